This design comes from an exercise in tuning for small area, a short achievable clock period and few clock cycles on the open sky130 flow, not from production work. At most, simulation tests tie the RTL to the original design; equivalence was not proved. Order is by start time. A run may have started before the one above it ended, and the first run may already hold edits. Some runs may be left out. An edit can pass the tests and still lose a function that they never use. Function not checked in runs 2 to 6, 9, 14 to 16 and 22: the RTL went through the layout flow alone. Power and IR drop assume default switching activity.

===== flow/run.sh =====
#!/bin/bash
# synth_recipe.tcl (not shown) runs the flow's synth.tcl, then flattens the netlist and writes it again
# the make line also repeats each setting of config.mk as NAME=value (left out here)
make -C /OpenROAD-flow-scripts/flow DESIGN_CONFIG=/design/flow/config.mk WORK_HOME=/design/flow/orfs CLKGATE_MAP_FILE= SYNTH_SCRIPT=/design/flow/synth_recipe.tcl finish

===== flow/config.mk =====
export PLATFORM = sky130hd
export DESIGN_NAME = ARS_des
export DESIGN_NICKNAME = ARS_des
export VERILOG_FILES = /design/flow/design.v
export SDC_FILE = /design/flow/constraint.sdc
export NUM_CORES = 4
export LEC_CHECK = 0
export CAP_MARGIN = 20
export CORE_MARGIN = 2
export CORE_UTILIZATION = 40
export SLEW_MARGIN = 20

===== flow/constraint.sdc =====
create_clock -name core_clock -period 6.0 [get_ports {clk}]
set_input_delay 1.2000 -clock core_clock [delete_from_list [all_inputs] [get_ports {clk}]]
set_output_delay 1.2000 -clock core_clock [all_outputs]
set_load 0.01 [all_outputs]

===== flow/design.v =====
module ARS_des(clk,reset,key,din,flag,dout,ready);
 input [64:1] din;
input [64:1] key;
input clk,reset;
input flag;
output [64:1] dout;
output ready;
reg [64:1] data1;
reg [64:1] key1;
wire [32:1] dout1,dout2;
wire [48:1] key2;
reg [4:1] round;
reg [4:1] state;
reg ready;
reg [64:1] dout;
parameter s0=4'h0,s1=4'h1,s2= 4'h2,s3=4'h3,s4= 4'h4,s5= 4'h5,s6= 4'h6,s7= 4'h7,s8= 4'h8,s9= 4'h9,s10= 4'ha,s11= 4'hb,s12= 4'hc;
function [64:1]	IP;
input	[64:1]	IPin;
begin
IP=	 {IPin[58],IPin[50],IPin[42],IPin[34],IPin[26],IPin[18],IPin[10],IPin[2],
      IPin[60],IPin[52],IPin[44],IPin[36],IPin[28],IPin[20],IPin[12],IPin[4],
      IPin[62],IPin[54],IPin[46],IPin[38],IPin[30],IPin[22],IPin[14],IPin[6],
      IPin[64],IPin[56],IPin[48],IPin[40],IPin[32],IPin[24],IPin[16],IPin[8],
      IPin[57],IPin[49],IPin[41],IPin[33],IPin[25],IPin[17],IPin[9],IPin[1],
      IPin[59],IPin[51],IPin[43],IPin[35],IPin[27],IPin[19],IPin[11],IPin[3],
      IPin[61],IPin[53],IPin[45],IPin[37],IPin[29],IPin[21],IPin[13],IPin[5],
      IPin[63],IPin[55],IPin[47],IPin[39],IPin[31],IPin[23],IPin[15],IPin[7]};
end
endfunction
function [64:1] IVIP;
input    [64:1]  IP_1in;
begin
IVIP = {IP_1in[40],IP_1in[8],IP_1in[48],IP_1in[16],IP_1in[56],IP_1in[24],IP_1in[64],IP_1in[32],
        IP_1in[39],IP_1in[7],IP_1in[47],IP_1in[15],IP_1in[55],IP_1in[23],IP_1in[63],IP_1in[31],
        IP_1in[38],IP_1in[6],IP_1in[46],IP_1in[14],IP_1in[54],IP_1in[22],IP_1in[62],IP_1in[30],
        IP_1in[37],IP_1in[5],IP_1in[45],IP_1in[13],IP_1in[53],IP_1in[21],IP_1in[61],IP_1in[29],
        IP_1in[36],IP_1in[4],IP_1in[44],IP_1in[12],IP_1in[52],IP_1in[20],IP_1in[60],IP_1in[28],
        IP_1in[35],IP_1in[3],IP_1in[43],IP_1in[11],IP_1in[51],IP_1in[19],IP_1in[59],IP_1in[27],
        IP_1in[34],IP_1in[2],IP_1in[42],IP_1in[10],IP_1in[50],IP_1in[18],IP_1in[58],IP_1in[26],
        IP_1in[33],IP_1in[1],IP_1in[41],IP_1in[9],IP_1in[49],IP_1in[17],IP_1in[57],IP_1in[25]};
end
endfunction
always @(posedge clk) 
begin
if(reset == 0) begin  
             state	=	s0;
		     ready	=	0;
		     round=	(flag == 0)? 4'h0  : 4'hf;
             end 
else 
case(state)
		s0 : begin 
		     data1  = din;  
		     key1  = key; 
		     state = s1; 
		     end
		s1 : begin 
				data1 = IP({data1[64:33], data1[32:1]});
				if(flag == 0) 
				begin 
				round = 0; 
				state = s2; 
				end
				else          
				begin 
				round = 15;state = s4; 
				end
			 end
		s2 : begin  
				data1 = {dout1, dout2};
				round = round + 4'h1;
				state = s3;
			 end
		s3 : begin 
				if(round == 15) 
					begin 
						data1 = IVIP({dout2, dout1}); 
						state = s6;
					end
				else 
				state = s2; 
			 end
		s4 : begin 
				data1 = {dout1, dout2};
				round = round - 4'h1;
				state = s5;
			 end
		s5 : begin 
				if(round == 0) 
					begin 
						data1 = IVIP({dout2, dout1}); 
						state = s6;
					end
				else state = s4; 
			 end
		s6: begin 
				dout = data1; ready = 1; 
				state = s7; 
			 end
		s7: begin 
		      ready = 1; 
		      state = s7;
		      end
		default : state = s7;
		endcase
end
ARS_ENDEcrp 	c1 (.OUTR(dout2),  .OUTL(dout1),  .INR(data1[32:1]),  .INL(data1[64:33]),  .K_sub(key2));
ARS_keyExtension	c2(.K_sub(key2), .key(key1), .round(round));
endmodule
module ARS_ENDEcrp(OUTR, OUTL, INR, INL, K_sub);
output	[32:1]	OUTR, OUTL;
input	[32:1]	INR, INL;
input	[48:1]	K_sub;
wire	[48:1] E;
wire	[48:1] X;
wire	[48:1] S;
assign E[48:1] = {	INR[32], INR[1], INR[2], INR[3], INR[4], INR[5], INR[4], INR[5],
			INR[6], INR[7], INR[8], INR[9], INR[8], INR[9], INR[10], INR[11],
			INR[12], INR[13], INR[12], INR[13], INR[14], INR[15], INR[16],
			INR[17], INR[16], INR[17], INR[18], INR[19], INR[20], INR[21],
			INR[20], INR[21], INR[22], INR[23], INR[24], INR[25], INR[24],
			INR[25], INR[26], INR[27], INR[28], INR[29], INR[28], INR[29],
			INR[30], INR[31], INR[32], INR[1]};
assign X = E ^ K_sub;
ARS_sbox1 u0( .addr(X[06:01]), .dout(S[04:01]) );
ARS_sbox2 u1( .addr(X[12:07]), .dout(S[08:05]) );
ARS_sbox3 u2( .addr(X[18:13]), .dout(S[12:09]) );
ARS_sbox4 u3( .addr(X[24:19]), .dout(S[16:13]) );
ARS_sbox5 u4( .addr(X[30:25]), .dout(S[20:17]) );
ARS_sbox6 u5( .addr(X[36:31]), .dout(S[24:21]) );
ARS_sbox7 u6( .addr(X[42:37]), .dout(S[28:25]) );
ARS_sbox8 u7( .addr(X[48:43]), .dout(S[32:29]) );
assign OUTR = {	S[16], S[7], S[20], S[21], S[29], S[12], S[28],
			S[17], S[1], S[15], S[23], S[26], S[5], S[18],
			S[31], S[10], S[2], S[8], S[24], S[14], S[32],
			S[27], S[3], S[9], S[19], S[13], S[30], S[6],
			S[22], S[11], S[4], S[25]}^ INL;
assign OUTL = INR;
endmodule
module ARS_sbox1(addr, dout);
input	[6:1] addr;
output	[4:1] dout;
reg	[4:1] dout;
always @(addr) begin
    case ({addr[6],addr[1], addr[5:2]})	
         0:  dout =  14;
         1:  dout =   4;
         2:  dout =  13;
         3:  dout =   1;
         4:  dout =   2;
         5:  dout =  15;
         6:  dout =  11;
         7:  dout =   8;
         8:  dout =   3;
         9:  dout =  10;
        10:  dout =   6;
        11:  dout =  12;
        12:  dout =   5;
        13:  dout =   9;
        14:  dout =   0;
        15:  dout =   7;
        16:  dout =   0;
        17:  dout =  15;
        18:  dout =   7;
        19:  dout =   4;
        20:  dout =  14;
        21:  dout =   2;
        22:  dout =  13;
        23:  dout =   1;
        24:  dout =  10;
        25:  dout =   6;
        26:  dout =  12;
        27:  dout =  11;
        28:  dout =   9;
        29:  dout =   5;
        30:  dout =   3;
        31:  dout =   8;
        32:  dout =   4;
        33:  dout =   1;
        34:  dout =  14;
        35:  dout =   8;
        36:  dout =  13;
        37:  dout =   6;
        38:  dout =   2;
        39:  dout =  11;
        40:  dout =  15;
        41:  dout =  12;
        42:  dout =   9;
        43:  dout =   7;
        44:  dout =   3;
        45:  dout =  10;
        46:  dout =   5;
        47:  dout =   0;
        48:  dout =  15;
        49:  dout =  12;
        50:  dout =   8;
        51:  dout =   2;
        52:  dout =   4;
        53:  dout =   9;
        54:  dout =   1;
        55:  dout =   7;
        56:  dout =   5;
        57:  dout =  11;
        58:  dout =   3;
        59:  dout =  14;
        60:  dout =  10;
        61:  dout =   0;
        62:  dout =   6;
        63:  dout =  13;
    endcase
    end
endmodule
module ARS_sbox2(addr, dout);
input	[6:1] addr;
output	[4:1] dout;
reg	[4:1] dout;
always @(addr) begin
    case ({addr[6],addr[1], addr[5:2]})
         0:  dout = 15;
         1:  dout =  1;
         2:  dout =  8;
         3:  dout = 14;
         4:  dout =  6;
         5:  dout = 11;
         6:  dout =  3;
         7:  dout =  4;
         8:  dout =  9;
         9:  dout =  7;
        10:  dout =  2;
        11:  dout = 13;
        12:  dout = 12;
        13:  dout =  0;
        14:  dout =  5;
        15:  dout = 10;
        16:  dout =  3;
        17:  dout = 13;
        18:  dout =  4;
        19:  dout =  7;
        20:  dout = 15;
        21:  dout =  2;
        22:  dout =  8;
        23:  dout = 14;
        24:  dout = 12;
        25:  dout =  0;
        26:  dout =  1;
        27:  dout = 10;
        28:  dout =  6;
        29:  dout =  9;
        30:  dout = 11;
        31:  dout =  5;
        32:  dout =  0;
        33:  dout = 14;
        34:  dout =  7;
        35:  dout = 11;
        36:  dout = 10;
        37:  dout =  4;
        38:  dout = 13;
        39:  dout =  1;
        40:  dout =  5;
        41:  dout =  8;
        42:  dout = 12;
        43:  dout =  6;
        44:  dout =  9;
        45:  dout =  3;
        46:  dout =  2;
        47:  dout = 15;
        48:  dout = 13;
        49:  dout =  8;
        50:  dout = 10;
        51:  dout =  1;
        52:  dout =  3;
        53:  dout = 15;
        54:  dout =  4;
        55:  dout =  2;
        56:  dout = 11;
        57:  dout =  6;
        58:  dout =  7;
        59:  dout = 12;
        60:  dout =  0;
        61:  dout =  5;
        62:  dout = 14;
        63:  dout =  9;
    endcase
    end
endmodule
module ARS_sbox3(addr, dout);
input	[6:1] addr;
output	[4:1] dout;
reg	[4:1] dout;
always @(addr) begin
    case ({addr[6],addr[1], addr[5:2]})
         0:  dout = 10;
         1:  dout =  0;
         2:  dout =  9;
         3:  dout = 14;
         4:  dout =  6;
         5:  dout =  3;
         6:  dout = 15;
         7:  dout =  5;
         8:  dout =  1;
         9:  dout = 13;
        10:  dout = 12;
        11:  dout =  7;
        12:  dout = 11;
        13:  dout =  4;
        14:  dout =  2;
        15:  dout =  8;
        16:  dout = 13;
        17:  dout =  7;
        18:  dout =  0;
        19:  dout =  9;
        20:  dout =  3;
        21:  dout =  4;
        22:  dout =  6;
        23:  dout = 10;
        24:  dout =  2;
        25:  dout =  8;
        26:  dout =  5;
        27:  dout = 14;
        28:  dout = 12;
        29:  dout = 11;
        30:  dout = 15;
        31:  dout =  1;
        32:  dout = 13;
        33:  dout =  6;
        34:  dout =  4;
        35:  dout =  9;
        36:  dout =  8;
        37:  dout = 15;
        38:  dout =  3;
        39:  dout =  0;
        40:  dout = 11;
        41:  dout =  1;
        42:  dout =  2;
        43:  dout = 12;
        44:  dout =  5;
        45:  dout = 10;
        46:  dout = 14;
        47:  dout =  7;
        48:  dout =  1;
        49:  dout = 10;
        50:  dout = 13;
        51:  dout =  0;
        52:  dout =  6;
        53:  dout =  9;
        54:  dout =  8;
        55:  dout =  7;
        56:  dout =  4;
        57:  dout = 15;
        58:  dout = 14;
        59:  dout =  3;
        60:  dout = 11;
        61:  dout =  5;
        62:  dout =  2;
        63:  dout = 12;
    endcase
    end
endmodule
module ARS_sbox4(addr, dout);
input	[6:1] addr;
output	[4:1] dout;
reg	[4:1] dout;
always @(addr) begin
    case ({addr[6],addr[1], addr[5:2]})
         0:  dout =  7;
         1:  dout = 13;
         2:  dout = 14;
         3:  dout =  3;
         4:  dout =  0;
         5:  dout =  6;
         6:  dout =  9;
         7:  dout = 10;
         8:  dout =  1;
         9:  dout =  2;
        10:  dout =  8;
        11:  dout =  5;
        12:  dout = 11;
        13:  dout = 12;
        14:  dout =  4;
        15:  dout = 15;
        16:  dout = 13;
        17:  dout =  8;
        18:  dout = 11;
        19:  dout =  5;
        20:  dout =  6;
        21:  dout = 15;
        22:  dout =  0;
        23:  dout =  3;
        24:  dout =  4;
        25:  dout =  7;
        26:  dout =  2;
        27:  dout = 12;
        28:  dout =  1;
        29:  dout = 10;
        30:  dout = 14;
        31:  dout =  9;
        32:  dout = 10;
        33:  dout =  6;
        34:  dout =  9;
        35:  dout =  0;
        36:  dout = 12;
        37:  dout = 11;
        38:  dout =  7;
        39:  dout = 13;
        40:  dout = 15;
        41:  dout =  1;
        42:  dout =  3;
        43:  dout = 14;
        44:  dout =  5;
        45:  dout =  2;
        46:  dout =  8;
        47:  dout =  4;
        48:  dout =  3;
        49:  dout = 15;
        50:  dout =  0;
        51:  dout =  6;
        52:  dout = 10;
        53:  dout =  1;
        54:  dout = 13;
        55:  dout =  8;
        56:  dout =  9;
        57:  dout =  4;
        58:  dout =  5;
        59:  dout = 11;
        60:  dout = 12;
        61:  dout =  7;
        62:  dout =  2;
        63:  dout = 14;
    endcase
    end
endmodule
module ARS_sbox5(addr, dout);
input	[6:1] addr;
output	[4:1] dout;
reg	[4:1] dout;
always @(addr) begin
    case ({addr[6],addr[1], addr[5:2]})	
         0:  dout =  2;
         1:  dout = 12;
         2:  dout =  4;
         3:  dout =  1;
         4:  dout =  7;
         5:  dout = 10;
         6:  dout = 11;
         7:  dout =  6;
         8:  dout =  8;
         9:  dout =  5;
        10:  dout =  3;
        11:  dout = 15;
        12:  dout = 13;
        13:  dout =  0;
        14:  dout = 14;
        15:  dout =  9;
        16:  dout = 14;
        17:  dout = 11;
        18:  dout =  2;
        19:  dout = 12;
        20:  dout =  4;
        21:  dout =  7;
        22:  dout = 13;
        23:  dout =  1;
        24:  dout =  5;
        25:  dout =  0;
        26:  dout = 15;
        27:  dout = 10;
        28:  dout =  3;
        29:  dout =  9;
        30:  dout =  8;
        31:  dout =  6;
        32:  dout =  4;
        33:  dout =  2;
        34:  dout =  1;
        35:  dout = 11;
        36:  dout = 10;
        37:  dout = 13;
        38:  dout =  7;
        39:  dout =  8;
        40:  dout = 15;
        41:  dout =  9;
        42:  dout = 12;
        43:  dout =  5;
        44:  dout =  6;
        45:  dout =  3;
        46:  dout =  0;
        47:  dout = 14;
        48:  dout = 11;
        49:  dout =  8;
        50:  dout = 12;
        51:  dout =  7;
        52:  dout =  1;
        53:  dout = 14;
        54:  dout =  2;
        55:  dout = 13;
        56:  dout =  6;
        57:  dout = 15;
        58:  dout =  0;
        59:  dout =  9;
        60:  dout = 10;
        61:  dout =  4;
        62:  dout =  5;
        63:  dout =  3;
    endcase
    end
endmodule
module ARS_sbox6(addr, dout);
input	[6:1] addr;
output	[4:1] dout;
reg	[4:1] dout;
always @(addr) begin
    case ({addr[6],addr[1], addr[5:2]})	
         0:  dout = 12;
         1:  dout =  1;
         2:  dout = 10;
         3:  dout = 15;
         4:  dout =  9;
         5:  dout =  2;
         6:  dout =  6;
         7:  dout =  8;
         8:  dout =  0;
         9:  dout = 13;
        10:  dout =  3;
        11:  dout =  4;
        12:  dout = 14;
        13:  dout =  7;
        14:  dout =  5;
        15:  dout = 11;
        16:  dout = 10;
        17:  dout = 15;
        18:  dout =  4;
        19:  dout =  2;
        20:  dout =  7;
        21:  dout = 12;
        22:  dout =  9;
        23:  dout =  5;
        24:  dout =  6;
        25:  dout =  1;
        26:  dout = 13;
        27:  dout = 14;
        28:  dout =  0;
        29:  dout = 11;
        30:  dout =  3;
        31:  dout =  8;
        32:  dout =  9;
        33:  dout = 14;
        34:  dout = 15;
        35:  dout =  5;
        36:  dout =  2;
        37:  dout =  8;
        38:  dout = 12;
        39:  dout =  3;
        40:  dout =  7;
        41:  dout =  0;
        42:  dout =  4;
        43:  dout = 10;
        44:  dout =  1;
        45:  dout = 13;
        46:  dout = 11;
        47:  dout =  6;
        48:  dout =  4;
        49:  dout =  3;
        50:  dout =  2;
        51:  dout = 12;
        52:  dout =  9;
        53:  dout =  5;
        54:  dout = 15;
        55:  dout = 10;
        56:  dout = 11;
        57:  dout = 14;
        58:  dout =  1;
        59:  dout =  7;
        60:  dout =  6;
        61:  dout =  0;
        62:  dout =  8;
        63:  dout = 13;
    endcase
    end
endmodule
module ARS_sbox7(addr, dout);
input	[6:1] addr;
output	[4:1] dout;
reg	[4:1] dout;
always @(addr) begin
    case ({addr[6],addr[1], addr[5:2]})	
         0:  dout =  4;
         1:  dout = 11;
         2:  dout =  2;
         3:  dout = 14;
         4:  dout = 15;
         5:  dout =  0;
         6:  dout =  8;
         7:  dout = 13;
         8:  dout =  3;
         9:  dout = 12;
        10:  dout =  9;
        11:  dout =  7;
        12:  dout =  5;
        13:  dout = 10;
        14:  dout =  6;
        15:  dout =  1;
        16:  dout = 13;
        17:  dout =  0;
        18:  dout = 11;
        19:  dout =  7;
        20:  dout =  4;
        21:  dout =  9;
        22:  dout =  1;
        23:  dout = 10;
        24:  dout = 14;
        25:  dout =  3;
        26:  dout =  5;
        27:  dout = 12;
        28:  dout =  2;
        29:  dout = 15;
        30:  dout =  8;
        31:  dout =  6;
        32:  dout =  1;
        33:  dout =  4;
        34:  dout = 11;
        35:  dout = 13;
        36:  dout = 12;
        37:  dout =  3;
        38:  dout =  7;
        39:  dout = 14;
        40:  dout = 10;
        41:  dout = 15;
        42:  dout =  6;
        43:  dout =  8;
        44:  dout =  0;
        45:  dout =  5;
        46:  dout =  9;
        47:  dout =  2;
        48:  dout =  6;
        49:  dout = 11;
        50:  dout = 13;
        51:  dout =  8;
        52:  dout =  1;
        53:  dout =  4;
        54:  dout = 10;
        55:  dout =  7;
        56:  dout =  9;
        57:  dout =  5;
        58:  dout =  0;
        59:  dout = 15;
        60:  dout = 14;
        61:  dout =  2;
        62:  dout =  3;
        63:  dout = 12;
    endcase
    end
endmodule
module ARS_sbox8(addr, dout);
input	[6:1] addr;
output	[4:1] dout;
reg	[4:1] dout;
always @(addr) begin
    case ({addr[6],addr[1], addr[5:2]})	
         0:  dout = 13;
         1:  dout =  2;
         2:  dout =  8;
         3:  dout =  4;
         4:  dout =  6;
         5:  dout = 15;
         6:  dout = 11;
         7:  dout =  1;
         8:  dout = 10;
         9:  dout =  9;
        10:  dout =  3;
        11:  dout = 14;
        12:  dout =  5;
        13:  dout =  0;
        14:  dout = 12;
        15:  dout =  7;
        16:  dout =  1;
        17:  dout = 15;
        18:  dout = 13;
        19:  dout =  8;
        20:  dout = 10;
        21:  dout =  3;
        22:  dout =  7;
        23:  dout =  4;
        24:  dout = 12;
        25:  dout =  5;
        26:  dout =  6;
        27:  dout = 11;
        28:  dout =  0;
        29:  dout = 14;
        30:  dout =  9;
        31:  dout =  2;
        32:  dout =  7;
        33:  dout = 11;
        34:  dout =  4;
        35:  dout =  1;
        36:  dout =  9;
        37:  dout = 12;
        38:  dout = 14;
        39:  dout =  2;
        40:  dout =  0;
        41:  dout =  6;
        42:  dout = 10;
        43:  dout = 13;
        44:  dout = 15;
        45:  dout =  3;
        46:  dout =  5;
        47:  dout =  8;
        48:  dout =  2;
        49:  dout =  1;
        50:  dout = 14;
        51:  dout =  7;
        52:  dout =  4;
        53:  dout = 10;
        54:  dout =  8;
        55:  dout = 13;
        56:  dout = 15;
        57:  dout = 12;
        58:  dout =  9;
        59:  dout =  0;
        60:  dout =  3;
        61:  dout =  5;
        62:  dout =  6;
        63:  dout = 11;
    endcase
    end
endmodule
module ARS_keyExtension(K_sub, key, round);
output	[1:48]	K_sub;
input	[1:64]	key;
input	[3:0]	round;
wire [55:0]	K;
reg  [1:48]	K_sub;
wire [1:48]	K1, K2, K3, K4, K5, K6, K7, K8, K9;
wire [1:48]	K10, K11, K12, K13, K14, K15, K16;
assign K = {		key[01 : 07], key[09:15], key[17:23], key[25:31],
				key[33: 39], key[41:47], key[49:55], key[57:63]
		   }; 
always @(K1 or K2 or K3 or K4 or K5 or K6 or K7 or K8 or K9 or K10
              or K11 or K12 or K13 or K14 or K15 or K16 or round)
	case (round)
            0:  K_sub = K1;
            1:  K_sub = K2;
            2:  K_sub = K3;
            3:  K_sub = K4;
            4:  K_sub = K5;
            5:  K_sub = K6;
            6:  K_sub = K7;
            7:  K_sub = K8;
            8:  K_sub = K9;
            9:  K_sub = K10;
            10: K_sub = K11;
            11: K_sub = K12;
            12: K_sub = K13;
            13: K_sub = K14;
            14: K_sub = K15;
            15: K_sub = K16;
	endcase
assign K1[1] = K[47];
assign K1[2] = K[11];
assign K1[3] = K[26];
assign K1[4] = K[3];
assign K1[5] = K[13];
assign K1[6] = K[41];
assign K1[7] = K[27];
assign K1[8] = K[6];
assign K1[9] = K[54];
assign K1[10] = K[48];
assign K1[11] = K[39];
assign K1[12] = K[19];
assign K1[13] = K[53];
assign K1[14] = K[25];
assign K1[15] = K[33];
assign K1[16] = K[34];
assign K1[17] = K[17];
assign K1[18] = K[5];
assign K1[19] = K[4];
assign K1[20] = K[55];
assign K1[21] = K[24];
assign K1[22] = K[32];
assign K1[23] = K[40];
assign K1[24] = K[20];
assign K1[25] = K[36];
assign K1[26] = K[31];
assign K1[27] = K[21];
assign K1[28] = K[8];
assign K1[29] = K[23];
assign K1[30] = K[52];
assign K1[31] = K[14];
assign K1[32] = K[29];
assign K1[33] = K[51];
assign K1[34] = K[9];
assign K1[35] = K[35];
assign K1[36] = K[30];
assign K1[37] = K[2];
assign K1[38] = K[37];
assign K1[39] = K[22];
assign K1[40] = K[0];
assign K1[41] = K[42];
assign K1[42] = K[38];
assign K1[43] = K[16];
assign K1[44] = K[43];
assign K1[45] = K[44];
assign K1[46] = K[1];
assign K1[47] = K[7];
assign K1[48] = K[28];
assign K2[1] = K[54];
assign K2[2] = K[18];
assign K2[3] = K[33];
assign K2[4] = K[10];
assign K2[5] = K[20];
assign K2[6] = K[48];
assign K2[7] = K[34];
assign K2[8] = K[13];
assign K2[9] = K[4];
assign K2[10] = K[55];
assign K2[11] = K[46];
assign K2[12] = K[26];
assign K2[13] = K[3];
assign K2[14] = K[32];
assign K2[15] = K[40];
assign K2[16] = K[41];
assign K2[17] = K[24];
assign K2[18] = K[12];
assign K2[19] = K[11];
assign K2[20] = K[5];
assign K2[21] = K[6];
assign K2[22] = K[39];
assign K2[23] = K[47];
assign K2[24] = K[27];
assign K2[25] = K[43];
assign K2[26] = K[38];
assign K2[27] = K[28];
assign K2[28] = K[15];
assign K2[29] = K[30];
assign K2[30] = K[0];
assign K2[31] = K[21];
assign K2[32] = K[36];
assign K2[33] = K[31];
assign K2[34] = K[16];
assign K2[35] = K[42];
assign K2[36] = K[37];
assign K2[37] = K[9];
assign K2[38] = K[44];
assign K2[39] = K[29];
assign K2[40] = K[7];
assign K2[41] = K[49];
assign K2[42] = K[45];
assign K2[43] = K[23];
assign K2[44] = K[50];
assign K2[45] = K[51];
assign K2[46] = K[8];
assign K2[47] = K[14];
assign K2[48] = K[35];
assign K3[1] = K[11];
assign K3[2] = K[32];
assign K3[3] = K[47];
assign K3[4] = K[24];
assign K3[5] = K[34];
assign K3[6] = K[5];
assign K3[7] = K[48];
assign K3[8] = K[27];
assign K3[9] = K[18];
assign K3[10] = K[12];
assign K3[11] = K[3];
assign K3[12] = K[40];
assign K3[13] = K[17];
assign K3[14] = K[46];
assign K3[15] = K[54];
assign K3[16] = K[55];
assign K3[17] = K[13];
assign K3[18] = K[26];
assign K3[19] = K[25];
assign K3[20] = K[19];
assign K3[21] = K[20];
assign K3[22] = K[53];
assign K3[23] = K[4];
assign K3[24] = K[41];
assign K3[25] = K[2];
assign K3[26] = K[52];
assign K3[27] = K[42];
assign K3[28] = K[29];
assign K3[29] = K[44];
assign K3[30] = K[14];
assign K3[31] = K[35];
assign K3[32] = K[50];
assign K3[33] = K[45];
assign K3[34] = K[30];
assign K3[35] = K[1];
assign K3[36] = K[51];
assign K3[37] = K[23];
assign K3[38] = K[31];
assign K3[39] = K[43];
assign K3[40] = K[21];
assign K3[41] = K[8];
assign K3[42] = K[0];
assign K3[43] = K[37];
assign K3[44] = K[9];
assign K3[45] = K[38];
assign K3[46] = K[22];
assign K3[47] = K[28];
assign K3[48] = K[49];
assign K4[1] = K[25];
assign K4[2] = K[46];
assign K4[3] = K[4];
assign K4[4] = K[13];
assign K4[5] = K[48];
assign K4[6] = K[19];
assign K4[7] = K[5];
assign K4[8] = K[41];
assign K4[9] = K[32];
assign K4[10] = K[26];
assign K4[11] = K[17];
assign K4[12] = K[54];
assign K4[13] = K[6];
assign K4[14] = K[3];
assign K4[15] = K[11];
assign K4[16] = K[12];
assign K4[17] = K[27];
assign K4[18] = K[40];
assign K4[19] = K[39];
assign K4[20] = K[33];
assign K4[21] = K[34];
assign K4[22] = K[10];
assign K4[23] = K[18];
assign K4[24] = K[55];
assign K4[25] = K[16];
assign K4[26] = K[7];
assign K4[27] = K[1];
assign K4[28] = K[43];
assign K4[29] = K[31];
assign K4[30] = K[28];
assign K4[31] = K[49];
assign K4[32] = K[9];
assign K4[33] = K[0];
assign K4[34] = K[44];
assign K4[35] = K[15];
assign K4[36] = K[38];
assign K4[37] = K[37];
assign K4[38] = K[45];
assign K4[39] = K[2];
assign K4[40] = K[35];
assign K4[41] = K[22];
assign K4[42] = K[14];
assign K4[43] = K[51];
assign K4[44] = K[23];
assign K4[45] = K[52];
assign K4[46] = K[36];
assign K4[47] = K[42];
assign K4[48] = K[8];
assign K5[1] = K[39];
assign K5[2] = K[3];
assign K5[3] = K[18];
assign K5[4] = K[27];
assign K5[5] = K[5];
assign K5[6] = K[33];
assign K5[7] = K[19];
assign K5[8] = K[55];
assign K5[9] = K[46];
assign K5[10] = K[40];
assign K5[11] = K[6];
assign K5[12] = K[11];
assign K5[13] = K[20];
assign K5[14] = K[17];
assign K5[15] = K[25];
assign K5[16] = K[26];
assign K5[17] = K[41];
assign K5[18] = K[54];
assign K5[19] = K[53];
assign K5[20] = K[47];
assign K5[21] = K[48];
assign K5[22] = K[24];
assign K5[23] = K[32];
assign K5[24] = K[12];
assign K5[25] = K[30];
assign K5[26] = K[21];
assign K5[27] = K[15];
assign K5[28] = K[2];
assign K5[29] = K[45];
assign K5[30] = K[42];
assign K5[31] = K[8];
assign K5[32] = K[23];
assign K5[33] = K[14];
assign K5[34] = K[31];
assign K5[35] = K[29];
assign K5[36] = K[52];
assign K5[37] = K[51];
assign K5[38] = K[0];
assign K5[39] = K[16];
assign K5[40] = K[49];
assign K5[41] = K[36];
assign K5[42] = K[28];
assign K5[43] = K[38];
assign K5[44] = K[37];
assign K5[45] = K[7];
assign K5[46] = K[50];
assign K5[47] = K[1];
assign K5[48] = K[22];
assign K6[1] = K[53];
assign K6[2] = K[17];
assign K6[3] = K[32];
assign K6[4] = K[41];
assign K6[5] = K[19];
assign K6[6] = K[47];
assign K6[7] = K[33];
assign K6[8] = K[12];
assign K6[9] = K[3];
assign K6[10] = K[54];
assign K6[11] = K[20];
assign K6[12] = K[25];
assign K6[13] = K[34];
assign K6[14] = K[6];
assign K6[15] = K[39];
assign K6[16] = K[40];
assign K6[17] = K[55];
assign K6[18] = K[11];
assign K6[19] = K[10];
assign K6[20] = K[4];
assign K6[21] = K[5];
assign K6[22] = K[13];
assign K6[23] = K[46];
assign K6[24] = K[26];
assign K6[25] = K[44];
assign K6[26] = K[35];
assign K6[27] = K[29];
assign K6[28] = K[16];
assign K6[29] = K[0];
assign K6[30] = K[1];
assign K6[31] = K[22];
assign K6[32] = K[37];
assign K6[33] = K[28];
assign K6[34] = K[45];
assign K6[35] = K[43];
assign K6[36] = K[7];
assign K6[37] = K[38];
assign K6[38] = K[14];
assign K6[39] = K[30];
assign K6[40] = K[8];
assign K6[41] = K[50];
assign K6[42] = K[42];
assign K6[43] = K[52];
assign K6[44] = K[51];
assign K6[45] = K[21];
assign K6[46] = K[9];
assign K6[47] = K[15];
assign K6[48] = K[36];
assign K7[1] = K[10];
assign K7[2] = K[6];
assign K7[3] = K[46];
assign K7[4] = K[55];
assign K7[5] = K[33];
assign K7[6] = K[4];
assign K7[7] = K[47];
assign K7[8] = K[26];
assign K7[9] = K[17];
assign K7[10] = K[11];
assign K7[11] = K[34];
assign K7[12] = K[39];
assign K7[13] = K[48];
assign K7[14] = K[20];
assign K7[15] = K[53];
assign K7[16] = K[54];
assign K7[17] = K[12];
assign K7[18] = K[25];
assign K7[19] = K[24];
assign K7[20] = K[18];
assign K7[21] = K[19];
assign K7[22] = K[27];
assign K7[23] = K[3];
assign K7[24] = K[40];
assign K7[25] = K[31];
assign K7[26] = K[49];
assign K7[27] = K[43];
assign K7[28] = K[30];
assign K7[29] = K[14];
assign K7[30] = K[15];
assign K7[31] = K[36];
assign K7[32] = K[51];
assign K7[33] = K[42];
assign K7[34] = K[0];
assign K7[35] = K[2];
assign K7[36] = K[21];
assign K7[37] = K[52];
assign K7[38] = K[28];
assign K7[39] = K[44];
assign K7[40] = K[22];
assign K7[41] = K[9];
assign K7[42] = K[1];
assign K7[43] = K[7];
assign K7[44] = K[38];
assign K7[45] = K[35];
assign K7[46] = K[23];
assign K7[47] = K[29];
assign K7[48] = K[50];
assign K8[1] = K[24];
assign K8[2] = K[20];
assign K8[3] = K[3];
assign K8[4] = K[12];
assign K8[5] = K[47];
assign K8[6] = K[18];
assign K8[7] = K[4];
assign K8[8] = K[40];
assign K8[9] = K[6];
assign K8[10] = K[25];
assign K8[11] = K[48];
assign K8[12] = K[53];
assign K8[13] = K[5];
assign K8[14] = K[34];
assign K8[15] = K[10];
assign K8[16] = K[11];
assign K8[17] = K[26];
assign K8[18] = K[39];
assign K8[19] = K[13];
assign K8[20] = K[32];
assign K8[21] = K[33];
assign K8[22] = K[41];
assign K8[23] = K[17];
assign K8[24] = K[54];
assign K8[25] = K[45];
assign K8[26] = K[8];
assign K8[27] = K[2];
assign K8[28] = K[44];
assign K8[29] = K[28];
assign K8[30] = K[29];
assign K8[31] = K[50];
assign K8[32] = K[38];
assign K8[33] = K[1];
assign K8[34] = K[14];
assign K8[35] = K[16];
assign K8[36] = K[35];
assign K8[37] = K[7];
assign K8[38] = K[42];
assign K8[39] = K[31];
assign K8[40] = K[36];
assign K8[41] = K[23];
assign K8[42] = K[15];
assign K8[43] = K[21];
assign K8[44] = K[52];
assign K8[45] = K[49];
assign K8[46] = K[37];
assign K8[47] = K[43];
assign K8[48] = K[9];
assign K9[1] = K[6];
assign K9[2] = K[27];
assign K9[3] = K[10];
assign K9[4] = K[19];
assign K9[5] = K[54];
assign K9[6] = K[25];
assign K9[7] = K[11];
assign K9[8] = K[47];
assign K9[9] = K[13];
assign K9[10] = K[32];
assign K9[11] = K[55];
assign K9[12] = K[3];
assign K9[13] = K[12];
assign K9[14] = K[41];
assign K9[15] = K[17];
assign K9[16] = K[18];
assign K9[17] = K[33];
assign K9[18] = K[46];
assign K9[19] = K[20];
assign K9[20] = K[39];
assign K9[21] = K[40];
assign K9[22] = K[48];
assign K9[23] = K[24];
assign K9[24] = K[4];
assign K9[25] = K[52];
assign K9[26] = K[15];
assign K9[27] = K[9];
assign K9[28] = K[51];
assign K9[29] = K[35];
assign K9[30] = K[36];
assign K9[31] = K[2];
assign K9[32] = K[45];
assign K9[33] = K[8];
assign K9[34] = K[21];
assign K9[35] = K[23];
assign K9[36] = K[42];
assign K9[37] = K[14];
assign K9[38] = K[49];
assign K9[39] = K[38];
assign K9[40] = K[43];
assign K9[41] = K[30];
assign K9[42] = K[22];
assign K9[43] = K[28];
assign K9[44] = K[0];
assign K9[45] = K[1];
assign K9[46] = K[44];
assign K9[47] = K[50];
assign K9[48] = K[16];
assign K10[1] = K[20];
assign K10[2] = K[41];
assign K10[3] = K[24];
assign K10[4] = K[33];
assign K10[5] = K[11];
assign K10[6] = K[39];
assign K10[7] = K[25];
assign K10[8] = K[4];
assign K10[9] = K[27];
assign K10[10] = K[46];
assign K10[11] = K[12];
assign K10[12] = K[17];
assign K10[13] = K[26];
assign K10[14] = K[55];
assign K10[15] = K[6];
assign K10[16] = K[32];
assign K10[17] = K[47];
assign K10[18] = K[3];
assign K10[19] = K[34];
assign K10[20] = K[53];
assign K10[21] = K[54];
assign K10[22] = K[5];
assign K10[23] = K[13];
assign K10[24] = K[18];
assign K10[25] = K[7];
assign K10[26] = K[29];
assign K10[27] = K[23];
assign K10[28] = K[38];
assign K10[29] = K[49];
assign K10[30] = K[50];
assign K10[31] = K[16];
assign K10[32] = K[0];
assign K10[33] = K[22];
assign K10[34] = K[35];
assign K10[35] = K[37];
assign K10[36] = K[1];
assign K10[37] = K[28];
assign K10[38] = K[8];
assign K10[39] = K[52];
assign K10[40] = K[2];
assign K10[41] = K[44];
assign K10[42] = K[36];
assign K10[43] = K[42];
assign K10[44] = K[14];
assign K10[45] = K[15];
assign K10[46] = K[31];
assign K10[47] = K[9];
assign K10[48] = K[30];
assign K11[1] = K[34];
assign K11[2] = K[55];
assign K11[3] = K[13];
assign K11[4] = K[47];
assign K11[5] = K[25];
assign K11[6] = K[53];
assign K11[7] = K[39];
assign K11[8] = K[18];
assign K11[9] = K[41];
assign K11[10] = K[3];
assign K11[11] = K[26];
assign K11[12] = K[6];
assign K11[13] = K[40];
assign K11[14] = K[12];
assign K11[15] = K[20];
assign K11[16] = K[46];
assign K11[17] = K[4];
assign K11[18] = K[17];
assign K11[19] = K[48];
assign K11[20] = K[10];
assign K11[21] = K[11];
assign K11[22] = K[19];
assign K11[23] = K[27];
assign K11[24] = K[32];
assign K11[25] = K[21];
assign K11[26] = K[43];
assign K11[27] = K[37];
assign K11[28] = K[52];
assign K11[29] = K[8];
assign K11[30] = K[9];
assign K11[31] = K[30];
assign K11[32] = K[14];
assign K11[33] = K[36];
assign K11[34] = K[49];
assign K11[35] = K[51];
assign K11[36] = K[15];
assign K11[37] = K[42];
assign K11[38] = K[22];
assign K11[39] = K[7];
assign K11[40] = K[16];
assign K11[41] = K[31];
assign K11[42] = K[50];
assign K11[43] = K[1];
assign K11[44] = K[28];
assign K11[45] = K[29];
assign K11[46] = K[45];
assign K11[47] = K[23];
assign K11[48] = K[44];
assign K12[1] = K[48];
assign K12[2] = K[12];
assign K12[3] = K[27];
assign K12[4] = K[4];
assign K12[5] = K[39];
assign K12[6] = K[10];
assign K12[7] = K[53];
assign K12[8] = K[32];
assign K12[9] = K[55];
assign K12[10] = K[17];
assign K12[11] = K[40];
assign K12[12] = K[20];
assign K12[13] = K[54];
assign K12[14] = K[26];
assign K12[15] = K[34];
assign K12[16] = K[3];
assign K12[17] = K[18];
assign K12[18] = K[6];
assign K12[19] = K[5];
assign K12[20] = K[24];
assign K12[21] = K[25];
assign K12[22] = K[33];
assign K12[23] = K[41];
assign K12[24] = K[46];
assign K12[25] = K[35];
assign K12[26] = K[2];
assign K12[27] = K[51];
assign K12[28] = K[7];
assign K12[29] = K[22];
assign K12[30] = K[23];
assign K12[31] = K[44];
assign K12[32] = K[28];
assign K12[33] = K[50];
assign K12[34] = K[8];
assign K12[35] = K[38];
assign K12[36] = K[29];
assign K12[37] = K[1];
assign K12[38] = K[36];
assign K12[39] = K[21];
assign K12[40] = K[30];
assign K12[41] = K[45];
assign K12[42] = K[9];
assign K12[43] = K[15];
assign K12[44] = K[42];
assign K12[45] = K[43];
assign K12[46] = K[0];
assign K12[47] = K[37];
assign K12[48] = K[31];
assign K13[1] = K[5];
assign K13[2] = K[26];
assign K13[3] = K[41];
assign K13[4] = K[18];
assign K13[5] = K[53];
assign K13[6] = K[24];
assign K13[7] = K[10];
assign K13[8] = K[46];
assign K13[9] = K[12];
assign K13[10] = K[6];
assign K13[11] = K[54];
assign K13[12] = K[34];
assign K13[13] = K[11];
assign K13[14] = K[40];
assign K13[15] = K[48];
assign K13[16] = K[17];
assign K13[17] = K[32];
assign K13[18] = K[20];
assign K13[19] = K[19];
assign K13[20] = K[13];
assign K13[21] = K[39];
assign K13[22] = K[47];
assign K13[23] = K[55];
assign K13[24] = K[3];
assign K13[25] = K[49];
assign K13[26] = K[16];
assign K13[27] = K[38];
assign K13[28] = K[21];
assign K13[29] = K[36];
assign K13[30] = K[37];
assign K13[31] = K[31];
assign K13[32] = K[42];
assign K13[33] = K[9];
assign K13[34] = K[22];
assign K13[35] = K[52];
assign K13[36] = K[43];
assign K13[37] = K[15];
assign K13[38] = K[50];
assign K13[39] = K[35];
assign K13[40] = K[44];
assign K13[41] = K[0];
assign K13[42] = K[23];
assign K13[43] = K[29];
assign K13[44] = K[1];
assign K13[45] = K[2];
assign K13[46] = K[14];
assign K13[47] = K[51];
assign K13[48] = K[45];
assign K14[1] = K[19];
assign K14[2] = K[40];
assign K14[3] = K[55];
assign K14[4] = K[32];
assign K14[5] = K[10];
assign K14[6] = K[13];
assign K14[7] = K[24];
assign K14[8] = K[3];
assign K14[9] = K[26];
assign K14[10] = K[20];
assign K14[11] = K[11];
assign K14[12] = K[48];
assign K14[13] = K[25];
assign K14[14] = K[54];
assign K14[15] = K[5];
assign K14[16] = K[6];
assign K14[17] = K[46];
assign K14[18] = K[34];
assign K14[19] = K[33];
assign K14[20] = K[27];
assign K14[21] = K[53];
assign K14[22] = K[4];
assign K14[23] = K[12];
assign K14[24] = K[17];
assign K14[25] = K[8];
assign K14[26] = K[30];
assign K14[27] = K[52];
assign K14[28] = K[35];
assign K14[29] = K[50];
assign K14[30] = K[51];
assign K14[31] = K[45];
assign K14[32] = K[1];
assign K14[33] = K[23];
assign K14[34] = K[36];
assign K14[35] = K[7];
assign K14[36] = K[2];
assign K14[37] = K[29];
assign K14[38] = K[9];
assign K14[39] = K[49];
assign K14[40] = K[31];
assign K14[41] = K[14];
assign K14[42] = K[37];
assign K14[43] = K[43];
assign K14[44] = K[15];
assign K14[45] = K[16];
assign K14[46] = K[28];
assign K14[47] = K[38];
assign K14[48] = K[0];
assign K15[1] = K[33];
assign K15[2] = K[54];
assign K15[3] = K[12];
assign K15[4] = K[46];
assign K15[5] = K[24];
assign K15[6] = K[27];
assign K15[7] = K[13];
assign K15[8] = K[17];
assign K15[9] = K[40];
assign K15[10] = K[34];
assign K15[11] = K[25];
assign K15[12] = K[5];
assign K15[13] = K[39];
assign K15[14] = K[11];
assign K15[15] = K[19];
assign K15[16] = K[20];
assign K15[17] = K[3];
assign K15[18] = K[48];
assign K15[19] = K[47];
assign K15[20] = K[41];
assign K15[21] = K[10];
assign K15[22] = K[18];
assign K15[23] = K[26];
assign K15[24] = K[6];
assign K15[25] = K[22];
assign K15[26] = K[44];
assign K15[27] = K[7];
assign K15[28] = K[49];
assign K15[29] = K[9];
assign K15[30] = K[38];
assign K15[31] = K[0];
assign K15[32] = K[15];
assign K15[33] = K[37];
assign K15[34] = K[50];
assign K15[35] = K[21];
assign K15[36] = K[16];
assign K15[37] = K[43];
assign K15[38] = K[23];
assign K15[39] = K[8];
assign K15[40] = K[45];
assign K15[41] = K[28];
assign K15[42] = K[51];
assign K15[43] = K[2];
assign K15[44] = K[29];
assign K15[45] = K[30];
assign K15[46] = K[42];
assign K15[47] = K[52];
assign K15[48] = K[14];
assign K16[1] = K[40];
assign K16[2] = K[4];
assign K16[3] = K[19];
assign K16[4] = K[53];
assign K16[5] = K[6];
assign K16[6] = K[34];
assign K16[7] = K[20];
assign K16[8] = K[24];
assign K16[9] = K[47];
assign K16[10] = K[41];
assign K16[11] = K[32];
assign K16[12] = K[12];
assign K16[13] = K[46];
assign K16[14] = K[18];
assign K16[15] = K[26];
assign K16[16] = K[27];
assign K16[17] = K[10];
assign K16[18] = K[55];
assign K16[19] = K[54];
assign K16[20] = K[48];
assign K16[21] = K[17];
assign K16[22] = K[25];
assign K16[23] = K[33];
assign K16[24] = K[13];
assign K16[25] = K[29];
assign K16[26] = K[51];
assign K16[27] = K[14];
assign K16[28] = K[1];
assign K16[29] = K[16];
assign K16[30] = K[45];
assign K16[31] = K[7];
assign K16[32] = K[22];
assign K16[33] = K[44];
assign K16[34] = K[2];
assign K16[35] = K[28];
assign K16[36] = K[23];
assign K16[37] = K[50];
assign K16[38] = K[30];
assign K16[39] = K[15];
assign K16[40] = K[52];
assign K16[41] = K[35];
assign K16[42] = K[31];
assign K16[43] = K[9];
assign K16[44] = K[36];
assign K16[45] = K[37];
assign K16[46] = K[49];
assign K16[47] = K[0];
assign K16[48] = K[21];
endmodule

==> results of run 1 <==
## layout by cell type, fill, tap and decap left out, types with 9 or more instances in the layout
cell type        count
nand2_1            261
nor2_1             189
edfxtp_1           188
clkdlybuf4s50_1    187
a21oi_1            182
mux2i_1            115
buf_4               94
o21ai_0             93
nand3_1             81
a221oi_1            80
o22ai_1             61
a22oi_1             58
xnor2_1             53
nor3_1              51
inv_1               48
o211ai_1            47
ha_1                46
a211oi_1            42
a31oi_1             40
a311oi_1            31
xor2_1              30
a31o_2              24
a222oi_1            23
nand2b_1            22
mux2_2              22
a32oi_1             20
a21boi_0            18
or3_1               18
a211o_1             17
clkbuf_16           17
nand4_1             16
and3_1              15
o221ai_1            15
nor4_1              13
o31ai_1             11
o21a_1              11
xnor2_2             10
nand3b_1            10
inv_2                9
and2_1               9
## power by group
part	internal [W]	total [W]	leakage (nW)	switching, W
Clock	0.000568	0.00122	0.296	0.000653
Sequential	0.00166	0.00203	1.79	0.000376
Combinational	0.00260	0.00673	5.94	0.00413
Total	0.00482	0.00999	8.02	0.00516
## worst register-to-register path, stage by stage (launching register included)
cell,delay [ns]
edfxtp_1,0.52
inv_1,0.17
ha_4,0.53
or3_4,0.53
nor2_4,0.07
buf_4,0.25
nor4_1,0.51
a21oi_1,0.20
xor2_1,0.61
inv_2,0.27
ha_1,0.28
or3_1,0.41
o311ai_0,0.13
a21oi_1,0.12
nor4_2,0.25
buf_4,0.20
nor3b_1,0.19
o31a_1,0.18
nor3_2,0.04
## worst paths after layout
check,startpoint,endpoint,slack [ns],cells past startpoint
hold reg to reg,data1[37],dout[37],0.49,0
hold / removal,data1[37],dout[37],0.49,0
setup / recovery,round[2],data1[20],0.32,18
setup reg to reg,round[2],data1[20],0.32,18
## routing by layer
layer	GRT usage	up-vias	routed length, um	share of wire
li1	-	9596	-	-
met1	0.434	10400	34500	0.40
met2	0.460	1632	36500	0.42
met3	0.0727	270	9880	0.11
met4	0.178	0	5180	0.060
met5	0	-	0	0
## final cells by class
class	count	area, sq um	share of cell area
diodes	1	2.50	0.000107
repair buffers	289	2740	0.118
inverters	63	236	0.0102
multi-input cells	1924	13100	0.564
flip-flops and latches	192	5730	0.246
well taps	672	841	0.0361
clock inverters	15	186	0.00800
clock buffers	17	425	0.0183
## state kept, by name, summed over array words and instances (netlist names)
name and cells:
data1 64, dout 64, key1 56, round 4, state 3, ready 1
## stage by stage
stage	cell area (sq um)	hold WS, ns	power [W]
after floorplan	20400	0.421	0.00649
after global placement	22700	0.459	0.00847
after global routing	23300	0.498	0.0105
after detailed placement	22700	0.467	0.00857
final	23300	0.490	0.00999
after CTS	23300	0.494	0.00981
## cells by family after synthesis
family          share of synthesized area
simple gates                        0.164
buf+inv                            0.0799
xor+xnor                           0.0453
compound gates                      0.320
flops                               0.281
mux                                0.0798
fa+ha+maj                          0.0307
==> reports/results.tsv, run 1 <==
stage	metric	value	unit
run_status	outcome	no timing/DRC/antenna violations	
critical_path	path_delay_family	simple AND/OR/NAND/NOR gates	
pwr	vdd_drop_max	0.242	mV
sta	min_period_over_period	0.946	
synthesis	yosysTopAreaCell	edfxtp_1	
synthesis	yosysWarnings	10	
die	fp.dieH	230	um
synthesis	synth_ff_type	edfxtp_1	
clocking	clock-sinks	192	
die	fp.dieW	230	um
cells_and_area	fin_nets	2668	
placement	place_congestion	1.01	
placement	port_buffers	187	
clocking	postCtsSetupBuffers	0	
synthesis	synth_common_cells	nand2_1 (262), nor2_1 (190), edfxtp_1 (188), a21oi_1 (184), clkbuf_1 (136)	
pwr	p_leak	8.02	nW
sta	max_slew_margin	0.230	
cells_and_area	fin_util	0.463	
synthesis	synth_cell_types	103	
grt	grt_pass1_vias	20100	
cells_and_area	layout-drive-gt1-share	0.104	
critical_path	max_stage_delay	0.61	ns
sta	period_needed	5.68	ns
grt	grt.total_usage	0.317	
grt	grt.overflow.total	0	
routing	wl_per_cell	27.1	um
critical_path	crit_chain	inv_1, ha_4, or3_4, nor2_4, buf_4, nor4_1, a21oi_1, xor2_1, inv_2, ha_1, or3_1, o311ai_0, a21oi_1, nor4_2, buf_4, nor3b_1, o31a_1, nor3_2	
synthesis	yosysMostFrequentCell	nand2_1	
placement	pre_cts_ws	0.597	ns
clocking	cts_tree	built	
cells_and_area	instances_no_fill	3173	
die	dieArea	52800	sq um
synthesis	async_flop_share	0	
sta	setup_tns	0	ns
routing	ant_nets	0	
clocking	root_buffer	clkbuf_16	
critical_path	critPathBufInv	4	
sta	worstMarginPinSlew	1.15	ns
synthesis	synth_seq_area_share	0.281	
clocking	clockBufferDepth	2	
die	initial_core_util	0.406	
sta	layout_setup_ws	0.322	ns
critical_path	cp_slowest_cell	xor2_1	
critical_path	cp_max_fo	44	
critical_path	critical_path_required	6.28	ns
routing	postRouteWirelength	86100	um
critical_path	cp.arrival	5.96	ns
clocking	ctsResizeCount	0	
clocking	clock_latency	0.51	ns
critical_path	critPathKind	flip-flop to flip-flop	
placement	dp_hpwl	60000	um
placement	placed_cells	3140	
sta	skew	0.0222	ns
job	max_cap_viol_count	0	
cells_and_area	num-fill-cells	4935	
grt	grt_max_degree	88	
synthesis	synth_nets	2638	
routing	drc	0	
synthesis	synth_top_area_share	0.277	
clocking	numCtsBuffers	17	
grt	grt_pass1_wl	129000	um
die	rows	82	
cells_and_area	syn_to_final_growth	14.1	%
grt	antenna_found_initial	3	
critical_path	cp-end-kind	flip-flop	
routing	routed_via_density	6.91	
routing	drt_iter0_markers	3598	
clocking	clkTransAtPathRegs	0.09	ns
sta	slew_violations	0	
synthesis	synthesis.area	20400	sq um
synthesis	synth_seq_cells	192	
die	ios	196	
routing	first_pass_iters	10	
routing	num_vias	21900	
sta	hold_violations	0	
synthesis	synthTopCellsByArea	edfxtp_1 (28%), mux2i_1 (5.6%), nand2_1 (4.8%)	
hold_path	hold_path.class	flip-flop to flip-flop	
sta	setup_viol	0	
synthesis	synthCells	2457	
sta	fmax	176	MHz
die	fp.coreArea	50300	sq um
synthesis	synth_edf_count	188	
pwr	p_per_area	429	nW/um^2
sta	rsz0062_at_grt	no	
critical_path	cp-start-kind	flip-flop	
synthesis	syn_avg_cell_area	8.30	sq um
clocking	cts.hold.buffers_added	0	
clocking	cts-htree-levels	4	
Testbench counts, summed over its fixed seeds: cycles 26,112.
==> run 2, diff against run 1 <==
==> flow/design.v (replaced) <==
module ARS_des(clk,reset,key,din,flag,dout,ready);
input [64:1] din;
input [64:1] key;
input clk,reset;
input flag;
output [64:1] dout;
output ready;
function [64:1]	IP;
input	[64:1]	IPin;
begin
IP=	 {IPin[58],IPin[50],IPin[42],IPin[34],IPin[26],IPin[18],IPin[10],IPin[2],
      IPin[60],IPin[52],IPin[44],IPin[36],IPin[28],IPin[20],IPin[12],IPin[4],
      IPin[62],IPin[54],IPin[46],IPin[38],IPin[30],IPin[22],IPin[14],IPin[6],
      IPin[64],IPin[56],IPin[48],IPin[40],IPin[32],IPin[24],IPin[16],IPin[8],
      IPin[57],IPin[49],IPin[41],IPin[33],IPin[25],IPin[17],IPin[9],IPin[1],
      IPin[59],IPin[51],IPin[43],IPin[35],IPin[27],IPin[19],IPin[11],IPin[3],
      IPin[61],IPin[53],IPin[45],IPin[37],IPin[29],IPin[21],IPin[13],IPin[5],
      IPin[63],IPin[55],IPin[47],IPin[39],IPin[31],IPin[23],IPin[15],IPin[7]};
end
endfunction
function [64:1] IVIP;
input    [64:1]  IP_1in;
begin
IVIP = {IP_1in[40],IP_1in[8],IP_1in[48],IP_1in[16],IP_1in[56],IP_1in[24],IP_1in[64],IP_1in[32],
        IP_1in[39],IP_1in[7],IP_1in[47],IP_1in[15],IP_1in[55],IP_1in[23],IP_1in[63],IP_1in[31],
        IP_1in[38],IP_1in[6],IP_1in[46],IP_1in[14],IP_1in[54],IP_1in[22],IP_1in[62],IP_1in[30],
        IP_1in[37],IP_1in[5],IP_1in[45],IP_1in[13],IP_1in[53],IP_1in[21],IP_1in[61],IP_1in[29],
        IP_1in[36],IP_1in[4],IP_1in[44],IP_1in[12],IP_1in[52],IP_1in[20],IP_1in[60],IP_1in[28],
        IP_1in[35],IP_1in[3],IP_1in[43],IP_1in[11],IP_1in[51],IP_1in[19],IP_1in[59],IP_1in[27],
        IP_1in[34],IP_1in[2],IP_1in[42],IP_1in[10],IP_1in[50],IP_1in[18],IP_1in[58],IP_1in[26],
        IP_1in[33],IP_1in[1],IP_1in[41],IP_1in[9],IP_1in[49],IP_1in[17],IP_1in[57],IP_1in[25]};
end
endfunction
reg [64:1] data;      
reg [1:56] cd;        
reg [3:0] cnt;        
reg mode;             
reg ready;
wire [48:1] ksub = {cd[14], cd[17], cd[11], cd[24], cd[1], cd[5], cd[3], cd[28], cd[15], cd[6], cd[21], cd[10], cd[23], cd[19], cd[12], cd[4], cd[26], cd[8], cd[16], cd[7], cd[27], cd[20], cd[13], cd[2], cd[41], cd[52], cd[31], cd[37], cd[47], cd[55], cd[30], cd[40], cd[51], cd[45], cd[33], cd[48], cd[44], cd[49], cd[39], cd[56], cd[34], cd[53], cd[46], cd[42], cd[50], cd[36], cd[29], cd[32]};
wire [32:1] rl, rr;
ARS_ENDEcrp c1 (.OUTR(rr), .OUTL(rl), .INR(data[32:1]), .INL(data[64:33]), .K_sub(ksub));
wire one = (cnt == 4'd0) | (cnt == 4'd7) | (cnt == 4'd14);
always @(posedge clk) begin
  if (reset == 1'b0) begin
    data  <= IP(din);
    cd    <= flag ? {key[8], key[16], key[24], key[32], key[40], key[48], key[56], key[64], key[7], key[15], key[23], key[31], key[39], key[47], key[55], key[63], key[6], key[14], key[22], key[30], key[38], key[46], key[54], key[62], key[5], key[13], key[21], key[29], key[2], key[10], key[18], key[26], key[34], key[42], key[50], key[58], key[3], key[11], key[19], key[27], key[35], key[43], key[51], key[59], key[4], key[12], key[20], key[28], key[36], key[44], key[52], key[60], key[37], key[45], key[53], key[61]} : {key[16], key[24], key[32], key[40], key[48], key[56], key[64], key[7], key[15], key[23], key[31], key[39], key[47], key[55], key[63], key[6], key[14], key[22], key[30], key[38], key[46], key[54], key[62], key[5], key[13], key[21], key[29], key[8], key[10], key[18], key[26], key[34], key[42], key[50], key[58], key[3], key[11], key[19], key[27], key[35], key[43], key[51], key[59], key[4], key[12], key[20], key[28], key[36], key[44], key[52], key[60], key[37], key[45], key[53], key[61], key[2]};
    mode  <= flag;
    cnt   <= 4'd0;
    ready <= 1'b0;
  end else begin
    if (!ready) data <= {rl, rr};
    if (mode)
      cd <= one ? {cd[28], cd[1], cd[2], cd[3], cd[4], cd[5], cd[6], cd[7], cd[8], cd[9], cd[10], cd[11], cd[12], cd[13], cd[14], cd[15], cd[16], cd[17], cd[18], cd[19], cd[20], cd[21], cd[22], cd[23], cd[24], cd[25], cd[26], cd[27], cd[56], cd[29], cd[30], cd[31], cd[32], cd[33], cd[34], cd[35], cd[36], cd[37], cd[38], cd[39], cd[40], cd[41], cd[42], cd[43], cd[44], cd[45], cd[46], cd[47], cd[48], cd[49], cd[50], cd[51], cd[52], cd[53], cd[54], cd[55]} : {cd[27], cd[28], cd[1], cd[2], cd[3], cd[4], cd[5], cd[6], cd[7], cd[8], cd[9], cd[10], cd[11], cd[12], cd[13], cd[14], cd[15], cd[16], cd[17], cd[18], cd[19], cd[20], cd[21], cd[22], cd[23], cd[24], cd[25], cd[26], cd[55], cd[56], cd[29], cd[30], cd[31], cd[32], cd[33], cd[34], cd[35], cd[36], cd[37], cd[38], cd[39], cd[40], cd[41], cd[42], cd[43], cd[44], cd[45], cd[46], cd[47], cd[48], cd[49], cd[50], cd[51], cd[52], cd[53], cd[54]};
    else
      cd <= one ? {cd[2], cd[3], cd[4], cd[5], cd[6], cd[7], cd[8], cd[9], cd[10], cd[11], cd[12], cd[13], cd[14], cd[15], cd[16], cd[17], cd[18], cd[19], cd[20], cd[21], cd[22], cd[23], cd[24], cd[25], cd[26], cd[27], cd[28], cd[1], cd[30], cd[31], cd[32], cd[33], cd[34], cd[35], cd[36], cd[37], cd[38], cd[39], cd[40], cd[41], cd[42], cd[43], cd[44], cd[45], cd[46], cd[47], cd[48], cd[49], cd[50], cd[51], cd[52], cd[53], cd[54], cd[55], cd[56], cd[29]} : {cd[3], cd[4], cd[5], cd[6], cd[7], cd[8], cd[9], cd[10], cd[11], cd[12], cd[13], cd[14], cd[15], cd[16], cd[17], cd[18], cd[19], cd[20], cd[21], cd[22], cd[23], cd[24], cd[25], cd[26], cd[27], cd[28], cd[1], cd[2], cd[31], cd[32], cd[33], cd[34], cd[35], cd[36], cd[37], cd[38], cd[39], cd[40], cd[41], cd[42], cd[43], cd[44], cd[45], cd[46], cd[47], cd[48], cd[49], cd[50], cd[51], cd[52], cd[53], cd[54], cd[55], cd[56], cd[29], cd[30]};
    cnt <= cnt + 4'd1;
    if (cnt == 4'd15) ready <= 1'b1;
  end
end
assign dout = IVIP({data[32:1], data[64:33]});
endmodule
module ARS_ENDEcrp(OUTR, OUTL, INR, INL, K_sub);
output	[32:1]	OUTR, OUTL;
input	[32:1]	INR, INL;
input	[48:1]	K_sub;
wire	[48:1] E;
wire	[48:1] X;
wire	[48:1] S;
assign E[48:1] = {	INR[32], INR[1], INR[2], INR[3], INR[4], INR[5], INR[4], INR[5],
			INR[6], INR[7], INR[8], INR[9], INR[8], INR[9], INR[10], INR[11],
			INR[12], INR[13], INR[12], INR[13], INR[14], INR[15], INR[16],
			INR[17], INR[16], INR[17], INR[18], INR[19], INR[20], INR[21],
			INR[20], INR[21], INR[22], INR[23], INR[24], INR[25], INR[24],
			INR[25], INR[26], INR[27], INR[28], INR[29], INR[28], INR[29],
			INR[30], INR[31], INR[32], INR[1]};
assign X = E ^ K_sub;
ARS_sbox1 u0( .addr(X[06:01]), .dout(S[04:01]) );
ARS_sbox2 u1( .addr(X[12:07]), .dout(S[08:05]) );
ARS_sbox3 u2( .addr(X[18:13]), .dout(S[12:09]) );
ARS_sbox4 u3( .addr(X[24:19]), .dout(S[16:13]) );
ARS_sbox5 u4( .addr(X[30:25]), .dout(S[20:17]) );
ARS_sbox6 u5( .addr(X[36:31]), .dout(S[24:21]) );
ARS_sbox7 u6( .addr(X[42:37]), .dout(S[28:25]) );
ARS_sbox8 u7( .addr(X[48:43]), .dout(S[32:29]) );
assign OUTR = {	S[16], S[7], S[20], S[21], S[29], S[12], S[28],
			S[17], S[1], S[15], S[23], S[26], S[5], S[18],
			S[31], S[10], S[2], S[8], S[24], S[14], S[32],
			S[27], S[3], S[9], S[19], S[13], S[30], S[6],
			S[22], S[11], S[4], S[25]}^ INL;
assign OUTL = INR;
endmodule
module ARS_sbox1(addr, dout);
input	[6:1] addr;
output	[4:1] dout;
reg	[4:1] dout;
always @(addr) begin
    case ({addr[6],addr[1], addr[5:2]})	
         0:  dout =  14;
         1:  dout =   4;
         2:  dout =  13;
         3:  dout =   1;
         4:  dout =   2;
         5:  dout =  15;
         6:  dout =  11;
         7:  dout =   8;
         8:  dout =   3;
         9:  dout =  10;
        10:  dout =   6;
        11:  dout =  12;
        12:  dout =   5;
        13:  dout =   9;
        14:  dout =   0;
        15:  dout =   7;
        16:  dout =   0;
        17:  dout =  15;
        18:  dout =   7;
        19:  dout =   4;
        20:  dout =  14;
        21:  dout =   2;
        22:  dout =  13;
        23:  dout =   1;
        24:  dout =  10;
        25:  dout =   6;
        26:  dout =  12;
        27:  dout =  11;
        28:  dout =   9;
        29:  dout =   5;
        30:  dout =   3;
        31:  dout =   8;
        32:  dout =   4;
        33:  dout =   1;
        34:  dout =  14;
        35:  dout =   8;
        36:  dout =  13;
        37:  dout =   6;
        38:  dout =   2;
        39:  dout =  11;
        40:  dout =  15;
        41:  dout =  12;
        42:  dout =   9;
        43:  dout =   7;
        44:  dout =   3;
        45:  dout =  10;
        46:  dout =   5;
        47:  dout =   0;
        48:  dout =  15;
        49:  dout =  12;
        50:  dout =   8;
        51:  dout =   2;
        52:  dout =   4;
        53:  dout =   9;
        54:  dout =   1;
        55:  dout =   7;
        56:  dout =   5;
        57:  dout =  11;
        58:  dout =   3;
        59:  dout =  14;
        60:  dout =  10;
        61:  dout =   0;
        62:  dout =   6;
        63:  dout =  13;
    endcase
    end
endmodule
module ARS_sbox2(addr, dout);
input	[6:1] addr;
output	[4:1] dout;
reg	[4:1] dout;
always @(addr) begin
    case ({addr[6],addr[1], addr[5:2]})
         0:  dout = 15;
         1:  dout =  1;
         2:  dout =  8;
         3:  dout = 14;
         4:  dout =  6;
         5:  dout = 11;
         6:  dout =  3;
         7:  dout =  4;
         8:  dout =  9;
         9:  dout =  7;
        10:  dout =  2;
        11:  dout = 13;
        12:  dout = 12;
        13:  dout =  0;
        14:  dout =  5;
        15:  dout = 10;
        16:  dout =  3;
        17:  dout = 13;
        18:  dout =  4;
        19:  dout =  7;
        20:  dout = 15;
        21:  dout =  2;
        22:  dout =  8;
        23:  dout = 14;
        24:  dout = 12;
        25:  dout =  0;
        26:  dout =  1;
        27:  dout = 10;
        28:  dout =  6;
        29:  dout =  9;
        30:  dout = 11;
        31:  dout =  5;
        32:  dout =  0;
        33:  dout = 14;
        34:  dout =  7;
        35:  dout = 11;
        36:  dout = 10;
        37:  dout =  4;
        38:  dout = 13;
        39:  dout =  1;
        40:  dout =  5;
        41:  dout =  8;
        42:  dout = 12;
        43:  dout =  6;
        44:  dout =  9;
        45:  dout =  3;
        46:  dout =  2;
        47:  dout = 15;
        48:  dout = 13;
        49:  dout =  8;
        50:  dout = 10;
        51:  dout =  1;
        52:  dout =  3;
        53:  dout = 15;
        54:  dout =  4;
        55:  dout =  2;
        56:  dout = 11;
        57:  dout =  6;
        58:  dout =  7;
        59:  dout = 12;
        60:  dout =  0;
        61:  dout =  5;
        62:  dout = 14;
        63:  dout =  9;
    endcase
    end
endmodule
module ARS_sbox3(addr, dout);
input	[6:1] addr;
output	[4:1] dout;
reg	[4:1] dout;
always @(addr) begin
    case ({addr[6],addr[1], addr[5:2]})
         0:  dout = 10;
         1:  dout =  0;
         2:  dout =  9;
         3:  dout = 14;
         4:  dout =  6;
         5:  dout =  3;
         6:  dout = 15;
         7:  dout =  5;
         8:  dout =  1;
         9:  dout = 13;
        10:  dout = 12;
        11:  dout =  7;
        12:  dout = 11;
        13:  dout =  4;
        14:  dout =  2;
        15:  dout =  8;
        16:  dout = 13;
        17:  dout =  7;
        18:  dout =  0;
        19:  dout =  9;
        20:  dout =  3;
        21:  dout =  4;
        22:  dout =  6;
        23:  dout = 10;
        24:  dout =  2;
        25:  dout =  8;
        26:  dout =  5;
        27:  dout = 14;
        28:  dout = 12;
        29:  dout = 11;
        30:  dout = 15;
        31:  dout =  1;
        32:  dout = 13;
        33:  dout =  6;
        34:  dout =  4;
        35:  dout =  9;
        36:  dout =  8;
        37:  dout = 15;
        38:  dout =  3;
        39:  dout =  0;
        40:  dout = 11;
        41:  dout =  1;
        42:  dout =  2;
        43:  dout = 12;
        44:  dout =  5;
        45:  dout = 10;
        46:  dout = 14;
        47:  dout =  7;
        48:  dout =  1;
        49:  dout = 10;
        50:  dout = 13;
        51:  dout =  0;
        52:  dout =  6;
        53:  dout =  9;
        54:  dout =  8;
        55:  dout =  7;
        56:  dout =  4;
        57:  dout = 15;
        58:  dout = 14;
        59:  dout =  3;
        60:  dout = 11;
        61:  dout =  5;
        62:  dout =  2;
        63:  dout = 12;
    endcase
    end
endmodule
module ARS_sbox4(addr, dout);
input	[6:1] addr;
output	[4:1] dout;
reg	[4:1] dout;
always @(addr) begin
    case ({addr[6],addr[1], addr[5:2]})
         0:  dout =  7;
         1:  dout = 13;
         2:  dout = 14;
         3:  dout =  3;
         4:  dout =  0;
         5:  dout =  6;
         6:  dout =  9;
         7:  dout = 10;
         8:  dout =  1;
         9:  dout =  2;
        10:  dout =  8;
        11:  dout =  5;
        12:  dout = 11;
        13:  dout = 12;
        14:  dout =  4;
        15:  dout = 15;
        16:  dout = 13;
        17:  dout =  8;
        18:  dout = 11;
        19:  dout =  5;
        20:  dout =  6;
        21:  dout = 15;
        22:  dout =  0;
        23:  dout =  3;
        24:  dout =  4;
        25:  dout =  7;
        26:  dout =  2;
        27:  dout = 12;
        28:  dout =  1;
        29:  dout = 10;
        30:  dout = 14;
        31:  dout =  9;
        32:  dout = 10;
        33:  dout =  6;
        34:  dout =  9;
        35:  dout =  0;
        36:  dout = 12;
        37:  dout = 11;
        38:  dout =  7;
        39:  dout = 13;
        40:  dout = 15;
        41:  dout =  1;
        42:  dout =  3;
        43:  dout = 14;
        44:  dout =  5;
        45:  dout =  2;
        46:  dout =  8;
        47:  dout =  4;
        48:  dout =  3;
        49:  dout = 15;
        50:  dout =  0;
        51:  dout =  6;
        52:  dout = 10;
        53:  dout =  1;
        54:  dout = 13;
        55:  dout =  8;
        56:  dout =  9;
        57:  dout =  4;
        58:  dout =  5;
        59:  dout = 11;
        60:  dout = 12;
        61:  dout =  7;
        62:  dout =  2;
        63:  dout = 14;
    endcase
    end
endmodule
module ARS_sbox5(addr, dout);
input	[6:1] addr;
output	[4:1] dout;
reg	[4:1] dout;
always @(addr) begin
    case ({addr[6],addr[1], addr[5:2]})	
         0:  dout =  2;
         1:  dout = 12;
         2:  dout =  4;
         3:  dout =  1;
         4:  dout =  7;
         5:  dout = 10;
         6:  dout = 11;
         7:  dout =  6;
         8:  dout =  8;
         9:  dout =  5;
        10:  dout =  3;
        11:  dout = 15;
        12:  dout = 13;
        13:  dout =  0;
        14:  dout = 14;
        15:  dout =  9;
        16:  dout = 14;
        17:  dout = 11;
        18:  dout =  2;
        19:  dout = 12;
        20:  dout =  4;
        21:  dout =  7;
        22:  dout = 13;
        23:  dout =  1;
        24:  dout =  5;
        25:  dout =  0;
        26:  dout = 15;
        27:  dout = 10;
        28:  dout =  3;
        29:  dout =  9;
        30:  dout =  8;
        31:  dout =  6;
        32:  dout =  4;
        33:  dout =  2;
        34:  dout =  1;
        35:  dout = 11;
        36:  dout = 10;
        37:  dout = 13;
        38:  dout =  7;
        39:  dout =  8;
        40:  dout = 15;
        41:  dout =  9;
        42:  dout = 12;
        43:  dout =  5;
        44:  dout =  6;
        45:  dout =  3;
        46:  dout =  0;
        47:  dout = 14;
        48:  dout = 11;
        49:  dout =  8;
        50:  dout = 12;
        51:  dout =  7;
        52:  dout =  1;
        53:  dout = 14;
        54:  dout =  2;
        55:  dout = 13;
        56:  dout =  6;
        57:  dout = 15;
        58:  dout =  0;
        59:  dout =  9;
        60:  dout = 10;
        61:  dout =  4;
        62:  dout =  5;
        63:  dout =  3;
    endcase
    end
endmodule
module ARS_sbox6(addr, dout);
input	[6:1] addr;
output	[4:1] dout;
reg	[4:1] dout;
always @(addr) begin
    case ({addr[6],addr[1], addr[5:2]})	
         0:  dout = 12;
         1:  dout =  1;
         2:  dout = 10;
         3:  dout = 15;
         4:  dout =  9;
         5:  dout =  2;
         6:  dout =  6;
         7:  dout =  8;
         8:  dout =  0;
         9:  dout = 13;
        10:  dout =  3;
        11:  dout =  4;
        12:  dout = 14;
        13:  dout =  7;
        14:  dout =  5;
        15:  dout = 11;
        16:  dout = 10;
        17:  dout = 15;
        18:  dout =  4;
        19:  dout =  2;
        20:  dout =  7;
        21:  dout = 12;
        22:  dout =  9;
        23:  dout =  5;
        24:  dout =  6;
        25:  dout =  1;
        26:  dout = 13;
        27:  dout = 14;
        28:  dout =  0;
        29:  dout = 11;
        30:  dout =  3;
        31:  dout =  8;
        32:  dout =  9;
        33:  dout = 14;
        34:  dout = 15;
        35:  dout =  5;
        36:  dout =  2;
        37:  dout =  8;
        38:  dout = 12;
        39:  dout =  3;
        40:  dout =  7;
        41:  dout =  0;
        42:  dout =  4;
        43:  dout = 10;
        44:  dout =  1;
        45:  dout = 13;
        46:  dout = 11;
        47:  dout =  6;
        48:  dout =  4;
        49:  dout =  3;
        50:  dout =  2;
        51:  dout = 12;
        52:  dout =  9;
        53:  dout =  5;
        54:  dout = 15;
        55:  dout = 10;
        56:  dout = 11;
        57:  dout = 14;
        58:  dout =  1;
        59:  dout =  7;
        60:  dout =  6;
        61:  dout =  0;
        62:  dout =  8;
        63:  dout = 13;
    endcase
    end
endmodule
module ARS_sbox7(addr, dout);
input	[6:1] addr;
output	[4:1] dout;
reg	[4:1] dout;
always @(addr) begin
    case ({addr[6],addr[1], addr[5:2]})	
         0:  dout =  4;
         1:  dout = 11;
         2:  dout =  2;
         3:  dout = 14;
         4:  dout = 15;
         5:  dout =  0;
         6:  dout =  8;
         7:  dout = 13;
         8:  dout =  3;
         9:  dout = 12;
        10:  dout =  9;
        11:  dout =  7;
        12:  dout =  5;
        13:  dout = 10;
        14:  dout =  6;
        15:  dout =  1;
        16:  dout = 13;
        17:  dout =  0;
        18:  dout = 11;
        19:  dout =  7;
        20:  dout =  4;
        21:  dout =  9;
        22:  dout =  1;
        23:  dout = 10;
        24:  dout = 14;
        25:  dout =  3;
        26:  dout =  5;
        27:  dout = 12;
        28:  dout =  2;
        29:  dout = 15;
        30:  dout =  8;
        31:  dout =  6;
        32:  dout =  1;
        33:  dout =  4;
        34:  dout = 11;
        35:  dout = 13;
        36:  dout = 12;
        37:  dout =  3;
        38:  dout =  7;
        39:  dout = 14;
        40:  dout = 10;
        41:  dout = 15;
        42:  dout =  6;
        43:  dout =  8;
        44:  dout =  0;
        45:  dout =  5;
        46:  dout =  9;
        47:  dout =  2;
        48:  dout =  6;
        49:  dout = 11;
        50:  dout = 13;
        51:  dout =  8;
        52:  dout =  1;
        53:  dout =  4;
        54:  dout = 10;
        55:  dout =  7;
        56:  dout =  9;
        57:  dout =  5;
        58:  dout =  0;
        59:  dout = 15;
        60:  dout = 14;
        61:  dout =  2;
        62:  dout =  3;
        63:  dout = 12;
    endcase
    end
endmodule
module ARS_sbox8(addr, dout);
input	[6:1] addr;
output	[4:1] dout;
reg	[4:1] dout;
always @(addr) begin
    case ({addr[6],addr[1], addr[5:2]})	
         0:  dout = 13;
         1:  dout =  2;
         2:  dout =  8;
         3:  dout =  4;
         4:  dout =  6;
         5:  dout = 15;
         6:  dout = 11;
         7:  dout =  1;
         8:  dout = 10;
         9:  dout =  9;
        10:  dout =  3;
        11:  dout = 14;
        12:  dout =  5;
        13:  dout =  0;
        14:  dout = 12;
        15:  dout =  7;
        16:  dout =  1;
        17:  dout = 15;
        18:  dout = 13;
        19:  dout =  8;
        20:  dout = 10;
        21:  dout =  3;
        22:  dout =  7;
        23:  dout =  4;
        24:  dout = 12;
        25:  dout =  5;
        26:  dout =  6;
        27:  dout = 11;
        28:  dout =  0;
        29:  dout = 14;
        30:  dout =  9;
        31:  dout =  2;
        32:  dout =  7;
        33:  dout = 11;
        34:  dout =  4;
        35:  dout =  1;
        36:  dout =  9;
        37:  dout = 12;
        38:  dout = 14;
        39:  dout =  2;
        40:  dout =  0;
        41:  dout =  6;
        42:  dout = 10;
        43:  dout = 13;
        44:  dout = 15;
        45:  dout =  3;
        46:  dout =  5;
        47:  dout =  8;
        48:  dout =  2;
        49:  dout =  1;
        50:  dout = 14;
        51:  dout =  7;
        52:  dout =  4;
        53:  dout = 10;
        54:  dout =  8;
        55:  dout = 13;
        56:  dout = 15;
        57:  dout = 12;
        58:  dout =  9;
        59:  dout =  0;
        60:  dout =  3;
        61:  dout =  5;
        62:  dout =  6;
        63:  dout = 11;
    endcase
    end
endmodule
==> reports/results.tsv, run 2 <==
stage	metric	value	unit	change
die	fp.dieH	182	um	-21%
critical_path	cp_max_fo	11		-75%
synthesis	synthSimpleGateAreaFrac	0.112		-0.0518
grt	grt.overflow.total	0		unchanged
hold_path	hold_path.class	flip-flop to flip-flop		
cells_and_area	largest_reg_flops	64		
grt	grt_pass1_wl	59200	um	-54%
pwr	vdd_drop_max	0.288	mV	+19%
cells_and_area	layout-drive-gt1-share	0.148		+0.0439
critical_path	cp-end-kind	flip-flop		
critical_path	critPathBufInv	1		-3
routing	routed_via_density	5.99		-13%
synthesis	synth_xor_xnor_area_share	0.0951		+0.0499
clocking	postCtsSetupBuffers	0		unchanged
die	rows	64		-22%
clocking	cts_tree	built		
routing	first_pass_iters	5		-5
routing	postRouteWirelength	37800	um	-56%
critical_path	critPathKind	flip-flop to flip-flop		
clocking	cts-htree-levels	4		unchanged
die	fp.coreArea	30800	sq um	-39%
routing	ant_nets	0		unchanged
clocking	clkTransAtPathRegs	0.06	ns	-0.03 ns
run_status	outcome	no timing/DRC/antenna violations		
pwr	p_per_area	624	nW/um^2	+45%
die	ios	196		unchanged
pwr	p_leak	5.90	nW	-26%
synthesis	async_flop_share	0		unchanged
pwr	p_clk_frac	0.110		-0.012
synthesis	synthTopCellsByArea	mux4_2 (16%), edfxtp_1 (15%), dfxtp_1 (9.7%)		
synthesis	synth_common_cells	nand2_1 (117), mux2i_1 (113), mux4_2 (87), o21ai_0 (78), nor2_1 (67)		
clocking	clock_latency	0.44	ns	-0.07 ns
synthesis	yosysTopAreaCell	mux4_2		
synthesis	synth_edf_count	65		-65%
synthesis	synth_nets	1445		-45%
placement	port_buffers	187		unchanged
synthesis	synth_top_family_by_area	multiplexers		
synthesis	synth_seq_area_share	0.252		-0.0288
critical_path	critical_path_required	6.19	ns	-0.09 ns
die	initial_core_util	0.409		+0.00293
synthesis	synth_ff_type	edfxtp_1		
synthesis	synth_mux_area_frac	0.296		+0.216
grt	grt_pass1_vias	10400		-49%
cells_and_area	fin_util	0.497		+0.0332
die	dieArea	32900	sq um	-38%
routing	num_vias	10800		-51%
cells_and_area	largest_register	data		
pwr	swShare	0.474		-0.0427
synthesis	synthesis.area	12600	sq um	-38%
routing	wl_per_cell	21.0	um	-23%
sta	worstMarginPinSlew	1.12	ns	-0.0295 ns
sta	fmax	268	MHz	+52%
routing	drc	0		unchanged
clocking	numCtsBuffers	17		unchanged
sta	setup_tns	0	ns	unchanged
sta	hold_violations	0		unchanged
grt	grt.total_usage	0.227		-0.0899
synthesis	yosysWarnings	9		-1
sta	period_needed	3.74	ns	-1.94 ns
synthesis	synth-compound-area-share	0.133		-0.187
sta	max_slew_margin	0.249		+0.0190
clocking	clock-sinks	126		-34%
synthesis	synth_top_area_share	0.155		-0.121
placement	dp_hpwl	27100	um	-55%
pwr	power_frac_seq	0.188		-0.016
synthesis	synthCells	1249		-49%
sta	min_period_over_period	0.623		-0.324
cells_and_area	syn_to_final_growth	21.5	%	
synthesis	synth_fa_ha_area_frac	0.0661		+0.0355
synthesis	synth_cell_types	74		-28%
cells_and_area	n_antenna_cell	0		-1
synthesis	syn_avg_cell_area	10.1	sq um	+22%
cells_and_area	fin_nets	1586		-41%
critical_path	cp-start-kind	flip-flop		
sta	rsz0062_at_grt	no		
clocking	clockBufferDepth	2		unchanged
clocking	cts.hold.buffers_added	0		unchanged
placement	place_congestion	0.907		-10%
grt	antenna_found_initial	0		-3
critical_path	cp.arrival	3.93	ns	-2.03 ns
pwr	internal_power	0.00502	W	+4.1%
job	max_cap_viol_count	0		unchanged
critical_path	crit_chain	xor2_1, inv_1, ha_1, mux4_2, mux4_2, xnor2_1, mux2_2		
pwr	p_switching	0.00453	W	-12%
cells_and_area	mostFrequentLayoutCells	clkdlybuf4s50_1 (185), nand2_1 (116), mux2i_1 (113), mux4_2 (87), o21ai_0 (77)		
clocking	root_buffer	clkbuf_16		
sta	slew_violations	0		unchanged
sta	skew	0.0136	ns	-0.00858 ns
critical_path	path_common_cell	mux4_2		
synthesis	yosysMostFrequentCell	nand2_1		
critical_path	path_delay_family	multiplexers		
pwr	combPwrFrac	0.702		+0.028
critical_path	max_stage_delay	0.79	ns	+0.18 ns
critical_path	cp_slowest_cell	xor2_1		
synthesis	synth_seq_cells	126		-34%
grt	grt_max_degree	128		+45%
cells_and_area	final_common_cell	clkdlybuf4s50_1		
sta	setup_viol	0		unchanged
clocking	ctsResizeCount	0		unchanged
routing	drt_iter0_markers	845		-77%
die	fp.dieW	182	um	-21%
[run 2: changes by cell type after synthesis, moves of 55 or more]
cell      delta
o22ai_1     -59
nand2_1    -145
dfxtp_1     +57
nor2_1     -123
a21oi_1    -153
a22oi_1     -55
mux4_2      +79
a221oi_1    -76
clkbuf_1    -94
edfxtp_1   -123
[run 2: power groups by stage]
stage          Combinational (W)  Sequential [W]  Clock [W]
6_report                 0.00670         0.00180    0.00105
3_5_place_dp             0.00661         0.00181          0
5_1_grt                  0.00732         0.00184    0.00109
2_1_floorplan            0.00506         0.00160          0
3_3_place_gp             0.00652         0.00181          0
4_1_cts                  0.00666         0.00180    0.00106
[run 2: path summary, 6_finish.rpt]
path / cells after the start / startpoint / end / slack (ns)
min reg2reg: 1 / cnt[0] / cnt[0] / 0.45
max reg2reg: 7 / data[32] / data[10] / 2.26
max: 7 / data[32] / data[10] / 2.26
min: 1 / cnt[0] / cnt[0] / 0.45
[run 2: final cells by class]
| cell class | instances | area [sq um] |
|---|---|---|
| Fill cell | 2802 | 15500 |
| Multi-Input combinational cell | 992 | 8870 |
| Sequential cell | 126 | 3170 |
| Timing Repair Buffer | 203 | 2020 |
| Tap cell | 396 | 495 |
| Clock buffer | 19 | 433 |
| Inverter | 50 | 188 |
| Clock inverter | 13 | 123 |
[run 2: cell families after synthesis]
group	count (synthesis)
compound gates	249
simple gates	311
mux	250
flops	126
fa+ha+maj	67
buf+inv	131
xor+xnor	115
[run 2: per-stage QoR]
step / cells / cell area, sq um / hold slack [ns] / power (W) / worst slack, ns
floorplan: 1249 / 12600 / 0.415 / 0.00666 / 1.77
global placement: 1766 / 14700 / 0.436 / 0.00833 / 2.32
detailed placement: 1766 / 14700 / 0.445 / 0.00843 / 2.34
CTS: 1798 / 15300 / 0.460 / 0.00952 / 2.24
global route: 1799 / 15300 / 0.495 / 0.0102 / 2.15
finish: 1799 / 15300 / 0.453 / 0.00955 / 2.26
[run 2: layer usage]
metal	global-route usage	wire, um	share of wire	vias up
met2	0.369	18000	0.48	409
met5	0	0	0	-
li1	-	-	-	5019
met1	0.311	16500	0.44	5307
met3	0.0375	2330	0.062	48
met4	0.0725	904	0.024	0
==> run 3, diff against run 2 <==
--- a/flow/config.mk
+++ b/flow/config.mk
@@ -9,3 +9,4 @@
 export CORE_MARGIN = 2
 export CORE_UTILIZATION = 40
+export SETUP_SLACK_MARGIN = 3.0
 export SLEW_MARGIN = 20
==> reports/results.tsv, run 3 <==
stage	metric	value	unit	change
run_status	outcome	no timing/DRC/antenna violations		
sta	period_needed	3.07	ns	-0.666 ns
hold_path	min_to	cnt[0]		
die	dieArea	32900	sq um	unchanged
routing	routed_via_density	5.94		-0.97%
routing	wl_per_cell	20.9	um	-0.38%
synthesis	synth_cell_types	74		unchanged
critical_path	cp.arrival	3.27	ns	-0.66 ns
cells_and_area	num-fill-cells	2757		-1.6%
job	max_cap_viol_count	0		unchanged
critical_path	rrSetupSlack	2.93	ns	+0.67 ns
grt	grt_max_degree	91		-29%
pwr	vdd_drop_max	0.312	mV	+8.4%
placement	placed_cells	1767		+0.057%
die	fp.dieH	182	um	unchanged
die	fp.dieW	182	um	unchanged
synthesis	synth_nets	1445		unchanged
grt	grt_pass1_vias	10600		+2.0%
placement	port_buffers	187		unchanged
grt	grt_pass1_wl	60500	um	+2.1%
grt	grt.total_usage	0.234		+0.00612
sta	worstMarginPinSlew	1.08	ns	-0.0465 ns
synthesis	syn_avg_cell_area	10.1	sq um	unchanged
synthesis	synth_edf_count	65		unchanged
clocking	clockBufferDepth	2		unchanged
cells_and_area	layout-drive-gt1-share	0.196		+0.0482
synthesis	yosysWarnings	9		unchanged
sta	setup_viol	0		unchanged
routing	drt_iter0_markers	832		-1.5%
critical_path	timing.rr.start	data[31]		
sta	fmax	326	MHz	+22%
critical_path	critPathKind	flip-flop to flip-flop		
hold_path	hold_depth	1		unchanged
placement	place_congestion	0.898		-1.0%
routing	postRouteWirelength	38600	um	+2.1%
routing	first_pass_iters	5		unchanged
sta	min_period_over_period	0.512		-0.111
routing	num_vias	10900		+1.5%
sta	skew	0.0182	ns	+0.00458 ns
synthesis	synthTopCellsByArea	mux4_2 (16%), edfxtp_1 (15%), dfxtp_1 (9.7%)		
placement	dp_hpwl	27400	um	+1.1%
hold_path	hp-start	cnt[0]		
synthesis	synthCells	1249		unchanged
routing	drc	0		unchanged
cells_and_area	mostFrequentLayoutCells	clkdlybuf4s50_1 (185), nand2_1 (116), mux2i_1 (113), mux4_2 (87), o21ai_0 (77)		
cells_and_area	syn_to_final_growth	27.5	%	
cells_and_area	register_area	3180	sq um	+0.12%
synthesis	yosysTopAreaCell	mux4_2		
sta	layout_setup_ws	2.93	ns	+0.666 ns
synthesis	synth_ff_type	edfxtp_1		
grt	antenna_found_initial	2		+2
routing	ant_nets	0		unchanged
die	ios	196		unchanged
pwr	p_leak	6.18	nW	+4.6%
clocking	root_buffer	clkbuf_16		
sta	slew_violations	0		unchanged
clocking	cts-htree-levels	4		unchanged
synthesis	synth_top_area_share	0.155		unchanged
critical_path	cp_max_fo	9		-2
cells_and_area	instances_no_fill	1844		+2.5%
sta	rsz0062_at_grt	yes		
pwr	p_total	0.0102	W	+6.3%
cells_and_area	final_common_cell	clkdlybuf4s50_1		
cells_and_area	largest_register	data		
grt	grt.overflow.total	0		unchanged
synthesis	yosysMostFrequentCell	nand2_1		
sta	setup_tns	0	ns	unchanged
synthesis	synthesis.area	12600	sq um	unchanged
die	initial_core_util	0.409		unchanged
hold_path	hold_path.class	flip-flop to flip-flop		
critical_path	ff2ff_path_depth	7		unchanged
cells_and_area	largest_reg_flops	64		unchanged
clocking	clock-sinks	126		unchanged
cells_and_area	multiInputGateArea	9260	sq um	+4.4%
clocking	cts_tree	built		
sta	whs	0.457	ns	+0.00326 ns
critical_path	crit_start	data[31]		
clocking	clkTransAtPathRegs	0.06	ns	about the same
pwr	p_per_area	632	nW/um^2	+1.3%
synthesis	async_flop_share	0		unchanged
die	rows	64		unchanged
critical_path	cp-end-kind	flip-flop		
sta	max_slew_margin	0.280		+0.0311
die	fp.coreArea	30800	sq um	unchanged
clocking	clock_latency	0.46	ns	+0.02 ns
synthesis	synth_common_cells	nand2_1 (117), mux2i_1 (113), mux4_2 (87), o21ai_0 (78), nor2_1 (67)		
clocking	numCtsBuffers	17		unchanged
critical_path	critical_path_required	6.20	ns	about the same
synthesis	synth_seq_cells	126		unchanged
critical_path	r2r_end	data[10]		
sta	hold_violations	0		unchanged
critical_path	cp-start-kind	flip-flop		
placement	pre_cts_ws	2.48	ns	+0.139 ns
synthesis	synth_seq_area_share	0.252		unchanged
cells_and_area	fin_nets	1629		+2.7%
==> run 3: cell types whose count changed in the layout (fill, tap and decap cells not counted), sizes merged <==
cell      before  now
buf           18   61
clkinv         9    6
clkinvlp       2    4
diode          0    2
bufinv         2    1
clkbuf        19   20
inv           50   51
==> run 3: critical path, stage by stage, from the launching register on <==
cell and delay, ns:
edfxtp_1 0.53, xor2_4 0.36, ha_1 0.39, maj3_1 0.38
mux2_2 0.26, mux4_2 0.51, xnor2_1 0.15, mux2_2 0.26
==> run 3: metrics by stage <==
| stage | cell area, sq um | utilization |
|---|---|---|
| detailed placement | 14700 | 0.478 |
| CTS | 15700 | 0.508 |
| global placement | 14700 | 0.478 |
| global route | 16100 | 0.521 |
| floorplan | 12600 | - |
| finish | 16100 | 0.521 |
==> run 3: kinds of logic after synthesis <==
kind of cell | share of synthesized area
buffers and inverters | 0.0458
xor gates and xnor gates | 0.0951
adders and majority gates | 0.0661
DFF | 0.252
and+or+nand+nor | 0.112
AOI/OAI and AO/OA | 0.133
muxes | 0.296
==> run 3: final cells by class <==
cell class,instances,share of cell area
repair buffers,246,0.147
clock buffers,20,0.0290
flip-flops and latches,126,0.198
well taps,396,0.0308
inverters,50,0.0125
diodes,2,0.000311
clock inverters,12,0.00685
multi-input cells,992,0.576
==> run 3: per-layer routing <==
layer,track usage,share of wire,vias up
met5,0,0,-
met4,0.0696,0.021,0
met3,0.0417,0.052,44
met2,0.384,0.48,388
met1,0.315,0.45,5387
li1,-,-,5126
==> run 3: worst max path at each step <==
stage	end	slack, ns	depth (start not counted)
after floorplan	data[10]	3.06	7
after global placement	data[26]	2.51	5
after detailed placement	data[26]	2.48	5
after CTS	data[10]	2.85	7
after global routing	data[10]	2.85	7
final	data[10]	2.93	7
==> run 3: repair_timing <==
item	4_1_cts	5_1_grt
pin swaps	3	7
gates resized for setup	23	27
hold buffers	0	0
setup buffers	17	25
cloned	0	0
setup endpoints to repair	25	21
==> run 3: power breakdown <==
| part | total (W) | internal, W | switching (W) |
|---|---|---|---|
| registers | 0.00178 | 0.00125 | 0.000528 |
| clock network | 0.00106 | 0.000604 | 0.000455 |
| logic | 0.00732 | 0.00352 | 0.00379 |
==> run 4, diff against run 3 <==
--- a/flow/config.mk
+++ b/flow/config.mk
@@ -6,4 +6,5 @@
 export NUM_CORES = 4
 export LEC_CHECK = 0
+export ABC_AREA = 1
 export CAP_MARGIN = 20
 export CORE_MARGIN = 2
==> reports/results.tsv, run 4 <==
stage	metric	value	unit	change
placement	dp_hpwl	34200	um	+25%
pwr	p_per_area	533	nW/um^2	-16%
cells_and_area	multiInputGateArea	8110	sq um	-12%
routing	drc	0		unchanged
cells_and_area	syn_to_final_growth	21.3	%	
routing	drt_iter0_markers	1198		+44%
synthesis	async_flop_share	0		unchanged
die	initial_core_util	0.406		-0.00280
cells_and_area	register_area	3170	sq um	-0.12%
cells_and_area	largest_reg_flops	64		unchanged
sta	worstMarginPinSlew	1.12	ns	+0.0405 ns
cells_and_area	mostFrequentLayoutCells	nand2_1 (822), nand3_1 (573), inv_1 (193), clkdlybuf4s50_1 (185), o21ai_0 (90)		
clocking	clock_latency	0.44	ns	-0.02 ns
sta	period_needed	2.91	ns	-0.157 ns
synthesis	synth_nets	2303		+59%
pwr	p_leak	7.53	nW	+22%
cells_and_area	fin_nets	2430		+49%
routing	postRouteWirelength	45300	um	+18%
hold_path	hp-start	cnt[0]		
synthesis	synth_top_area_share	0.249		+0.0936
synthesis	yosysMostFrequentCell	nand2_1		
hold_path	hold_path.class	flip-flop to flip-flop		
clocking	clock-sinks	126		unchanged
synthesis	yosysWarnings	9		unchanged
clocking	root_buffer	clkbuf_16		
synthesis	synthTopCellsByArea	nand2_1 (25%), nand3_1 (23%), edfxtp_1 (16%)		
grt	grt_pass1_wl	69900	um	+16%
placement	port_buffers	187		unchanged
die	dieArea	32500	sq um	-1.4%
routing	wl_per_cell	17.1	um	-18%
sta	setup_tns	0	ns	unchanged
critical_path	cp_max_fo	5		-4
die	ios	196		unchanged
synthesis	synth_cell_types	25		-66%
critical_path	critical_path_required	4.80	ns	-1.40 ns
routing	routed_via_density	5.38		-9.3%
critical_path	cp.arrival	1.71	ns	-1.56 ns
critical_path	crit_chain	clkdlybuf4s50_1		
run_status	outcome	no timing/DRC/antenna violations		
synthesis	synth_seq_cells	126		unchanged
clocking	clockBufferDepth	2		unchanged
die	fp.coreArea	30600	sq um	-0.78%
critical_path	r2r_end	cd[44]		
sta	whs	0.479	ns	+0.0228 ns
sta	setup_viol	0		unchanged
sta	slew_violations	0		unchanged
sta	min_period_over_period	0.486		-0.0262
grt	antenna_found_initial	0		-2
hold_path	hold_depth	1		unchanged
job	max_cap_viol_count	0		unchanged
cells_and_area	layout-drive-gt1-share	0.0307		-0.166
hold_path	min_to	cnt[0]		
synthesis	synth_edf_count	65		unchanged
die	rows	64		unchanged
die	fp.dieW	180	um	-0.72%
sta	skew	0.0139	ns	-0.00422 ns
cells_and_area	largest_register	data		
sta	rsz0062_at_grt	no		
pwr	vdd_drop_max	0.228	mV	-27%
critical_path	rrSetupSlack	3.19	ns	+0.26 ns
synthesis	yosysTopAreaCell	nand2_1		
critical_path	cp-start-kind	flip-flop		
routing	ant_nets	0		unchanged
critical_path	critPathKind	flip-flop to output pin		
critical_path	ff2ff_path_depth	10		+3
critical_path	cp_slowest_cell	edfxtp_1		
placement	place_congestion	0.883		-1.6%
critical_path	critPathBufInv	1		+1
clocking	cts_tree	built		
sta	hold_violations	0		unchanged
synthesis	synth_seq_area_share	0.255		+0.00373
synthesis	synth_ff_type	edfxtp_1		
synthesis	synthCells	2107		+69%
cells_and_area	n_antenna_cell	0		-2
clocking	numCtsBuffers	17		unchanged
die	fp.dieH	180	um	-0.72%
cells_and_area	final_common_cell	nand2_1		
grt	grt.total_usage	0.270		+0.0366
synthesis	synth_common_cells	nand2_1 (824), nand3_1 (574), inv_1 (193), o21ai_0 (90)		
grt	grt.overflow.total	0		unchanged
routing	num_vias	14200		+30%
clocking	cts-htree-levels	4		unchanged
critical_path	path_delay_family	flip-flops		
clocking	clkTransAtPathRegs	0.06	ns	about the same
synthesis	syn_avg_cell_area	5.89	sq um	-42%
grt	grt_pass1_vias	12900		+22%
sta	fmax	343	MHz	+5.4%
synthesis	synthesis.area	12400	sq um	-1.5%
critical_path	timing.rr.start	cnt[0]		
routing	first_pass_iters	6		+1
sta	max_slew_margin	0.250		-0.0299
grt	grt_max_degree	150		+65%
cells_and_area	num-fill-cells	3205		+16%
critical_path	cp-end-kind	output pin		
critical_path	max_stage_delay	0.65	ns	+0.12 ns
[run 4: changes by cell type after synthesis, moves of 43 or more]
cell / delta
mux4_2: -87
mux2i_1: -113
inv_1: +152
mux2_2: -44
nand2_1: +707
xor2_1: -43
nand3_1: +528
[run 4: report_power, final]
part           switching [W]  total (W)  leakage (nW)  internal (W)
sequential          0.000411    0.00161          1.22       0.00120
combinational        0.00347    0.00534          6.02       0.00188
clock               0.000437    0.00107         0.292      0.000636
[run 4: area by class of cell]
| type | count | area share |
|---|---|---|
| clock buffer | 22 | 0.0330 |
| clock inverter | 10 | 0.00673 |
| inverter | 200 | 0.0499 |
| multi-input combinational | 1694 | 0.538 |
| sequential | 126 | 0.211 |
| tap | 396 | 0.0329 |
| timing repair buffer | 195 | 0.129 |
[run 4: worst max-delay path by stage]
| stage | cells past startpoint | to | slack, ns | startpoint |
|---|---|---|---|---|
| 2_1_floorplan | 4 | data[10] | 3.23 | reset |
| 3_3_place_gp | 5 | data[47] | 2.96 | reset |
| 3_5_place_dp | 5 | data[47] | 2.90 | reset |
| 4_1_cts | 1 | dout[40] | 3.08 | data[5] |
| 5_1_grt | 10 | cd[40] | 3.04 | cnt[0] |
| 6_report | 1 | dout[40] | 3.09 | data[5] |
[run 4: logic make-up (layout without fill, tap and decap cells)]
family          after synthesis  after routing  synth area share
simple gates               1451           1451             0.501
buf+inv                     287            427            0.0926
compound gates              154            154            0.0621
flops                       126            126             0.255
fa+ha+maj                    65             65            0.0655
xor+xnor                     24             24            0.0236
[run 4: what timing repair did]
item,in CTS,in global routing
hold buffers,0,0
resized for setup,0,1
hold endpoints to repair,0,0
setup buffers,1,0
pin swaps,0,0
endpoints found under the setup margin,1,1
[run 4: layer usage]
metal  track usage  part of all wire
met1         0.374              0.46
met2         0.429              0.45
met3        0.0449             0.067
met4        0.0848             0.028
met5             0                 0
[run 4: per-stage QoR]
step                utilization  total power, W  worst slack [ns]  instance area (sq um)  std cells
floorplan                     -         0.00528              3.23                  12400       2107
global placement          0.473         0.00690              2.96                  14500       2610
detailed placement        0.473         0.00688              2.90                  14500       2610
CTS                       0.492         0.00799              3.08                  15100       2643
global route              0.493         0.00882              3.04                  15100       2643
finish                    0.493         0.00803              3.09                  15100       2643
==> run 5, diff against run 4 <==
--- a/flow/config.mk
+++ b/flow/config.mk
@@ -10,4 +10,4 @@
 export CORE_MARGIN = 2
 export CORE_UTILIZATION = 40
-export SETUP_SLACK_MARGIN = 3.0
+export SETUP_SLACK_MARGIN = 4.2
 export SLEW_MARGIN = 20
==> reports/results.tsv, run 5 <==
stage	metric	value	unit	change
run_status	outcome	no timing/DRC/antenna violations		
critical_path	cp-end-kind	output pin		
grt	grt.total_usage	0.305		+0.0352
hold_path	min_to	ready		
placement	port_buffers	187		unchanged
pwr	p_per_area	567	nW/um^2	+6.4%
critical_path	path_delay_family	flip-flops		
routing	routed_via_density	5.63		+4.5%
critical_path	critPathKind	flip-flop to output pin		
routing	postRouteWirelength	55100	um	+22%
critical_path	rrSetupSlack	3.75	ns	+0.56 ns
sta	period_needed	2.41	ns	-0.506 ns
routing	num_vias	16100		+13%
synthesis	synth_top_area_share	0.249		unchanged
die	fp.dieW	180	um	unchanged
placement	dp_hpwl	33400	um	-2.4%
pwr	vdd_drop_max	0.283	mV	+24%
job	max_cap_viol_count	0		unchanged
die	fp.dieH	180	um	unchanged
cells_and_area	final_common_cell	nand2_1		
sta	setup_viol	0		unchanged
sta	max_slew_margin	0.602		+0.351
synthesis	synth_seq_cells	126		unchanged
cells_and_area	mostFrequentLayoutCells	nand2_1 (612), nand3_1 (358), nand3_2 (190), inv_1 (158), buf_4 (145)		
die	rows	64		unchanged
sta	fmax	415	MHz	+21%
sta	skew	0.0153	ns	+0.00136 ns
synthesis	yosysWarnings	9		unchanged
die	initial_core_util	0.406		unchanged
synthesis	synth_cell_types	25		unchanged
grt	antenna_found_initial	1		+1
placement	place_congestion	0.911		+3.1%
hold_path	hp-start	cnt[3]		
synthesis	synthesis.area	12400	sq um	unchanged
critical_path	cp.arrival	1.21	ns	-0.50 ns
routing	ant_nets	0		unchanged
clocking	clkTransAtPathRegs	0.07	ns	about the same
synthesis	async_flop_share	0		unchanged
critical_path	ff2ff_path_depth	10		unchanged
synthesis	yosysMostFrequentCell	nand2_1		
sta	setup_tns	0	ns	unchanged
clocking	numCtsBuffers	17		unchanged
sta	slew_violations	0		unchanged
synthesis	synth_edf_count	65		unchanged
clocking	clock_latency	0.44	ns	about the same
synthesis	synth_nets	2303		unchanged
hold_path	hold_path.class	flip-flop to flip-flop		
cells_and_area	largest_register	data		
critical_path	cp_slowest_cell	edfxtp_1		
routing	drc	0		unchanged
cells_and_area	num-fill-cells	2631		-18%
routing	wl_per_cell	19.2	um	+12%
cells_and_area	syn_to_final_growth	65.5	%	
clocking	clockBufferDepth	2		unchanged
critical_path	timing.rr.start	data[16]		
clocking	clock-sinks	126		unchanged
critical_path	r2r_end	data[7]		
cells_and_area	largest_reg_flops	64		unchanged
clocking	cts-htree-levels	4		unchanged
critical_path	critPathBufInv	1		unchanged
routing	first_pass_iters	5		-1
grt	grt_pass1_wl	78800	um	+13%
synthesis	synthTopCellsByArea	nand2_1 (25%), nand3_1 (23%), edfxtp_1 (16%)		
cells_and_area	fin_util	0.672		+0.179
clocking	cts.hold.buffers_added	0		unchanged
synthesis	synth_ff_type	edfxtp_1		
critical_path	cp_max_fo	2		-3
synthesis	synthCells	2107		unchanged
grt	grt_max_degree	114		-24%
critical_path	crit_chain	buf_2		
sta	min_period_over_period	0.401		-0.0843
grt	grt_pass1_vias	14500		+12%
clocking	cts_tree	built		
clocking	root_buffer	clkbuf_16		
sta	rsz0062_at_grt	yes		
hold_path	hold_depth	2		+1
pwr	p_total	0.0116	W	+45%
pwr	p_leak	9.74	nW	+29%
synthesis	yosysTopAreaCell	nand2_1		
critical_path	critical_path_required	4.80	ns	about the same
critical_path	max_stage_delay	0.55	ns	-0.10 ns
sta	worstMarginPinSlew	0.595	ns	-0.522 ns
cells_and_area	layout-drive-gt1-share	0.366		+0.335
critical_path	cp-start-kind	flip-flop		
sta	hold_violations	0		unchanged
die	dieArea	32500	sq um	unchanged
grt	grt.overflow.total	0		unchanged
routing	drt_iter0_markers	1459		+22%
synthesis	synth_common_cells	nand2_1 (824), nand3_1 (574), inv_1 (193), o21ai_0 (90)		
cells_and_area	fin_nets	2655		+9.3%
die	fp.coreArea	30600	sq um	unchanged
synthesis	syn_avg_cell_area	5.89	sq um	unchanged
die	ios	196		unchanged
synthesis	synth_seq_area_share	0.255		unchanged
## run 5: cell counts after synthesis
No cell type changed its count.
## run 5: through the flow
stage	hold slack (ns)	area (sq um)	worst slack (ns)	instances
after floorplan	0.430	12600	3.74	2107
after global placement	0.445	14500	2.51	2610
after detailed placement	0.456	14500	2.48	2610
after CTS	0.433	18000	3.61	2777
after global routing	0.583	20600	3.58	2869
final	0.559	20600	3.59	2869
## run 5: cell type report
class | instances | area [sq um] | area share
diodes | 1 | 2.50 | 0.000122
inverters | 200 | 858 | 0.0418
repair buffers | 414 | 4030 | 0.196
clock inverters | 14 | 129 | 0.00627
multi-input cells | 1696 | 11300 | 0.552
clock buffers | 18 | 450 | 0.0219
repair inverters | 4 | 47.5 | 0.00231
well taps | 396 | 495 | 0.0241
flip-flops and latches | 126 | 3200 | 0.156
## run 5: power breakdown
| part | switching [W] | internal, W | total (W) |
|---|---|---|---|
| sequential | 0.000299 | 0.00120 | 0.00149 |
| clock | 0.000472 | 0.000601 | 0.00107 |
| combinational | 0.00535 | 0.00373 | 0.00908 |
| total | 0.00612 | 0.00553 | 0.0116 |
## run 5: cells by family (layout without fill, tap and decap cells)
group,after synthesis,after routing,synth area share
XOR/XNOR,24,24,0.0236
AND/OR/NAND/NOR,1451,1453,0.501
AO/OA/AOI/OAI,154,154,0.0621
flip-flops,126,126,0.255
buffers and inverters,287,650,0.0926
other,0,1,0
adder cells (fa/ha/maj),65,65,0.0655
## run 5: repair_timing
action                     in CTS  in global routing
setup buffers                 125                 84
cloned                         10                  7
resized for setup             705                414
setup endpoints to repair     256                169
pin swaps                     146                216
## run 5: how the worst max path moves through the flow
stage,slack [ns],to,cells past startpoint,startpoint
3_3_place_gp,2.51,data[57],4,reset
6_report,3.59,dout[38],1,data[13]
4_1_cts,3.61,dout[38],1,data[13]
3_5_place_dp,2.48,data[57],5,reset
5_1_grt,3.58,dout[38],1,data[13]
2_1_floorplan,3.74,data[10],4,reset
## run 5: metal layers
layer	vias up	GRT usage	routed length [um]
met4	0	0.108	2170
met1	7643	0.412	22900
li1	7649	-	-
met2	725	0.499	25900
met5	-	0	0
met3	122	0.0435	4140
==> run 6, diff against run 5 <==
--- a/flow/config.mk
+++ b/flow/config.mk
@@ -10,4 +10,4 @@
 export CORE_MARGIN = 2
 export CORE_UTILIZATION = 40
-export SETUP_SLACK_MARGIN = 4.2
+export SETUP_SLACK_MARGIN = 3.6
 export SLEW_MARGIN = 20
==> reports/results.tsv, run 6 <==
stage	metric	value	unit	change
run_status	outcome	no timing/DRC/antenna violations		
grt	grt_pass1_wl	71900	um	-8.8%
placement	dp_hpwl	34100	um	+2.1%
synthesis	synth_common_cells	nand2_1 (824), nand3_1 (574), inv_1 (193), o21ai_0 (90)		
synthesis	synth_top_area_share	0.249		unchanged
synthesis	synthCells	2107		unchanged
pwr	p_leak	8.05	nW	-17%
die	fp.dieH	180	um	unchanged
hold_path	min_to	cnt[0]		
synthesis	synth_edf_count	65		unchanged
clocking	numCtsBuffers	17		unchanged
clocking	clock-sinks	126		unchanged
routing	first_pass_iters	5		unchanged
pwr	combPwrFrac	0.697		-0.083
critical_path	cp_slowest_cell	dfxtp_2		
cells_and_area	mostFrequentLayoutCells	nand2_1 (792), nand3_1 (558), inv_1 (185), clkdlybuf4s50_1 (120), o21ai_0 (90)		
sta	slew_violations	0		unchanged
cells_and_area	final_common_cell	nand2_1		
sta	period_needed	2.44	ns	+0.0304 ns
critical_path	max_stage_delay	0.50	ns	-0.05 ns
critical_path	path_delay_family	flip-flops		
sta	skew	0.0133	ns	-0.00196 ns
critical_path	ff2ff_path_depth	8		-2
cells_and_area	syn_to_final_growth	28.3	%	
critical_path	cp_max_fo	3		+1
pwr	p_per_area	538	nW/um^2	-5.1%
die	rows	64		unchanged
pwr	p_clk_frac	0.138		+0.046
clocking	clockBufferDepth	2		unchanged
die	ios	196		unchanged
critical_path	critical_path_required	4.80	ns	about the same
die	initial_core_util	0.406		unchanged
routing	routed_via_density	5.43		-3.4%
synthesis	synth_seq_area_share	0.255		unchanged
cells_and_area	fin_util	0.521		-0.151
clocking	root_buffer	clkbuf_16		
synthesis	yosysMostFrequentCell	nand2_1		
cells_and_area	n_antenna_cell	0		-1
sta	hold_violations	0		unchanged
critical_path	critPathKind	flip-flop to output pin		
sta	setup_tns	0	ns	unchanged
critical_path	cp-end-kind	output pin		
hold_path	hold_depth	1		-1
sta	min_period_over_period	0.407		+0.00507
critical_path	cp-start-kind	flip-flop		
synthesis	synth_seq_cells	126		unchanged
die	dieArea	32500	sq um	unchanged
grt	grt.total_usage	0.276		-0.0290
critical_path	timing.rr.start	data[12]		
synthesis	yosysTopAreaCell	nand2_1		
pwr	p_switching	0.00450	W	-27%
critical_path	critPathBufInv	1		unchanged
sta	max_slew_margin	0.354		-0.248
grt	grt.overflow.total	0		unchanged
routing	wl_per_cell	17.2	um	-11%
cells_and_area	postLayoutCellArea	15900	sq um	-22%
cells_and_area	fin_nets	2497		-6.0%
cells_and_area	largest_reg_flops	64		unchanged
clocking	cts.hold.buffers_added	0		unchanged
placement	place_congestion	0.903		-0.92%
clocking	clkTransAtPathRegs	0.06	ns	about the same
grt	antenna_found_initial	0		-1
synthesis	yosysWarnings	9		unchanged
die	fp.coreArea	30600	sq um	unchanged
critical_path	crit_chain	dlygate4sd2_1		
clocking	clock_latency	0.43	ns	about the same
synthesis	async_flop_share	0		unchanged
critical_path	rrSetupSlack	3.65	ns	-0.10 ns
sta	rsz0062_at_grt	yes		
placement	place_area	14500	sq um	-0.10%
placement	port_buffers	187		unchanged
sta	whs	0.465	ns	-0.0943 ns
pwr	power_frac_seq	0.165		+0.037
critical_path	r2r_end	data[25]		
job	max_cap_viol_count	0		unchanged
hold_path	hold_path.class	flip-flop to flip-flop		
synthesis	synth_nets	2303		unchanged
routing	num_vias	14700		-8.7%
routing	ant_nets	0		unchanged
cells_and_area	layout-drive-gt1-share	0.0908		-0.275
routing	drt_iter0_markers	1136		-22%
routing	postRouteWirelength	46500	um	-16%
pwr	internal_power	0.00407	W	-26%
pwr	p_total	0.00857	W	-26%
hold_path	hp-start	cnt[0]		
die	fp.dieW	180	um	unchanged
pwr	swShare	0.525		about the same
clocking	cts_tree	built		
synthesis	synthesis.area	12400	sq um	unchanged
cells_and_area	largest_register	data		
synthesis	synthTopCellsByArea	nand2_1 (25%), nand3_1 (23%), edfxtp_1 (16%)		
sta	fmax	410	MHz	-1.2%
sta	setup_viol	0		unchanged
synthesis	synth_ff_type	edfxtp_1		
synthesis	syn_avg_cell_area	5.89	sq um	unchanged
grt	grt_pass1_vias	13500		-6.9%
grt	grt_max_degree	114		unchanged
synthesis	synth_cell_types	25		unchanged
sta	worstMarginPinSlew	0.970	ns	+0.375 ns
clocking	cts-htree-levels	4		unchanged
pwr	vdd_drop_max	0.200	mV	-29%
critical_path	cp.arrival	1.24	ns	+0.03 ns
routing	drc	0		unchanged
-- run 6: logic make-up (layout without fill, tap and decap cells) --
logic type	count (synthesis)	after routing	share of synthesized area
and+or+nand+nor	1451	1452	0.501
buffers and inverters	287	493	0.0926
AOI/OAI and AO/OA	154	154	0.0621
DFF	126	126	0.255
adders and majority gates	65	65	0.0655
xor gates and xnor gates	24	24	0.0236
-- run 6: worst max-delay path by stage --
stage	startpoint	endpoint	cells past startpoint
floorplan	reset	data[10]	4
global placement	reset	data[11]	5
detailed placement	reset	data[43]	5
CTS	data[29]	dout[34]	1
global route	data[15]	data[19]	15
finish	ready	ready	1
-- run 6: per-stage QoR --
step	instances	setup slack, ns
after floorplan	2107	3.63
after global placement	2612	2.55
after detailed placement	2612	2.51
after CTS	2692	3.47
after global routing	2710	3.47
final	2710	3.56
-- run 6: power by group through the flow --
stage | sequential (W) | clock (W) | combinational (W)
6_report | 0.00141 | 0.00118 | 0.00597
4_1_cts | 0.00141 | 0.00119 | 0.00569
3_5_place_dp | 0.00162 | 0 | 0.00528
2_1_floorplan | 0.00150 | 0 | 0.00378
3_3_place_gp | 0.00162 | 0 | 0.00527
5_1_grt | 0.00145 | 0.00122 | 0.00673
-- run 6: layout make-up --
type / instances / area, sq um
fillers: 3228 / 14700
multi-input cells: 1695 / 8500
flip-flops and latches: 126 / 3170
repair buffers: 261 / 2340
inverters: 200 / 767
clock buffers: 23 / 532
well taps: 396 / 495
clock inverters: 9 / 123
-- run 6: timing repair --
| item | CTS | global route |
|---|---|---|
| resized for setup | 121 | 66 |
| gates cloned | 0 | 1 |
| setup buffers | 48 | 17 |
| pin swaps | 1 | 6 |
| setup endpoints to repair | 199 | 147 |
-- run 6: routing by layer --
| layer | up-vias | track usage | part of all wire |
|---|---|---|---|
| met5 | - | 0 | 0 |
| met4 | 0 | 0.104 | 0.034 |
| met3 | 71 | 0.0455 | 0.071 |
| met2 | 598 | 0.453 | 0.46 |
| met1 | 6750 | 0.365 | 0.44 |
| li1 | 7309 | - | - |
==> run 7, diff against run 6 <==
--- a/flow/design.v
+++ b/flow/design.v
@@ -37,8 +37,8 @@
 reg mode;             
 reg ready;
+reg sh1;              
 wire [48:1] ksub = {cd[14], cd[17], cd[11], cd[24], cd[1], cd[5], cd[3], cd[28], cd[15], cd[6], cd[21], cd[10], cd[23], cd[19], cd[12], cd[4], cd[26], cd[8], cd[16], cd[7], cd[27], cd[20], cd[13], cd[2], cd[41], cd[52], cd[31], cd[37], cd[47], cd[55], cd[30], cd[40], cd[51], cd[45], cd[33], cd[48], cd[44], cd[49], cd[39], cd[56], cd[34], cd[53], cd[46], cd[42], cd[50], cd[36], cd[29], cd[32]};
 wire [32:1] rl, rr;
 ARS_ENDEcrp c1 (.OUTR(rr), .OUTL(rl), .INR(data[32:1]), .INL(data[64:33]), .K_sub(ksub));
-wire one = (cnt == 4'd0) | (cnt == 4'd7) | (cnt == 4'd14);
 always @(posedge clk) begin
   if (reset == 1'b0) begin
@@ -48,11 +48,13 @@
     cnt   <= 4'd0;
     ready <= 1'b0;
+    sh1   <= 1'b1;
   end else begin
     if (!ready) data <= {rl, rr};
     if (mode)
-      cd <= one ? {cd[28], cd[1], cd[2], cd[3], cd[4], cd[5], cd[6], cd[7], cd[8], cd[9], cd[10], cd[11], cd[12], cd[13], cd[14], cd[15], cd[16], cd[17], cd[18], cd[19], cd[20], cd[21], cd[22], cd[23], cd[24], cd[25], cd[26], cd[27], cd[56], cd[29], cd[30], cd[31], cd[32], cd[33], cd[34], cd[35], cd[36], cd[37], cd[38], cd[39], cd[40], cd[41], cd[42], cd[43], cd[44], cd[45], cd[46], cd[47], cd[48], cd[49], cd[50], cd[51], cd[52], cd[53], cd[54], cd[55]} : {cd[27], cd[28], cd[1], cd[2], cd[3], cd[4], cd[5], cd[6], cd[7], cd[8], cd[9], cd[10], cd[11], cd[12], cd[13], cd[14], cd[15], cd[16], cd[17], cd[18], cd[19], cd[20], cd[21], cd[22], cd[23], cd[24], cd[25], cd[26], cd[55], cd[56], cd[29], cd[30], cd[31], cd[32], cd[33], cd[34], cd[35], cd[36], cd[37], cd[38], cd[39], cd[40], cd[41], cd[42], cd[43], cd[44], cd[45], cd[46], cd[47], cd[48], cd[49], cd[50], cd[51], cd[52], cd[53], cd[54]};
+      cd <= sh1 ? {cd[28], cd[1], cd[2], cd[3], cd[4], cd[5], cd[6], cd[7], cd[8], cd[9], cd[10], cd[11], cd[12], cd[13], cd[14], cd[15], cd[16], cd[17], cd[18], cd[19], cd[20], cd[21], cd[22], cd[23], cd[24], cd[25], cd[26], cd[27], cd[56], cd[29], cd[30], cd[31], cd[32], cd[33], cd[34], cd[35], cd[36], cd[37], cd[38], cd[39], cd[40], cd[41], cd[42], cd[43], cd[44], cd[45], cd[46], cd[47], cd[48], cd[49], cd[50], cd[51], cd[52], cd[53], cd[54], cd[55]} : {cd[27], cd[28], cd[1], cd[2], cd[3], cd[4], cd[5], cd[6], cd[7], cd[8], cd[9], cd[10], cd[11], cd[12], cd[13], cd[14], cd[15], cd[16], cd[17], cd[18], cd[19], cd[20], cd[21], cd[22], cd[23], cd[24], cd[25], cd[26], cd[55], cd[56], cd[29], cd[30], cd[31], cd[32], cd[33], cd[34], cd[35], cd[36], cd[37], cd[38], cd[39], cd[40], cd[41], cd[42], cd[43], cd[44], cd[45], cd[46], cd[47], cd[48], cd[49], cd[50], cd[51], cd[52], cd[53], cd[54]};
     else
-      cd <= one ? {cd[2], cd[3], cd[4], cd[5], cd[6], cd[7], cd[8], cd[9], cd[10], cd[11], cd[12], cd[13], cd[14], cd[15], cd[16], cd[17], cd[18], cd[19], cd[20], cd[21], cd[22], cd[23], cd[24], cd[25], cd[26], cd[27], cd[28], cd[1], cd[30], cd[31], cd[32], cd[33], cd[34], cd[35], cd[36], cd[37], cd[38], cd[39], cd[40], cd[41], cd[42], cd[43], cd[44], cd[45], cd[46], cd[47], cd[48], cd[49], cd[50], cd[51], cd[52], cd[53], cd[54], cd[55], cd[56], cd[29]} : {cd[3], cd[4], cd[5], cd[6], cd[7], cd[8], cd[9], cd[10], cd[11], cd[12], cd[13], cd[14], cd[15], cd[16], cd[17], cd[18], cd[19], cd[20], cd[21], cd[22], cd[23], cd[24], cd[25], cd[26], cd[27], cd[28], cd[1], cd[2], cd[31], cd[32], cd[33], cd[34], cd[35], cd[36], cd[37], cd[38], cd[39], cd[40], cd[41], cd[42], cd[43], cd[44], cd[45], cd[46], cd[47], cd[48], cd[49], cd[50], cd[51], cd[52], cd[53], cd[54], cd[55], cd[56], cd[29], cd[30]};
+      cd <= sh1 ? {cd[2], cd[3], cd[4], cd[5], cd[6], cd[7], cd[8], cd[9], cd[10], cd[11], cd[12], cd[13], cd[14], cd[15], cd[16], cd[17], cd[18], cd[19], cd[20], cd[21], cd[22], cd[23], cd[24], cd[25], cd[26], cd[27], cd[28], cd[1], cd[30], cd[31], cd[32], cd[33], cd[34], cd[35], cd[36], cd[37], cd[38], cd[39], cd[40], cd[41], cd[42], cd[43], cd[44], cd[45], cd[46], cd[47], cd[48], cd[49], cd[50], cd[51], cd[52], cd[53], cd[54], cd[55], cd[56], cd[29]} : {cd[3], cd[4], cd[5], cd[6], cd[7], cd[8], cd[9], cd[10], cd[11], cd[12], cd[13], cd[14], cd[15], cd[16], cd[17], cd[18], cd[19], cd[20], cd[21], cd[22], cd[23], cd[24], cd[25], cd[26], cd[27], cd[28], cd[1], cd[2], cd[31], cd[32], cd[33], cd[34], cd[35], cd[36], cd[37], cd[38], cd[39], cd[40], cd[41], cd[42], cd[43], cd[44], cd[45], cd[46], cd[47], cd[48], cd[49], cd[50], cd[51], cd[52], cd[53], cd[54], cd[55], cd[56], cd[29], cd[30]};
     cnt <= cnt + 4'd1;
+    sh1 <= (cnt == 4'd6) | (cnt == 4'd13);
     if (cnt == 4'd15) ready <= 1'b1;
   end
==> reports/results.tsv, run 7 <==
stage	metric	value	unit	change
grt	antenna_found_initial	1		+1
routing	routed_via_density	5.36		-1.4%
hold_path	hp-start	cnt[2]		
sta	min_period_over_period	0.395		-0.0118
clocking	root_buffer	clkbuf_16		
pwr	p_total	0.00871	W	+1.7%
routing	wl_per_cell	16.6	um	-3.5%
cells_and_area	n_antenna_cell	0		unchanged
critical_path	crit_chain	clkdlybuf4s15_1		
clocking	clockBufferDepth	2		unchanged
die	fp.dieH	179	um	-0.90%
grt	grt.total_usage	0.271		-0.00544
cells_and_area	largest_register	data		
routing	postRouteWirelength	43400	um	-6.7%
synthesis	synth_common_cells	nand2_1 (778), nand3_1 (516), inv_1 (161), o21ai_0 (87)		
sta	max_slew_margin	0.533		+0.180
sta	period_needed	2.37	ns	-0.0709 ns
sta	setup_viol	0		unchanged
synthesis	yosysMostFrequentCell	nand2_1		
synthesis	synth_edf_count	65		unchanged
die	ios	196		unchanged
cells_and_area	multiInputGateArea	8520	sq um	+0.18%
critical_path	timing.rr.start	data[24]		
grt	grt_pass1_wl	67200	um	-6.5%
sta	skew	0.0141	ns	+0.000761 ns
critical_path	cp_slowest_cell	edfxtp_1		
routing	drt_iter0_markers	1382		+22%
synthesis	yosysTopAreaCell	nand2_1		
critical_path	critPathBufInv	1		unchanged
die	initial_core_util	0.409		+0.00317
pwr	p_leak	7.87	nW	-2.2%
cells_and_area	fin_nets	2413		-3.4%
critical_path	cp-end-kind	output pin		
synthesis	synth_cell_types	33		+32%
die	fp.coreArea	29800	sq um	-2.6%
run_status	outcome	no timing/DRC/antenna violations		
synthesis	synth_nets	2217		-3.7%
hold_path	hold_depth	2		+1
cells_and_area	layout-drive-gt1-share	0.0996		+0.00880
clocking	cts.hold.buffers_added	0		unchanged
routing	wl_met2	19200	um	-10%
grt	grt_pass1_vias	12500		-7.3%
cells_and_area	final_common_cell	nand2_1		
sta	whs	0.525	ns	+0.0599 ns
critical_path	cp.arrival	1.17	ns	-0.07 ns
sta	rsz0062_at_grt	yes		
routing	first_pass_iters	5		unchanged
synthesis	synthCells	2021		-4.1%
hold_path	hold_path.class	flip-flop to flip-flop		
synthesis	synth_seq_cells	127		+0.79%
synthesis	async_flop_share	0		unchanged
pwr	p_per_area	548	nW/um^2	+1.9%
cells_and_area	syn_to_final_growth	30.5	%	
cells_and_area	mostFrequentLayoutCells	nand2_1 (762), nand3_1 (513), inv_1 (154), clkdlybuf4s50_1 (120), o21ai_0 (87)		
grt	grt_max_degree	67		-41%
routing	met3_length	3150	um	-5.1%
die	fp.dieW	179	um	-0.90%
hold_path	min_to	sh1		
die	dieArea	31900	sq um	-1.8%
critical_path	r2r_end	data[27]		
critical_path	rrSetupSlack	3.72	ns	+0.07 ns
pwr	vdd_drop_max	0.256	mV	+28%
synthesis	synthTopCellsByArea	nand2_1 (24%), nand3_1 (21%), edfxtp_1 (16%)		
grt	grt.overflow.total	0		unchanged
critical_path	ff2ff_path_depth	13		+5
routing	ant_nets	0		unchanged
routing	topRoutingLayerUsed	met5		
clocking	cts_tree	built		
clocking	clock-sinks	127		+0.79%
synthesis	syn_avg_cell_area	6.03	sq um	+2.3%
critical_path	max_stage_delay	0.42	ns	-0.08 ns
placement	port_buffers	187		unchanged
sta	slew_violations	0		unchanged
cells_and_area	register_area	3200	sq um	+0.83%
synthesis	yosysWarnings	9		unchanged
placement	dp_hpwl	31000	um	-9.0%
routing	met1_length	19700	um	-3.0%
critical_path	critPathKind	flip-flop to output pin		
clocking	clock_latency	0.44	ns	about the same
synthesis	synthesis.area	12200	sq um	-1.8%
placement	place_congestion	0.935		+3.6%
critical_path	path_delay_family	flip-flops		
critical_path	cp-start-kind	flip-flop		
sta	worstMarginPinSlew	0.697	ns	-0.273 ns
routing	drc	0		unchanged
clocking	cts-htree-levels	4		unchanged
cells_and_area	largest_reg_flops	64		unchanged
sta	fmax	422	MHz	+3.0%
synthesis	synth_top_area_share	0.240		-0.00951
routing	num_vias	14000		-4.6%
critical_path	critical_path_required	4.80	ns	about the same
die	rows	63		-1.6%
job	max_cap_viol_count	0		unchanged
clocking	numCtsBuffers	17		unchanged
critical_path	cp_max_fo	3		unchanged
sta	hold_violations	0		unchanged
sta	setup_tns	0	ns	unchanged
cells_and_area	num-fill-cells	3031		-6.1%
synthesis	synth_seq_area_share	0.262		+0.00641
synthesis	synth_ff_type	edfxtp_1		
clocking	clkTransAtPathRegs	0.07	ns	about the same
[run 7: metal layers]
metal / track usage / vias up
li1: - / 7046
met1: 0.385 / 6401
met2: 0.409 / 547
met3: 0.0448 / 49
met4: 0.104 / 2
met5: 0 / -
[run 7: how the worst max path moves through the flow]
stage                     to      from  cells past startpoint  slack, ns
finish              dout[33]  data[61]                      1       3.63
global route         data[5]  data[27]                     15       3.55
CTS                 dout[40]   data[5]                      2       3.51
detailed placement   data[3]     reset                      5       2.62
global placement     data[9]     reset                      5       2.64
floorplan               mode     reset                      4       3.63
[run 7: repair_timing]
| item | in CTS | in global routing |
|---|---|---|
| setup endpoints to repair | 152 | 70 |
| pin swaps | 1 | 5 |
| setup buffers | 45 | 30 |
| resized for setup | 141 | 72 |
[run 7: final cells by class]
class | instances | area share
Timing Repair Buffer | 271 | 0.155
Sequential cell | 127 | 0.201
Clock inverter | 15 | 0.0101
Tap cell | 390 | 0.0307
Inverter | 171 | 0.0411
Clock buffer | 17 | 0.0267
Multi-Input combinational cell | 1629 | 0.535
[run 7: cell families (layout without fill, tap and decap cells)]
kind of cell,after synthesis,after routing,synth area share
simple gates,1357,1357,0.475
compound gates,155,155,0.0654
xor+xnor,52,52,0.0451
buf+inv,265,474,0.0858
fa+ha+maj,65,65,0.0667
flops,127,127,0.262
[run 7: metrics by stage]
step | instance area [sq um] | util | cells | worst slack [ns]
3_3_place_gp | 14200 | 0.477 | 2513 | 2.64
3_5_place_dp | 14200 | 0.477 | 2513 | 2.62
5_1_grt | 15900 | 0.534 | 2620 | 3.55
4_1_cts | 15300 | 0.514 | 2590 | 3.51
6_report | 15900 | 0.534 | 2620 | 3.63
2_1_floorplan | 12200 | - | 2021 | 3.63
[run 7: power by group]
part | internal [W] | switching, W
registers | 0.00119 | 0.000238
clock network | 0.000563 | 0.000516
logic | 0.00234 | 0.00387
Testbench counts for the RTL of run 7, summed over its fixed seeds: cycles 13,056.
==> run 8, diff against run 7 <==
==> flow/flow/run.sh (new file) <==
#!/bin/bash
# Own layout flow: the standard ORFS layout with two changes.
#  1. Synthesis maps the logic with an area-oriented ABC script (flow/abc_area.script) instead of
#     ORFS's, and without the full-adder extraction. Flip-flop mapping (dfflibmap) is unchanged, so
#     the registers, their names and cell types are those of the standard synthesis.
#  2. Ports are buffered with sky130_fd_sc_hd__buf_1 instead of the default buffer cell.
# Each make run's full output goes to its own log file in this folder.
set -euo pipefail
work=$(pwd)
rm -rf "$work/scripts_area"
cp -r "$FLOW_HOME/scripts" "$work/scripts_area"
cp "$work/flow/abc_area.script" "$work/scripts_area/abc_area.script"
bash standard.sh synth SCRIPTS_DIR="$work/scripts_area" ABC_AREA=1 ADDER_MAP_FILE= > "$work/synth.log" 2>&1
bash standard.sh finish BUFFER_PORTS_ARGS="-buffer_cell sky130_fd_sc_hd__buf_1" > "$work/layout.log" 2>&1
test -f "$work/out/final.def"
==> flow/flow/abc_area.script (new file) <==
strash
&get -n
&deepsyn -T 60
&put
dch -f
map -a
topo
==> flow/standard.sh (new file) <==
#!/bin/bash
# synth_recipe.tcl (not shown) runs the flow's synth.tcl, then flattens the netlist and writes it again
# the make line also repeats each setting of config.mk as NAME=value (left out here)
make -C /OpenROAD-flow-scripts/flow DESIGN_CONFIG=/design/flow/config.mk WORK_HOME=/design/flow/orfs CLKGATE_MAP_FILE= SYNTH_SCRIPT=/design/flow/synth_recipe.tcl "${@:-finish}"
removed: flow/run.sh
==> reports/results.tsv, run 8 <==
stage	metric	value	unit	change
critical_path	ff2ff_path_depth	14		+1
hold_path	hold_path.class	flip-flop to flip-flop		
clocking	cts.hold.buffers_added	0		unchanged
critical_path	cp_slowest_cell	edfxtp_1		
job	max_cap_viol_count	0		unchanged
pwr	p_per_area	613	nW/um^2	+12%
synthesis	synth_seq_area_share	0.330		+0.0684
clocking	clockBufferDepth	2		unchanged
sta	setup_tns	0	ns	unchanged
die	rows	56		-11%
clocking	cts-htree-levels	4		unchanged
cells_and_area	n_antenna_cell	0		unchanged
cells_and_area	fin_nets	2029		-16%
clocking	clkTransAtPathRegs	0.06	ns	about the same
critical_path	crit_end	data[31]		
die	fp.dieW	159	um	-11%
placement	pre_cts_ws	2.76	ns	+0.139 ns
routing	drc	0		unchanged
placement	place_congestion	0.923		-1.4%
die	fp.coreArea	23600	sq um	-21%
pwr	p_switching	0.00444	W	-3.8%
synthesis	async_flop_share	0		unchanged
routing	first_pass_iters	9		+4
synthesis	synth_ff_type	edfxtp_1		
critical_path	crit_chain	xnor2_4, inv_4, nor2_4, nor2_4, inv_4, nand2_4, nand2_2, nand2_2, nand2_2, a31oi_1, nor2_1, o31ai_2, xor2_1, a21oi_1		
critical_path	rrSetupSlack	3.34	ns	-0.38 ns
die	fp.dieH	159	um	-11%
grt	grt_pass1_wl	57000	um	-15%
pwr	power_frac_seq	0.162		-0.002
synthesis	yosysMostFrequentCell	nand2_1		
critical_path	r2r_end	data[31]		
placement	port_buffers	187		unchanged
cells_and_area	syn_to_final_growth	52.6	%	
synthesis	synth_edf_count	65		unchanged
grt	grt_pass1_vias	11000		-11%
critical_path	critical_path_required	6.16	ns	+1.36 ns
critical_path	max_stage_delay	0.54	ns	+0.12 ns
synthesis	synthCells	1533		-24%
critical_path	cp-start-kind	flip-flop		
cells_and_area	fin_util	0.625		+0.0910
synthesis	synth_common_cells	nand2_1 (310), nor2_1 (286), nand3_1 (196), o21ai_0 (195), clkinv_1 (145)		
sta	min_period_over_period	0.443		+0.0479
sta	worstMarginPinSlew	1.03	ns	+0.333 ns
synthesis	yosysWarnings	9		unchanged
critical_path	critPathKind	flip-flop to flip-flop		
clocking	root_buffer	clkbuf_16		
routing	num_vias	12500		-11%
critical_path	crit_start	data[26]		
clocking	clock-sinks	127		unchanged
synthesis	synth_cell_types	34		+3.0%
synthesis	syn_avg_cell_area	6.31	sq um	+4.5%
sta	rsz0062_at_grt	yes		
cells_and_area	largest_reg_flops	64		unchanged
synthesis	synthTopCellsByArea	edfxtp_1 (20%), dfxtp_1 (13%), nand2_1 (12%)		
cells_and_area	final_common_cell	nand2_1		
synthesis	synth_seq_cells	127		unchanged
die	dieArea	25400	sq um	-20%
routing	drt_iter0_markers	1308		-5.4%
cells_and_area	postLayoutCellArea	14800	sq um	-7.2%
grt	grt.total_usage	0.280		+0.00880
sta	fmax	377	MHz	-11%
synthesis	synth_top_area_share	0.202		-0.0376
grt	grt_max_degree	111		+66%
pwr	vdd_drop_max	0.349	mV	+36%
routing	routed_via_density	5.60		+4.5%
pwr	combPwrFrac	0.718		+0.006
pwr	p_leak	5.88	nW	-25%
sta	hold_violations	0		unchanged
synthesis	synth_nets	1664		-25%
cells_and_area	mostFrequentLayoutCells	nand2_1 (248), nor2_1 (203), nand3_1 (189), buf_1 (173), o21ai_0 (156)		
critical_path	timing.rr.start	data[26]		
critical_path	cp_max_fo	4		+1
pwr	internal_power	0.00460	W	+12%
pwr	p_clk_frac	0.120		-0.004
critical_path	cp-end-kind	flip-flop		
pwr	swShare	0.491		-0.0388
cells_and_area	layout-drive-gt1-share	0.290		+0.191
placement	dp_hpwl	23800	um	-23%
clocking	clock_latency	0.44	ns	about the same
cells_and_area	largest_register	data		
grt	antenna_found_initial	4		+3
grt	grt.overflow.total	0		unchanged
synthesis	yosysTopAreaCell	edfxtp_1		
routing	postRouteWirelength	39000	um	-10%
critical_path	cp.arrival	2.82	ns	+1.65 ns
sta	layout_setup_ws	3.34	ns	-0.287 ns
critical_path	path_common_cell	nand2_2		
clocking	numCtsBuffers	17		unchanged
placement	place_area	11000	sq um	-22%
routing	wl_per_cell	17.5	um	+5.7%
clocking	cts_tree	built		
sta	period_needed	2.66	ns	+0.287 ns
sta	skew	0.0155	ns	+0.00139 ns
sta	max_slew_margin	0.313		-0.221
die	ios	196		unchanged
sta	whs	0.458	ns	-0.0670 ns
sta	setup_viol	0		unchanged
sta	slew_violations	0		unchanged
synthesis	synthesis.area	9670	sq um	-21%
routing	ant_nets	0		unchanged
run_status	outcome	no timing/DRC/antenna violations		
die	initial_core_util	0.409		about the same
[run 8: worst min path at each step]
stage            from      to  slack [ns]  depth (start not counted)
3_5_place_dp   cnt[0]  cnt[0]        0.45                          1
5_1_grt        cnt[0]  cnt[0]        0.49                          1
3_3_place_gp   cnt[0]  cnt[0]        0.44                          1
6_report       cnt[0]  cnt[0]        0.46                          1
4_1_cts        cnt[0]  cnt[0]        0.46                          1
2_1_floorplan  cnt[0]  cnt[0]        0.43                          1
[run 8: final cells by class]
class	count	area (sq um)
Inverter	145	739
Fill cell	2191	8860
Tap cell	319	399
Timing Repair Buffer	346	2210
Sequential cell	127	3200
Multi-Input combinational cell	1261	7610
Clock buffer	20	500
Clock inverter	11	101
[run 8: what timing repair did]
action                                  4_1_cts  5_1_grt
setup buffers                                93       61
gates resized for setup                     246      301
pin swaps                                    96      163
endpoints found under the setup margin      160      174
[run 8: per-layer routing]
layer	vias up	share of wire	GRT usage
met1	5825	0.42	0.373
met4	8	0.026	0.0893
met3	74	0.080	0.0758
met5	-	0.0015	0
li1	6039	-	-
met2	546	0.47	0.440
[run 8: power by group through the flow]
stage / combinational (W) / clock, W / sequential [W]
2_1_floorplan: 0.00271 / 0 / 0.00148
3_3_place_gp: 0.00367 / 0 / 0.00154
3_5_place_dp: 0.00365 / 0 / 0.00154
4_1_cts: 0.00496 / 0.00109 / 0.00146
5_1_grt: 0.00698 / 0.00113 / 0.00149
6_report: 0.00650 / 0.00108 / 0.00147
[run 8: kinds of logic (layout without fill, tap and decap cells)]
group	after synthesis	after routing	synth area share
AND/OR/NAND/NOR	845	845	0.366
AO/OA/AOI/OAI	381	381	0.216
XOR/XNOR	35	35	0.0317
flip-flops	127	127	0.330
buffers and inverters	145	522	0.0563
[run 8: per-stage QoR]
step	total power, W	std cells
2_1_floorplan	0.00419	1533
3_3_place_gp	0.00521	2044
3_5_place_dp	0.00520	2044
4_1_cts	0.00751	2168
5_1_grt	0.00959	2229
6_report	0.00905	2229
[run 8: worst max-delay path: cells and delay by family, from the launching register on]
family | cells | cell delay (ns)
DFF | 1 | 0.54
and+or+nand+nor | 7 | 0.58
AOI/OAI and AO/OA | 3 | 0.64
buffers and inverters | 2 | 0.19
xor gates and xnor gates | 2 | 0.43
==> run 9, diff against run 8 <==
==> flow/design.v (replaced) <==
module ARS_des(clk,reset,key,din,flag,dout,ready);
input [64:1] din;
input [64:1] key;
input clk,reset;
input flag;
output [64:1] dout;
output ready;
function [64:1]	IP;
input	[64:1]	IPin;
begin
IP=	 {IPin[58],IPin[50],IPin[42],IPin[34],IPin[26],IPin[18],IPin[10],IPin[2],
      IPin[60],IPin[52],IPin[44],IPin[36],IPin[28],IPin[20],IPin[12],IPin[4],
      IPin[62],IPin[54],IPin[46],IPin[38],IPin[30],IPin[22],IPin[14],IPin[6],
      IPin[64],IPin[56],IPin[48],IPin[40],IPin[32],IPin[24],IPin[16],IPin[8],
      IPin[57],IPin[49],IPin[41],IPin[33],IPin[25],IPin[17],IPin[9],IPin[1],
      IPin[59],IPin[51],IPin[43],IPin[35],IPin[27],IPin[19],IPin[11],IPin[3],
      IPin[61],IPin[53],IPin[45],IPin[37],IPin[29],IPin[21],IPin[13],IPin[5],
      IPin[63],IPin[55],IPin[47],IPin[39],IPin[31],IPin[23],IPin[15],IPin[7]};
end
endfunction
function [64:1] IVIP;
input    [64:1]  IP_1in;
begin
IVIP = {IP_1in[40],IP_1in[8],IP_1in[48],IP_1in[16],IP_1in[56],IP_1in[24],IP_1in[64],IP_1in[32],
        IP_1in[39],IP_1in[7],IP_1in[47],IP_1in[15],IP_1in[55],IP_1in[23],IP_1in[63],IP_1in[31],
        IP_1in[38],IP_1in[6],IP_1in[46],IP_1in[14],IP_1in[54],IP_1in[22],IP_1in[62],IP_1in[30],
        IP_1in[37],IP_1in[5],IP_1in[45],IP_1in[13],IP_1in[53],IP_1in[21],IP_1in[61],IP_1in[29],
        IP_1in[36],IP_1in[4],IP_1in[44],IP_1in[12],IP_1in[52],IP_1in[20],IP_1in[60],IP_1in[28],
        IP_1in[35],IP_1in[3],IP_1in[43],IP_1in[11],IP_1in[51],IP_1in[19],IP_1in[59],IP_1in[27],
        IP_1in[34],IP_1in[2],IP_1in[42],IP_1in[10],IP_1in[50],IP_1in[18],IP_1in[58],IP_1in[26],
        IP_1in[33],IP_1in[1],IP_1in[41],IP_1in[9],IP_1in[49],IP_1in[17],IP_1in[57],IP_1in[25]};
end
endfunction
reg [64:1] data;      
reg [1:56] cd;        
reg [3:0] cnt;        
reg mode;             
reg ready;
reg sh1;              
wire [48:1] ksub = {cd[14], cd[17], cd[11], cd[24], cd[1], cd[5], cd[3], cd[28], cd[15], cd[6], cd[21], cd[10], cd[23], cd[19], cd[12], cd[4], cd[26], cd[8], cd[16], cd[7], cd[27], cd[20], cd[13], cd[2], cd[41], cd[52], cd[31], cd[37], cd[47], cd[55], cd[30], cd[40], cd[51], cd[45], cd[33], cd[48], cd[44], cd[49], cd[39], cd[56], cd[34], cd[53], cd[46], cd[42], cd[50], cd[36], cd[29], cd[32]};
wire [32:1] rl, rr;
ARS_ENDEcrp c1 (.OUTR(rr), .OUTL(rl), .INR(data[32:1]), .INL(data[64:33]), .K_sub(ksub));
always @(posedge clk) begin
  if (reset == 1'b0) begin
    data  <= IP(din);
    cd    <= flag ? {key[8], key[16], key[24], key[32], key[40], key[48], key[56], key[64], key[7], key[15], key[23], key[31], key[39], key[47], key[55], key[63], key[6], key[14], key[22], key[30], key[38], key[46], key[54], key[62], key[5], key[13], key[21], key[29], key[2], key[10], key[18], key[26], key[34], key[42], key[50], key[58], key[3], key[11], key[19], key[27], key[35], key[43], key[51], key[59], key[4], key[12], key[20], key[28], key[36], key[44], key[52], key[60], key[37], key[45], key[53], key[61]} : {key[16], key[24], key[32], key[40], key[48], key[56], key[64], key[7], key[15], key[23], key[31], key[39], key[47], key[55], key[63], key[6], key[14], key[22], key[30], key[38], key[46], key[54], key[62], key[5], key[13], key[21], key[29], key[8], key[10], key[18], key[26], key[34], key[42], key[50], key[58], key[3], key[11], key[19], key[27], key[35], key[43], key[51], key[59], key[4], key[12], key[20], key[28], key[36], key[44], key[52], key[60], key[37], key[45], key[53], key[61], key[2]};
    mode  <= flag;
    cnt   <= 4'd0;
    ready <= 1'b0;
    sh1   <= 1'b1;
  end else begin
    if (!ready) data <= {rl, rr};
    if (mode)
      cd <= sh1 ? {cd[28], cd[1], cd[2], cd[3], cd[4], cd[5], cd[6], cd[7], cd[8], cd[9], cd[10], cd[11], cd[12], cd[13], cd[14], cd[15], cd[16], cd[17], cd[18], cd[19], cd[20], cd[21], cd[22], cd[23], cd[24], cd[25], cd[26], cd[27], cd[56], cd[29], cd[30], cd[31], cd[32], cd[33], cd[34], cd[35], cd[36], cd[37], cd[38], cd[39], cd[40], cd[41], cd[42], cd[43], cd[44], cd[45], cd[46], cd[47], cd[48], cd[49], cd[50], cd[51], cd[52], cd[53], cd[54], cd[55]} : {cd[27], cd[28], cd[1], cd[2], cd[3], cd[4], cd[5], cd[6], cd[7], cd[8], cd[9], cd[10], cd[11], cd[12], cd[13], cd[14], cd[15], cd[16], cd[17], cd[18], cd[19], cd[20], cd[21], cd[22], cd[23], cd[24], cd[25], cd[26], cd[55], cd[56], cd[29], cd[30], cd[31], cd[32], cd[33], cd[34], cd[35], cd[36], cd[37], cd[38], cd[39], cd[40], cd[41], cd[42], cd[43], cd[44], cd[45], cd[46], cd[47], cd[48], cd[49], cd[50], cd[51], cd[52], cd[53], cd[54]};
    else
      cd <= sh1 ? {cd[2], cd[3], cd[4], cd[5], cd[6], cd[7], cd[8], cd[9], cd[10], cd[11], cd[12], cd[13], cd[14], cd[15], cd[16], cd[17], cd[18], cd[19], cd[20], cd[21], cd[22], cd[23], cd[24], cd[25], cd[26], cd[27], cd[28], cd[1], cd[30], cd[31], cd[32], cd[33], cd[34], cd[35], cd[36], cd[37], cd[38], cd[39], cd[40], cd[41], cd[42], cd[43], cd[44], cd[45], cd[46], cd[47], cd[48], cd[49], cd[50], cd[51], cd[52], cd[53], cd[54], cd[55], cd[56], cd[29]} : {cd[3], cd[4], cd[5], cd[6], cd[7], cd[8], cd[9], cd[10], cd[11], cd[12], cd[13], cd[14], cd[15], cd[16], cd[17], cd[18], cd[19], cd[20], cd[21], cd[22], cd[23], cd[24], cd[25], cd[26], cd[27], cd[28], cd[1], cd[2], cd[31], cd[32], cd[33], cd[34], cd[35], cd[36], cd[37], cd[38], cd[39], cd[40], cd[41], cd[42], cd[43], cd[44], cd[45], cd[46], cd[47], cd[48], cd[49], cd[50], cd[51], cd[52], cd[53], cd[54], cd[55], cd[56], cd[29], cd[30]};
    cnt <= cnt + 4'd1;
    sh1 <= (cnt == 4'd6) | (cnt == 4'd13);
    if (cnt == 4'd15) ready <= 1'b1;
  end
end
assign dout = IVIP({data[32:1], data[64:33]});
endmodule
module ARS_ENDEcrp(OUTR, OUTL, INR, INL, K_sub);
output	[32:1]	OUTR, OUTL;
input	[32:1]	INR, INL;
input	[48:1]	K_sub;
wire	[48:1] E;
wire	[48:1] X;
wire	[48:1] S;
assign E[48:1] = {	INR[32], INR[1], INR[2], INR[3], INR[4], INR[5], INR[4], INR[5],
			INR[6], INR[7], INR[8], INR[9], INR[8], INR[9], INR[10], INR[11],
			INR[12], INR[13], INR[12], INR[13], INR[14], INR[15], INR[16],
			INR[17], INR[16], INR[17], INR[18], INR[19], INR[20], INR[21],
			INR[20], INR[21], INR[22], INR[23], INR[24], INR[25], INR[24],
			INR[25], INR[26], INR[27], INR[28], INR[29], INR[28], INR[29],
			INR[30], INR[31], INR[32], INR[1]};
assign X = E ^ K_sub;
ARS_sbox1 u0( .addr(X[06:01]), .dout(S[04:01]) );
ARS_sbox2 u1( .addr(X[12:07]), .dout(S[08:05]) );
ARS_sbox3 u2( .addr(X[18:13]), .dout(S[12:09]) );
ARS_sbox4 u3( .addr(X[24:19]), .dout(S[16:13]) );
ARS_sbox5 u4( .addr(X[30:25]), .dout(S[20:17]) );
ARS_sbox6 u5( .addr(X[36:31]), .dout(S[24:21]) );
ARS_sbox7 u6( .addr(X[42:37]), .dout(S[28:25]) );
ARS_sbox8 u7( .addr(X[48:43]), .dout(S[32:29]) );
assign OUTR = {	S[16], S[7], S[20], S[21], S[29], S[12], S[28],
			S[17], S[1], S[15], S[23], S[26], S[5], S[18],
			S[31], S[10], S[2], S[8], S[24], S[14], S[32],
			S[27], S[3], S[9], S[19], S[13], S[30], S[6],
			S[22], S[11], S[4], S[25]}^ INL;
assign OUTL = INR;
endmodule
module ARS_sbox1_core ( 
    a1, a2, a3, a4, a5, a6,
    d1, d2, d3, d4  );
  input  a1, a2, a3, a4, a5, a6;
  output d1, d2, d3, d4;
  wire new_n11, new_n12, new_n13, new_n14, new_n15, new_n16, new_n17,
    new_n18, new_n19, new_n20, new_n21, new_n22, new_n23, new_n24, new_n25,
    new_n26, new_n27, new_n28, new_n29, new_n30, new_n31, new_n32, new_n33,
    new_n34, new_n35, new_n36, new_n37, new_n38, new_n39, new_n40, new_n41,
    new_n42, new_n43, new_n44, new_n45, new_n46, new_n47, new_n48, new_n49,
    new_n50, new_n51, new_n52, new_n53, new_n54, new_n55, new_n56, new_n57,
    new_n58, new_n59, new_n60, new_n61, new_n62, new_n63, new_n64, new_n65,
    new_n67, new_n68, new_n69, new_n70, new_n71, new_n72, new_n73, new_n74,
    new_n75, new_n76, new_n77, new_n78, new_n79, new_n80, new_n81, new_n82,
    new_n83, new_n84, new_n85, new_n86, new_n87, new_n88, new_n89, new_n90,
    new_n91, new_n92, new_n93, new_n94, new_n95, new_n96, new_n97, new_n98,
    new_n99, new_n101, new_n102, new_n103, new_n104, new_n105, new_n106,
    new_n107, new_n108, new_n109, new_n111, new_n112, new_n113, new_n114,
    new_n115, new_n116, new_n117, new_n118, new_n119, new_n120, new_n121;
  assign new_n11 = ~a2 & ~a5;
  assign new_n12 = ~a4 & ~a6;
  assign new_n13 = a4 & a6;
  assign new_n14 = ~new_n12 & ~new_n13;
  assign new_n15 = new_n11 & ~new_n14;
  assign new_n16 = a3 & ~a5;
  assign new_n17 = ~a3 & a6;
  assign new_n18 = ~a3 & a5;
  assign new_n19 = ~new_n17 & new_n18;
  assign new_n20 = ~new_n16 & ~new_n19;
  assign new_n21 = a2 & ~new_n20;
  assign new_n22 = ~new_n15 & ~new_n21;
  assign new_n23 = ~a1 & new_n22;
  assign new_n24 = a1 & a4;
  assign new_n25 = ~a1 & ~a4;
  assign new_n26 = ~new_n24 & ~new_n25;
  assign new_n27 = ~a2 & a5;
  assign new_n28 = ~new_n26 & ~new_n27;
  assign new_n29 = new_n23 & ~new_n28;
  assign new_n30 = ~a4 & ~new_n23;
  assign new_n31 = a2 & a6;
  assign new_n32 = ~new_n18 & new_n31;
  assign new_n33 = ~a6 & new_n27;
  assign new_n34 = ~new_n32 & ~new_n33;
  assign new_n35 = ~new_n30 & ~new_n34;
  assign new_n36 = ~new_n29 & new_n35;
  assign new_n37 = ~a3 & ~new_n26;
  assign new_n38 = a3 & ~a6;
  assign new_n39 = ~new_n17 & ~new_n38;
  assign new_n40 = ~a4 & ~new_n39;
  assign new_n41 = a1 & new_n40;
  assign new_n42 = a2 & a5;
  assign new_n43 = new_n41 & new_n42;
  assign new_n44 = a2 & ~new_n25;
  assign new_n45 = ~a5 & ~new_n39;
  assign new_n46 = ~new_n44 & new_n45;
  assign new_n47 = ~new_n43 & ~new_n46;
  assign new_n48 = ~new_n37 & ~new_n47;
  assign new_n49 = ~new_n25 & ~new_n38;
  assign new_n50 = ~new_n41 & new_n49;
  assign new_n51 = a2 & ~a5;
  assign new_n52 = ~new_n50 & new_n51;
  assign new_n53 = ~a4 & a5;
  assign new_n54 = ~new_n24 & ~new_n53;
  assign new_n55 = a2 & ~a6;
  assign new_n56 = new_n54 & new_n55;
  assign new_n57 = ~new_n52 & new_n56;
  assign new_n58 = ~new_n20 & new_n24;
  assign new_n59 = ~a4 & a6;
  assign new_n60 = a1 & ~new_n59;
  assign new_n61 = new_n27 & ~new_n38;
  assign new_n62 = ~new_n60 & new_n61;
  assign new_n63 = ~new_n58 & ~new_n62;
  assign new_n64 = ~new_n57 & new_n63;
  assign new_n65 = ~new_n48 & new_n64;
  assign d1 = new_n36 | ~new_n65;
  assign new_n67 = ~a5 & ~new_n26;
  assign new_n68 = a4 & a5;
  assign new_n69 = ~a1 & ~new_n68;
  assign new_n70 = ~new_n67 & new_n69;
  assign new_n71 = ~new_n11 & ~new_n70;
  assign new_n72 = new_n17 & ~new_n71;
  assign new_n73 = ~a1 & a2;
  assign new_n74 = new_n40 & ~new_n73;
  assign new_n75 = ~a3 & ~new_n24;
  assign new_n76 = new_n55 & new_n75;
  assign new_n77 = ~new_n74 & ~new_n76;
  assign new_n78 = ~new_n42 & ~new_n77;
  assign new_n79 = new_n11 & ~new_n13;
  assign new_n80 = ~new_n26 & new_n79;
  assign new_n81 = a3 & new_n31;
  assign new_n82 = ~new_n54 & new_n81;
  assign new_n83 = ~new_n80 & ~new_n82;
  assign new_n84 = ~new_n78 & new_n83;
  assign new_n85 = ~new_n72 & new_n84;
  assign new_n86 = a1 & new_n11;
  assign new_n87 = new_n85 & new_n86;
  assign new_n88 = new_n13 & new_n48;
  assign new_n89 = ~a1 & a3;
  assign new_n90 = ~new_n12 & new_n89;
  assign new_n91 = ~new_n41 & ~new_n90;
  assign new_n92 = new_n27 & ~new_n91;
  assign new_n93 = ~new_n19 & ~new_n81;
  assign new_n94 = new_n68 & ~new_n93;
  assign new_n95 = new_n28 & ~new_n39;
  assign new_n96 = ~new_n94 & ~new_n95;
  assign new_n97 = ~new_n52 & new_n96;
  assign new_n98 = ~new_n92 & new_n97;
  assign new_n99 = ~new_n88 & new_n98;
  assign d2 = ~new_n87 & new_n99;
  assign new_n101 = a1 & ~a3;
  assign new_n102 = ~a2 & a4;
  assign new_n103 = ~new_n101 & new_n102;
  assign new_n104 = new_n39 & new_n103;
  assign new_n105 = a2 & new_n101;
  assign new_n106 = ~new_n89 & ~new_n105;
  assign new_n107 = new_n55 & ~new_n106;
  assign new_n108 = ~new_n104 & ~new_n107;
  assign new_n109 = a5 & ~new_n108;
  assign d3 = ~new_n85 | new_n109;
  assign new_n111 = ~new_n55 & ~new_n72;
  assign new_n112 = new_n67 & ~new_n111;
  assign new_n113 = new_n23 & ~new_n34;
  assign new_n114 = ~new_n62 & ~new_n103;
  assign new_n115 = new_n71 & ~new_n114;
  assign new_n116 = a1 & ~new_n22;
  assign new_n117 = new_n68 & ~new_n106;
  assign new_n118 = ~new_n104 & ~new_n117;
  assign new_n119 = ~new_n116 & new_n118;
  assign new_n120 = ~new_n115 & new_n119;
  assign new_n121 = ~new_n113 & new_n120;
  assign d4 = ~new_n112 & new_n121;
endmodule
module ARS_sbox1(addr, dout);
input [6:1] addr;
output [4:1] dout;
ARS_sbox1_core c(.a1(addr[1]), .a2(addr[2]), .a3(addr[3]), .a4(addr[4]), .a5(addr[5]), .a6(addr[6]),
  .d1(dout[1]), .d2(dout[2]), .d3(dout[3]), .d4(dout[4]));
endmodule
module ARS_sbox2_core ( 
    a1, a2, a3, a4, a5, a6,
    d1, d2, d3, d4  );
  input  a1, a2, a3, a4, a5, a6;
  output d1, d2, d3, d4;
  wire new_n11, new_n12, new_n13, new_n14, new_n15, new_n16, new_n17,
    new_n18, new_n19, new_n20, new_n21, new_n22, new_n23, new_n24, new_n25,
    new_n26, new_n27, new_n28, new_n29, new_n30, new_n31, new_n32, new_n33,
    new_n34, new_n35, new_n36, new_n37, new_n38, new_n39, new_n40, new_n41,
    new_n42, new_n43, new_n44, new_n45, new_n46, new_n47, new_n48, new_n49,
    new_n50, new_n51, new_n52, new_n53, new_n54, new_n56, new_n57, new_n58,
    new_n59, new_n60, new_n61, new_n62, new_n63, new_n64, new_n65, new_n66,
    new_n67, new_n68, new_n69, new_n70, new_n71, new_n72, new_n73, new_n74,
    new_n75, new_n76, new_n77, new_n78, new_n79, new_n80, new_n81, new_n82,
    new_n83, new_n84, new_n85, new_n87, new_n88, new_n89, new_n90, new_n91,
    new_n92, new_n93, new_n94, new_n95, new_n96, new_n97, new_n98, new_n99,
    new_n100, new_n101, new_n102, new_n104, new_n105, new_n106, new_n107,
    new_n108, new_n109, new_n110, new_n111, new_n112, new_n113, new_n114,
    new_n115, new_n116, new_n117, new_n118, new_n119, new_n120, new_n121;
  assign new_n11 = a2 & a6;
  assign new_n12 = a3 & ~a5;
  assign new_n13 = new_n11 & new_n12;
  assign new_n14 = a1 & ~a5;
  assign new_n15 = ~a1 & a5;
  assign new_n16 = ~new_n14 & ~new_n15;
  assign new_n17 = ~a2 & a3;
  assign new_n18 = ~a6 & new_n17;
  assign new_n19 = new_n16 & new_n18;
  assign new_n20 = ~new_n13 & ~new_n19;
  assign new_n21 = a1 & a2;
  assign new_n22 = a4 & new_n21;
  assign new_n23 = ~a2 & a6;
  assign new_n24 = ~a1 & a3;
  assign new_n25 = ~a4 & ~new_n24;
  assign new_n26 = new_n23 & new_n25;
  assign new_n27 = ~new_n22 & ~new_n26;
  assign new_n28 = a4 & new_n11;
  assign new_n29 = new_n27 & ~new_n28;
  assign new_n30 = new_n20 & new_n29;
  assign new_n31 = a5 & ~new_n30;
  assign new_n32 = ~a5 & a6;
  assign new_n33 = a4 & ~a6;
  assign new_n34 = a2 & ~a6;
  assign new_n35 = ~new_n23 & ~new_n34;
  assign new_n36 = new_n33 & new_n35;
  assign new_n37 = ~new_n32 & ~new_n36;
  assign new_n38 = new_n24 & ~new_n37;
  assign new_n39 = ~a3 & a4;
  assign new_n40 = ~new_n34 & ~new_n39;
  assign new_n41 = ~new_n16 & ~new_n33;
  assign new_n42 = ~new_n40 & new_n41;
  assign new_n43 = ~a1 & ~a6;
  assign new_n44 = ~a3 & new_n43;
  assign new_n45 = ~new_n13 & ~new_n44;
  assign new_n46 = ~a4 & ~new_n45;
  assign new_n47 = ~a1 & ~a2;
  assign new_n48 = ~new_n21 & ~new_n47;
  assign new_n49 = ~a3 & ~a5;
  assign new_n50 = ~new_n11 & new_n49;
  assign new_n51 = new_n48 & new_n50;
  assign new_n52 = ~new_n46 & ~new_n51;
  assign new_n53 = ~new_n42 & new_n52;
  assign new_n54 = ~new_n38 & new_n53;
  assign d1 = new_n31 | ~new_n54;
  assign new_n56 = ~a4 & a5;
  assign new_n57 = ~a6 & ~new_n48;
  assign new_n58 = new_n56 & ~new_n57;
  assign new_n59 = a1 & a6;
  assign new_n60 = ~new_n43 & ~new_n59;
  assign new_n61 = new_n58 & ~new_n60;
  assign new_n62 = ~a3 & ~new_n61;
  assign new_n63 = a6 & new_n48;
  assign new_n64 = ~new_n57 & ~new_n63;
  assign new_n65 = new_n56 & ~new_n64;
  assign new_n66 = a5 & new_n27;
  assign new_n67 = ~a4 & new_n66;
  assign new_n68 = a4 & ~new_n66;
  assign new_n69 = ~new_n35 & ~new_n68;
  assign new_n70 = ~new_n67 & new_n69;
  assign new_n71 = ~new_n65 & ~new_n70;
  assign new_n72 = a3 & new_n71;
  assign new_n73 = ~new_n62 & ~new_n72;
  assign new_n74 = new_n50 & new_n71;
  assign new_n75 = new_n28 & new_n66;
  assign new_n76 = new_n16 & new_n36;
  assign new_n77 = a1 & ~a4;
  assign new_n78 = ~a1 & a4;
  assign new_n79 = ~new_n77 & ~new_n78;
  assign new_n80 = ~new_n43 & new_n79;
  assign new_n81 = a2 & new_n80;
  assign new_n82 = ~a5 & new_n81;
  assign new_n83 = ~new_n76 & ~new_n82;
  assign new_n84 = ~new_n75 & new_n83;
  assign new_n85 = ~new_n74 & new_n84;
  assign d2 = new_n73 | ~new_n85;
  assign new_n87 = new_n74 & new_n77;
  assign new_n88 = a1 & ~new_n39;
  assign new_n89 = ~new_n12 & ~new_n35;
  assign new_n90 = ~new_n88 & new_n89;
  assign new_n91 = new_n11 & new_n88;
  assign new_n92 = ~new_n56 & ~new_n91;
  assign new_n93 = ~new_n90 & new_n92;
  assign new_n94 = ~new_n58 & ~new_n93;
  assign new_n95 = ~a4 & new_n59;
  assign new_n96 = ~new_n36 & ~new_n95;
  assign new_n97 = new_n12 & ~new_n96;
  assign new_n98 = ~a3 & a5;
  assign new_n99 = new_n63 & new_n98;
  assign new_n100 = new_n20 & ~new_n99;
  assign new_n101 = ~new_n97 & new_n100;
  assign new_n102 = ~new_n94 & new_n101;
  assign d3 = ~new_n87 & new_n102;
  assign new_n104 = ~new_n59 & new_n81;
  assign new_n105 = ~a2 & ~new_n80;
  assign new_n106 = a5 & ~new_n105;
  assign new_n107 = ~new_n104 & new_n106;
  assign new_n108 = ~a5 & new_n79;
  assign new_n109 = a3 & ~new_n32;
  assign new_n110 = ~new_n108 & new_n109;
  assign new_n111 = ~new_n107 & ~new_n110;
  assign new_n112 = new_n107 & new_n110;
  assign new_n113 = ~new_n111 & ~new_n112;
  assign new_n114 = ~new_n23 & ~new_n90;
  assign new_n115 = new_n108 & ~new_n114;
  assign new_n116 = a1 & ~new_n20;
  assign new_n117 = ~new_n78 & ~new_n116;
  assign new_n118 = ~a5 & new_n35;
  assign new_n119 = ~new_n117 & new_n118;
  assign new_n120 = ~new_n115 & ~new_n119;
  assign new_n121 = ~new_n113 & new_n120;
  assign d4 = ~new_n87 & new_n121;
endmodule
module ARS_sbox2(addr, dout);
input [6:1] addr;
output [4:1] dout;
ARS_sbox2_core c(.a1(addr[1]), .a2(addr[2]), .a3(addr[3]), .a4(addr[4]), .a5(addr[5]), .a6(addr[6]),
  .d1(dout[1]), .d2(dout[2]), .d3(dout[3]), .d4(dout[4]));
endmodule
module ARS_sbox3_core ( 
    a1, a2, a3, a4, a5, a6,
    d1, d2, d3, d4  );
  input  a1, a2, a3, a4, a5, a6;
  output d1, d2, d3, d4;
  wire new_n11, new_n12, new_n13, new_n14, new_n15, new_n16, new_n17,
    new_n18, new_n19, new_n20, new_n21, new_n22, new_n23, new_n24, new_n25,
    new_n26, new_n27, new_n28, new_n29, new_n30, new_n31, new_n32, new_n33,
    new_n34, new_n35, new_n36, new_n37, new_n38, new_n39, new_n40, new_n41,
    new_n42, new_n43, new_n44, new_n45, new_n46, new_n47, new_n48, new_n49,
    new_n50, new_n51, new_n52, new_n53, new_n54, new_n55, new_n56, new_n57,
    new_n58, new_n59, new_n60, new_n61, new_n62, new_n63, new_n64, new_n65,
    new_n66, new_n67, new_n68, new_n69, new_n70, new_n71, new_n72, new_n74,
    new_n75, new_n76, new_n77, new_n78, new_n80, new_n81, new_n82, new_n83,
    new_n84, new_n85, new_n86, new_n87, new_n88, new_n89, new_n90, new_n91,
    new_n92, new_n93, new_n94, new_n95, new_n97, new_n98, new_n99,
    new_n100, new_n101, new_n102, new_n103, new_n104, new_n105, new_n106,
    new_n107, new_n108, new_n109, new_n110, new_n111, new_n112, new_n113,
    new_n114, new_n115, new_n116, new_n117, new_n118, new_n119, new_n120;
  assign new_n11 = a3 & a5;
  assign new_n12 = ~a1 & new_n11;
  assign new_n13 = ~a2 & ~a4;
  assign new_n14 = a2 & a4;
  assign new_n15 = ~new_n13 & ~new_n14;
  assign new_n16 = a1 & ~new_n15;
  assign new_n17 = ~a1 & new_n15;
  assign new_n18 = a5 & ~new_n17;
  assign new_n19 = ~new_n16 & new_n18;
  assign new_n20 = a3 & a6;
  assign new_n21 = ~a3 & ~a6;
  assign new_n22 = ~new_n20 & ~new_n21;
  assign new_n23 = ~a1 & a2;
  assign new_n24 = ~a5 & new_n23;
  assign new_n25 = new_n22 & new_n24;
  assign new_n26 = ~a2 & new_n11;
  assign new_n27 = ~new_n25 & ~new_n26;
  assign new_n28 = ~new_n19 & new_n27;
  assign new_n29 = a6 & ~new_n28;
  assign new_n30 = a2 & ~a4;
  assign new_n31 = a1 & ~a5;
  assign new_n32 = ~a3 & new_n31;
  assign new_n33 = ~a4 & ~a6;
  assign new_n34 = new_n11 & new_n33;
  assign new_n35 = ~new_n25 & ~new_n34;
  assign new_n36 = ~new_n32 & new_n35;
  assign new_n37 = new_n30 & ~new_n36;
  assign new_n38 = a3 & new_n31;
  assign new_n39 = new_n14 & new_n38;
  assign new_n40 = ~a1 & a5;
  assign new_n41 = ~new_n31 & ~new_n40;
  assign new_n42 = ~new_n15 & new_n21;
  assign new_n43 = new_n41 & new_n42;
  assign new_n44 = ~new_n39 & ~new_n43;
  assign new_n45 = ~new_n37 & new_n44;
  assign new_n46 = ~new_n29 & new_n45;
  assign new_n47 = a2 & ~new_n46;
  assign new_n48 = new_n12 & ~new_n47;
  assign new_n49 = ~a1 & a3;
  assign new_n50 = a1 & ~a3;
  assign new_n51 = ~new_n49 & ~new_n50;
  assign new_n52 = a4 & a5;
  assign new_n53 = ~new_n51 & ~new_n52;
  assign new_n54 = ~a2 & new_n53;
  assign new_n55 = ~a2 & a3;
  assign new_n56 = ~new_n14 & ~new_n55;
  assign new_n57 = ~new_n31 & ~new_n56;
  assign new_n58 = ~new_n20 & ~new_n40;
  assign new_n59 = ~new_n12 & ~new_n58;
  assign new_n60 = new_n57 & new_n59;
  assign new_n61 = ~new_n54 & new_n60;
  assign new_n62 = ~a5 & ~new_n49;
  assign new_n63 = ~new_n15 & new_n62;
  assign new_n64 = ~new_n13 & ~new_n62;
  assign new_n65 = a6 & ~new_n40;
  assign new_n66 = ~new_n64 & new_n65;
  assign new_n67 = ~new_n63 & new_n66;
  assign new_n68 = ~new_n41 & new_n56;
  assign new_n69 = ~a6 & ~new_n68;
  assign new_n70 = ~new_n57 & new_n69;
  assign new_n71 = ~new_n67 & ~new_n70;
  assign new_n72 = ~new_n61 & new_n71;
  assign d1 = ~new_n48 & new_n72;
  assign new_n74 = ~a3 & new_n19;
  assign new_n75 = ~a2 & a4;
  assign new_n76 = a6 & new_n51;
  assign new_n77 = new_n75 & ~new_n76;
  assign new_n78 = ~new_n74 & new_n77;
  assign d2 = ~new_n46 | new_n78;
  assign new_n80 = a4 & a6;
  assign new_n81 = ~new_n16 & new_n80;
  assign new_n82 = ~a6 & ~new_n75;
  assign new_n83 = new_n32 & ~new_n82;
  assign new_n84 = ~new_n32 & new_n82;
  assign new_n85 = a3 & new_n30;
  assign new_n86 = ~new_n40 & ~new_n85;
  assign new_n87 = ~new_n84 & new_n86;
  assign new_n88 = ~new_n83 & new_n87;
  assign new_n89 = ~new_n81 & new_n88;
  assign new_n90 = a2 & ~new_n22;
  assign new_n91 = a6 & new_n75;
  assign new_n92 = ~new_n90 & ~new_n91;
  assign new_n93 = ~new_n32 & ~new_n40;
  assign new_n94 = ~new_n92 & ~new_n93;
  assign new_n95 = new_n35 & ~new_n94;
  assign d3 = new_n89 | ~new_n95;
  assign new_n97 = a4 & new_n51;
  assign new_n98 = ~d2 & new_n97;
  assign new_n99 = new_n12 & new_n15;
  assign new_n100 = ~a6 & ~new_n99;
  assign new_n101 = ~new_n98 & new_n100;
  assign new_n102 = a2 & ~new_n53;
  assign new_n103 = ~new_n97 & new_n102;
  assign new_n104 = a6 & ~new_n54;
  assign new_n105 = ~new_n103 & new_n104;
  assign new_n106 = ~new_n101 & ~new_n105;
  assign new_n107 = ~new_n13 & new_n21;
  assign new_n108 = ~a1 & ~a6;
  assign new_n109 = ~new_n20 & ~new_n108;
  assign new_n110 = new_n14 & ~new_n109;
  assign new_n111 = ~new_n107 & ~new_n110;
  assign new_n112 = ~a5 & ~new_n111;
  assign new_n113 = new_n52 & new_n76;
  assign new_n114 = ~a6 & new_n38;
  assign new_n115 = a5 & ~new_n49;
  assign new_n116 = new_n33 & new_n115;
  assign new_n117 = ~new_n114 & ~new_n116;
  assign new_n118 = ~new_n113 & new_n117;
  assign new_n119 = ~a2 & ~new_n118;
  assign new_n120 = ~new_n112 & ~new_n119;
  assign d4 = ~new_n106 & new_n120;
endmodule
module ARS_sbox3(addr, dout);
input [6:1] addr;
output [4:1] dout;
ARS_sbox3_core c(.a1(addr[1]), .a2(addr[2]), .a3(addr[3]), .a4(addr[4]), .a5(addr[5]), .a6(addr[6]),
  .d1(dout[1]), .d2(dout[2]), .d3(dout[3]), .d4(dout[4]));
endmodule
module ARS_sbox4_core ( 
    a1, a2, a3, a4, a5, a6,
    d1, d2, d3, d4  );
  input  a1, a2, a3, a4, a5, a6;
  output d1, d2, d3, d4;
  wire new_n11, new_n12, new_n13, new_n14, new_n15, new_n16, new_n17,
    new_n18, new_n19, new_n20, new_n21, new_n22, new_n23, new_n24, new_n25,
    new_n26, new_n27, new_n28, new_n29, new_n30, new_n31, new_n32, new_n33,
    new_n34, new_n35, new_n36, new_n37, new_n38, new_n39, new_n40, new_n41,
    new_n42, new_n43, new_n44, new_n45, new_n46, new_n47, new_n48, new_n49,
    new_n50, new_n51, new_n52, new_n53, new_n54, new_n55, new_n56, new_n57,
    new_n58, new_n59, new_n60, new_n61, new_n62, new_n63, new_n64, new_n66,
    new_n67, new_n68, new_n69, new_n70, new_n71, new_n72, new_n73, new_n74,
    new_n75, new_n76, new_n77, new_n78, new_n79, new_n80, new_n81, new_n83,
    new_n84, new_n85, new_n86, new_n87, new_n88, new_n89, new_n90, new_n91,
    new_n92, new_n93, new_n94, new_n95, new_n96, new_n97, new_n98, new_n99,
    new_n100, new_n101, new_n102, new_n103, new_n104, new_n105, new_n106,
    new_n107, new_n109, new_n110, new_n111, new_n112, new_n113, new_n114,
    new_n115, new_n116, new_n117, new_n118, new_n119, new_n120, new_n121,
    new_n122, new_n123, new_n124;
  assign new_n11 = a5 & ~a6;
  assign new_n12 = ~a2 & a3;
  assign new_n13 = new_n11 & new_n12;
  assign new_n14 = a3 & a6;
  assign new_n15 = a5 & new_n14;
  assign new_n16 = ~a2 & ~a3;
  assign new_n17 = ~a5 & new_n16;
  assign new_n18 = ~new_n15 & ~new_n17;
  assign new_n19 = a4 & ~new_n18;
  assign new_n20 = ~new_n13 & ~new_n19;
  assign new_n21 = ~a4 & ~a5;
  assign new_n22 = a3 & new_n21;
  assign new_n23 = ~a5 & a6;
  assign new_n24 = ~new_n11 & ~new_n23;
  assign new_n25 = a1 & a4;
  assign new_n26 = ~a1 & ~a4;
  assign new_n27 = ~new_n25 & ~new_n26;
  assign new_n28 = ~new_n24 & new_n27;
  assign new_n29 = ~a2 & ~a6;
  assign new_n30 = ~new_n27 & new_n29;
  assign new_n31 = ~new_n28 & ~new_n30;
  assign new_n32 = new_n22 & ~new_n31;
  assign new_n33 = ~new_n14 & ~new_n27;
  assign new_n34 = a2 & ~a3;
  assign new_n35 = a1 & ~a4;
  assign new_n36 = ~new_n34 & new_n35;
  assign new_n37 = a2 & ~new_n36;
  assign new_n38 = ~new_n28 & new_n37;
  assign new_n39 = ~new_n33 & new_n38;
  assign new_n40 = ~new_n32 & ~new_n39;
  assign new_n41 = new_n20 & new_n40;
  assign new_n42 = ~new_n24 & new_n26;
  assign new_n43 = ~a1 & a4;
  assign new_n44 = ~new_n16 & new_n43;
  assign new_n45 = ~new_n34 & ~new_n43;
  assign new_n46 = new_n11 & ~new_n45;
  assign new_n47 = ~new_n44 & new_n46;
  assign new_n48 = a4 & ~a6;
  assign new_n49 = a2 & ~a5;
  assign new_n50 = new_n48 & new_n49;
  assign new_n51 = ~a6 & ~new_n12;
  assign new_n52 = ~new_n14 & new_n21;
  assign new_n53 = ~new_n51 & new_n52;
  assign new_n54 = ~new_n50 & ~new_n53;
  assign new_n55 = ~new_n47 & new_n54;
  assign new_n56 = new_n42 & ~new_n55;
  assign new_n57 = a2 & ~new_n22;
  assign new_n58 = new_n24 & ~new_n57;
  assign new_n59 = new_n25 & new_n58;
  assign new_n60 = new_n34 & ~new_n35;
  assign new_n61 = ~new_n36 & ~new_n60;
  assign new_n62 = new_n11 & ~new_n61;
  assign new_n63 = ~new_n59 & ~new_n62;
  assign new_n64 = ~new_n56 & new_n63;
  assign d1 = new_n41 & new_n64;
  assign new_n66 = a2 & a6;
  assign new_n67 = a3 & ~a4;
  assign new_n68 = ~a3 & a4;
  assign new_n69 = ~new_n67 & ~new_n68;
  assign new_n70 = ~a5 & ~new_n27;
  assign new_n71 = ~new_n69 & ~new_n70;
  assign new_n72 = new_n66 & new_n71;
  assign new_n73 = new_n26 & new_n58;
  assign new_n74 = new_n55 & ~new_n73;
  assign new_n75 = ~new_n72 & new_n74;
  assign new_n76 = a1 & ~new_n20;
  assign new_n77 = ~new_n29 & ~new_n66;
  assign new_n78 = a3 & new_n43;
  assign new_n79 = new_n77 & new_n78;
  assign new_n80 = new_n20 & new_n79;
  assign new_n81 = ~new_n76 & ~new_n80;
  assign d2 = ~new_n75 | ~new_n81;
  assign new_n83 = new_n35 & new_n77;
  assign new_n84 = ~a3 & ~new_n11;
  assign new_n85 = new_n83 & new_n84;
  assign new_n86 = ~a3 & ~new_n66;
  assign new_n87 = a4 & ~a5;
  assign new_n88 = ~new_n14 & new_n87;
  assign new_n89 = ~new_n86 & new_n88;
  assign new_n90 = ~a2 & a6;
  assign new_n91 = new_n21 & new_n90;
  assign new_n92 = ~new_n12 & new_n25;
  assign new_n93 = ~new_n24 & new_n92;
  assign new_n94 = ~new_n91 & ~new_n93;
  assign new_n95 = ~new_n89 & new_n94;
  assign new_n96 = ~new_n85 & new_n95;
  assign new_n97 = new_n29 & new_n71;
  assign new_n98 = a2 & new_n22;
  assign new_n99 = ~a3 & a5;
  assign new_n100 = ~new_n48 & new_n99;
  assign new_n101 = ~new_n90 & new_n100;
  assign new_n102 = ~new_n98 & ~new_n101;
  assign new_n103 = ~a1 & ~new_n102;
  assign new_n104 = new_n15 & ~new_n83;
  assign new_n105 = ~new_n38 & new_n104;
  assign new_n106 = ~new_n103 & ~new_n105;
  assign new_n107 = ~new_n97 & new_n106;
  assign d3 = new_n96 & new_n107;
  assign new_n109 = new_n24 & new_n43;
  assign new_n110 = a1 & new_n68;
  assign new_n111 = ~new_n109 & ~new_n110;
  assign new_n112 = a6 & ~new_n111;
  assign new_n113 = ~new_n42 & ~new_n112;
  assign new_n114 = a2 & ~new_n113;
  assign new_n115 = ~new_n15 & ~new_n89;
  assign new_n116 = ~new_n43 & ~new_n66;
  assign new_n117 = ~new_n115 & new_n116;
  assign new_n118 = ~new_n30 & ~new_n109;
  assign new_n119 = ~a3 & ~new_n118;
  assign new_n120 = ~a2 & ~new_n68;
  assign new_n121 = new_n28 & new_n120;
  assign new_n122 = new_n102 & ~new_n121;
  assign new_n123 = ~new_n119 & new_n122;
  assign new_n124 = ~new_n117 & new_n123;
  assign d4 = ~new_n114 & new_n124;
endmodule
module ARS_sbox4(addr, dout);
input [6:1] addr;
output [4:1] dout;
ARS_sbox4_core c(.a1(addr[1]), .a2(addr[2]), .a3(addr[3]), .a4(addr[4]), .a5(addr[5]), .a6(addr[6]),
  .d1(dout[1]), .d2(dout[2]), .d3(dout[3]), .d4(dout[4]));
endmodule
module ARS_sbox5_core ( 
    a1, a2, a3, a4, a5, a6,
    d1, d2, d3, d4  );
  input  a1, a2, a3, a4, a5, a6;
  output d1, d2, d3, d4;
  wire new_n11, new_n12, new_n13, new_n14, new_n15, new_n16, new_n17,
    new_n18, new_n19, new_n20, new_n21, new_n22, new_n23, new_n24, new_n25,
    new_n26, new_n27, new_n28, new_n29, new_n30, new_n31, new_n32, new_n33,
    new_n34, new_n35, new_n36, new_n37, new_n38, new_n39, new_n40, new_n41,
    new_n42, new_n43, new_n44, new_n45, new_n46, new_n47, new_n48, new_n49,
    new_n50, new_n51, new_n52, new_n53, new_n55, new_n56, new_n57, new_n58,
    new_n59, new_n60, new_n61, new_n62, new_n63, new_n64, new_n65, new_n66,
    new_n67, new_n68, new_n69, new_n70, new_n71, new_n72, new_n73, new_n74,
    new_n75, new_n76, new_n77, new_n78, new_n79, new_n81, new_n82, new_n83,
    new_n84, new_n85, new_n86, new_n87, new_n88, new_n89, new_n90, new_n91,
    new_n92, new_n93, new_n94, new_n95, new_n96, new_n97, new_n98, new_n99,
    new_n100, new_n101, new_n102, new_n103, new_n104, new_n106, new_n107,
    new_n108, new_n109, new_n110, new_n111, new_n112, new_n113, new_n114,
    new_n115, new_n116, new_n117, new_n118, new_n119, new_n120, new_n121,
    new_n122, new_n123, new_n124, new_n125, new_n126;
  assign new_n11 = ~a1 & a2;
  assign new_n12 = a4 & ~a6;
  assign new_n13 = ~new_n11 & new_n12;
  assign new_n14 = ~a4 & a6;
  assign new_n15 = ~a1 & new_n14;
  assign new_n16 = ~new_n13 & ~new_n15;
  assign new_n17 = ~a1 & ~a3;
  assign new_n18 = new_n16 & ~new_n17;
  assign new_n19 = a4 & a6;
  assign new_n20 = a2 & new_n19;
  assign new_n21 = ~new_n18 & new_n20;
  assign new_n22 = a2 & a6;
  assign new_n23 = ~a2 & ~a6;
  assign new_n24 = ~new_n22 & ~new_n23;
  assign new_n25 = ~a3 & ~a5;
  assign new_n26 = new_n24 & new_n25;
  assign new_n27 = a3 & a5;
  assign new_n28 = new_n19 & new_n27;
  assign new_n29 = ~new_n26 & ~new_n28;
  assign new_n30 = a1 & ~new_n29;
  assign new_n31 = a3 & ~a5;
  assign new_n32 = a6 & new_n31;
  assign new_n33 = a1 & ~a2;
  assign new_n34 = ~new_n11 & ~new_n33;
  assign new_n35 = new_n32 & new_n34;
  assign new_n36 = ~a6 & new_n27;
  assign new_n37 = ~a4 & ~new_n25;
  assign new_n38 = ~new_n36 & ~new_n37;
  assign new_n39 = new_n11 & ~new_n38;
  assign new_n40 = ~new_n35 & ~new_n39;
  assign new_n41 = ~new_n30 & new_n40;
  assign new_n42 = ~new_n21 & new_n41;
  assign new_n43 = a5 & ~new_n19;
  assign new_n44 = ~new_n24 & new_n43;
  assign new_n45 = new_n18 & new_n44;
  assign new_n46 = ~a4 & ~a6;
  assign new_n47 = new_n33 & new_n46;
  assign new_n48 = ~a1 & new_n12;
  assign new_n49 = ~new_n47 & ~new_n48;
  assign new_n50 = new_n25 & new_n49;
  assign new_n51 = ~new_n16 & ~new_n27;
  assign new_n52 = ~new_n50 & new_n51;
  assign new_n53 = ~new_n45 & ~new_n52;
  assign d1 = ~new_n42 | ~new_n53;
  assign new_n55 = a1 & ~a3;
  assign new_n56 = new_n34 & ~new_n55;
  assign new_n57 = a1 & ~a5;
  assign new_n58 = new_n12 & ~new_n57;
  assign new_n59 = ~new_n56 & new_n58;
  assign new_n60 = new_n36 & ~new_n59;
  assign new_n61 = ~a5 & ~new_n49;
  assign new_n62 = new_n25 & new_n34;
  assign new_n63 = ~new_n14 & new_n62;
  assign new_n64 = ~new_n61 & ~new_n63;
  assign new_n65 = ~new_n60 & new_n64;
  assign new_n66 = ~a3 & ~new_n11;
  assign new_n67 = a2 & ~a5;
  assign new_n68 = ~new_n66 & ~new_n67;
  assign new_n69 = ~new_n62 & ~new_n68;
  assign new_n70 = new_n14 & new_n69;
  assign new_n71 = new_n20 & ~new_n69;
  assign new_n72 = a4 & a5;
  assign new_n73 = new_n55 & new_n72;
  assign new_n74 = new_n19 & ~new_n27;
  assign new_n75 = ~new_n55 & new_n74;
  assign new_n76 = ~new_n73 & ~new_n75;
  assign new_n77 = ~a2 & ~new_n76;
  assign new_n78 = ~new_n71 & ~new_n77;
  assign new_n79 = ~new_n70 & new_n78;
  assign d2 = ~new_n65 | ~new_n79;
  assign new_n81 = new_n27 & new_n42;
  assign new_n82 = ~new_n25 & ~new_n81;
  assign new_n83 = ~a1 & ~a2;
  assign new_n84 = new_n14 & ~new_n83;
  assign new_n85 = ~a2 & new_n19;
  assign new_n86 = ~new_n84 & ~new_n85;
  assign new_n87 = ~new_n82 & ~new_n86;
  assign new_n88 = new_n12 & new_n34;
  assign new_n89 = ~new_n15 & new_n31;
  assign new_n90 = new_n11 & ~new_n12;
  assign new_n91 = ~new_n47 & ~new_n90;
  assign new_n92 = new_n89 & new_n91;
  assign new_n93 = ~new_n88 & new_n92;
  assign new_n94 = new_n34 & new_n46;
  assign new_n95 = ~new_n31 & ~new_n94;
  assign new_n96 = ~new_n59 & new_n95;
  assign new_n97 = ~new_n93 & ~new_n96;
  assign new_n98 = new_n33 & ~new_n76;
  assign new_n99 = ~a1 & a3;
  assign new_n100 = a5 & ~new_n99;
  assign new_n101 = new_n22 & ~new_n55;
  assign new_n102 = new_n100 & new_n101;
  assign new_n103 = ~new_n98 & ~new_n102;
  assign new_n104 = ~new_n97 & new_n103;
  assign d3 = ~new_n87 & new_n104;
  assign new_n106 = ~new_n26 & ~new_n32;
  assign new_n107 = new_n11 & ~new_n106;
  assign new_n108 = ~a2 & ~new_n17;
  assign new_n109 = new_n19 & ~new_n100;
  assign new_n110 = ~new_n108 & new_n109;
  assign new_n111 = new_n17 & new_n44;
  assign new_n112 = new_n24 & new_n73;
  assign new_n113 = a5 & new_n14;
  assign new_n114 = new_n34 & new_n113;
  assign new_n115 = ~new_n112 & ~new_n114;
  assign new_n116 = ~new_n111 & new_n115;
  assign new_n117 = ~new_n110 & new_n116;
  assign new_n118 = ~new_n107 & new_n117;
  assign new_n119 = new_n36 & ~new_n83;
  assign new_n120 = a3 & ~new_n24;
  assign new_n121 = new_n57 & ~new_n120;
  assign new_n122 = ~new_n119 & ~new_n121;
  assign new_n123 = ~a4 & ~new_n122;
  assign new_n124 = ~new_n39 & ~new_n120;
  assign new_n125 = new_n12 & ~new_n124;
  assign new_n126 = ~new_n123 & ~new_n125;
  assign d4 = ~new_n118 | ~new_n126;
endmodule
module ARS_sbox5(addr, dout);
input [6:1] addr;
output [4:1] dout;
ARS_sbox5_core c(.a1(addr[1]), .a2(addr[2]), .a3(addr[3]), .a4(addr[4]), .a5(addr[5]), .a6(addr[6]),
  .d1(dout[1]), .d2(dout[2]), .d3(dout[3]), .d4(dout[4]));
endmodule
module ARS_sbox6_core ( 
    a1, a2, a3, a4, a5, a6,
    d1, d2, d3, d4  );
  input  a1, a2, a3, a4, a5, a6;
  output d1, d2, d3, d4;
  wire new_n11, new_n12, new_n13, new_n14, new_n15, new_n16, new_n17,
    new_n18, new_n19, new_n20, new_n21, new_n22, new_n23, new_n24, new_n25,
    new_n26, new_n27, new_n28, new_n29, new_n30, new_n31, new_n32, new_n33,
    new_n34, new_n35, new_n36, new_n37, new_n38, new_n39, new_n40, new_n41,
    new_n42, new_n43, new_n44, new_n45, new_n46, new_n47, new_n49, new_n50,
    new_n51, new_n52, new_n53, new_n54, new_n55, new_n56, new_n57, new_n58,
    new_n59, new_n60, new_n61, new_n62, new_n63, new_n64, new_n65, new_n66,
    new_n67, new_n68, new_n69, new_n70, new_n71, new_n72, new_n73, new_n75,
    new_n76, new_n77, new_n78, new_n79, new_n80, new_n81, new_n82, new_n83,
    new_n84, new_n85, new_n86, new_n87, new_n88, new_n89, new_n90, new_n91,
    new_n92, new_n93, new_n94, new_n95, new_n96, new_n97, new_n98, new_n99,
    new_n100, new_n101, new_n102, new_n103, new_n104, new_n105, new_n106,
    new_n107, new_n108, new_n110, new_n111, new_n112, new_n113, new_n114,
    new_n115, new_n116;
  assign new_n11 = ~a1 & a4;
  assign new_n12 = a2 & ~new_n11;
  assign new_n13 = ~a6 & ~new_n12;
  assign new_n14 = ~a1 & ~new_n13;
  assign new_n15 = ~a3 & ~a6;
  assign new_n16 = a2 & a4;
  assign new_n17 = new_n15 & new_n16;
  assign new_n18 = a1 & a4;
  assign new_n19 = ~a2 & ~a4;
  assign new_n20 = ~a3 & ~new_n19;
  assign new_n21 = ~new_n18 & ~new_n20;
  assign new_n22 = ~new_n17 & ~new_n21;
  assign new_n23 = ~a5 & ~new_n22;
  assign new_n24 = ~new_n14 & new_n23;
  assign new_n25 = a1 & a3;
  assign new_n26 = a6 & new_n25;
  assign new_n27 = a3 & a6;
  assign new_n28 = ~new_n15 & ~new_n27;
  assign new_n29 = ~a1 & new_n28;
  assign new_n30 = ~new_n26 & ~new_n29;
  assign new_n31 = a2 & ~new_n30;
  assign new_n32 = ~a5 & a6;
  assign new_n33 = new_n31 & new_n32;
  assign new_n34 = ~new_n12 & new_n28;
  assign new_n35 = a5 & ~new_n26;
  assign new_n36 = a2 & new_n15;
  assign new_n37 = ~a2 & a6;
  assign new_n38 = a4 & new_n37;
  assign new_n39 = ~new_n36 & ~new_n38;
  assign new_n40 = new_n35 & new_n39;
  assign new_n41 = ~new_n34 & new_n40;
  assign new_n42 = ~a1 & ~a5;
  assign new_n43 = a1 & a5;
  assign new_n44 = ~new_n42 & ~new_n43;
  assign new_n45 = new_n38 & ~new_n44;
  assign new_n46 = ~new_n41 & ~new_n45;
  assign new_n47 = ~new_n33 & new_n46;
  assign d1 = ~new_n24 & new_n47;
  assign new_n49 = a5 & ~a6;
  assign new_n50 = new_n18 & ~new_n49;
  assign new_n51 = ~new_n19 & ~new_n50;
  assign new_n52 = a3 & new_n32;
  assign new_n53 = ~new_n25 & ~new_n32;
  assign new_n54 = ~new_n27 & new_n53;
  assign new_n55 = ~new_n52 & ~new_n54;
  assign new_n56 = ~new_n51 & new_n55;
  assign new_n57 = ~a1 & ~a3;
  assign new_n58 = ~new_n49 & new_n57;
  assign new_n59 = new_n49 & ~new_n57;
  assign new_n60 = ~new_n58 & ~new_n59;
  assign new_n61 = new_n53 & ~new_n60;
  assign new_n62 = ~new_n52 & ~new_n61;
  assign new_n63 = ~new_n16 & new_n51;
  assign new_n64 = ~new_n62 & new_n63;
  assign new_n65 = ~a4 & new_n57;
  assign new_n66 = new_n16 & ~new_n57;
  assign new_n67 = ~a5 & new_n66;
  assign new_n68 = ~new_n65 & ~new_n67;
  assign new_n69 = ~a6 & ~new_n68;
  assign new_n70 = new_n16 & new_n28;
  assign new_n71 = ~new_n13 & new_n70;
  assign new_n72 = ~new_n69 & ~new_n71;
  assign new_n73 = ~new_n64 & new_n72;
  assign d2 = ~new_n56 & new_n73;
  assign new_n75 = ~new_n25 & ~new_n43;
  assign new_n76 = ~new_n57 & new_n75;
  assign new_n77 = new_n37 & new_n76;
  assign new_n78 = a2 & ~a6;
  assign new_n79 = new_n25 & ~new_n49;
  assign new_n80 = ~new_n37 & new_n57;
  assign new_n81 = ~new_n79 & ~new_n80;
  assign new_n82 = ~new_n78 & ~new_n81;
  assign new_n83 = ~new_n77 & ~new_n82;
  assign new_n84 = ~new_n28 & new_n83;
  assign new_n85 = new_n44 & ~new_n84;
  assign new_n86 = ~new_n44 & new_n84;
  assign new_n87 = ~a4 & ~new_n86;
  assign new_n88 = ~new_n85 & new_n87;
  assign new_n89 = ~new_n16 & ~new_n19;
  assign new_n90 = new_n55 & new_n89;
  assign new_n91 = ~new_n88 & new_n90;
  assign new_n92 = new_n43 & ~new_n73;
  assign new_n93 = ~a6 & ~new_n76;
  assign new_n94 = a6 & new_n75;
  assign new_n95 = new_n19 & ~new_n94;
  assign new_n96 = ~new_n93 & new_n95;
  assign new_n97 = ~a4 & ~new_n37;
  assign new_n98 = ~new_n78 & new_n97;
  assign new_n99 = ~new_n60 & ~new_n98;
  assign new_n100 = ~new_n40 & new_n99;
  assign new_n101 = ~new_n96 & ~new_n100;
  assign new_n102 = ~new_n15 & new_n66;
  assign new_n103 = ~new_n55 & new_n102;
  assign new_n104 = ~a1 & new_n98;
  assign new_n105 = new_n40 & new_n104;
  assign new_n106 = ~new_n103 & ~new_n105;
  assign new_n107 = new_n101 & new_n106;
  assign new_n108 = ~new_n92 & new_n107;
  assign d3 = ~new_n91 & new_n108;
  assign new_n110 = ~new_n26 & new_n88;
  assign new_n111 = a4 & ~new_n83;
  assign new_n112 = ~a5 & new_n31;
  assign new_n113 = ~new_n15 & ~new_n49;
  assign new_n114 = new_n66 & ~new_n113;
  assign new_n115 = ~new_n112 & ~new_n114;
  assign new_n116 = ~new_n111 & new_n115;
  assign d4 = new_n110 | ~new_n116;
endmodule
module ARS_sbox6(addr, dout);
input [6:1] addr;
output [4:1] dout;
ARS_sbox6_core c(.a1(addr[1]), .a2(addr[2]), .a3(addr[3]), .a4(addr[4]), .a5(addr[5]), .a6(addr[6]),
  .d1(dout[1]), .d2(dout[2]), .d3(dout[3]), .d4(dout[4]));
endmodule
module ARS_sbox7_core ( 
    a1, a2, a3, a4, a5, a6,
    d1, d2, d3, d4  );
  input  a1, a2, a3, a4, a5, a6;
  output d1, d2, d3, d4;
  wire new_n11, new_n12, new_n13, new_n14, new_n15, new_n16, new_n17,
    new_n18, new_n19, new_n20, new_n21, new_n22, new_n23, new_n24, new_n25,
    new_n26, new_n27, new_n28, new_n29, new_n30, new_n31, new_n32, new_n33,
    new_n34, new_n35, new_n36, new_n37, new_n38, new_n39, new_n40, new_n41,
    new_n42, new_n43, new_n44, new_n45, new_n46, new_n47, new_n48, new_n49,
    new_n50, new_n51, new_n52, new_n53, new_n54, new_n55, new_n56, new_n57,
    new_n58, new_n59, new_n60, new_n61, new_n62, new_n63, new_n64, new_n65,
    new_n66, new_n67, new_n68, new_n69, new_n70, new_n71, new_n72, new_n73,
    new_n74, new_n75, new_n76, new_n77, new_n78, new_n79, new_n80, new_n81,
    new_n82, new_n84, new_n85, new_n86, new_n87, new_n88, new_n89, new_n90,
    new_n91, new_n92, new_n93, new_n94, new_n95, new_n96, new_n97, new_n99,
    new_n100, new_n101, new_n102, new_n103, new_n104, new_n105, new_n106,
    new_n107, new_n109, new_n110, new_n111, new_n112, new_n113, new_n114,
    new_n115, new_n116;
  assign new_n11 = ~a3 & a5;
  assign new_n12 = ~a6 & new_n11;
  assign new_n13 = ~a2 & ~a6;
  assign new_n14 = ~a1 & a2;
  assign new_n15 = ~a4 & ~a6;
  assign new_n16 = a4 & a6;
  assign new_n17 = ~new_n15 & ~new_n16;
  assign new_n18 = ~new_n14 & ~new_n17;
  assign new_n19 = ~new_n13 & ~new_n18;
  assign new_n20 = new_n12 & new_n19;
  assign new_n21 = ~a5 & ~a6;
  assign new_n22 = a3 & ~a5;
  assign new_n23 = ~new_n11 & ~new_n22;
  assign new_n24 = ~new_n21 & new_n23;
  assign new_n25 = ~a2 & ~new_n24;
  assign new_n26 = a2 & a3;
  assign new_n27 = a5 & new_n26;
  assign new_n28 = ~new_n25 & ~new_n27;
  assign new_n29 = ~a1 & a4;
  assign new_n30 = a1 & ~a4;
  assign new_n31 = ~new_n29 & ~new_n30;
  assign new_n32 = ~a6 & new_n31;
  assign new_n33 = ~new_n29 & ~new_n32;
  assign new_n34 = ~new_n28 & new_n33;
  assign new_n35 = ~new_n20 & ~new_n34;
  assign new_n36 = ~a3 & new_n35;
  assign new_n37 = a2 & new_n31;
  assign new_n38 = a1 & new_n21;
  assign new_n39 = ~new_n37 & new_n38;
  assign new_n40 = ~new_n36 & new_n39;
  assign new_n41 = ~a6 & new_n29;
  assign new_n42 = ~new_n19 & ~new_n41;
  assign new_n43 = new_n23 & new_n42;
  assign new_n44 = a5 & a6;
  assign new_n45 = ~new_n21 & ~new_n44;
  assign new_n46 = ~a2 & ~new_n31;
  assign new_n47 = ~new_n37 & ~new_n46;
  assign new_n48 = new_n45 & ~new_n47;
  assign new_n49 = a1 & ~a5;
  assign new_n50 = ~a1 & a5;
  assign new_n51 = ~new_n49 & ~new_n50;
  assign new_n52 = ~new_n15 & ~new_n51;
  assign new_n53 = new_n26 & ~new_n52;
  assign new_n54 = ~new_n48 & ~new_n53;
  assign new_n55 = a6 & new_n54;
  assign new_n56 = new_n43 & new_n55;
  assign new_n57 = new_n31 & ~new_n50;
  assign new_n58 = a2 & ~a6;
  assign new_n59 = new_n57 & ~new_n58;
  assign new_n60 = a2 & a6;
  assign new_n61 = ~new_n13 & ~new_n60;
  assign new_n62 = ~new_n15 & ~new_n61;
  assign new_n63 = ~new_n57 & ~new_n62;
  assign new_n64 = ~a3 & ~new_n63;
  assign new_n65 = ~new_n59 & new_n64;
  assign new_n66 = a1 & a2;
  assign new_n67 = ~a1 & ~a2;
  assign new_n68 = ~a3 & ~new_n67;
  assign new_n69 = ~new_n66 & ~new_n68;
  assign new_n70 = ~new_n45 & new_n69;
  assign new_n71 = ~new_n44 & ~new_n69;
  assign new_n72 = ~a4 & ~new_n71;
  assign new_n73 = ~new_n70 & new_n72;
  assign new_n74 = new_n26 & new_n41;
  assign new_n75 = new_n16 & new_n22;
  assign new_n76 = ~new_n12 & ~new_n75;
  assign new_n77 = ~new_n66 & ~new_n67;
  assign new_n78 = ~new_n76 & ~new_n77;
  assign new_n79 = ~new_n74 & ~new_n78;
  assign new_n80 = ~new_n73 & new_n79;
  assign new_n81 = ~new_n65 & new_n80;
  assign new_n82 = ~new_n56 & new_n81;
  assign d1 = new_n40 | ~new_n82;
  assign new_n84 = ~new_n11 & ~new_n17;
  assign new_n85 = ~new_n43 & new_n84;
  assign new_n86 = new_n14 & new_n15;
  assign new_n87 = ~new_n15 & ~new_n58;
  assign new_n88 = ~new_n31 & new_n87;
  assign new_n89 = ~new_n86 & ~new_n88;
  assign new_n90 = new_n11 & new_n89;
  assign new_n91 = a3 & new_n61;
  assign new_n92 = new_n17 & new_n23;
  assign new_n93 = ~new_n91 & new_n92;
  assign new_n94 = ~new_n89 & new_n93;
  assign new_n95 = new_n31 & new_n91;
  assign new_n96 = ~new_n94 & ~new_n95;
  assign new_n97 = ~new_n90 & new_n96;
  assign d2 = new_n85 | ~new_n97;
  assign new_n99 = ~a4 & new_n60;
  assign new_n100 = new_n16 & new_n47;
  assign new_n101 = ~new_n99 & ~new_n100;
  assign new_n102 = new_n11 & ~new_n101;
  assign new_n103 = a5 & new_n95;
  assign new_n104 = new_n101 & new_n103;
  assign new_n105 = new_n23 & new_n25;
  assign new_n106 = new_n54 & ~new_n105;
  assign new_n107 = ~new_n104 & new_n106;
  assign d3 = new_n102 | ~new_n107;
  assign new_n109 = ~new_n21 & ~new_n43;
  assign new_n110 = ~new_n89 & ~new_n109;
  assign new_n111 = new_n28 & new_n32;
  assign new_n112 = ~new_n51 & new_n99;
  assign new_n113 = ~new_n22 & ~new_n112;
  assign new_n114 = ~new_n42 & ~new_n113;
  assign new_n115 = ~new_n111 & ~new_n114;
  assign new_n116 = new_n35 & new_n115;
  assign d4 = new_n110 | ~new_n116;
endmodule
module ARS_sbox7(addr, dout);
input [6:1] addr;
output [4:1] dout;
ARS_sbox7_core c(.a1(addr[1]), .a2(addr[2]), .a3(addr[3]), .a4(addr[4]), .a5(addr[5]), .a6(addr[6]),
  .d1(dout[1]), .d2(dout[2]), .d3(dout[3]), .d4(dout[4]));
endmodule
module ARS_sbox8_core ( 
    a1, a2, a3, a4, a5, a6,
    d1, d2, d3, d4  );
  input  a1, a2, a3, a4, a5, a6;
  output d1, d2, d3, d4;
  wire new_n11, new_n12, new_n13, new_n14, new_n15, new_n16, new_n17,
    new_n18, new_n19, new_n20, new_n21, new_n22, new_n23, new_n24, new_n25,
    new_n26, new_n27, new_n28, new_n29, new_n30, new_n31, new_n32, new_n33,
    new_n34, new_n35, new_n36, new_n37, new_n38, new_n39, new_n40, new_n41,
    new_n42, new_n43, new_n44, new_n45, new_n46, new_n47, new_n48, new_n49,
    new_n50, new_n51, new_n52, new_n53, new_n54, new_n55, new_n56, new_n57,
    new_n58, new_n59, new_n60, new_n61, new_n62, new_n63, new_n64, new_n65,
    new_n66, new_n67, new_n68, new_n69, new_n70, new_n71, new_n72, new_n73,
    new_n74, new_n75, new_n76, new_n77, new_n78, new_n80, new_n81, new_n82,
    new_n83, new_n84, new_n85, new_n86, new_n87, new_n88, new_n89, new_n90,
    new_n91, new_n92, new_n93, new_n94, new_n95, new_n96, new_n97, new_n98,
    new_n99, new_n100, new_n101, new_n102, new_n103, new_n104, new_n105,
    new_n107, new_n108, new_n109, new_n110, new_n112, new_n113, new_n114,
    new_n115, new_n116, new_n117, new_n118, new_n119, new_n120, new_n121,
    new_n122, new_n123, new_n124, new_n125, new_n126, new_n127, new_n128,
    new_n129;
  assign new_n11 = a1 & ~a5;
  assign new_n12 = a2 & ~a3;
  assign new_n13 = new_n11 & ~new_n12;
  assign new_n14 = ~a4 & a6;
  assign new_n15 = ~a1 & ~a5;
  assign new_n16 = a1 & new_n14;
  assign new_n17 = ~new_n15 & ~new_n16;
  assign new_n18 = new_n14 & new_n17;
  assign new_n19 = ~new_n13 & ~new_n18;
  assign new_n20 = a6 & ~new_n19;
  assign new_n21 = a2 & ~new_n20;
  assign new_n22 = a4 & ~a6;
  assign new_n23 = a4 & a5;
  assign new_n24 = ~a4 & ~a5;
  assign new_n25 = ~new_n23 & ~new_n24;
  assign new_n26 = ~new_n22 & ~new_n25;
  assign new_n27 = ~a3 & ~new_n26;
  assign new_n28 = a6 & new_n15;
  assign new_n29 = ~new_n27 & new_n28;
  assign new_n30 = ~a1 & a4;
  assign new_n31 = ~a4 & ~a6;
  assign new_n32 = a1 & new_n31;
  assign new_n33 = ~new_n30 & ~new_n32;
  assign new_n34 = a5 & ~new_n33;
  assign new_n35 = ~a2 & ~new_n34;
  assign new_n36 = a3 & ~new_n25;
  assign new_n37 = a6 & new_n36;
  assign new_n38 = new_n35 & ~new_n37;
  assign new_n39 = ~new_n29 & new_n38;
  assign new_n40 = ~new_n21 & ~new_n39;
  assign new_n41 = a2 & ~a4;
  assign new_n42 = new_n11 & ~new_n41;
  assign new_n43 = ~new_n23 & ~new_n41;
  assign new_n44 = ~a1 & ~new_n43;
  assign new_n45 = ~new_n42 & ~new_n44;
  assign new_n46 = ~a6 & ~new_n45;
  assign new_n47 = a3 & new_n46;
  assign new_n48 = a1 & a5;
  assign new_n49 = ~new_n23 & ~new_n33;
  assign new_n50 = ~new_n48 & ~new_n49;
  assign new_n51 = new_n12 & ~new_n50;
  assign new_n52 = ~new_n47 & ~new_n51;
  assign new_n53 = ~new_n40 & new_n52;
  assign new_n54 = ~a6 & ~new_n34;
  assign new_n55 = ~a2 & ~new_n54;
  assign new_n56 = a6 & new_n34;
  assign new_n57 = a3 & ~new_n56;
  assign new_n58 = new_n55 & new_n57;
  assign new_n59 = ~new_n53 & new_n58;
  assign new_n60 = ~new_n48 & ~new_n54;
  assign new_n61 = a2 & ~new_n60;
  assign new_n62 = ~new_n55 & ~new_n61;
  assign new_n63 = ~new_n19 & ~new_n62;
  assign new_n64 = new_n27 & new_n62;
  assign new_n65 = ~new_n14 & ~new_n22;
  assign new_n66 = a2 & new_n65;
  assign new_n67 = new_n48 & ~new_n66;
  assign new_n68 = ~new_n35 & new_n67;
  assign new_n69 = ~a2 & ~a3;
  assign new_n70 = new_n15 & new_n31;
  assign new_n71 = ~new_n69 & new_n70;
  assign new_n72 = a2 & a3;
  assign new_n73 = ~a1 & new_n72;
  assign new_n74 = new_n65 & new_n73;
  assign new_n75 = ~new_n71 & ~new_n74;
  assign new_n76 = ~new_n68 & new_n75;
  assign new_n77 = ~new_n64 & new_n76;
  assign new_n78 = ~new_n63 & new_n77;
  assign d1 = ~new_n59 & new_n78;
  assign new_n80 = a4 & new_n68;
  assign new_n81 = ~a1 & ~a2;
  assign new_n82 = ~a6 & new_n81;
  assign new_n83 = ~a3 & ~new_n82;
  assign new_n84 = a6 & ~new_n81;
  assign new_n85 = ~a2 & a4;
  assign new_n86 = ~new_n84 & ~new_n85;
  assign new_n87 = a5 & new_n86;
  assign new_n88 = ~new_n83 & new_n87;
  assign new_n89 = a1 & ~new_n25;
  assign new_n90 = a6 & ~new_n89;
  assign new_n91 = new_n12 & new_n17;
  assign new_n92 = new_n90 & new_n91;
  assign new_n93 = a4 & ~new_n26;
  assign new_n94 = new_n69 & ~new_n86;
  assign new_n95 = ~new_n93 & new_n94;
  assign new_n96 = ~new_n92 & ~new_n95;
  assign new_n97 = ~new_n88 & new_n96;
  assign new_n98 = new_n29 & ~new_n36;
  assign new_n99 = a1 & new_n37;
  assign new_n100 = ~new_n12 & ~new_n85;
  assign new_n101 = ~a5 & ~a6;
  assign new_n102 = ~new_n100 & new_n101;
  assign new_n103 = ~new_n99 & ~new_n102;
  assign new_n104 = ~new_n98 & new_n103;
  assign new_n105 = new_n97 & new_n104;
  assign d2 = new_n80 | ~new_n105;
  assign new_n107 = ~new_n18 & new_n90;
  assign new_n108 = ~new_n15 & ~new_n107;
  assign new_n109 = ~new_n28 & new_n69;
  assign new_n110 = ~new_n108 & new_n109;
  assign d3 = ~new_n53 | new_n110;
  assign new_n112 = ~new_n11 & ~new_n72;
  assign new_n113 = new_n22 & ~new_n112;
  assign new_n114 = ~new_n46 & ~new_n72;
  assign new_n115 = a5 & new_n65;
  assign new_n116 = new_n114 & new_n115;
  assign new_n117 = ~new_n113 & ~new_n116;
  assign new_n118 = ~new_n69 & ~new_n117;
  assign new_n119 = ~new_n17 & ~new_n114;
  assign new_n120 = ~a3 & ~new_n31;
  assign new_n121 = ~new_n54 & new_n120;
  assign new_n122 = ~new_n107 & new_n121;
  assign new_n123 = new_n28 & new_n86;
  assign new_n124 = ~new_n11 & ~new_n22;
  assign new_n125 = new_n69 & ~new_n124;
  assign new_n126 = ~new_n113 & new_n125;
  assign new_n127 = ~new_n123 & ~new_n126;
  assign new_n128 = ~new_n122 & new_n127;
  assign new_n129 = ~new_n119 & new_n128;
  assign d4 = ~new_n118 & new_n129;
endmodule
module ARS_sbox8(addr, dout);
input [6:1] addr;
output [4:1] dout;
ARS_sbox8_core c(.a1(addr[1]), .a2(addr[2]), .a3(addr[3]), .a4(addr[4]), .a5(addr[5]), .a6(addr[6]),
  .d1(dout[1]), .d2(dout[2]), .d3(dout[3]), .d4(dout[4]));
endmodule
==> flow/run.sh (new file) <==
#!/bin/bash
# synth_recipe.tcl (not shown) runs the flow's synth.tcl, then flattens the netlist and writes it again
# the make line also repeats each setting of config.mk as NAME=value (left out here)
make -C /OpenROAD-flow-scripts/flow DESIGN_CONFIG=/design/flow/config.mk WORK_HOME=/design/flow/orfs CLKGATE_MAP_FILE= SYNTH_SCRIPT=/design/flow/synth_recipe.tcl finish
removed: flow/flow/run.sh
removed: flow/flow/abc_area.script
removed: flow/standard.sh
==> reports/results.tsv, run 9 <==
stage	metric	value	unit	change
critical_path	cp-start-kind	flip-flop		
die	dieArea	29000	sq um	+14%
die	rows	60		+7.1%
routing	first_pass_iters	6		-3
cells_and_area	postLayoutCellArea	16500	sq um	+12%
cells_and_area	mostFrequentLayoutCells	nand2_1 (485), nand3_1 (225), inv_1 (121), clkdlybuf4s50_1 (120), buf_4 (114)		
synthesis	synth_seq_cells	127		unchanged
pwr	p_leak	7.50	nW	+28%
pwr	p_per_area	633	nW/um^2	+3.3%
synthesis	synth_common_cells	nand2_1 (528), nand3_1 (241), inv_1 (154), o21ai_0 (142), nor2_1 (120)		
synthesis	synth_cell_types	46		+35%
sta	setup_tns	0	ns	unchanged
routing	postRouteWirelength	42400	um	+8.7%
clocking	numCtsBuffers	17		unchanged
die	ios	196		unchanged
synthesis	syn_avg_cell_area	6.43	sq um	+2.0%
grt	use_met2	0.478		+0.0387
synthesis	synth_edf_count	65		unchanged
cells_and_area	num-fill-cells	2490		+14%
placement	place_congestion	0.900		-2.5%
cells_and_area	multiInputGateArea	8530	sq um	+12%
critical_path	path_common_cell	nand2_1		
synthesis	yosysTopAreaCell	nand2_1		
cells_and_area	fin_nets	2205		+8.7%
cells_and_area	register_area	3200	sq um	unchanged
critical_path	critPathKind	flip-flop to flip-flop		
routing	drc	0		unchanged
critical_path	r2r_end	data[1]		
routing	drt_iter0_markers	1090		-17%
grt	grt_max_degree	114		+2.7%
critical_path	cp_slowest_cell	edfxtp_1		
die	fp.coreArea	27000	sq um	+14%
routing	ant_nets	0		unchanged
hold_path	hold_path.class	flip-flop to flip-flop		
routing	num_vias	13000		+4.1%
pwr	vdd_drop_max	0.333	mV	-4.5%
die	fp.dieH	170	um	+6.8%
synthesis	synthTopCellsByArea	nand2_1 (18%), edfxtp_1 (18%), dfxtp_1 (11%)		
sta	fmax	400	MHz	+6.3%
sta	rsz0062_at_grt	yes		
grt	grt_pass1_wl	63500	um	+11%
synthesis	synth_top_area_share	0.179		-0.0226
critical_path	cp.arrival	2.69	ns	-0.13 ns
clocking	cts_tree	built		
cells_and_area	syn_to_final_growth	49.5	%	
job	max_cap_viol_count	0		unchanged
critical_path	cp-end-kind	flip-flop		
die	fp.dieW	170	um	+6.8%
synthesis	async_flop_share	0		unchanged
hold_path	hold_depth	1		unchanged
synthesis	synthesis.area	11100	sq um	+14%
synthesis	synth_nets	1910		+15%
die	initial_core_util	0.409		about the same
critical_path	cp_max_fo	3		-1
placement	port_buffers	187		unchanged
routing	routed_via_density	5.49		-2.0%
sta	period_needed	2.50	ns	-0.157 ns
cells_and_area	final_common_cell	nand2_1		
critical_path	critical_path_required	6.19	ns	+0.03 ns
grt	antenna_found_initial	1		-3
routing	wl_per_cell	17.9	um	+2.3%
grt	grt_busiest_layer	met2		
cells_and_area	layout-drive-gt1-share	0.214		-0.0764
grt	grt_pass1_vias	12000		+8.2%
synthesis	synth_seq_area_share	0.289		-0.0415
sta	worstMarginPinSlew	1.00	ns	-0.0261 ns
clocking	clock-sinks	127		unchanged
grt	use_met1	0.359		-0.0142
sta	skew	0.0126	ns	-0.00289 ns
clocking	clkTransAtPathRegs	0.07	ns	about the same
clocking	cts-htree-levels	4		unchanged
grt	grt.total_usage	0.279		-0.00119
synthesis	yosysMostFrequentCell	nand2_1		
critical_path	timing.rr.start	data[7]		
placement	dp_hpwl	28700	um	+21%
synthesis	synth_ff_type	edfxtp_1		
hold_path	min_to	cnt[0]		
critical_path	rrSetupSlack	3.50	ns	+0.16 ns
critical_path	crit_chain	buf_4, xor2_4, inv_2, ha_4, inv_1, o21ai_2, o21ai_2, a31oi_2, nand2_1, nand2_1, nand3b_1, nand3_1, nand2_1		
critical_path	ff2ff_path_depth	13		-1
placement	place_area	13200	sq um	+19%
sta	hold_violations	0		unchanged
sta	min_period_over_period	0.416		-0.0262
synthesis	yosysWarnings	1		-8
run_status	outcome	no timing/DRC/antenna violations		
grt	gr-usage-met3	0.0365		-0.0393
clocking	clock_latency	0.43	ns	about the same
sta	setup_viol	0		unchanged
cells_and_area	largest_register	data		
grt	grt.overflow.total	0		unchanged
sta	slew_violations	0		unchanged
synthesis	synthCells	1719		+12%
critical_path	max_stage_delay	0.45	ns	-0.09 ns
clocking	root_buffer	clkbuf_16		
cells_and_area	largest_reg_flops	64		unchanged
hold_path	hp-start	cnt[0]		
sta	max_slew_margin	0.331		+0.0180
clocking	clockBufferDepth	2		unchanged
-- run 9: changes by cell type in the layout (fill, tap and decap cells not counted), sizes merged, moves of 48 or more --
cell	before	now
buf	344	166
clkdlybuf4s50	0	120
clkinv	102	6
dlygate4sd2	0	48
ha	0	60
inv	48	157
nand2	310	529
nor2	286	121
-- run 9: cells by family (layout without fill, tap and decap cells) --
family | Yosys count | count (layout) | share of synthesized area
and+or+nand+nor | 939 | 939 | 0.356
other | 0 | 1 | 0
buffers and inverters | 222 | 530 | 0.0773
DFF | 127 | 127 | 0.289
AOI/OAI and AO/OA | 306 | 306 | 0.152
adders and majority gates | 60 | 60 | 0.0679
xor gates and xnor gates | 65 | 65 | 0.0576
-- run 9: routing by layer --
layer	part of all wire	wire length, um
met3	0.050	2140
met1	0.42	18000
met4	0.037	1560
met5	0	0
met2	0.49	20700
-- run 9: area by class of cell --
cell class | instances | area share
Clock buffer | 20 | 0.0289
Inverter | 157 | 0.0374
Tap cell | 341 | 0.0258
Sequential cell | 127 | 0.193
Timing Repair Buffer | 341 | 0.189
Antenna cell | 1 | 0.000151
Multi-Input combinational cell | 1370 | 0.516
Clock inverter | 12 | 0.00938
-- run 9: timing repair --
item / CTS / global route
buffers inserted: 89 / 58
setup endpoints to repair: 110 / 63
pin swaps: 29 / 118
resized for setup: 226 / 235
cloned: 0 / 0
hold buffers: 0 / 0
-- run 9: worst max path at each step --
stage | start | endpoint | cells after the start
after floorplan | data[29] | data[5] | 9
final | data[7] | data[1] | 13
after detailed placement | data[1] | data[16] | 11
after CTS | data[29] | data[5] | 10
after global placement | data[24] | data[20] | 9
after global routing | data[7] | data[1] | 13
-- run 9: where the power goes --
group	internal, W	switching, W	leakage, nW
Combinational	0.00344	0.00445	5.97
Clock	0.000703	0.000436	0.308
Sequential	0.00121	0.000227	1.23
-- run 9: metrics by stage --
| stage | power (W) | instances | util | hold slack (ns) | worst slack [ns] |
|---|---|---|---|---|---|
| 3_3_place_gp | 0.00678 | 2189 | 0.488 | 0.468 | 2.83 |
| 4_1_cts | 0.00896 | 2310 | 0.562 | 0.497 | 3.49 |
| 5_1_grt | 0.0113 | 2368 | 0.612 | 0.534 | 3.39 |
| 6_report | 0.0105 | 2369 | 0.612 | 0.491 | 3.50 |
| 3_5_place_dp | 0.00673 | 2189 | 0.488 | 0.480 | 2.85 |
| 2_1_floorplan | 0.00509 | 1719 | - | 0.445 | 3.61 |
-- run 9: worst max-delay path: cells and delay by family (launching register included) --
family / cells / cell delay (ns)
AOI/OAI and AO/OA: 3 / 0.46
xor gates and xnor gates: 1 / 0.28
adders and majority gates: 1 / 0.29
buffers and inverters: 3 / 0.36
DFF: 1 / 0.45
and+or+nand+nor: 5 / 0.41
==> run 10, diff against run 9 <==
==> flow/design.v: back to that of run 7 <==
==> flow/flow/run.sh (new file) <==
#!/bin/bash
# Own layout flow: the standard ORFS layout, with ports buffered by sky130_fd_sc_hd__buf_1
# instead of the default buffer cell. Each make run's full output goes to its own log file here.
set -euo pipefail
work=$(pwd)
bash standard.sh synth > "$work/synth.log" 2>&1
bash standard.sh finish BUFFER_PORTS_ARGS="-buffer_cell sky130_fd_sc_hd__buf_1" > "$work/layout.log" 2>&1
test -f "$work/out/final.def"
==> flow/standard.sh (new file) <==
#!/bin/bash
# synth_recipe.tcl (not shown) runs the flow's synth.tcl, then flattens the netlist and writes it again
# the make line also repeats each setting of config.mk as NAME=value (left out here)
make -C /OpenROAD-flow-scripts/flow DESIGN_CONFIG=/design/flow/config.mk WORK_HOME=/design/flow/orfs CLKGATE_MAP_FILE= SYNTH_SCRIPT=/design/flow/synth_recipe.tcl "${@:-finish}"
removed: flow/run.sh
==> reports/results.tsv, run 10 <==
stage	metric	value	unit	change
sta	worstMarginPinSlew	0.734	ns	-0.270 ns
routing	ant_nets	0		unchanged
synthesis	syn_avg_cell_area	6.03	sq um	-6.2%
clocking	clockBufferDepth	2		unchanged
routing	wl_met2	18100	um	-13%
die	fp.dieW	179	um	+4.9%
sta	skew	0.0136	ns	+0.00103 ns
critical_path	timing.rr.start	data[32]		
sta	setup_viol	0		unchanged
pwr	p_per_area	577	nW/um^2	-8.9%
sta	period_needed	2.39	ns	-0.107 ns
cells_and_area	mostFrequentLayoutCells	nand2_1 (767), nand3_1 (516), buf_1 (185), inv_1 (156), o21ai_0 (86)		
hold_path	hp-start	cnt[0]		
cells_and_area	largest_register	data		
synthesis	synth_common_cells	nand2_1 (778), nand3_1 (516), inv_1 (161), o21ai_0 (87)		
critical_path	critical_path_required	4.80	ns	-1.39 ns
hold_path	min_to	cnt[0]		
synthesis	synthCells	2021		+18%
placement	placed_cells	2513		+15%
run_status	outcome	no timing/DRC/antenna violations		
hold_path	hold_depth	1		unchanged
sta	hold_violations	0		unchanged
routing	topRoutingLayerUsed	met5		
critical_path	rrSetupSlack	3.68	ns	+0.18 ns
critical_path	cp_max_fo	4		+1
synthesis	synth_nets	2217		+16%
clocking	cts-htree-levels	4		unchanged
clocking	numCtsBuffers	17		unchanged
clocking	clkTransAtPathRegs	0.07	ns	about the same
die	fp.dieH	179	um	+4.9%
synthesis	synth_seq_area_share	0.262		-0.0269
synthesis	synth_edf_count	65		unchanged
synthesis	synth_cell_types	33		-28%
placement	place_congestion	0.963		+7.0%
routing	met3_length	3230	um	+51%
grt	grt.overflow.total	0		unchanged
critical_path	max_stage_delay	0.55	ns	+0.10 ns
cells_and_area	multiInputGateArea	8450	sq um	-0.88%
job	max_cap_viol_count	0		unchanged
routing	met1_length	19100	um	+6.3%
critical_path	cp-start-kind	flip-flop		
cells_and_area	n_antenna_cell	0		-1
synthesis	synthTopCellsByArea	nand2_1 (24%), nand3_1 (21%), edfxtp_1 (16%)		
cells_and_area	layout-drive-gt1-share	0.0819		-0.132
die	initial_core_util	0.409		about the same
cells_and_area	num-fill-cells	3120		+25%
critical_path	ff2ff_path_depth	13		unchanged
clocking	cts_tree	built		
critical_path	path_delay_family	flip-flops		
critical_path	critPathBufInv	1		-2
critical_path	r2r_end	data[24]		
sta	setup_tns	0	ns	unchanged
synthesis	synth_top_area_share	0.240		+0.0603
clocking	cts.hold.buffers_added	0		unchanged
cells_and_area	instances_no_fill	2600		+9.8%
cells_and_area	postLayoutCellArea	14600	sq um	-11%
grt	grt.total_usage	0.254		-0.0240
critical_path	cp-end-kind	output pin		
grt	grt_max_degree	78		-32%
routing	routed_via_density	5.35		-2.5%
synthesis	synth_seq_cells	127		unchanged
pwr	p_leak	7.17	nW	-4.5%
die	dieArea	31900	sq um	+10%
synthesis	yosysMostFrequentCell	nand2_1		
grt	grt_pass1_vias	12000		-0.0084%
routing	first_pass_iters	6		unchanged
critical_path	cp.arrival	1.19	ns	-1.50 ns
sta	max_slew_margin	0.509		+0.178
clocking	root_buffer	clkbuf_16		
die	fp.coreArea	29800	sq um	+10%
routing	num_vias	13900		+7.0%
clocking	clock-sinks	127		unchanged
clocking	clock_latency	0.44	ns	about the same
placement	place_area	13100	sq um	-0.88%
synthesis	yosysWarnings	9		+8
cells_and_area	final_common_cell	nand2_1		
placement	dp_hpwl	30200	um	+5.2%
die	rows	63		+5.0%
critical_path	cp_slowest_cell	edfxtp_1		
synthesis	async_flop_share	0		unchanged
sta	layout_setup_ws	3.61	ns	+0.107 ns
grt	grt_pass1_wl	63200	um	-0.43%
die	ios	196		unchanged
routing	wl_per_cell	16.0	um	-11%
sta	rsz0062_at_grt	yes		
cells_and_area	largest_reg_flops	64		unchanged
cells_and_area	register_area	3200	sq um	about the same
routing	drt_iter0_markers	1657		+52%
sta	slew_violations	0		unchanged
synthesis	synth_ff_type	edfxtp_1		
synthesis	yosysTopAreaCell	nand2_1		
cells_and_area	fin_nets	2393		+8.5%
routing	postRouteWirelength	41500	um	-2.1%
critical_path	critPathKind	flip-flop to output pin		
hold_path	hold_path.class	flip-flop to flip-flop		
pwr	p_total	0.00845	W	-19%
sta	fmax	418	MHz	+4.5%
critical_path	crit_chain	buf_1		
placement	port_buffers	187		unchanged
pwr	vdd_drop_max	0.232	mV	-30%
synthesis	synthesis.area	12200	sq um	+10%
cells_and_area	syn_to_final_growth	20.2	%	
grt	antenna_found_initial	1		unchanged
placement	pre_cts_ws	2.82	ns	-0.0279 ns
routing	drc	0		unchanged
sta	min_period_over_period	0.399		-0.0178
run 10: changes by cell type in the layout (fill, tap and decap cells not counted), sizes merged, moves of 30 or more:
| cell | before | now |
|---|---|---|
| nand3 | 241 | 518 |
| dlygate4sd2 | 48 | 0 |
| o21ai | 154 | 89 |
| a21oi | 89 | 59 |
| nand2 | 529 | 779 |
| clkdlybuf4s50 | 120 | 0 |
| buf | 166 | 248 |
| nor2 | 121 | 48 |
run 10: power breakdown:
| part | internal, W | total (W) | switching [W] | leakage, nW |
|---|---|---|---|---|
| sequential | 0.00119 | 0.00149 | 0.000291 | 1.23 |
| combinational | 0.00212 | 0.00585 | 0.00373 | 5.64 |
| clock | 0.000643 | 0.00111 | 0.000471 | 0.303 |
run 10: what timing repair did:
item	4_1_cts	5_1_grt
cloned	1	0
gates resized for setup	32	50
pin swaps	0	7
endpoints found under the setup margin	61	43
setup buffers	31	23
run 10: how the worst max path moves through the flow:
stage / startpoint / to / slack (ns) / depth (start not counted)
5_1_grt: data[32] / data[24] / 3.53 / 13
3_3_place_gp: reset / data[57] / 2.85 / 4
3_5_place_dp: reset / data[57] / 2.82 / 4
4_1_cts: data[15] / dout[54] / 3.56 / 1
2_1_floorplan: reset / mode / 3.63 / 4
6_report: data[9] / dout[6] / 3.61 / 1
run 10: per-layer routing:
| layer | track usage | vias to the layer above |
|---|---|---|
| met5 | 0 | - |
| met4 | 0.0840 | 2 |
| met3 | 0.0522 | 59 |
| met2 | 0.380 | 501 |
| met1 | 0.364 | 6351 |
| li1 | - | 7001 |
run 10: cell type report:
class / instances / area share
clock buffer: 21 / 0.0337
timing repair inverter: 1 / 0.000342
sequential: 127 / 0.218
inverter: 171 / 0.0448
timing repair buffer: 250 / 0.0846
multi-input combinational: 1629 / 0.577
tap: 390 / 0.0333
clock inverter: 11 / 0.00786
run 10: logic make-up (layout without fill, tap and decap cells):
| group | count (synthesis) | count (layout) | synth area share |
|---|---|---|---|
| compound gates | 155 | 155 | 0.0654 |
| xor+xnor | 52 | 52 | 0.0451 |
| fa+ha+maj | 65 | 65 | 0.0667 |
| buf+inv | 265 | 454 | 0.0858 |
| flops | 127 | 127 | 0.262 |
| simple gates | 1357 | 1357 | 0.475 |
run 10: through the flow:
| stage | hold slack (ns) | utilization |
|---|---|---|
| 2_1_floorplan | 0.445 | - |
| 3_3_place_gp | 0.468 | 0.439 |
| 3_5_place_dp | 0.498 | 0.439 |
| 4_1_cts | 0.512 | 0.476 |
| 5_1_grt | 0.528 | 0.492 |
| 6_report | 0.498 | 0.492 |
Testbench counts for the RTL of run 10, summed over its fixed seeds: cycles 13,056.
==> run 11, diff against run 10 <==
--- a/flow/config.mk
+++ b/flow/config.mk
@@ -10,4 +10,4 @@
 export CORE_MARGIN = 2
 export CORE_UTILIZATION = 40
-export SETUP_SLACK_MARGIN = 3.6
+export SETUP_SLACK_MARGIN = 3.8
 export SLEW_MARGIN = 20
==> reports/results.tsv, run 11 <==
stage	metric	value	unit	change
run_status	outcome	no timing/DRC/antenna violations		
sta	slew_violations	0		unchanged
synthesis	synthTopCellsByArea	nand2_1 (24%), nand3_1 (21%), edfxtp_1 (16%)		
cells_and_area	final_common_cell	nand2_1		
cells_and_area	instances_no_fill	2708		+4.2%
clocking	clkTransAtPathRegs	0.06	ns	about the same
clocking	cts-htree-levels	4		unchanged
sta	hold_violations	0		unchanged
sta	skew	0.0103	ns	-0.00337 ns
critical_path	critical_path_required	4.80	ns	about the same
clocking	cts_tree	built		
clocking	clockBufferDepth	2		unchanged
job	max_cap_viol_count	0		unchanged
clocking	numCtsBuffers	17		unchanged
die	rows	63		unchanged
placement	dp_hpwl	30700	um	+1.7%
pwr	combPwrFrac	0.761		+0.069
grt	antenna_found_initial	1		unchanged
hold_path	hold_depth	1		unchanged
die	fp.dieW	179	um	unchanged
die	initial_core_util	0.409		unchanged
synthesis	synth_seq_cells	127		unchanged
synthesis	synth_cell_types	33		unchanged
grt	grt.overflow.total	0		unchanged
critical_path	cp_max_fo	4		unchanged
critical_path	cp-start-kind	flip-flop		
routing	num_vias	14600		+4.8%
grt	grt_max_degree	87		+12%
sta	fmax	417	MHz	-0.24%
synthesis	synth_fa_ha_area_frac	0.0667		unchanged
sta	max_slew_margin	0.408		-0.101
cells_and_area	layout-drive-gt1-share	0.262		+0.180
clocking	clock-sinks	127		unchanged
sta	worstMarginPinSlew	0.888	ns	+0.153 ns
pwr	p_leak	8.36	nW	+17%
critical_path	timing.rr.start	data[8]		
die	dieArea	31900	sq um	unchanged
synthesis	yosysWarnings	9		unchanged
placement	place_congestion	0.940		-2.4%
sta	setup_viol	0		unchanged
sta	min_period_over_period	0.400		+0.000973
grt	grt.total_usage	0.267		+0.0126
placement	placed_cells	2513		unchanged
synthesis	synth-compound-area-share	0.0654		unchanged
synthesis	synth_ff_type	edfxtp_1		
critical_path	cp.arrival	1.20	ns	about the same
pwr	p_switching	0.00546	W	+22%
pwr	p_per_area	606	nW/um^2	+5.1%
synthesis	synth_common_cells	nand2_1 (778), nand3_1 (516), inv_1 (161), o21ai_0 (87)		
synthesis	synth_edf_count	65		unchanged
routing	first_pass_iters	7		+1
routing	ant_nets	0		unchanged
synthesis	yosysTopAreaCell	nand2_1		
synthesis	yosysMostFrequentCell	nand2_1		
pwr	p_clk_frac	0.100		-0.032
synthesis	synth_mux_area_frac	0		unchanged
cells_and_area	fin_nets	2500		+4.5%
cells_and_area	largest_register	data		
hold_path	hold_path.class	flip-flop to flip-flop		
clocking	cts.hold.buffers_added	0		unchanged
cells_and_area	syn_to_final_growth	42.5	%	
synthesis	synth_xor_xnor_area_share	0.0451		unchanged
synthesis	synth_nets	2217		unchanged
sta	rsz0062_at_grt	yes		
grt	grt_pass1_vias	12400		+4.0%
critical_path	cp_slowest_cell	edfxtp_1		
die	fp.coreArea	29800	sq um	unchanged
pwr	power_frac_seq	0.139		-0.037
synthesis	synthesis.area	12200	sq um	unchanged
critical_path	max_stage_delay	0.54	ns	about the same
routing	routed_via_density	5.38		+0.61%
critical_path	crit_chain	buf_2		
cells_and_area	largest_reg_flops	64		unchanged
synthesis	synthCells	2021		unchanged
synthesis	syn_avg_cell_area	6.03	sq um	unchanged
clocking	root_buffer	clkbuf_16		
synthesis	async_flop_share	0		unchanged
cells_and_area	num-fill-cells	2857		-8.4%
routing	drt_iter0_markers	1345		-19%
cells_and_area	register_area	3210	sq um	+0.23%
pwr	vdd_drop_max	0.273	mV	+18%
die	fp.dieH	179	um	unchanged
sta	period_needed	2.40	ns	+0.00584 ns
clocking	clock_latency	0.45	ns	about the same
synthesis	synth_top_family_by_area	simple AND/OR/NAND/NOR gates		
critical_path	crit_start	data[23]		
hold_path	hp-start	cnt[0]		
routing	postRouteWirelength	46200	um	+11%
die	ios	196		unchanged
pwr	swShare	0.518		-0.0132
pwr	p_total	0.0105	W	+25%
grt	grt_pass1_wl	65700	um	+3.9%
critical_path	worst-path-stages	1		unchanged
critical_path	ff2ff_path_depth	14		+1
critical_path	critPathBufInv	1		unchanged
synthesis	synth_seq_area_share	0.262		unchanged
sta	setup_tns	0	ns	unchanged
critical_path	critPathKind	flip-flop to output pin		
synthesis	synthSimpleGateAreaFrac	0.475		unchanged
critical_path	path_delay_family	flip-flops		
pwr	internal_power	0.00508	W	+28%
routing	drc	0		unchanged
critical_path	cp-end-kind	output pin		
placement	port_buffers	187		unchanged
synthesis	synth_top_area_share	0.240		unchanged
cells_and_area	multiInputGateArea	9990	sq um	+18%
routing	wl_per_cell	17.1	um	+7.0%
cells_and_area	mostFrequentLayoutCells	nand2_1 (695), nand3_1 (396), inv_1 (137), buf_1 (133), nand3_2 (121)		
## run 11: cell counts after synthesis
No cell type changed its count.
## run 11: worst paths after layout
path / to / slack [ns]
worst min register to register: cnt[0] / 0.48
worst max-delay path: dout[52] / 3.60
worst max register to register: data[26] / 3.72
worst min-delay path: cnt[0] / 0.48
## run 11: final cells by class
class | instances | area share
Antenna cell | 1 | 0.000144
Clock buffer | 19 | 0.0261
Clock inverter | 13 | 0.00727
Inverter | 171 | 0.0385
Multi-Input combinational cell | 1630 | 0.575
Sequential cell | 127 | 0.185
Tap cell | 390 | 0.0281
Timing Repair Buffer | 357 | 0.141
## run 11: stage by stage
step                utilization  cell area [sq um]  worst slack (ns)  hold slack [ns]
finish                    0.583              17400              3.60            0.485
global route              0.583              17400              3.58            0.519
CTS                       0.507              15100              3.58            0.496
detailed placement        0.439              13100              2.88            0.481
global placement          0.439              13100              2.90            0.467
floorplan                     -              12200              3.81            0.445
## run 11: kinds of logic after synthesis
| group | after synthesis |
|---|---|
| simple gates | 1357 |
| fa+ha+maj | 65 |
| compound gates | 155 |
| flops | 127 |
| xor+xnor | 52 |
| buf+inv | 265 |
## run 11: what timing repair did
action / CTS / global route
endpoints found under the setup margin: 214 / 170
buffers inserted: 96 / 65
gates resized for setup: 121 / 422
cloned: 0 / 1
pin swaps: 9 / 184
## run 11: power by group through the flow
stage | logic, W | clock network (W) | registers [W]
detailed placement | 0.00496 | 0 | 0.00167
CTS | 0.00610 | 0.00107 | 0.00144
global route | 0.00874 | 0.00111 | 0.00149
finish | 0.00802 | 0.00106 | 0.00146
floorplan | 0.00385 | 0 | 0.00152
global placement | 0.00497 | 0 | 0.00166
## run 11: layer usage
| metal | track usage | vias to the layer above | wire length (um) | share of wire |
|---|---|---|---|---|
| met4 | 0.0928 | 0 | 1620 | 0.035 |
| met5 | 0 | - | 0 | 0 |
| met2 | 0.424 | 535 | 21400 | 0.46 |
| met1 | 0.360 | 6749 | 20000 | 0.43 |
| li1 | - | 7214 | - | - |
| met3 | 0.0533 | 83 | 3140 | 0.068 |
==> run 12, diff against run 11 <==
--- a/flow/config.mk
+++ b/flow/config.mk
@@ -10,4 +10,4 @@
 export CORE_MARGIN = 2
 export CORE_UTILIZATION = 40
-export SETUP_SLACK_MARGIN = 3.8
+export SETUP_SLACK_MARGIN = 4.0
 export SLEW_MARGIN = 20
==> reports/results.tsv, run 12 <==
stage	metric	value	unit	change
run_status	outcome	no timing/DRC/antenna violations		
die	initial_core_util	0.409		unchanged
placement	place_congestion	0.928		-1.3%
die	ios	196		unchanged
sta	max_slew_margin	0.531		+0.122
sta	min_period_over_period	0.395		-0.00432
synthesis	synthSimpleGateAreaFrac	0.475		unchanged
cells_and_area	n_antenna_cell	0		-1
cells_and_area	largest_reg_flops	64		unchanged
grt	antenna_found_initial	0		-1
grt	gr-usage-met3	0.0543		+0.00107
routing	wl_per_cell	17.1	um	+0.25%
synthesis	yosysWarnings	9		unchanged
sta	skew	0.0160	ns	+0.00578 ns
synthesis	synthTopCellsByArea	nand2_1 (24%), nand3_1 (21%), edfxtp_1 (16%)		
grt	grt_busiest_layer	met2		
hold_path	hold_path.class	flip-flop to flip-flop		
clocking	numCtsBuffers	17		unchanged
grt	grt.overflow.total	0		unchanged
routing	num_vias	14800		+1.5%
placement	port_buffers	187		unchanged
synthesis	synth_seq_area_share	0.262		unchanged
sta	slew_violations	0		unchanged
sta	hold_violations	0		unchanged
sta	period_needed	2.37	ns	-0.0259 ns
die	rows	63		unchanged
sta	setup_tns	0	ns	unchanged
clocking	clockBufferDepth	2		unchanged
synthesis	synth_edf_count	65		unchanged
synthesis	syn_avg_cell_area	6.03	sq um	unchanged
cells_and_area	final_common_cell	nand2_1		
synthesis	synth_nets	2217		unchanged
routing	drc	0		unchanged
routing	routed_via_density	5.43		+0.88%
sta	worstMarginPinSlew	0.699	ns	-0.188 ns
critical_path	critPathBufInv	1		unchanged
synthesis	synth_xor_xnor_area_share	0.0451		unchanged
synthesis	synth_seq_cells	127		unchanged
synthesis	synth_fa_ha_area_frac	0.0667		unchanged
grt	use_met1	0.379		+0.0194
critical_path	cp-start-kind	flip-flop		
critical_path	cp.arrival	1.17	ns	-0.03 ns
cells_and_area	fin_util	0.600		+0.0169
critical_path	cp_max_fo	3		-1
routing	first_pass_iters	8		+1
sta	setup_viol	0		unchanged
sta	rsz0062_at_grt	yes		
cells_and_area	fin_nets	2517		+0.68%
routing	ant_nets	0		unchanged
critical_path	cp_slowest_cell	edfxtp_1		
synthesis	async_flop_share	0		unchanged
die	fp.coreArea	29800	sq um	unchanged
pwr	p_per_area	608	nW/um^2	+0.32%
clocking	clock-sinks	127		unchanged
job	max_cap_viol_count	0		unchanged
synthesis	synthCells	2021		unchanged
cells_and_area	mostFrequentLayoutCells	nand2_1 (660), nand3_1 (384), inv_1 (129), nand3_2 (128), buf_1 (125)		
die	fp.dieH	179	um	unchanged
critical_path	critPathKind	flip-flop to output pin		
clocking	root_buffer	clkbuf_16		
synthesis	synth_common_cells	nand2_1 (778), nand3_1 (516), inv_1 (161), o21ai_0 (87)		
synthesis	synth_mux_area_frac	0		unchanged
critical_path	path_delay_family	flip-flops		
synthesis	synth_top_family_by_area	simple AND/OR/NAND/NOR gates		
routing	drt_iter0_markers	1518		+13%
synthesis	synth_ff_type	edfxtp_1		
pwr	p_leak	8.55	nW	+2.4%
die	fp.dieW	179	um	unchanged
synthesis	synthesis.area	12200	sq um	unchanged
grt	grt.total_usage	0.281		+0.0137
synthesis	yosysTopAreaCell	nand2_1		
cells_and_area	num-fill-cells	2752		-3.7%
clocking	cts_tree	built		
placement	placed_cells	2512		-0.040%
cells_and_area	instances_no_fill	2724		+0.59%
critical_path	crit_chain	buf_1		
clocking	clkTransAtPathRegs	0.07	ns	about the same
critical_path	critical_path_required	4.80	ns	about the same
placement	dp_hpwl	31200	um	+1.5%
die	dieArea	31900	sq um	unchanged
cells_and_area	layout-drive-gt1-share	0.295		+0.0332
synthesis	yosysMostFrequentCell	nand2_1		
grt	grt_max_degree	75		-14%
synthesis	synth-compound-area-share	0.0654		unchanged
critical_path	cp-end-kind	output pin		
sta	fmax	422	MHz	+1.1%
synthesis	synth_top_area_share	0.240		unchanged
clocking	clock_latency	0.45	ns	about the same
grt	grt_pass1_wl	69300	um	+5.5%
grt	use_met2	0.445		+0.0204
cells_and_area	syn_to_final_growth	46.6	%	
grt	grt_pass1_vias	13000		+4.5%
synthesis	synth_cell_types	33		unchanged
cells_and_area	largest_register	data		
routing	postRouteWirelength	46600	um	+0.84%
clocking	cts-htree-levels	4		unchanged
critical_path	max_stage_delay	0.53	ns	about the same
pwr	vdd_drop_max	0.303	mV	+11%
run 12: cell types whose count changed in the layout (fill, tap and decap cells not counted), moves of 5 or more:
cell        delta
buf_1          -8
buf_4          +5
buf_6         +12
clkbuf_2       +6
clkinvlp_4     +5
inv_1          -8
inv_6          +7
nand2_1       -35
nand2_2       +23
nand2_4       +10
nand3_1       -12
nand3_2        +7
nand3_4        +5
run 12: cell type report:
| cell class | count | area (sq um) | share of cell area |
|---|---|---|---|
| Clock buffer | 17 | 425 | 0.0238 |
| Inverter | 171 | 704 | 0.0394 |
| Timing Repair inverter | 1 | 5.00 | 0.000280 |
| Tap cell | 390 | 488 | 0.0273 |
| Sequential cell | 127 | 3210 | 0.180 |
| Timing Repair Buffer | 373 | 2660 | 0.149 |
| Clock inverter | 15 | 146 | 0.00819 |
| Multi-Input combinational cell | 1630 | 10200 | 0.573 |
run 12: stage by stage:
| step | instance area (sq um) | total power (W) | setup WS, ns | hold slack [ns] |
|---|---|---|---|---|
| 6_report | 17900 | 0.0109 | 3.63 | 0.496 |
| 5_1_grt | 17900 | 0.0117 | 3.59 | 0.523 |
| 4_1_cts | 16300 | 0.00950 | 3.62 | 0.499 |
| 3_5_place_dp | 13200 | 0.00671 | 2.65 | 0.485 |
| 3_3_place_gp | 13200 | 0.00671 | 2.75 | 0.470 |
| 2_1_floorplan | 12400 | 0.00542 | 3.88 | 0.444 |
run 12: logic make-up after synthesis:
group                    count (synthesis)
XOR/XNOR                                52
adder cells (fa/ha/maj)                 65
buffers and inverters                  265
AND/OR/NAND/NOR                       1357
AO/OA/AOI/OAI                          155
flip-flops                             127
run 12: worst register-to-register path, stage by stage (launching register included):
cell and delay (ns):
edfxtp_1 0.53, buf_6 0.19, buf_6 0.12, xnor2_4 0.24, ha_2 0.24, inv_2 0.05, nand4_1 0.14, nand2_1 0.07
nand2_1 0.09, nand3_2 0.08, nand3_2 0.09, nand3_1 0.07, nand3_1 0.09, nand2_1 0.06
run 12: power by group:
group,switching [W],total [W],internal [W]
logic,0.00489,0.00833,0.00343
registers,0.000291,0.00148,0.00119
clock network,0.000481,0.00106,0.000583
run 12: layer usage:
metal / part of all wire / vias to the layer above
met5: 0 / -
met4: 0.032 / 0
met3: 0.085 / 94
met2: 0.46 / 648
met1: 0.42 / 6790
li1: - / 7264
run 12: final timing paths:
path	start	to	slack (ns)	cells past startpoint
setup reg to reg	data[28]	data[31]	3.72	13
setup / recovery	data[15]	dout[54]	3.63	1
hold / removal	cnt[0]	cnt[0]	0.50	1
hold reg to reg	cnt[0]	cnt[0]	0.50	1
run 12: what timing repair did:
item,4_1_cts,5_1_grt
resized for setup,334,316
hold endpoints to repair,0,0
setup endpoints to repair,256,194
setup buffers,134,44
hold buffers,0,0
gates cloned,2,0
pin swaps,140,180
==> run 13, diff against run 12 <==
==> flow/flow/run.sh (replaced) <==
#!/bin/bash
# Own layout flow: the standard ORFS layout with two changes.
#  1. Synthesis skips ORFS's full-adder extraction (ADDER_MAP_FILE empty), which otherwise turns
#     the XORs of the round function into half-adder cells that ABC cannot optimise. Flip-flop
#     mapping is unchanged, so the registers, their names and cell types are the standard ones.
#  2. Ports are buffered with sky130_fd_sc_hd__buf_1 instead of the default buffer cell.
# Each make run's full output goes to its own log file in this folder.
set -euo pipefail
work=$(pwd)
bash standard.sh synth ADDER_MAP_FILE= > "$work/synth.log" 2>&1
bash standard.sh finish BUFFER_PORTS_ARGS="-buffer_cell sky130_fd_sc_hd__buf_1" > "$work/layout.log" 2>&1
test -f "$work/out/final.def"
--- a/flow/config.mk
+++ b/flow/config.mk
@@ -10,4 +10,4 @@
 export CORE_MARGIN = 2
 export CORE_UTILIZATION = 40
-export SETUP_SLACK_MARGIN = 4.0
+export SETUP_SLACK_MARGIN = 3.6
 export SLEW_MARGIN = 20
==> reports/results.tsv, run 13 <==
stage	metric	value	unit	change
cells_and_area	largest_register	data		
clocking	clock-sinks	127		unchanged
critical_path	path_delay_family	flip-flops		
critical_path	cp_max_fo	3		unchanged
sta	hold_violations	0		unchanged
cells_and_area	fin_nets	2127		-15%
critical_path	cp_slowest_cell	dfxtp_1		
synthesis	synth_nets	1957		-12%
routing	num_vias	12800		-14%
cells_and_area	syn_to_final_growth	18.5	%	
grt	grt.overflow.total	0		unchanged
placement	placed_cells	2289		-8.9%
sta	fmax	405	MHz	-3.8%
critical_path	cp-start-kind	flip-flop		
critical_path	critical_path_required	4.80	ns	about the same
critical_path	crit_chain	buf_1		
synthesis	synthSimpleGateAreaFrac	0.494		+0.0190
clocking	clock_latency	0.44	ns	about the same
critical_path	critPathKind	flip-flop to output pin		
pwr	swShare	0.536		+0.0149
sta	setup_tns	0	ns	unchanged
die	fp.coreArea	26900	sq um	-9.8%
placement	port_buffers	187		unchanged
critical_path	max_stage_delay	0.62	ns	+0.09 ns
pwr	combPwrFrac	0.655		-0.111
clocking	cts_tree	built		
cells_and_area	postLayoutCellArea	12900	sq um	-28%
pwr	internal_power	0.00353	W	-32%
synthesis	synthesis.area	10900	sq um	-10%
synthesis	synth_fa_ha_area_frac	0		-0.0667
routing	wl_per_cell	16.1	um	-5.6%
clocking	clkTransAtPathRegs	0.07	ns	about the same
synthesis	synth_xor_xnor_area_share	0.0560		+0.0109
sta	slew_violations	0		unchanged
placement	place_congestion	0.930		+0.20%
sta	layout_setup_ws	3.53	ns	-0.0949 ns
sta	period_needed	2.47	ns	+0.0949 ns
pwr	p_leak	6.21	nW	-27%
synthesis	synth_top_area_share	0.244		+0.00474
placement	pre_cts_ws	2.78	ns	+0.135 ns
synthesis	synth_seq_cells	127		unchanged
routing	drc	0		unchanged
die	dieArea	28700	sq um	-10%
pwr	p_clk_frac	0.139		+0.041
synthesis	synth_top_family_by_area	simple AND/OR/NAND/NOR gates		
critical_path	cp-end-kind	output pin		
synthesis	yosysMostFrequentCell	nand2_1		
die	initial_core_util	0.407		-0.00265
run_status	outcome	no timing/DRC/antenna violations		
clocking	root_buffer	clkbuf_16		
sta	worstMarginPinSlew	0.698	ns	-0.00152 ns
routing	postRouteWirelength	38000	um	-19%
pwr	power_frac_seq	0.206		+0.069
pwr	vdd_drop_max	0.229	mV	-24%
clocking	clockBufferDepth	2		unchanged
grt	grt_pass1_wl	59000	um	-15%
synthesis	async_flop_share	0		unchanged
synthesis	synth_ff_type	edfxtp_1		
synthesis	synth-compound-area-share	0.0853		+0.0199
synthesis	synth_common_cells	nand2_1 (711), nand3_1 (441), inv_1 (119), o21ai_0 (87), a21oi_1 (78)		
cells_and_area	final_common_cell	nand2_1		
cells_and_area	instances_no_fill	2351		-14%
synthesis	yosysTopAreaCell	nand2_1		
sta	min_period_over_period	0.411		+0.0158
placement	dp_hpwl	27500	um	-12%
synthesis	synthTopCellsByArea	nand2_1 (24%), nand3_1 (20%), edfxtp_1 (18%)		
synthesis	synth_cell_types	31		-6.1%
cells_and_area	num-fill-cells	2936		+6.7%
cells_and_area	largest_reg_flops	64		unchanged
sta	rsz0062_at_grt	yes		
job	max_cap_viol_count	0		unchanged
synthesis	synth_edf_count	65		unchanged
cells_and_area	layout-drive-gt1-share	0.0702		-0.225
grt	grt_pass1_vias	11400		-12%
routing	first_pass_iters	6		-2
placement	place_area	11900	sq um	-9.8%
grt	antenna_found_initial	1		+1
sta	skew	0.0216	ns	+0.00559 ns
critical_path	critPathBufInv	1		unchanged
synthesis	syn_avg_cell_area	5.98	sq um	-0.82%
die	fp.dieW	169	um	-5.2%
routing	routed_via_density	5.44		+0.18%
synthesis	yosysWarnings	9		unchanged
pwr	p_per_area	587	nW/um^2	-3.6%
sta	setup_viol	0		unchanged
clocking	numCtsBuffers	17		unchanged
grt	grt.total_usage	0.258		-0.0227
die	ios	196		unchanged
die	rows	60		-4.8%
synthesis	synthCells	1826		-9.6%
die	fp.dieH	169	um	-5.2%
synthesis	synth_seq_area_share	0.292		+0.0304
clocking	cts-htree-levels	4		unchanged
cells_and_area	mostFrequentLayoutCells	nand2_1 (705), nand3_1 (441), buf_1 (185), inv_1 (115), o21ai_0 (87)		
routing	drt_iter0_markers	1176		-23%
pwr	p_switching	0.00407	W	-28%
hold_path	hold_path.class	flip-flop to flip-flop		
critical_path	cp.arrival	1.27	ns	+0.10 ns
sta	max_slew_margin	0.535		+0.00436
grt	grt_max_degree	90		+20%
routing	ant_nets	0		unchanged
synthesis	synth_mux_area_frac	0		unchanged
-- run 13: cell types whose count changed after synthesis, moves of 5 or more --
cell and delta:
buf_2 -17, inv_1 -42, o21ai_1 +5, a21oi_1 +19, buf_1 -5, nand2_2 +11, ha_1 -65, clkbuf_1 +7
nand4_1 +7, nand2_1 -67, nor2_1 +22, clkinv_1 +5, nand3_1 -75
-- run 13: layer usage --
| layer | wire (um) | track usage | share of wire |
|---|---|---|---|
| met1 | 18000 | 0.370 | 0.47 |
| met2 | 16600 | 0.407 | 0.44 |
| met3 | 2320 | 0.0275 | 0.061 |
| met4 | 1030 | 0.0821 | 0.027 |
| met5 | 0 | 0 | 0 |
-- run 13: final timing paths --
path            from      end  slack (ns)  depth (start not counted)
min reg2reg   cnt[0]   cnt[0]        0.48                          1
max reg2reg  data[1]  data[6]        3.67                         10
max            ready    ready        3.53                          1
min           cnt[0]   cnt[0]        0.48                          1
-- run 13: area by class of cell --
cell class / instances / area, sq um / share of cell area
multi-input cells: 1494 / 7210 / 0.557
repair buffers: 226 / 1020 / 0.0791
clock inverters: 15 / 148 / 0.0114
diodes: 1 / 2.50 / 0.000193
repair inverters: 1 / 5.00 / 0.000387
inverters: 129 / 508 / 0.0392
flip-flops and latches: 127 / 3190 / 0.247
well taps: 341 / 427 / 0.0330
clock buffers: 17 / 425 / 0.0329
-- run 13: cell families (layout without fill, tap and decap cells) --
kind of cell	count (synthesis)	after routing
AO/OA/AOI/OAI	181	181
XOR/XNOR	54	54
buffers and inverters	206	388
flip-flops	127	127
other	0	1
AND/OR/NAND/NOR	1258	1259
-- run 13: power by group through the flow --
stage                     logic (W)  clock network (W)  registers (W)
final                       0.00497            0.00105        0.00157
after global routing        0.00564            0.00109        0.00159
after CTS                   0.00470            0.00106        0.00158
after floorplan             0.00347                  0        0.00153
after global placement      0.00451                  0        0.00164
after detailed placement    0.00452                  0        0.00165
-- run 13: through the flow --
stage	utilization	total power, W	hold WS [ns]
2_1_floorplan	-	0.00500	0.434
3_3_place_gp	0.441	0.00615	0.453
3_5_place_dp	0.441	0.00616	0.463
4_1_cts	0.469	0.00734	0.479
5_1_grt	0.482	0.00832	0.516
6_report	0.482	0.00759	0.478
-- run 13: timing repair --
item                                    in CTS  in global routing
pin swaps                                    1                  2
endpoints found under the setup margin     152                117
gates cloned                                 0                  2
resized for setup                           15                 31
setup buffers                               11                 16
hold buffers                                 0                  0
==> run 14, diff against run 13 <==
--- a/flow/design.v
+++ b/flow/design.v
@@ -37,4 +37,5 @@
 reg mode;             
 reg ready;
+reg busy;             
 reg sh1;              
 wire [48:1] ksub = {cd[14], cd[17], cd[11], cd[24], cd[1], cd[5], cd[3], cd[28], cd[15], cd[6], cd[21], cd[10], cd[23], cd[19], cd[12], cd[4], cd[26], cd[8], cd[16], cd[7], cd[27], cd[20], cd[13], cd[2], cd[41], cd[52], cd[31], cd[37], cd[47], cd[55], cd[30], cd[40], cd[51], cd[45], cd[33], cd[48], cd[44], cd[49], cd[39], cd[56], cd[34], cd[53], cd[46], cd[42], cd[50], cd[36], cd[29], cd[32]};
@@ -48,7 +49,8 @@
     cnt   <= 4'd0;
     ready <= 1'b0;
+    busy  <= 1'b1;
     sh1   <= 1'b1;
   end else begin
-    if (!ready) data <= {rl, rr};
+    if (busy) data <= {rl, rr};
     if (mode)
       cd <= sh1 ? {cd[28], cd[1], cd[2], cd[3], cd[4], cd[5], cd[6], cd[7], cd[8], cd[9], cd[10], cd[11], cd[12], cd[13], cd[14], cd[15], cd[16], cd[17], cd[18], cd[19], cd[20], cd[21], cd[22], cd[23], cd[24], cd[25], cd[26], cd[27], cd[56], cd[29], cd[30], cd[31], cd[32], cd[33], cd[34], cd[35], cd[36], cd[37], cd[38], cd[39], cd[40], cd[41], cd[42], cd[43], cd[44], cd[45], cd[46], cd[47], cd[48], cd[49], cd[50], cd[51], cd[52], cd[53], cd[54], cd[55]} : {cd[27], cd[28], cd[1], cd[2], cd[3], cd[4], cd[5], cd[6], cd[7], cd[8], cd[9], cd[10], cd[11], cd[12], cd[13], cd[14], cd[15], cd[16], cd[17], cd[18], cd[19], cd[20], cd[21], cd[22], cd[23], cd[24], cd[25], cd[26], cd[55], cd[56], cd[29], cd[30], cd[31], cd[32], cd[33], cd[34], cd[35], cd[36], cd[37], cd[38], cd[39], cd[40], cd[41], cd[42], cd[43], cd[44], cd[45], cd[46], cd[47], cd[48], cd[49], cd[50], cd[51], cd[52], cd[53], cd[54]};
@@ -57,5 +59,8 @@
     cnt <= cnt + 4'd1;
     sh1 <= (cnt == 4'd6) | (cnt == 4'd13);
-    if (cnt == 4'd15) ready <= 1'b1;
+    if (cnt == 4'd15) begin
+      ready <= 1'b1;
+      busy  <= 1'b0;
+    end
   end
 end
==> reports/results.tsv, run 14 <==
stage	metric	value	unit	change
sta	setup_tns	0	ns	unchanged
job	max_cap_viol_count	0		unchanged
synthesis	syn_avg_cell_area	5.96	sq um	-0.37%
critical_path	cp.arrival	1.24	ns	-0.03 ns
critical_path	crit_chain	buf_2		
cells_and_area	largest_register	data		
die	ios	196		unchanged
synthesis	synthesis.area	10900	sq um	about the same
clocking	cts-htree-levels	4		unchanged
synthesis	yosysMostFrequentCell	nand2_1		
synthesis	synthTopCellsByArea	nand2_1 (25%), nand3_1 (20%), edfxtp_1 (18%)		
routing	first_pass_iters	6		unchanged
synthesis	async_flop_share	0		unchanged
synthesis	synth_cell_types	33		+6.5%
critical_path	path_delay_family	flip-flops		
hold_path	hold_depth	2		+1
synthesis	yosysTopAreaCell	nand2_1		
cells_and_area	n_antenna_cell	0		-1
clocking	clkTransAtPathRegs	0.07	ns	about the same
routing	routed_via_density	5.40		-0.70%
critical_path	cp_slowest_cell	edfxtp_1		
critical_path	rrSetupSlack	3.67	ns	about the same
sta	fmax	411	MHz	+1.2%
critical_path	critPathKind	flip-flop to output pin		
grt	grt_max_degree	77		-14%
pwr	p_total	0.00773	W	+1.8%
routing	wl_per_cell	15.9	um	-1.4%
die	dieArea	28600	sq um	about the same
pwr	p_per_area	586	nW/um^2	about the same
pwr	vdd_drop_max	0.239	mV	+4.4%
clocking	root_buffer	clkbuf_16		
placement	dp_hpwl	27200	um	-0.95%
placement	port_buffers	187		unchanged
clocking	cts.hold.buffers_added	0		unchanged
cells_and_area	postLayoutCellArea	13200	sq um	+1.9%
cells_and_area	syn_to_final_growth	20.7	%	
critical_path	cp-start-kind	flip-flop		
critical_path	critical_path_required	4.80	ns	about the same
grt	antenna_found_initial	0		-1
placement	place_congestion	0.957		+3.0%
sta	max_slew_margin	0.451		-0.0838
critical_path	critPathBufInv	1		unchanged
synthesis	synth_top_area_share	0.246		+0.00183
routing	ant_nets	0		unchanged
synthesis	synth_seq_area_share	0.294		+0.00197
routing	drc	0		unchanged
cells_and_area	fin_nets	2161		+1.6%
cells_and_area	final_common_cell	nand2_1		
critical_path	r2r_end	data[22]		
grt	grt_pass1_vias	11100		-2.4%
clocking	clock-sinks	128		+0.79%
die	fp.coreArea	26900	sq um	unchanged
cells_and_area	layout-drive-gt1-share	0.0852		+0.0150
synthesis	synth_ff_type	edfxtp_1		
critical_path	timing.rr.start	data[10]		
routing	num_vias	12900		+0.70%
sta	rsz0062_at_grt	yes		
critical_path	ff2ff_path_depth	10		unchanged
placement	place_area	11800	sq um	-0.31%
die	initial_core_util	0.406		about the same
sta	setup_viol	0		unchanged
run_status	outcome	no timing/DRC/antenna violations		
synthesis	synth_common_cells	nand2_1 (716), nand3_1 (443), inv_1 (129), o21ai_0 (93), a21oi_1 (78)		
sta	skew	0.0106	ns	-0.0110 ns
sta	slew_violations	0		unchanged
die	fp.dieW	169	um	about the same
hold_path	min_to	ready		
sta	min_period_over_period	0.406		-0.00505
clocking	clock_latency	0.43	ns	about the same
clocking	clockBufferDepth	2		unchanged
hold_path	hold_path.class	flip-flop to flip-flop		
grt	grt.overflow.total	0		unchanged
hold_path	hp-start	ready		
pwr	p_leak	6.40	nW	+3.1%
cells_and_area	mostFrequentLayoutCells	nand2_1 (712), nand3_1 (442), buf_1 (183), inv_1 (122), o21ai_0 (93)		
sta	worstMarginPinSlew	0.823	ns	+0.126 ns
die	rows	60		unchanged
grt	grt.total_usage	0.258		about the same
critical_path	cp_max_fo	4		+1
sta	period_needed	2.44	ns	-0.0303 ns
grt	grt_pass1_wl	58500	um	-0.91%
sta	hold_violations	0		unchanged
clocking	cts_tree	built		
clocking	numCtsBuffers	17		unchanged
routing	postRouteWirelength	37900	um	about the same
cells_and_area	largest_reg_flops	64		unchanged
synthesis	synth_nets	1963		+0.31%
synthesis	yosysWarnings	9		unchanged
synthesis	synthCells	1832		+0.33%
critical_path	max_stage_delay	0.60	ns	-0.02 ns
routing	drt_iter0_markers	1419		+21%
synthesis	synth_edf_count	65		unchanged
synthesis	synth_seq_cells	128		+0.79%
critical_path	cp-end-kind	output pin		
die	fp.dieH	169	um	about the same
## run 14: cell types whose count changed after synthesis, moves of 3 or more
cell,delta
buf_1,+3
clkbuf_1,-4
clkinv_1,-5
inv_1,+10
nand2_1,+5
nor2_1,-7
o21ai_0,+6
o21ai_1,-4
## run 14: worst max path at each step
stage | start | depth (start not counted) | endpoint
2_1_floorplan | reset | 3 | data[10]
3_3_place_gp | reset | 3 | data[9]
3_5_place_dp | reset | 3 | data[20]
4_1_cts | data[13] | 1 | dout[38]
5_1_grt | data[10] | 10 | data[22]
6_report | data[10] | 1 | dout[14]
## run 14: report_power, final
group	switching (W)	internal, W
logic	0.00330	0.00187
clock network	0.000470	0.000569
registers	0.000316	0.00120
total	0.00409	0.00364
## run 14: layer usage
layer  track usage  routed length, um
met1         0.359              17000
met2         0.392              16600
met3        0.0494               2920
met4         0.108               1420
met5             0                  0
## run 14: worst min-delay path: stages, from the launching register on
cell     delay [ns]
dfxtp_1        0.33
nor2_1         0.04
nor2_1         0.07
## run 14: kinds of logic after synthesis
group / count (synthesis) / share of synthesized area
compound gates: 184 / 0.0871
xor+xnor: 50 / 0.0490
buf+inv: 210 / 0.0741
flops: 128 / 0.294
simple gates: 1260 / 0.496
## run 14: final cells by class
| class | instances | area [sq um] |
|---|---|---|
| repair buffers | 257 | 1250 |
| inverters | 132 | 515 |
| well taps | 341 | 427 |
| flip-flops and latches | 128 | 3220 |
| fillers | 2916 | 13700 |
| clock inverters | 13 | 114 |
| multi-input cells | 1494 | 7200 |
| clock buffers | 19 | 454 |
## run 14: stage by stage
stage,setup WS (ns),cells,hold slack (ns),util
floorplan,3.69,1832,0.434,-
global placement,2.91,2291,0.448,0.440
detailed placement,2.89,2291,0.460,0.440
CTS,3.55,2345,0.477,0.474
global route,3.53,2384,0.498,0.491
finish,3.56,2384,0.469,0.491
## run 14: what timing repair did
item                                    CTS  global route
resized for setup                        22            30
setup buffers                            22            39
pin swaps                                 0             5
endpoints found under the setup margin  122            84
==> run 15, diff against run 14 <==
==> flow/flow/run.sh (replaced) <==
#!/bin/bash
# Own layout flow: the standard ORFS layout with two changes.
#  1. Synthesis maps the logic with an area-oriented ABC script (flow/abc_area.script, used in
#     place of ORFS's) and skips ORFS's full-adder extraction (ADDER_MAP_FILE empty). Flip-flop
#     mapping is unchanged, so the registers, their names and cell types are the standard ones.
#  2. Ports are buffered with sky130_fd_sc_hd__buf_1 instead of the default buffer cell.
# Each make run's full output goes to its own log file in this folder.
set -euo pipefail
work=$(pwd)
rm -rf "$work/scripts_area"
cp -r "$FLOW_HOME/scripts" "$work/scripts_area"
cp "$work/flow/abc_area.script" "$work/scripts_area/abc_area.script"
bash standard.sh synth SCRIPTS_DIR="$work/scripts_area" ADDER_MAP_FILE= > "$work/synth.log" 2>&1
bash standard.sh finish BUFFER_PORTS_ARGS="-buffer_cell sky130_fd_sc_hd__buf_1" > "$work/layout.log" 2>&1
test -f "$work/out/final.def"
==> flow/flow/abc_area.script (new file) <==
strash
dch -f
map -a
topo
==> reports/results.tsv, run 15 <==
stage	metric	value	unit	change
sta	setup_tns	0	ns	unchanged
routing	drc	0		unchanged
routing	postRouteWirelength	36500	um	-3.7%
clocking	cts_tree	built		
synthesis	synthesis.area	9870	sq um	-9.6%
grt	grt_pass1_wl	54300	um	-7.1%
clocking	clockBufferDepth	2		unchanged
cells_and_area	largest_register	data		
critical_path	worst-path-stages	3		+2
die	fp.dieH	161	um	-4.8%
sta	whs	0.454	ns	-0.0147 ns
grt	grt_max_degree	139		+81%
cells_and_area	layout-drive-gt1-share	0.230		+0.145
critical_path	cp_max_fo	3		-1
synthesis	syn_avg_cell_area	6.51	sq um	+9.2%
cells_and_area	mostFrequentLayoutCells	nand2_1 (354), buf_1 (179), nand3_1 (145), o21ai_0 (134), nor2_1 (109)		
critical_path	max_stage_delay	0.45	ns	-0.15 ns
cells_and_area	syn_to_final_growth	39.4	%	
routing	drt_iter0_markers	1023		-28%
synthesis	synth_seq_area_share	0.326		+0.0313
clocking	clock-sinks	128		unchanged
sta	skew	0.0136	ns	+0.00297 ns
sta	hold_violations	0		unchanged
synthesis	yosysTopAreaCell	edfxtp_1		
critical_path	critical_path_required	4.80	ns	about the same
hold_path	hp-start	cnt[0]		
critical_path	cp-start-kind	flip-flop		
clocking	numCtsBuffers	17		unchanged
routing	num_vias	12100		-6.2%
pwr	p_leak	5.52	nW	-14%
grt	grt_pass1_vias	10700		-3.9%
pwr	vdd_drop_max	0.212	mV	-11%
clocking	cts.hold.buffers_added	0		unchanged
cells_and_area	fin_nets	1959		-9.3%
pwr	p_per_area	583	nW/um^2	-0.58%
die	fp.coreArea	24200	sq um	-9.8%
hold_path	hold_depth	1		-1
critical_path	crit_chain	buf_6, buf_4, buf_1		
clocking	cts-htree-levels	4		unchanged
critical_path	critPathBufInv	3		+2
critical_path	cp-end-kind	output pin		
cells_and_area	final_common_cell	nand2_1		
job	max_cap_viol_count	0		unchanged
synthesis	synth_seq_cells	128		unchanged
synthesis	synth_top_area_share	0.198		-0.0484
critical_path	ff2ff_path_depth	13		+3
synthesis	synth_ff_type	edfxtp_1		
clocking	clock_latency	0.44	ns	about the same
synthesis	synth_cell_types	30		-9.1%
synthesis	yosysWarnings	9		unchanged
sta	period_needed	2.53	ns	+0.0945 ns
critical_path	cp_slowest_cell	edfxtp_1		
die	initial_core_util	0.407		+0.000738
die	dieArea	26000	sq um	-9.4%
die	ios	196		unchanged
sta	worstMarginPinSlew	0.964	ns	+0.141 ns
critical_path	r2r_end	data[8]		
routing	routed_via_density	5.58		+3.3%
sta	max_slew_margin	0.357		-0.0940
cells_and_area	largest_reg_flops	64		unchanged
synthesis	synthCells	1516		-17%
placement	port_buffers	187		unchanged
synthesis	async_flop_share	0		unchanged
synthesis	synth_common_cells	nand2_1 (403), o21ai_0 (169), nor2_1 (165), clkinv_1 (154), nand3_1 (147)		
routing	ant_nets	0		unchanged
placement	dp_hpwl	23600	um	-13%
synthesis	synth_nets	1647		-16%
critical_path	timing.rr.start	data[16]		
clocking	root_buffer	clkbuf_16		
synthesis	yosysMostFrequentCell	nand2_1		
synthesis	synth_edf_count	65		unchanged
critical_path	critPathKind	flip-flop to output pin		
die	rows	57		-5.0%
placement	place_congestion	0.936		-2.2%
critical_path	rrSetupSlack	3.52	ns	-0.15 ns
grt	grt.total_usage	0.263		+0.00487
die	fp.dieW	161	um	-4.8%
hold_path	hold_path.class	flip-flop to flip-flop		
routing	wl_per_cell	16.9	um	+6.0%
clocking	clkTransAtPathRegs	0.07	ns	about the same
grt	antenna_found_initial	1		+1
sta	rsz0062_at_grt	yes		
sta	min_period_over_period	0.422		+0.0157
run_status	outcome	no timing/DRC/antenna violations		
synthesis	synthTopCellsByArea	edfxtp_1 (20%), nand2_1 (15%), dfxtp_1 (13%)		
pwr	p_total	0.00802	W	+3.8%
sta	setup_viol	0		unchanged
sta	fmax	395	MHz	-3.7%
critical_path	cp.arrival	1.33	ns	+0.09 ns
grt	grt.overflow.total	0		unchanged
sta	slew_violations	0		unchanged
hold_path	min_to	cnt[0]		
routing	first_pass_iters	6		unchanged
critical_path	path_delay_family	buffers and inverters		
## run 15: cell count changes after synthesis, moves of 14 or more
cell / previous run / this run
xor2_1: 8 / 25
or2_2: 1 / 24
buf_2: 14 / 0
o21ai_0: 93 / 169
nand2_1: 716 / 403
a21oi_1: 78 / 123
a31oi_1: 2 / 40
nor2_1: 63 / 165
inv_1: 129 / 0
nand3_1: 443 / 147
clkinv_1: 1 / 154
clkbuf_1: 53 / 0
a22o_2: 0 / 28
## run 15: kinds of logic after synthesis
family / count (synthesis) / share of synthesized area
compound gates: 423 / 0.251
simple gates: 753 / 0.313
buf+inv: 154 / 0.0586
mux: 1 / 0.00101
xor+xnor: 57 / 0.0506
flops: 128 / 0.326
## run 15: cell type report
type / instances / area [sq um]
sequential: 128 / 3220
clock buffer: 18 / 429
antenna: 1 / 2.50
multi-input combinational: 1234 / 7200
timing repair buffer: 293 / 1640
inverter: 154 / 721
clock inverter: 14 / 151
fill: 2392 / 10500
tap: 324 / 405
## run 15: through the flow
step / setup WS [ns] / utilization / instances / instance area, sq um
final: 3.47 / 0.567 / 2166 / 13800
after global routing: 3.41 / 0.567 / 2166 / 13800
after CTS: 3.48 / 0.517 / 2104 / 12500
after detailed placement: 2.63 / 0.458 / 2031 / 11100
after global placement: 2.61 / 0.458 / 2031 / 11100
after floorplan: 3.60 / - / 1516 / 9960
## run 15: how the worst max path moves through the flow
stage | start | endpoint | slack, ns
2_1_floorplan | data[20] | data[23] | 3.60
3_3_place_gp | reset | cd[41] | 2.61
3_5_place_dp | reset | cd[18] | 2.63
4_1_cts | reset | data[42] | 3.48
5_1_grt | data[3] | data[28] | 3.41
6_report | data[12] | dout[30] | 3.47
## run 15: repair_timing
item | in CTS | in global routing
endpoints found under the setup margin | 166 | 198
setup buffers | 41 | 61
pin swaps | 21 | 91
gates resized for setup | 156 | 247
cloned | 0 | 0
## run 15: worst reg2reg max path: cells and delay by family, from the launching register on
| family | cells | cell delay, ns |
|---|---|---|
| AOI/OAI and AO/OA | 5 | 0.67 |
| xor gates and xnor gates | 1 | 0.15 |
| and+or+nand+nor | 3 | 0.51 |
| buffers and inverters | 4 | 0.46 |
| DFF | 1 | 0.43 |
## run 15: power by group
group	internal (W)	leakage (nW)	switching [W]	total (W)
registers	0.00121	1.23	0.000225	0.00143
logic	0.00222	4.00	0.00330	0.00552
clock network	0.000619	0.289	0.000448	0.00107
## run 15: routing by layer
metal,global-route usage,up-vias,share of wire
met2,0.428,493,0.48
met4,0.114,0,0.026
met5,0,-,0
met3,0.0406,62,0.063
li1,-,5927,-
met1,0.348,5606,0.43
==> run 16, diff against run 15 <==
==> flow/flow/run.sh (replaced) <==
#!/bin/bash
# Own layout flow: the standard ORFS layout with two changes.
#  1. Synthesis skips ORFS's full-adder extraction (ADDER_MAP_FILE empty), which otherwise turns
#     the XORs of the round function into half-adder cells that ABC cannot optimise. Flip-flop
#     mapping is unchanged, so the registers, their names and cell types are the standard ones.
#  2. Ports are buffered with sky130_fd_sc_hd__buf_1 instead of the default buffer cell.
# Each make run's full output goes to its own log file in this folder.
set -euo pipefail
work=$(pwd)
bash standard.sh synth ADDER_MAP_FILE= > "$work/synth.log" 2>&1
bash standard.sh finish BUFFER_PORTS_ARGS="-buffer_cell sky130_fd_sc_hd__buf_1" > "$work/layout.log" 2>&1
test -f "$work/out/final.def"
--- a/flow/config.mk
+++ b/flow/config.mk
@@ -9,5 +9,5 @@
 export CAP_MARGIN = 20
 export CORE_MARGIN = 2
-export CORE_UTILIZATION = 40
+export CORE_UTILIZATION = 55
 export SETUP_SLACK_MARGIN = 3.6
 export SLEW_MARGIN = 20
removed: flow/flow/abc_area.script
==> reports/results.tsv, run 16 <==
stage	metric	value	unit	change
run_status	outcome	no timing/DRC/antenna violations		
clocking	numCtsBuffers	17		unchanged
grt	use_met1	0.455		+0.107
placement	place_congestion	0.985		+5.3%
job	max_cap_viol_count	0		unchanged
routing	wl_per_cell	15.5	um	-8.0%
synthesis	yosysMostFrequentCell	nand2_1		
synthesis	synth_common_cells	nand2_1 (716), nand3_1 (443), inv_1 (129), o21ai_0 (93), a21oi_1 (78)		
cells_and_area	final_common_cell	nand2_1		
sta	setup_viol	0		unchanged
die	dieArea	21000	sq um	-19%
critical_path	crit_chain	buf_1		
sta	skew	0.00988	ns	-0.00368 ns
synthesis	yosysWarnings	9		unchanged
sta	max_slew_margin	0.578		+0.221
die	fp.dieH	145	um	-10%
critical_path	cp_max_fo	4		+1
grt	grt.total_usage	0.323		+0.0596
synthesis	synth_top_area_share	0.246		+0.0484
critical_path	max_stage_delay	0.60	ns	+0.15 ns
placement	dp_hpwl	25300	um	+7.0%
synthesis	synthTopCellsByArea	nand2_1 (25%), nand3_1 (20%), edfxtp_1 (18%)		
sta	hold_violations	0		unchanged
cells_and_area	fin_nets	2131		+8.8%
synthesis	synth_nets	1963		+19%
clocking	clockBufferDepth	2		unchanged
critical_path	critPathBufInv	1		-2
grt	grt_pass1_wl	55600	um	+2.3%
critical_path	path_delay_family	flip-flops		
routing	ant_nets	0		unchanged
cells_and_area	largest_register	data		
synthesis	syn_avg_cell_area	5.96	sq um	-8.4%
clocking	clkTransAtPathRegs	0.06	ns	about the same
placement	pre_cts_ws	2.81	ns	+0.172 ns
synthesis	synth_ff_type	edfxtp_1		
cells_and_area	num-fill-cells	1864		-22%
synthesis	synth_seq_area_share	0.294		-0.0313
routing	routed_via_density	5.71		+2.4%
critical_path	cp.arrival	1.25	ns	-0.08 ns
clocking	cts.hold.buffers_added	0		unchanged
critical_path	critPathKind	flip-flop to output pin		
grt	grt_pass1_vias	11200		+5.0%
sta	fmax	409	MHz	+3.4%
sta	period_needed	2.45	ns	-0.0830 ns
sta	setup_tns	0	ns	unchanged
sta	slew_violations	0		unchanged
critical_path	critical_path_required	4.80	ns	about the same
critical_path	cp-start-kind	flip-flop		
die	ios	196		unchanged
pwr	p_leak	6.27	nW	+14%
cells_and_area	syn_to_final_growth	17.3	%	
critical_path	cp-end-kind	output pin		
synthesis	synth_seq_cells	128		unchanged
grt	antenna_found_initial	0		-1
pwr	p_per_area	582	nW/um^2	about the same
grt	use_met2	0.503		+0.0751
grt	gr-usage-met3	0.0544		+0.0138
hold_path	hold_path.class	flip-flop to flip-flop		
synthesis	yosysTopAreaCell	nand2_1		
routing	num_vias	13000		+7.6%
die	fp.dieW	145	um	-10%
pwr	vdd_drop_max	0.270	mV	+27%
sta	min_period_over_period	0.408		-0.0138
clocking	cts_tree	built		
grt	grt_max_degree	75		-46%
synthesis	synthCells	1832		+21%
cells_and_area	largest_reg_flops	64		unchanged
grt	grt_busiest_layer	met2		
routing	drt_iter0_markers	1485		+45%
clocking	clock_latency	0.44	ns	about the same
sta	rsz0062_at_grt	yes		
routing	drc	0		unchanged
cells_and_area	mostFrequentLayoutCells	nand2_1 (713), nand3_1 (442), buf_1 (185), inv_1 (128), o21ai_0 (93)		
synthesis	synthesis.area	10900	sq um	+11%
sta	layout_setup_ws	3.55	ns	+0.0830 ns
critical_path	cp_slowest_cell	edfxtp_1		
clocking	clock-sinks	128		unchanged
die	initial_core_util	0.561		+0.154
cells_and_area	layout-drive-gt1-share	0.0646		-0.165
routing	first_pass_iters	7		+1
synthesis	async_flop_share	0		unchanged
synthesis	synth_cell_types	33		+10%
placement	port_buffers	187		unchanged
routing	postRouteWirelength	35300	um	-3.3%
synthesis	synth_edf_count	65		unchanged
die	rows	51		-11%
sta	worstMarginPinSlew	0.628	ns	-0.336 ns
clocking	root_buffer	clkbuf_16		
clocking	cts-htree-levels	4		unchanged
cells_and_area	n_antenna_cell	0		-1
die	fp.coreArea	19500	sq um	-20%
grt	grt.overflow.total	0		unchanged
## run 16: layer usage
layer,part of all wire,vias to the layer above
met5,0,-
met4,0.027,0
met3,0.087,63
met2,0.44,640
met1,0.44,5880
li1,-,6429
## run 16: repair_timing
action	CTS	global route
endpoints found under the hold margin	0	0
buffers inserted	7	22
resized for setup	17	18
setup endpoints to repair	111	100
pin swaps	0	5
gates cloned	0	1
## run 16: worst paths after layout
kind / startpoint / end / slack (ns) / depth (start not counted)
worst min register to register: ready / ready / 0.47 / 2
worst max register to register: data[1] / data[6] / 3.70 / 13
worst min-delay path: ready / ready / 0.47 / 2
worst max-delay path: data[25] / dout[2] / 3.55 / 1
## run 16: power by group
part | switching [W] | leakage (nW) | internal, W | total [W]
Clock | 0.000439 | 0.286 | 0.000586 | 0.00102
Combinational | 0.00316 | 4.75 | 0.00171 | 0.00487
Sequential | 0.000358 | 1.23 | 0.00120 | 0.00156
## run 16: metrics by stage
| step | area, sq um | power (W) | hold WS [ns] | utilization | std cells |
|---|---|---|---|---|---|
| detailed placement | 11700 | 0.00602 | 0.463 | 0.603 | 2216 |
| finish | 12800 | 0.00746 | 0.472 | 0.658 | 2278 |
| floorplan | 10900 | 0.00495 | 0.434 | - | 1832 |
| global placement | 11700 | 0.00598 | 0.449 | 0.603 | 2216 |
| CTS | 12500 | 0.00714 | 0.478 | 0.641 | 2255 |
| global route | 12800 | 0.00815 | 0.496 | 0.658 | 2278 |
## run 16: kinds of logic after synthesis
| family | share of synthesized area |
|---|---|
| AOI/OAI and AO/OA | 0.0871 |
| xor gates and xnor gates | 0.0490 |
| buffers and inverters | 0.0741 |
| DFF | 0.294 |
| and+or+nand+nor | 0.496 |
## run 16: area by class of cell
type | instances | area (sq um) | share of cell area
clock buffer | 18 | 439 | 0.0343
timing repair buffer | 226 | 1040 | 0.0815
clock inverter | 14 | 129 | 0.0101
sequential | 128 | 3210 | 0.251
tap | 265 | 332 | 0.0259
inverter | 132 | 503 | 0.0393
multi-input combinational | 1495 | 7150 | 0.558
==> run 17, diff against run 16 <==
--- a/flow/design.v
+++ b/flow/design.v
@@ -42,8 +42,17 @@
 wire [32:1] rl, rr;
 ARS_ENDEcrp c1 (.OUTR(rr), .OUTL(rl), .INR(data[32:1]), .INL(data[64:33]), .K_sub(ksub));
+wire ld_dec = ~reset & flag;
+wire ld_enc = ~reset & ~flag;
+wire ro_l1 = reset & ~mode & sh1;
+wire ro_l2 = reset & ~mode & ~sh1;
+wire ro_r1 = reset & mode & sh1;
+wire ro_r2 = reset & mode & ~sh1;
+always @(posedge clk)
+  cd <= ({56{ld_dec}} & {key[8], key[16], key[24], key[32], key[40], key[48], key[56], key[64], key[7], key[15], key[23], key[31], key[39], key[47], key[55], key[63], key[6], key[14], key[22], key[30], key[38], key[46], key[54], key[62], key[5], key[13], key[21], key[29], key[2], key[10], key[18], key[26], key[34], key[42], key[50], key[58], key[3], key[11], key[19], key[27], key[35], key[43], key[51], key[59], key[4], key[12], key[20], key[28], key[36], key[44], key[52], key[60], key[37], key[45], key[53], key[61]}) | ({56{ld_enc}} & {key[16], key[24], key[32], key[40], key[48], key[56], key[64], key[7], key[15], key[23], key[31], key[39], key[47], key[55], key[63], key[6], key[14], key[22], key[30], key[38], key[46], key[54], key[62], key[5], key[13], key[21], key[29], key[8], key[10], key[18], key[26], key[34], key[42], key[50], key[58], key[3], key[11], key[19], key[27], key[35], key[43], key[51], key[59], key[4], key[12], key[20], key[28], key[36], key[44], key[52], key[60], key[37], key[45], key[53], key[61], key[2]}) |
+        ({56{ro_l1}} & {cd[2], cd[3], cd[4], cd[5], cd[6], cd[7], cd[8], cd[9], cd[10], cd[11], cd[12], cd[13], cd[14], cd[15], cd[16], cd[17], cd[18], cd[19], cd[20], cd[21], cd[22], cd[23], cd[24], cd[25], cd[26], cd[27], cd[28], cd[1], cd[30], cd[31], cd[32], cd[33], cd[34], cd[35], cd[36], cd[37], cd[38], cd[39], cd[40], cd[41], cd[42], cd[43], cd[44], cd[45], cd[46], cd[47], cd[48], cd[49], cd[50], cd[51], cd[52], cd[53], cd[54], cd[55], cd[56], cd[29]}) | ({56{ro_l2}} & {cd[3], cd[4], cd[5], cd[6], cd[7], cd[8], cd[9], cd[10], cd[11], cd[12], cd[13], cd[14], cd[15], cd[16], cd[17], cd[18], cd[19], cd[20], cd[21], cd[22], cd[23], cd[24], cd[25], cd[26], cd[27], cd[28], cd[1], cd[2], cd[31], cd[32], cd[33], cd[34], cd[35], cd[36], cd[37], cd[38], cd[39], cd[40], cd[41], cd[42], cd[43], cd[44], cd[45], cd[46], cd[47], cd[48], cd[49], cd[50], cd[51], cd[52], cd[53], cd[54], cd[55], cd[56], cd[29], cd[30]}) |
+        ({56{ro_r1}} & {cd[28], cd[1], cd[2], cd[3], cd[4], cd[5], cd[6], cd[7], cd[8], cd[9], cd[10], cd[11], cd[12], cd[13], cd[14], cd[15], cd[16], cd[17], cd[18], cd[19], cd[20], cd[21], cd[22], cd[23], cd[24], cd[25], cd[26], cd[27], cd[56], cd[29], cd[30], cd[31], cd[32], cd[33], cd[34], cd[35], cd[36], cd[37], cd[38], cd[39], cd[40], cd[41], cd[42], cd[43], cd[44], cd[45], cd[46], cd[47], cd[48], cd[49], cd[50], cd[51], cd[52], cd[53], cd[54], cd[55]}) | ({56{ro_r2}} & {cd[27], cd[28], cd[1], cd[2], cd[3], cd[4], cd[5], cd[6], cd[7], cd[8], cd[9], cd[10], cd[11], cd[12], cd[13], cd[14], cd[15], cd[16], cd[17], cd[18], cd[19], cd[20], cd[21], cd[22], cd[23], cd[24], cd[25], cd[26], cd[55], cd[56], cd[29], cd[30], cd[31], cd[32], cd[33], cd[34], cd[35], cd[36], cd[37], cd[38], cd[39], cd[40], cd[41], cd[42], cd[43], cd[44], cd[45], cd[46], cd[47], cd[48], cd[49], cd[50], cd[51], cd[52], cd[53], cd[54]});
 always @(posedge clk) begin
   if (reset == 1'b0) begin
     data  <= IP(din);
-    cd    <= flag ? {key[8], key[16], key[24], key[32], key[40], key[48], key[56], key[64], key[7], key[15], key[23], key[31], key[39], key[47], key[55], key[63], key[6], key[14], key[22], key[30], key[38], key[46], key[54], key[62], key[5], key[13], key[21], key[29], key[2], key[10], key[18], key[26], key[34], key[42], key[50], key[58], key[3], key[11], key[19], key[27], key[35], key[43], key[51], key[59], key[4], key[12], key[20], key[28], key[36], key[44], key[52], key[60], key[37], key[45], key[53], key[61]} : {key[16], key[24], key[32], key[40], key[48], key[56], key[64], key[7], key[15], key[23], key[31], key[39], key[47], key[55], key[63], key[6], key[14], key[22], key[30], key[38], key[46], key[54], key[62], key[5], key[13], key[21], key[29], key[8], key[10], key[18], key[26], key[34], key[42], key[50], key[58], key[3], key[11], key[19], key[27], key[35], key[43], key[51], key[59], key[4], key[12], key[20], key[28], key[36], key[44], key[52], key[60], key[37], key[45], key[53], key[61], key[2]};
     mode  <= flag;
     cnt   <= 4'd0;
@@ -53,8 +62,4 @@
   end else begin
     if (busy) data <= {rl, rr};
-    if (mode)
-      cd <= sh1 ? {cd[28], cd[1], cd[2], cd[3], cd[4], cd[5], cd[6], cd[7], cd[8], cd[9], cd[10], cd[11], cd[12], cd[13], cd[14], cd[15], cd[16], cd[17], cd[18], cd[19], cd[20], cd[21], cd[22], cd[23], cd[24], cd[25], cd[26], cd[27], cd[56], cd[29], cd[30], cd[31], cd[32], cd[33], cd[34], cd[35], cd[36], cd[37], cd[38], cd[39], cd[40], cd[41], cd[42], cd[43], cd[44], cd[45], cd[46], cd[47], cd[48], cd[49], cd[50], cd[51], cd[52], cd[53], cd[54], cd[55]} : {cd[27], cd[28], cd[1], cd[2], cd[3], cd[4], cd[5], cd[6], cd[7], cd[8], cd[9], cd[10], cd[11], cd[12], cd[13], cd[14], cd[15], cd[16], cd[17], cd[18], cd[19], cd[20], cd[21], cd[22], cd[23], cd[24], cd[25], cd[26], cd[55], cd[56], cd[29], cd[30], cd[31], cd[32], cd[33], cd[34], cd[35], cd[36], cd[37], cd[38], cd[39], cd[40], cd[41], cd[42], cd[43], cd[44], cd[45], cd[46], cd[47], cd[48], cd[49], cd[50], cd[51], cd[52], cd[53], cd[54]};
-    else
-      cd <= sh1 ? {cd[2], cd[3], cd[4], cd[5], cd[6], cd[7], cd[8], cd[9], cd[10], cd[11], cd[12], cd[13], cd[14], cd[15], cd[16], cd[17], cd[18], cd[19], cd[20], cd[21], cd[22], cd[23], cd[24], cd[25], cd[26], cd[27], cd[28], cd[1], cd[30], cd[31], cd[32], cd[33], cd[34], cd[35], cd[36], cd[37], cd[38], cd[39], cd[40], cd[41], cd[42], cd[43], cd[44], cd[45], cd[46], cd[47], cd[48], cd[49], cd[50], cd[51], cd[52], cd[53], cd[54], cd[55], cd[56], cd[29]} : {cd[3], cd[4], cd[5], cd[6], cd[7], cd[8], cd[9], cd[10], cd[11], cd[12], cd[13], cd[14], cd[15], cd[16], cd[17], cd[18], cd[19], cd[20], cd[21], cd[22], cd[23], cd[24], cd[25], cd[26], cd[27], cd[28], cd[1], cd[2], cd[31], cd[32], cd[33], cd[34], cd[35], cd[36], cd[37], cd[38], cd[39], cd[40], cd[41], cd[42], cd[43], cd[44], cd[45], cd[46], cd[47], cd[48], cd[49], cd[50], cd[51], cd[52], cd[53], cd[54], cd[55], cd[56], cd[29], cd[30]};
     cnt <= cnt + 4'd1;
     sh1 <= (cnt == 4'd6) | (cnt == 4'd13);
--- a/flow/config.mk
+++ b/flow/config.mk
@@ -9,5 +9,5 @@
 export CAP_MARGIN = 20
 export CORE_MARGIN = 2
-export CORE_UTILIZATION = 55
+export CORE_UTILIZATION = 40
 export SETUP_SLACK_MARGIN = 3.6
 export SLEW_MARGIN = 20
==> reports/results.tsv, run 17 <==
stage	metric	value	unit	change
critical_path	cp-end-kind	output pin		
clocking	cts-htree-levels	4		unchanged
placement	placed_cells	2120		-4.3%
synthesis	syn_avg_cell_area	6.35	sq um	+6.5%
die	dieArea	27500	sq um	+31%
grt	grt_pass1_wl	61300	um	+10%
pwr	p_leak	6.09	nW	-2.8%
cells_and_area	largest_reg_flops	64		unchanged
die	ios	196		unchanged
critical_path	cp-start-kind	flip-flop		
sta	fmax	413	MHz	+1.1%
cells_and_area	instances_no_fill	2222		-2.5%
synthesis	synth_seq_cells	128		unchanged
sta	min_period_over_period	0.403		-0.00461
sta	period_needed	2.42	ns	-0.0277 ns
routing	ant_nets	0		unchanged
sta	worstMarginPinSlew	0.671	ns	+0.0429 ns
synthesis	synthTopCellsByArea	nand2_1 (22%), edfxtp_1 (19%), nand3_1 (14%)		
critical_path	critical_path_required	4.80	ns	about the same
synthesis	synth_cell_types	37		+12%
routing	routed_via_density	5.66		-0.95%
critical_path	crit_chain	buf_1		
grt	grt.overflow.total	0		unchanged
synthesis	async_flop_share	0		unchanged
critical_path	critPathKind	flip-flop to output pin		
routing	drt_iter0_markers	1324		-11%
synthesis	synth_nets	1782		-9.2%
placement	port_buffers	187		unchanged
clocking	clock-sinks	128		unchanged
pwr	p_per_area	602	nW/um^2	+3.4%
synthesis	yosysTopAreaCell	nand2_1		
job	max_cap_viol_count	0		unchanged
clocking	cts_tree	built		
placement	dp_hpwl	27900	um	+10%
critical_path	cp_max_fo	3		-1
grt	grt_pass1_vias	10900		-2.2%
clocking	clkTransAtPathRegs	0.07	ns	about the same
synthesis	yosysMostFrequentCell	nand2_1		
grt	grt.total_usage	0.279		-0.0438
hold_path	hold_path.class	flip-flop to flip-flop		
die	fp.coreArea	25900	sq um	+33%
routing	wl_per_cell	18.2	um	+17%
sta	setup_viol	0		unchanged
cells_and_area	largest_register	data		
die	rows	59		+16%
sta	hold_violations	0		unchanged
cells_and_area	n_antenna_cell	0		unchanged
synthesis	synth_seq_area_share	0.307		+0.0124
critical_path	critPathBufInv	1		unchanged
cells_and_area	fin_util	0.504		-0.154
clocking	clockBufferDepth	2		unchanged
synthesis	synth_common_cells	nand2_1 (618), nand3_1 (290), inv_1 (164), edfxtp_1 (65), dfxtp_1 (63)		
critical_path	max_stage_delay	0.58	ns	-0.02 ns
grt	antenna_found_initial	0		unchanged
synthesis	synthesis.area	10500	sq um	-4.0%
synthesis	synthCells	1651		-9.9%
cells_and_area	syn_to_final_growth	24.6	%	
sta	max_slew_margin	0.550		-0.0288
cells_and_area	fin_nets	2005		-5.9%
die	fp.dieW	166	um	+14%
synthesis	synth_top_area_share	0.221		-0.0247
critical_path	cp_slowest_cell	edfxtp_1		
synthesis	yosysWarnings	9		unchanged
clocking	numCtsBuffers	17		unchanged
sta	setup_tns	0	ns	unchanged
die	fp.dieH	166	um	+14%
routing	postRouteWirelength	40400	um	+14%
run_status	outcome	no timing/DRC/antenna violations		
pwr	p_total	0.00786	W	+5.4%
routing	num_vias	12600		-3.4%
placement	place_congestion	0.953		-3.3%
cells_and_area	layout-drive-gt1-share	0.0949		+0.0303
grt	grt_max_degree	79		+5.3%
synthesis	synth_edf_count	65		unchanged
cells_and_area	mostFrequentLayoutCells	nand2_1 (612), nand3_1 (290), buf_1 (185), inv_1 (155), buf_4 (66)		
cells_and_area	final_common_cell	nand2_1		
critical_path	cp.arrival	1.22	ns	-0.03 ns
sta	skew	0.0102	ns	+0.000358 ns
critical_path	path_delay_family	flip-flops		
sta	rsz0062_at_grt	yes		
routing	first_pass_iters	6		-1
routing	drc	0		unchanged
clocking	root_buffer	clkbuf_16		
die	initial_core_util	0.404		-0.157
clocking	clock_latency	0.44	ns	about the same
sta	slew_violations	0		unchanged
synthesis	synth_ff_type	edfxtp_1		
pwr	vdd_drop_max	0.270	mV	-0.19%
==> run 17: cell types whose count changed after synthesis, moves of 9 or more <==
cell       previous run  this run
nand2_1             716       618
o22ai_1               0        40
inv_1               129       164
a22oi_1               0        25
o21ai_0              93        49
o211ai_1              5        23
nand3_1             443       290
o2111ai_1             0        10
clkbuf_1             53        36
o221ai_1              0        12
nor2_1               63        54
a221oi_1              0        34
a21oi_1              78        47
==> run 17: logic make-up (layout without fill, tap and decap cells) <==
kind of cell    Yosys count  in the layout  share of synthesized area
flops                   128            128                      0.307
compound gates          245            245                      0.154
buf+inv                 236            472                     0.0884
xor+xnor                 51             51                     0.0519
simple gates            991            991                      0.399
==> run 17: final cells by class <==
type	instances	area, sq um
Clock buffer	21	483
Clock inverter	11	93.8
Fill cell	2714	12900
Inverter	169	671
Multi-Input combinational cell	1287	6630
Sequential cell	128	3210
Tap cell	335	419
Timing Repair Buffer	270	1530
Timing Repair inverter	1	7.51
==> run 17: metal layers <==
metal  vias up  wire length, um  global-route usage
met1      5798            17900               0.410
li1       6055                -                   -
met3        51             3990              0.0484
met2       667            17700               0.427
met4         0              850              0.0631
met5         -                0                   0
==> run 17: final timing paths <==
| kind | endpoint | startpoint | cells after the start | slack (ns) |
|---|---|---|---|---|
| setup / recovery | dout[14] | data[10] | 1 | 3.58 |
| hold / removal | cnt[0] | cnt[0] | 1 | 0.47 |
| setup reg to reg | data[14] | data[9] | 11 | 3.70 |
| hold reg to reg | cnt[0] | cnt[0] | 1 | 0.47 |
==> run 17: repair_timing <==
item,in CTS,in global routing
gates resized for setup,35,34
endpoints found under the setup margin,161,61
buffers inserted,30,32
cloned,4,4
pin swaps,1,5
hold buffers,0,0
==> run 17: where the power goes <==
part	leakage, nW	switching, W	internal, W
clock network	0.276	0.000457	0.000587
logic	4.58	0.00336	0.00189
registers	1.23	0.000358	0.00121
==> run 17: stage by stage <==
step	worst slack [ns]	instance area [sq um]	hold slack (ns)
2_1_floorplan	3.60	10500	0.434
3_3_place_gp	2.25	11500	0.449
3_5_place_dp	2.19	11500	0.454
4_1_cts	3.57	12600	0.470
5_1_grt	3.55	13100	0.493
6_report	3.58	13100	0.468
Testbench counts for the RTL of run 17, summed over its fixed seeds: cycles 13,056.
==> run 18, diff against run 17 <==
--- a/flow/config.mk
+++ b/flow/config.mk
@@ -10,4 +10,5 @@
 export CORE_MARGIN = 2
 export CORE_UTILIZATION = 40
+export CTS_BUF_LIST = sky130_fd_sc_hd__clkbuf_4 sky130_fd_sc_hd__clkbuf_8
 export SETUP_SLACK_MARGIN = 3.6
 export SLEW_MARGIN = 20
==> reports/results.tsv, run 18 <==
stage	metric	value	unit	change
synthesis	synth_fa_ha_area_frac	0		unchanged
synthesis	synth_seq_area_share	0.307		unchanged
die	fp.coreArea	25900	sq um	unchanged
grt	grt.total_usage	0.277		-0.00168
synthesis	yosysWarnings	9		unchanged
hold_path	min_to	cnt[0]		
sta	setup_tns	0	ns	unchanged
sta	period_needed	2.46	ns	+0.0452 ns
critical_path	timing.rr.start	data[1]		
die	dieArea	27500	sq um	unchanged
sta	layout_setup_ws	3.54	ns	-0.0452 ns
cells_and_area	largest_reg_flops	64		unchanged
synthesis	synthesis.area	10500	sq um	unchanged
hold_path	hp-start	cnt[0]		
synthesis	async_flop_share	0		unchanged
grt	grt_pass1_vias	10900		-0.18%
pwr	p_per_area	597	nW/um^2	-0.90%
synthesis	yosysTopAreaCell	nand2_1		
die	fp.dieH	166	um	unchanged
critical_path	cp-end-kind	output pin		
critical_path	rrSetupSlack	3.66	ns	-0.04 ns
cells_and_area	final_common_cell	nand2_1		
synthesis	synthCells	1651		unchanged
critical_path	ff2ff_path_depth	11		unchanged
synthesis	synth_seq_cells	128		unchanged
clocking	cts-htree-levels	4		unchanged
cells_and_area	layout-drive-gt1-share	0.0972		+0.00233
die	initial_core_util	0.404		unchanged
synthesis	synth_common_cells	nand2_1 (618), nand3_1 (290), inv_1 (164), edfxtp_1 (65), dfxtp_1 (63)		
synthesis	synthSimpleGateAreaFrac	0.399		unchanged
routing	drc	0		unchanged
clocking	clockBufferDepth	2		unchanged
sta	slew_violations	0		unchanged
sta	max_slew_margin	0.514		-0.0360
critical_path	cp_slowest_cell	edfxtp_1		
routing	ant_nets	0		unchanged
critical_path	max_stage_delay	0.58	ns	about the same
clocking	cts.hold.buffers_added	0		unchanged
synthesis	synth_top_family_by_area	simple AND/OR/NAND/NOR gates		
sta	worstMarginPinSlew	0.724	ns	+0.0536 ns
clocking	numCtsBuffers	17		unchanged
critical_path	critPathKind	flip-flop to output pin		
sta	rsz0062_at_grt	yes		
clocking	clock_latency	0.48	ns	+0.04 ns
grt	grt_pass1_wl	61000	um	-0.40%
run_status	outcome	no timing/DRC/antenna violations		
synthesis	synth_ff_type	edfxtp_1		
routing	routed_via_density	5.64		-0.39%
job	max_cap_viol_count	0		unchanged
synthesis	synth-compound-area-share	0.154		unchanged
routing	first_pass_iters	6		unchanged
critical_path	cp_max_fo	2		-1
die	rows	59		unchanged
placement	place_area	11500	sq um	unchanged
cells_and_area	postLayoutCellArea	12900	sq um	-1.1%
critical_path	critical_path_required	4.80	ns	about the same
pwr	combPwrFrac	0.692		+0.025
pwr	swShare	0.541		+0.00968
synthesis	synth_top_area_share	0.221		unchanged
critical_path	path_delay_family	flip-flops		
synthesis	synth_nets	1782		unchanged
die	fp.dieW	166	um	unchanged
sta	setup_viol	0		unchanged
placement	port_buffers	187		unchanged
pwr	p_switching	0.00417	W	-0.22%
clocking	cts_tree	built		
sta	fmax	406	MHz	-1.8%
routing	postRouteWirelength	40000	um	-1.0%
grt	antenna_found_initial	0		unchanged
grt	grt.overflow.total	0		unchanged
grt	grt_max_degree	79		unchanged
synthesis	synth_edf_count	65		unchanged
clocking	root_buffer	clkbuf_8		
clocking	clkTransAtPathRegs	0.09	ns	+0.02 ns
die	ios	196		unchanged
placement	place_congestion	0.953		unchanged
critical_path	crit_chain	clkbuf_2		
cells_and_area	largest_register	data		
pwr	power_frac_seq	0.203		+0.003
clocking	clock-sinks	128		unchanged
critical_path	cp.arrival	1.26	ns	+0.04 ns
synthesis	syn_avg_cell_area	6.35	sq um	unchanged
cells_and_area	fin_nets	2001		-0.20%
pwr	p_leak	6.00	nW	-1.5%
synthesis	synth_mux_area_frac	0		unchanged
synthesis	yosysMostFrequentCell	nand2_1		
cells_and_area	n_antenna_cell	0		unchanged
sta	min_period_over_period	0.411		+0.00754
cells_and_area	syn_to_final_growth	23.2	%	
synthesis	synth_xor_xnor_area_share	0.0519		unchanged
critical_path	r2r_end	data[28]		
hold_path	hold_path.class	flip-flop to flip-flop		
sta	skew	0.0193	ns	+0.00907 ns
placement	dp_hpwl	27900	um	unchanged
sta	hold_violations	0		unchanged
critical_path	critPathBufInv	1		unchanged
pwr	p_clk_frac	0.105		-0.028
synthesis	synthTopCellsByArea	nand2_1 (22%), edfxtp_1 (19%), nand3_1 (14%)		
synthesis	synth_cell_types	37		unchanged
routing	num_vias	12500		-0.57%
hold_path	hold_depth	1		unchanged
cells_and_area	mostFrequentLayoutCells	nand2_1 (610), nand3_1 (290), buf_1 (183), inv_1 (154), edfxtp_1 (65)		
cells_and_area	fin_util	0.498		-0.00560
pwr	internal_power	0.00354	W	-4.0%
routing	drt_iter0_markers	1405		+6.1%
routing	wl_per_cell	18.0	um	-0.84%
critical_path	cp-start-kind	flip-flop		
pwr	vdd_drop_max	0.294	mV	+9.2%
placement	pre_cts_ws	2.19	ns	unchanged
## run 18: cell counts after synthesis
No cell type changed its count.
## run 18: timing repair
| item | CTS | global route |
|---|---|---|
| setup buffers | 29 | 31 |
| cloned | 3 | 3 |
| pin swaps | 1 | 5 |
| resized for setup | 32 | 54 |
| endpoints found under the setup margin | 139 | 77 |
## run 18: final cells by class
| class | instances | area (sq um) |
|---|---|---|
| clock buffer | 19 | 249 |
| clock inverter | 13 | 154 |
| fill | 2705 | 13000 |
| inverter | 169 | 674 |
| multi-input combinational | 1287 | 6690 |
| sequential | 128 | 3210 |
| tap | 335 | 419 |
| timing repair buffer | 266 | 1510 |
| timing repair inverter | 1 | 7.51 |
## run 18: logic make-up (layout without fill, tap and decap cells)
group	after synthesis	count (layout)
AO/OA/AOI/OAI	245	245
XOR/XNOR	51	51
buffers and inverters	236	468
flip-flops	128	128
AND/OR/NAND/NOR	991	991
## run 18: metrics by stage
stage | cells | power (W) | hold slack [ns]
after floorplan | 1651 | 0.00500 | 0.434
after global placement | 2120 | 0.00624 | 0.449
after detailed placement | 2120 | 0.00623 | 0.454
after CTS | 2184 | 0.00729 | 0.476
after global routing | 2218 | 0.00840 | 0.498
final | 2218 | 0.00771 | 0.475
## run 18: power groups by stage
stage	sequential, W	clock, W	combinational, W
after global placement	0.00170	0	0.00454
after CTS	0.00157	0.000809	0.00491
final	0.00157	0.000810	0.00533
after detailed placement	0.00170	0	0.00454
after floorplan	0.00154	0	0.00346
after global routing	0.00159	0.000848	0.00597
## run 18: metal layers
| layer | share of wire | up-vias | routed length [um] | global-route usage |
|---|---|---|---|---|
| met4 | 0.019 | 0 | 741 | 0.0612 |
| met3 | 0.088 | 42 | 3520 | 0.0534 |
| met1 | 0.45 | 5749 | 18200 | 0.402 |
| li1 | - | 6038 | - | - |
| met5 | 0 | - | 0 | 0 |
| met2 | 0.44 | 670 | 17600 | 0.428 |
## run 18: worst max path at each step
| stage | startpoint | end | depth (start not counted) |
|---|---|---|---|
| 2_1_floorplan | reset | cd[23] | 7 |
| 3_3_place_gp | reset | cd[29] | 10 |
| 3_5_place_dp | reset | cd[29] | 10 |
| 4_1_cts | data[10] | dout[14] | 1 |
| 5_1_grt | data[1] | dout[8] | 1 |
| 6_report | data[1] | dout[8] | 1 |
==> run 19, diff against run 18 <==
==> flow/flow/run.sh (replaced) <==
#!/bin/bash
# Own layout flow: the standard ORFS layout with two changes.
#  1. Synthesis maps the logic with an area-oriented ABC script (flow/abc_area.script, used in
#     place of ORFS's) and skips ORFS's full-adder extraction (ADDER_MAP_FILE empty). Flip-flop
#     mapping is unchanged, so the registers, their names and cell types are the standard ones.
#  2. Ports are buffered with sky130_fd_sc_hd__buf_1 instead of the default buffer cell.
# Each make run's full output goes to its own log file in this folder.
set -euo pipefail
work=$(pwd)
rm -rf "$work/scripts_area"
cp -r "$FLOW_HOME/scripts" "$work/scripts_area"
cp "$work/flow/abc_area.script" "$work/scripts_area/abc_area.script"
bash standard.sh synth SCRIPTS_DIR="$work/scripts_area" ADDER_MAP_FILE= > "$work/synth.log" 2>&1
bash standard.sh finish BUFFER_PORTS_ARGS="-buffer_cell sky130_fd_sc_hd__buf_1" > "$work/layout.log" 2>&1
test -f "$work/out/final.def"
==> flow/flow/abc_area.script (new file) <==
strash
&get -n
&dch
&nf -p
&put
topo
stime -c
buffer -c
upsize -c
dnsize -c
--- a/flow/config.mk
+++ b/flow/config.mk
@@ -10,5 +10,4 @@
 export CORE_MARGIN = 2
 export CORE_UTILIZATION = 40
-export CTS_BUF_LIST = sky130_fd_sc_hd__clkbuf_4 sky130_fd_sc_hd__clkbuf_8
 export SETUP_SLACK_MARGIN = 3.6
 export SLEW_MARGIN = 20
==> reports/results.tsv, run 19 <==
stage	metric	value	unit	change
run_status	outcome	no timing/DRC/antenna violations		
routing	postRouteWirelength	33900	um	-15%
synthesis	synth_seq_cells	128		unchanged
job	max_cap_viol_count	0		unchanged
clocking	cts-htree-levels	4		unchanged
die	fp.dieW	159	um	-3.9%
critical_path	crit_start	data[30]		
critical_path	max_stage_delay	0.54	ns	-0.04 ns
clocking	cts.hold.buffers_added	0		unchanged
die	fp.coreArea	23600	sq um	-8.9%
cells_and_area	fin_nets	1471		-26%
sta	worstMarginPinSlew	0.994	ns	+0.270 ns
clocking	clock-sinks	128		unchanged
synthesis	synth_edf_count	65		unchanged
grt	grt_max_degree	69		-13%
routing	ant_nets	0		unchanged
sta	period_needed	2.49	ns	+0.0251 ns
cells_and_area	largest_register	data		
cells_and_area	final_common_cell	buf_1		
hold_path	hold_depth	2		+1
routing	num_vias	10400		-17%
clocking	root_buffer	clkbuf_16		
routing	drt_iter0_markers	1572		+12%
critical_path	cp_max_fo	5		+3
routing	wl_per_cell	20.3	um	+12%
critical_path	cp_slowest_cell	or4_4		
critical_path	cp-start-kind	flip-flop		
cells_and_area	multiInputGateArea	7480	sq um	+12%
synthesis	yosysTopAreaCell	edfxtp_1		
sta	layout_setup_ws	3.51	ns	-0.0251 ns
synthesis	synth_ff_type	edfxtp_1		
die	ios	196		unchanged
critical_path	cp.arrival	2.67	ns	+1.41 ns
sta	skew	0.0108	ns	-0.00847 ns
placement	port_buffers	187		unchanged
clocking	clock_latency	0.44	ns	-0.04 ns
cells_and_area	largest_reg_flops	64		unchanged
placement	dp_hpwl	22400	um	-20%
critical_path	crit_end	data[24]		
clocking	clockBufferDepth	2		unchanged
sta	fmax	402	MHz	-1.0%
sta	whs	0.453	ns	-0.0215 ns
synthesis	yosysMostFrequentCell	nand2_1		
critical_path	cp-end-kind	flip-flop		
grt	antenna_found_initial	1		+1
routing	drc	0		unchanged
pwr	p_per_area	726	nW/um^2	+22%
placement	pre_cts_ws	2.89	ns	+0.701 ns
sta	hold_violations	0		unchanged
sta	setup_tns	0	ns	unchanged
placement	place_congestion	0.900		-5.6%
cells_and_area	register_area	3250	sq um	+1.1%
sta	slew_violations	0		unchanged
die	dieArea	25400	sq um	-7.6%
synthesis	yosysWarnings	9		unchanged
critical_path	rrSetupSlack	3.51	ns	-0.15 ns
critical_path	critical_path_required	6.18	ns	+1.38 ns
sta	max_slew_margin	0.337		-0.176
synthesis	synth_common_cells	nand2_1 (120), a222oi_1 (112), a21oi_1 (104), nor2_1 (95), o21ai_0 (80)		
critical_path	timing.rr.start	data[30]		
critical_path	ff2ff_path_depth	9		-2
sta	min_period_over_period	0.415		+0.00419
sta	setup_viol	0		unchanged
synthesis	synthesis.area	9660	sq um	-7.8%
clocking	numCtsBuffers	17		unchanged
die	fp.dieH	159	um	-3.9%
routing	routed_via_density	6.22		+10%
pwr	p_leak	4.87	nW	-19%
grt	grt.overflow.total	0		unchanged
synthesis	synthCells	1110		-33%
cells_and_area	mostFrequentLayoutCells	buf_1 (185), nand2_1 (115), a222oi_1 (112), buf_4 (104), a21oi_1 (91)		
hold_path	hold_path.class	flip-flop to flip-flop		
cells_and_area	n_antenna_cell	0		unchanged
cells_and_area	layout-drive-gt1-share	0.285		+0.188
grt	grt.total_usage	0.246		-0.0313
synthesis	synthTopCellsByArea	edfxtp_1 (20%), dfxtp_1 (13%), a222oi_1 (12%)		
critical_path	r2r_end	data[24]		
synthesis	synth_seq_area_share	0.333		+0.0259
critical_path	crit_chain	buf_12, xor2_4, nor2_4, or4_4, o211ai_1, o21ai_1, a21oi_2, xnor2_1, a21oi_1		
synthesis	async_flop_share	0		unchanged
cells_and_area	syn_to_final_growth	40.7	%	
clocking	cts_tree	built		
die	rows	56		-5.1%
synthesis	synth_cell_types	61		+65%
synthesis	synth_nets	1241		-30%
grt	grt_pass1_vias	9075		-17%
synthesis	syn_avg_cell_area	8.71	sq um	+37%
pwr	vdd_drop_max	0.252	mV	-15%
sta	rsz0062_at_grt	yes		
synthesis	synth_top_area_share	0.202		-0.0194
routing	first_pass_iters	14		+8
cells_and_area	num-fill-cells	2102		-22%
clocking	clkTransAtPathRegs	0.06	ns	-0.03 ns
critical_path	critPathKind	flip-flop to flip-flop		
grt	grt_pass1_wl	50300	um	-18%
die	initial_core_util	0.409		+0.00482
-- run 19: worst min path at each step --
stage            from     end  slack (ns)
6_report         busy    busy        0.45
5_1_grt          busy    busy        0.48
4_1_cts        cnt[0]  cnt[0]        0.45
3_5_place_dp   cnt[0]  cnt[0]        0.44
3_3_place_gp     busy    busy        0.43
2_1_floorplan  cnt[0]  cnt[0]        0.41
-- run 19: power breakdown --
group	leakage (nW)	total [W]	internal (W)	switching (W)
sequential	1.21	0.00158	0.00125	0.000336
clock	0.297	0.00109	0.000642	0.000451
combinational	3.37	0.00720	0.00324	0.00396
total	4.87	0.00987	0.00513	0.00474
-- run 19: through the flow --
stage / std cells / instance area, sq um / total power [W] / util
after floorplan: 1110 / 9680 / 0.00525 / -
after global placement: 1520 / 10500 / 0.00647 / 0.443
after detailed placement: 1520 / 10500 / 0.00646 / 0.443
after CTS: 1591 / 12300 / 0.00848 / 0.521
after global routing: 1672 / 13600 / 0.0105 / 0.576
final: 1672 / 13600 / 0.00987 / 0.576
-- run 19: kinds of logic (layout without fill, tap and decap cells) --
family	count (synthesis)	after routing	synth area share
fa+ha+maj	1	1	0.00104
flops	128	128	0.333
simple gates	271	271	0.116
buf+inv	107	347	0.0449
compound gates	417	417	0.307
mux	40	40	0.0456
xor+xnor	146	149	0.153
-- run 19: what timing repair did --
item / in CTS / in global routing
setup buffers: 39 / 78
gates cloned: 0 / 3
setup endpoints to repair: 126 / 51
hold endpoints to repair: 0 / 0
gates resized for setup: 119 / 130
pin swaps: 17 / 85
-- run 19: routing by layer --
metal	GRT usage	share of wire	vias up
met5	0	0	-
li1	-	-	4772
met2	0.371	0.46	595
met1	0.348	0.43	4970
met3	0.0508	0.085	61
met4	0.0872	0.022	0
-- run 19: layout make-up --
cell class / count / area share
clock buffers: 18 / 0.0331
clock inverters: 14 / 0.0112
inverters: 1 / 0.000276
multi-input cells: 878 / 0.550
flip-flops and latches: 128 / 0.239
well taps: 319 / 0.0294
repair buffers: 314 / 0.137
-- run 19: worst max-delay path: cells and delay by family (launching register included) --
kind	cells	cell delay [ns]
AND/OR/NAND/NOR	2	0.61
AO/OA/AOI/OAI	4	0.57
XOR/XNOR	2	0.45
flip-flops	1	0.43
buffers and inverters	1	0.17
==> run 20, diff against run 19 <==
==> flow/flow/abc_area.script (replaced) <==
strash
&get -n
&dch
&nf -p -R 50
&put
topo
stime -c
buffer -c
upsize -c
dnsize -c
==> reports/results.tsv, run 20 <==
stage	metric	value	unit	change
run_status	outcome	no timing/DRC/antenna violations		
cells_and_area	multiInputGateArea	7270	sq um	-2.8%
critical_path	rrSetupSlack	3.34	ns	-0.17 ns
synthesis	synth_seq_area_share	0.344		+0.0112
synthesis	synth_ff_type	edfxtp_1		
synthesis	synth_seq_cells	128		unchanged
hold_path	hold_path.class	flip-flop to flip-flop		
critical_path	critPathBufInv	1		unchanged
critical_path	cp-end-kind	flip-flop		
pwr	p_switching	0.00455	W	-4.1%
pwr	p_per_area	700	nW/um^2	-3.5%
synthesis	synth_common_cells	nand2_1 (167), a21oi_1 (125), a222oi_1 (112), nor2_1 (104), clkbuf_1 (84)		
placement	placed_cells	1531		+0.72%
routing	wl_per_cell	20.6	um	+1.6%
die	initial_core_util	0.410		+0.00121
synthesis	yosysTopAreaCell	edfxtp_1		
sta	hold_violations	0		unchanged
pwr	p_clk_frac	0.117		+0.006
pwr	p_leak	4.80	nW	-1.4%
grt	grt.overflow.total	0		unchanged
sta	slew_violations	0		unchanged
clocking	clockBufferDepth	2		unchanged
synthesis	synth-compound-area-share	0.301		-0.00535
synthesis	yosysWarnings	9		unchanged
cells_and_area	register_area	3250	sq um	+0.12%
grt	grt_max_degree	91		+32%
cells_and_area	n_antenna_cell	0		unchanged
die	fp.dieH	157	um	-1.6%
routing	first_pass_iters	11		-3
synthesis	synthSimpleGateAreaFrac	0.141		+0.0242
cells_and_area	layout-drive-gt1-share	0.299		+0.0138
critical_path	cp_max_fo	4		-1
sta	skew	0.0112	ns	+0.000327 ns
critical_path	ff2ff_path_depth	11		+2
sta	min_period_over_period	0.443		+0.0284
placement	place_congestion	0.950		+5.6%
sta	period_needed	2.66	ns	+0.170 ns
critical_path	max_stage_delay	0.40	ns	-0.14 ns
cells_and_area	fin_nets	1472		+0.068%
synthesis	async_flop_share	0		unchanged
grt	grt_pass1_vias	9163		+0.97%
clocking	cts_tree	built		
sta	max_slew_margin	0.384		+0.0471
cells_and_area	syn_to_final_growth	41.2	%	
routing	drc	0		unchanged
pwr	power_frac_seq	0.177		+0.017
die	ios	196		unchanged
die	dieArea	24600	sq um	-3.2%
cells_and_area	final_common_cell	buf_1		
synthesis	synthesis.area	9350	sq um	-3.3%
routing	ant_nets	0		unchanged
cells_and_area	num-fill-cells	1975		-6.0%
critical_path	worst-path-stages	11		+2
critical_path	critical_path_required	6.16	ns	-0.02 ns
synthesis	synth_top_area_share	0.209		+0.00679
critical_path	cp.arrival	2.82	ns	+0.15 ns
pwr	vdd_drop_max	0.276	mV	+9.6%
clocking	clkTransAtPathRegs	0.07	ns	about the same
synthesis	synth_top_family_by_area	compound AO/OA/AOI/OAI gates		
sta	fmax	376	MHz	-6.4%
placement	port_buffers	187		unchanged
synthesis	synth_fa_ha_area_frac	0		-0.00104
grt	grt.total_usage	0.261		+0.0150
cells_and_area	instances_no_fill	1667		-0.30%
synthesis	synth_edf_count	65		unchanged
sta	worstMarginPinSlew	0.924	ns	-0.0706 ns
critical_path	critPathKind	flip-flop to flip-flop		
clocking	cts.hold.buffers_added	0		unchanged
hold_path	hold_depth	2		unchanged
routing	drt_iter0_markers	1346		-14%
sta	setup_viol	0		unchanged
synthesis	syn_avg_cell_area	8.27	sq um	-5.0%
clocking	clock_latency	0.43	ns	about the same
pwr	combPwrFrac	0.706		-0.023
critical_path	crit_chain	buf_6, xor2_2, nor2_2, or2_4, and2_4, or3_4, nand2_2, o31ai_2, a22oi_2, xnor2_1, a21oi_1		
synthesis	yosysMostFrequentCell	nand2_1		
die	fp.dieW	157	um	-1.6%
clocking	numCtsBuffers	17		unchanged
routing	num_vias	10300		-1.2%
pwr	internal_power	0.00470	W	-8.4%
synthesis	synthCells	1130		+1.8%
cells_and_area	largest_reg_flops	64		unchanged
die	fp.coreArea	22800	sq um	-3.5%
clocking	clock-sinks	128		unchanged
pwr	swShare	0.492		+0.0116
critical_path	path_delay_family	simple AND/OR/NAND/NOR gates		
cells_and_area	largest_register	data		
synthesis	synth_nets	1261		+1.6%
synthesis	synth_mux_area_frac	0.0396		-0.00596
clocking	cts-htree-levels	4		unchanged
grt	antenna_found_initial	0		-1
routing	postRouteWirelength	34300	um	+1.3%
critical_path	cp_slowest_cell	or3_4		
sta	setup_tns	0	ns	unchanged
die	rows	55		-1.8%
synthesis	synthTopCellsByArea	edfxtp_1 (21%), dfxtp_1 (13%), a222oi_1 (12%)		
routing	routed_via_density	6.16		-0.90%
synthesis	synth_cell_types	57		-6.6%
job	max_cap_viol_count	0		unchanged
cells_and_area	mostFrequentLayoutCells	buf_1 (182), nand2_1 (141), a222oi_1 (112), a21oi_1 (103), buf_4 (87)		
synthesis	synth_xor_xnor_area_share	0.127		-0.0258
grt	grt_pass1_wl	50000	um	-0.67%
critical_path	cp-start-kind	flip-flop		
clocking	root_buffer	clkbuf_16		
placement	dp_hpwl	22700	um	+1.4%
sta	rsz0062_at_grt	yes		
-- run 20: changes by cell type in the layout (fill, tap and decap cells not counted), moves of 7 or more --
cell     delta
nand2_2    +19
nand2_1    +26
a21oi_1    +12
xnor2_2     +7
buf_6       +7
nand3_1     +8
buf_4      -17
xnor2_4    -18
nor2_4     +10
-- run 20: layer usage --
metal	up-vias	wire, um	global-route usage
li1	4747	-	-
met1	4883	13600	0.326
met2	570	16900	0.447
met3	74	2530	0.0426
met4	0	1270	0.106
met5	-	0	0
-- run 20: final cells by class --
cell class                 count  area share
clock inverter                10     0.00616
inverter                       1    0.000569
multi-input combinational    898       0.551
sequential                   128       0.246
clock buffer                  22      0.0401
tap                          313      0.0297
timing repair buffer         295       0.126
-- run 20: worst min-delay path: stages, from the launching register on --
cell and delay, ns:
dfxtp_1 0.31, nand2_1 0.05, nand2_1 0.04
-- run 20: worst paths after layout --
kind,from,endpoint
worst max register to register,data[24],data[17]
worst min-delay path,busy,busy
worst max-delay path,data[24],data[17]
worst min register to register,busy,busy
-- run 20: cell families (layout without fill, tap and decap cells) --
| family | count (synthesis) | in the layout |
|---|---|---|
| compound gates | 406 | 406 |
| xor+xnor | 134 | 134 |
| buf+inv | 106 | 328 |
| flops | 128 | 128 |
| mux | 33 | 33 |
| simple gates | 323 | 325 |
-- run 20: through the flow --
| step | total power, W | cell area (sq um) | hold slack (ns) | worst slack (ns) | utilization |
|---|---|---|---|---|---|
| after detailed placement | 0.00604 | 10100 | 0.436 | 2.78 | 0.444 |
| final | 0.00925 | 13200 | 0.444 | 3.34 | 0.580 |
| after global placement | 0.00609 | 10100 | 0.432 | 2.78 | 0.444 |
| after global routing | 0.00985 | 13200 | 0.473 | 3.26 | 0.580 |
| after floorplan | 0.00491 | 9370 | 0.414 | 3.60 | - |
| after CTS | 0.00785 | 11800 | 0.445 | 3.39 | 0.517 |
-- run 20: what timing repair did --
action                     in CTS  in global routing
setup endpoints to repair     126                124
gates resized for setup       117                213
gates cloned                    2                  0
setup buffers                  49                 53
pin swaps                      35                 89
-- run 20: power by group through the flow --
stage	sequential [W]	clock [W]	combinational, W
floorplan	0.00153	0	0.00337
global placement	0.00172	0	0.00436
detailed placement	0.00173	0	0.00431
CTS	0.00168	0.00109	0.00507
global route	0.00167	0.00113	0.00704
finish	0.00164	0.00108	0.00653
==> run 21, diff against run 20 <==
==> flow/flow/abc_area.script (replaced) <==
strash
&get -n
&dch
&nf -p
&put
topo
stime -c
buffer -c
upsize -c
dnsize -c
--- a/flow/config.mk
+++ b/flow/config.mk
@@ -9,5 +9,5 @@
 export CAP_MARGIN = 20
 export CORE_MARGIN = 2
-export CORE_UTILIZATION = 40
+export CORE_UTILIZATION = 30
 export SETUP_SLACK_MARGIN = 3.6
 export SLEW_MARGIN = 20
==> reports/results.tsv, run 21 <==
stage	metric	value	unit	change
critical_path	critPathKind	flip-flop to flip-flop		
critical_path	r2r_end	data[24]		
routing	first_pass_iters	14		+3
sta	max_slew_margin	0.306		-0.0786
die	ios	196		unchanged
cells_and_area	mostFrequentLayoutCells	buf_1 (177), buf_4 (124), nand2_1 (117), a222oi_1 (112), a21oi_1 (90)		
clocking	cts_tree	built		
routing	postRouteWirelength	37000	um	+7.7%
job	max_cap_viol_count	0		unchanged
grt	grt_pass1_vias	9142		-0.23%
routing	routed_via_density	5.89		-4.4%
sta	hold_violations	0		unchanged
synthesis	synth_cell_types	61		+7.0%
synthesis	synth_edf_count	65		unchanged
hold_path	hold_depth	2		unchanged
hold_path	hold_path.class	flip-flop to flip-flop		
synthesis	synth_seq_area_share	0.333		-0.0112
critical_path	crit_chain	buf_12, xnor2_4, buf_6, nor3_4, or4_4, o211ai_1, o21ai_1, a21oi_2, xnor2_1, a21oi_1		
die	fp.coreArea	31600	sq um	+39%
pwr	p_per_area	729	nW/um^2	+4.1%
synthesis	async_flop_share	0		unchanged
critical_path	cp-end-kind	flip-flop		
sta	slew_violations	0		unchanged
clocking	cts.hold.buffers_added	0		unchanged
cells_and_area	layout-drive-gt1-share	0.311		+0.0120
clocking	clock_latency	0.45	ns	+0.02 ns
synthesis	synth_common_cells	nand2_1 (120), a222oi_1 (112), a21oi_1 (104), nor2_1 (95), o21ai_0 (80)		
die	dieArea	33700	sq um	+37%
critical_path	cp_slowest_cell	or4_4		
critical_path	path_delay_family	simple AND/OR/NAND/NOR gates		
critical_path	timing.rr.start	data[32]		
clocking	clkTransAtPathRegs	0.06	ns	about the same
synthesis	synthesis.area	9660	sq um	+3.4%
cells_and_area	postLayoutCellArea	14100	sq um	+6.6%
sta	rsz0062_at_grt	yes		
sta	setup_tns	0	ns	unchanged
cells_and_area	syn_to_final_growth	45.7	%	
cells_and_area	final_common_cell	buf_1		
routing	drc	0		unchanged
synthesis	yosysTopAreaCell	edfxtp_1		
die	initial_core_util	0.305		-0.105
routing	num_vias	10500		+2.1%
clocking	numCtsBuffers	17		unchanged
cells_and_area	register_area	3240	sq um	-0.27%
synthesis	yosysMostFrequentCell	nand2_1		
hold_path	min_to	sh1		
clocking	clock-sinks	128		unchanged
synthesis	synth_ff_type	edfxtp_1		
synthesis	synthTopCellsByArea	edfxtp_1 (20%), dfxtp_1 (13%), a222oi_1 (12%)		
placement	place_congestion	0.912		-4.0%
sta	period_needed	2.48	ns	-0.179 ns
critical_path	cp_max_fo	5		+1
cells_and_area	multiInputGateArea	7590	sq um	+4.4%
synthesis	synth_top_area_share	0.202		-0.00679
sta	fmax	403	MHz	+7.2%
routing	wl_per_cell	20.8	um	+0.84%
critical_path	cp.arrival	2.68	ns	-0.14 ns
critical_path	cp-start-kind	flip-flop		
grt	grt_pass1_wl	51800	um	+3.6%
placement	port_buffers	187		unchanged
pwr	vdd_drop_max	0.231	mV	-16%
run_status	outcome	no timing/DRC/antenna violations		
grt	grt.overflow.total	0		unchanged
die	fp.dieH	183	um	+17%
clocking	clockBufferDepth	2		unchanged
grt	grt.total_usage	0.199		-0.0622
critical_path	rrSetupSlack	3.52	ns	+0.18 ns
placement	place_area	10600	sq um	+4.6%
sta	worstMarginPinSlew	1.04	ns	+0.118 ns
cells_and_area	largest_reg_flops	64		unchanged
pwr	p_leak	5.06	nW	+5.3%
cells_and_area	fin_util	0.445		-0.135
critical_path	max_stage_delay	0.54	ns	+0.14 ns
clocking	root_buffer	clkbuf_16		
die	rows	65		+18%
cells_and_area	num-fill-cells	2950		+49%
sta	min_period_over_period	0.413		-0.0299
cells_and_area	n_antenna_cell	0		unchanged
sta	setup_viol	0		unchanged
grt	antenna_found_initial	0		unchanged
critical_path	critical_path_required	6.20	ns	+0.04 ns
synthesis	yosysWarnings	9		unchanged
synthesis	synth_seq_cells	128		unchanged
sta	skew	0.0100	ns	-0.00116 ns
synthesis	synth_nets	1241		-1.6%
critical_path	ff2ff_path_depth	10		-1
synthesis	synthCells	1110		-1.8%
clocking	cts-htree-levels	4		unchanged
cells_and_area	fin_nets	1497		+1.7%
routing	ant_nets	0		unchanged
grt	grt_max_degree	71		-22%
synthesis	syn_avg_cell_area	8.71	sq um	+5.2%
placement	dp_hpwl	24200	um	+6.6%
die	fp.dieW	183	um	+17%
hold_path	hp-start	cnt[2]		
critical_path	critPathBufInv	2		+1
routing	drt_iter0_markers	1425		+5.9%
cells_and_area	largest_register	data		
==> run 21: cell types whose count changed in the layout (fill, tap and decap cells not counted), sizes merged, moves of 6 or more <==
cell | before | now
mux2i | 1 | 8
xnor2 | 75 | 87
a211oi | 6 | 12
nor2 | 106 | 97
nand2 | 167 | 120
nor3 | 14 | 24
buf | 295 | 340
o211ai | 8 | 14
a21oi | 125 | 106
nand3 | 18 | 10
==> run 21: final cells by class <==
class,count,area share
tap,402,0.0357
multi-input combinational,877,0.539
timing repair buffer,341,0.153
inverter,1,0.000267
clock buffer,21,0.0335
sequential,128,0.230
clock inverter,11,0.00782
==> run 21: logic make-up (layout without fill, tap and decap cells) <==
| family | after synthesis | count (layout) | share of synthesized area |
|---|---|---|---|
| AO/OA/AOI/OAI | 417 | 417 | 0.307 |
| adder cells (fa/ha/maj) | 1 | 1 | 0.00104 |
| AND/OR/NAND/NOR | 271 | 272 | 0.116 |
| XOR/XNOR | 146 | 147 | 0.153 |
| multiplexers | 40 | 40 | 0.0456 |
| buffers and inverters | 107 | 374 | 0.0449 |
| flip-flops | 128 | 128 | 0.333 |
==> run 21: where the power goes <==
group          switching (W)  leakage [nW]  internal (W)
Combinational        0.00411          3.57       0.00348
Sequential          0.000367          1.21       0.00125
Clock               0.000424         0.281      0.000641
==> run 21: worst max path at each step <==
stage	start	slack [ns]	depth (start not counted)	end
4_1_cts	data[25]	3.49	1	dout[2]
5_1_grt	data[12]	3.42	9	data[29]
2_1_floorplan	reset	3.62	3	data[10]
6_report	data[32]	3.52	10	data[24]
3_3_place_gp	reset	2.56	6	cd[36]
3_5_place_dp	reset	2.55	6	cd[44]
==> run 21: stage by stage <==
stage | hold WS (ns) | power, W | worst slack, ns | std cells
4_1_cts | 0.455 | 0.00864 | 3.49 | 1698
6_report | 0.457 | 0.0103 | 3.52 | 1781
5_1_grt | 0.481 | 0.0109 | 3.42 | 1781
3_5_place_dp | 0.440 | 0.00654 | 2.55 | 1605
2_1_floorplan | 0.414 | 0.00525 | 3.62 | 1110
3_3_place_gp | 0.432 | 0.00652 | 2.56 | 1605
==> run 21: repair_timing <==
| item | in CTS | in global routing |
|---|---|---|
| setup buffers | 60 | 81 |
| gates resized for setup | 119 | 184 |
| gates cloned | 1 | 2 |
| pin swaps | 18 | 86 |
| setup endpoints to repair | 127 | 104 |
==> run 21: tightest hold or removal path, delay by kind of cell, from the launching register on <==
family	cells	cell delay (ns)
flops	1	0.32
simple gates	2	0.09
==> run 21: metal layers <==
metal	share of wire	vias up	wire (um)	track usage
li1	-	4837	-	-
met1	0.42	5045	15700	0.265
met2	0.46	535	16900	0.309
met3	0.082	76	3040	0.0468
met4	0.038	0	1400	0.0819
met5	0	-	0	0
==> run 22, diff against run 21 <==
==> flow/design.v (replaced) <==
module ARS_des(clk,reset,key,din,flag,dout,ready);
input [64:1] din;
input [64:1] key;
input clk,reset;
input flag;
output [64:1] dout;
output ready;
function [64:1]	IP;
input	[64:1]	IPin;
begin
IP=	 {IPin[58],IPin[50],IPin[42],IPin[34],IPin[26],IPin[18],IPin[10],IPin[2],
      IPin[60],IPin[52],IPin[44],IPin[36],IPin[28],IPin[20],IPin[12],IPin[4],
      IPin[62],IPin[54],IPin[46],IPin[38],IPin[30],IPin[22],IPin[14],IPin[6],
      IPin[64],IPin[56],IPin[48],IPin[40],IPin[32],IPin[24],IPin[16],IPin[8],
      IPin[57],IPin[49],IPin[41],IPin[33],IPin[25],IPin[17],IPin[9],IPin[1],
      IPin[59],IPin[51],IPin[43],IPin[35],IPin[27],IPin[19],IPin[11],IPin[3],
      IPin[61],IPin[53],IPin[45],IPin[37],IPin[29],IPin[21],IPin[13],IPin[5],
      IPin[63],IPin[55],IPin[47],IPin[39],IPin[31],IPin[23],IPin[15],IPin[7]};
end
endfunction
function [64:1] IVIP;
input    [64:1]  IP_1in;
begin
IVIP = {IP_1in[40],IP_1in[8],IP_1in[48],IP_1in[16],IP_1in[56],IP_1in[24],IP_1in[64],IP_1in[32],
        IP_1in[39],IP_1in[7],IP_1in[47],IP_1in[15],IP_1in[55],IP_1in[23],IP_1in[63],IP_1in[31],
        IP_1in[38],IP_1in[6],IP_1in[46],IP_1in[14],IP_1in[54],IP_1in[22],IP_1in[62],IP_1in[30],
        IP_1in[37],IP_1in[5],IP_1in[45],IP_1in[13],IP_1in[53],IP_1in[21],IP_1in[61],IP_1in[29],
        IP_1in[36],IP_1in[4],IP_1in[44],IP_1in[12],IP_1in[52],IP_1in[20],IP_1in[60],IP_1in[28],
        IP_1in[35],IP_1in[3],IP_1in[43],IP_1in[11],IP_1in[51],IP_1in[19],IP_1in[59],IP_1in[27],
        IP_1in[34],IP_1in[2],IP_1in[42],IP_1in[10],IP_1in[50],IP_1in[18],IP_1in[58],IP_1in[26],
        IP_1in[33],IP_1in[1],IP_1in[41],IP_1in[9],IP_1in[49],IP_1in[17],IP_1in[57],IP_1in[25]};
end
endfunction
reg [64:1] data;      
reg [1:56] cd;        
reg [3:0] cnt;        
reg mode;             
reg ready;
reg busy;             
reg sh1;              
wire [48:1] ksub = {cd[14], cd[17], cd[11], cd[24], cd[1], cd[5], cd[3], cd[28], cd[15], cd[6], cd[21], cd[10], cd[23], cd[19], cd[12], cd[4], cd[26], cd[8], cd[16], cd[7], cd[27], cd[20], cd[13], cd[2], cd[41], cd[52], cd[31], cd[37], cd[47], cd[55], cd[30], cd[40], cd[51], cd[45], cd[33], cd[48], cd[44], cd[49], cd[39], cd[56], cd[34], cd[53], cd[46], cd[42], cd[50], cd[36], cd[29], cd[32]};
wire [32:1] rl, rr;
ARS_ENDEcrp c1 (.OUTR(rr), .OUTL(rl), .INR(data[32:1]), .INL(data[64:33]), .K_sub(ksub));
wire ld_dec = ~reset & flag;
wire ld_enc = ~reset & ~flag;
wire ro_l1 = reset & ~mode & sh1;
wire ro_l2 = reset & ~mode & ~sh1;
wire ro_r1 = reset & mode & sh1;
wire ro_r2 = reset & mode & ~sh1;
always @(posedge clk)
  cd <= ({56{ld_dec}} & {key[8], key[16], key[24], key[32], key[40], key[48], key[56], key[64], key[7], key[15], key[23], key[31], key[39], key[47], key[55], key[63], key[6], key[14], key[22], key[30], key[38], key[46], key[54], key[62], key[5], key[13], key[21], key[29], key[2], key[10], key[18], key[26], key[34], key[42], key[50], key[58], key[3], key[11], key[19], key[27], key[35], key[43], key[51], key[59], key[4], key[12], key[20], key[28], key[36], key[44], key[52], key[60], key[37], key[45], key[53], key[61]}) | ({56{ld_enc}} & {key[16], key[24], key[32], key[40], key[48], key[56], key[64], key[7], key[15], key[23], key[31], key[39], key[47], key[55], key[63], key[6], key[14], key[22], key[30], key[38], key[46], key[54], key[62], key[5], key[13], key[21], key[29], key[8], key[10], key[18], key[26], key[34], key[42], key[50], key[58], key[3], key[11], key[19], key[27], key[35], key[43], key[51], key[59], key[4], key[12], key[20], key[28], key[36], key[44], key[52], key[60], key[37], key[45], key[53], key[61], key[2]}) |
        ({56{ro_l1}} & {cd[2], cd[3], cd[4], cd[5], cd[6], cd[7], cd[8], cd[9], cd[10], cd[11], cd[12], cd[13], cd[14], cd[15], cd[16], cd[17], cd[18], cd[19], cd[20], cd[21], cd[22], cd[23], cd[24], cd[25], cd[26], cd[27], cd[28], cd[1], cd[30], cd[31], cd[32], cd[33], cd[34], cd[35], cd[36], cd[37], cd[38], cd[39], cd[40], cd[41], cd[42], cd[43], cd[44], cd[45], cd[46], cd[47], cd[48], cd[49], cd[50], cd[51], cd[52], cd[53], cd[54], cd[55], cd[56], cd[29]}) | ({56{ro_l2}} & {cd[3], cd[4], cd[5], cd[6], cd[7], cd[8], cd[9], cd[10], cd[11], cd[12], cd[13], cd[14], cd[15], cd[16], cd[17], cd[18], cd[19], cd[20], cd[21], cd[22], cd[23], cd[24], cd[25], cd[26], cd[27], cd[28], cd[1], cd[2], cd[31], cd[32], cd[33], cd[34], cd[35], cd[36], cd[37], cd[38], cd[39], cd[40], cd[41], cd[42], cd[43], cd[44], cd[45], cd[46], cd[47], cd[48], cd[49], cd[50], cd[51], cd[52], cd[53], cd[54], cd[55], cd[56], cd[29], cd[30]}) |
        ({56{ro_r1}} & {cd[28], cd[1], cd[2], cd[3], cd[4], cd[5], cd[6], cd[7], cd[8], cd[9], cd[10], cd[11], cd[12], cd[13], cd[14], cd[15], cd[16], cd[17], cd[18], cd[19], cd[20], cd[21], cd[22], cd[23], cd[24], cd[25], cd[26], cd[27], cd[56], cd[29], cd[30], cd[31], cd[32], cd[33], cd[34], cd[35], cd[36], cd[37], cd[38], cd[39], cd[40], cd[41], cd[42], cd[43], cd[44], cd[45], cd[46], cd[47], cd[48], cd[49], cd[50], cd[51], cd[52], cd[53], cd[54], cd[55]}) | ({56{ro_r2}} & {cd[27], cd[28], cd[1], cd[2], cd[3], cd[4], cd[5], cd[6], cd[7], cd[8], cd[9], cd[10], cd[11], cd[12], cd[13], cd[14], cd[15], cd[16], cd[17], cd[18], cd[19], cd[20], cd[21], cd[22], cd[23], cd[24], cd[25], cd[26], cd[55], cd[56], cd[29], cd[30], cd[31], cd[32], cd[33], cd[34], cd[35], cd[36], cd[37], cd[38], cd[39], cd[40], cd[41], cd[42], cd[43], cd[44], cd[45], cd[46], cd[47], cd[48], cd[49], cd[50], cd[51], cd[52], cd[53], cd[54]});
always @(posedge clk) begin
  if (reset == 1'b0) begin
    data  <= IP(din);
    mode  <= flag;
    cnt   <= 4'd0;
    ready <= 1'b0;
    busy  <= 1'b1;
    sh1   <= 1'b1;
  end else begin
    if (busy) data <= {rl, rr};
    cnt <= cnt + 4'd1;
    sh1 <= (cnt == 4'd6) | (cnt == 4'd13);
    if (cnt == 4'd15) begin
      ready <= 1'b1;
      busy  <= 1'b0;
    end
  end
end
assign dout = IVIP({data[32:1], data[64:33]});
endmodule
module ARS_ENDEcrp(OUTR, OUTL, INR, INL, K_sub);
output	[32:1]	OUTR, OUTL;
input	[32:1]	INR, INL;
input	[48:1]	K_sub;
wire	[48:1] E;
wire	[48:1] X;
wire	[48:1] S;
assign E[48:1] = {	INR[32], INR[1], INR[2], INR[3], INR[4], INR[5], INR[4], INR[5],
			INR[6], INR[7], INR[8], INR[9], INR[8], INR[9], INR[10], INR[11],
			INR[12], INR[13], INR[12], INR[13], INR[14], INR[15], INR[16],
			INR[17], INR[16], INR[17], INR[18], INR[19], INR[20], INR[21],
			INR[20], INR[21], INR[22], INR[23], INR[24], INR[25], INR[24],
			INR[25], INR[26], INR[27], INR[28], INR[29], INR[28], INR[29],
			INR[30], INR[31], INR[32], INR[1]};
assign X = E ^ K_sub;
function [4:1] sbox1;
input [6:1] addr;
begin
  case ({addr[6], addr[1], addr[5:2]})	
         0:  sbox1 =  14;
         1:  sbox1 =   4;
         2:  sbox1 =  13;
         3:  sbox1 =   1;
         4:  sbox1 =   2;
         5:  sbox1 =  15;
         6:  sbox1 =  11;
         7:  sbox1 =   8;
         8:  sbox1 =   3;
         9:  sbox1 =  10;
        10:  sbox1 =   6;
        11:  sbox1 =  12;
        12:  sbox1 =   5;
        13:  sbox1 =   9;
        14:  sbox1 =   0;
        15:  sbox1 =   7;
        16:  sbox1 =   0;
        17:  sbox1 =  15;
        18:  sbox1 =   7;
        19:  sbox1 =   4;
        20:  sbox1 =  14;
        21:  sbox1 =   2;
        22:  sbox1 =  13;
        23:  sbox1 =   1;
        24:  sbox1 =  10;
        25:  sbox1 =   6;
        26:  sbox1 =  12;
        27:  sbox1 =  11;
        28:  sbox1 =   9;
        29:  sbox1 =   5;
        30:  sbox1 =   3;
        31:  sbox1 =   8;
        32:  sbox1 =   4;
        33:  sbox1 =   1;
        34:  sbox1 =  14;
        35:  sbox1 =   8;
        36:  sbox1 =  13;
        37:  sbox1 =   6;
        38:  sbox1 =   2;
        39:  sbox1 =  11;
        40:  sbox1 =  15;
        41:  sbox1 =  12;
        42:  sbox1 =   9;
        43:  sbox1 =   7;
        44:  sbox1 =   3;
        45:  sbox1 =  10;
        46:  sbox1 =   5;
        47:  sbox1 =   0;
        48:  sbox1 =  15;
        49:  sbox1 =  12;
        50:  sbox1 =   8;
        51:  sbox1 =   2;
        52:  sbox1 =   4;
        53:  sbox1 =   9;
        54:  sbox1 =   1;
        55:  sbox1 =   7;
        56:  sbox1 =   5;
        57:  sbox1 =  11;
        58:  sbox1 =   3;
        59:  sbox1 =  14;
        60:  sbox1 =  10;
        61:  sbox1 =   0;
        62:  sbox1 =   6;
        63:  sbox1 =  13;
      endcase
end
endfunction
function [4:1] sbox2;
input [6:1] addr;
begin
  case ({addr[6], addr[1], addr[5:2]})
         0:  sbox2 = 15;
         1:  sbox2 =  1;
         2:  sbox2 =  8;
         3:  sbox2 = 14;
         4:  sbox2 =  6;
         5:  sbox2 = 11;
         6:  sbox2 =  3;
         7:  sbox2 =  4;
         8:  sbox2 =  9;
         9:  sbox2 =  7;
        10:  sbox2 =  2;
        11:  sbox2 = 13;
        12:  sbox2 = 12;
        13:  sbox2 =  0;
        14:  sbox2 =  5;
        15:  sbox2 = 10;
        16:  sbox2 =  3;
        17:  sbox2 = 13;
        18:  sbox2 =  4;
        19:  sbox2 =  7;
        20:  sbox2 = 15;
        21:  sbox2 =  2;
        22:  sbox2 =  8;
        23:  sbox2 = 14;
        24:  sbox2 = 12;
        25:  sbox2 =  0;
        26:  sbox2 =  1;
        27:  sbox2 = 10;
        28:  sbox2 =  6;
        29:  sbox2 =  9;
        30:  sbox2 = 11;
        31:  sbox2 =  5;
        32:  sbox2 =  0;
        33:  sbox2 = 14;
        34:  sbox2 =  7;
        35:  sbox2 = 11;
        36:  sbox2 = 10;
        37:  sbox2 =  4;
        38:  sbox2 = 13;
        39:  sbox2 =  1;
        40:  sbox2 =  5;
        41:  sbox2 =  8;
        42:  sbox2 = 12;
        43:  sbox2 =  6;
        44:  sbox2 =  9;
        45:  sbox2 =  3;
        46:  sbox2 =  2;
        47:  sbox2 = 15;
        48:  sbox2 = 13;
        49:  sbox2 =  8;
        50:  sbox2 = 10;
        51:  sbox2 =  1;
        52:  sbox2 =  3;
        53:  sbox2 = 15;
        54:  sbox2 =  4;
        55:  sbox2 =  2;
        56:  sbox2 = 11;
        57:  sbox2 =  6;
        58:  sbox2 =  7;
        59:  sbox2 = 12;
        60:  sbox2 =  0;
        61:  sbox2 =  5;
        62:  sbox2 = 14;
        63:  sbox2 =  9;
      endcase
end
endfunction
function [4:1] sbox3;
input [6:1] addr;
begin
  case ({addr[6], addr[1], addr[5:2]})
         0:  sbox3 = 10;
         1:  sbox3 =  0;
         2:  sbox3 =  9;
         3:  sbox3 = 14;
         4:  sbox3 =  6;
         5:  sbox3 =  3;
         6:  sbox3 = 15;
         7:  sbox3 =  5;
         8:  sbox3 =  1;
         9:  sbox3 = 13;
        10:  sbox3 = 12;
        11:  sbox3 =  7;
        12:  sbox3 = 11;
        13:  sbox3 =  4;
        14:  sbox3 =  2;
        15:  sbox3 =  8;
        16:  sbox3 = 13;
        17:  sbox3 =  7;
        18:  sbox3 =  0;
        19:  sbox3 =  9;
        20:  sbox3 =  3;
        21:  sbox3 =  4;
        22:  sbox3 =  6;
        23:  sbox3 = 10;
        24:  sbox3 =  2;
        25:  sbox3 =  8;
        26:  sbox3 =  5;
        27:  sbox3 = 14;
        28:  sbox3 = 12;
        29:  sbox3 = 11;
        30:  sbox3 = 15;
        31:  sbox3 =  1;
        32:  sbox3 = 13;
        33:  sbox3 =  6;
        34:  sbox3 =  4;
        35:  sbox3 =  9;
        36:  sbox3 =  8;
        37:  sbox3 = 15;
        38:  sbox3 =  3;
        39:  sbox3 =  0;
        40:  sbox3 = 11;
        41:  sbox3 =  1;
        42:  sbox3 =  2;
        43:  sbox3 = 12;
        44:  sbox3 =  5;
        45:  sbox3 = 10;
        46:  sbox3 = 14;
        47:  sbox3 =  7;
        48:  sbox3 =  1;
        49:  sbox3 = 10;
        50:  sbox3 = 13;
        51:  sbox3 =  0;
        52:  sbox3 =  6;
        53:  sbox3 =  9;
        54:  sbox3 =  8;
        55:  sbox3 =  7;
        56:  sbox3 =  4;
        57:  sbox3 = 15;
        58:  sbox3 = 14;
        59:  sbox3 =  3;
        60:  sbox3 = 11;
        61:  sbox3 =  5;
        62:  sbox3 =  2;
        63:  sbox3 = 12;
      endcase
end
endfunction
function [4:1] sbox4;
input [6:1] addr;
begin
  case ({addr[6], addr[1], addr[5:2]})
         0:  sbox4 =  7;
         1:  sbox4 = 13;
         2:  sbox4 = 14;
         3:  sbox4 =  3;
         4:  sbox4 =  0;
         5:  sbox4 =  6;
         6:  sbox4 =  9;
         7:  sbox4 = 10;
         8:  sbox4 =  1;
         9:  sbox4 =  2;
        10:  sbox4 =  8;
        11:  sbox4 =  5;
        12:  sbox4 = 11;
        13:  sbox4 = 12;
        14:  sbox4 =  4;
        15:  sbox4 = 15;
        16:  sbox4 = 13;
        17:  sbox4 =  8;
        18:  sbox4 = 11;
        19:  sbox4 =  5;
        20:  sbox4 =  6;
        21:  sbox4 = 15;
        22:  sbox4 =  0;
        23:  sbox4 =  3;
        24:  sbox4 =  4;
        25:  sbox4 =  7;
        26:  sbox4 =  2;
        27:  sbox4 = 12;
        28:  sbox4 =  1;
        29:  sbox4 = 10;
        30:  sbox4 = 14;
        31:  sbox4 =  9;
        32:  sbox4 = 10;
        33:  sbox4 =  6;
        34:  sbox4 =  9;
        35:  sbox4 =  0;
        36:  sbox4 = 12;
        37:  sbox4 = 11;
        38:  sbox4 =  7;
        39:  sbox4 = 13;
        40:  sbox4 = 15;
        41:  sbox4 =  1;
        42:  sbox4 =  3;
        43:  sbox4 = 14;
        44:  sbox4 =  5;
        45:  sbox4 =  2;
        46:  sbox4 =  8;
        47:  sbox4 =  4;
        48:  sbox4 =  3;
        49:  sbox4 = 15;
        50:  sbox4 =  0;
        51:  sbox4 =  6;
        52:  sbox4 = 10;
        53:  sbox4 =  1;
        54:  sbox4 = 13;
        55:  sbox4 =  8;
        56:  sbox4 =  9;
        57:  sbox4 =  4;
        58:  sbox4 =  5;
        59:  sbox4 = 11;
        60:  sbox4 = 12;
        61:  sbox4 =  7;
        62:  sbox4 =  2;
        63:  sbox4 = 14;
      endcase
end
endfunction
function [4:1] sbox5;
input [6:1] addr;
begin
  case ({addr[6], addr[1], addr[5:2]})	
         0:  sbox5 =  2;
         1:  sbox5 = 12;
         2:  sbox5 =  4;
         3:  sbox5 =  1;
         4:  sbox5 =  7;
         5:  sbox5 = 10;
         6:  sbox5 = 11;
         7:  sbox5 =  6;
         8:  sbox5 =  8;
         9:  sbox5 =  5;
        10:  sbox5 =  3;
        11:  sbox5 = 15;
        12:  sbox5 = 13;
        13:  sbox5 =  0;
        14:  sbox5 = 14;
        15:  sbox5 =  9;
        16:  sbox5 = 14;
        17:  sbox5 = 11;
        18:  sbox5 =  2;
        19:  sbox5 = 12;
        20:  sbox5 =  4;
        21:  sbox5 =  7;
        22:  sbox5 = 13;
        23:  sbox5 =  1;
        24:  sbox5 =  5;
        25:  sbox5 =  0;
        26:  sbox5 = 15;
        27:  sbox5 = 10;
        28:  sbox5 =  3;
        29:  sbox5 =  9;
        30:  sbox5 =  8;
        31:  sbox5 =  6;
        32:  sbox5 =  4;
        33:  sbox5 =  2;
        34:  sbox5 =  1;
        35:  sbox5 = 11;
        36:  sbox5 = 10;
        37:  sbox5 = 13;
        38:  sbox5 =  7;
        39:  sbox5 =  8;
        40:  sbox5 = 15;
        41:  sbox5 =  9;
        42:  sbox5 = 12;
        43:  sbox5 =  5;
        44:  sbox5 =  6;
        45:  sbox5 =  3;
        46:  sbox5 =  0;
        47:  sbox5 = 14;
        48:  sbox5 = 11;
        49:  sbox5 =  8;
        50:  sbox5 = 12;
        51:  sbox5 =  7;
        52:  sbox5 =  1;
        53:  sbox5 = 14;
        54:  sbox5 =  2;
        55:  sbox5 = 13;
        56:  sbox5 =  6;
        57:  sbox5 = 15;
        58:  sbox5 =  0;
        59:  sbox5 =  9;
        60:  sbox5 = 10;
        61:  sbox5 =  4;
        62:  sbox5 =  5;
        63:  sbox5 =  3;
      endcase
end
endfunction
function [4:1] sbox6;
input [6:1] addr;
begin
  case ({addr[6], addr[1], addr[5:2]})	
         0:  sbox6 = 12;
         1:  sbox6 =  1;
         2:  sbox6 = 10;
         3:  sbox6 = 15;
         4:  sbox6 =  9;
         5:  sbox6 =  2;
         6:  sbox6 =  6;
         7:  sbox6 =  8;
         8:  sbox6 =  0;
         9:  sbox6 = 13;
        10:  sbox6 =  3;
        11:  sbox6 =  4;
        12:  sbox6 = 14;
        13:  sbox6 =  7;
        14:  sbox6 =  5;
        15:  sbox6 = 11;
        16:  sbox6 = 10;
        17:  sbox6 = 15;
        18:  sbox6 =  4;
        19:  sbox6 =  2;
        20:  sbox6 =  7;
        21:  sbox6 = 12;
        22:  sbox6 =  9;
        23:  sbox6 =  5;
        24:  sbox6 =  6;
        25:  sbox6 =  1;
        26:  sbox6 = 13;
        27:  sbox6 = 14;
        28:  sbox6 =  0;
        29:  sbox6 = 11;
        30:  sbox6 =  3;
        31:  sbox6 =  8;
        32:  sbox6 =  9;
        33:  sbox6 = 14;
        34:  sbox6 = 15;
        35:  sbox6 =  5;
        36:  sbox6 =  2;
        37:  sbox6 =  8;
        38:  sbox6 = 12;
        39:  sbox6 =  3;
        40:  sbox6 =  7;
        41:  sbox6 =  0;
        42:  sbox6 =  4;
        43:  sbox6 = 10;
        44:  sbox6 =  1;
        45:  sbox6 = 13;
        46:  sbox6 = 11;
        47:  sbox6 =  6;
        48:  sbox6 =  4;
        49:  sbox6 =  3;
        50:  sbox6 =  2;
        51:  sbox6 = 12;
        52:  sbox6 =  9;
        53:  sbox6 =  5;
        54:  sbox6 = 15;
        55:  sbox6 = 10;
        56:  sbox6 = 11;
        57:  sbox6 = 14;
        58:  sbox6 =  1;
        59:  sbox6 =  7;
        60:  sbox6 =  6;
        61:  sbox6 =  0;
        62:  sbox6 =  8;
        63:  sbox6 = 13;
      endcase
end
endfunction
function [4:1] sbox7;
input [6:1] addr;
begin
  case ({addr[6], addr[1], addr[5:2]})	
         0:  sbox7 =  4;
         1:  sbox7 = 11;
         2:  sbox7 =  2;
         3:  sbox7 = 14;
         4:  sbox7 = 15;
         5:  sbox7 =  0;
         6:  sbox7 =  8;
         7:  sbox7 = 13;
         8:  sbox7 =  3;
         9:  sbox7 = 12;
        10:  sbox7 =  9;
        11:  sbox7 =  7;
        12:  sbox7 =  5;
        13:  sbox7 = 10;
        14:  sbox7 =  6;
        15:  sbox7 =  1;
        16:  sbox7 = 13;
        17:  sbox7 =  0;
        18:  sbox7 = 11;
        19:  sbox7 =  7;
        20:  sbox7 =  4;
        21:  sbox7 =  9;
        22:  sbox7 =  1;
        23:  sbox7 = 10;
        24:  sbox7 = 14;
        25:  sbox7 =  3;
        26:  sbox7 =  5;
        27:  sbox7 = 12;
        28:  sbox7 =  2;
        29:  sbox7 = 15;
        30:  sbox7 =  8;
        31:  sbox7 =  6;
        32:  sbox7 =  1;
        33:  sbox7 =  4;
        34:  sbox7 = 11;
        35:  sbox7 = 13;
        36:  sbox7 = 12;
        37:  sbox7 =  3;
        38:  sbox7 =  7;
        39:  sbox7 = 14;
        40:  sbox7 = 10;
        41:  sbox7 = 15;
        42:  sbox7 =  6;
        43:  sbox7 =  8;
        44:  sbox7 =  0;
        45:  sbox7 =  5;
        46:  sbox7 =  9;
        47:  sbox7 =  2;
        48:  sbox7 =  6;
        49:  sbox7 = 11;
        50:  sbox7 = 13;
        51:  sbox7 =  8;
        52:  sbox7 =  1;
        53:  sbox7 =  4;
        54:  sbox7 = 10;
        55:  sbox7 =  7;
        56:  sbox7 =  9;
        57:  sbox7 =  5;
        58:  sbox7 =  0;
        59:  sbox7 = 15;
        60:  sbox7 = 14;
        61:  sbox7 =  2;
        62:  sbox7 =  3;
        63:  sbox7 = 12;
      endcase
end
endfunction
function [4:1] sbox8;
input [6:1] addr;
begin
  case ({addr[6], addr[1], addr[5:2]})	
         0:  sbox8 = 13;
         1:  sbox8 =  2;
         2:  sbox8 =  8;
         3:  sbox8 =  4;
         4:  sbox8 =  6;
         5:  sbox8 = 15;
         6:  sbox8 = 11;
         7:  sbox8 =  1;
         8:  sbox8 = 10;
         9:  sbox8 =  9;
        10:  sbox8 =  3;
        11:  sbox8 = 14;
        12:  sbox8 =  5;
        13:  sbox8 =  0;
        14:  sbox8 = 12;
        15:  sbox8 =  7;
        16:  sbox8 =  1;
        17:  sbox8 = 15;
        18:  sbox8 = 13;
        19:  sbox8 =  8;
        20:  sbox8 = 10;
        21:  sbox8 =  3;
        22:  sbox8 =  7;
        23:  sbox8 =  4;
        24:  sbox8 = 12;
        25:  sbox8 =  5;
        26:  sbox8 =  6;
        27:  sbox8 = 11;
        28:  sbox8 =  0;
        29:  sbox8 = 14;
        30:  sbox8 =  9;
        31:  sbox8 =  2;
        32:  sbox8 =  7;
        33:  sbox8 = 11;
        34:  sbox8 =  4;
        35:  sbox8 =  1;
        36:  sbox8 =  9;
        37:  sbox8 = 12;
        38:  sbox8 = 14;
        39:  sbox8 =  2;
        40:  sbox8 =  0;
        41:  sbox8 =  6;
        42:  sbox8 = 10;
        43:  sbox8 = 13;
        44:  sbox8 = 15;
        45:  sbox8 =  3;
        46:  sbox8 =  5;
        47:  sbox8 =  8;
        48:  sbox8 =  2;
        49:  sbox8 =  1;
        50:  sbox8 = 14;
        51:  sbox8 =  7;
        52:  sbox8 =  4;
        53:  sbox8 = 10;
        54:  sbox8 =  8;
        55:  sbox8 = 13;
        56:  sbox8 = 15;
        57:  sbox8 = 12;
        58:  sbox8 =  9;
        59:  sbox8 =  0;
        60:  sbox8 =  3;
        61:  sbox8 =  5;
        62:  sbox8 =  6;
        63:  sbox8 = 11;
      endcase
end
endfunction
assign S[04:01] = sbox1(X[06:01]);
assign S[08:05] = sbox2(X[12:07]);
assign S[12:09] = sbox3(X[18:13]);
assign S[16:13] = sbox4(X[24:19]);
assign S[20:17] = sbox5(X[30:25]);
assign S[24:21] = sbox6(X[36:31]);
assign S[28:25] = sbox7(X[42:37]);
assign S[32:29] = sbox8(X[48:43]);
assign OUTR = {	S[16], S[7], S[20], S[21], S[29], S[12], S[28],
			S[17], S[1], S[15], S[23], S[26], S[5], S[18],
			S[31], S[10], S[2], S[8], S[24], S[14], S[32],
			S[27], S[3], S[9], S[19], S[13], S[30], S[6],
			S[22], S[11], S[4], S[25]}^ INL;
assign OUTL = INR;
endmodule
==> flow/flow/run.sh (replaced) <==
#!/bin/bash
# Own layout flow: the standard ORFS layout with these changes.
#  1. Synthesis keeps the two modules apart (SYNTH_HIERARCHICAL=1; the standard flow's synthesis script
#     flattens them afterwards) so that ABC maps each with its own script: the round function
#     (ARS_ENDEcrp) with ORFS's area script (flow/abc_round.script), the top module's
#     multiplexers with the &nf mapper (flow/abc_top.script). It skips ORFS's full-adder
#     extraction (ADDER_MAP_FILE empty). Flip-flop mapping is unchanged, so the registers, their
#     names and cell types are those of the standard synthesis.
#  2. Ports are buffered with sky130_fd_sc_hd__buf_1 instead of the default buffer cell.
# Each make run's full output goes to its own log file in this folder.
set -euo pipefail
work=$(pwd)
rm -rf "$work/scripts_own"
cp -r "$FLOW_HOME/scripts" "$work/scripts_own"
cp "$work/flow/abc_round.script" "$work/scripts_own/abc_area.script"
cp "$work/flow/abc_top.script" "$work/scripts_own/abc_top.script"
python3 - "$work/scripts_own/synth.tcl" <<'PY'
import sys
p = sys.argv[1]
s = open(p).read()
old = "  log_cmd abc {*}$abc_args\n"
assert s.count(old) == 1
new = ("  log_cmd abc {*}$abc_args ARS_ENDEcrp\n"
       "  log_cmd abc {*}[lreplace $abc_args 1 1 $::env(SCRIPTS_DIR)/abc_top.script] ARS_des\n")
open(p, 'w').write(s.replace(old, new))
PY
bash standard.sh synth SCRIPTS_DIR="$work/scripts_own" ADDER_MAP_FILE= SYNTH_HIERARCHICAL=1 SYNTH_MINIMUM_KEEP_SIZE=0 > "$work/synth.log" 2>&1
bash standard.sh finish BUFFER_PORTS_ARGS="-buffer_cell sky130_fd_sc_hd__buf_1" > "$work/layout.log" 2>&1
test -f "$work/out/final.def"
==> flow/flow/abc_round.script (new file) <==
strash
dch
map -B 0.9
topo
stime -c
buffer -c
upsize -c
dnsize -c
==> flow/flow/abc_top.script (new file) <==
strash
&get -n
&dch
&nf -p
&put
topo
stime -c
buffer -c
upsize -c
dnsize -c
--- a/flow/config.mk
+++ b/flow/config.mk
@@ -9,5 +9,5 @@
 export CAP_MARGIN = 20
 export CORE_MARGIN = 2
-export CORE_UTILIZATION = 30
+export CORE_UTILIZATION = 40
 export SETUP_SLACK_MARGIN = 3.6
 export SLEW_MARGIN = 20
removed: flow/flow/abc_area.script
==> reports/results.tsv, run 22 <==
stage	metric	value	unit	change
cells_and_area	register_area	3220	sq um	-0.66%
sta	rsz0062_at_grt	yes		
cells_and_area	final_common_cell	nand2_1		
synthesis	yosysTopAreaCell	nand2_1		
critical_path	critPathKind	flip-flop to output pin		
job	max_cap_viol_count	0		unchanged
synthesis	synth_ff_type	edfxtp_1		
cells_and_area	mostFrequentLayoutCells	nand2_1 (520), nand3_1 (254), buf_1 (185), a222oi_1 (112), inv_1 (74)		
clocking	numCtsBuffers	17		unchanged
critical_path	cp_max_fo	3		-2
critical_path	cp-end-kind	output pin		
routing	ant_nets	0		unchanged
run_status	outcome	no timing/DRC/antenna violations		
pwr	p_per_area	659	nW/um^2	-9.6%
routing	postRouteWirelength	36100	um	-2.4%
cells_and_area	layout-drive-gt1-share	0.173		-0.138
grt	grt.overflow.total	0		unchanged
placement	port_buffers	187		unchanged
sta	worstMarginPinSlew	1.00	ns	-0.0400 ns
routing	wl_per_cell	18.0	um	-13%
synthesis	synthCells	1456		+31%
synthesis	synth_seq_area_share	0.302		-0.0305
hold_path	hold_path.class	flip-flop to flip-flop		
cells_and_area	syn_to_final_growth	23.9	%	
grt	grt.total_usage	0.246		+0.0476
cells_and_area	largest_register	data		
clocking	root_buffer	clkbuf_16		
routing	drc	0		unchanged
sta	hold_violations	0		unchanged
sta	slew_violations	0		unchanged
sta	setup_tns	0	ns	unchanged
synthesis	synth_common_cells	nand2_1 (535), nand3_1 (262), a222oi_1 (112), inv_1 (78), edfxtp_1 (65)		
sta	period_needed	2.45	ns	-0.0303 ns
pwr	p_leak	5.98	nW	+18%
grt	grt_pass1_vias	10200		+11%
grt	grt_pass1_wl	55300	um	+6.7%
placement	placed_cells	1893		+18%
synthesis	synth_seq_cells	128		unchanged
sta	max_slew_margin	0.332		+0.0267
routing	first_pass_iters	14		unchanged
synthesis	async_flop_share	0		unchanged
clocking	cts-htree-levels	4		unchanged
synthesis	synthesis.area	10600	sq um	+10%
cells_and_area	fin_nets	1784		+19%
cells_and_area	postLayoutCellArea	13200	sq um	-6.4%
routing	num_vias	11700		+11%
clocking	cts_tree	built		
die	fp.dieH	167	um	-8.9%
sta	min_period_over_period	0.408		-0.00504
synthesis	yosysMostFrequentCell	nand2_1		
die	rows	59		-9.2%
synthesis	synth_nets	1587		+28%
die	dieArea	27900	sq um	-17%
grt	antenna_found_initial	1		+1
cells_and_area	num-fill-cells	2582		-12%
die	initial_core_util	0.408		+0.103
synthesis	syn_avg_cell_area	7.31	sq um	-16%
clocking	clock-sinks	128		unchanged
placement	place_congestion	0.961		+5.4%
clocking	cts.hold.buffers_added	0		unchanged
synthesis	synth_cell_types	41		-33%
die	fp.dieW	167	um	-8.9%
sta	whs	0.473	ns	+0.0163 ns
cells_and_area	multiInputGateArea	7160	sq um	-5.7%
pwr	vdd_drop_max	0.290	mV	+25%
clocking	clkTransAtPathRegs	0.06	ns	about the same
placement	dp_hpwl	25000	um	+3.3%
placement	place_area	11300	sq um	+6.6%
critical_path	cp.arrival	1.25	ns	-1.43 ns
critical_path	critical_path_required	4.80	ns	-1.40 ns
cells_and_area	largest_reg_flops	64		unchanged
die	ios	196		unchanged
grt	grt_max_degree	66		-7.0%
sta	skew	0.0108	ns	+0.000753 ns
clocking	clock_latency	0.43	ns	-0.02 ns
synthesis	yosysWarnings	8		-1
synthesis	synth_top_area_share	0.189		-0.0132
sta	fmax	408	MHz	+1.2%
clocking	clockBufferDepth	2		unchanged
sta	setup_viol	0		unchanged
synthesis	synthTopCellsByArea	nand2_1 (19%), edfxtp_1 (18%), nand3_1 (12%)		
cells_and_area	instances_no_fill	2002		+12%
die	fp.coreArea	26100	sq um	-18%
critical_path	cp-start-kind	flip-flop		
routing	routed_via_density	5.82		-1.1%
synthesis	synth_edf_count	65		unchanged
cells_and_area	fin_util	0.506		+0.0606
routing	drt_iter0_markers	1680		+18%
## run 22: cell count changes after synthesis, moves of 65 or more
cell     previous run  this run
nor2_1             95        30
inv_1               1        78
a21oi_1           104        17
nand3_1            10       262
o21ai_0            80        11
nand2_1           120       535
## run 22: logic make-up (layout without fill, tap and decap cells)
logic type                Yosys count  in the layout  synth area share
AOI/OAI and AO/OA                 155            155             0.127
xor gates and xnor gates           57             57            0.0621
buffers and inverters             179            385            0.0868
DFF                               128            128             0.302
muxes                              64             64            0.0677
other                               0              1                 0
and+or+nand+nor                   873            877             0.354
## run 22: final timing paths
path              startpoint  endpoint  slack [ns]  cells past startpoint
setup reg to reg     data[9]  data[14]        3.66                     11
hold reg to reg        ready     ready        0.47                      1
hold / removal         ready     ready        0.47                      1
setup / recovery    data[15]  dout[54]        3.55                      2
## run 22: area by class of cell
class	instances	share of cell area
clock inverter	10	0.00883
timing repair buffer	267	0.107
antenna	1	0.000190
clock buffer	22	0.0393
inverter	86	0.0251
tap	335	0.0318
multi-input combinational	1153	0.543
sequential	128	0.245
## run 22: modules after synthesis, one instance, submodules excluded
module       cells inside  cell area [sq um]  flip-flops and latches  times used
ARS_ENDEcrp          1028               4930                       0           1
ARS_des               428               5700                     128           1
## run 22: through the flow
step	worst slack, ns	total power (W)
CTS	3.47	0.00807
global route	3.51	0.00949
floorplan	3.63	0.00555
global placement	2.49	0.00659
finish	3.55	0.00869
detailed placement	2.49	0.00660
## run 22: timing repair
item,4_1_cts,5_1_grt
endpoints found under the hold margin,0,0
pin swaps,3,16
setup endpoints to repair,177,44
resized for setup,37,73
buffers inserted,24,47
gates cloned,4,1
## run 22: layer usage
metal | track usage | up-vias | wire [um]
met1 | 0.338 | 5383 | 15200
met3 | 0.0385 | 70 | 3010
met4 | 0.100 | 0 | 1300
met2 | 0.388 | 629 | 16600
met5 | 0 | - | 0
li1 | - | 5579 | -
## run 22: power breakdown
group / total (W) / switching (W) / internal [W]
logic: 0.00589 / 0.00353 / 0.00236
clock network: 0.00114 / 0.000436 / 0.000700
registers: 0.00166 / 0.000416 / 0.00125
total: 0.00869 / 0.00438 / 0.00430
## run 22: worst max-delay path: stages, from the launching register on
cell      delay [ns]
edfxtp_1        0.51
buf_4           0.19
buf_1           0.12
==> run 23, diff against run 22 <==
==> flow/design.v: back to that of run 17 <==
==> flow/flow/run.sh (replaced) <==
#!/bin/bash
# Own layout flow: the standard ORFS layout with two changes.
#  1. Synthesis skips ORFS's full-adder extraction (ADDER_MAP_FILE empty), which otherwise turns
#     the XORs of the round function into half-adder cells that ABC cannot optimise. Flip-flop
#     mapping is unchanged, so the registers, their names and cell types are the standard ones.
#  2. Ports are buffered with sky130_fd_sc_hd__buf_1 instead of the default buffer cell.
# Each make run's full output goes to its own log file in this folder.
set -euo pipefail
work=$(pwd)
bash standard.sh synth ADDER_MAP_FILE= > "$work/synth.log" 2>&1
bash standard.sh finish BUFFER_PORTS_ARGS="-buffer_cell sky130_fd_sc_hd__buf_1" > "$work/layout.log" 2>&1
test -f "$work/out/final.def"
--- a/flow/config.mk
+++ b/flow/config.mk
@@ -10,4 +10,6 @@
 export CORE_MARGIN = 2
 export CORE_UTILIZATION = 40
+export CTS_CLUSTER_DIAMETER = 300
+export CTS_CLUSTER_SIZE = 64
 export SETUP_SLACK_MARGIN = 3.6
 export SLEW_MARGIN = 20
removed: flow/flow/abc_round.script
removed: flow/flow/abc_top.script
==> reports/results.tsv, run 23 <==
stage	metric	value	unit	change
run_status	outcome	no timing/DRC/antenna violations		
cells_and_area	final_common_cell	nand2_1		
die	ios	196		unchanged
hold_path	min_to	cnt[0]		
synthesis	synth_ff_type	edfxtp_1		
sta	hold_violations	0		unchanged
routing	num_vias	12600		+7.8%
critical_path	ff2ff_path_depth	11		unchanged
pwr	swShare	0.531		+0.0265
critical_path	cp_slowest_cell	edfxtp_1		
die	dieArea	27500	sq um	-1.5%
routing	ant_nets	0		unchanged
sta	setup_tns	0	ns	unchanged
pwr	power_frac_seq	0.200		+0.009
critical_path	cp-start-kind	flip-flop		
critical_path	cp-end-kind	output pin		
cells_and_area	largest_reg_flops	64		unchanged
synthesis	async_flop_share	0		unchanged
synthesis	yosysWarnings	9		+1
grt	grt_pass1_vias	10900		+7.5%
synthesis	synth_top_area_share	0.221		+0.0326
synthesis	synthCells	1651		+13%
routing	first_pass_iters	6		-8
grt	grt_max_degree	79		+20%
synthesis	synth_nets	1782		+12%
cells_and_area	num-fill-cells	2714		+5.1%
critical_path	cp.arrival	1.22	ns	-0.03 ns
sta	slew_violations	0		unchanged
critical_path	r2r_end	data[14]		
hold_path	hp-start	cnt[0]		
routing	routed_via_density	5.66		-2.9%
sta	rsz0062_at_grt	yes		
die	fp.coreArea	25900	sq um	-0.57%
critical_path	max_stage_delay	0.58	ns	+0.07 ns
sta	worstMarginPinSlew	0.671	ns	-0.331 ns
pwr	p_switching	0.00418	W	-4.7%
hold_path	hold_path.class	flip-flop to flip-flop		
synthesis	synth_common_cells	nand2_1 (618), nand3_1 (290), inv_1 (164), edfxtp_1 (65), dfxtp_1 (63)		
cells_and_area	mostFrequentLayoutCells	nand2_1 (612), nand3_1 (290), buf_1 (185), inv_1 (155), buf_4 (66)		
hold_path	hold_depth	1		unchanged
die	fp.dieW	166	um	-0.73%
synthesis	yosysTopAreaCell	nand2_1		
sta	setup_viol	0		unchanged
job	max_cap_viol_count	0		unchanged
routing	postRouteWirelength	40400	um	+12%
die	rows	59		unchanged
synthesis	synth_cell_types	37		-9.8%
cells_and_area	layout-drive-gt1-share	0.0949		-0.0786
synthesis	synthTopCellsByArea	nand2_1 (22%), edfxtp_1 (19%), nand3_1 (14%)		
pwr	p_leak	6.09	nW	+2.0%
synthesis	synth_edf_count	65		unchanged
critical_path	timing.rr.start	data[9]		
cells_and_area	largest_register	data		
critical_path	cp_max_fo	3		unchanged
clocking	cts-htree-levels	4		unchanged
pwr	p_per_area	602	nW/um^2	-8.6%
sta	min_period_over_period	0.403		-0.00514
sta	fmax	413	MHz	+1.3%
clocking	clock-sinks	128		unchanged
cells_and_area	n_antenna_cell	0		-1
grt	grt.overflow.total	0		unchanged
routing	drc	0		unchanged
synthesis	synth_seq_area_share	0.307		+0.00458
grt	grt.total_usage	0.279		+0.0326
routing	drt_iter0_markers	1324		-21%
critical_path	path_delay_family	flip-flops		
placement	dp_hpwl	27900	um	+12%
synthesis	synthesis.area	10500	sq um	-1.5%
pwr	p_clk_frac	0.133		+0.002
routing	wl_per_cell	18.2	um	+0.86%
clocking	cts_tree	built		
pwr	internal_power	0.00369	W	-14%
critical_path	critPathBufInv	1		-1
clocking	root_buffer	clkbuf_16		
synthesis	syn_avg_cell_area	6.35	sq um	-13%
clocking	clockBufferDepth	2		unchanged
clocking	cts.hold.buffers_added	0		unchanged
grt	antenna_found_initial	0		-1
synthesis	yosysMostFrequentCell	nand2_1		
sta	max_slew_margin	0.550		+0.217
pwr	combPwrFrac	0.667		-0.011
cells_and_area	fin_nets	2005		+12%
clocking	numCtsBuffers	17		unchanged
placement	place_area	11500	sq um	+1.6%
critical_path	crit_chain	buf_1		
clocking	clkTransAtPathRegs	0.07	ns	about the same
sta	skew	0.0102	ns	-0.000525 ns
critical_path	critical_path_required	4.80	ns	about the same
critical_path	crit_start	data[10]		
die	initial_core_util	0.404		-0.00381
die	fp.dieH	166	um	-0.73%
placement	port_buffers	187		unchanged
clocking	clock_latency	0.44	ns	about the same
placement	place_congestion	0.953		-0.83%
critical_path	rrSetupSlack	3.70	ns	+0.04 ns
cells_and_area	syn_to_final_growth	24.6	%	
cells_and_area	postLayoutCellArea	13100	sq um	-0.93%
synthesis	synth_seq_cells	128		unchanged
pwr	vdd_drop_max	0.270	mV	-7.0%
sta	period_needed	2.42	ns	-0.0309 ns
grt	grt_pass1_wl	61300	um	+11%
critical_path	critPathKind	flip-flop to output pin		
==> run 23: cell count changes after synthesis, sizes merged, moves of 19 or more <==
cell    delta
o22ai     +40
mux2      -64
buf       -52
clkbuf    +26
a222oi   -112
o21ai     +33
a21oi     +30
nand2     +80
nor2      +21
inv       +81
o211ai    +19
a22oi     +25
nand3     +28
a221oi    +34
==> run 23: final cells by class <==
class,instances,area [sq um],share of cell area
inverters,169,671,0.0514
clock buffers,21,483,0.0370
repair buffers,270,1530,0.117
repair inverters,1,7.51,0.000575
clock inverters,11,93.8,0.00719
flip-flops and latches,128,3210,0.246
well taps,335,419,0.0321
multi-input cells,1287,6630,0.508
==> run 23: worst max-delay path by stage <==
| stage | slack [ns] | to | cells after the start |
|---|---|---|---|
| after floorplan | 3.60 | cd[23] | 7 |
| after global placement | 2.25 | cd[29] | 10 |
| after detailed placement | 2.19 | cd[29] | 10 |
| after CTS | 3.57 | data[4] | 11 |
| after global routing | 3.55 | data[4] | 14 |
| final | 3.58 | dout[14] | 1 |
==> run 23: timing repair <==
item / CTS / global route
gates cloned: 4 / 4
setup endpoints to repair: 161 / 61
gates resized for setup: 35 / 34
setup buffers: 30 / 32
pin swaps: 1 / 5
==> run 23: layer usage <==
layer | track usage | wire, um
met5 | 0 | 0
met1 | 0.410 | 17900
met4 | 0.0631 | 850
met3 | 0.0484 | 3990
met2 | 0.427 | 17700
==> run 23: per-stage QoR <==
step | total power (W) | utilization | hold WS, ns | instances | worst slack [ns]
3_3_place_gp | 0.00624 | 0.442 | 0.449 | 2120 | 2.25
2_1_floorplan | 0.00500 | - | 0.434 | 1651 | 3.60
4_1_cts | 0.00752 | 0.485 | 0.470 | 2186 | 3.57
3_5_place_dp | 0.00623 | 0.442 | 0.454 | 2120 | 2.19
5_1_grt | 0.00857 | 0.504 | 0.493 | 2222 | 3.55
6_report | 0.00786 | 0.504 | 0.468 | 2222 | 3.58
==> run 23: kinds of logic (layout without fill, tap and decap cells) <==
logic type / Yosys count / after routing / synth area share
buf+inv: 236 / 472 / 0.0884
simple gates: 991 / 991 / 0.399
xor+xnor: 51 / 51 / 0.0519
compound gates: 245 / 245 / 0.154
flops: 128 / 128 / 0.307
==> run 23: power groups by stage <==
stage / logic [W] / clock network (W) / registers [W]
floorplan: 0.00346 / 0 / 0.00154
global placement: 0.00454 / 0 / 0.00170
detailed placement: 0.00454 / 0 / 0.00170
CTS: 0.00488 / 0.00105 / 0.00159
global route: 0.00589 / 0.00109 / 0.00160
finish: 0.00525 / 0.00104 / 0.00157
==> run 23: worst register-to-register path, delay by kind of cell (launching register included) <==
kind          cells  cell delay (ns)
buf+inv           3             0.65
simple gates      7             0.65
flops             1             0.53
xor+xnor          1             0.25
Testbench counts for the RTL of run 23, summed over its fixed seeds: cycles 13,056.
==> run 24, diff against run 23 <==
--- a/flow/config.mk
+++ b/flow/config.mk
@@ -9,7 +9,5 @@
 export CAP_MARGIN = 20
 export CORE_MARGIN = 2
-export CORE_UTILIZATION = 40
-export CTS_CLUSTER_DIAMETER = 300
-export CTS_CLUSTER_SIZE = 64
+export CORE_UTILIZATION = 52
 export SETUP_SLACK_MARGIN = 3.6
 export SLEW_MARGIN = 20
==> reports/results.tsv, run 24 <==
stage	metric	value	unit	change
die	initial_core_util	0.535		+0.130
cells_and_area	syn_to_final_growth	22.3	%	
hold_path	hp-start	ready		
synthesis	yosysWarnings	9		unchanged
cells_and_area	num-fill-cells	1844		-32%
sta	hold_violations	0		unchanged
synthesis	synth_seq_cells	128		unchanged
synthesis	synth_top_area_share	0.221		unchanged
synthesis	yosysTopAreaCell	nand2_1		
critical_path	cp.arrival	1.24	ns	+0.02 ns
routing	wl_per_cell	17.5	um	-3.9%
die	fp.dieW	146	um	-12%
cells_and_area	mostFrequentLayoutCells	nand2_1 (614), nand3_1 (290), buf_1 (185), inv_1 (158), edfxtp_1 (65)		
sta	skew	0.0140	ns	+0.00381 ns
die	fp.dieH	146	um	-12%
sta	setup_viol	0		unchanged
critical_path	critPathBufInv	1		unchanged
pwr	p_clk_frac	0.135		+0.002
sta	setup_tns	0	ns	unchanged
cells_and_area	largest_register	data		
pwr	p_leak	6.02	nW	-1.2%
routing	drt_iter0_markers	1236		-6.6%
placement	port_buffers	187		unchanged
die	fp.coreArea	19600	sq um	-24%
synthesis	syn_avg_cell_area	6.35	sq um	unchanged
synthesis	synth_nets	1782		unchanged
routing	first_pass_iters	6		unchanged
cells_and_area	fin_util	0.654		+0.151
critical_path	r2r_end	data[4]		
clocking	cts-htree-levels	4		unchanged
cells_and_area	largest_reg_flops	64		unchanged
hold_path	hold_path.class	flip-flop to flip-flop		
routing	ant_nets	0		unchanged
synthesis	synth_seq_area_share	0.307		unchanged
die	ios	196		unchanged
synthesis	synthTopCellsByArea	nand2_1 (22%), edfxtp_1 (19%), nand3_1 (14%)		
sta	period_needed	2.44	ns	+0.0205 ns
critical_path	path_delay_family	flip-flops		
cells_and_area	fin_nets	1991		-0.70%
cells_and_area	layout-drive-gt1-share	0.0870		-0.00783
pwr	p_switching	0.00413	W	-1.1%
placement	place_congestion	0.994		+4.3%
routing	num_vias	12500		-0.88%
die	dieArea	21300	sq um	-23%
pwr	power_frac_seq	0.206		+0.006
hold_path	hold_depth	2		+1
run_status	outcome	no timing/DRC/antenna violations		
placement	placed_cells	2049		-3.3%
critical_path	rrSetupSlack	3.66	ns	-0.04 ns
critical_path	critical_path_required	4.80	ns	about the same
clocking	numCtsBuffers	17		unchanged
job	max_cap_viol_count	0		unchanged
sta	worstMarginPinSlew	0.645	ns	-0.0255 ns
synthesis	synthCells	1651		unchanged
sta	fmax	410	MHz	-0.84%
critical_path	critPathKind	flip-flop to output pin		
cells_and_area	register_area	3210	sq um	unchanged
pwr	internal_power	0.00367	W	-0.42%
clocking	clock-sinks	128		unchanged
critical_path	cp_max_fo	3		unchanged
cells_and_area	final_common_cell	nand2_1		
routing	routed_via_density	5.83		+3.0%
sta	rsz0062_at_grt	yes		
critical_path	cp-start-kind	flip-flop		
cells_and_area	n_antenna_cell	0		unchanged
critical_path	ff2ff_path_depth	11		unchanged
sta	min_period_over_period	0.407		+0.00341
grt	grt.total_usage	0.331		+0.0522
clocking	clkTransAtPathRegs	0.07	ns	about the same
placement	dp_hpwl	25800	um	-7.5%
critical_path	crit_chain	buf_1		
pwr	p_per_area	609	nW/um^2	+1.0%
synthesis	synth_common_cells	nand2_1 (618), nand3_1 (290), inv_1 (164), edfxtp_1 (65), dfxtp_1 (63)		
critical_path	cp_slowest_cell	edfxtp_1		
synthesis	yosysMostFrequentCell	nand2_1		
synthesis	synthesis.area	10500	sq um	unchanged
grt	grt_pass1_wl	56700	um	-7.5%
die	rows	51		-14%
critical_path	cp-end-kind	output pin		
clocking	cts.hold.buffers_added	0		unchanged
critical_path	timing.rr.start	data[9]		
cells_and_area	multiInputGateArea	6620	sq um	-0.15%
hold_path	min_to	ready		
routing	drc	0		unchanged
pwr	combPwrFrac	0.658		-0.009
synthesis	synth_ff_type	edfxtp_1		
clocking	clock_latency	0.44	ns	about the same
grt	grt_max_degree	79		unchanged
cells_and_area	instances_no_fill	2138		-3.8%
sta	slew_violations	0		unchanged
synthesis	async_flop_share	0		unchanged
clocking	clockBufferDepth	2		unchanged
synthesis	synth_cell_types	37		unchanged
pwr	swShare	0.529		-0.00170
grt	grt.overflow.total	0		unchanged
critical_path	max_stage_delay	0.61	ns	+0.03 ns
synthesis	synth_edf_count	65		unchanged
pwr	vdd_drop_max	0.280	mV	+3.9%
grt	antenna_found_initial	0		unchanged
sta	max_slew_margin	0.567		+0.0171
clocking	root_buffer	clkbuf_16		
grt	grt_pass1_vias	10900		-0.66%
routing	postRouteWirelength	37400	um	-7.6%
clocking	cts_tree	built		
run 24: cell counts after synthesis:
No cell type changed its count.
run 24: logic make-up (layout without fill, tap and decap cells):
family | Yosys count | count (layout) | share of synthesized area
and+or+nand+nor | 991 | 991 | 0.399
AOI/OAI and AO/OA | 245 | 245 | 0.154
buffers and inverters | 236 | 458 | 0.0884
DFF | 128 | 128 | 0.307
xor gates and xnor gates | 51 | 51 | 0.0519
run 24: how the worst max path moves through the flow:
stage | slack, ns | depth (start not counted) | startpoint | endpoint
floorplan | 3.60 | 7 | reset | cd[23]
global placement | 2.74 | 11 | reset | cd[42]
detailed placement | 2.76 | 11 | reset | cd[42]
CTS | 3.49 | 1 | data[9] | dout[6]
global route | 3.55 | 11 | data[13] | data[22]
finish | 3.56 | 1 | data[1] | dout[8]
run 24: what timing repair did:
item                                    in CTS  in global routing
buffers inserted                            14                 39
pin swaps                                    0                  5
gates resized for setup                     21                 44
endpoints found under the setup margin      83                 75
cloned                                       1                  3
run 24: layout make-up:
cell class              count  share of cell area
clock inverters            13             0.00898
clock buffers              19              0.0371
repair inverters            1            0.000586
inverters                 169              0.0518
repair buffers            256               0.108
well taps                 265              0.0259
flip-flops and latches    128               0.251
multi-input cells        1287               0.517
run 24: per-stage QoR:
step                cell area [sq um]  worst slack (ns)  power [W]  hold slack [ns]
global placement                11400              2.74    0.00613            0.449
detailed placement              11400              2.76    0.00613            0.460
floorplan                       10500              3.60    0.00500            0.434
global route                    12800              3.55    0.00851            0.515
finish                          12800              3.56    0.00780            0.467
CTS                             12200              3.49    0.00735            0.474
run 24: layer usage:
metal	part of all wire	vias up	global-route usage	routed length [um]
met5	0	-	0	0
met1	0.42	5627	0.485	15900
li1	-	6031	-	-
met3	0.11	84	0.0605	4180
met4	0.030	0	0.116	1110
met2	0.43	719	0.489	16200
run 24: power groups by stage:
| stage | Sequential, W | Clock (W) | Combinational, W |
|---|---|---|---|
| 3_5_place_dp | 0.00166 | 0 | 0.00446 |
| 4_1_cts | 0.00161 | 0.00106 | 0.00468 |
| 6_report | 0.00161 | 0.00106 | 0.00514 |
| 5_1_grt | 0.00163 | 0.00109 | 0.00579 |
| 3_3_place_gp | 0.00166 | 0 | 0.00446 |
| 2_1_floorplan | 0.00154 | 0 | 0.00346 |
==> run 25, diff against run 24 <==
--- a/flow/config.mk
+++ b/flow/config.mk
@@ -10,4 +10,5 @@
 export CORE_MARGIN = 2
 export CORE_UTILIZATION = 52
+export CTS_BUF_LIST = sky130_fd_sc_hd__clkbuf_4 sky130_fd_sc_hd__clkbuf_8
 export SETUP_SLACK_MARGIN = 3.6
 export SLEW_MARGIN = 20
==> reports/results.tsv, run 25 <==
stage	metric	value	unit	change
die	dieArea	21300	sq um	unchanged
clocking	clock_latency	0.46	ns	+0.02 ns
routing	first_pass_iters	7		+1
critical_path	ff2ff_path_depth	11		unchanged
pwr	p_leak	5.92	nW	-1.7%
pwr	swShare	0.544		+0.0143
synthesis	yosysMostFrequentCell	nand2_1		
die	initial_core_util	0.535		unchanged
placement	placed_cells	2049		unchanged
critical_path	cp-end-kind	output pin		
sta	min_period_over_period	0.408		+0.000890
synthesis	synth_seq_cells	128		unchanged
sta	setup_viol	0		unchanged
sta	worstMarginPinSlew	0.633	ns	-0.0120 ns
pwr	combPwrFrac	0.684		+0.026
sta	period_needed	2.45	ns	+0.00534 ns
hold_path	hp-start	ready		
clocking	numCtsBuffers	17		unchanged
clocking	root_buffer	clkbuf_8		
sta	max_slew_margin	0.575		+0.00807
synthesis	yosysTopAreaCell	nand2_1		
die	ios	196		unchanged
clocking	clockBufferDepth	2		unchanged
cells_and_area	mostFrequentLayoutCells	nand2_1 (609), nand3_1 (290), buf_1 (185), inv_1 (155), edfxtp_1 (65)		
critical_path	rrSetupSlack	3.67	ns	about the same
sta	slew_violations	0		unchanged
synthesis	synth_edf_count	65		unchanged
cells_and_area	fin_nets	1988		-0.15%
cells_and_area	largest_reg_flops	64		unchanged
critical_path	cp.arrival	1.25	ns	about the same
critical_path	path_delay_family	flip-flops		
sta	hold_violations	0		unchanged
synthesis	synth_top_area_share	0.221		unchanged
critical_path	cp-start-kind	flip-flop		
routing	drt_iter0_markers	1124		-9.1%
job	max_cap_viol_count	0		unchanged
critical_path	timing.rr.start	data[9]		
routing	num_vias	12500		+0.19%
sta	whs	0.470	ns	+0.00338 ns
clocking	cts_tree	built		
sta	rsz0062_at_grt	yes		
critical_path	max_stage_delay	0.59	ns	-0.02 ns
die	fp.coreArea	19600	sq um	unchanged
hold_path	hold_path.class	flip-flop to flip-flop		
pwr	p_total	0.00757	W	-3.0%
hold_path	min_to	ready		
placement	port_buffers	187		unchanged
synthesis	synthesis.area	10500	sq um	unchanged
clocking	cts-htree-levels	4		unchanged
pwr	vdd_drop_max	0.276	mV	-1.6%
die	fp.dieH	146	um	unchanged
die	fp.dieW	146	um	unchanged
hold_path	hold_depth	2		unchanged
synthesis	synth_seq_area_share	0.307		unchanged
synthesis	async_flop_share	0		unchanged
routing	drc	0		unchanged
cells_and_area	layout-drive-gt1-share	0.0914		+0.00442
grt	grt.overflow.total	0		unchanged
pwr	power_frac_seq	0.210		+0.004
placement	place_congestion	0.994		unchanged
pwr	p_clk_frac	0.106		-0.029
critical_path	crit_chain	buf_1		
clocking	cts.hold.buffers_added	0		unchanged
routing	ant_nets	0		unchanged
routing	postRouteWirelength	37600	um	+0.50%
grt	grt.total_usage	0.338		+0.00648
grt	grt_max_degree	79		unchanged
critical_path	critical_path_required	4.80	ns	about the same
synthesis	syn_avg_cell_area	6.35	sq um	unchanged
sta	fmax	409	MHz	-0.22%
grt	grt_pass1_wl	57600	um	+1.7%
cells_and_area	instances_no_fill	2135		-0.14%
synthesis	synthTopCellsByArea	nand2_1 (22%), edfxtp_1 (19%), nand3_1 (14%)		
cells_and_area	syn_to_final_growth	20.7	%	
synthesis	synth_cell_types	37		unchanged
sta	setup_tns	0	ns	unchanged
critical_path	r2r_end	data[29]		
cells_and_area	num-fill-cells	1863		+1.0%
synthesis	synth_nets	1782		unchanged
pwr	internal_power	0.00346	W	-5.9%
cells_and_area	final_common_cell	nand2_1		
clocking	clkTransAtPathRegs	0.08	ns	about the same
synthesis	yosysWarnings	9		unchanged
critical_path	critPathKind	flip-flop to output pin		
synthesis	synth_ff_type	edfxtp_1		
cells_and_area	n_antenna_cell	0		unchanged
routing	routed_via_density	5.85		+0.33%
synthesis	synth_common_cells	nand2_1 (618), nand3_1 (290), inv_1 (164), edfxtp_1 (65), dfxtp_1 (63)		
placement	dp_hpwl	25800	um	unchanged
sta	skew	0.0142	ns	+0.000172 ns
grt	grt_pass1_vias	10900		+0.14%
synthesis	synthCells	1651		unchanged
pwr	p_per_area	599	nW/um^2	-1.6%
routing	wl_per_cell	17.6	um	+0.64%
die	rows	51		unchanged
grt	antenna_found_initial	0		unchanged
critical_path	cp_slowest_cell	edfxtp_1		
pwr	p_switching	0.00412	W	-0.34%
run_status	outcome	no timing/DRC/antenna violations		
critical_path	cp_max_fo	3		unchanged
clocking	clock-sinks	128		unchanged
critical_path	critPathBufInv	1		unchanged
cells_and_area	largest_register	data		
-- run 25: cell types whose count changed in the layout (fill, tap and decap cells not counted), sizes merged --
cell / change
inv: -2
buf: -5
clkinv: +1
clkbuf: -1
bufbuf: +1
bufinv: +2
clkinvlp: +1
-- run 25: logic make-up (layout without fill, tap and decap cells) --
logic type	after synthesis	after routing	synth area share
compound gates	245	245	0.154
flops	128	128	0.307
simple gates	991	991	0.399
buf+inv	236	455	0.0884
xor+xnor	51	51	0.0519
-- run 25: power by group through the flow --
stage,logic (W),registers [W],clock network [W]
finish,0.00518,0.00159,0.000803
global placement,0.00446,0.00166,0
CTS,0.00480,0.00156,0.000807
detailed placement,0.00446,0.00166,0
global route,0.00583,0.00161,0.000839
floorplan,0.00346,0.00154,0
-- run 25: final cells by class --
| cell class | instances | area, sq um | share of cell area |
|---|---|---|---|
| clock buffers | 17 | 234 | 0.0185 |
| clock inverters | 15 | 175 | 0.0139 |
| inverters | 169 | 667 | 0.0527 |
| multi-input cells | 1287 | 6670 | 0.528 |
| flip-flops and latches | 128 | 3210 | 0.254 |
| well taps | 265 | 332 | 0.0262 |
| repair buffers | 253 | 1340 | 0.106 |
| repair inverters | 1 | 7.51 | 0.000594 |
-- run 25: repair_timing --
action / 4_1_cts / 5_1_grt
resized for setup: 29 / 45
buffers inserted: 23 / 27
pin swaps: 0 / 6
gates cloned: 2 / 2
endpoints found under the setup margin: 83 / 71
-- run 25: per-stage QoR --
step | instance area (sq um) | utilization | setup WS [ns]
finish | 12600 | 0.645 | 3.55
global route | 12600 | 0.645 | 3.54
CTS | 12200 | 0.621 | 3.58
detailed placement | 11400 | 0.580 | 2.76
global placement | 11400 | 0.580 | 2.74
floorplan | 10500 | - | 3.60
-- run 25: worst max path at each step --
stage          startpoint        to  cells after the start
4_1_cts           data[9]   data[4]                     11
2_1_floorplan       reset    cd[23]                      7
5_1_grt           data[2]  dout[16]                      1
3_3_place_gp        reset    cd[42]                     11
6_report          data[2]  dout[16]                      1
3_5_place_dp        reset    cd[42]                     11
-- run 25: routing by layer --
layer  global-route usage  vias up  routed length, um
met5                    0        -                  0
met1                0.495     5715              16000
met3               0.0611       76               4130
li1                     -     6016                  -
met2                0.503      678              16500
met4                0.108        0               1020
==> run 26, diff against run 25 <==
--- a/flow/design.v
+++ b/flow/design.v
@@ -42,14 +42,8 @@
 wire [32:1] rl, rr;
 ARS_ENDEcrp c1 (.OUTR(rr), .OUTL(rl), .INR(data[32:1]), .INL(data[64:33]), .K_sub(ksub));
-wire ld_dec = ~reset & flag;
-wire ld_enc = ~reset & ~flag;
-wire ro_l1 = reset & ~mode & sh1;
-wire ro_l2 = reset & ~mode & ~sh1;
-wire ro_r1 = reset & mode & sh1;
-wire ro_r2 = reset & mode & ~sh1;
+wire [1:56] cd_next;
+ARS_keyNext c2 (.cd(cd), .key(key), .flag(flag), .reset(reset), .mode(mode), .sh1(sh1), .cd_next(cd_next));
 always @(posedge clk)
-  cd <= ({56{ld_dec}} & {key[8], key[16], key[24], key[32], key[40], key[48], key[56], key[64], key[7], key[15], key[23], key[31], key[39], key[47], key[55], key[63], key[6], key[14], key[22], key[30], key[38], key[46], key[54], key[62], key[5], key[13], key[21], key[29], key[2], key[10], key[18], key[26], key[34], key[42], key[50], key[58], key[3], key[11], key[19], key[27], key[35], key[43], key[51], key[59], key[4], key[12], key[20], key[28], key[36], key[44], key[52], key[60], key[37], key[45], key[53], key[61]}) | ({56{ld_enc}} & {key[16], key[24], key[32], key[40], key[48], key[56], key[64], key[7], key[15], key[23], key[31], key[39], key[47], key[55], key[63], key[6], key[14], key[22], key[30], key[38], key[46], key[54], key[62], key[5], key[13], key[21], key[29], key[8], key[10], key[18], key[26], key[34], key[42], key[50], key[58], key[3], key[11], key[19], key[27], key[35], key[43], key[51], key[59], key[4], key[12], key[20], key[28], key[36], key[44], key[52], key[60], key[37], key[45], key[53], key[61], key[2]}) |
-        ({56{ro_l1}} & {cd[2], cd[3], cd[4], cd[5], cd[6], cd[7], cd[8], cd[9], cd[10], cd[11], cd[12], cd[13], cd[14], cd[15], cd[16], cd[17], cd[18], cd[19], cd[20], cd[21], cd[22], cd[23], cd[24], cd[25], cd[26], cd[27], cd[28], cd[1], cd[30], cd[31], cd[32], cd[33], cd[34], cd[35], cd[36], cd[37], cd[38], cd[39], cd[40], cd[41], cd[42], cd[43], cd[44], cd[45], cd[46], cd[47], cd[48], cd[49], cd[50], cd[51], cd[52], cd[53], cd[54], cd[55], cd[56], cd[29]}) | ({56{ro_l2}} & {cd[3], cd[4], cd[5], cd[6], cd[7], cd[8], cd[9], cd[10], cd[11], cd[12], cd[13], cd[14], cd[15], cd[16], cd[17], cd[18], cd[19], cd[20], cd[21], cd[22], cd[23], cd[24], cd[25], cd[26], cd[27], cd[28], cd[1], cd[2], cd[31], cd[32], cd[33], cd[34], cd[35], cd[36], cd[37], cd[38], cd[39], cd[40], cd[41], cd[42], cd[43], cd[44], cd[45], cd[46], cd[47], cd[48], cd[49], cd[50], cd[51], cd[52], cd[53], cd[54], cd[55], cd[56], cd[29], cd[30]}) |
-        ({56{ro_r1}} & {cd[28], cd[1], cd[2], cd[3], cd[4], cd[5], cd[6], cd[7], cd[8], cd[9], cd[10], cd[11], cd[12], cd[13], cd[14], cd[15], cd[16], cd[17], cd[18], cd[19], cd[20], cd[21], cd[22], cd[23], cd[24], cd[25], cd[26], cd[27], cd[56], cd[29], cd[30], cd[31], cd[32], cd[33], cd[34], cd[35], cd[36], cd[37], cd[38], cd[39], cd[40], cd[41], cd[42], cd[43], cd[44], cd[45], cd[46], cd[47], cd[48], cd[49], cd[50], cd[51], cd[52], cd[53], cd[54], cd[55]}) | ({56{ro_r2}} & {cd[27], cd[28], cd[1], cd[2], cd[3], cd[4], cd[5], cd[6], cd[7], cd[8], cd[9], cd[10], cd[11], cd[12], cd[13], cd[14], cd[15], cd[16], cd[17], cd[18], cd[19], cd[20], cd[21], cd[22], cd[23], cd[24], cd[25], cd[26], cd[55], cd[56], cd[29], cd[30], cd[31], cd[32], cd[33], cd[34], cd[35], cd[36], cd[37], cd[38], cd[39], cd[40], cd[41], cd[42], cd[43], cd[44], cd[45], cd[46], cd[47], cd[48], cd[49], cd[50], cd[51], cd[52], cd[53], cd[54]});
+  cd <= cd_next;
 always @(posedge clk) begin
   if (reset == 1'b0) begin
@@ -686,2 +680,17 @@
     end
 endmodule
+module ARS_keyNext(cd, key, flag, reset, mode, sh1, cd_next);
+input [1:56] cd;
+input [64:1] key;
+input flag, reset, mode, sh1;
+output [1:56] cd_next;
+wire ld_dec = ~reset & flag;
+wire ld_enc = ~reset & ~flag;
+wire ro_l1 = reset & ~mode & sh1;
+wire ro_l2 = reset & ~mode & ~sh1;
+wire ro_r1 = reset & mode & sh1;
+wire ro_r2 = reset & mode & ~sh1;
+assign cd_next = ({56{ld_dec}} & {key[8], key[16], key[24], key[32], key[40], key[48], key[56], key[64], key[7], key[15], key[23], key[31], key[39], key[47], key[55], key[63], key[6], key[14], key[22], key[30], key[38], key[46], key[54], key[62], key[5], key[13], key[21], key[29], key[2], key[10], key[18], key[26], key[34], key[42], key[50], key[58], key[3], key[11], key[19], key[27], key[35], key[43], key[51], key[59], key[4], key[12], key[20], key[28], key[36], key[44], key[52], key[60], key[37], key[45], key[53], key[61]}) | ({56{ld_enc}} & {key[16], key[24], key[32], key[40], key[48], key[56], key[64], key[7], key[15], key[23], key[31], key[39], key[47], key[55], key[63], key[6], key[14], key[22], key[30], key[38], key[46], key[54], key[62], key[5], key[13], key[21], key[29], key[8], key[10], key[18], key[26], key[34], key[42], key[50], key[58], key[3], key[11], key[19], key[27], key[35], key[43], key[51], key[59], key[4], key[12], key[20], key[28], key[36], key[44], key[52], key[60], key[37], key[45], key[53], key[61], key[2]}) |
+        ({56{ro_l1}} & {cd[2], cd[3], cd[4], cd[5], cd[6], cd[7], cd[8], cd[9], cd[10], cd[11], cd[12], cd[13], cd[14], cd[15], cd[16], cd[17], cd[18], cd[19], cd[20], cd[21], cd[22], cd[23], cd[24], cd[25], cd[26], cd[27], cd[28], cd[1], cd[30], cd[31], cd[32], cd[33], cd[34], cd[35], cd[36], cd[37], cd[38], cd[39], cd[40], cd[41], cd[42], cd[43], cd[44], cd[45], cd[46], cd[47], cd[48], cd[49], cd[50], cd[51], cd[52], cd[53], cd[54], cd[55], cd[56], cd[29]}) | ({56{ro_l2}} & {cd[3], cd[4], cd[5], cd[6], cd[7], cd[8], cd[9], cd[10], cd[11], cd[12], cd[13], cd[14], cd[15], cd[16], cd[17], cd[18], cd[19], cd[20], cd[21], cd[22], cd[23], cd[24], cd[25], cd[26], cd[27], cd[28], cd[1], cd[2], cd[31], cd[32], cd[33], cd[34], cd[35], cd[36], cd[37], cd[38], cd[39], cd[40], cd[41], cd[42], cd[43], cd[44], cd[45], cd[46], cd[47], cd[48], cd[49], cd[50], cd[51], cd[52], cd[53], cd[54], cd[55], cd[56], cd[29], cd[30]}) |
+        ({56{ro_r1}} & {cd[28], cd[1], cd[2], cd[3], cd[4], cd[5], cd[6], cd[7], cd[8], cd[9], cd[10], cd[11], cd[12], cd[13], cd[14], cd[15], cd[16], cd[17], cd[18], cd[19], cd[20], cd[21], cd[22], cd[23], cd[24], cd[25], cd[26], cd[27], cd[56], cd[29], cd[30], cd[31], cd[32], cd[33], cd[34], cd[35], cd[36], cd[37], cd[38], cd[39], cd[40], cd[41], cd[42], cd[43], cd[44], cd[45], cd[46], cd[47], cd[48], cd[49], cd[50], cd[51], cd[52], cd[53], cd[54], cd[55]}) | ({56{ro_r2}} & {cd[27], cd[28], cd[1], cd[2], cd[3], cd[4], cd[5], cd[6], cd[7], cd[8], cd[9], cd[10], cd[11], cd[12], cd[13], cd[14], cd[15], cd[16], cd[17], cd[18], cd[19], cd[20], cd[21], cd[22], cd[23], cd[24], cd[25], cd[26], cd[55], cd[56], cd[29], cd[30], cd[31], cd[32], cd[33], cd[34], cd[35], cd[36], cd[37], cd[38], cd[39], cd[40], cd[41], cd[42], cd[43], cd[44], cd[45], cd[46], cd[47], cd[48], cd[49], cd[50], cd[51], cd[52], cd[53], cd[54]});
+endmodule
==> flow/flow/run.sh (replaced) <==
#!/bin/bash
# Own layout flow: the standard ORFS layout with these changes.
#  1. Synthesis keeps the key schedule's next-state logic (module ARS_keyNext) apart until after
#     technology mapping (SYNTH_KEEP_MODULES; the standard flow's synthesis script flattens it afterwards)
#     and maps it with ABC's &nf mapper (flow/abc_keynext.script); the rest of the design is
#     mapped with ORFS's own area script. It skips ORFS's full-adder extraction
#     (ADDER_MAP_FILE empty). Flip-flop mapping is unchanged, so the registers, their names and
#     cell types are those of the standard synthesis.
#  2. Ports are buffered with sky130_fd_sc_hd__buf_1 instead of the default buffer cell.
# Each make run's full output goes to its own log file in this folder.
set -euo pipefail
work=$(pwd)
rm -rf "$work/scripts_own"
cp -r "$FLOW_HOME/scripts" "$work/scripts_own"
cp "$work/flow/abc_keynext.script" "$work/scripts_own/abc_keynext.script"
python3 - "$work/scripts_own/synth.tcl" <<'PY'
import sys
p = sys.argv[1]
s = open(p).read()
old = "  log_cmd abc {*}$abc_args\n"
assert s.count(old) == 1
new = ("  log_cmd abc {*}$abc_args ARS_des\n"
       "  log_cmd abc {*}[lreplace $abc_args 1 1 $::env(SCRIPTS_DIR)/abc_keynext.script] ARS_keyNext\n")
open(p, 'w').write(s.replace(old, new))
PY
bash standard.sh synth SCRIPTS_DIR="$work/scripts_own" ADDER_MAP_FILE= SYNTH_KEEP_MODULES=ARS_keyNext > "$work/synth.log" 2>&1
bash standard.sh finish BUFFER_PORTS_ARGS="-buffer_cell sky130_fd_sc_hd__buf_1" > "$work/layout.log" 2>&1
test -f "$work/out/final.def"
==> flow/flow/abc_keynext.script (new file) <==
strash
&get -n
&dch
&nf -p
&put
topo
stime -c
buffer -c
upsize -c
dnsize -c
--- a/flow/config.mk
+++ b/flow/config.mk
@@ -9,5 +9,5 @@
 export CAP_MARGIN = 20
 export CORE_MARGIN = 2
-export CORE_UTILIZATION = 52
+export CORE_UTILIZATION = 40
 export CTS_BUF_LIST = sky130_fd_sc_hd__clkbuf_4 sky130_fd_sc_hd__clkbuf_8
 export SETUP_SLACK_MARGIN = 3.6
==> reports/results.tsv, run 26 <==
stage	metric	value	unit	change
run_status	outcome	no timing/DRC/antenna violations		
sta	max_slew_margin	0.504		-0.0708
cells_and_area	n_antenna_cell	0		unchanged
clocking	cts_tree	built		
synthesis	synthCells	1512		-8.4%
synthesis	synthesis.area	10100	sq um	-3.8%
grt	grt_pass1_wl	55700	um	-3.3%
synthesis	synth_xor_xnor_area_share	0.0556		+0.00366
cells_and_area	syn_to_final_growth	18.3	%	
cells_and_area	final_common_cell	nand2_1		
placement	placed_cells	1971		-3.8%
pwr	p_leak	5.61	nW	-5.2%
sta	min_period_over_period	0.399		-0.00823
cells_and_area	fin_nets	1834		-7.7%
critical_path	cp-end-kind	output pin		
routing	drt_iter0_markers	2472		+120%
critical_path	max_stage_delay	0.46	ns	-0.13 ns
critical_path	path_delay_family	flip-flops		
synthesis	synth_seq_cells	128		unchanged
cells_and_area	instances_no_fill	2046		-4.2%
critical_path	cp.arrival	1.20	ns	-0.05 ns
die	fp.dieW	163	um	+12%
synthesis	syn_avg_cell_area	6.67	sq um	+5.0%
placement	port_buffers	187		unchanged
pwr	vdd_drop_max	0.185	mV	-33%
clocking	clock-sinks	128		unchanged
placement	place_congestion	0.928		-6.7%
routing	num_vias	11900		-4.8%
critical_path	cp_max_fo	4		+1
synthesis	synth_cell_types	34		-8.1%
critical_path	critPathBufInv	2		+1
die	initial_core_util	0.404		-0.131
cells_and_area	fin_util	0.478		-0.168
cells_and_area	postLayoutCellArea	11900	sq um	-5.7%
grt	grt.overflow.total	0		unchanged
synthesis	synth_nets	1643		-7.8%
synthesis	synth_edf_count	65		unchanged
grt	antenna_found_initial	0		unchanged
cells_and_area	layout-drive-gt1-share	0.0892		-0.00228
critical_path	critPathKind	flip-flop to output pin		
sta	worstMarginPinSlew	0.742	ns	+0.109 ns
grt	grt.total_usage	0.269		-0.0690
synthesis	yosysWarnings	9		unchanged
grt	grt_pass1_vias	10200		-6.4%
synthesis	synth_top_family_by_area	simple AND/OR/NAND/NOR gates		
die	rows	58		+14%
cells_and_area	num-fill-cells	2674		+44%
critical_path	cp-start-kind	flip-flop		
sta	setup_tns	0	ns	unchanged
sta	slew_violations	0		unchanged
critical_path	crit_chain	buf_4, buf_1		
sta	skew	0.0170	ns	+0.00274 ns
cells_and_area	mostFrequentLayoutCells	nand2_1 (638), nand3_1 (296), buf_1 (184), a222oi_1 (112), inv_1 (88)		
synthesis	synthTopCellsByArea	nand2_1 (24%), edfxtp_1 (19%), nand3_1 (15%)		
synthesis	yosysTopAreaCell	nand2_1		
synthesis	synth_seq_area_share	0.319		+0.0121
synthesis	async_flop_share	0		unchanged
sta	setup_viol	0		unchanged
cells_and_area	largest_register	data		
die	fp.dieH	163	um	+12%
synthesis	yosysMostFrequentCell	nand2_1		
sta	fmax	417	MHz	+2.1%
cells_and_area	largest_reg_flops	64		unchanged
clocking	clkTransAtPathRegs	0.09	ns	about the same
synthesis	synth_common_cells	nand2_1 (647), nand3_1 (296), a222oi_1 (112), inv_1 (92), edfxtp_1 (65)		
clocking	root_buffer	clkbuf_8		
synthesis	synth_fa_ha_area_frac	0		unchanged
die	ios	196		unchanged
critical_path	critical_path_required	4.80	ns	about the same
synthesis	synth_ff_type	edfxtp_1		
sta	period_needed	2.40	ns	-0.0494 ns
synthesis	synth_top_area_share	0.241		+0.0195
clocking	cts-htree-levels	4		unchanged
clocking	clock_latency	0.46	ns	about the same
hold_path	hold_path.class	flip-flop to flip-flop		
routing	ant_nets	0		unchanged
clocking	numCtsBuffers	17		unchanged
job	max_cap_viol_count	0		unchanged
placement	place_area	11000	sq um	-3.4%
sta	rsz0062_at_grt	yes		
synthesis	synth_mux_area_frac	0		unchanged
critical_path	cp_slowest_cell	edfxtp_1		
die	dieArea	26500	sq um	+24%
clocking	clockBufferDepth	2		unchanged
pwr	p_per_area	611	nW/um^2	+2.0%
die	fp.coreArea	25000	sq um	+27%
clocking	cts.hold.buffers_added	0		unchanged
routing	routed_via_density	5.81		-0.65%
synthesis	synth-compound-area-share	0.139		-0.0151
routing	wl_per_cell	18.2	um	+3.5%
grt	grt_max_degree	70		-11%
routing	first_pass_iters	17		+10
placement	dp_hpwl	25700	um	-0.33%
routing	drc	0		unchanged
sta	hold_violations	0		unchanged
synthesis	synthSimpleGateAreaFrac	0.419		+0.0203
routing	postRouteWirelength	37300	um	-0.80%
-- run 26: changes by cell type after synthesis, moves of 10 or more --
cell and change:
o211ai_1 -21, a221oi_1 -34, o21ai_0 -20, nor2_1 -19, a222oi_1 +112, a21oi_1 -27
o22ai_1 -40, inv_1 -72, nand2_1 +29, a22oi_1 -25, o2111ai_1 -10, o221ai_1 -12
-- run 26: final cells by class --
| cell class | instances | area [sq um] | area share |
|---|---|---|---|
| clock buffer | 20 | 256 | 0.0215 |
| clock inverter | 12 | 87.6 | 0.00735 |
| inverter | 97 | 372 | 0.0312 |
| multi-input combinational | 1227 | 6510 | 0.546 |
| sequential | 128 | 3220 | 0.270 |
| tap | 330 | 413 | 0.0346 |
| timing repair buffer | 231 | 1060 | 0.0888 |
| timing repair inverter | 1 | 7.51 | 0.000630 |
-- run 26: through the flow --
| step | power [W] | worst slack (ns) | hold WS [ns] |
|---|---|---|---|
| floorplan | 0.00497 | 3.63 | 0.434 |
| global placement | 0.00613 | 2.65 | 0.449 |
| detailed placement | 0.00612 | 2.68 | 0.466 |
| CTS | 0.00697 | 3.60 | 0.486 |
| global route | 0.00802 | 3.47 | 0.505 |
| finish | 0.00728 | 3.60 | 0.483 |
-- run 26: worst paths after layout --
| path | from | to | slack, ns | depth (start not counted) |
|---|---|---|---|---|
| worst min register to register | cnt[0] | cnt[0] | 0.48 | 1 |
| worst min-delay path | cnt[0] | cnt[0] | 0.48 | 1 |
| worst max-delay path | data[8] | dout[64] | 3.60 | 2 |
| worst max register to register | data[17] | data[30] | 3.64 | 11 |
-- run 26: metal layers --
layer	up-vias	routed length [um]	global-route usage
li1	5715	-	-
met1	5384	15800	0.386
met2	726	16100	0.400
met3	62	4380	0.0614
met4	0	962	0.0833
met5	-	0	0
-- run 26: what timing repair did --
| item | in CTS | in global routing |
|---|---|---|
| buffers inserted | 19 | 19 |
| pin swaps | 1 | 1 |
| cloned | 2 | 3 |
| gates resized for setup | 16 | 44 |
| endpoints found under the setup margin | 133 | 91 |
| hold endpoints to repair | 0 | 0 |
-- run 26: report_power, final --
| group | internal, W | total [W] | switching (W) |
|---|---|---|---|
| Sequential | 0.00121 | 0.00157 | 0.000354 |
| Combinational | 0.00177 | 0.00502 | 0.00325 |
| Clock | 0.000301 | 0.000695 | 0.000394 |
-- run 26: kinds of logic (layout without fill, tap and decap cells) --
group	Yosys count	in the layout
and+or+nand+nor	1005	1009
AOI/OAI and AO/OA	166	166
buffers and inverters	161	361
DFF	128	128
xor gates and xnor gates	52	52
-- run 26: per-module statistics from Yosys, one instance, submodules excluded --
| module | times used | cells | flops+latches |
|---|---|---|---|
| ARS_des | 1 | 1302 | 128 |
| ARS_keyNext | 1 | 210 | 0 |
Testbench counts for the RTL of run 26, summed over its fixed seeds: cycles 13,056.
==> run 27, diff against run 26 <==
--- a/flow/config.mk
+++ b/flow/config.mk
@@ -11,4 +11,4 @@
 export CORE_UTILIZATION = 40
 export CTS_BUF_LIST = sky130_fd_sc_hd__clkbuf_4 sky130_fd_sc_hd__clkbuf_8
-export SETUP_SLACK_MARGIN = 3.6
+export SETUP_SLACK_MARGIN = 3.5
 export SLEW_MARGIN = 20
==> reports/results.tsv, run 27 <==
stage	metric	value	unit	change
clocking	root_buffer	clkbuf_8		
grt	antenna_found_initial	0		unchanged
hold_path	hp-start	cnt[0]		
synthesis	synth_nets	1643		unchanged
cells_and_area	largest_register	data		
routing	wl_per_cell	18.0	um	-1.4%
synthesis	synthCells	1512		unchanged
pwr	p_clk_frac	0.099		+0.004
critical_path	ff2ff_path_depth	10		-1
pwr	p_leak	5.44	nW	-3.0%
synthesis	synth_cell_types	34		unchanged
critical_path	cp-start-kind	flip-flop		
pwr	vdd_drop_max	0.176	mV	-4.4%
critical_path	critical_path_required	4.80	ns	about the same
routing	routed_via_density	5.84		+0.57%
die	dieArea	26500	sq um	unchanged
cells_and_area	mostFrequentLayoutCells	nand2_1 (644), nand3_1 (296), buf_1 (186), a222oi_1 (112), inv_1 (91)		
cells_and_area	fin_nets	1805		-1.6%
placement	place_congestion	0.928		unchanged
routing	ant_nets	0		unchanged
hold_path	min_to	cnt[0]		
grt	grt.overflow.total	0		unchanged
die	ios	196		unchanged
cells_and_area	num-fill-cells	2676		+0.075%
cells_and_area	syn_to_final_growth	14.7	%	
pwr	swShare	0.556		+0.00746
routing	postRouteWirelength	36200	um	-2.8%
critical_path	cp-end-kind	output pin		
sta	fmax	406	MHz	-2.8%
synthesis	synth_seq_cells	128		unchanged
critical_path	critPathBufInv	1		-1
die	fp.dieW	163	um	unchanged
sta	skew	0.0161	ns	-0.000885 ns
sta	worstMarginPinSlew	0.859	ns	+0.117 ns
synthesis	synth_seq_area_share	0.319		unchanged
grt	grt_pass1_wl	55400	um	-0.57%
routing	drt_iter0_markers	2088		-16%
critical_path	cp_slowest_cell	edfxtp_1		
pwr	power_frac_seq	0.232		+0.017
clocking	clockBufferDepth	2		unchanged
routing	first_pass_iters	12		-5
sta	setup_tns	0	ns	unchanged
sta	hold_violations	0		unchanged
sta	slew_violations	0		unchanged
synthesis	synthesis.area	10100	sq um	unchanged
cells_and_area	layout-drive-gt1-share	0.0616		-0.0275
sta	setup_viol	0		unchanged
pwr	combPwrFrac	0.670		-0.020
sta	period_needed	2.46	ns	+0.0683 ns
synthesis	yosysWarnings	9		unchanged
sta	max_slew_margin	0.425		-0.0786
critical_path	critPathKind	flip-flop to output pin		
clocking	clkTransAtPathRegs	0.09	ns	about the same
critical_path	worst-path-stages	1		-1
synthesis	syn_avg_cell_area	6.67	sq um	unchanged
pwr	p_per_area	608	nW/um^2	-0.47%
routing	drc	0		unchanged
critical_path	crit_chain	buf_1		
synthesis	synth_ff_type	edfxtp_1		
critical_path	rrSetupSlack	3.56	ns	-0.08 ns
synthesis	yosysTopAreaCell	nand2_1		
clocking	clock_latency	0.46	ns	about the same
run_status	outcome	no timing/DRC/antenna violations		
grt	grt_max_degree	70		unchanged
hold_path	hold_path.class	flip-flop to flip-flop		
sta	whs	0.481	ns	-0.00255 ns
synthesis	synthTopCellsByArea	nand2_1 (24%), edfxtp_1 (19%), nand3_1 (15%)		
critical_path	cp.arrival	1.26	ns	+0.06 ns
synthesis	synth_top_area_share	0.241		unchanged
die	fp.coreArea	25000	sq um	unchanged
cells_and_area	largest_reg_flops	64		unchanged
critical_path	timing.rr.start	data[5]		
clocking	cts_tree	built		
grt	grt_pass1_vias	10100		-0.76%
grt	grt.total_usage	0.267		-0.00185
cells_and_area	n_antenna_cell	0		unchanged
sta	min_period_over_period	0.411		+0.0114
synthesis	synth_edf_count	65		unchanged
synthesis	synth_common_cells	nand2_1 (647), nand3_1 (296), a222oi_1 (112), inv_1 (92), edfxtp_1 (65)		
synthesis	yosysMostFrequentCell	nand2_1		
die	rows	58		unchanged
critical_path	max_stage_delay	0.62	ns	+0.16 ns
pwr	internal_power	0.00312	W	-5.1%
placement	port_buffers	187		unchanged
job	max_cap_viol_count	0		unchanged
sta	rsz0062_at_grt	yes		
clocking	cts-htree-levels	4		unchanged
routing	num_vias	11800		-0.86%
die	fp.dieH	163	um	unchanged
critical_path	r2r_end	data[1]		
clocking	clock-sinks	128		unchanged
clocking	numCtsBuffers	17		unchanged
critical_path	cp_max_fo	4		unchanged
cells_and_area	final_common_cell	nand2_1		
pwr	p_switching	0.00391	W	-2.2%
placement	dp_hpwl	25700	um	unchanged
die	initial_core_util	0.404		unchanged
synthesis	async_flop_share	0		unchanged
clocking	cts.hold.buffers_added	0		unchanged
critical_path	path_delay_family	flip-flops		
hold_path	hold_depth	1		unchanged
-- run 27: cell counts after synthesis --
No cell type changed its count.
-- run 27: worst max-delay path by stage --
stage / startpoint / end / slack (ns)
3_5_place_dp: reset / data[44] / 2.68
5_1_grt: data[5] / data[6] / 3.40
4_1_cts: data[25] / dout[2] / 3.50
2_1_floorplan: reset / data[10] / 3.63
3_3_place_gp: reset / cd[12] / 2.65
6_report: data[9] / dout[6] / 3.54
-- run 27: power groups by stage --
| stage | registers [W] | clock network, W | logic [W] |
|---|---|---|---|
| after floorplan | 0.00156 | 0 | 0.00340 |
| after global placement | 0.00169 | 0 | 0.00444 |
| after detailed placement | 0.00169 | 0 | 0.00444 |
| after CTS | 0.00163 | 0.000702 | 0.00455 |
| after global routing | 0.00165 | 0.000738 | 0.00537 |
| final | 0.00163 | 0.000693 | 0.00471 |
-- run 27: layer usage --
metal,vias to the layer above,routed length [um],global-route usage,share of wire
li1,5653,-,-,-
met5,-,0,0,0
met4,0,930,0.0829,0.026
met2,729,15400,0.395,0.42
met3,52,4110,0.0586,0.11
met1,5351,15800,0.386,0.44
-- run 27: what timing repair did --
item | CTS | global route
gates cloned | 2 | 0
buffers inserted | 5 | 7
hold endpoints to repair | 0 | 0
endpoints found under the setup margin | 120 | 29
pin swaps | 1 | 0
gates resized for setup | 11 | 18
-- run 27: cell type report --
class / instances / area, sq um / share of cell area
Sequential cell: 128 / 3220 / 0.278
Multi-Input combinational cell: 1225 / 6370 / 0.551
Inverter: 97 / 368 / 0.0318
Timing Repair Buffer: 205 / 848 / 0.0734
Clock buffer: 20 / 256 / 0.0222
Tap cell: 330 / 413 / 0.0357
Clock inverter: 12 / 87.6 / 0.00757
-- run 27: cell families after synthesis --
kind of cell,share of synthesized area
and+or+nand+nor,0.419
AOI/OAI and AO/OA,0.139
buffers and inverters,0.0674
DFF,0.319
xor gates and xnor gates,0.0556
-- run 27: modules after synthesis, one instance, submodules excluded --
module	copies in the design	cell area (sq um)
ARS_des	1	8510
ARS_keyNext	1	1570
-- run 27: stage by stage --
step | setup WS [ns] | total power (W) | cell area, sq um | instances | utilization
final | 3.54 | 0.00703 | 11600 | 2017 | 0.463
after global routing | 3.40 | 0.00776 | 11600 | 2017 | 0.463
after CTS | 3.50 | 0.00688 | 11400 | 2010 | 0.457
after detailed placement | 2.68 | 0.00612 | 11000 | 1971 | 0.439
after global placement | 2.65 | 0.00613 | 11000 | 1971 | 0.439
after floorplan | 3.63 | 0.00497 | 10100 | 1512 | -

## port drivers added, routing unchanged
No port has a modelled driver above. Below, the same layouts with a new extraction and two added sets of constraints.
Step 1, drivers: a clkbuf_16 drives clk and a buf_2 each remaining input, both assumed.
Step 2 moves the port delays by t, midway between the first and last clock arrival at a register: inputs arrive t later, outputs are due t later. That takes back most of the time a late clock gives input paths.
Slacks: ideal ports / drivers / drivers and shift; pairs: ideal ports / drivers.
run | t (ns) | setup WS [ns] | worst setup path at the end | pins driven straight from the clock port
run 1 | 0.568 | 0.322 / 0.322 / 0.322 | register to register | 1
run 2 | 0.486 | 2.263 / 2.263 / 2.263 | register to register | 1
run 3 | 0.502 | 2.929 / 2.900 / 2.825 | input to register | 1
run 4 | 0.478 | 3.086 / 3.035 / 2.861 | input to register | 1
run 5 | 0.484 | 3.591 / 3.541 / 3.667 | input to register | 1
run 6 | 0.467 | 3.561 / 3.513 / 3.169 | input to register | 1
run 7 | 0.484 | 3.632 / 3.580 / 3.301 | input to register | 1
run 8 | 0.484 | 3.345 / 3.345 / 3.203 | input to register | 1
run 9 | 0.473 | 3.502 / 3.454 / 3.323 | input to register | 1
run 10 | 0.487 | 3.608 / 3.559 / 3.296 | input to register | 1
run 11 | 0.494 | 3.603 / 3.552 / 3.356 | input to register | 1
run 12 | 0.492 | 3.629 / 3.575 / 3.592 | input to register | 1
run 13 | 0.482 | 3.534 / 3.483 / 3.275 | input to register | 1
run 14 | 0.476 | 3.564 / 3.515 / 3.165 | input to register | 1
run 15 | 0.479 | 3.470 / 3.421 / 3.072 | input to register | 1
run 16 | 0.478 | 3.553 / 3.505 / 3.276 | input to register | 1
run 17 | 0.478 | 3.580 / 3.534 / 3.197 | input to register | 1
run 18 | 0.516 | 3.535 / 3.492 / 3.201 | input to register | 1
run 19 | 0.478 | 3.510 / 3.470 / 3.160 | input to register | 1
run 20 | 0.466 | 3.340 / 3.340 / 3.231 | input to register | 1
run 21 | 0.489 | 3.519 / 3.519 / 3.191 | input to register | 1
run 22 | 0.476 | 3.549 / 3.502 / 3.266 | input to register | 1
run 23 | 0.478 | 3.580 / 3.534 / 3.197 | input to register | 1
run 24 | 0.479 | 3.560 / 3.510 / 3.144 | input to register | 1
run 25 | 0.501 | 3.554 / 3.509 / 3.081 | input to register | 1
run 26 | 0.498 | 3.604 / 3.559 / 3.181 | input to register | 1
run 27 | 0.491 | 3.536 / 3.492 / 3.084 | input to register | 1
After both steps every run listed still meets setup and hold. The setup slack of run 25, which loses most, moves by -0.045 ns with the drivers and by -0.473 ns with both steps.
